Background: an optimization exercise with open tools, aiming at small area, a short achievable clock period and few clock cycles per item. Do not read the settings as production practice. RTL that was checked went through simulation tests only; none was proved equivalent to the original. Order is by start time. A run may have started before the one above it ended, and the first run may already hold edits. Not every run is shown, and edits may drop behaviour that the tests do not exercise. Function not checked in runs 1 to 29, 37 to 39, 51 to 53, 65, 66, 75 and 76: the RTL went through the layout flow alone. Power figures rest on the tool's default switching activity, not on a simulated workload.

### flow/run.sh
#!/bin/bash
# synth_recipe.tcl (not shown) runs the flow's synth.tcl, then flattens the netlist and writes it again
# the make line also repeats each setting of config.mk as NAME=value (left out here)
make -C /OpenROAD-flow-scripts/flow DESIGN_CONFIG=/design/flow/config.mk WORK_HOME=/design/flow/orfs CLKGATE_MAP_FILE= SYNTH_SCRIPT=/design/flow/synth_recipe.tcl finish
### flow/config.mk
export PLATFORM = sky130hd
export DESIGN_NAME = axi4l_slv_top
export DESIGN_NICKNAME = axi4l_slv_top
export VERILOG_FILES = /design/flow/design.v
export SDC_FILE = /design/flow/constraint.sdc
export NUM_CORES = 4
export LEC_CHECK = 0
export CAP_MARGIN = 20
export CORE_MARGIN = 2
export CORE_UTILIZATION = 40
export SLEW_MARGIN = 20
### flow/design.v
`timescale 1 ns / 1 ps
`default_nettype none
module axi4l_slv_top #(
    parameter int ADDR_WIDTH = 12,
    parameter int DATA_WIDTH = 32
) (
    input var                     aclk,
    input var                     aresetn,
    input var  [  ADDR_WIDTH-1:0] s_axi_awaddr,
    input var  [             2:0] s_axi_awprot,
    input var                     s_axi_awvalid,
    output var                    s_axi_awready,
    input var  [  DATA_WIDTH-1:0] s_axi_wdata,
    input var  [DATA_WIDTH/8-1:0] s_axi_wstrb,
    input var                     s_axi_wvalid,
    output var                    s_axi_wready,
    output var [             1:0] s_axi_bresp,
    output var                    s_axi_bvalid,
    input var                     s_axi_bready,
    input var  [  ADDR_WIDTH-1:0] s_axi_araddr,
    input var  [             2:0] s_axi_arprot,
    input var                     s_axi_arvalid,
    output var                    s_axi_arready,
    output var [  DATA_WIDTH-1:0] s_axi_rdata,
    output var [             1:0] s_axi_rresp,
    output var                    s_axi_rvalid,
    input var                     s_axi_rready,
    output var                    irq_reg_irq,
    input var                     reg_irq_bit0,
    output var [            31:0] reg_a_b,
    input var  [            31:0] reg_c_d
);
  localparam logic [1:0] RespOkay = 2'b00;   
  localparam logic [1:0] ResqExokay = 2'b01;   
  localparam logic [1:0] ResqSlverr = 2'b10;   
  localparam logic [1:0] ResqDecerr = 2'b11;   
  typedef enum int {
    S_WRRST,   
    S_WRIDLE,   
    S_WRADDR,   
    S_WRDATA,   
    S_WRREQ,   
    S_WRDEC,   
    S_WRRESP   
  } wr_state_t;
  wr_state_t wr_state, wr_state_next;
  var logic wr_valid, wr_addr_valid, wr_data_valid;
  always_ff @(posedge aclk) begin
    if (!aresetn) begin
      wr_state <= S_WRRST;
    end else begin
      wr_state <= wr_state_next;
    end
  end
  always_comb begin
    case (wr_state)
      S_WRRST: wr_state_next = S_WRIDLE;
      S_WRIDLE:
      wr_state_next = (s_axi_awvalid && s_axi_wvalid) ? S_WRREQ :
                                                         s_axi_awvalid ? S_WRADDR :
                                                         s_axi_wvalid  ? S_WRDATA : S_WRIDLE;
      S_WRADDR: wr_state_next = !s_axi_wvalid ? S_WRADDR : S_WRREQ;
      S_WRDATA: wr_state_next = !s_axi_awvalid ? S_WRDATA : S_WRREQ;
      S_WRREQ: wr_state_next = S_WRDEC;
      S_WRDEC: wr_state_next = S_WRRESP;
      S_WRRESP: wr_state_next = !s_axi_bready ? S_WRRESP : S_WRIDLE;
      default: wr_state_next = S_WRRST;
    endcase
  end
  assign wr_valid = ((wr_state == S_WRIDLE) && s_axi_awvalid && s_axi_wvalid) ||
        ((wr_state == S_WRADDR) && s_axi_wvalid) ||
        ((wr_state == S_WRDATA) && s_axi_awvalid);
  assign wr_addr_valid = ((wr_state == S_WRIDLE) && s_axi_awvalid) ||
        ((wr_state == S_WRDATA) && s_axi_awvalid);
  assign wr_data_valid = ((wr_state == S_WRIDLE) && s_axi_wvalid) ||
        ((wr_state == S_WRADDR) && s_axi_wvalid);
  var logic [ADDR_WIDTH-3:0] wr_addr;
  always_ff @(posedge aclk) begin
    if (!aresetn) begin
      wr_addr <= 'd0;
    end else if (wr_addr_valid) begin
      wr_addr <= s_axi_awaddr[ADDR_WIDTH-1:2];
    end
  end
  always_ff @(posedge aclk) begin
    if (!aresetn) begin
      s_axi_awready <= 1'b0;
    end else begin
      s_axi_awready <= (wr_state_next == S_WRIDLE || wr_state_next == S_WRDATA);
    end
  end
  var logic [  DATA_WIDTH-1:0] wr_data;
  var logic [DATA_WIDTH/8-1:0] wr_be;
  always_ff @(posedge aclk) begin
    if (!aresetn) begin
      wr_data <= 'd0;
      wr_be   <= 'd0;
    end
    if (wr_data_valid) begin
      wr_data <= s_axi_wdata;
      wr_be   <= s_axi_wstrb;
    end
  end
  always_ff @(posedge aclk) begin
    if (!aresetn) begin
      s_axi_wready <= 1'b0;
    end else begin
      s_axi_wready <= (wr_state_next == S_WRIDLE || wr_state_next == S_WRADDR);
    end
  end
  var logic wr_req, wr_dec_err;
  always_ff @(posedge aclk) begin
    if (!aresetn) begin
      wr_req <= 1'b0;
    end else begin
      wr_req <= wr_valid;
    end
  end
  always_ff @(posedge aclk) begin
    if (!aresetn) begin
      s_axi_bvalid <= 1'b0;
    end else begin
      s_axi_bvalid <= (wr_state_next == S_WRRESP);
    end
  end
  always_ff @(posedge aclk) begin
    if (!aresetn) begin
      s_axi_bresp <= 0;
    end else if (wr_state == S_WRDEC) begin
      s_axi_bresp <= wr_dec_err ? ResqDecerr : RespOkay;
    end
  end
  typedef enum int {
    S_RDRST,
    S_RDIDLE,
    S_RDREQ,
    S_RDDEC,
    S_RDRESP
  } rd_state_t;
  rd_state_t rd_state, rd_state_next;
  var logic rd_valid;
  always_ff @(posedge aclk) begin
    if (!aresetn) begin
      rd_state <= S_RDRST;
    end else begin
      rd_state <= rd_state_next;
    end
  end
  always_comb begin
    case (rd_state)
      S_RDRST:  rd_state_next = S_RDIDLE;
      S_RDIDLE: rd_state_next = !s_axi_arvalid ? S_RDIDLE : S_RDREQ;
      S_RDREQ:  rd_state_next = S_RDDEC;
      S_RDDEC:  rd_state_next = S_RDRESP;
      S_RDRESP: rd_state_next = !s_axi_rready ? S_RDRESP : S_RDIDLE;
      default:  rd_state_next = S_RDRST;
    endcase
  end
  assign rd_valid = (rd_state == S_RDIDLE) && s_axi_arvalid;
  var logic [ADDR_WIDTH-3:0] rd_addr;
  always_ff @(posedge aclk) begin
    if (!aresetn) begin
      rd_addr <= 'd0;
    end else if (rd_valid) begin
      rd_addr <= s_axi_araddr[ADDR_WIDTH-1:2];
    end
  end
  always_ff @(posedge aclk) begin
    if (!aresetn) begin
      s_axi_arready <= 1'b0;
    end else begin
      s_axi_arready <= (rd_state_next == S_RDIDLE);
    end
  end
  var logic rd_req, rd_dec_err;
  var logic [DATA_WIDTH-1:0] rd_data;
  always_ff @(posedge aclk) begin
    if (!aresetn) begin
      rd_req <= 1'b0;
    end else begin
      rd_req <= rd_valid;
    end
  end
  always_ff @(posedge aclk) begin
    if (!aresetn) begin
      s_axi_rvalid <= 1'b0;
    end else begin
      s_axi_rvalid <= (rd_state_next == S_RDRESP);
    end
  end
  always_ff @(posedge aclk) begin
    if (!aresetn) begin
      s_axi_rdata <= 0;
    end else if (rd_state == S_RDDEC) begin
      s_axi_rdata <= rd_data;
    end
  end
  always_ff @(posedge aclk) begin
    if (!aresetn) begin
      s_axi_rresp <= 0;
    end else if (rd_state == S_RDDEC) begin
      s_axi_rresp <= rd_dec_err ? ResqDecerr : RespOkay;
    end
  end
  logic reg_irq_bit0_ireg;
  logic reg_irq_bit0_d;
  logic reg_irq_bit0_int;
  logic reg_irq_bit0_trap;
  logic reg_irq_bit0_mask;
  logic reg_irq_bit0_force;
  logic reg_irq_bit0_dbg;
  logic reg_irq_bit0_trig;
  always_ff @(posedge aclk) begin
    reg_irq_bit0_ireg <= reg_irq_bit0;
    reg_irq_bit0_d <= reg_irq_bit0_ireg;
  end
  always_ff @(posedge aclk) begin
    if (!aresetn) begin
      reg_irq_bit0_int <= 'b0;
    end else begin
      reg_irq_bit0_int <= reg_irq_bit0_trap & reg_irq_bit0_mask;
    end
  end
  always_ff @(posedge aclk) begin
    if (!aresetn) begin
      reg_irq_bit0_trap <= 'b0;
    end else if (wr_req && wr_addr == 'd1) begin
      reg_irq_bit0_trap <= (reg_irq_bit0_trap & wr_data[0]) | reg_irq_bit0_force |
        (reg_irq_bit0_ireg & (~reg_irq_bit0_d | ~reg_irq_bit0_trig));
    end else begin
      reg_irq_bit0_trap <= reg_irq_bit0_trap | reg_irq_bit0_force |
        (reg_irq_bit0_ireg & (~reg_irq_bit0_d | ~reg_irq_bit0_trig));
    end
  end
  always_ff @(posedge aclk) begin
    if (!aresetn) begin
      reg_irq_bit0_mask <= 'b0;
    end else if (wr_req && wr_addr == 'd2) begin
      reg_irq_bit0_mask <= wr_data[0];
    end else begin
      reg_irq_bit0_mask <= reg_irq_bit0_mask;
    end
  end
  always_ff @(posedge aclk) begin
    if (!aresetn) begin
      reg_irq_bit0_force <= 'b0;
    end else if (wr_req && wr_addr == 'd3) begin
      reg_irq_bit0_force <= wr_data[0];
    end else begin
      reg_irq_bit0_force <= 'b0;
    end
  end
  always_ff @(posedge aclk) begin
    reg_irq_bit0_dbg <= reg_irq_bit0_ireg;
  end
  always_ff @(posedge aclk) begin
    if (!aresetn) begin
      reg_irq_bit0_trig <= 'b0;
    end else if (wr_req && wr_addr == 'd5) begin
      reg_irq_bit0_trig <= wr_data[0];
    end else begin
      reg_irq_bit0_trig <= reg_irq_bit0_trig;
    end
  end
  logic [31:0] reg_a_b_oreg;
  always_ff @(posedge aclk) begin
    if (!aresetn) begin
      reg_a_b_oreg <= 'b0;
    end else if (wr_req && wr_addr == 'd8) begin
      reg_a_b_oreg <= wr_data;
    end else begin
      reg_a_b_oreg <= reg_a_b_oreg;
    end
  end
  assign reg_a_b = reg_a_b_oreg;
  assign irq_reg_irq = reg_irq_bit0_int;
  logic [31:0] reg_c_d_ireg;
  always_ff @(posedge aclk) begin
    reg_c_d_ireg <= reg_c_d;
  end
  always_ff @(posedge aclk) begin
    case (wr_addr)
      'd0:     wr_dec_err <= 1'b0;
      'd1:     wr_dec_err <= 1'b0;
      'd2:     wr_dec_err <= 1'b0;
      'd3:     wr_dec_err <= 1'b0;
      'd4:     wr_dec_err <= 1'b0;
      'd5:     wr_dec_err <= 1'b0;
      'd8:     wr_dec_err <= 1'b0;
      default: wr_dec_err <= 1'b1;
    endcase
  end
  always_ff @(posedge aclk) begin
    if (!aresetn) begin
      rd_data <= 'b0;
    end else if (rd_req) begin
      case (rd_addr)
        'd0:     rd_data <= {31'd0, reg_irq_bit0_trap & reg_irq_bit0_mask};
        'd1:     rd_data <= {31'd0, reg_irq_bit0_trap};
        'd2:     rd_data <= {31'd0, reg_irq_bit0_mask};
        'd4:     rd_data <= {31'd0, reg_irq_bit0_dbg};
        'd5:     rd_data <= {31'd0, reg_irq_bit0_trig};
        'd8:     rd_data <= reg_a_b_oreg;
        'd9:     rd_data <= reg_c_d_ireg;
        default: rd_data <= 'b0;
      endcase
    end
  end
  always_ff @(posedge aclk) begin
    case (rd_addr)
      'd0:     rd_dec_err <= 1'b0;
      'd1:     rd_dec_err <= 1'b0;
      'd2:     rd_dec_err <= 1'b0;
      'd3:     rd_dec_err <= 1'b0;
      'd4:     rd_dec_err <= 1'b0;
      'd5:     rd_dec_err <= 1'b0;
      'd8:     rd_dec_err <= 1'b0;
      'd9:     rd_dec_err <= 1'b0;
      default: rd_dec_err <= 1'b1;
    endcase
  end
endmodule
`default_nettype wire
### flow/constraint.sdc
create_clock -name core_clock -period 3.0 [get_ports {aclk}]
set_input_delay 0.6000 -clock core_clock [delete_from_list [all_inputs] [get_ports {aclk}]]
set_output_delay 0.6000 -clock core_clock [all_outputs]
set_load 0.01 [all_outputs]
==> results of run 1 <==
[stage by stage]
stage | instance area [sq um] | hold WS [ns] | total power [mW] | std cells | setup WS [ns]
after CTS | 9760 | 0.357 | 6.03 | 1132 | 0.876
after detailed placement | 9080 | 0.346 | 3.50 | 1096 | 0.466
after global placement | 9080 | 0.344 | 3.48 | 1096 | 0.473
final | 9770 | 0.355 | 5.95 | 1132 | 0.907
after floorplan | 7270 | 0.331 | 3.29 | 743 | 0.907
after global routing | 9770 | 0.369 | 6.20 | 1132 | 0.845
[cells by family after synthesis]
logic type / share of synthesized area, %
simple gates: 18.5
flops: 60.6
compound gates: 12.1
buf+inv: 3.32
mux: 5.23
xor+xnor: 0.120
fa+ha+maj: 0.172
[report_power, final]
group / total (mW) / switching (mW) / internal, mW
registers: 3.00 / 0.0734 / 2.92
logic: 0.441 / 0.204 / 0.237
clock network: 2.51 / 1.01 / 1.50
[synth_stat cells (2+ instances only)]
master	instances
a21oi_1	95
a2bb2oi_1	31
and2_1	35
buf_1	3
buf_2	10
buf_4	2
clkbuf_1	34
dfxtp_1	172
edfxtp_1	32
inv_1	7
mux2i_1	38
nand2_1	181
nand2b_1	3
nand3b_1	2
nand4_1	4
nor2_1	46
nor2b_1	7
nor3_1	6
nor3b_1	3
o22a_1	2
o31ai_1	3
or3b_1	2
[layout by cell type, fill, tap and decap left out, drive strengths merged, types with 2 or more instances in the layout]
| cell type | Yosys | routed |
|---|---|---|
| buf | 16 | 9 |
| mux2i | 38 | 38 |
| a211oi | 2 | 2 |
| nor2 | 46 | 46 |
| o31ai | 3 | 3 |
| nor4b | 2 | 2 |
| clkdlybuf4s50 | 0 | 165 |
| inv | 7 | 8 |
| or2 | 2 | 2 |
| a21oi | 95 | 95 |
| clkbuf | 34 | 31 |
| nor3 | 6 | 6 |
| nor3b | 4 | 4 |
| dfxtp | 172 | 172 |
| and2 | 35 | 35 |
| edfxtp | 32 | 32 |
| nor2b | 7 | 7 |
| nor4 | 2 | 2 |
| clkinv | 0 | 3 |
| nand4 | 4 | 4 |
| nand2 | 181 | 181 |
| a2bb2oi | 31 | 31 |
| or3b | 2 | 2 |
| nand3b | 2 | 2 |
| o22a | 2 | 2 |
| nand2b | 3 | 3 |
[worst min-delay path by stage]
stage / from / to / slack (ns) / depth (start not counted)
3_5_place_dp: reg_irq_bit0_ireg / reg_irq_bit0_dbg / 0.35 / 0
5_1_grt: reg_irq_bit0_ireg / reg_irq_bit0_dbg / 0.37 / 0
6_report: reg_irq_bit0_ireg / reg_irq_bit0_dbg / 0.36 / 0
4_1_cts: reg_irq_bit0_ireg / reg_irq_bit0_dbg / 0.36 / 0
2_1_floorplan: reg_irq_bit0_ireg / reg_irq_bit0_dbg / 0.33 / 0
3_3_place_gp: reg_irq_bit0_ireg / reg_irq_bit0_dbg / 0.34 / 0
[layer usage]
metal	track usage (%)	share of wire, %	routed length (microns)	vias up
li1	-	-	-	2801
met1	24.5	46	7880	2518
met2	27.5	46	7800	136
met3	2.73	4.8	813	39
met4	7.12	3.5	604	0
met5	0	0	0	-
[layout make-up]
class | instances | area [sq um] | area share [%]
clock buffers | 31 | 654 | 6.70
inverters | 7 | 28.8 | 0.295
multi-input cells | 482 | 2630 | 26.9
clock inverters | 5 | 28.8 | 0.295
well taps | 229 | 287 | 2.93
repair buffers | 174 | 1730 | 17.7
flip-flops and latches | 204 | 4410 | 45.1
[flip-flops by register name (all words and copies together), names as in the netlist, 3 cells and up]
signal        cells
s_axi_rdata      32
rd_state          3
rd_addr          10
reg_a_b_oreg     32
wr_addr          10
wr_state          3
wr_data          32
rd_data          32
reg_c_d_ireg     32
==> reports/metrics.csv, run 1 <==
metric,value,unit
status,finished clean,
# diodes,0,
drt wl/cell,15.1,microns
Post-Synthesis Cells,743,
routed vias,5494,
RSZ-0062 raised after global routing,no,
Crit path required time,2.40,ns
first-pass GRT wire length,27.7,mm
CTS Hold Bufs,0,
Final ANT Viol Nets,0,
Levels on crit path,1,
Post-DP HPWL,12.5,mm
Site Rows,49,
DRT iter0 DRCs,282,
critical-path cell list,clkdlybuf4s50_1,
"Top FF cell, synth",dfxtp_1,
drt pass-1 iters,4,
CP Launch Point,reg_a_b_oreg[2],
die width,139,microns
Worst Hold Class,flip-flop to flip-flop,
Initial Util,40.6,%
CP endpoint kind,output port,
post-layout min period,2.09,ns
"EDFF count, synth",32,
f_max,0.478,GHz
"Remaining Overflow, GRT",0,
final net count,997,
GPL Wtd Cong,0.841,
Post-Syn Area,7270,sq um
TritonCTS buffer count,21,
Reg2Reg Setup Slack,1.14,ns
Critical Path AT,1.49,ns
FF-to-FF End,rd_data[13],
Post-CTS Setup Inserts,0,
Fillers,1571,
final hold vios,0,
Port Buffer Count,165,
crit path buf inv count,1,
Crit path largest cell delay,0.62,ns
Layout area overhead,34.3,%
Area contributors post-synth,"dfxtp_1, edfxtp_1, nand2_1, a21oi_1, mux2i_1",
Syn. warnings,1,
r2r worst-path depth,4,
die height,139,microns
CTS tree,built,
crit-path leading delay family,buffers and inverters,
crit start category,flip-flop,
number of antenna violations at the first check in global routing,0,
crit-path max FO,3,
DR vias/cell,4.85,
clk buf depth,3,
"FF+latch count, synth",204,
clock skew,0.00772,ns
post-synth cell types,47,
Max-Cap Viols,0,
"Avg Cell Area, Syn",9.79,sq um
asr flop ratio synth,0,%
Setup crit end,reg_a_b[2],
overall routed net length,17.1,mm
Worst Tran Pin Value,0.971,ns
cell taking the most area after synthesis,dfxtp_1,
final core utilization,54.5,%
Pleak,3.43,nW
Final period util,69.8,%
vias in the first global route,5375,
RR Startpoint,rd_addr[0],
DR DRC count,0,
CTS sink count,204,
H-tree lvl count,1,
Clock Latency Late Sink,0.49,ns
Mapped Nets,850,
PwrDens,609,nW/um^2
CP Class,flip-flop to output port,
relative slew slack,35.2,%
share of post-route cells with drive strength above 1,5.65,%
total die area,19300,sq um
largest net degree at the start of global routing,74,
"Slew Viols, Final",0,
sequential area share after synthesis,60.6,%
"CTS clk-pin slew, worst paths",0.06,ns
core area,17900,sq um
critical path's slowest cell,clkdlybuf4s50_1,
post-cts resize count,0,
CTS root buffer,clkbuf_16,
I/O pin total,180,
Final Setup Violations,0,
VDD IR-drop max,0.000329,V
area share of the largest cell type after synthesis,47.3,%
GRT Total Usage,17.6,%
setup_tns,0,ns
==> inputs of run 2 (changes only) <==
==> flow/design.v (replaced) <==
`timescale 1 ns / 1 ps
`default_nettype none
module axi4l_slv_top #(
    parameter int ADDR_WIDTH = 12,
    parameter int DATA_WIDTH = 32
) (
    input var                     aclk,
    input var                     aresetn,
    input var  [  ADDR_WIDTH-1:0] s_axi_awaddr,
    input var  [             2:0] s_axi_awprot,
    input var                     s_axi_awvalid,
    output var                    s_axi_awready,
    input var  [  DATA_WIDTH-1:0] s_axi_wdata,
    input var  [DATA_WIDTH/8-1:0] s_axi_wstrb,
    input var                     s_axi_wvalid,
    output var                    s_axi_wready,
    output var [             1:0] s_axi_bresp,
    output var                    s_axi_bvalid,
    input var                     s_axi_bready,
    input var  [  ADDR_WIDTH-1:0] s_axi_araddr,
    input var  [             2:0] s_axi_arprot,
    input var                     s_axi_arvalid,
    output var                    s_axi_arready,
    output var [  DATA_WIDTH-1:0] s_axi_rdata,
    output var [             1:0] s_axi_rresp,
    output var                    s_axi_rvalid,
    input var                     s_axi_rready,
    output var                    irq_reg_irq,
    input var                     reg_irq_bit0,
    output var [            31:0] reg_a_b,
    input var  [            31:0] reg_c_d
);
  logic b_free, wr_hs;
  logic bvalid_q, berr_q;
  assign b_free = !bvalid_q || s_axi_bready;
  assign s_axi_awready = s_axi_wvalid && b_free;
  assign s_axi_wready = s_axi_awvalid && b_free;
  assign wr_hs = s_axi_awvalid && s_axi_wvalid && b_free;
  logic [9:0] wa;
  logic wa_lo;   
  assign wa = s_axi_awaddr[11:2];
  assign wa_lo = (wa[9:4] == 6'd0);
  logic wr_trap, wr_mask, wr_force, wr_trig, wr_a, wr_ok;
  assign wr_trap = wr_hs && wa_lo && (wa[3:0] == 4'd1);
  assign wr_mask = wr_hs && wa_lo && (wa[3:0] == 4'd2);
  assign wr_force = wr_hs && wa_lo && (wa[3:0] == 4'd3);
  assign wr_trig = wr_hs && wa_lo && (wa[3:0] == 4'd5);
  assign wr_a = wr_hs && wa_lo && (wa[3:0] == 4'd8);
  assign wr_ok = wa_lo && (wa[3:0] <= 4'd5 || wa[3:0] == 4'd8);
  always_ff @(posedge aclk) begin
    if (!aresetn) bvalid_q <= 1'b0;
    else if (wr_hs) bvalid_q <= 1'b1;
    else if (s_axi_bready) bvalid_q <= 1'b0;
  end
  always_ff @(posedge aclk) begin
    if (b_free) berr_q <= !wr_ok;
  end
  assign s_axi_bvalid = bvalid_q;
  assign s_axi_bresp = {berr_q, berr_q};
  logic trap_q, mask_q, trig_q, irq_in_q;
  logic [31:0] a_q;
  logic irq_event;
  always_ff @(posedge aclk) irq_in_q <= reg_irq_bit0;
  assign irq_event = reg_irq_bit0 && (!trig_q || !irq_in_q);
  always_ff @(posedge aclk) begin
    if (!aresetn) trap_q <= 1'b0;
    else
      trap_q <= (trap_q && !(wr_trap && !s_axi_wdata[0])) || (wr_force && s_axi_wdata[0]) ||
          irq_event;
  end
  always_ff @(posedge aclk) begin
    if (!aresetn) mask_q <= 1'b0;
    else if (wr_mask) mask_q <= s_axi_wdata[0];
  end
  always_ff @(posedge aclk) begin
    if (!aresetn) trig_q <= 1'b0;
    else if (wr_trig) trig_q <= s_axi_wdata[0];
  end
  always_ff @(posedge aclk) begin
    if (!aresetn) a_q <= '0;
    else if (wr_a) a_q <= s_axi_wdata;
  end
  assign reg_a_b = a_q;
  assign irq_reg_irq = trap_q && mask_q;
  logic rvalid_q, rerr_q, r_free;
  logic [31:0] rdata_q;
  assign r_free = !rvalid_q || s_axi_rready;
  assign s_axi_arready = r_free;
  logic [9:0] ra;
  logic ra_lo;
  assign ra = s_axi_araddr[11:2];
  assign ra_lo = (ra[9:4] == 6'd0);
  logic [31:0] rd_val;
  always_comb begin
    rd_val = '0;
    if (ra_lo) begin
      case (ra[3:0])
        4'd0: rd_val[0] = trap_q && mask_q;
        4'd1: rd_val[0] = trap_q;
        4'd2: rd_val[0] = mask_q;
        4'd4: rd_val[0] = irq_in_q;
        4'd5: rd_val[0] = trig_q;
        4'd8: rd_val = a_q;
        4'd9: rd_val = reg_c_d;
        default: rd_val = '0;
      endcase
    end
  end
  always_ff @(posedge aclk) begin
    if (!aresetn) rvalid_q <= 1'b0;
    else if (r_free) rvalid_q <= s_axi_arvalid;
  end
  always_ff @(posedge aclk) begin
    if (r_free) begin
      rdata_q <= rd_val;
      rerr_q  <= !(ra_lo && (ra[3:0] <= 4'd5 || ra[3:0] == 4'd8 || ra[3:0] == 4'd9));
    end
  end
  assign s_axi_rvalid = rvalid_q;
  assign s_axi_rdata = rdata_q;
  assign s_axi_rresp = {rerr_q, rerr_q};
endmodule
`default_nettype wire
==> run 2 against run 1 <==
Largest cell class unchanged. Wire length decreased by 42%. Worst hold slack improved by 0.13 ns. Synthesized cell count decreased by 57%. Still clean. Largest power group unchanged. Die area decreased by 54%. Clock skew increased by 0.0035 ns.
==> reports/metrics.csv, run 2 <==
metric,value,unit,change
status,finished clean,,
"Slew Viols, Final",0,,unchanged
Fillers,660,,-58%
CTS sink count,72,,-65%
Max-Cap Viols,0,,unchanged
Sequential Area,1780,sq um,-60%
Port Buffer Count,165,,unchanged
Initial Util,41.6,%,+0.96 points
"FF+latch count, synth",72,,-65%
post-layout min period,2.46,ns,+0.367 ns
final net count,581,,-42%
share of post-route cells with drive strength above 1,7.52,%,+1.9 points
Layout area overhead,57.4,%,
post-synth cell types,43,,-8.5%
Post-Syn Area,3230,sq um,-56%
"EDFF count, synth",34,,+6.3%
Largest regs,"a_q x32, rdata_q x32",,
Final ANT Viol Nets,0,,unchanged
relative slew slack,56.1,%,+21 points
area of the multi-input gates,1240,sq um,-53%
Pleak,1.70,nW,-50%
TritonCTS buffer count,9,,-57%
Synth top cells by count,"a21oi_1, dfxtp_1, nor2_1",,
CTS root buffer,clkbuf_8,,
GR peak layer,met2,,
FF-to-FF End,a_q[15],,
r2r worst-path depth,5,,+1
Final period util,82.0,%,+12 points
dpl ws,0.347,ns,-0.118 ns
final core utilization,65.5,%,+11 points
# diodes,0,,unchanged
clk buf depth,2,,-1
Hold WS,0.486,ns,+0.131 ns
"Top FF cell, synth",dfxtp_1,,
"CTS clk-pin slew, worst paths",0.07,ns,about the same
met3 Usage GRT,6.10,%,+3.4 points
number of antenna violations at the first check in global routing,0,,unchanged
RSZ-0062 raised after global routing,no,,
Worst Hold Class,flip-flop to flip-flop,,
CP endpoint kind,output port,,
Final WS setup,0.540,ns,-0.367 ns
total power,1.98,mW,-67%
f_max,0.406,GHz,-15%
DR vias/cell,5.34,,+10%
Crit path required time,2.40,ns,about the same
drt wl/cell,17.2,microns,+14%
die height,93.9,microns,-32%
Setup crit end,s_axi_awready,,
placed cells,566,,-48%
==> run 2: worst max-delay path, cell delays in order <==
cell,delay (ns)
clkdlybuf4s50_1,0.45
nand2b_4,0.15
and2_1,0.13
clkdlybuf4s50_1,0.53
==> run 2: cell type report <==
| class | instances | share of cell area [%] |
|---|---|---|
| Clock buffer | 11 | 2.78 |
| Clock inverter | 4 | 0.443 |
| Inverter | 2 | 0.148 |
| Multi-Input combinational cell | 213 | 24.3 |
| Sequential cell | 72 | 35.0 |
| Tap cell | 102 | 2.51 |
| Timing Repair Buffer | 177 | 34.7 |
==> run 2: logic make-up after synthesis <==
family,Yosys count,share of synthesized area [%]
compound gates,111,20.3
mux,1,0.349
simple gates,101,16.8
buf+inv,32,7.44
flops,72,55.2
==> run 2: power breakdown <==
group          switching (mW)  total [mW]  leakage (nW)  internal [mW]
Sequential            0.00685        1.05         0.694           1.04
Combinational          0.0965       0.259         0.921          0.162
Clock                   0.355       0.669        0.0850          0.315
==> run 2: how the worst min path moves through the flow <==
stage,slack [ns],depth (start not counted),endpoint,startpoint
final,0.49,2,mask_q,mask_q
after global routing,0.51,2,mask_q,mask_q
after CTS,0.49,2,mask_q,mask_q
after detailed placement,0.48,2,mask_q,mask_q
after global placement,0.47,2,mask_q,mask_q
after floorplan,0.45,2,trig_q,trig_q
==> inputs of run 3 (changes only) <==
==> flow/flow/run.sh (new file) <==
#!/bin/bash
# Standard ORFS layout, but the port buffers are small sky130 buf_1 cells
# instead of the delay buffers buffer_ports picks by default.
set -euo pipefail
export BUFFER_PORTS_ARGS="-buffer_cell sky130_fd_sc_hd__buf_1"
bash standard.sh > standard.log 2>&1
==> flow/standard.sh (new file) <==
#!/bin/bash
# synth_recipe.tcl (not shown) runs the flow's synth.tcl, then flattens the netlist and writes it again
# the make line also repeats each setting of config.mk as NAME=value (left out here)
make -C /OpenROAD-flow-scripts/flow DESIGN_CONFIG=/design/flow/config.mk WORK_HOME=/design/flow/orfs CLKGATE_MAP_FILE= SYNTH_SCRIPT=/design/flow/synth_recipe.tcl "${@:-finish}"
removed: flow/run.sh
==> run 3 against run 2 <==
Clock power increased by 26%. Register-to-register slack got worse by 0.02 ns. Non-clock buffer count decreased by 2. Die area unchanged. First-iteration DRC count increased by 4.7%. Synthesized area unchanged. Via count decreased by 1.4%. Critical path type is now input port to flip-flop. Sequential power about the same. Wire length decreased by 7.8%. Largest cell class unchanged. Clock skew decreased by 0.0052 ns. Total power increased by 3.3%. Sequential share of layout area increased by 8.8 points.
==> reports/metrics.csv, run 3 <==
metric,value,unit,change
post-layout min period,1.95,ns,-0.512 ns
final core utilization,52.4,%,-13 points
"FF+latch count, synth",72,,unchanged
relative slew slack,54.1,%,-2.0 points
CP Launch Point,s_axi_awaddr[7],,
critical-path cell list,buf_1 -> or4_4 -> nand4b_4 -> buf_4 -> o21ai_1 -> a21oi_1,,
Pleak,1.28,nW,-25%
Levels on crit path,6,,+2
"CTS clk-pin slew, worst paths",0.08,ns,about the same
Initial Util,41.6,%,unchanged
"Slew Viols, Final",0,,unchanged
RSZ-0062 raised after global routing,no,,
Synth top cells by count,"a21oi_1, dfxtp_1, nor2_1",,
Largest regs,"a_q x32, rdata_q x32",,
drt wl/cell,15.9,microns,-7.6%
total power,2.05,mW,+3.3%
final net count,579,,-0.34%
share of post-route cells with drive strength above 1,7.53,%,+0.016 points
FF-to-FF End,a_q[31],,
Layout area overhead,25.9,%,
Final WS setup,1.05,ns,+0.512 ns
final hold vios,0,,
crit path buf inv count,2,,unchanged
Post-Syn Area,3230,sq um,unchanged
Port Buffer Count,165,,unchanged
Final period util,65.0,%,-17 points
CTS tree,built,,
"EDFF count, synth",34,,unchanged
Max-Cap Viols,0,,unchanged
f_max,0.513,GHz,+26%
Final ANT Viol Nets,0,,unchanged
DR vias/cell,5.27,,-1.3%
area of the multi-input gates,1240,sq um,unchanged
placed cells,564,,-0.35%
r2r worst-path depth,5,,unchanged
H-tree lvl count,3,,
die height,93.9,microns,unchanged
critical path's slowest cell,or4_4,,
Crit path required time,3.20,ns,+0.80 ns
CTS root buffer,clkbuf_8,,
Setup crit end,a_q[31],,
Hold WS,0.406,ns,-0.0807 ns
# diodes,0,,unchanged
dpl ws,0.706,ns,+0.359 ns
crit-path leading delay family,simple AND/OR/NAND/NOR gates,,
Crit path largest cell delay,0.53,ns,about the same
clk buf depth,2,,unchanged
status,finished clean,,
CTS sink count,72,,unchanged
## run 3: cell counts after synthesis
No cell type changed its count.
## run 3: worst min-delay path by stage
stage | from | end | slack (ns) | cells after the start
global placement | mask_q | mask_q | 0.47 | 2
CTS | reg_irq_bit0 | irq_in_q | 0.38 | 1
detailed placement | mask_q | mask_q | 0.48 | 2
floorplan | trig_q | trig_q | 0.45 | 2
finish | reg_irq_bit0 | irq_in_q | 0.41 | 1
global route | reg_irq_bit0 | irq_in_q | 0.39 | 1
## run 3: layer usage
layer  global-route usage, %  wire length, microns  vias up
li1                        -                     -     1489
met1                    28.2                  4150     1411
met2                    32.4                  4130      149
met3                    4.90                   799       10
met4                    7.61                   116        0
met5                       0                     0        -
## run 3: power breakdown
group	leakage, nW	internal (mW)	switching (mW)	total (mW)
clock network	0.110	0.469	0.373	0.842
registers	0.694	1.04	0.00742	1.05
logic	0.480	0.0565	0.0944	0.151
## run 3: logic make-up after synthesis
| group | synth area share [%] |
|---|---|
| DFF | 55.2 |
| muxes | 0.349 |
| AOI/OAI and AO/OA | 20.3 |
| buffers and inverters | 7.44 |
| and+or+nand+nor | 16.8 |
## run 3: final cells by class
class | instances | area share (%)
multi-input cells | 213 | 30.4
inverters | 2 | 0.185
flip-flops and latches | 72 | 43.8
well taps | 102 | 3.14
repair buffers | 175 | 17.1
clock inverters | 7 | 2.34
clock buffers | 9 | 3.05
==> inputs of run 4 (changes only) <==
--- a/flow/config.mk
+++ b/flow/config.mk
@@ -9,3 +9,4 @@
 export CORE_MARGIN = 2
 export CORE_UTILIZATION = 40
+export SETUP_SLACK_MARGIN = 1.4
 export SLEW_MARGIN = 20
==> run 4 against run 3 <==
Clock skew grew 0.0015 ns. Sequential power about the same. Cell count rose by 2.2%. Worst hold slack improved by 0.0036 ns. Critical path depth rose by 1. Critical endpoint is now a_q[7].
==> reports/metrics.csv, run 4 <==
metric,value,unit,change
status,finished clean,,
simple-gate area share of the yosys netlist,16.8,%,unchanged
placed cells,563,,-0.18%
"EDFF count, synth",34,,unchanged
Max-Cap Viols,0,,unchanged
RR Startpoint,bvalid_q,,
post-layout min period,1.76,ns,-0.193 ns
met1 WL,4.21,mm,+1.3%
share of post-route cells with drive strength above 1,12.2,%,+4.7 points
"FF+latch count, synth",72,,unchanged
Port Buffer Count,165,,unchanged
drt wl/cell,16.4,microns,+3.3%
Layout area overhead,34.5,%,
critical-path cell list,buf_1 -> or4_4 -> nand4b_4 -> buf_12 -> clkbuf_16 -> o21ai_1 -> a21oi_1,,
Hold WS,0.409,ns,+0.00363 ns
crit path buf inv count,3,,+1
Post-Synth XOR/XNOR Area,0,%,unchanged
Synth top cells by count,"a21oi_1, dfxtp_1, nor2_1",,
Crit path largest cell delay,0.53,ns,about the same
clk buf depth,2,,unchanged
compound-gate portion of the synthesized area,20.3,%,unchanged
largest family of logic cells by synthesized area,compound AO/OA/AOI/OAI gates,,
WL met3,785,microns,-1.8%
metal2 WL,4.60,mm,+11%
DR top layer,met4,,
r2r worst-path depth,7,,+2
f_max,0.570,GHz,+11%
Final ANT Viol Nets,0,,unchanged
DR DRC count,0,,
total power,1.99,mW,-2.7%
DR vias/cell,5.33,,+1.0%
final core utilization,55.9,%,+3.6 points
Post-Syn Area,3230,sq um,unchanged
dpl ws,0.619,ns,-0.0877 ns
# diodes,0,,unchanged
die height,93.9,microns,unchanged
hold path depth,1,,unchanged
CTS sink count,72,,unchanged
Hold EP,irq_in_q,,
mux cell area share after synthesis,0.349,%,unchanged
H-tree lvl count,3,,unchanged
Post-Synth Adder-Cell Area,0,%,unchanged
final net count,592,,+2.2%
CTS root buffer,clkbuf_8,,
Final WS setup,1.24,ns,+0.193 ns
Final period util,58.5,%,-6.4 points
final hold vios,0,,unchanged
hold path startpoint,reg_irq_bit0,,
Largest regs,"a_q x32, rdata_q x32",,
-- run 4: cell families after synthesis --
kind of cell / Yosys count
AOI/OAI and AO/OA: 111
and+or+nand+nor: 101
buffers and inverters: 32
muxes: 1
DFF: 72
-- run 4: layout make-up --
type                       count  area, sq um  area share (%)
inverter                       2         7.51           0.173
timing repair buffer         188          955            22.0
sequential                    72         1780            41.0
clock inverter                 5         56.3            1.30
multi-input combinational    213         1270            29.3
tap                          102          128            2.94
clock buffer                  11          141            3.25
-- run 4: timing repair --
action	4_1_cts	5_1_grt
endpoints found under the setup margin	48	40
setup buffers	5	5
pin swaps	3	1
resized for setup	15	17
gates cloned	0	4
-- run 4: routing by layer --
metal  vias up  track usage (%)
li1       1519                -
met1      1487             26.4
met2       145             33.9
met3         9             4.74
met4         0             7.25
met5         -                0
-- run 4: how the worst max path moves through the flow --
stage / endpoint / start / cells after the start
final: a_q[7] / s_axi_awaddr[7] / 7
after global routing: a_q[7] / s_axi_awaddr[7] / 7
after CTS: a_q[9] / s_axi_awaddr[7] / 6
after detailed placement: a_q[9] / s_axi_awaddr[2] / 6
after global placement: a_q[19] / s_axi_awaddr[2] / 6
after floorplan: a_q[10] / s_axi_awaddr[7] / 6
-- run 4: power by group --
part	total, mW	internal [mW]	switching [mW]
clock	0.768	0.406	0.362
combinational	0.170	0.0695	0.100
sequential	1.05	1.04	0.00732
total	1.99	1.52	0.470
==> inputs of run 5 (changes only) <==
--- a/flow/config.mk
+++ b/flow/config.mk
@@ -6,4 +6,5 @@
 export NUM_CORES = 4
 export LEC_CHECK = 0
+export ABC_AREA = 1
 export CAP_MARGIN = 20
 export CORE_MARGIN = 2
==> run 5 against run 4 <==
Critical path type is now input port to output port. Sequential share of layout area is 1.7 points higher. Total power increased by 7.8%. Synthesized area about the same. Critical endpoint is now s_axi_wready.
==> reports/metrics.csv, run 5 <==
metric,value,unit,change
Setup crit end,s_axi_wready,,
TritonCTS buffer count,9,,
critical-path cell list,buf_1 -> inv_2 -> a21boi_1 -> buf_2,,
area of the multi-input gates,1260,sq um,-1.3%
Largest regs,"a_q x32, rdata_q x32",,
post-synth cell types,23,,
RR Startpoint,bvalid_q,,
crit start category,input port,,
GRT Total Usage,21.0,%,
Final ANT Viol Nets,0,,unchanged
P_seq,1.05,mW,about the same
post-cts resize count,12,,-3
CTS Hold Bufs,0,,
Comb pwr share,7.4,%,-1.1 points
Levels on crit path,4,,-3
DR DRC count,0,,unchanged
Site Rows,32,,
RSZ-0062 raised after global routing,yes,,
r2r worst-path depth,6,,-1
drt pass-1 iters,4,,
Comb. pwr,0.160,mW,-6%
Clock group,0.933,mW,+21%
switching portion of total power,21.9,%,-1.7 points
Hold WS,0.392,ns,-0.0175 ns
crit path buf inv count,3,,unchanged
Max-Cap Viols,0,,unchanged
Final WS setup,1.38,ns,+0.140 ns
"EDFF count, synth",34,,unchanged
Post-DP HPWL,6.05,mm,
Post-Synthesis Cells,371,,
drt wl/cell,14.3,microns,-13%
Seq pwr share,49.1,%,-3.8 points
final instance area,4190,sq um,
die height,93.9,microns,about the same
Worst Hold Class,input port to flip-flop,,
final net count,636,,+7.4%
"Avg Cell Area, Syn",8.70,sq um,
Switch Pwr,0.470,mW,about the same
"Remaining Overflow, GRT",0,,
CTS root buffer,clkbuf_8,,
total power,2.15,mW,+7.8%
DR vias/cell,4.95,,-7.1%
I/O pin total,180,,
share of post-route cells with drive strength above 1,9.16,%,-3.1 points
vias in the first global route,2953,,
Top Consumer,registers,,
f_max,0.619,GHz,+8.7%
Crit path largest cell delay,0.14,ns,-0.39 ns
Int Pwr,1.68,mW,+10%
"FF+latch count, synth",72,,unchanged
Synth top cells by count,"nand2_1, a21oi_1, nand3_1",,
Layout area overhead,29.7,%,
clk buf depth,2,,unchanged
Sequential Area,1790,sq um,+0.35%
Final period util,53.9,%,-4.7 points
Post-CTS Setup Inserts,2,,-3
post-layout min period,1.62,ns,-0.140 ns
H-tree lvl count,3,,unchanged
final core utilization,53.9,%,-2.0 points
"Cell Count, Final, Fillers Out",637,,
CTS sink count,72,,unchanged
placed cells,617,,+9.6%
Port Buffer Count,165,,unchanged
clock network power share,43.5,%,+4.9 points
final hold vios,0,,unchanged
CP Launch Point,s_axi_bready,,
Post-Syn Area,3230,sq um,about the same
dpl ws,0.892,ns,+0.274 ns
status,finished clean,,
top-count cell post-synth,nand2_1,,
# diodes,0,,unchanged
-- run 5: how the worst min path moves through the flow --
stage | startpoint | end | slack [ns] | cells past startpoint
floorplan | mask_q | mask_q | 0.45 | 2
global placement | a_q[21] | a_q[21] | 0.46 | 2
detailed placement | a_q[22] | a_q[22] | 0.47 | 2
CTS | reg_irq_bit0 | irq_in_q | 0.37 | 1
global route | reg_irq_bit0 | irq_in_q | 0.39 | 1
finish | reg_irq_bit0 | irq_in_q | 0.39 | 1
-- run 5: final cells by class --
class / instances / share of cell area [%]
Multi-Input combinational cell: 258 / 30.1
Inverter: 13 / 1.17
Clock inverter: 5 / 2.48
Tap cell: 102 / 3.05
Timing Repair Buffer: 176 / 17.2
Clock buffer: 11 / 3.38
Sequential cell: 72 / 42.7
-- run 5: logic make-up (layout without fill, tap and decap cells) --
family / count (synthesis) / in the layout / share of synthesized area (%)
AOI/OAI and AO/OA: 76 / 76 / 12.0
and+or+nand+nor: 181 / 182 / 25.0
DFF: 72 / 72 / 55.2
buffers and inverters: 42 / 205 / 7.79
-- run 5: layer usage --
metal / vias to the layer above / GRT usage (%) / wire length, microns
met5: - / 0 / 0
met4: 0 / 7.37 / 128
met3: 10 / 4.33 / 724
met2: 123 / 35.3 / 4440
met1: 1425 / 26.7 / 3790
li1: 1596 / - / -
==> inputs of run 6 (changes only) <==
--- a/flow/design.v
+++ b/flow/design.v
@@ -77,8 +77,8 @@
     else if (wr_trig) trig_q <= s_axi_wdata[0];
   end
-  always_ff @(posedge aclk) begin
-    if (!aresetn) a_q <= '0;
-    else if (wr_a) a_q <= s_axi_wdata;
-  end
+  logic a_ld, a_keep;
+  assign a_ld = wr_a && aresetn;
+  assign a_keep = !wr_a && aresetn;
+  always_ff @(posedge aclk) a_q <= ({32{a_ld}} & s_axi_wdata) | ({32{a_keep}} & a_q);
   assign reg_a_b = a_q;
   assign irq_reg_irq = trap_q && mask_q;
@@ -91,19 +91,20 @@
   assign ra = s_axi_araddr[11:2];
   assign ra_lo = (ra[9:4] == 6'd0);
-  logic [31:0] rd_val;
+  logic ra_ok, rd_a, rd_c;
+  assign ra_ok = ra_lo && (ra[3:0] <= 4'd5 || ra[3:0] == 4'd8 || ra[3:0] == 4'd9);
+  assign rd_a = ra_lo && (ra[3:0] == 4'd8);
+  assign rd_c = ra_lo && (ra[3:0] == 4'd9);
+  logic rd_bit0;
   always_comb begin
-    rd_val = '0;
-    if (ra_lo) begin
-      case (ra[3:0])
-        4'd0: rd_val[0] = trap_q && mask_q;
-        4'd1: rd_val[0] = trap_q;
-        4'd2: rd_val[0] = mask_q;
-        4'd4: rd_val[0] = irq_in_q;
-        4'd5: rd_val[0] = trig_q;
-        4'd8: rd_val = a_q;
-        4'd9: rd_val = reg_c_d;
-        default: rd_val = '0;
-      endcase
-    end
+    case (ra[3:0])
+      4'd0: rd_bit0 = trap_q && mask_q;
+      4'd1: rd_bit0 = trap_q;
+      4'd2: rd_bit0 = mask_q;
+      4'd4: rd_bit0 = irq_in_q;
+      4'd5: rd_bit0 = trig_q;
+      4'd8: rd_bit0 = a_q[0];
+      4'd9: rd_bit0 = reg_c_d[0];
+      default: rd_bit0 = 1'b0;
+    endcase
   end
   always_ff @(posedge aclk) begin
@@ -111,9 +112,13 @@
     else if (r_free) rvalid_q <= s_axi_arvalid;
   end
+  logic ld_a, ld_c, r_keep;
+  assign ld_a = r_free && rd_a;
+  assign ld_c = r_free && rd_c;
+  assign r_keep = !r_free;
   always_ff @(posedge aclk) begin
-    if (r_free) begin
-      rdata_q <= rd_val;
-      rerr_q  <= !(ra_lo && (ra[3:0] <= 4'd5 || ra[3:0] == 4'd8 || ra[3:0] == 4'd9));
-    end
+    rdata_q[31:1] <= ({31{ld_a}} & a_q[31:1]) | ({31{ld_c}} & reg_c_d[31:1]) |
+        ({31{r_keep}} & rdata_q[31:1]);
+    rdata_q[0] <= (r_free && ra_lo && rd_bit0) || (r_keep && rdata_q[0]);
+    rerr_q <= (r_free && !ra_ok) || (r_keep && rerr_q);
   end
   assign s_axi_rvalid = rvalid_q;
==> run 6 against run 5 <==
Critical path depth did not move. Still clean on timing, DRC and antenna. Synthesized cell count increased by 10%. Via count up 7.1%. Count of clock-buffer cells in the layout stayed put. Largest cell class is now multi-input gates. Cell area down 0.60%. Register-to-register slack barely moved. Setup slack improved by 0.035 ns. Cell count grew 6.8%. Clock power fell by 3.0%. Die area fell by 4.5%.
==> reports/metrics.csv, run 6 <==
metric,value,unit,change
share of post-route cells with drive strength above 1,12.2,%,+3.1 points
Post-Synth XOR/XNOR Area,0,%,unchanged
"Remaining Overflow, GRT",0,,unchanged
mux cell area share after synthesis,0,%,unchanged
hold path depth,1,,unchanged
Post-Synthesis Cells,408,,+10%
Final WS setup,1.42,ns,+0.0353 ns
Layout area overhead,35.3,%,
Post-Synth Adder-Cell Area,0,%,unchanged
f_max,0.633,GHz,+2.2%
Synth top cells by count,"nand3_1, nand2_1, dfxtp_1",,
post-layout min period,1.58,ns,-0.0353 ns
Site Rows,31,,-3.1%
Crit path largest cell delay,0.34,ns,+0.20 ns
Comb. pwr,0.130,mW,-19%
"EDFF count, synth",2,,-94%
Max-Cap Viols,0,,unchanged
clk buf depth,2,,unchanged
Final period util,52.7,%,-1.2 points
# diodes,0,,unchanged
Setup crit end,s_axi_arready,,
Comb pwr share,6.5,%,-0.9 points
TritonCTS buffer count,9,,unchanged
Switch Pwr,0.449,mW,-4.4%
CTS root buffer,clkbuf_8,,
H-tree lvl count,3,,unchanged
GRT Total Usage,21.2,%,+0.27 points
Seq pwr share,48.3,%,-0.8 points
P_seq,0.966,mW,-8%
Post-Syn Area,3080,sq um,-4.7%
Int Pwr,1.55,mW,-7.4%
Hold WS,0.372,ns,-0.0195 ns
total power,2.00,mW,-6.8%
"Avg Cell Area, Syn",7.54,sq um,-13%
Final ANT Viol Nets,0,,unchanged
r2r worst-path depth,6,,unchanged
Hold EP,irq_in_q,,
RSZ-0062 raised after global routing,yes,,
status,finished clean,,
die height,91.7,microns,-2.3%
simple-gate area share of the yosys netlist,42.6,%,+18 points
final net count,683,,+7.4%
drt pass-1 iters,4,,unchanged
clock network power share,45.2,%,+1.7 points
RR Startpoint,rvalid_q,,
Largest regs,"a_q x32, rdata_q x32",,
hold path startpoint,reg_irq_bit0,,
drt wl/cell,14.0,microns,-2.1%
"FF+latch count, synth",72,,unchanged
-- run 6: cell families (layout without fill, tap and decap cells) --
logic type	count (synthesis)	count (layout)
and+or+nand+nor	278	282
DFF	72	72
buffers and inverters	45	214
AOI/OAI and AO/OA	13	13
-- run 6: final cells by class --
| type | count | area [sq um] | share of cell area (%) |
|---|---|---|---|
| tap | 99 | 124 | 2.98 |
| timing repair buffer | 183 | 803 | 19.3 |
| clock buffer | 11 | 163 | 3.91 |
| clock inverter | 4 | 73.8 | 1.77 |
| multi-input combinational | 295 | 1470 | 35.4 |
| inverter | 16 | 60.1 | 1.44 |
| sequential | 72 | 1470 | 35.2 |
-- run 6: timing repair --
item,CTS,global route
cloned,2,2
endpoints found under the setup margin,66,67
hold buffers,0,0
buffers inserted,5,8
resized for setup,5,12
pin swaps,4,5
-- run 6: worst max-delay path, delay by kind of cell (launching register included) --
| kind | cells | cell delay (ns) |
|---|---|---|
| buffers and inverters | 3 | 0.20 |
| and+or+nand+nor | 1 | 0.10 |
| DFF | 1 | 0.34 |
-- run 6: stage by stage --
step	instances	cell area (sq um)
floorplan	408	3090
CTS	670	4060
detailed placement	648	3740
global route	680	4160
global placement	648	3740
finish	680	4160
-- run 6: routing by layer --
metal  track usage [%]  wire [microns]  vias up
li1                  -               -     1691
met1              26.2            4010     1539
met2              35.4            4560      133
met3              4.85             734       15
met4              9.45             191        0
met5                 0               0        -
==> inputs of run 7 (changes only) <==
--- a/flow/config.mk
+++ b/flow/config.mk
@@ -6,5 +6,4 @@
 export NUM_CORES = 4
 export LEC_CHECK = 0
-export ABC_AREA = 1
 export CAP_MARGIN = 20
 export CORE_MARGIN = 2
==> run 7 against run 6 <==
Critical path depth increased by 2. Wire length rose by 5.8%. Maximum frequency fell by 18%. Flip-flop and latch count stayed put. Synthesized cell count is 12% lower. Clock power fell by 18%. First-iteration DRC count is 9.7% higher. Critical endpoint is now trap_q. Global-route usage increased by 1.2 points. Largest cell class unchanged. Register-to-register slack got worse by 0.36 ns.
==> reports/metrics.csv, run 7 <==
metric,value,unit,change
drt wl/cell,15.5,microns,+11%
relative slew slack,60.1,%,
area of the multi-input gates,1650,sq um,+12%
GRT Total Usage,22.4,%,+1.2 points
Max-area cell class,multi-input gates,,
Synth top cells by count,"dfxtp_1, o21ai_0, a21oi_1",,
Final period util,64.6,%,+12 points
DR vias/cell,5.27,,
Layout non-clock buf frac,25.2,%,+5.9 points
Max-Cap Viols,0,,unchanged
RR Startpoint,bvalid_q,,
"EDFF count, synth",2,,unchanged
Hold WS,0.399,ns,+0.0267 ns
placed cells,606,,-6.5%
Clock-cell share,4.10,%,-1.6 points
Setup crit end,trap_q,,
"FF+latch count, synth",72,,unchanged
Final Setup Violations,0,,
hold path depth,1,,unchanged
Site Rows,32,,+3.2%
Post-Synthesis Cells,359,,-12%
Repair and plain buffers,204,,+11%
Signal inverters,8,,-8
RSZ-0062 raised after global routing,yes,,
r2r worst-path depth,8,,+2
total power,1.89,mW,-5.7%
multi-input gate share of total cell area,35.6,%,+0.19 points
Largest regs,"a_q x32, rdata_q x32",,
H-tree lvl count,3,,unchanged
Final ANT Viol Nets,0,,unchanged
Final WS setup,1.06,ns,-0.357 ns
multi-input gates,245,,-17%
post-layout min period,1.94,ns,+0.357 ns
final net count,646,,-5.4%
"Cell Count, Final, Fillers Out",647,,-4.9%
Sequential Area,1470,sq um,about the same
final instance area,4630,sq um,+11%
status,finished clean,,
f_max,0.516,GHz,-18%
share of post-route cells with drive strength above 1,20.6,%,+8.3 points
clk buf depth,2,,unchanged
TritonCTS buffer count,9,,unchanged
"Avg Cell Area, Syn",8.62,sq um,+14%
Layout area overhead,49.7,%,
sequential cell count,72,,unchanged
Clock Buffer Count,10,,-1
Post-Syn Area,3100,sq um,+0.61%
area share of the largest cell type after synthesis,45.3,%,
sequential cell area share,31.7,%,-3.5 points
## run 7: cell count changes after synthesis, sizes merged, moves of 17 or more
cell,delta
a21oi,+33
nand2,-83
buf,-17
mux2i,+31
nand4,+33
nand3,-130
o21ai,+63
clkbuf,+22
## run 7: critical path, cell delays in order
cell,delay (ns)
buf_1,0.07
or4_4,0.54
nor4b_4,0.34
buf_4,0.22
a31oi_1,0.10
o31a_1,0.29
## run 7: what timing repair did
action / 4_1_cts / 5_1_grt
hold buffers: 0 / 0
hold endpoints to repair: 0 / 0
setup buffers: 12 / 6
setup endpoints to repair: 71 / 71
pin swaps: 8 / 9
gates resized for setup: 34 / 37
gates cloned: 4 / 3
## run 7: cells by family (layout without fill, tap and decap cells)
logic type	Yosys count	in the layout	share of synthesized area, %
AND/OR/NAND/NOR	100	100	17.8
buffers and inverters	42	228	5.74
flip-flops	72	72	47.2
multiplexers	31	31	10.0
AO/OA/AOI/OAI	114	114	19.2
## run 7: per-layer routing
layer / vias to the layer above / wire (microns) / global-route usage, %
met5: - / 0 / 0
met1: 1608 / 4280 / 28.3
met2: 125 / 5040 / 38.1
met4: 0 / 114 / 7.21
li1: 1669 / - / -
met3: 10 / 608 / 5.18
## run 7: where the power goes
part           internal [mW]  switching [mW]  total (mW)
logic                 0.0796           0.102       0.182
clock network          0.352           0.388       0.741
registers              0.962         0.00259       0.965
total                   1.39           0.493        1.89
==> inputs of run 8 (changes only) <==
--- a/flow/config.mk
+++ b/flow/config.mk
@@ -6,7 +6,8 @@
 export NUM_CORES = 4
 export LEC_CHECK = 0
+export ABC_AREA = 1
 export CAP_MARGIN = 20
 export CORE_MARGIN = 2
 export CORE_UTILIZATION = 40
-export SETUP_SLACK_MARGIN = 1.4
+export SETUP_SLACK_MARGIN = 1.2
 export SLEW_MARGIN = 20
==> run 8 against run 7 <==
Total power is 3.5% lower. Synthesized cell count is 14% higher. Sequential power hardly changed. First-iteration DRC count is 0.81% higher. Critical path depth is 2 lower. Largest cell class is now registers.
==> reports/metrics.csv, run 8 <==
metric,value,unit,change
GR Util met2,33.1,%,-4.9 points
Final ANT Viol Nets,0,,unchanged
final net count,672,,+4.0%
status,finished clean,,
Pleak,1.66,nW,
DR vias/cell,4.87,,-7.7%
Final WS setup,1.33,ns,+0.265 ns
CP Class,flip-flop to output port,,
post-layout min period,1.67,ns,-0.265 ns
RSZ-0062 raised after global routing,no,,
Post-Synthesis Cells,408,,+14%
hold path depth,1,,unchanged
Post-CTS Setup Inserts,2,,-10
area share of the largest cell type after synthesis,45.5,%,+0.28 points
"EDFF count, synth",2,,unchanged
Critical Path AT,1.07,ns,
sequential area share after synthesis,47.5,%,
setup_tns,0,ns,
GRT Total Usage,20.7,%,-1.8 points
relative slew slack,60.0,%,about the same
largest net degree at the start of global routing,63,,
Worst Tran Pin Value,0.600,ns,
cell taking the most area after synthesis,dfxtp_1,,
GR peak layer,met2,,
share of post-route cells with drive strength above 1,8.60,%,-12 points
DRT iter0 DRCs,125,,
final instance area,3990,sq um,-14%
VDD IR-drop max,0.000334,V,
total power,1.82,mW,-3.5%
met1 GRT Util,26.8,%,-1.5 points
Largest regs,"a_q x32, rdata_q x32",,
Hold EP,irq_in_q,,
Post-Syn Area,3080,sq um,-0.61%
die height,91.7,microns,
CTS Hold Bufs,0,,unchanged
Reg2Reg Setup Slack,1.48,ns,
Synth top cells by count,"nand3_1, nand2_1, dfxtp_1",,
clk buf depth,2,,unchanged
dpl ws,0.769,ns,
Final Setup Violations,0,,unchanged
RR Startpoint,bvalid_q,,
hold path startpoint,reg_irq_bit0,,
r2r worst-path depth,8,,unchanged
die width,91.7,microns,
DR DRC count,0,,
Initial Util,41.7,%,
f_max,0.598,GHz,+16%
post-cts resize count,0,,-100%
Final period util,55.7,%,-8.8 points
Mapped Nets,514,,
"Avg Cell Area, Syn",7.54,sq um,-13%
Setup crit end,s_axi_arready,,
PwrDens,457,nW/um^2,
Post-Place Cell Area,3720,sq um,
Site Rows,31,,-3.1%
placed cells,649,,+7.1%
Max-Cap Viols,0,,unchanged
"Cell Count, Final, Fillers Out",669,,+3.4%
crit-path max FO,3,,
Layout area overhead,29.6,%,
H-tree lvl count,3,,unchanged
"FF+latch count, synth",72,,unchanged
drt wl/cell,13.0,microns,-16%
Hold WS,0.381,ns,-0.0176 ns
Area contributors post-synth,"dfxtp_1, nand3_1, nand2_1, buf_2, nand2_2",,
CTS sink count,72,,
met3 Usage GRT,4.60,%,-0.58 points
top-count cell post-synth,nand3_1,,
Fillers,760,,
post-synth cell types,28,,
TritonCTS buffer count,9,,unchanged
-- run 8: cell types whose count changed in the layout (fill, tap and decap cells not counted), sizes merged, moves of 15 or more --
cell	change
nand3	+130
o21ai	-63
buf	-26
nor2	+15
nand4	-33
mux2i	-31
a21oi	-33
nand2	+83
-- run 8: critical path: stages, from the launching register on --
cell	delay, ns
dfxtp_1	0.34
inv_1	0.07
nor2_4	0.12
inv_1	0.09
buf_1	0.13
-- run 8: routing by layer --
layer	wire, microns	part of all wire [%]
met1	3870	44
met3	617	7.1
met4	167	1.9
met5	0	0
met2	4040	46
-- run 8: report_power, final --
part | total [mW] | internal [mW] | switching (mW)
combinational | 0.120 | 0.0451 | 0.0750
sequential | 0.965 | 0.963 | 0.00259
clock | 0.735 | 0.380 | 0.355
total | 1.82 | 1.39 | 0.433
-- run 8: final cells by class --
class / instances / area, sq um / share of cell area (%)
Clock inverter: 5 / 57.6 / 1.44
Multi-Input combinational cell: 292 / 1440 / 36.0
Timing Repair Buffer: 175 / 721 / 18.1
Inverter: 16 / 60.1 / 1.51
Tap cell: 99 / 124 / 3.11
Clock buffer: 10 / 128 / 3.20
Sequential cell: 72 / 1460 / 36.7
-- run 8: cells by family (layout without fill, tap and decap cells) --
family	count (synthesis)	in the layout	synth area share [%]
AND/OR/NAND/NOR	278	279	42.6
buffers and inverters	45	206	7.44
AO/OA/AOI/OAI	13	13	2.44
flip-flops	72	72	47.5
==> inputs of run 9 (changes only) <==
--- a/flow/config.mk
+++ b/flow/config.mk
@@ -10,4 +10,4 @@
 export CORE_MARGIN = 2
 export CORE_UTILIZATION = 40
-export SETUP_SLACK_MARGIN = 1.2
+export SETUP_SLACK_MARGIN = 1.5
 export SLEW_MARGIN = 20
==> run 9 against run 8 <==
Total power up 9.8%. Sequential share of layout area down 3.8 points. Count of clock-buffer cells in the layout up 1. Critical path depth up 1. Critical path type unchanged. Setup slack worse by 0.013 ns. Via count up 6.1%. Maximum frequency down 0.74%. Register-to-register slack better by 0.17 ns. Worst hold slack worse by 0.0062 ns. First-iteration DRC count down 4.0%. Critical endpoint unchanged. Combinational power up 27%.
==> reports/metrics.csv, run 9 <==
metric,value,unit,change
Post-Syn Area,3080,sq um,unchanged
Post-Synthesis Cells,408,,unchanged
CTS Hold Bufs,0,,unchanged
critical path's slowest cell,dfxtp_2,,
Initial Util,41.7,%,unchanged
die height,91.7,microns,unchanged
Largest regs,"a_q x32, rdata_q x32",,
mux cell area share after synthesis,0,%,unchanged
dpl ws,0.797,ns,+0.0280 ns
Pleak,2.02,nW,+22%
post-cts resize count,19,,+19
die width,91.7,microns,unchanged
DR DRC count,0,,unchanged
drt wl/cell,14.8,microns,+14%
crit-path leading delay family,flip-flops,,
Comb. pwr,0.152,mW,+27%
crit path buf inv count,4,,+1
TritonCTS buffer count,9,,unchanged
"EDFF count, synth",2,,unchanged
Worst Tran Pin Value,0.534,ns,-0.0652 ns
clk buf depth,2,,unchanged
share of post-route cells with drive strength above 1,21.2,%,+13 points
Switch Pwr,0.457,mW,+5.5%
switching portion of total power,22.8,%,-0.92 points
status,finished clean,,
Seq pwr share,48.3,%,-4.7 points
Int Pwr,1.54,mW,+11%
largest family of logic cells by synthesized area,simple AND/OR/NAND/NOR gates,,
sequential area share after synthesis,47.5,%,unchanged
"FF+latch count, synth",72,,unchanged
Critical Path AT,1.08,ns,about the same
Synth top cells by count,"nand3_1, nand2_1, dfxtp_1",,
Mapped Nets,514,,unchanged
CP Class,flip-flop to output port,,
Final ANT Viol Nets,0,,unchanged
cell taking the most area after synthesis,dfxtp_1,,
final instance area,4470,sq um,+12%
Site Rows,31,,unchanged
largest net degree at the start of global routing,34,,-46%
Clock group,0.881,mW,+20%
Fillers,722,,-5.0%
Post-Synth Adder-Cell Area,0,%,unchanged
clock network power share,44.1,%,+3.7 points
relative slew slack,64.3,%,+4.3 points
VDD IR-drop max,0.000220,V,-34%
crit-path max FO,2,,-1
Post-CTS Setup Inserts,16,,+14
post-layout min period,1.68,ns,+0.0125 ns
Final period util,56.2,%,+0.42 points
-- run 9: layout make-up --
cell class | count | area, sq um | area share (%)
Sequential cell | 72 | 1470 | 32.9
Timing Repair Buffer | 193 | 1010 | 22.7
Tap cell | 99 | 124 | 2.77
Clock buffer | 11 | 153 | 3.41
Inverter | 16 | 62.6 | 1.40
Multi-Input combinational cell | 295 | 1570 | 35.2
Clock inverter | 4 | 76.3 | 1.71
-- run 9: through the flow --
stage	utilization [%]	hold slack (ns)	instances
final	60.7	0.375	690
after global routing	60.7	0.384	690
after CTS	57.6	0.369	685
after detailed placement	50.7	0.439	649
after global placement	50.7	0.438	649
after floorplan	-	0.450	408
-- run 9: worst paths after layout --
kind	start	endpoint	slack, ns	cells past startpoint
max	rvalid_q	s_axi_arready	1.32	5
min reg2reg	rdata_q[0]	rdata_q[0]	0.45	2
min	reg_irq_bit0	irq_in_q	0.38	1
max reg2reg	bvalid_q	a_q[1]	1.65	8
-- run 9: cells by family (layout without fill, tap and decap cells) --
kind of cell / after synthesis / after routing
AOI/OAI and AO/OA: 13 / 13
DFF: 72 / 72
buffers and inverters: 45 / 224
and+or+nand+nor: 278 / 282
-- run 9: metal layers --
metal  part of all wire (%)  track usage (%)  vias to the layer above  wire length (microns)
met5                      0                0                        -                      0
met4                    1.9             7.96                        0                    189
met3                    5.7             4.11                       13                    577
met2                     50             41.2                      113                   5120
met1                     42             29.6                     1618                   4300
li1                       -                -                     1711                      -
==> inputs of run 10 (changes only) <==
--- a/flow/config.mk
+++ b/flow/config.mk
@@ -10,4 +10,4 @@
 export CORE_MARGIN = 2
 export CORE_UTILIZATION = 40
-export SETUP_SLACK_MARGIN = 1.5
+export SETUP_SLACK_MARGIN = 1.6
 export SLEW_MARGIN = 20
==> run 10 against run 9 <==
Still clean. Maximum frequency increased by 6.0%. Total power increased by 4.6%. Clock skew decreased by 0.0017 ns.
==> reports/metrics.csv, run 10 <==
metric,value,unit,change
Repair and plain buffers,226,,+17%
Max-area cell class,buffers,,
post-layout min period,1.59,ns,-0.0951 ns
Post-Synthesis Cells,408,,unchanged
largest family of logic cells by synthesized area,simple AND/OR/NAND/NOR gates,,
Hold EP,irq_in_q,,
cell taking the most area after synthesis,dfxtp_1,,
status,finished clean,,
GR peak layer,met2,,
Comb. pwr,0.149,mW,about the same
relative slew slack,62.6,%,-1.8 points
Tapcells,99,,unchanged
die width,91.7,microns,unchanged
crit path buf inv count,2,,-2
DR DRC count,0,,unchanged
met1 GRT Util,31.2,%,+1.5 points
VDD IR-drop max,0.000242,V,+10%
Int Pwr,1.62,mW,+5.3%
Clock-cell share,4.75,%,-0.37 points
Site Rows,31,,unchanged
TritonCTS buffer count,9,,unchanged
Pleak,2.48,nW,+23%
met1 WL,4.46,mm,+3.7%
metal2 WL,5.43,mm,+6.1%
mux cell area share after synthesis,0,%,unchanged
crit-path max FO,2,,unchanged
Layout non-clock buf frac,31.6,%,+9.0 points
"FF+latch count, synth",72,,unchanged
Synth top cells by count,"nand3_1, nand2_1, dfxtp_1",,
die height,91.7,microns,unchanged
DR top layer,met4,,
clock network power share,46.7,%,+2.6 points
critical path's slowest cell,a21boi_2,,
clk buf depth,2,,unchanged
sequential cell count,72,,unchanged
RR Startpoint,rvalid_q,,
Reg2Reg Setup Slack,1.47,ns,-0.18 ns
Largest regs,"a_q x32, rdata_q x32",,
switching portion of total power,22.4,%,-0.49 points
CTS Hold Bufs,0,,unchanged
Signal inverters,16,,unchanged
sequential area share after synthesis,47.5,%,unchanged
"EDFF count, synth",2,,unchanged
drt wl/cell,14.8,microns,about the same
Sequential Area,1550,sq um,+5.3%
r2r worst-path depth,7,,-1
Final ANT Viol Nets,0,,unchanged
Fillers,580,,-20%
Initial Util,41.7,%,unchanged
[run 10: cell counts after synthesis]
Identical to the previous run, type by type.
[run 10: per-stage QoR]
stage	worst slack [ns]	cell area, sq um	cells	utilization (%)	power, mW
6_report	1.41	5290	724	71.8	2.09
5_1_grt	1.36	5290	724	71.8	2.16
4_1_cts	1.41	4910	714	66.6	2.09
3_5_place_dp	0.815	3760	650	51.0	1.11
3_3_place_gp	0.827	3760	650	51.0	1.11
2_1_floorplan	1.43	3130	408	-	1.04
[run 10: kinds of logic (layout without fill, tap and decap cells)]
logic type / Yosys count / after routing
AO/OA/AOI/OAI: 13 / 13
buffers and inverters: 45 / 257
flip-flops: 72 / 72
AND/OR/NAND/NOR: 278 / 283
[run 10: worst max path at each step]
| stage | start | cells past startpoint | to |
|---|---|---|---|
| 3_3_place_gp | s_axi_awaddr[9] | 8 | a_q[19] |
| 5_1_grt | rvalid_q | 7 | rdata_q[7] |
| 3_5_place_dp | s_axi_awaddr[11] | 8 | a_q[13] |
| 2_1_floorplan | s_axi_rready | 3 | s_axi_arready |
| 4_1_cts | rvalid_q | 4 | s_axi_arready |
| 6_report | s_axi_awvalid | 3 | s_axi_wready |
[run 10: timing repair]
item / 4_1_cts / 5_1_grt
gates resized for setup: 188 / 71
pin swaps: 8 / 18
gates cloned: 6 / 0
setup buffers: 43 / 10
endpoints found under the setup margin: 138 / 140
hold endpoints to repair: 0 / 0
==> inputs of run 11 (changes only) <==
--- a/flow/config.mk
+++ b/flow/config.mk
@@ -10,4 +10,6 @@
 export CORE_MARGIN = 2
 export CORE_UTILIZATION = 40
-export SETUP_SLACK_MARGIN = 1.6
+export CTS_CLUSTER_DIAMETER = 150
+export CTS_CLUSTER_SIZE = 40
+export SETUP_SLACK_MARGIN = 1.4
 export SLEW_MARGIN = 20
==> run 11 against run 10 <==
Non-clock buffer count shrank 43. Clock power fell by 7.4%. Setup slack improved by 0.0093 ns. Via count is 6.6% lower. Flip-flop and latch count unchanged. Sequential power is essentially flat. Critical path type is now flip-flop to output port.
==> reports/metrics.csv, run 11 <==
metric,value,unit,change
status,finished clean,,
CTS Hold Bufs,0,,unchanged
Int Pwr,1.55,mW,-4.4%
Port Buffer Count,165,,
final net count,683,,
total die area,8410,sq um,
clock skew,0.00972,ns,
asr flop ratio synth,0,%,
crit-path max FO,2,,unchanged
Syn. warnings,1,,
Crit path largest cell delay,0.34,ns,
total power,2.00,mW,-4.3%
post-synth cell types,28,,
Switch Pwr,0.449,mW,
Mapped Nets,514,,
VDD IR-drop max,0.000240,V,-1.2%
critical path's slowest cell,dfxtp_2,,
Post-CTS Setup Inserts,5,,-88%
Synth top cells by count,"nand3_1, nand2_1, dfxtp_1",,
f_max,0.633,GHz,
cell taking the most area after synthesis,dfxtp_1,,
clock network power share,45.2,%,-1.5 points
post-layout min period,1.58,ns,-0.00933 ns
RSZ-0062 raised after global routing,yes,,
final core utilization,56.5,%,-15 points
sequential area share after synthesis,47.5,%,unchanged
Pleak,1.76,nW,-29%
post-cts resize count,5,,-97%
metal2 WL,4.56,mm,-16%
final instance area,4160,sq um,-21%
Comb pwr share,6.5,%,
Initial Util,41.7,%,unchanged
Hold EP,irq_in_q,,
RR Startpoint,rvalid_q,,
Critical Path AT,0.98,ns,
Final period util,52.7,%,
DRT iter0 DRCs,113,,
"FF+latch count, synth",72,,unchanged
Hold WS,0.372,ns,
die height,91.7,microns,unchanged
DR DRC count,0,,unchanged
TritonCTS buffer count,9,,unchanged
Final ANT Viol Nets,0,,unchanged
drt pass-1 iters,4,,
dpl ws,0.803,ns,-0.0127 ns
Layout area overhead,35.3,%,
drt wl/cell,14.0,microns,-5.4%
final hold vios,0,,
"EDFF count, synth",2,,unchanged
Final WS setup,1.42,ns,+0.00933 ns
Fillers,762,,+31%
switching portion of total power,22.4,%,+0.075 points
Post-Synthesis Cells,408,,unchanged
"Cell Count, Final, Fillers Out",680,,-6.1%
Largest regs,"a_q x32, rdata_q x32",,
met1 WL,4.01,mm,-10%
Reg2Reg Setup Slack,1.70,ns,+0.23 ns
Crit path required time,2.40,ns,
Site Rows,31,,unchanged
die width,91.7,microns,unchanged
overall routed net length,9.49,mm,
met1 GRT Util,26.2,%,-4.9 points
r2r worst-path depth,6,,-1
Post-Place Cell Area,3740,sq um,-0.63%
Seq pwr share,48.3,%,
placed cells,648,,-0.31%
GRT Total Usage,21.2,%,
clk buf depth,2,,unchanged
GR peak layer,met2,,
relative slew slack,67.2,%,+4.6 points
DR top layer,met4,,
run 11: power by group through the flow:
stage | Combinational [mW] | Clock (mW) | Sequential, mW
CTS | 0.123 | 0.925 | 0.965
detailed placement | 0.119 | 0 | 0.988
global route | 0.145 | 0.959 | 0.966
floorplan | 0.0496 | 0 | 0.988
global placement | 0.119 | 0 | 0.987
finish | 0.130 | 0.905 | 0.966
run 11: critical path: cells and delay by family (launching register included):
family	cells	cell delay (ns)
and+or+nand+nor	1	0.10
buffers and inverters	3	0.20
DFF	1	0.34
run 11: final cells by class:
type	instances	area, sq um	area share (%)
multi-input cells	295	1470	35.4
flip-flops and latches	72	1470	35.2
repair buffers	183	803	19.3
clock buffers	11	163	3.91
well taps	99	124	2.98
clock inverters	4	73.8	1.77
inverters	16	60.1	1.44
run 11: how the worst max path moves through the flow:
stage	cells past startpoint	slack, ns	to	startpoint
after global routing	4	1.38	s_axi_arready	rvalid_q
after global placement	7	0.81	a_q[31]	s_axi_awaddr[5]
final	4	1.42	s_axi_arready	rvalid_q
after CTS	4	1.17	s_axi_arready	rvalid_q
after detailed placement	7	0.80	a_q[24]	s_axi_awaddr[5]
after floorplan	3	1.41	s_axi_arready	s_axi_rready
run 11: logic make-up after synthesis:
kind of cell	share of synthesized area (%)
AO/OA/AOI/OAI	2.44
buffers and inverters	7.44
flip-flops	47.5
AND/OR/NAND/NOR	42.6
==> inputs of run 12 (changes only) <==
--- a/flow/config.mk
+++ b/flow/config.mk
@@ -9,7 +9,5 @@
 export CAP_MARGIN = 20
 export CORE_MARGIN = 2
-export CORE_UTILIZATION = 40
-export CTS_CLUSTER_DIAMETER = 150
-export CTS_CLUSTER_SIZE = 40
+export CORE_UTILIZATION = 60
 export SETUP_SLACK_MARGIN = 1.4
 export SLEW_MARGIN = 20
==> run 12 against run 11 <==
Global-route usage rose by 10 points. Die area fell by 32%. Worst hold slack gained 0.040 ns. Critical path depth rose by 6. Flip-flop and latch count unchanged. First-iteration DRC count grew 47%. Non-clock buffer count is 10 higher. Synthesized area unchanged. Register-to-register slack worse by 0.33 ns. Via count grew 5.5%. Highest routed layer unchanged. Clock skew down 0.0032 ns. Count of clock-buffer cells in the layout shrank 2.
==> reports/metrics.csv, run 12 <==
metric,value,unit,change
status,finished clean,,
asr flop ratio synth,0,%,unchanged
Final WS setup,1.37,ns,-0.0472 ns
"FF+latch count, synth",72,,unchanged
GRT Total Usage,31.4,%,+10 points
critical path's slowest cell,dfxtp_2,,
cell taking the most area after synthesis,dfxtp_1,,
area of the multi-input gates,1460,sq um,-0.85%
CTS Hold Bufs,0,,unchanged
post-layout min period,1.63,ns,+0.0472 ns
Fillers,365,,-52%
clock network power share,39.9,%,-5.3 points
overall routed net length,9.55,mm,+0.59%
Hold WS,0.412,ns,+0.0398 ns
TritonCTS buffer count,9,,unchanged
GR peak layer,met2,,
total power,1.85,mW,-7.5%
DR DRC count,0,,unchanged
DRT iter0 DRCs,166,,+47%
final core utilization,82.6,%,+26 points
RR Startpoint,rvalid_q,,
final instance area,4170,sq um,about the same
Syn. warnings,1,,unchanged
drt pass-1 iters,4,,unchanged
RSZ-0062 raised after global routing,yes,,
die height,75.6,microns,-18%
Sequential Area,1470,sq um,about the same
clock skew,0.00652,ns,-0.00320 ns
dpl ws,0.845,ns,+0.0427 ns
Initial Util,61.0,%,+19 points
Port Buffer Count,165,,unchanged
post-synth cell types,28,,unchanged
crit-path max FO,2,,unchanged
met1 WL,3.87,mm,-3.4%
Crit path largest cell delay,0.34,ns,about the same
total die area,5720,sq um,-32%
final net count,692,,+1.3%
DR top layer,met4,,
Comb pwr share,7.9,%,+1.4 points
"Cell Count, Final, Fillers Out",660,,-2.9%
Post-Place Cell Area,3690,sq um,-1.1%
Crit path required time,3.13,ns,+0.73 ns
Critical Path AT,1.75,ns,+0.77 ns
switching portion of total power,24.4,%,+2.0 points
sequential area share after synthesis,47.5,%,unchanged
die width,75.6,microns,-18%
Layout area overhead,35.4,%,about the same
Final ANT Viol Nets,0,,unchanged
Site Rows,26,,-16%
run 12: cell counts after synthesis:
No cell type changed its count.
run 12: area by class of cell:
type | instances | area share, %
clock buffers | 9 | 2.97
well taps | 70 | 2.10
multi-input cells | 294 | 35.0
repair buffers | 193 | 21.7
flip-flops and latches | 72 | 35.2
clock inverters | 6 | 1.47
inverters | 16 | 1.53
run 12: worst max-delay path by stage:
stage,slack [ns],cells past startpoint,to,startpoint
after CTS,1.41,4,s_axi_arready,rvalid_q
after detailed placement,0.85,7,a_q[22],s_axi_awaddr[5]
after floorplan,1.41,3,s_axi_arready,s_axi_rready
after global placement,0.92,8,a_q[22],s_axi_awaddr[9]
final,1.37,10,flip-flop,rvalid_q
after global routing,1.35,10,flip-flop,rvalid_q
run 12: power by group through the flow:
stage	sequential, mW	combinational, mW	clock [mW]
2_1_floorplan	0.988	0.0496	0
3_3_place_gp	0.987	0.115	0
3_5_place_dp	0.987	0.117	0
4_1_cts	0.966	0.132	0.738
5_1_grt	0.966	0.157	0.780
6_report	0.966	0.145	0.739
run 12: cells by family (layout without fill, tap and decap cells):
logic type | count (synthesis) | in the layout | synth area share (%)
AO/OA/AOI/OAI | 13 | 13 | 2.44
buffers and inverters | 45 | 224 | 7.44
flip-flops | 72 | 72 | 47.5
AND/OR/NAND/NOR | 278 | 281 | 42.6
==> inputs of run 13 (changes only) <==
--- a/flow/config.mk
+++ b/flow/config.mk
@@ -9,5 +9,6 @@
 export CAP_MARGIN = 20
 export CORE_MARGIN = 2
-export CORE_UTILIZATION = 60
+export CORE_UTILIZATION = 40
 export SETUP_SLACK_MARGIN = 1.4
 export SLEW_MARGIN = 20
+export TNS_END_PERCENT = 100
==> run 13 against run 12 <==
Still clean. Worst hold slack lost 0.040 ns. Non-clock buffer count shrank 10. Die area grew 47%. Cell count grew 3.0%. Setup slack gained 0.047 ns. Synthesized area is the same. Wire length shrank 0.59%. Sequential share of layout area grew 0.062 points. Clock skew grew 0.0032 ns. Critical path depth shrank 6. Register-to-register slack gained 0.33 ns. Largest power group unchanged. Highest routed layer unchanged.
==> reports/metrics.csv, run 13 <==
metric,value,unit,change
Port Buffer Count,165,,unchanged
Comb pwr share,6.5,%,-1.4 points
Initial Util,41.7,%,-19 points
die width,91.7,microns,+21%
GRT Total Usage,21.2,%,-10 points
cell taking the most area after synthesis,dfxtp_1,,
status,finished clean,,
DR DRC count,0,,unchanged
die height,91.7,microns,+21%
sequential area share after synthesis,47.5,%,unchanged
largest family of logic cells by synthesized area,simple AND/OR/NAND/NOR gates,,
Post-Synth Adder-Cell Area,0,%,unchanged
Sequential Area,1470,sq um,about the same
P_seq,0.966,mW,about the same
met1 WL,4.01,mm,+3.5%
compound-gate portion of the synthesized area,2.44,%,unchanged
Final ANT Viol Nets,0,,unchanged
Final WS setup,1.42,ns,+0.0472 ns
clock network power share,45.2,%,+5.3 points
Syn. warnings,1,,unchanged
switching portion of total power,22.4,%,-2.0 points
post-synth cell types,28,,unchanged
drt pass-1 iters,4,,unchanged
total die area,8410,sq um,+47%
GR peak layer,met2,,
Clock group,0.905,mW,+22%
crit-path max FO,2,,unchanged
mux cell area share after synthesis,0,%,unchanged
Crit path required time,2.40,ns,-0.73 ns
CTS sink count,72,,
critical path's slowest cell,dfxtp_2,,
DR top layer,met4,,
dpl ws,0.803,ns,-0.0427 ns
Layout area overhead,35.3,%,about the same
DRT iter0 DRCs,113,,-32%
final net count,683,,-1.3%
Top Consumer,registers,,
simple-gate area share of the yosys netlist,42.6,%,unchanged
CTS Hold Bufs,0,,unchanged
RSZ-0062 raised after global routing,yes,,
Critical Path AT,0.98,ns,-0.77 ns
post-layout min period,1.58,ns,-0.0472 ns
overall routed net length,9.49,mm,-0.59%
asr flop ratio synth,0,%,unchanged
TritonCTS buffer count,9,,unchanged
clk buf depth,2,,
clock skew,0.00972,ns,+0.00320 ns
area of the multi-input gates,1470,sq um,+0.86%
Site Rows,31,,+19%
[run 13: cell counts after synthesis]
No cell type changed its count.
[run 13: worst paths after layout]
kind | startpoint | end | slack, ns | depth (start not counted)
setup / recovery | rvalid_q | s_axi_arready | 1.42 | 4
hold / removal | reg_irq_bit0 | irq_in_q | 0.37 | 1
setup reg to reg | rvalid_q | rdata_q[30] | 1.70 | 6
hold reg to reg | rdata_q[0] | rdata_q[0] | 0.45 | 2
[run 13: repair_timing]
| action | CTS | global route |
|---|---|---|
| cloned | 2 | 2 |
| pin swaps | 4 | 5 |
| resized for setup | 5 | 12 |
| setup buffers | 5 | 8 |
| setup endpoints to repair | 66 | 67 |
[run 13: layout make-up]
cell class | instances | area share, %
Multi-Input combinational cell | 295 | 35.4
Sequential cell | 72 | 35.2
Timing Repair Buffer | 183 | 19.3
Clock buffer | 11 | 3.91
Tap cell | 99 | 2.98
Clock inverter | 4 | 1.77
Inverter | 16 | 1.44
[run 13: through the flow]
step | instance area [sq um] | instances | total power [mW] | hold WS (ns) | utilization (%)
final | 4160 | 680 | 2.00 | 0.372 | 56.5
after global routing | 4160 | 680 | 2.07 | 0.374 | 56.5
after global placement | 3740 | 648 | 1.11 | 0.439 | 50.7
after floorplan | 3090 | 408 | 1.04 | 0.450 | -
after detailed placement | 3740 | 648 | 1.11 | 0.447 | 50.7
after CTS | 4060 | 670 | 2.01 | 0.360 | 55.1
==> inputs of run 14 (changes only) <==
--- a/flow/config.mk
+++ b/flow/config.mk
@@ -7,4 +7,5 @@
 export LEC_CHECK = 0
 export ABC_AREA = 1
+export ABC_CLOCK_PERIOD_IN_PS = 1000
 export CAP_MARGIN = 20
 export CORE_MARGIN = 2
@@ -12,3 +13,2 @@
 export SETUP_SLACK_MARGIN = 1.4
 export SLEW_MARGIN = 20
-export TNS_END_PERCENT = 100
==> run 14 against run 13 <==
Still clean on timing, DRC and antenna. Die area unchanged. Sequential power about the same. Sequential share of layout area unchanged. Via count unchanged.
==> reports/metrics.csv, run 14 <==
metric,value,unit,change
status,finished clean,,
top-count cell post-synth,nand3_1,,
first-pass GRT wire length,14.3,mm,
Site Rows,31,,unchanged
GR peak layer,met2,,
number of antenna violations at the first check in global routing,0,,
CTS sink count,72,,unchanged
relative slew slack,67.2,%,
total power,2.00,mW,unchanged
DR vias/cell,4.97,,
GPL Wtd Cong,0.799,,
met1 WL,4.01,mm,unchanged
clk buf depth,2,,unchanged
dpl ws,0.803,ns,unchanged
Hold WS,0.372,ns,unchanged
Final Setup Violations,0,,
WL met3,734,microns,
die width,91.7,microns,unchanged
final net count,683,,unchanged
post-layout min period,1.58,ns,unchanged
Final ANT Viol Nets,0,,unchanged
clock network power share,45.2,%,about the same
Syn. warnings,1,,unchanged
"Slew Viols, Final",0,,
Crit path required time,2.40,ns,about the same
die height,91.7,microns,unchanged
CTS tree,built,,
Worst Hold Class,input port to flip-flop,,
Layout area overhead,35.3,%,unchanged
Max-Cap Viols,0,,
Synth top cells by count,"nand3_1, nand2_1, dfxtp_1",,
"Remaining Overflow, GRT",0,,
DR DRC count,0,,unchanged
RSZ-0062 raised after global routing,yes,,
DRT iter0 DRCs,113,,unchanged
final instance area,4160,sq um,unchanged
sequential area share after synthesis,47.5,%,unchanged
"Top FF cell, synth",dfxtp_1,,
Seq pwr share,48.3,%,
post-synth cell types,28,,unchanged
GRT Total Usage,21.2,%,unchanged
"Cell Count, Final, Fillers Out",680,,unchanged
CTS Hold Bufs,0,,unchanged
Post-Syn Area,3080,sq um,
drt pass-1 iters,4,,unchanged
cell taking the most area after synthesis,dfxtp_1,,
largest net degree at the start of global routing,36,,
crit-path max FO,2,,unchanged
Post-Place Cell Area,3740,sq um,unchanged
Worst Tran Pin Value,0.492,ns,
H-tree lvl count,3,,
overall routed net length,9.49,mm,unchanged
asr flop ratio synth,0,%,unchanged
total die area,8410,sq um,unchanged
CP Class,flip-flop to output port,,
Critical Path AT,0.98,ns,about the same
met1 GRT Util,26.2,%,
TritonCTS buffer count,9,,unchanged
Port Buffer Count,165,,unchanged
Pleak,1.76,nW,
Post-Synthesis Cells,408,,
final core utilization,56.5,%,unchanged
clock skew,0.00972,ns,unchanged
Comb pwr share,6.5,%,about the same
Largest regs,"a_q x32, rdata_q x32",,
CP endpoint kind,output port,,
Final WS setup,1.42,ns,unchanged
switching portion of total power,22.4,%,unchanged
DR top layer,met4,,
Initial Util,41.7,%,unchanged
placed cells,648,,unchanged
-- run 14: repair_timing --
item,in CTS,in global routing
setup endpoints to repair,66,67
pin swaps,4,5
setup buffers,5,8
cloned,2,2
resized for setup,5,12
-- run 14: worst paths after layout --
kind / to / slack [ns] / from / cells past startpoint
max: s_axi_arready / 1.42 / rvalid_q / 4
min: irq_in_q / 0.37 / reg_irq_bit0 / 1
max reg2reg: rdata_q[30] / 1.70 / rvalid_q / 6
min reg2reg: rdata_q[0] / 0.45 / rdata_q[0] / 2
-- run 14: cell families (layout without fill, tap and decap cells) --
group	after synthesis	in the layout	share of synthesized area (%)
buffers and inverters	45	214	7.44
and+or+nand+nor	278	282	42.6
AOI/OAI and AO/OA	13	13	2.44
DFF	72	72	47.5
-- run 14: power by group through the flow --
stage	Combinational, mW	Clock (mW)	Sequential (mW)
floorplan	0.0496	0	0.988
global placement	0.119	0	0.987
detailed placement	0.119	0	0.988
CTS	0.123	0.925	0.965
global route	0.145	0.959	0.966
finish	0.130	0.905	0.966
-- run 14: worst max-delay path, cell delays in order (launching register included) --
cell and delay (ns):
dfxtp_2 0.34, inv_2 0.04, nor2_4 0.10, inv_2 0.05, buf_6 0.11
-- run 14: final cells by class --
class,instances,area (sq um)
Fill cell,762,3210
Multi-Input combinational cell,295,1470
Sequential cell,72,1470
Timing Repair Buffer,183,803
Clock buffer,11,163
Tap cell,99,124
Clock inverter,4,73.8
Inverter,16,60.1
==> inputs of run 15 (changes only) <==
--- a/flow/config.mk
+++ b/flow/config.mk
@@ -7,5 +7,5 @@
 export LEC_CHECK = 0
 export ABC_AREA = 1
-export ABC_CLOCK_PERIOD_IN_PS = 1000
+export ABC_CLOCK_PERIOD_IN_PS = 1500
 export CAP_MARGIN = 20
 export CORE_MARGIN = 2
==> run 15 against run 14 <==
Clock power about the same. Count of clock-buffer cells in the layout unchanged. Setup slack unchanged. Critical endpoint unchanged. First-iteration DRC count unchanged. Critical path type unchanged. Cell count unchanged. Total power stayed put. Combinational power is essentially flat. Cell area stayed put. Flip-flop and latch count is the same.
==> reports/metrics.csv, run 15 <==
metric,value,unit,change
Hold WS,0.372,ns,unchanged
Crit path required time,2.40,ns,about the same
Synth top cells by count,"nand3_1, nand2_1, dfxtp_1",,
CP Class,flip-flop to output port,,
Initial Util,41.7,%,unchanged
switching portion of total power,22.4,%,unchanged
Seq pwr share,48.3,%,about the same
placed cells,648,,unchanged
RSZ-0062 raised after global routing,yes,,
post-synth cell types,28,,unchanged
Post-Syn Area,3080,sq um,unchanged
number of antenna violations at the first check in global routing,0,,unchanged
top-count cell post-synth,nand3_1,,
Worst Hold Class,input port to flip-flop,,
"Slew Viols, Final",0,,unchanged
final instance area,4160,sq um,unchanged
Layout area overhead,35.3,%,unchanged
Most common cell on crit path,inv_2,,
Worst Tran Pin Value,0.492,ns,unchanged
sequential area share after synthesis,47.5,%,unchanged
Final WS setup,1.42,ns,unchanged
clock network power share,45.2,%,about the same
final core utilization,56.5,%,unchanged
cell taking the most area after synthesis,dfxtp_1,,
overall routed net length,9.49,mm,unchanged
die width,91.7,microns,unchanged
clk buf depth,2,,unchanged
first-pass GRT wire length,14.3,mm,unchanged
Fillers,762,,unchanged
Site Rows,31,,unchanged
Post-Synthesis Cells,408,,unchanged
DR DRC count,0,,unchanged
status,finished clean,,
post-layout min period,1.58,ns,unchanged
P_seq,0.966,mW,about the same
DRT iter0 DRCs,113,,unchanged
total die area,8410,sq um,unchanged
CP endpoint kind,output port,,
Final ANT Viol Nets,0,,unchanged
Top Consumer,registers,,
H-tree lvl count,3,,unchanged
drt pass-1 iters,4,,unchanged
CTS tree,built,,
Pleak,1.76,nW,unchanged
dpl ws,0.803,ns,unchanged
Critical Path AT,0.98,ns,about the same
"Top FF cell, synth",dfxtp_1,,
crit-path max FO,2,,unchanged
die height,91.7,microns,unchanged
-- run 15: layout make-up --
cell class | count | area (sq um) | share of cell area [%]
inverter | 16 | 60.1 | 1.44
clock buffer | 11 | 163 | 3.91
timing repair buffer | 183 | 803 | 19.3
multi-input combinational | 295 | 1470 | 35.4
clock inverter | 4 | 73.8 | 1.77
sequential | 72 | 1470 | 35.2
tap | 99 | 124 | 2.98
-- run 15: worst paths after layout --
check / slack [ns] / cells past startpoint / from / endpoint
hold / removal: 0.37 / 1 / reg_irq_bit0 / irq_in_q
setup reg to reg: 1.70 / 6 / rvalid_q / rdata_q[30]
setup / recovery: 1.42 / 4 / rvalid_q / s_axi_arready
hold reg to reg: 0.45 / 2 / rdata_q[0] / rdata_q[0]
-- run 15: what timing repair did --
action,4_1_cts,5_1_grt
pin swaps,4,5
resized for setup,5,12
endpoints found under the setup margin,66,67
setup buffers,5,8
cloned,2,2
-- run 15: metal layers --
metal,GRT usage (%),vias to the layer above,part of all wire [%]
li1,-,1691,-
met1,26.2,1539,42
met2,35.4,133,48
met3,4.85,15,7.7
met4,9.45,0,2.0
met5,0,-,0
-- run 15: cells by family (layout without fill, tap and decap cells) --
| logic type | after synthesis | after routing | share of synthesized area, % |
|---|---|---|---|
| simple gates | 278 | 282 | 42.6 |
| flops | 72 | 72 | 47.5 |
| buf+inv | 45 | 214 | 7.44 |
| compound gates | 13 | 13 | 2.44 |
==> inputs of run 16 (changes only) <==
--- a/flow/config.mk
+++ b/flow/config.mk
@@ -7,5 +7,5 @@
 export LEC_CHECK = 0
 export ABC_AREA = 1
-export ABC_CLOCK_PERIOD_IN_PS = 1500
+export ABC_CLOCK_PERIOD_IN_PS = 5000
 export CAP_MARGIN = 20
 export CORE_MARGIN = 2
==> run 16 against run 15 <==
Cell count is the same. Total power unchanged. Sequential power hardly changed. Worst hold slack stayed put. Via count unchanged. Wire length is the same. Synthesized area did not move. Die area did not move. Clock power barely moved. Cell area unchanged. Count of clock-buffer cells in the layout did not move. Critical path type unchanged. Critical endpoint unchanged. Largest power group unchanged.
==> reports/metrics.csv, run 16 <==
metric,value,unit,change
Levels on crit path,4,,unchanged
area of the multi-input gates,1470,sq um,unchanged
switching portion of total power,22.4,%,unchanged
Pleak,1.76,nW,unchanged
RSZ-0062 raised after global routing,yes,,
sequential area share after synthesis,47.5,%,unchanged
Post-Synthesis Cells,408,,unchanged
"Top FF cell, synth",dfxtp_1,,
Worst Hold Class,input port to flip-flop,,
Final ANT Viol Nets,0,,unchanged
Crit path required time,2.40,ns,about the same
post-layout min period,1.58,ns,unchanged
DR DRC count,0,,unchanged
cell taking the most area after synthesis,dfxtp_1,,
WL met3,734,microns,unchanged
DRT iter0 DRCs,113,,unchanged
dpl ws,0.803,ns,unchanged
H-tree lvl count,3,,unchanged
hold path startpoint,reg_irq_bit0,,
Fillers,762,,unchanged
Final WS setup,1.42,ns,unchanged
CTS root buffer,clkbuf_8,,
die height,91.7,microns,unchanged
die width,91.7,microns,unchanged
overall routed net length,9.49,mm,unchanged
CTS tree,built,,
status,finished clean,,
number of antenna violations at the first check in global routing,0,,unchanged
CP Class,flip-flop to output port,,
CP Launch Point,rvalid_q,,
drt wl/cell,14.0,microns,
f_max,0.633,GHz,
Post-Syn Area,3080,sq um,unchanged
Most common cell on crit path,inv_2,,
crit-path max FO,2,,unchanged
CP endpoint kind,output port,,
DR top layer,met4,,
final hold vios,0,,
placed cells,648,,unchanged
Top Consumer,registers,,
Hold EP,irq_in_q,,
FF-to-FF End,rdata_q[30],,
Critical Path AT,0.98,ns,about the same
post-synth cell types,28,,unchanged
Synth top cells by count,"nand3_1, nand2_1, dfxtp_1",,
Layout area overhead,35.3,%,unchanged
top-count cell post-synth,nand3_1,,
P_seq,0.966,mW,about the same
Worst Tran Pin Value,0.492,ns,unchanged
Clock group,0.905,mW,
clock network power share,45.2,%,about the same
Reg2Reg Setup Slack,1.70,ns,about the same
met1 WL,4.01,mm,unchanged
drt pass-1 iters,4,,unchanged
"Cell Count, Final, Fillers Out",680,,
Seq pwr share,48.3,%,about the same
Max-Cap Viols,0,,
Sequential Area,1470,sq um,unchanged
Initial Util,41.7,%,unchanged
clk buf depth,2,,unchanged
"Avg Cell Area, Syn",7.54,sq um,
Post-DP HPWL,5.94,mm,
hold path depth,1,,unchanged
"Slew Viols, Final",0,,unchanged
final net count,683,,
GRT Total Usage,21.2,%,
metal2 WL,4.56,mm,unchanged
Setup crit end,s_axi_arready,,
first-pass GRT wire length,14.3,mm,unchanged
RR Startpoint,rvalid_q,,
total die area,8410,sq um,unchanged
run 16: cell counts after synthesis:
Identical to the previous run, type by type.
run 16: kinds of logic after synthesis:
family | Yosys count | share of synthesized area, %
compound gates | 13 | 2.44
buf+inv | 45 | 7.44
flops | 72 | 47.5
simple gates | 278 | 42.6
run 16: stage by stage:
| step | cell area [sq um] | hold WS (ns) | util, % |
|---|---|---|---|
| floorplan | 3090 | 0.450 | - |
| global placement | 3740 | 0.439 | 50.7 |
| detailed placement | 3740 | 0.447 | 50.7 |
| CTS | 4060 | 0.360 | 55.1 |
| global route | 4160 | 0.374 | 56.5 |
| finish | 4160 | 0.372 | 56.5 |
run 16: cell type report:
cell class	count	share of cell area (%)
Timing Repair Buffer	183	19.3
Clock buffer	11	3.91
Sequential cell	72	35.2
Multi-Input combinational cell	295	35.4
Clock inverter	4	1.77
Inverter	16	1.44
Tap cell	99	2.98
run 16: timing repair:
item | 4_1_cts | 5_1_grt
endpoints found under the hold margin | 0 | 0
gates resized for setup | 5 | 12
buffers inserted | 5 | 8
endpoints found under the setup margin | 66 | 67
cloned | 2 | 2
pin swaps | 4 | 5
run 16: metal layers:
| metal | up-vias | GRT usage, % |
|---|---|---|
| met4 | 0 | 9.45 |
| met3 | 15 | 4.85 |
| li1 | 1691 | - |
| met2 | 133 | 35.4 |
| met1 | 1539 | 26.2 |
| met5 | - | 0 |
==> inputs of run 17 (changes only) <==
--- a/flow/config.mk
+++ b/flow/config.mk
@@ -6,6 +6,5 @@
 export NUM_CORES = 4
 export LEC_CHECK = 0
-export ABC_AREA = 1
-export ABC_CLOCK_PERIOD_IN_PS = 5000
+export ABC_CLOCK_PERIOD_IN_PS = 1000
 export CAP_MARGIN = 20
 export CORE_MARGIN = 2
==> run 17 against run 16 <==
Clock skew is essentially flat. Largest cell class unchanged. Die area is 0.59% higher. Critical endpoint is now trap_q. Wire length increased by 5.8%. Largest power group unchanged. Still clean. Critical path type is now input port to flip-flop. Setup slack worse by 0.36 ns. Via count up 1.0%. Synthesized cell count is 12% lower. Clock power is 18% lower. Synthesized area increased by 0.61%.
==> reports/metrics.csv, run 17 <==
metric,value,unit,change
Reg2Reg Setup Slack,1.34,ns,-0.36 ns
Top Consumer,registers,,
Setup crit end,trap_q,,
post-layout min period,1.94,ns,+0.357 ns
final net count,646,,-5.4%
switching portion of total power,26.1,%,+3.7 points
Post-CTS Setup Inserts,12,,+7
cell taking the most area after synthesis,dfxtp_1,,
Worst Tran Pin Value,0.595,ns,+0.103 ns
drt pass-1 iters,4,,unchanged
crit-path max FO,4,,+2
final core utilization,60.9,%,+4.4 points
CP Launch Point,s_axi_awaddr[7],,
top-count cell post-synth,dfxtp_1,,
Clock Buffer Count,10,,-1
status,finished clean,,
P_seq,0.965,mW,about the same
Critical Path AT,2.17,ns,+1.19 ns
Post-Synthesis Cells,359,,-12%
Max-Cap Viols,0,,unchanged
DRT iter0 DRCs,124,,+9.7%
GRT Total Usage,22.4,%,+1.2 points
first-pass GRT wire length,14.9,mm,+4.7%
"Top FF cell, synth",dfxtp_1,,
Layout non-clock buf frac,25.2,%,+5.9 points
multi-input gates,245,,-17%
H-tree lvl count,3,,unchanged
Max-area cell class,multi-input gates,,
Worst Hold Class,input port to flip-flop,,
Clock group,0.741,mW,-18%
"Avg Cell Area, Syn",8.62,sq um,+14%
number of antenna violations at the first check in global routing,0,,unchanged
Fillers,708,,-7.1%
Synth top cells by count,"dfxtp_1, o21ai_0, a21oi_1",,
Layout area overhead,49.7,%,
RR Startpoint,bvalid_q,,
multi-input gate share of total cell area,35.6,%,+0.19 points
post-cts resize count,34,,+29
Repair and plain buffers,204,,+11%
Post-Syn Area,3100,sq um,+0.61%
final hold vios,0,,unchanged
Levels on crit path,6,,+2
clock network power share,39.2,%,-6.0 points
area of the multi-input gates,1650,sq um,+12%
Initial Util,40.7,%,-1.1 points
total die area,8460,sq um,+0.59%
drt wl/cell,15.5,microns,+11%
Signal inverters,8,,-8
Tapcells,102,,+3.0%
run 17: cell types whose count changed in the layout (fill, tap and decap cells not counted), moves of 7 or more:
cell and delta:
o21ai_0 +23, nand2_1 -70, nand3_1 -130, o21ai_1 +10, buf_4 +7, o21ai_2 +30, a21oi_1 +29, inv_1 -7
mux2i_1 +31, nand2_2 -12, nor2_1 -10, nand4_1 +33
run 17: cells by family after synthesis:
group	Yosys count	synth area share, %
compound gates	114	19.2
buf+inv	42	5.74
flops	72	47.2
mux	31	10.0
simple gates	100	17.8
run 17: per-stage QoR:
step / setup slack, ns / std cells / cell area [sq um]
after floorplan: 0.848 / 359 / 3160
after global placement: 0.544 / 606 / 3830
after detailed placement: 0.495 / 606 / 3830
after CTS: 1.14 / 638 / 4350
after global routing: 1.01 / 647 / 4630
final: 1.06 / 647 / 4630
run 17: how the worst min path moves through the flow:
stage	slack, ns	start	to	depth (start not counted)
3_5_place_dp	0.44	rdata_q[25]	rdata_q[25]	2
6_report	0.40	reg_irq_bit0	irq_in_q	1
2_1_floorplan	0.46	trig_q	trig_q	2
3_3_place_gp	0.43	rdata_q[28]	rdata_q[28]	2
5_1_grt	0.37	reg_irq_bit0	irq_in_q	1
4_1_cts	0.37	reg_irq_bit0	irq_in_q	1
run 17: per-layer routing:
metal	vias up	wire [microns]	GRT usage, %
met5	-	0	0
met3	10	608	5.18
met4	0	114	7.21
li1	1669	-	-
met1	1608	4280	28.3
met2	125	5040	38.1
==> inputs of run 18 (changes only) <==
--- a/flow/config.mk
+++ b/flow/config.mk
@@ -6,8 +6,9 @@
 export NUM_CORES = 4
 export LEC_CHECK = 0
+export ABC_AREA = 1
 export ABC_CLOCK_PERIOD_IN_PS = 1000
 export CAP_MARGIN = 20
 export CORE_MARGIN = 2
 export CORE_UTILIZATION = 40
-export SETUP_SLACK_MARGIN = 1.4
+export SETUP_SLACK_MARGIN = 1.3
 export SLEW_MARGIN = 20
==> run 18 against run 17 <==
Still clean. Combinational power decreased by 32%. Setup slack improved by 0.30 ns. Wire length decreased by 8.5%. Critical path depth decreased by 2. Utilization decreased by 5.5 points. Non-clock buffer count decreased by 29. Die area decreased by 0.59%. Register-to-register slack improved by 0.13 ns. Clock skew decreased by 0.0032 ns. Via count decreased by 3.0%. Largest power group is now clock. Highest routed layer unchanged.
==> reports/metrics.csv, run 18 <==
metric,value,unit,change
status,finished clean,,
first-pass GRT wire length,14.5,mm,-3.2%
cell taking the most area after synthesis,dfxtp_1,,
number of antenna violations at the first check in global routing,0,,unchanged
Largest regs,"a_q x32, rdata_q x32",,
core area,7370,sq um,
"commonest non-fill, non-tap cell in the layout",buf_1,,
Hold EP,irq_in_q,,
Post-Syn Area,3080,sq um,-0.61%
Post-Place Cell Area,3740,sq um,-2.4%
Setup crit end,s_axi_wready,,
Initial Util,41.7,%,+1.1 points
Levels on crit path,4,,-2
Fillers,755,,+6.6%
final net count,674,,+4.3%
largest family of logic cells by synthesized area,simple AND/OR/NAND/NOR gates,,
CP Launch Point,s_axi_bready,,
"Cell Count, Final, Fillers Out",671,,+3.7%
"Avg Cell Area, Syn",7.54,sq um,-13%
simple-gate area share of the yosys netlist,42.6,%,+25 points
final hold vios,0,,unchanged
drt pass-1 iters,5,,+1
mux cell area share after synthesis,0,%,-10 points
total die area,8410,sq um,-0.59%
Final WS setup,1.36,ns,+0.302 ns
final core utilization,55.4,%,-5.5 points
final instance area,4080,sq um,-12%
Reg2Reg Setup Slack,1.47,ns,+0.13 ns
GRT Total Usage,21.4,%,-1.1 points
RR Startpoint,bvalid_q,,
dpl ws,0.780,ns,+0.285 ns
Worst Tran Pin Value,0.624,ns,+0.0289 ns
top-count cell post-synth,nand3_1,,
vias in the first global route,3019,,
Layout area overhead,32.7,%,
Critical Path AT,1.04,ns,-1.13 ns
DRT iter0 DRCs,139,,+12%
Post-Synth Adder-Cell Area,0,%,unchanged
post-layout min period,1.64,ns,-0.302 ns
"Top FF cell, synth",dfxtp_1,,
Post-Synth XOR/XNOR Area,0,%,unchanged
Synth top cells by count,"nand3_1, nand2_1, dfxtp_1",,
compound-gate portion of the synthesized area,2.44,%,-17 points
hold path startpoint,reg_irq_bit0,,
Post-Synthesis Cells,408,,+14%
Max-Cap Viols,0,,unchanged
crit-path max FO,3,,-1
placed cells,650,,+7.3%
die width,91.7,microns,
-- run 18: changes by cell type after synthesis, moves of 22 or more --
cell | before | now
a21oi_1 | 39 | 6
clkbuf_1 | 26 | 4
mux2i_1 | 31 | 0
nand4_1 | 34 | 1
nand2_1 | 37 | 107
o21ai_0 | 50 | 3
nand3_1 | 2 | 131
-- run 18: routing by layer --
metal,share of wire [%],vias up,GRT usage (%)
met5,0,-,0
met4,0.50,0,4.85
met3,7.4,4,5.83
met2,49,131,36.7
met1,43,1491,26.8
li1,-,1682,-
-- run 18: cell type report --
class / instances / area [sq um] / area share (%)
sequential: 72 / 1460 / 35.8
multi-input combinational: 294 / 1450 / 35.6
clock buffer: 11 / 163 / 3.99
inverter: 16 / 60.1 / 1.47
timing repair buffer: 175 / 721 / 17.7
tap: 99 / 124 / 3.03
clock inverter: 4 / 98.8 / 2.42
-- run 18: report_power, final --
group / total [mW] / switching, mW / internal, mW
clock network: 0.978 / 0.355 / 0.623
logic: 0.124 / 0.0783 / 0.0460
registers: 0.965 / 0.00249 / 0.963
-- run 18: repair_timing --
item,4_1_cts,5_1_grt
setup endpoints to repair,33,51
gates cloned,1,2
pin swaps,2,3
setup buffers,3,0
resized for setup,0,4
-- run 18: kinds of logic after synthesis --
logic type / count (synthesis)
buf+inv: 45
flops: 72
compound gates: 13
simple gates: 278
==> inputs of run 19 (changes only) <==
--- a/flow/design.v
+++ b/flow/design.v
@@ -120,5 +120,7 @@
         ({31{r_keep}} & rdata_q[31:1]);
     rdata_q[0] <= (r_free && ra_lo && rd_bit0) || (r_keep && rdata_q[0]);
-    rerr_q <= (r_free && !ra_ok) || (r_keep && rerr_q);
+  end
+  always_ff @(posedge aclk) begin
+    if (r_free) rerr_q <= !ra_ok;
   end
   assign s_axi_rvalid = rvalid_q;
==> flow/flow/run.sh (replaced) <==
#!/bin/bash
# Standard ORFS layout with two changes:
#  - synthesis maps logic with an area-oriented ABC script (flow/abc_area.script);
#    everything before ABC, so every register and its name, is the standard synthesis;
#  - the port buffers are sky130 buf_1 cells instead of buffer_ports' default.
set -euo pipefail
here=$PWD
rm -rf "$here/scripts_abc"
cp -r "$FLOW_HOME/scripts" "$here/scripts_abc"
cp "$here/flow/abc_area.script" "$here/scripts_abc/abc_area.script"
export BUFFER_PORTS_ARGS="-buffer_cell sky130_fd_sc_hd__buf_1"
bash standard.sh SCRIPTS_DIR="$here/scripts_abc" synth > synth.log 2>&1
bash standard.sh > standard.log 2>&1
==> flow/flow/abc_area.script (new file) <==
strash
&get -n
&dch
&nf -R 1000
&put
topo
stime -c
--- a/flow/config.mk
+++ b/flow/config.mk
@@ -7,8 +7,7 @@
 export LEC_CHECK = 0
 export ABC_AREA = 1
-export ABC_CLOCK_PERIOD_IN_PS = 1000
 export CAP_MARGIN = 20
 export CORE_MARGIN = 2
 export CORE_UTILIZATION = 40
-export SETUP_SLACK_MARGIN = 1.3
+export SETUP_SLACK_MARGIN = 1.4
 export SLEW_MARGIN = 20
==> run 19 against run 18 <==
Maximum frequency is 14% lower. Setup slack got worse by 0.28 ns. Register-to-register slack gained 0.03 ns. Worst hold slack got worse by 0.00099 ns. Synthesized area decreased by 17%. Critical endpoint is now a_q[12]. Largest cell class unchanged.
==> reports/metrics.csv, run 19 <==
metric,value,unit,change
Layout area overhead,60.7,%,
GR Util met2,41.7,%,+5.0 points
Post-Syn Area,2550,sq um,-17%
simple-gate area share of the yosys netlist,16.9,%,-26 points
Initial Util,40.7,%,-1.1 points
GRT Total Usage,24.3,%,+3.0 points
Worst Tran Pin Value,0.671,ns,+0.0471 ns
Post-Synth XOR/XNOR Area,0,%,unchanged
drt pass-1 iters,7,,+2
area of the multi-input gates,1390,sq um,-4.7%
Signal inverters,3,,-13
cell taking the most area after synthesis,dfxtp_1,,
number of antenna violations at the first check in global routing,0,,unchanged
total die area,7040,sq um,-16%
Fillers,555,,-26%
GR peak layer,met2,,
"commonest non-fill, non-tap cell in the layout",buf_1,,
Layout non-clock buf frac,22.8,%,+5.2 points
"Cell Count, Final, Fillers Out",541,,-19%
final core utilization,65.4,%,+10 points
status,finished clean,,
met1 WL,3.74,mm,-5.8%
Tapcells,77,,-22%
post-layout min period,1.91,ns,+0.277 ns
"Top FF cell, synth",dfxtp_1,,
final instance area,4100,sq um,+0.52%
WL met3,544,microns,-20%
compound-gate portion of the synthesized area,24.3,%,+22 points
Final ANT Viol Nets,0,,
Synth top cells by count,"dfxtp_1, nand2_1, a22o_1, a22oi_1",,
Repair and plain buffers,186,,+6.3%
multi-input gates,187,,-36%
Final period util,63.8,%,
placed cells,502,,-23%
Max-area cell class,registers,,
Post-Synthesis Cells,260,,-36%
final hold vios,0,,unchanged
core area,6280,sq um,-15%
sequential cell area share,35.7,%,-0.12 points
mux cell area share after synthesis,0,%,unchanged
metal2 WL,4.45,mm,-1.1%
Clock-cell share,4.94,%,-1.5 points
crit-path max FO,8,,+5
Largest regs,"a_q x32, rdata_q x32",,
final net count,565,,-16%
Max-Cap Viols,0,,unchanged
"Avg Cell Area, Syn",9.82,sq um,+30%
Final WS setup,1.09,ns,-0.277 ns
Clock Buffer Count,10,,-1
-- run 19: changes by cell type after synthesis, sizes merged, moves of 4 or more --
| cell | delta |
|---|---|
| nor2 | -9 |
| a22oi | +32 |
| clkbuf | -4 |
| nand2 | -51 |
| a22o | +32 |
| inv | -16 |
| and2 | +4 |
| buf | -21 |
| o21ai | +6 |
| nand3 | -131 |
-- run 19: critical path: stages --
cell and delay [ns]:
buf_1 0.07, or4_4 0.53, nor3_4 0.13, and3_4 0.23
buf_12 0.13, a31oi_4 0.18, a22o_1 0.27
-- run 19: logic make-up (layout without fill, tap and decap cells) --
logic type | after synthesis | in the layout
flip-flops | 72 | 72
AO/OA/AOI/OAI | 82 | 85
buffers and inverters | 7 | 205
AND/OR/NAND/NOR | 99 | 102
-- run 19: where the power goes --
| part | internal (mW) | total [mW] | leakage [nW] | switching (mW) |
|---|---|---|---|---|
| clock network | 0.409 | 0.789 | 0.0992 | 0.380 |
| logic | 0.0536 | 0.128 | 0.879 | 0.0743 |
| registers | 0.963 | 0.966 | 0.581 | 0.00260 |
-- run 19: worst paths after layout --
path / slack (ns) / cells past startpoint / end / from
min reg2reg: 0.45 / 2 / mask_q / mask_q
max: 1.09 / 7 / a_q[12] / s_axi_awaddr[7]
min: 0.39 / 1 / irq_in_q / reg_irq_bit0
max reg2reg: 1.50 / 6 / a_q[12] / bvalid_q
==> inputs of run 20 (changes only) <==
==> flow/flow/run.sh (replaced) <==
#!/bin/bash
# Standard ORFS layout, but the port buffers are small sky130 buf_1 cells
# instead of the delay buffers buffer_ports picks by default.
set -euo pipefail
export BUFFER_PORTS_ARGS="-buffer_cell sky130_fd_sc_hd__buf_1"
bash standard.sh > standard.log 2>&1
removed: flow/flow/abc_area.script
==> run 20 against run 19 <==
Critical path depth decreased by 3. Setup slack improved by 0.28 ns. Cell count increased by 26%. Sequential share of layout area about the same. Wire length increased by 8.3%. Via count increased by 21%. First-iteration DRC count increased by 51%. Largest cell class unchanged. Still clean on timing, DRC and antenna. Global-route usage decreased by 3.1 points. Critical path type is now input port to output port. Cell area about the same. Die area increased by 25%. Register-to-register slack improved by 0.05 ns.
==> reports/metrics.csv, run 20 <==
metric,value,unit,change
final net count,682,,+21%
Switch Pwr,0.461,mW,+0.96%
CTS tree,built,,
GRT Total Usage,21.2,%,-3.1 points
Post-Syn Area,3230,sq um,+27%
number of antenna violations at the first check in global routing,0,,unchanged
"Avg Cell Area, Syn",7.70,sq um,-22%
Layout area overhead,26.8,%,
total die area,8820,sq um,+25%
Initial Util,41.6,%,+0.96 points
drt pass-1 iters,5,,-2
post-layout min period,1.64,ns,-0.278 ns
Max-Cap Viols,0,,unchanged
CP endpoint kind,output port,,
final hold vios,0,,unchanged
crit-path max FO,2,,-6
status,finished clean,,
Crit path required time,2.40,ns,
hold path startpoint,reg_irq_bit0,,
top-count cell post-synth,nand2_1,,
Clock group,0.779,mW,-1%
Top Consumer,registers,,
FF-to-FF End,rdata_q[0],,
switching portion of total power,24.5,%,+0.22 points
Int Pwr,1.42,mW,-0.24%
Final period util,54.5,%,-9.3 points
Synth top cells by count,"nand2_1, dfxtp_1, nand3_1",,
Comb. pwr,0.139,mW,+9%
Post-Synthesis Cells,420,,+62%
"commonest non-fill, non-tap cell in the layout",buf_1,,
CP Launch Point,s_axi_rready,,
Worst Tran Pin Value,0.462,ns,-0.209 ns
Final WS setup,1.36,ns,+0.278 ns
CTS Hold Bufs,0,,
Largest regs,"a_q x32, rdata_q x32",,
clock network power share,41.3,%,-0.6 points
r2r worst-path depth,7,,+1
placed cells,660,,+31%
RR Startpoint,rvalid_q,,
Setup crit end,s_axi_arready,,
"Top FF cell, synth",dfxtp_1,,
Seq pwr share,51.3,%,about the same
"Cell Count, Final, Fillers Out",683,,+26%
P_seq,0.966,mW,about the same
cell taking the most area after synthesis,dfxtp_1,,
Final ANT Viol Nets,0,,unchanged
Reg2Reg Setup Slack,1.55,ns,+0.05 ns
final instance area,4100,sq um,about the same
core area,7770,sq um,+24%
[run 20: cell types whose count changed in the layout (fill, tap and decap cells not counted), moves of 5 or more]
cell,delta
a22oi_1,-13
nand2_2,-7
inv_2,+7
a22oi_2,-19
o21ai_0,-5
and3_4,-5
nand3_1,+67
nor2_1,+5
a22o_1,-32
inv_1,+13
nand2_1,+62
nand4_1,+66
buf_6,-6
[run 20: cell type report]
class	instances	area [sq um]
Sequential cell	72	1460
Clock inverter	6	67.6
Timing Repair inverter	1	6.26
Inverter	21	86.3
Multi-Input combinational cell	292	1450
Timing Repair Buffer	179	759
Tap cell	102	128
Clock buffer	10	138
Fill cell	833	3670
[run 20: metal layers]
| layer | global-route usage, % | part of all wire (%) | vias up |
|---|---|---|---|
| met2 | 35.4 | 48 | 119 |
| met5 | 0 | 0 | - |
| met1 | 27.8 | 45 | 1561 |
| met4 | 6.64 | 0.94 | 0 |
| li1 | - | - | 1753 |
| met3 | 3.61 | 6.1 | 8 |
[run 20: critical path, stage by stage]
cell	delay [ns]
buf_1	0.10
nor2_4	0.18
inv_8	0.04
clkbuf_2	0.12
[run 20: cell families (layout without fill, tap and decap cells)]
logic type             after synthesis  count (layout)  synth area share [%]
DFF                                 72              72                  45.2
buffers and inverters               57             217                  10.6
and+or+nand+nor                    280             281                  42.2
AOI/OAI and AO/OA                   11              11                  2.01
==> inputs of run 21 (changes only) <==
==> flow/flow/run.sh (replaced) <==
#!/bin/bash
# Standard ORFS layout with two changes:
#  - synthesis maps logic with an area-oriented ABC script (flow/abc_area.script);
#    everything before ABC, so every register and its name, is the standard synthesis;
#  - the port buffers are sky130 buf_1 cells instead of buffer_ports' default.
set -euo pipefail
here=$PWD
rm -rf "$here/scripts_abc"
cp -r "$FLOW_HOME/scripts" "$here/scripts_abc"
cp "$here/flow/abc_area.script" "$here/scripts_abc/abc_area.script"
export BUFFER_PORTS_ARGS="-buffer_cell sky130_fd_sc_hd__buf_1"
bash standard.sh SCRIPTS_DIR="$here/scripts_abc" synth > synth.log 2>&1
bash standard.sh > standard.log 2>&1
==> flow/flow/abc_area.script (new file) <==
strash
&get -n
&dch
&nf
&put
topo
stime -c
==> run 21 against run 20 <==
Still clean. Via count is 20% lower. Global-route usage is 0.14 points higher. Die area is 19% lower. Cell count is 21% lower. Utilization is 9.8 points higher. Sequential power hardly changed. Clock skew is 0.0018 ns lower. Synthesized cell count is 38% lower. Non-clock buffer count is 11 higher. Synthesized area is 20% lower. Cell area is 3.6% lower. Total power hardly changed. Critical path type is now input port to flip-flop.
==> reports/metrics.csv, run 21 <==
metric,value,unit,change
status,finished clean,,
core area,6310,sq um,-19%
r2r worst-path depth,7,,unchanged
top-count cell post-synth,dfxtp_1,,
GR Util met2,34.7,%,-0.70 points
crit path buf inv count,3,,unchanged
Largest regs,"a_q x32, rdata_q x32",,
Worst Tran Pin Value,0.390,ns,-0.0723 ns
GRT Total Usage,21.3,%,+0.14 points
CTS Hold Bufs,0,,unchanged
hold path startpoint,reg_irq_bit0,,
Synth top cells by count,"dfxtp_1, nand2_1, a22o_1",,
mux cell area share after synthesis,0,%,unchanged
Post-Syn Area,2600,sq um,-20%
critical path's slowest cell,or4_4,,
Max-Cap Viols,0,,unchanged
Final ANT Viol Nets,0,,unchanged
metal2 WL,4.05,mm,-11%
met1 GRT Util,26.9,%,-0.92 points
Initial Util,41.2,%,-0.48 points
compound-gate portion of the synthesized area,24.1,%,+22 points
"commonest non-fill, non-tap cell in the layout",buf_1,,
final instance area,3950,sq um,-3.6%
cell taking the most area after synthesis,dfxtp_1,,
CP endpoint kind,flip-flop,,
largest family of logic cells by synthesized area,compound AO/OA/AOI/OAI gates,,
drt pass-1 iters,4,,-1
RR Startpoint,rvalid_q,,
total die area,7160,sq um,-19%
final net count,565,,-17%
Post-Synth XOR/XNOR Area,0,%,unchanged
FF-to-FF End,rdata_q[30],,
Crit path required time,3.27,ns,+0.87 ns
Site Rows,29,,
crit-path max FO,8,,+6
DR top layer,met4,,
crit-path leading delay family,simple AND/OR/NAND/NOR gates,,
simple-gate area share of the yosys netlist,18.0,%,-24 points
Post-Synthesis Cells,262,,-38%
DR vias/cell,5.07,,
Final WS setup,1.31,ns,-0.0577 ns
Reg2Reg Setup Slack,1.41,ns,-0.14 ns
"Top FF cell, synth",dfxtp_1,,
Layout area overhead,52.1,%,
CTS sink count,72,,
WL met3,539,microns,-7.4%
Fillers,613,,-26%
met1 WL,3.59,mm,-16%
met3 Usage GRT,5.41,%,+1.8 points
run 21: worst max path at each step:
stage / endpoint / depth (start not counted) / startpoint / slack, ns
2_1_floorplan: rdata_q[15] / 4 / s_axi_araddr[11] / -0.74
3_3_place_gp: rdata_q[5] / 6 / s_axi_araddr[11] / 0.86
3_5_place_dp: rdata_q[15] / 6 / s_axi_araddr[11] / 0.84
4_1_cts: s_axi_awready / 4 / s_axi_bready / 1.33
5_1_grt: rdata_q[5] / 7 / s_axi_araddr[9] / 1.27
6_report: rdata_q[5] / 7 / s_axi_araddr[9] / 1.31
run 21: power by group:
group,switching (mW),internal (mW)
Combinational,0.0710,0.0680
Clock,0.351,0.428
Sequential,0.00242,0.963
Total,0.424,1.46
run 21: kinds of logic after synthesis:
kind of cell           after synthesis
and+or+nand+nor                    103
AOI/OAI and AO/OA                   79
DFF                                 72
buffers and inverters                8
run 21: timing repair:
item	in CTS	in global routing
setup buffers	7	8
pin swaps	8	38
resized for setup	29	23
setup endpoints to repair	67	70
endpoints found under the hold margin	0	0
gates cloned	2	3
run 21: area by class of cell:
class	instances	area, sq um	area share, %
sequential	72	1470	37.1
timing repair buffer	190	942	23.8
clock inverter	5	53.8	1.36
inverter	4	16.3	0.411
tap	77	96.3	2.44
multi-input combinational	182	1230	31.1
clock buffer	10	149	3.77
==> inputs of run 22 (changes only) <==
==> flow/flow/abc_area.script (replaced) <==
strash
dch
map
topo
stime -c
==> run 22 against run 21 <==
Critical path type is now flip-flop to output port. Global-route usage increased by 3.8 points. Critical endpoint is now s_axi_arready. Critical path depth decreased by 3. Synthesized area increased by 14%. Flip-flop and latch count unchanged. Clock skew increased by 0.0015 ns. First-iteration DRC count increased to 2.8 times the previous value. Setup slack got worse by 0.047 ns. Non-clock buffer count decreased by 5. Sequential share of layout area decreased by 4.2 points. Register-to-register slack improved by 0.10 ns.
==> reports/metrics.csv, run 22 <==
metric,value,unit,change
switching portion of total power,24.9,%,+2.4 points
total die area,8140,sq um,+14%
multi-input gate share of total cell area,36.4,%,+5.3 points
final net count,673,,+19%
"Top FF cell, synth",dfxtp_1,,
top-count cell post-synth,dfxtp_1,,
Final ANT Viol Nets,0,,unchanged
Switch Pwr,0.476,mW,+12%
Crit path required time,2.40,ns,-0.87 ns
crit-path max FO,2,,-6
Clock Buffer Count,11,,+1
post-cts resize count,19,,-34%
multi-input gates,253,,+39%
Signal inverters,46,,+42
CP endpoint kind,output port,,
Synth top cells by count,"dfxtp_1, nand4_1, nand3_1",,
Max-area cell class,multi-input gates,,
status,finished clean,,
Sequential Area,1470,sq um,+0.17%
core area,7210,sq um,+14%
crit path buf inv count,3,,unchanged
sequential cell count,72,,unchanged
Worst Tran Pin Value,0.679,ns,+0.289 ns
crit-path leading delay family,flip-flops,,
GRT Total Usage,25.2,%,+3.8 points
"EDFF count, synth",2,,
Fillers,695,,+13%
cell taking the most area after synthesis,dfxtp_1,,
Final WS setup,1.26,ns,-0.0473 ns
drt wl/cell,15.7,microns,
Layout non-clock buf frac,18.9,%,-4.9 points
critical path's slowest cell,dfxtp_2,,
final instance area,4470,sq um,+13%
sequential cell area share,32.9,%,-4.2 points
area of the multi-input gates,1630,sq um,+32%
"commonest non-fill, non-tap cell in the layout",buf_1,,
Post-Synthesis Cells,370,,+41%
Largest regs,"a_q x32, rdata_q x32",,
Max-Cap Viols,0,,unchanged
Initial Util,41.2,%,+0.080 points
drt pass-1 iters,4,,unchanged
CTS sink count,72,,unchanged
Layout area overhead,50.1,%,
Post-Syn Area,2980,sq um,+14%
Clock-cell share,4.43,%,-0.70 points
DR vias/cell,5.32,,+4.9%
Post-CTS Setup Inserts,11,,+4
Tapcells,99,,+29%
Repair and plain buffers,185,,-2.6%
run 22: changes by cell type after synthesis, moves of 3 or more:
cell	delta
a21boi_0	+3
nor3_1	-3
nor2b_1	-3
or4_1	-3
nand4_1	+68
nand3_1	+66
a22oi_1	-31
and2_0	-3
o21ai_0	+34
a22o_1	-33
nor2_1	+7
clkinv_1	+40
nand2_1	-32
a21oi_1	+4
run 22: kinds of logic after synthesis:
group	share of synthesized area, %
AND/OR/NAND/NOR	34.7
buffers and inverters	6.56
AO/OA/AOI/OAI	9.59
flip-flops	49.1
run 22: metal layers:
layer / part of all wire, % / GRT usage (%)
met5: 0 / 0
met1: 42 / 32.6
met4: 1.3 / 7.56
met2: 49 / 42.2
met3: 7.5 / 5.45
run 22: power groups by stage:
stage	registers (mW)	clock network (mW)	logic [mW]
4_1_cts	0.967	0.784	0.162
2_1_floorplan	0.988	0	0.0537
3_5_place_dp	0.988	0	0.144
5_1_grt	0.967	0.836	0.190
6_report	0.966	0.768	0.172
3_3_place_gp	0.988	0	0.142
run 22: path summary, 6_finish.rpt:
check                        to    startpoint  cells past startpoint  slack (ns)
setup / recovery  s_axi_arready      rvalid_q                      4        1.26
hold / removal         irq_in_q  reg_irq_bit0                      1        0.39
setup reg to reg     rdata_q[2]      rvalid_q                      8        1.51
hold reg to reg      rdata_q[0]    rdata_q[0]                      2        0.47
==> inputs of run 23 (changes only) <==
==> flow/flow/abc_area.script (replaced) <==
strash
&get -n
&dch
&nf -R 1000
&put
buffer -c
topo
stime -c
upsize -c
dnsize -c
==> run 23 against run 22 <==
Synthesized cell count down 25%. Cell area decreased by 6.0%. Sequential share of layout area grew 2.0 points. Clock power up 14%. Setup slack worse by 0.23 ns. Combinational power decreased by about 30%. Critical path depth is 4 higher. Highest routed layer unchanged. Maximum frequency down 11%. Clock skew increased by 0.0023 ns. Critical endpoint is now a_q[16]. Global-route usage is 3.8 points lower. Still clean.
==> reports/metrics.csv, run 23 <==
metric,value,unit,change
status,finished clean,,
critical path's slowest cell,or4_4,,
hold path startpoint,reg_irq_bit0,,
final net count,564,,-16%
final instance area,4200,sq um,-6.0%
Crit path required time,3.24,ns,+0.84 ns
CP Launch Point,s_axi_awaddr[7],,
hold path depth,1,,unchanged
Worst Tran Pin Value,0.569,ns,-0.110 ns
switching portion of total power,22.5,%,-2.5 points
Switch Pwr,0.440,mW,-7.4%
met1 WL,3.62,mm,-18%
total die area,7540,sq um,-7.4%
CP endpoint kind,flip-flop,,
core area,6720,sq um,-6.9%
WL met3,671,microns,-15%
"Top FF cell, synth",dfxtp_1,,
mux cell area share after synthesis,0,%,unchanged
crit-path max FO,21,,+19
cell taking the most area after synthesis,dfxtp_1,,
DR vias/cell,5.08,,-4.4%
Reg2Reg Setup Slack,1.52,ns,about the same
I/O pin total,180,,
Final ANT Viol Nets,0,,unchanged
Post-Synthesis Cells,278,,-25%
Post-Synth Adder-Cell Area,0,%,unchanged
FF-to-FF End,a_q[16],,
Max-Cap Viols,0,,unchanged
Layout area overhead,52.9,%,
Levels on crit path,8,,+4
Comb pwr share,6.1,%,
drt pass-1 iters,4,,unchanged
Post-Synth XOR/XNOR Area,0,%,unchanged
"commonest non-fill, non-tap cell in the layout",buf_1,,
largest family of logic cells by synthesized area,compound AO/OA/AOI/OAI gates,,
Initial Util,40.9,%,-0.39 points
r2r worst-path depth,7,,-1
Fillers,597,,-14%
Mapped Nets,384,,
crit-path leading delay family,simple AND/OR/NAND/NOR gates,,
Final WS setup,1.03,ns,-0.226 ns
crit path buf inv count,3,,unchanged
DR top layer,met4,,
Hold EP,irq_in_q,,
Setup crit end,a_q[16],,
Largest regs,"a_q x32, rdata_q x32",,
compound-gate portion of the synthesized area,23.1,%,+14 points
CTS sink count,72,,unchanged
metal2 WL,4.01,mm,-22%
-- run 23: cell types whose count changed after synthesis, sizes merged, moves of 32 or more --
cell / change
a22o: +32
nand4: -69
nand3: -66
a22oi: +32
clkinv: -44
nand2: +32
-- run 23: metal layers --
layer	up-vias	global-route usage [%]
met3	6	6.67
li1	1360	-
met5	-	0
met4	0	5.54
met1	1271	25.8
met2	118	36.8
-- run 23: layout make-up --
class / instances / area (sq um) / share of cell area [%]
Tap cell: 80 / 100 / 2.38
Clock inverter: 3 / 43.8 / 1.04
Inverter: 3 / 11.3 / 0.268
Clock buffer: 12 / 188 / 4.47
Sequential cell: 72 / 1470 / 34.9
Timing Repair Buffer: 190 / 1040 / 24.8
Multi-Input combinational cell: 182 / 1350 / 32.1
-- run 23: power by group through the flow --
stage / clock network [mW] / registers [mW] / logic [mW]
4_1_cts: 0.884 / 0.965 / 0.118
2_1_floorplan: 0 / 0.988 / 0.0374
6_report: 0.874 / 0.965 / 0.120
3_3_place_gp: 0 / 0.987 / 0.0997
3_5_place_dp: 0 / 0.987 / 0.101
5_1_grt: 0.920 / 0.966 / 0.132
-- run 23: repair_timing --
action	4_1_cts	5_1_grt
setup endpoints to repair	69	70
gates cloned	5	2
resized for setup	57	9
hold endpoints to repair	0	0
pin swaps	38	4
buffers inserted	11	2
==> inputs of run 24 (changes only) <==
==> flow/flow/run.sh (replaced) <==
#!/bin/bash
# Standard ORFS layout with these changes:
#  - synthesis maps logic with the ABC script flow/abc_area.script (when present);
#    everything before ABC, so every register and its name, is the standard synthesis;
#  - the cells listed in flow/dont_use.txt (when present) are not used, in synthesis
#    and in the resizer (slow many-input OR/NOR gates);
#  - the port buffers are sky130 buf_1 cells instead of buffer_ports' default.
set -euo pipefail
here=$PWD
rm -rf "$here/scripts_abc"
cp -r "$FLOW_HOME/scripts" "$here/scripts_abc"
if [[ -f "$here/flow/abc_area.script" ]]; then
  cp "$here/flow/abc_area.script" "$here/scripts_abc/abc_area.script"
fi
if [[ -f "$here/flow/dont_use.txt" ]]; then
  export DONT_USE_CELLS="$(tr '\n' ' ' < "$here/flow/dont_use.txt")"
fi
export BUFFER_PORTS_ARGS="-buffer_cell sky130_fd_sc_hd__buf_1"
bash standard.sh SCRIPTS_DIR="$here/scripts_abc" synth > synth.log 2>&1
bash standard.sh > standard.log 2>&1
==> flow/flow/abc_area.script (replaced) <==
strash
&get -n
&dch
&nf -R 1000
&put
topo
stime -c
==> flow/flow/dont_use.txt (new file) <==
sky130_fd_sc_hd__nor3_1
sky130_fd_sc_hd__nor3_2
sky130_fd_sc_hd__nor3_4
sky130_fd_sc_hd__nor3b_1
sky130_fd_sc_hd__nor3b_2
sky130_fd_sc_hd__nor3b_4
sky130_fd_sc_hd__nor4_1
sky130_fd_sc_hd__nor4_2
sky130_fd_sc_hd__nor4_4
sky130_fd_sc_hd__nor4b_1
sky130_fd_sc_hd__nor4b_2
sky130_fd_sc_hd__nor4b_4
sky130_fd_sc_hd__nor4bb_1
sky130_fd_sc_hd__nor4bb_2
sky130_fd_sc_hd__nor4bb_4
sky130_fd_sc_hd__or3_1
sky130_fd_sc_hd__or3_2
sky130_fd_sc_hd__or3_4
sky130_fd_sc_hd__or3b_1
sky130_fd_sc_hd__or3b_2
sky130_fd_sc_hd__or3b_4
sky130_fd_sc_hd__or4_1
sky130_fd_sc_hd__or4_2
sky130_fd_sc_hd__or4_4
sky130_fd_sc_hd__or4b_1
sky130_fd_sc_hd__or4b_2
sky130_fd_sc_hd__or4b_4
sky130_fd_sc_hd__or4bb_1
sky130_fd_sc_hd__or4bb_2
sky130_fd_sc_hd__or4bb_4
==> run 24 against run 23 <==
Wire length grew 5.0%. First-iteration DRC count is 3.8% lower. Worst hold slack better by 0.019 ns. Critical path depth decreased by 1. Flip-flop and latch count did not move. Count of clock-buffer cells in the layout is 2 lower. Via count grew 3.5%.
==> reports/metrics.csv, run 24 <==
metric,value,unit,change
CTS tree,built,,
overall routed net length,8.80,mm,
Hold WS,0.390,ns,
compound-gate portion of the synthesized area,24.3,%,+1.1 points
met1 WL,3.74,mm,+3.1%
crit-path leading delay family,simple AND/OR/NAND/NOR gates,,
Crit path required time,3.23,ns,about the same
drt pass-1 iters,7,,+3
Post-Synth Adder-Cell Area,0,%,unchanged
"Slew Viols, Final",0,,
area share of the largest cell type after synthesis,54.9,%,
die height,83.9,microns,
Post-Synth XOR/XNOR Area,0,%,unchanged
post-synth cell types,22,,
vias in the first global route,2650,,
GR Util met2,41.7,%,+5.0 points
Clock group,0.789,mW,-9.7%
"Avg Cell Area, Syn",9.82,sq um,
"Cell Count, Final, Fillers Out",541,,
Layout area overhead,60.7,%,
"Top FF cell, synth",dfxtp_1,,
Mapped Nets,366,,-4.7%
Largest regs,"a_q x32, rdata_q x32",,
Crit path largest cell delay,0.53,ns,
Pleak,1.56,nW,
VDD IR-drop max,0.000375,V,
cell taking the most area after synthesis,dfxtp_1,,
P_seq,0.966,mW,about the same
DR top layer,met4,,
top-count cell post-synth,dfxtp_1,,
core area,6280,sq um,-6.6%
critical path's slowest cell,or4_4,,
Post-Synthesis Cells,260,,-6.5%
met3 Usage GRT,4.85,%,-1.8 points
asr flop ratio synth,0,%,
PwrDens,459,nW/um^2,
Fillers,555,,-7.0%
Switch Pwr,0.457,mW,+3.7%
metal2 WL,4.45,mm,+11%
crit path buf inv count,2,,-1
CP endpoint kind,flip-flop,,
GR peak layer,met2,,
Comb pwr share,6.8,%,+0.7 points
I/O pin total,180,,unchanged
total die area,7040,sq um,-6.7%
GRT Total Usage,24.3,%,
crit start category,input port,,
crit-path max FO,8,,-62%
switching portion of total power,24.3,%,+1.8 points
met1 GRT Util,30.2,%,+4.4 points
relative slew slack,55.2,%,
Top Consumer,registers,,
WL met3,544,microns,-19%
Final ANT Viol Nets,0,,unchanged
critical-path cell list,buf_1 -> or4_4 -> nor3_4 -> and3_4 -> buf_12 -> a31oi_4 -> a22o_1,,
Worst Tran Pin Value,0.671,ns,+0.102 ns
mux cell area share after synthesis,0,%,unchanged
status,finished clean,,
Max-Cap Viols,0,,unchanged
largest family of logic cells by synthesized area,compound AO/OA/AOI/OAI gates,,
Final WS setup,1.09,ns,+0.0533 ns
"commonest non-fill, non-tap cell in the layout",buf_1,,
DR vias/cell,5.27,,+3.7%
Initial Util,40.7,%,-0.17 points
DRT iter0 DRCs,76,,
Synth top cells by count,"dfxtp_1, nand2_1, a22o_1, a22oi_1",,
Int Pwr,1.43,mW,
final instance area,4100,sq um,-2.3%
CTS sink count,72,,unchanged
Comb. pwr,0.128,mW,+7%
final net count,565,,+0.18%
[run 24: cell count changes after synthesis, moves of 2 or more]
| cell | before | now |
|---|---|---|
| and2_0 | 0 | 4 |
| buf_6 | 4 | 0 |
| inv_1 | 2 | 0 |
| clkbuf_1 | 5 | 0 |
| clkinv_1 | 0 | 3 |
| buf_2 | 6 | 0 |
| and2_1 | 4 | 0 |
| o21ai_1 | 3 | 0 |
| buf_8 | 3 | 0 |
| o21ai_0 | 6 | 9 |
[run 24: layout make-up]
class	count	area (sq um)	area share (%)
clock inverter	6	65.1	1.59
tap	77	96.3	2.35
sequential	72	1470	35.7
inverter	3	16.3	0.396
clock buffer	10	138	3.35
multi-input combinational	187	1390	33.8
timing repair buffer	186	937	22.8
[run 24: final timing paths]
| check | slack (ns) | depth (start not counted) | to | from |
|---|---|---|---|---|
| setup / recovery | 1.09 | 7 | a_q[12] | s_axi_awaddr[7] |
| hold / removal | 0.39 | 1 | irq_in_q | reg_irq_bit0 |
| setup reg to reg | 1.50 | 6 | a_q[12] | bvalid_q |
| hold reg to reg | 0.45 | 2 | mask_q | mask_q |
[run 24: repair_timing]
action	in CTS	in global routing
hold buffers	0	0
gates cloned	7	2
endpoints found under the setup margin	68	71
gates resized for setup	30	37
pin swaps	50	40
buffers inserted	11	3
==> inputs of run 25 (changes only) <==
==> flow/flow/abc_area.script (replaced) <==
strash
&get -n
&dch
&nf
&put
topo
stime -c
==> run 25 against run 24 <==
Sequential share of layout area is 1.4 points higher. Die area is 1.7% higher. Flip-flop and latch count unchanged. Non-clock buffer count rose by 4. Utilization is 2.7 points lower. Total power is essentially flat. Still clean on timing, DRC and antenna. Register-to-register slack lost 0.09 ns. Synthesized area grew 1.8%.
==> reports/metrics.csv, run 25 <==
metric,value,unit,change
Max-Cap Viols,0,,unchanged
status,finished clean,,
crit start category,input port,,
VDD IR-drop max,0.000309,V,-18%
crit path buf inv count,3,,+1
"Top FF cell, synth",dfxtp_1,,
Crit path required time,3.27,ns,+0.04 ns
CTS Hold Bufs,0,,unchanged
Initial Util,41.2,%,+0.48 points
Synth top cells by count,"dfxtp_1, nand2_1, a22o_1",,
PwrDens,476,nW/um^2,+3.8%
Final ANT Viol Nets,0,,unchanged
drt pass-1 iters,4,,-3
Post-Synth Adder-Cell Area,0,%,unchanged
relative slew slack,74.0,%,+19 points
compound-gate portion of the synthesized area,24.1,%,-0.18 points
post-cts resize count,29,,-3.3%
Worst Tran Pin Value,0.390,ns,-0.282 ns
Sequential Area,1470,sq um,about the same
total die area,7160,sq um,+1.7%
Post-CTS Setup Inserts,7,,-4
Pleak,1.57,nW,+0.89%
"Avg Cell Area, Syn",9.92,sq um,+0.99%
Largest regs,"a_q x32, rdata_q x32",,
Final WS setup,1.31,ns,+0.220 ns
area share of the largest cell type after synthesis,53.9,%,-0.95 points
"commonest non-fill, non-tap cell in the layout",buf_1,,
DR vias/cell,5.07,,-3.9%
Mapped Nets,368,,+0.55%
top-count cell post-synth,dfxtp_1,,
vias in the first global route,2431,,-8.3%
critical-path cell list,buf_1 -> or4_4 -> nor4_4 -> buf_6 -> buf_8 -> a22oi_1 -> nand2_1,,
CTS tree,built,,
area of the multi-input gates,1230,sq um,-11%
critical path's slowest cell,or4_4,,
Int Pwr,1.46,mW,+2.3%
largest family of logic cells by synthesized area,compound AO/OA/AOI/OAI gates,,
final instance area,3950,sq um,-3.6%
GR peak layer,met2,,
crit-path max FO,8,,unchanged
met3 Usage GRT,5.41,%,+0.56 points
Crit path largest cell delay,0.57,ns,+0.04 ns
GR Util met2,34.7,%,-7.0 points
core area,6310,sq um,+0.58%
Post-Synth XOR/XNOR Area,0,%,unchanged
Layout area overhead,52.1,%,
Hold WS,0.403,ns,+0.0132 ns
CTS sink count,72,,unchanged
"Cell Count, Final, Fillers Out",540,,-0.18%
==> run 25: cell count changes after synthesis, moves of 3 or more <==
cell,before,now
nor4_1,0,4
and3_1,3,0
a21oi_1,6,3
o21ai_0,9,2
==> run 25: area by class of cell <==
type	instances	share of cell area (%)
sequential	72	37.1
tap	77	2.44
inverter	4	0.411
clock buffer	10	3.77
timing repair buffer	190	23.8
multi-input combinational	182	31.1
clock inverter	5	1.36
==> run 25: power by group through the flow <==
stage                     clock network, mW  registers [mW]  logic, mW
after CTS                             0.797           0.965      0.113
after detailed placement                  0           0.987      0.103
after global routing                  0.850           0.966      0.151
final                                 0.779           0.966      0.139
after global placement                    0           0.987      0.102
after floorplan                           0           0.988     0.0339
==> run 25: path summary, 6_finish.rpt <==
path              startpoint           to  slack (ns)  cells after the start
min             reg_irq_bit0     irq_in_q        0.40                      1
max reg2reg         rvalid_q  rdata_q[30]        1.41                      7
min reg2reg       rdata_q[0]   rdata_q[0]        0.46                      2
max          s_axi_araddr[9]   rdata_q[5]        1.31                      7
==> run 25: routing by layer <==
layer / wire length (microns) / vias to the layer above / share of wire, %
li1: - / 1367 / -
met1: 3590 / 1264 / 43
met2: 4050 / 97 / 49
met3: 539 / 8 / 6.5
met4: 117 / 0 / 1.4
met5: 0 / - / 0
==> inputs of run 26 (changes only) <==
==> flow/flow/abc_area.script (replaced) <==
strash
dch
map -B 0.9
topo
stime -c
buffer -c
upsize -c
dnsize -c
==> run 26 against run 25 <==
Still clean on timing, DRC and antenna. Maximum frequency is 3.5% higher. Utilization decreased by 9.8 points. Synthesized cell count rose by 60%. Total power barely moved. Combinational power about the same. Register-to-register slack improved by 0.14 ns. Count of clock-buffer cells in the layout did not move. Critical path depth decreased by 3. First-iteration DRC count up 69%. Via count grew 26%. Cell area grew 3.7%. Critical endpoint is now s_axi_arready. Largest power group unchanged.
==> reports/metrics.csv, run 26 <==
metric,value,unit,change
Final ANT Viol Nets,0,,unchanged
status,finished clean,,
CTS tree,built,,
critical path's slowest cell,nor2_4,,
crit start category,input port,,
Layout area overhead,26.8,%,
Synth top cells by count,"nand2_1, dfxtp_1, nand3_1",,
Mapped Nets,526,,+43%
P_seq,0.966,mW,about the same
area share of the largest cell type after synthesis,43.3,%,-11 points
core area,7770,sq um,+23%
FF-to-FF End,rdata_q[0],,
total die area,8820,sq um,+23%
vias in the first global route,3074,,+26%
Reg2Reg Setup Slack,1.55,ns,+0.14 ns
PwrDens,459,nW/um^2,-3.6%
Hold EP,irq_in_q,,
Comb. pwr,0.139,mW,about the same
Crit path required time,2.40,ns,-0.87 ns
"Avg Cell Area, Syn",7.70,sq um,-22%
crit path buf inv count,3,,unchanged
Pleak,1.72,nW,+9.0%
# diodes,0,,
H-tree lvl count,3,,
"Cell Count, Final, Fillers Out",683,,+26%
Worst Tran Pin Value,0.462,ns,+0.0723 ns
hold path depth,1,,unchanged
r2r worst-path depth,7,,unchanged
"commonest non-fill, non-tap cell in the layout",buf_1,,
top-count cell post-synth,nand2_1,,
post-cts resize count,8,,-72%
DR vias/cell,5.04,,-0.56%
hold path startpoint,reg_irq_bit0,,
Max-Cap Viols,0,,unchanged
Critical Path AT,1.04,ns,
"Top FF cell, synth",dfxtp_1,,
CTS sink count,72,,unchanged
Int Pwr,1.42,mW,-2.5%
Final WS setup,1.36,ns,+0.0577 ns
CP Launch Point,s_axi_rready,,
Initial Util,41.6,%,+0.48 points
clock network power share,41.3,%,
Clock group,0.779,mW,about the same
die width,93.9,microns,
Crit path largest cell delay,0.18,ns,-0.39 ns
Setup crit end,s_axi_arready,,
critical-path cell list,buf_1 -> nor2_4 -> inv_8 -> clkbuf_2,,
VDD IR-drop max,0.000246,V,-20%
Largest regs,"a_q x32, rdata_q x32",,
==> run 26: cell count changes after synthesis, sizes merged, moves of 13 or more <==
cell,before,now
nand3,1,67
a22o,33,0
buf,4,23
nand2,69,124
inv,0,21
nand4,1,66
clkbuf,0,13
a22oi,31,0
==> run 26: cell type report <==
cell class / count / area (sq um)
repair inverters: 1 / 6.26
clock inverters: 6 / 67.6
repair buffers: 179 / 759
fillers: 833 / 3670
inverters: 21 / 86.3
multi-input cells: 292 / 1450
well taps: 102 / 128
flip-flops and latches: 72 / 1460
clock buffers: 10 / 138
==> run 26: routing by layer <==
| layer | part of all wire, % | vias to the layer above | global-route usage, % |
|---|---|---|---|
| met5 | 0 | - | 0 |
| met4 | 0.94 | 0 | 6.64 |
| met3 | 6.1 | 8 | 3.61 |
| met2 | 48 | 119 | 35.4 |
| met1 | 45 | 1561 | 27.8 |
| li1 | - | 1753 | - |
==> run 26: kinds of logic (layout without fill, tap and decap cells) <==
family                 Yosys count  after routing  synth area share [%]
flip-flops                      72             72                  45.2
AND/OR/NAND/NOR                280            281                  42.2
AO/OA/AOI/OAI                   11             11                  2.01
buffers and inverters           57            217                  10.6
==> run 26: per-stage QoR <==
stage / hold slack (ns) / area, sq um
5_1_grt: 0.379 / 4100
4_1_cts: 0.373 / 4040
3_3_place_gp: 0.452 / 3790
2_1_floorplan: 0.450 / 3240
3_5_place_dp: 0.453 / 3790
6_report: 0.385 / 4100
==> inputs of run 27 (changes only) <==
==> flow/flow/run.sh (replaced) <==
#!/bin/bash
# Standard ORFS layout with these changes:
#  - synthesis maps logic with the ABC script flow/abc_area.script (when present);
#    everything before ABC, so every register and its name, is the standard synthesis;
#  - the cells listed in flow/dont_use.txt (when present) are added to the platform's
#    don't-use list, for synthesis and the resizer (slow many-input OR/NOR gates);
#  - the port buffers are sky130 buf_1 cells instead of buffer_ports' default.
set -euo pipefail
here=$PWD
rm -rf "$here/scripts_abc"
cp -r "$FLOW_HOME/scripts" "$here/scripts_abc"
if [[ -f "$here/flow/abc_area.script" ]]; then
  cp "$here/flow/abc_area.script" "$here/scripts_abc/abc_area.script"
fi
args=()
if [[ -f "$here/flow/dont_use.txt" ]]; then
  base=$(make -s -C "$FLOW_HOME" DESIGN_CONFIG="$here/config.mk" WORK_HOME="$here/orfs" print-DONT_USE_CELLS | sed -n 's/^DONT_USE_CELLS: //p')
  args+=("DONT_USE_CELLS=$base $(tr '\n' ' ' < "$here/flow/dont_use.txt")")
fi
export BUFFER_PORTS_ARGS="-buffer_cell sky130_fd_sc_hd__buf_1"
bash standard.sh SCRIPTS_DIR="$here/scripts_abc" "${args[@]}" synth > synth.log 2>&1
bash standard.sh "${args[@]}" > standard.log 2>&1
==> flow/flow/abc_area.script (replaced) <==
strash
&get -n
&dch
&nf -R 1000
&put
topo
stime -c
==> run 27 against run 26 <==
Still clean on timing, DRC and antenna. Sequential power barely moved. First-iteration DRC count fell by 10%. Die area fell by 20%. Largest cell class unchanged. Highest routed layer unchanged.
==> reports/metrics.csv, run 27 <==
metric,value,unit,change
"commonest non-fill, non-tap cell in the layout",buf_1,,
vias in the first global route,2520,,-18%
critical path's slowest cell,nand2b_4,,
DR top layer,met4,,
Final ANT Viol Nets,0,,unchanged
CTS tree,built,,
met1 GRT Util,25.8,%,-2.0 points
Hold WS,0.389,ns,+0.00385 ns
core area,6280,sq um,-19%
Post-Syn Area,2570,sq um,
"Cell Count, Final, Fillers Out",533,,-22%
H-tree lvl count,3,,unchanged
DR DRC count,0,,
Critical Path AT,1.07,ns,+0.03 ns
critical-path cell list,buf_1 -> nand2b_4 -> and2_4 -> buf_6,,
Mapped Nets,371,,-29%
Syn. warnings,1,,
Layout area overhead,43.7,%,
area share of the largest cell type after synthesis,54.6,%,+11 points
Synth top cells by count,"dfxtp_1, nand2_1, a22o_1, a22oi_1, nor2_1",,
post-cts resize count,11,,+3
Max-Cap Viols,0,,unchanged
Crit path required time,2.40,ns,about the same
Pleak,1.45,nW,-16%
"EDFF count, synth",2,,
top-count cell post-synth,dfxtp_1,,
Final WS setup,1.33,ns,-0.0378 ns
Post-Synth XOR/XNOR Area,0,%,unchanged
met1 WL,3.46,mm,-19%
CTS sink count,72,,unchanged
r2r worst-path depth,7,,unchanged
GR Util met2,34.5,%,-0.93 points
Hold EP,irq_in_q,,
met3 Usage GRT,6.92,%,+3.3 points
largest family of logic cells by synthesized area,compound AO/OA/AOI/OAI gates,,
status,finished clean,,
final instance area,3690,sq um,-10%
"Avg Cell Area, Syn",9.68,sq um,+26%
mux cell area share after synthesis,0,%,unchanged
VDD IR-drop max,0.000246,V,-0.10%
Post-Place Cell Area,3360,sq um,-11%
share of post-route cells with drive strength above 1,11.6,%,
Crit path largest cell delay,0.14,ns,-0.04 ns
Worst Tran Pin Value,0.404,ns,-0.0577 ns
Initial Util,40.9,%,-0.76 points
GR peak layer,met2,,
PwrDens,484,nW/um^2,+5.3%
largest net degree at the start of global routing,34,,
total die area,7070,sq um,-20%
simple-gate area share of the yosys netlist,16.8,%,-25 points
cell taking the most area after synthesis,dfxtp_1,,
compound-gate portion of the synthesized area,24.4,%,+22 points
Largest regs,"a_q x32, rdata_q x32",,
metal2 WL,3.77,mm,-18%
setup_tns,0,ns,
# diodes,0,,unchanged
"FF+latch count, synth",72,,
Post-Synth Adder-Cell Area,0,%,unchanged
"Top FF cell, synth",dfxtp_1,,
GPL Wtd Cong,0.820,,
DR vias/cell,5.11,,+1.3%
Reg2Reg Setup Slack,1.48,ns,-0.07 ns
final hold vios,0,,
hold path depth,1,,unchanged
die width,84.1,microns,-10%
WL met3,528,microns,-9.3%
routed vias,2721,,
DRT iter0 DRCs,103,,
crit start category,input port,,
hold path startpoint,reg_irq_bit0,,
FF-to-FF End,a_q[5],,
run 27: changes by cell type after synthesis, moves of 7 or more:
cell and delta:
buf_6 -13, nand3_1 -64, inv_2 -7, nand2_1 -52, nand4_1 -66, a22o_1 +32, a22oi_1 +32, clkbuf_1 -11
o21ai_0 +9, inv_1 -13
run 27: worst max-delay path: cells and delay by family:
kind,cells,cell delay (ns)
AND/OR/NAND/NOR,2,0.28
buffers and inverters,2,0.19
run 27: report_power, final:
part           switching [mW]  internal, mW
Clock                   0.377         0.325
Combinational          0.0614        0.0550
Sequential            0.00256         0.963
Total                   0.441          1.34
run 27: worst max path at each step:
stage / start / to / slack (ns)
floorplan: s_axi_rready / rdata_q[10] / 1.17
global placement: s_axi_bready / a_q[6] / 0.90
detailed placement: s_axi_bready / a_q[6] / 0.88
CTS: s_axi_bready / s_axi_wready / 1.35
global route: s_axi_bready / s_axi_awready / 1.31
finish: s_axi_bready / s_axi_awready / 1.33
run 27: final cells by class:
| class | instances | area (sq um) |
|---|---|---|
| Multi-Input combinational cell | 185 | 1140 |
| Inverter | 5 | 23.8 |
| Clock buffer | 10 | 138 |
| Sequential cell | 72 | 1470 |
| Tap cell | 77 | 96.3 |
| Clock inverter | 6 | 41.3 |
| Timing Repair Buffer | 178 | 781 |
| Fill cell | 652 | 2590 |
==> inputs of run 28 (changes only) <==
==> flow/flow/abc_area.script (replaced) <==
strash
&get -n
&dch
&nf
&put
topo
stime -c
==> run 28 against run 27 <==
First-iteration DRC count fell by 4.9%. Non-clock buffer count fell by 4. Critical path depth did not move. Clock power fell by 6.6%. Combinational power barely moved. Cell area fell by 0.31%. Global-route usage fell by 0.13 points.
==> reports/metrics.csv, run 28 <==
metric,value,unit,change
"FF+latch count, synth",72,,unchanged
Initial Util,41.5,%,+0.62 points
DRT iter0 DRCs,98,,-4.9%
largest net degree at the start of global routing,34,,unchanged
status,finished clean,,
CTS tree,built,,
DR top layer,met4,,
compound-gate portion of the synthesized area,26.8,%,+2.4 points
Syn. warnings,1,,unchanged
"Avg Cell Area, Syn",11.4,sq um,+17%
Post-Place Cell Area,3420,sq um,+1.6%
Post-Synth Adder-Cell Area,0.378,%,+0.38 points
Synth top cells by count,"dfxtp_1, and2_0, a22o_1",,
"EDFF count, synth",2,,unchanged
top-count cell post-synth,dfxtp_1,,
"Top FF cell, synth",dfxtp_1,,
crit start category,input port,,
Post-Syn Area,2650,sq um,+3.3%
crit path buf inv count,2,,unchanged
cell taking the most area after synthesis,dfxtp_1,,
CTS sink count,72,,unchanged
vias in the first global route,2393,,-5.0%
Seq pwr share,55.7,%,+1.6 points
PwrDens,472,nW/um^2,-2.5%
share of post-route cells with drive strength above 1,9.79,%,-1.8 points
r2r worst-path depth,6,,-1
"Cell Count, Final, Fillers Out",496,,-6.9%
Clock group,0.656,mW,-6.6%
final instance area,3680,sq um,-0.31%
setup_tns,0,ns,unchanged
Comb. pwr,0.113,mW,about the same
"commonest non-fill, non-tap cell in the layout",buf_1,,
Switch Pwr,0.401,mW,-9.1%
Max-Cap Viols,0,,unchanged
Layout area overhead,38.8,%,
met1 WL,3.52,mm,+1.8%
die width,85.4,microns,+1.5%
final hold vios,0,,unchanged
critical path's slowest cell,nand2b_4,,
largest family of logic cells by synthesized area,compound AO/OA/AOI/OAI gates,,
Comb pwr share,6.5,%,about the same
Post-Synth XOR/XNOR Area,0,%,unchanged
VDD IR-drop max,0.000267,V,+8.6%
Crit path largest cell delay,0.13,ns,about the same
DR DRC count,0,,unchanged
Levels on crit path,4,,unchanged
Largest regs,"a_q x32, rdata_q x32",,
metal2 WL,3.83,mm,+1.8%
critical-path cell list,buf_1 -> nand2b_4 -> and2_0 -> buf_2,,
[run 28: final timing paths]
kind / startpoint / endpoint / slack [ns]
worst min register to register: rdata_q[0] / rdata_q[0] / 0.47
worst min-delay path: reg_irq_bit0 / irq_in_q / 0.41
worst max-delay path: s_axi_bready / s_axi_wready / 1.34
worst max register to register: bvalid_q / a_q[5] / 1.52
[run 28: what timing repair did]
action | 4_1_cts | 5_1_grt
setup buffers | 5 | 0
setup endpoints to repair | 23 | 67
hold endpoints to repair | 0 | 0
cloned | 0 | 1
pin swaps | 3 | 0
resized for setup | 8 | 10
[run 28: worst register-to-register path, stage by stage, from the launching register on]
cell      delay [ns]
dfxtp_2         0.34
nand2b_4        0.07
buf_4           0.10
buf_4           0.09
and3_4          0.23
and4_4          0.41
a22o_1          0.18
[run 28: area by class of cell]
class / instances / area [sq um]
clock inverter: 3 / 18.8
timing repair buffer: 174 / 722
multi-input combinational: 153 / 1210
fill: 605 / 2710
inverter: 5 / 21.3
clock buffer: 12 / 145
sequential: 72 / 1470
tap: 77 / 96.3
[run 28: metal layers]
metal  vias up  track usage, %
met4         0            7.65
met1      1239            28.0
met5         -               0
li1       1285               -
met2       133            33.2
met3        12            4.86
[run 28: cell families (layout without fill, tap and decap cells)]
family / count (synthesis) / count (layout)
AOI/OAI and AO/OA: 79 / 79
adders and majority gates: 1 / 1
buffers and inverters: 9 / 194
and+or+nand+nor: 72 / 73
DFF: 72 / 72
==> inputs of run 29 (changes only) <==
==> flow/flow/abc_area.script (replaced) <==
strash
dch
map -B 0.9
topo
stime -c
buffer -c
upsize -c
dnsize -c
==> run 29 against run 28 <==
Critical path type unchanged. Utilization shrank 2.5 points. Cell count grew 39%. Still clean. Synthesized cell count grew 78%. Combinational power grew 14%. Clock skew shrank 0.0031 ns. Clock power grew 47%.
==> reports/metrics.csv, run 29 <==
metric,value,unit,change
critical-path cell list,buf_1 -> a21boi_2 -> buf_2,,
cell taking the most area after synthesis,dfxtp_1,,
"Cell Count, Final, Fillers Out",690,,+39%
DRT iter0 DRCs,155,,+58%
Hold WS,0.399,ns,
met1 GRT Util,27.0,%,-1.0 points
share of post-route cells with drive strength above 1,12.6,%,+2.8 points
crit-path max FO,2,,
setup_tns,0,ns,unchanged
sequential area share after synthesis,47.2,%,
Post-Synthesis Cells,414,,
critical path's slowest cell,a21boi_2,,
overall routed net length,9.34,mm,
GR peak layer,met2,,
"Top FF cell, synth",dfxtp_1,,
clk buf depth,2,,
CP Class,input port to output port,,
DR top layer,met4,,
Syn. warnings,1,,unchanged
"CTS clk-pin slew, worst paths",0.07,ns,
final hold vios,0,,unchanged
crit path buf inv count,2,,unchanged
Final Setup Violations,0,,
CTS Hold Bufs,0,,
GPL Wtd Cong,0.810,,
Largest regs,"a_q x32, rdata_q x32",,
clock network power share,46.9,%,
number of antenna violations at the first check in global routing,0,,
Seq pwr share,46.8,%,-8.9 points
Comb. pwr,0.129,mW,+14%
CTS sink count,72,,unchanged
met1 WL,4.12,mm,+17%
"commonest non-fill, non-tap cell in the layout",buf_1,,
GR Util met2,35.3,%,+2.1 points
crit start category,input port,,
Clock group,0.967,mW,+47%
Crit path largest cell delay,0.16,ns,+0.03 ns
final instance area,4190,sq um,+14%
"FF+latch count, synth",72,,unchanged
vias in the first global route,2997,,+25%
DR DRC count,0,,unchanged
Synth top cells by count,"nand3_1, nand2_1, dfxtp_1",,
top-count cell post-synth,nand3_1,,
post-synth cell types,26,,
core area,7610,sq um,
Final period util,53.0,%,
Layout area overhead,35.2,%,
"Remaining Overflow, GRT",0,,
post-layout min period,1.59,ns,
drt pass-1 iters,4,,
PwrDens,493,nW/um^2,+4.4%
Fillers,765,,+26%
Comb pwr share,6.3,%,-0.2 points
Site Rows,32,,
Initial Util,40.7,%,-0.79 points
"EDFF count, synth",2,,unchanged
met3 Usage GRT,5.51,%,+0.64 points
Post-Place Cell Area,3730,sq um,+9.0%
status,finished clean,,
VDD IR-drop max,0.000189,V,-29%
Post-Syn Area,3100,sq um,+17%
switching portion of total power,21.4,%,
metal2 WL,4.47,mm,+17%
largest net degree at the start of global routing,38,,+12%
# diodes,0,,
CTS tree,built,,
Switch Pwr,0.441,mW,+10%
Max-Cap Viols,0,,unchanged
die width,92.0,microns,+7.7%
CTS root buffer,clkbuf_8,,
"Avg Cell Area, Syn",7.48,sq um,-34%
## run 29: timing repair
item,in CTS,in global routing
cloned,2,2
setup buffers,5,7
pin swaps,3,5
resized for setup,14,5
endpoints found under the setup margin,55,55
## run 29: final cells by class
| type | count | area [sq um] | share of cell area [%] |
|---|---|---|---|
| sequential | 72 | 1470 | 35.0 |
| multi-input combinational | 298 | 1450 | 34.7 |
| timing repair buffer | 184 | 820 | 19.6 |
| clock buffer | 12 | 156 | 3.73 |
| tap | 102 | 128 | 3.05 |
| clock inverter | 4 | 98.8 | 2.36 |
| inverter | 18 | 67.6 | 1.61 |
## run 29: worst paths after layout
path	from	endpoint	slack, ns	depth (start not counted)
setup / recovery	s_axi_wvalid	s_axi_awready	1.41	3
hold / removal	reg_irq_bit0	irq_in_q	0.40	1
setup reg to reg	rvalid_q	rdata_q[21]	1.55	10
hold reg to reg	rdata_q[0]	rdata_q[0]	0.47	2
## run 29: logic make-up after synthesis
group                  count (synthesis)  synth area share (%)
buffers and inverters                 48                  8.24
and+or+nand+nor                      282                  42.2
DFF                                   72                  47.2
AOI/OAI and AO/OA                     12                  2.34
## run 29: through the flow
step                      power, mW  util [%]  setup WS, ns
after floorplan                1.04         -          1.45
after global placement         1.10      49.0         0.824
after detailed placement       1.10      49.0         0.793
after CTS                      2.09      53.7          1.38
after global routing           2.14      55.0          1.38
final                          2.06      55.0          1.41
==> inputs of run 30 (changes only) <==
--- a/flow/design.v
+++ b/flow/design.v
@@ -32,6 +32,6 @@
 );
   logic b_free, wr_hs;
-  logic bvalid_q, berr_q;
-  assign b_free = !bvalid_q || s_axi_bready;
+  logic bvalid_q, bidle_q, berr_q;
+  assign b_free = bidle_q || s_axi_bready;
   assign s_axi_awready = s_axi_wvalid && b_free;
   assign s_axi_wready = s_axi_awvalid && b_free;
@@ -52,4 +52,9 @@
     else if (wr_hs) bvalid_q <= 1'b1;
     else if (s_axi_bready) bvalid_q <= 1'b0;
+  end
+  always_ff @(posedge aclk) begin
+    if (!aresetn) bidle_q <= 1'b1;
+    else if (wr_hs) bidle_q <= 1'b0;
+    else if (s_axi_bready) bidle_q <= 1'b1;
   end
   always_ff @(posedge aclk) begin
@@ -83,7 +88,7 @@
   assign reg_a_b = a_q;
   assign irq_reg_irq = trap_q && mask_q;
-  logic rvalid_q, rerr_q, r_free;
+  logic rvalid_q, ridle_q, rerr_q, r_free;
   logic [31:0] rdata_q;
-  assign r_free = !rvalid_q || s_axi_rready;
+  assign r_free = ridle_q || s_axi_rready;
   assign s_axi_arready = r_free;
   logic [9:0] ra;
@@ -112,4 +117,8 @@
     else if (r_free) rvalid_q <= s_axi_arvalid;
   end
+  always_ff @(posedge aclk) begin
+    if (!aresetn) ridle_q <= 1'b1;
+    else if (r_free) ridle_q <= !s_axi_arvalid;
+  end
   logic ld_a, ld_c, r_keep;
   assign ld_a = r_free && rd_a;
==> flow/flow/abc_area.script (replaced) <==
strash
&get -n
&dch
&nf
&put
topo
stime -c
==> run 30 against run 29 <==
Global-route usage fell by 0.34 points. Synthesized cell count decreased by 43%. Worst hold slack about the same. Cell count decreased by 27%. Count of clock-buffer cells in the layout up 1. Die area is 12% lower. Synthesized area down 13%. Wire length is 8.7% lower. Register-to-register slack lost 0.03 ns. Setup slack got worse by 0.0066 ns. Total power down 6.4%. Cell area shrank 9.7%. Critical path type unchanged. Largest power group is now registers.
==> reports/metrics.csv, run 30 <==
metric,value,unit,change
status,finished clean,,
PwrDens,511,nW/um^2,+3.7%
Clock group,0.819,mW,-15%
Repair and plain buffers,175,,-4.9%
Comb. pwr,0.117,mW,-9%
RR Startpoint,ridle_q,,
final core utilization,58.5,%,+3.5 points
setup_tns,0,ns,unchanged
Signal inverters,4,,-14
cell taking the most area after synthesis,dfxtp_1,,
Site Rows,29,,-9.4%
CTS Hold Bufs,0,,unchanged
Layout area overhead,39.9,%,
dpl ws,0.861,ns,+0.0688 ns
hold path depth,1,,unchanged
area of the multi-input gates,1220,sq um,-16%
post-layout min period,1.60,ns,+0.00661 ns
VDD IR-drop max,0.000229,V,+21%
Tapcells,77,,-25%
"Avg Cell Area, Syn",11.4,sq um,+52%
top-count cell post-synth,dfxtp_1,,
CP Class,input port to output port,,
DRT iter0 DRCs,79,,-49%
sequential cell area share,39.8,%,+4.8 points
crit start category,input port,,
Comb pwr share,6.1,%,-0.2 points
Final Setup Violations,0,,unchanged
Max-Cap Viols,0,,unchanged
number of antenna violations at the first check in global routing,0,,unchanged
core area,6460,sq um,-15%
DR DRC count,0,,unchanged
Hold WS,0.399,ns,-0.000342 ns
# diodes,0,,unchanged
Initial Util,41.8,%,+1.1 points
Max-area cell class,registers,,
Final WS setup,1.40,ns,-0.00661 ns
Post-Synthesis Cells,238,,-43%
Seq pwr share,51.5,%,+4.7 points
crit-path max FO,3,,+1
clock network power share,42.4,%,-4.5 points
"EDFF count, synth",2,,unchanged
FF-to-FF End,rdata_q[26],,
vias in the first global route,2457,,-18%
final hold vios,0,,unchanged
"CTS clk-pin slew, worst paths",0.08,ns,about the same
r2r worst-path depth,5,,-5
"Remaining Overflow, GRT",0,,unchanged
Synth top cells by count,"dfxtp_1, and3_1, a22o_1",,
"FF+latch count, synth",74,,+2.8%
==> run 30: cell types whose count changed after synthesis, moves of 7 or more <==
cell | before | now
a221o_1 | 0 | 31
nand3_1 | 133 | 1
buf_4 | 11 | 4
inv_1 | 14 | 0
a22o_1 | 0 | 33
and3_1 | 0 | 34
clkbuf_1 | 7 | 0
nand2_2 | 12 | 0
nand2_1 | 110 | 3
==> run 30: worst max-delay path, cell delays in order <==
cell	delay, ns
buf_6	0.10
nor2_4	0.11
nor2b_1	0.05
buf_2	0.13
==> run 30: how the worst max path moves through the flow <==
stage	startpoint	cells past startpoint	slack [ns]	end
finish	s_axi_bready	4	1.40	s_axi_wready
global route	bidle_q	3	1.37	s_axi_wready
CTS	s_axi_rready	4	1.40	s_axi_arready
detailed placement	s_axi_bready	5	0.86	a_q[7]
global placement	s_axi_bready	5	0.89	a_q[15]
floorplan	s_axi_rready	5	0.88	rdata_q[10]
==> run 30: kinds of logic (layout without fill, tap and decap cells) <==
kind of cell / count (synthesis) / count (layout) / share of synthesized area (%)
DFF: 74 / 74 / 55.6
and+or+nand+nor: 72 / 75 / 15.4
buffers and inverters: 8 / 195 / 1.67
AOI/OAI and AO/OA: 84 / 84 / 27.4
==> run 30: per-layer routing <==
layer | GRT usage (%) | wire length, microns
met5 | 0 | 0
met4 | 8.52 | 143
met3 | 4.19 | 565
met2 | 37.1 | 4110
met1 | 24.7 | 3710
Testbench counts for the RTL of run 30, summed over its fixed seeds: cycles 1,608, items 3,200.
==> inputs of run 31 (changes only) <==
==> flow/flow/abc_area.script (replaced) <==
strash
&get -n
&dch
&nf -R 1000
&put
topo
stime -c
==> run 31 against run 30 <==
Via count rose by 0.99%. Clock power rose by 5.1%. Clock skew fell by 0.0014 ns. Sequential power barely moved. Cell area rose by 3.2%.
==> reports/metrics.csv, run 31 <==
metric,value,unit,change
clock network power share,43.4,%,+1.0 points
Layout area overhead,48.3,%,
r2r worst-path depth,10,,+5
DRT iter0 DRCs,107,,+35%
crit start category,flip-flop,,
drt wl/cell,15.0,microns,
first-pass GRT wire length,11.9,mm,
Final Setup Violations,0,,unchanged
critical-path cell list,nor2_4 -> inv_4 -> and2_4 -> buf_6,,
post-layout min period,1.69,ns,+0.0949 ns
crit-path max FO,4,,+1
PwrDens,509,nW/um^2,-0.35%
DR top layer,met4,,
# diodes,0,,unchanged
clock skew,0.00856,ns,
FF-to-FF End,a_q[0],,
placed cells,514,,
core area,6350,sq um,-1.7%
Final WS setup,1.31,ns,-0.0949 ns
met1 WL,3.46,mm,-6.7%
sequential area share after synthesis,57.1,%,
RR Startpoint,bidle_q,,
P_seq,0.995,mW,
Initial Util,41.4,%,-0.41 points
area of the multi-input gates,1180,sq um,-3.8%
status,finished clean,,
Comb. pwr,0.130,mW,+11%
hold path depth,1,,unchanged
Hold EP,irq_in_q,,
WL met3,604,microns,+6.9%
Post-Synth Adder-Cell Area,0,%,unchanged
vias in the first global route,2412,,-1.8%
"Cell Count, Final, Fillers Out",547,,
crit path buf inv count,2,,unchanged
cell taking the most area after synthesis,dfxtp_1,,
number of antenna violations at the first check in global routing,0,,unchanged
CTS Hold Bufs,0,,unchanged
Max-Cap Viols,0,,unchanged
Post-Syn Area,2630,sq um,
dpl ws,0.889,ns,+0.0274 ns
Comb pwr share,6.5,%,+0.4 points
routed vias,2756,,
I/O pin total,180,,
"FF+latch count, synth",74,,unchanged
VDD IR-drop max,0.000326,V,+42%
CP Class,flip-flop to output port,,
overall routed net length,8.19,mm,
compound-gate portion of the synthesized area,24.1,%,-3.3 points
"Avg Cell Area, Syn",9.67,sq um,-15%
Crit path largest cell delay,0.34,ns,+0.21 ns
final core utilization,61.5,%,+2.9 points
total die area,7240,sq um,
Site Rows,29,,unchanged
Clock group,0.861,mW,+5.1%
final hold vios,0,,unchanged
Post-Synthesis Cells,272,,+14%
Port Buffer Count,165,,
metal2 WL,3.98,mm,-3.1%
Seq pwr share,50.1,%,-1.4 points
Synth top cells by count,"dfxtp_1, nand2_1, a22o_1, a22oi_1, nor2_1",,
simple-gate area share of the yosys netlist,17.2,%,+1.8 points
"Remaining Overflow, GRT",0,,unchanged
TritonCTS buffer count,9,,
mux cell area share after synthesis,0,%,unchanged
"CTS clk-pin slew, worst paths",0.07,ns,about the same
largest family of logic cells by synthesized area,compound AO/OA/AOI/OAI gates,,
setup_tns,0,ns,unchanged
critical path's slowest cell,dfxtp_2,,
DR DRC count,0,,unchanged
top-count cell post-synth,dfxtp_1,,
f_max,0.591,GHz,
run 31: worst max-delay path by stage:
stage | end | cells after the start | slack (ns) | start
4_1_cts | s_axi_wready | 5 | 1.27 | s_axi_bready
5_1_grt | s_axi_wready | 4 | 1.26 | bidle_q
2_1_floorplan | rdata_q[10] | 5 | 1.19 | s_axi_rready
3_3_place_gp | a_q[7] | 9 | 0.89 | s_axi_bready
6_report | s_axi_wready | 4 | 1.31 | bidle_q
3_5_place_dp | a_q[6] | 9 | 0.89 | s_axi_bready
run 31: per-layer routing:
metal	GRT usage [%]	up-vias
met3	6.03	11
met2	35.5	108
met5	0	-
li1	-	1383
met4	9.67	0
met1	25.4	1254
run 31: worst register-to-register path, cell delays in order (launching register included):
cell and delay, ns:
dfxtp_2 0.36, nor2_4 0.05, inv_4 0.05, buf_4 0.09, and3_4 0.18, nand2_4 0.06, nor2_4 0.18, buf_6 0.13
nor2b_4 0.04, clkbuf_16 0.15, a22o_1 0.20
run 31: area by class of cell:
| cell class | instances | area share [%] |
|---|---|---|
| Timing Repair Buffer | 185 | 22.5 |
| Tap cell | 77 | 2.47 |
| Clock buffer | 10 | 3.82 |
| Inverter | 4 | 0.577 |
| Sequential cell | 74 | 38.6 |
| Clock inverter | 4 | 1.89 |
| Multi-Input combinational cell | 193 | 30.2 |
==> inputs of run 32 (changes only) <==
==> flow/flow/abc_area.script (replaced) <==
strash
&get -n
&dch -f
&nf
&put
topo
stime -c
==> run 32 against run 31 <==
Cell area down 4.5%. Cell count decreased by 9.1%. Sequential share of layout area up 1.8 points. Worst hold slack lost 0.031 ns. Die area increased by 2.5%. First-iteration DRC count shrank 31%. Sequential power hardly changed.
==> reports/metrics.csv, run 32 <==
metric,value,unit,change
setup_tns,0,ns,unchanged
critical path's slowest cell,buf_2,,
"FF+latch count, synth",74,,unchanged
Max-Cap Viols,0,,unchanged
Synth top cells by count,"dfxtp_1, a22o_1, and2_0",,
cell taking the most area after synthesis,dfxtp_1,,
DR DRC count,0,,unchanged
core area,6420,sq um,+1.1%
"CTS clk-pin slew, worst paths",0.08,ns,about the same
I/O pin total,180,,unchanged
"Avg Cell Area, Syn",11.5,sq um,+19%
multi-input gate share of total cell area,32.7,%,+2.4 points
sequential cell count,74,,unchanged
CP Class,input port to output port,,
area of the multi-input gates,1220,sq um,+3.3%
Seq pwr share,55.1,%,+5.0 points
Clock group,0.702,mW,-18%
f_max,0.624,GHz,+5.6%
PwrDens,485,nW/um^2,-4.8%
Final WS setup,1.40,ns,+0.0898 ns
overall routed net length,8.00,mm,-2.3%
Crit path largest cell delay,0.13,ns,-0.21 ns
Clock-cell share,4.77,%,-0.94 points
Comb. pwr,0.109,mW,-16%
Site Rows,29,,unchanged
critical-path cell list,buf_8 -> nor2_4 -> nor2b_1 -> buf_2,,
crit start category,input port,,
first-pass GRT wire length,11.9,mm,-0.41%
final hold vios,0,,unchanged
VDD IR-drop max,0.000232,V,-29%
Post-Synthesis Cells,235,,-14%
routed vias,2631,,-4.5%
dpl ws,0.866,ns,-0.0223 ns
Layout non-clock buf frac,19.2,%,-3.2 points
crit path buf inv count,2,,unchanged
Final Setup Violations,0,,unchanged
DRT iter0 DRCs,74,,-31%
Tapcells,77,,unchanged
Max-area cell class,registers,,
total die area,7420,sq um,+2.5%
Repair and plain buffers,173,,-6.5%
status,finished clean,,
placed cells,477,,-7.2%
"Remaining Overflow, GRT",0,,unchanged
# diodes,0,,unchanged
final core utilization,58.1,%,-3.4 points
sequential area share after synthesis,55.6,%,-1.5 points
P_seq,0.995,mW,about the same
Comb pwr share,6.0,%,-0.5 points
==> run 32: cell count changes after synthesis, sizes merged, moves of 2 or more <==
cell	delta
nand2	-67
a22oi	-32
a221o	+31
and2	+28
o21ai	-7
nand4	+3
nor2	-3
a21oi	-2
a32oi	+2
and4bb	+2
nand2b	+2
nor2b	+2
o41ai	+2
==> run 32: cell families after synthesis <==
kind of cell / count (synthesis) / share of synthesized area (%)
flip-flops: 74 / 55.6
AND/OR/NAND/NOR: 69 / 15.0
buffers and inverters: 7 / 1.53
AO/OA/AOI/OAI: 85 / 27.9
==> run 32: timing repair <==
action / CTS / global route
cloned: 0 / 1
endpoints found under the setup margin: 35 / 66
buffers inserted: 4 / 0
pin swaps: 3 / 1
hold buffers: 0 / 0
resized for setup: 14 / 9
==> run 32: final timing paths <==
kind / from / endpoint / slack [ns] / depth (start not counted)
worst max-delay path: s_axi_bready / s_axi_wready / 1.40 / 4
worst max register to register: bidle_q / a_q[5] / 1.50 / 5
worst min register to register: rdata_q[0] / rdata_q[0] / 0.46 / 1
worst min-delay path: reg_irq_bit0 / irq_in_q / 0.39 / 1
==> run 32: layer usage <==
metal  wire length (microns)  global-route usage [%]  part of all wire, %  vias up
met5                       0                       0                    0        -
met2                    3650                    33.7                   46      112
li1                        -                       -                    -     1290
met4                     128                    9.38                  1.6        0
met1                    3600                    24.8                   45     1217
met3                     630                    5.77                  7.9       12
==> inputs of run 33 (changes only) <==
--- a/flow/config.mk
+++ b/flow/config.mk
@@ -10,4 +10,5 @@
 export CORE_MARGIN = 2
 export CORE_UTILIZATION = 40
+export CTS_BUF_LIST = sky130_fd_sc_hd__clkbuf_4
 export SETUP_SLACK_MARGIN = 1.4
 export SLEW_MARGIN = 20
==> run 33 against run 32 <==
Critical path depth down 1. Setup slack worse by 0.047 ns. Flip-flop and latch count is the same. Cell count grew 0.60%. First-iteration DRC count shrank 5.4%. Still clean. Critical path type is now flip-flop to output port. Clock skew up 0.0055 ns. Non-clock buffer count increased by 3. Worst hold slack got worse by 0.062 ns. Sequential share of layout area is 0.31 points higher. Highest routed layer unchanged. Global-route usage increased by 0.66 points.
==> reports/metrics.csv, run 33 <==
metric,value,unit,change
status,finished clean,,
Hold EP,irq_in_q,,
FF-to-FF End,a_q[28],,
post-cts resize count,13,,-1
Seq pwr share,58.8,%,+3.7 points
core area,6420,sq um,unchanged
Reg2Reg Setup Slack,1.44,ns,-0.06 ns
final hold vios,0,,unchanged
"EDFF count, synth",2,,
total die area,7420,sq um,unchanged
"Avg Cell Area, Syn",11.5,sq um,unchanged
Final Setup Violations,0,,unchanged
critical-path cell list,nor2_4 -> nor2b_1 -> clkbuf_2,,
final core utilization,58.2,%,+0.18 points
crit start category,flip-flop,,
"Remaining Overflow, GRT",0,,unchanged
# diodes,0,,unchanged
placed cells,477,,unchanged
Site Rows,29,,unchanged
setup_tns,0,ns,unchanged
P_seq,0.995,mW,about the same
RR Startpoint,bidle_q,,
Final WS setup,1.35,ns,-0.0471 ns
CP Class,flip-flop to output port,,
first-pass GRT wire length,12.1,mm,+2.0%
PwrDens,452,nW/um^2,-6.6%
Comb pwr share,6.4,%,+0.4 points
routed vias,2642,,+0.42%
Synth top cells by count,"dfxtp_1, a22o_1, and2_0",,
Crit path largest cell delay,0.37,ns,+0.24 ns
clk buf depth,2,,
dpl ws,0.866,ns,unchanged
Comb. pwr,0.109,mW,about the same
"FF+latch count, synth",74,,unchanged
CTS Hold Bufs,0,,unchanged
VDD IR-drop max,0.000225,V,-3.1%
overall routed net length,7.96,mm,-0.55%
Clock group,0.587,mW,-16%
hold path startpoint,reg_irq_bit0,,
"CTS clk-pin slew, worst paths",0.11,ns,+0.03 ns
top-count cell post-synth,dfxtp_1,,
crit path buf inv count,1,,-1
cell taking the most area after synthesis,dfxtp_1,,
hold path depth,1,,unchanged
critical path's slowest cell,dfxtp_2,,
Post-Synthesis Cells,235,,unchanged
DRT iter0 DRCs,70,,-5.4%
r2r worst-path depth,6,,+1
Post-CTS Setup Inserts,6,,+2
==> run 33: worst max-delay path by stage <==
stage                 start             to  slack [ns]
3_5_place_dp   s_axi_bready         a_q[2]        0.87
2_1_floorplan  s_axi_rready    rdata_q[10]        1.07
6_report            bidle_q  s_axi_awready        1.35
4_1_cts             bidle_q  s_axi_awready        1.31
3_3_place_gp   s_axi_bready        a_q[15]        0.88
5_1_grt             bidle_q   s_axi_wready        1.27
==> run 33: kinds of logic (layout without fill, tap and decap cells) <==
family,after synthesis,in the layout,share of synthesized area (%)
AOI/OAI and AO/OA,85,85,27.9
DFF,74,74,55.6
and+or+nand+nor,69,70,15.0
buffers and inverters,7,194,1.53
==> run 33: area by class of cell <==
cell class	instances	area (sq um)	area share (%)
clock inverters	5	55.1	1.47
flip-flops and latches	74	1520	40.7
clock buffers	10	75.1	2.01
inverters	3	13.8	0.368
well taps	77	96.3	2.58
multi-input cells	155	1220	32.6
repair buffers	176	757	20.2
==> run 33: per-layer routing <==
| layer | up-vias | track usage [%] | share of wire, % | wire [microns] |
|---|---|---|---|---|
| met5 | - | 0 | 0 | 0 |
| met4 | 0 | 9.81 | 1.4 | 108 |
| met3 | 10 | 5.58 | 7.6 | 606 |
| met2 | 111 | 34.3 | 46 | 3680 |
| met1 | 1222 | 26.2 | 45 | 3560 |
| li1 | 1299 | - | - | - |
==> inputs of run 34 (changes only) <==
--- a/flow/config.mk
+++ b/flow/config.mk
@@ -10,5 +10,5 @@
 export CORE_MARGIN = 2
 export CORE_UTILIZATION = 40
-export CTS_BUF_LIST = sky130_fd_sc_hd__clkbuf_4
+export CTS_BUF_LIST = sky130_fd_sc_hd__clkbuf_16
 export SETUP_SLACK_MARGIN = 1.4
 export SLEW_MARGIN = 20
==> run 34 against run 33 <==
Cell count decreased by 0.40%. Largest power group unchanged. Synthesized cell count is the same. Flip-flop and latch count unchanged. Count of clock-buffer cells in the layout stayed put. Critical path type is now input port to output port. Largest cell class unchanged.
==> reports/metrics.csv, run 34 <==
metric,value,unit,change
status,finished clean,,
CTS root buffer,clkbuf_16,,
Top Consumer,registers,,
"FF+latch count, synth",74,,unchanged
FF-to-FF End,a_q[5],,
Site Rows,29,,unchanged
cell taking the most area after synthesis,dfxtp_1,,
CP Class,input port to output port,,
Final WS setup,1.40,ns,+0.0487 ns
Mapped Nets,341,,
CTS Hold Bufs,0,,unchanged
Max-Cap Viols,0,,
hold path depth,1,,unchanged
CTS tree,built,,
crit start category,input port,,
final core utilization,59.7,%,+1.5 points
critical-path cell list,buf_8 -> nor2_4 -> nor2b_1 -> buf_2,,
"Avg Cell Area, Syn",11.5,sq um,unchanged
first-pass GRT wire length,11.8,mm,-3.0%
Setup crit end,s_axi_wready,,
share of post-route cells with drive strength above 1,9.26,%,
Hold EP,irq_in_q,,
Crit path largest cell delay,0.13,ns,-0.24 ns
area of the multi-input gates,1220,sq um,-0.20%
setup_tns,0,ns,unchanged
PwrDens,548,nW/um^2,+21%
P_seq,0.996,mW,about the same
r2r worst-path depth,5,,-1
"CTS clk-pin slew, worst paths",0.06,ns,-0.05 ns
vias in the first global route,2446,,
VDD IR-drop max,0.000305,V,+36%
# diodes,0,,unchanged
"Remaining Overflow, GRT",0,,unchanged
Post-DP HPWL,5.28,mm,
Comb. pwr,0.110,mW,about the same
Post-Synthesis Cells,235,,unchanged
Final Setup Violations,0,,unchanged
Sequential Area,1500,sq um,-1.3%
clk buf depth,2,,unchanged
hold path startpoint,reg_irq_bit0,,
dpl ws,0.866,ns,unchanged
Seq pwr share,47.4,%,-11 points
CP Launch Point,s_axi_bready,,
"Slew Viols, Final",0,,
Synth top cells by count,"dfxtp_1, a22o_1, and2_0",,
"commonest non-fill, non-tap cell in the layout",buf_1,,
DRT iter0 DRCs,91,,+30%
top-count cell post-synth,dfxtp_1,,
GRT Total Usage,20.2,%,
CP endpoint kind,output port,,
overall routed net length,7.97,mm,+0.19%
RSZ-0062 raised after global routing,yes,,
Pleak,1.42,nW,
Critical Path AT,1.00,ns,
final net count,523,,
Clock group,0.994,mW,+69%
clock network power share,47.3,%,
relative slew slack,69.1,%,
routed vias,2618,,-0.91%
RR Startpoint,bidle_q,,
Crit path required time,2.40,ns,
DR vias/cell,5.26,,
Int Pwr,1.64,mW,
Reg2Reg Setup Slack,1.50,ns,+0.06 ns
TritonCTS buffer count,9,,
"EDFF count, synth",2,,unchanged
critical path's slowest cell,buf_2,,
Comb pwr share,5.2,%,-1.2 points
total die area,7420,sq um,unchanged
core area,6420,sq um,unchanged
final hold vios,0,,unchanged
[run 34: per-stage QoR]
| stage | hold WS (ns) | instances |
|---|---|---|
| final | 0.406 | 498 |
| after global routing | 0.412 | 498 |
| after CTS | 0.399 | 496 |
| after detailed placement | 0.447 | 477 |
| after global placement | 0.435 | 477 |
| after floorplan | 0.456 | 235 |
[run 34: logic make-up after synthesis]
kind of cell / synth area share (%)
buffers and inverters: 1.53
and+or+nand+nor: 15.0
AOI/OAI and AO/OA: 27.9
DFF: 55.6
[run 34: worst max-delay path: cells and delay by family]
kind	cells	cell delay, ns
simple gates	2	0.16
buf+inv	2	0.23
[run 34: metal layers]
metal	vias up	part of all wire [%]	track usage (%)
met3	11	7.3	5.58
met4	0	1.7	9.09
li1	1291	-	-
met2	107	46	33.0
met5	-	0	0
met1	1209	45	24.8
[run 34: layout make-up]
| type | instances | share of cell area (%) |
|---|---|---|
| Sequential cell | 74 | 39.2 |
| Multi-Input combinational cell | 155 | 31.8 |
| Timing Repair Buffer | 174 | 18.9 |
| Clock buffer | 10 | 6.53 |
| Tap cell | 77 | 2.51 |
| Clock inverter | 5 | 0.751 |
| Inverter | 3 | 0.359 |
[run 34: timing repair]
| action | CTS | global route |
|---|---|---|
| gates cloned | 0 | 1 |
| gates resized for setup | 13 | 7 |
| setup endpoints to repair | 35 | 67 |
| pin swaps | 3 | 1 |
| setup buffers | 4 | 1 |
==> inputs of run 35 (changes only) <==
--- a/flow/config.mk
+++ b/flow/config.mk
@@ -10,5 +10,4 @@
 export CORE_MARGIN = 2
 export CORE_UTILIZATION = 40
-export CTS_BUF_LIST = sky130_fd_sc_hd__clkbuf_16
-export SETUP_SLACK_MARGIN = 1.4
+export SETUP_SLACK_MARGIN = 1.3
 export SLEW_MARGIN = 20
==> run 35 against run 34 <==
Still clean on timing, DRC and antenna. First-iteration DRC count down 9.9%. Non-clock buffer count down 4. Clock skew up 0.0060 ns. Combinational power down 8%. Total power down 15%. Die area unchanged. Register-to-register slack worse by 0.04 ns. Synthesized cell count unchanged. Synthesized area unchanged. Critical path depth unchanged. Sequential share of layout area up 2.0 points. Largest power group unchanged.
==> reports/metrics.csv, run 35 <==
metric,value,unit,change
met1 WL,3.42,mm,-5.6%
simple-gate area share of the yosys netlist,15.0,%,unchanged
Post-DP HPWL,5.28,mm,unchanged
"Avg Cell Area, Syn",11.5,sq um,unchanged
critical path's slowest cell,buf_1,,
DRT iter0 DRCs,82,,-9.9%
Top Consumer,registers,,
Synth top cells by count,"dfxtp_1, a22o_1, and2_0",,
vias in the first global route,2466,,+0.82%
clk buf depth,2,,unchanged
Final Setup Violations,0,,unchanged
CTS root buffer,clkbuf_8,,
core area,6420,sq um,unchanged
mux cell area share after synthesis,0,%,unchanged
Comb pwr share,5.6,%,+0.4 points
RSZ-0062 raised after global routing,no,,
P_seq,0.994,mW,about the same
status,finished clean,,
top-count cell post-synth,dfxtp_1,,
PwrDens,492,nW/um^2,-10%
WL met3,605,microns,+4.5%
crit-path leading delay family,buffers and inverters,,
Hold WS,0.395,ns,-0.0107 ns
Reg2Reg Setup Slack,1.46,ns,-0.04 ns
largest family of logic cells by synthesized area,compound AO/OA/AOI/OAI gates,,
first-pass GRT wire length,11.8,mm,+0.36%
GRT Total Usage,20.4,%,+0.17 points
hold path depth,1,,unchanged
"Remaining Overflow, GRT",0,,unchanged
"CTS clk-pin slew, worst paths",0.08,ns,+0.02 ns
Post-Synth Adder-Cell Area,0,%,unchanged
Critical Path AT,1.04,ns,+0.04 ns
"commonest non-fill, non-tap cell in the layout",buf_1,,
routed vias,2570,,-1.8%
metal2 WL,3.55,mm,-2.3%
DR top layer,met4,,
final net count,518,,-0.96%
Clock group,0.700,mW,-30%
Hold EP,irq_in_q,,
CP Launch Point,s_axi_rready,,
Crit path required time,2.40,ns,about the same
GR peak layer,met2,,
relative slew slack,74.2,%,+5.0 points
# diodes,0,,unchanged
RR Startpoint,bidle_q,,
Crit path largest cell delay,0.13,ns,about the same
Seq pwr share,55.4,%,+8.0 points
GR Util met2,33.4,%,+0.42 points
Mapped Nets,341,,unchanged
[run 35: cell counts after synthesis]
No cell type changed its count.
[run 35: final cells by class]
class | count | area [sq um] | area share, %
Clock buffer | 11 | 153 | 4.18
Multi-Input combinational cell | 154 | 1200 | 32.9
Clock inverter | 4 | 25.0 | 0.686
Timing Repair Buffer | 170 | 659 | 18.1
Sequential cell | 74 | 1500 | 41.2
Tap cell | 77 | 96.3 | 2.64
Inverter | 3 | 12.5 | 0.343
[run 35: worst max path at each step]
stage,endpoint,slack (ns),depth (start not counted)
final,s_axi_arready,1.36,4
after global routing,s_axi_wready,1.31,4
after CTS,s_axi_awready,1.34,4
after detailed placement,a_q[2],0.87,5
after global placement,a_q[15],0.88,5
after floorplan,rdata_q[10],1.07,5
[run 35: per-stage QoR]
step / util (%) / area (sq um) / instances / total power [mW] / worst slack [ns]
6_report: 56.8 / 3650 / 493 / 1.80 / 1.36
4_1_cts: 56.8 / 3650 / 493 / 1.81 / 1.34
3_5_place_dp: 53.8 / 3450 / 477 / 1.12 / 0.866
5_1_grt: 56.8 / 3650 / 493 / 1.87 / 1.31
3_3_place_gp: 53.8 / 3450 / 477 / 1.12 / 0.879
2_1_floorplan: - / 2740 / 235 / 1.05 / 1.07
[run 35: timing repair]
action,4_1_cts,5_1_grt
cloned,0,0
hold buffers,0,0
pin swaps,1,0
endpoints found under the setup margin,34,2
buffers inserted,1,0
gates resized for setup,2,2
==> inputs of run 36 (changes only) <==
--- a/flow/config.mk
+++ b/flow/config.mk
@@ -10,4 +10,4 @@
 export CORE_MARGIN = 2
 export CORE_UTILIZATION = 40
-export SETUP_SLACK_MARGIN = 1.3
+export SETUP_SLACK_MARGIN = 1.45
 export SLEW_MARGIN = 20
==> run 36 against run 35 <==
Die area stayed put. First-iteration DRC count up 1.2%. Still clean on timing, DRC and antenna. Largest cell class unchanged. Sequential share of layout area fell by 0.95 points. Largest power group unchanged. Critical path depth unchanged. Highest routed layer unchanged.
==> reports/metrics.csv, run 36 <==
metric,value,unit,change
"Slew Viols, Final",0,,
Clock group,0.695,mW,-0.7%
CP Launch Point,s_axi_bready,,
Largest regs,"a_q x32, rdata_q x32",,
Hold EP,irq_in_q,,
area share of the largest cell type after synthesis,53.4,%,
Clock-cell share,4.74,%,-0.13 points
Mapped Nets,341,,unchanged
RSZ-0062 raised after global routing,yes,,
Crit path required time,2.40,ns,about the same
hold path depth,1,,unchanged
most frequent cells in the layout,"buf_1, dfxtp_1, a22o_1",,
Switch Pwr,0.412,mW,
CTS tree,built,,
relative slew slack,69.5,%,-4.6 points
"Top FF cell, synth",dfxtp_1,,
die width,86.2,microns,
"CTS clk-pin slew, worst paths",0.07,ns,about the same
multi-input gate share of total cell area,32.6,%,-0.37 points
hold path startpoint,reg_irq_bit0,,
crit start category,input port,,
post-synth cell types,31,,
first-pass GRT wire length,12.2,mm,+3.2%
Top Consumer,registers,,
largest net degree at the start of global routing,34,,
Sequential Area,1510,sq um,+0.33%
Signal inverters,3,,unchanged
sequential cell count,74,,unchanged
Comb pwr share,6.1,%,+0.5 points
sequential cell area share,40.2,%,-0.95 points
VDD IR-drop max,0.000231,V,
Layout non-clock buf frac,19.6,%,+1.5 points
area of the multi-input gates,1220,sq um,+1.6%
final net count,523,,+0.97%
final instance area,3750,sq um,+2.7%
Setup crit end,s_axi_wready,,
CTS Hold Bufs,0,,unchanged
# diodes,0,,unchanged
vias in the first global route,2516,,+2.0%
"commonest non-fill, non-tap cell in the layout",buf_1,,
Reg2Reg Setup Slack,1.51,ns,+0.05 ns
I/O pin total,180,,
Max-area cell class,registers,,
Post-Place Cell Area,3450,sq um,unchanged
Tapcells,77,,unchanged
Worst Tran Pin Value,0.457,ns,
Synth top cells by count,"dfxtp_1, a22o_1, and2_0",,
RR Startpoint,bidle_q,,
Seq pwr share,55.3,%,about the same
Final Setup Violations,0,,unchanged
clk buf depth,2,,unchanged
P_seq,0.995,mW,about the same
core area,6420,sq um,unchanged
Repair and plain buffers,174,,+2.4%
GRT Total Usage,21.1,%,+0.75 points
Critical Path AT,1.00,ns,-0.04 ns
die height,86.2,microns,
PwrDens,481,nW/um^2,-2.3%
"Avg Cell Area, Syn",11.5,sq um,unchanged
Post-DP HPWL,5.28,mm,unchanged
top-count cell post-synth,dfxtp_1,,
CTS root buffer,clkbuf_8,,
Clock Buffer Count,11,,unchanged
"Remaining Overflow, GRT",0,,unchanged
multi-input gates,155,,+0.65%
Syn. warnings,1,,
Post-Synthesis Cells,235,,
DRT iter0 DRCs,83,,+1.2%
status,finished clean,,
routed vias,2640,,+2.7%
cell taking the most area after synthesis,dfxtp_1,,
-- run 36: cell counts after synthesis --
No cell type changed its count.
-- run 36: what timing repair did --
action                                  4_1_cts  5_1_grt
endpoints found under the setup margin       51       58
pin swaps                                     3        1
gates resized for setup                      18        9
gates cloned                                  1        0
setup buffers                                 5        0
-- run 36: worst max-delay path, cell delays in order --
cell and delay [ns]:
buf_8 0.10, nor2_4 0.10, nor2b_1 0.06, buf_2 0.13
-- run 36: per-stage QoR --
stage | worst slack (ns) | power, mW | util [%] | cells | hold slack [ns]
3_5_place_dp | 0.866 | 1.12 | 53.8 | 477 | 0.447
5_1_grt | 1.37 | 1.88 | 58.3 | 498 | 0.385
4_1_cts | 1.40 | 1.82 | 58.0 | 498 | 0.376
2_1_floorplan | 1.07 | 1.05 | - | 235 | 0.456
6_report | 1.40 | 1.80 | 58.3 | 498 | 0.396
3_3_place_gp | 0.879 | 1.12 | 53.8 | 477 | 0.435
-- run 36: kinds of logic after synthesis --
| group | synth area share [%] |
|---|---|
| and+or+nand+nor | 15.0 |
| buffers and inverters | 1.53 |
| DFF | 55.6 |
| AOI/OAI and AO/OA | 27.9 |
-- run 36: layer usage --
layer	share of wire (%)	vias to the layer above	track usage (%)
met5	0	-	0
li1	-	1295	-
met2	46	110	34.0
met1	45	1224	26.5
met3	7.3	11	5.39
met4	1.6	0	9.67
==> inputs of run 37 (changes only) <==
--- a/flow/design.v
+++ b/flow/design.v
@@ -33,6 +33,6 @@
   logic b_free, wr_hs;
   logic bvalid_q, bidle_q, berr_q;
-  assign b_free = bidle_q || s_axi_bready;
-  assign s_axi_awready = s_axi_wvalid && b_free;
+  assign b_free = !bvalid_q || s_axi_bready;
+  assign s_axi_awready = s_axi_wvalid && (bidle_q || s_axi_bready);
   assign s_axi_wready = s_axi_awvalid && b_free;
   assign wr_hs = s_axi_awvalid && s_axi_wvalid && b_free;
@@ -90,6 +90,6 @@
   logic rvalid_q, ridle_q, rerr_q, r_free;
   logic [31:0] rdata_q;
-  assign r_free = ridle_q || s_axi_rready;
-  assign s_axi_arready = r_free;
+  assign r_free = !rvalid_q || s_axi_rready;
+  assign s_axi_arready = ridle_q || s_axi_rready;
   logic [9:0] ra;
   logic ra_lo;
--- a/flow/config.mk
+++ b/flow/config.mk
@@ -10,4 +10,4 @@
 export CORE_MARGIN = 2
 export CORE_UTILIZATION = 40
-export SETUP_SLACK_MARGIN = 1.45
+export SETUP_SLACK_MARGIN = 1.4
 export SLEW_MARGIN = 20
==> run 37 against run 36 <==
Still clean on timing, DRC and antenna. Worst hold slack worse by 0.0059 ns. Flip-flop and latch count did not move. Via count is 2.8% higher. Critical endpoint unchanged. Largest cell class unchanged. Largest power group unchanged.
==> reports/metrics.csv, run 37 <==
metric,value,unit,change
Crit path largest cell delay,0.14,ns,about the same
VDD IR-drop max,0.000292,V,+27%
Seq pwr share,49.5,%,-5.8 points
CP Launch Point,s_axi_bready,,
CTS root buffer,clkbuf_8,,
CTS tree,built,,
Post-Synthesis Cells,240,,+2.1%
Synth top cells by count,"dfxtp_1, and2_0, a22o_1",,
critical path's slowest cell,nand2b_4,,
"Cell Count, Final, Fillers Out",506,,+1.6%
Final WS setup,1.33,ns,-0.0712 ns
Post-Place Cell Area,3470,sq um,+0.43%
Critical Path AT,1.07,ns,+0.07 ns
placed cells,483,,+1.3%
"CTS clk-pin slew, worst paths",0.08,ns,about the same
core area,6680,sq um,+4.0%
Clock group,0.909,mW,+31%
GRT Total Usage,20.5,%,-0.60 points
area share of the largest cell type after synthesis,53.1,%,-0.27 points
Comb pwr share,5.3,%,-0.8 points
clk buf depth,2,,unchanged
# diodes,0,,unchanged
Worst Tran Pin Value,0.392,ns,-0.0654 ns
"Avg Cell Area, Syn",11.3,sq um,-1.6%
I/O pin total,180,,unchanged
die width,86.4,microns,+0.24%
Final Setup Violations,0,,unchanged
total power,2.01,mW,+12%
Post-DP HPWL,5.33,mm,+0.95%
final core utilization,56.8,%,-1.5 points
crit start category,input port,,
routed vias,2714,,+2.8%
Mapped Nets,346,,+1.5%
vias in the first global route,2371,,-5.8%
status,finished clean,,
Crit path required time,2.40,ns,about the same
Switch Pwr,0.432,mW,+4.8%
dpl ws,0.868,ns,+0.00129 ns
P_seq,0.995,mW,about the same
hold path depth,1,,unchanged
RSZ-0062 raised after global routing,yes,,
RR Startpoint,bvalid_q,,
Top Consumer,registers,,
Syn. warnings,1,,unchanged
"Slew Viols, Final",0,,unchanged
CTS Hold Bufs,0,,unchanged
"commonest non-fill, non-tap cell in the layout",buf_1,,
final net count,528,,+0.96%
final instance area,3800,sq um,+1.3%
[run 37: cells by family (layout without fill, tap and decap cells)]
kind of cell,after synthesis,count (layout),synth area share [%]
flops,74,74,55.3
compound gates,82,82,26.7
simple gates,76,78,16.3
buf+inv,8,192,1.66
[run 37: how the worst min path moves through the flow]
stage                             from  endpoint  slack (ns)
after floorplan                ridle_q   ridle_q        0.41
after global placement         ridle_q   ridle_q        0.43
after detailed placement       ridle_q   ridle_q        0.44
after CTS                 reg_irq_bit0  irq_in_q        0.38
after global routing      reg_irq_bit0  irq_in_q        0.38
final                     reg_irq_bit0  irq_in_q        0.39
[run 37: repair_timing]
item | 4_1_cts | 5_1_grt
cloned | 1 | 1
gates resized for setup | 3 | 8
setup endpoints to repair | 49 | 67
setup buffers | 2 | 4
pin swaps | 1 | 4
[run 37: final cells by class]
cell class	count	area, sq um	share of cell area, %
clock buffer	12	166	4.38
multi-input combinational	160	1240	32.7
clock inverter	3	68.8	1.81
tap	80	100	2.64
timing repair buffer	173	698	18.4
sequential	74	1510	39.7
inverter	4	16.3	0.428
[run 37: worst max-delay path, delay by kind of cell]
family / cells / cell delay [ns]
AND/OR/NAND/NOR: 2 / 0.26
buffers and inverters: 2 / 0.21
[run 37: layer usage]
layer  part of all wire [%]  track usage (%)  vias up
li1                       -                -     1310
met1                     46             27.3     1286
met2                     45             32.0      112
met3                    7.8             6.38        6
met4                    1.2             6.39        0
met5                      0                0        -
==> inputs of run 38 (changes only) <==
==> flow/flow/abc_area.script (replaced) <==
strash
&get -n
&dch
&nf
&put
topo
stime -c
==> run 38 against run 37 <==
Non-clock buffer count is 1 higher. Clock power is 29% lower. Critical endpoint unchanged. Sequential share of layout area is 0.30 points higher. Setup slack better by 0.015 ns. Via count is 0.29% higher. Still clean on timing, DRC and antenna.
==> reports/metrics.csv, run 38 <==
metric,value,unit,change
status,finished clean,,
largest family of logic cells by synthesized area,compound AO/OA/AOI/OAI gates,,
core area,6680,sq um,unchanged
Hold EP,irq_in_q,,
Worst Tran Pin Value,0.338,ns,-0.0538 ns
"commonest non-fill, non-tap cell in the layout",buf_1,,
Comb pwr share,6.8,%,+1.5 points
clk buf depth,2,,unchanged
"Top FF cell, synth",dfxtp_1,,
Post-CTS Setup Inserts,6,,+4
final hold vios,0,,
hold path startpoint,reg_irq_bit0,,
routed vias,2722,,+0.29%
Syn. warnings,1,,unchanged
Mapped Nets,347,,+0.29%
Post-Synth Adder-Cell Area,0.369,%,+0.37 points
Final Setup Violations,0,,unchanged
final core utilization,56.3,%,-0.47 points
# diodes,0,,unchanged
mux cell area share after synthesis,0,%,unchanged
I/O pin total,180,,unchanged
RR Startpoint,rvalid_q,,
DR DRC count,0,,
Switch Pwr,0.428,mW,-0.97%
Post-DP HPWL,5.23,mm,-1.9%
final net count,530,,+0.38%
area share of the largest cell type after synthesis,53.1,%,about the same
"Avg Cell Area, Syn",11.3,sq um,-0.37%
CTS Hold Bufs,0,,unchanged
Post-Synth XOR/XNOR Area,0,%,unchanged
simple-gate area share of the yosys netlist,16.3,%,-0.054 points
hold path depth,1,,unchanged
GRT Total Usage,21.8,%,+1.3 points
final instance area,3760,sq um,-0.82%
Post-Place Cell Area,3480,sq um,+0.32%
crit start category,input port,,
Seq pwr share,56.4,%,+6.9 points
post-cts resize count,7,,+4
clock network power share,36.8,%,
RSZ-0062 raised after global routing,yes,,
CP Launch Point,s_axi_bready,,
die width,86.4,microns,about the same
vias in the first global route,2506,,+5.7%
"Remaining Overflow, GRT",0,,
CTS root buffer,clkbuf_8,,
compound-gate portion of the synthesized area,26.3,%,-0.43 points
CTS tree,built,,
drt wl/cell,16.3,microns,
Crit path required time,2.40,ns,about the same
==> run 38: area by class of cell <==
cell class	instances	area, sq um	area share, %
Clock buffer	9	124	3.29
Clock inverter	5	32.5	0.864
Inverter	5	20.0	0.532
Multi-Input combinational cell	160	1260	33.4
Sequential cell	74	1500	39.9
Tap cell	80	100	2.66
Timing Repair Buffer	174	727	19.3
==> run 38: routing by layer <==
metal	part of all wire [%]	GRT usage (%)	wire length, microns
met3	7.5	5.81	621
met1	42	26.4	3500
met2	48	36.4	3940
met4	2.3	9.52	192
met5	0	0	0
==> run 38: power groups by stage <==
stage	registers [mW]	clock network [mW]	logic, mW
after floorplan	1.02	0	0.0376
after detailed placement	1.02	0	0.104
after global routing	0.995	0.708	0.134
final	0.995	0.649	0.121
after CTS	0.994	0.664	0.119
after global placement	1.02	0	0.103
==> run 38: stage by stage <==
step	cells	setup slack (ns)	total power, mW
finish	507	1.34	1.76
global route	507	1.33	1.84
CTS	507	1.33	1.78
detailed placement	485	0.772	1.12
global placement	485	0.808	1.12
floorplan	241	1.15	1.06
==> run 38: worst max path at each step <==
stage | to | slack [ns]
after floorplan | rdata_q[10] | 1.15
after global placement | a_q[25] | 0.81
after detailed placement | a_q[18] | 0.77
after CTS | s_axi_wready | 1.33
after global routing | s_axi_wready | 1.33
final | s_axi_wready | 1.34
==> run 38: critical path, stage by stage <==
cell      delay [ns]
buf_1           0.08
nand2b_4        0.13
and2_4          0.13
buf_6           0.11
==> inputs of run 39 (changes only) <==
==> flow/flow/abc_area.script (replaced) <==
strash
&get -n
&dch -f
&nf -R 1000
&put
topo
stime -c
==> run 39 against run 38 <==
Wire length shrank 7.0%. Register-to-register slack better by 0.02 ns. Die area is 2.8% lower. Flip-flop and latch count did not move. First-iteration DRC count increased by 7.6%. Critical path type unchanged. Global-route usage is 0.70 points lower. Clock skew fell by 0.0015 ns. Non-clock buffer count unchanged.
==> reports/metrics.csv, run 39 <==
metric,value,unit,change
status,finished clean,,
metal2 WL,3.67,mm,-6.9%
"Remaining Overflow, GRT",0,,unchanged
"commonest non-fill, non-tap cell in the layout",buf_1,,
"FF+latch count, synth",74,,
vias in the first global route,2542,,+1.4%
drt wl/cell,14.3,microns,-12%
TritonCTS buffer count,9,,
Most common cell on crit path,buf_6,,
CTS root buffer,clkbuf_8,,
"Avg Cell Area, Syn",9.65,sq um,-14%
area share of the largest cell type after synthesis,54.7,%,+1.6 points
final core utilization,58.3,%,+2.0 points
post-layout min period,1.68,ns,
dpl ws,0.852,ns,+0.0799 ns
Int Pwr,1.39,mW,
clock network power share,39.6,%,+2.8 points
crit path buf inv count,2,,unchanged
crit start category,input port,,
routed vias,2706,,-0.59%
Crit path required time,2.40,ns,about the same
Post-DP HPWL,5.36,mm,+2.6%
clk buf depth,2,,unchanged
number of antenna violations at the first check in global routing,0,,
Clock Latency Late Sink,0.33,ns,
DR top layer,met4,,
Final Setup Violations,0,,unchanged
die width,85.2,microns,-1.4%
final hold vios,0,,unchanged
Crit path largest cell delay,0.15,ns,+0.02 ns
total power,1.83,mW,+3.4%
Switch Pwr,0.438,mW,+2.4%
Comb pwr share,5.9,%,-0.9 points
placed cells,516,,+6.4%
Syn. warnings,1,,unchanged
RSZ-0062 raised after global routing,yes,,
CTS tree,built,,
# diodes,0,,unchanged
final instance area,3700,sq um,-1.6%
VDD IR-drop max,0.000268,V,
core area,6350,sq um,-5.0%
I/O pin total,180,,unchanged
die height,85.2,microns,
Seq pwr share,54.5,%,-1.9 points
GRT Total Usage,21.1,%,-0.70 points
Mapped Nets,379,,+9.2%
final net count,560,,+5.7%
CTS Hold Bufs,0,,unchanged
WL met3,558,microns,-10%
## run 39: logic make-up after synthesis
kind of cell    Yosys count  share of synthesized area, %
simple gates            107                          17.3
compound gates           82                          23.7
buf+inv                  10                          1.99
flops                    74                          57.0
## run 39: power by group through the flow
stage                     clock, mW  sequential, mW  combinational (mW)
after CTS                     0.736           0.994               0.108
after global routing          0.783           0.995               0.121
after detailed placement          0            1.02               0.102
after floorplan                   0            1.02              0.0366
final                         0.723           0.995               0.108
after global placement            0            1.02               0.101
## run 39: worst paths after layout
path                startpoint            to  slack (ns)  cells after the start
setup / recovery  s_axi_bready  s_axi_wready        1.32                      4
setup reg to reg      bvalid_q        a_q[8]        1.53                      6
hold / removal    reg_irq_bit0      irq_in_q        0.40                      1
hold reg to reg        ridle_q       ridle_q        0.44                      2
## run 39: what timing repair did
| action | CTS | global route |
|---|---|---|
| pin swaps | 2 | 2 |
| setup endpoints to repair | 33 | 62 |
| gates resized for setup | 11 | 5 |
| buffers inserted | 1 | 3 |
## run 39: layer usage
metal  vias up  global-route usage, %
met5         -                      0
met4         0                   6.64
met3        10                   4.96
met2       100                   35.1
met1      1242                   27.2
li1       1354                      -
## run 39: cell type report
class	count	area, sq um
Clock buffer	11	151
Clock inverter	5	36.3
Fill cell	631	2650
Inverter	6	23.8
Multi-Input combinational cell	189	1160
Sequential cell	74	1500
Tap cell	77	96.3
Timing Repair Buffer	174	736
==> inputs of run 40 (changes only) <==
--- a/flow/design.v
+++ b/flow/design.v
@@ -33,6 +33,6 @@
   logic b_free, wr_hs;
   logic bvalid_q, bidle_q, berr_q;
-  assign b_free = !bvalid_q || s_axi_bready;
-  assign s_axi_awready = s_axi_wvalid && (bidle_q || s_axi_bready);
+  assign b_free = bidle_q || s_axi_bready;
+  assign s_axi_awready = s_axi_wvalid && b_free;
   assign s_axi_wready = s_axi_awvalid && b_free;
   assign wr_hs = s_axi_awvalid && s_axi_wvalid && b_free;
@@ -90,6 +90,6 @@
   logic rvalid_q, ridle_q, rerr_q, r_free;
   logic [31:0] rdata_q;
-  assign r_free = !rvalid_q || s_axi_rready;
-  assign s_axi_arready = ridle_q || s_axi_rready;
+  assign r_free = ridle_q || s_axi_rready;
+  assign s_axi_arready = r_free;
   logic [9:0] ra;
   logic ra_lo;
==> flow/flow/abc_area.script (replaced) <==
strash
&get -n
&dch -f
&nf
&put
topo
stime -c
--- a/flow/config.mk
+++ b/flow/config.mk
@@ -10,4 +10,5 @@
 export CORE_MARGIN = 2
 export CORE_UTILIZATION = 40
-export SETUP_SLACK_MARGIN = 1.4
+export SETUP_SLACK_MARGIN = 1.5
 export SLEW_MARGIN = 20
+export TNS_END_PERCENT = 0
==> run 40 against run 39 <==
Utilization down 0.41 points. Worst hold slack worse by 0.012 ns. Die area up 2.4%. Combinational power down 4%. Sequential power about the same. Critical endpoint is now s_axi_awready. Largest cell class unchanged.
==> reports/metrics.csv, run 40 <==
metric,value,unit,change
clk buf depth,2,,unchanged
met3 Usage GRT,8.18,%,+3.2 points
first-pass GRT wire length,12.6,mm,
Largest regs,"a_q x32, rdata_q x32",,
"CTS clk-pin slew, worst paths",0.07,ns,
critical path's slowest cell,buf_2,,
core area,6420,sq um,+1.1%
placed cells,477,,-7.6%
DR top layer,met4,,
I/O pin total,180,,unchanged
crit start category,input port,,
GR peak layer,met2,,
area share of the largest cell type after synthesis,53.4,%,-1.3 points
Reg2Reg Setup Slack,1.46,ns,-0.07 ns
post-layout min period,1.61,ns,-0.0743 ns
Post-CTS Setup Inserts,0,,-1
clock skew,0.00912,ns,
vias in the first global route,2523,,-0.75%
"commonest non-fill, non-tap cell in the layout",buf_1,,
routed vias,2596,,-4.1%
final net count,518,,-7.5%
critical-path cell list,buf_6 -> nor2_4 -> nor2b_1 -> buf_2,,
dpl ws,0.824,ns,-0.0282 ns
metal2 WL,3.65,mm,-0.41%
Crit path required time,2.40,ns,about the same
Clock Latency Late Sink,0.34,ns,about the same
setup_tns,0,ns,
sequential area share after synthesis,55.6,%,
status,finished clean,,
post-cts resize count,17,,+6
final hold vios,0,,unchanged
GRT Total Usage,21.7,%,+0.55 points
Final period util,53.7,%,
"Remaining Overflow, GRT",0,,unchanged
Layout area overhead,37.8,%,
Fillers,618,,-2.1%
met1 GRT Util,27.3,%,+0.061 points
"FF+latch count, synth",74,,unchanged
drt wl/cell,16.0,microns,+12%
# diodes,0,,unchanged
VDD IR-drop max,0.000301,V,+12%
"Slew Viols, Final",0,,
"Avg Cell Area, Syn",11.5,sq um,+19%
die height,86.2,microns,+1.2%
cell taking the most area after synthesis,dfxtp_1,,
GR Util met2,35.2,%,+0.080 points
Final WS setup,1.39,ns,
crit-path max FO,4,,
RSZ-0062 raised after global routing,yes,,
Post-DP HPWL,5.27,mm,-1.7%
final core utilization,57.9,%,-0.41 points
CP Class,input port to output port,,
CTS tree,built,,
Syn. warnings,1,,unchanged
post-synth cell types,31,,
number of antenna violations at the first check in global routing,0,,unchanged
CTS root buffer,clkbuf_8,,
Final Setup Violations,0,,unchanged
total power,1.91,mW,+4.6%
CTS Hold Bufs,0,,unchanged
Area contributors post-synth,"dfxtp_1, a221o_1, a22o_1, and2_0, edfxtp_1",,
WL met3,697,microns,+25%
Mapped Nets,341,,-10%
total die area,7420,sq um,
PwrDens,513,nW/um^2,
TritonCTS buffer count,9,,unchanged
GPL Wtd Cong,0.765,,
Crit path largest cell delay,0.13,ns,-0.02 ns
final instance area,3720,sq um,+0.44%
die width,86.2,microns,+1.2%
DR DRC count,0,,
## run 40: power by group
part / switching [mW] / total, mW / internal, mW / leakage, nW
sequential: 0.00360 / 0.995 / 0.991 / 0.596
combinational: 0.0564 / 0.104 / 0.0474 / 0.650
clock: 0.372 / 0.811 / 0.438 / 0.105
total: 0.432 / 1.91 / 1.48 / 1.35
## run 40: logic make-up (layout without fill, tap and decap cells)
| logic type | after synthesis | after routing | synth area share [%] |
|---|---|---|---|
| buffers and inverters | 7 | 188 | 1.53 |
| and+or+nand+nor | 69 | 70 | 15.0 |
| AOI/OAI and AO/OA | 85 | 85 | 27.9 |
| DFF | 74 | 74 | 55.6 |
## run 40: final cells by class
type | count | area, sq um | share of cell area (%)
Clock inverter | 5 | 60.1 | 1.61
Sequential cell | 74 | 1500 | 40.4
Inverter | 3 | 12.5 | 0.336
Clock buffer | 11 | 153 | 4.10
Multi-Input combinational cell | 155 | 1220 | 32.7
Timing Repair Buffer | 169 | 678 | 18.2
Tap cell | 77 | 96.3 | 2.59
## run 40: worst paths after layout
check | from | endpoint | depth (start not counted)
setup reg to reg | bidle_q | a_q[1] | 5
hold reg to reg | rdata_q[0] | rdata_q[0] | 1
hold / removal | reg_irq_bit0 | irq_in_q | 1
setup / recovery | s_axi_bready | s_axi_awready | 4
## run 40: worst max-delay path: cells and delay by family
family                 cells  cell delay, ns
buffers and inverters      2            0.23
and+or+nand+nor            2            0.18
Testbench counts for the RTL of run 40, summed over its fixed seeds: cycles 1,608, items 3,200.
==> inputs of run 41 (changes only) <==
--- a/flow/config.mk
+++ b/flow/config.mk
@@ -10,5 +10,5 @@
 export CORE_MARGIN = 2
 export CORE_UTILIZATION = 40
-export SETUP_SLACK_MARGIN = 1.5
+export SETUP_SLACK_MARGIN = 1.6
 export SLEW_MARGIN = 20
 export TNS_END_PERCENT = 0
==> run 41 against run 40 <==
Critical path type unchanged. Die area unchanged. Register-to-register slack about the same. Flip-flop and latch count unchanged. Clock power about the same. Largest cell class unchanged. Cell count unchanged. Global-route usage unchanged.
==> reports/metrics.csv, run 41 <==
metric,value,unit,change
post-synth cell types,31,,unchanged
FF-to-FF End,a_q[1],,
clock skew,0.00912,ns,unchanged
P_seq,0.995,mW,about the same
clock network power share,42.5,%,about the same
Initial Util,42.0,%,
"commonest non-fill, non-tap cell in the layout",buf_1,,
CP Launch Point,s_axi_bready,,
CTS tree,built,,
"CTS clk-pin slew, worst paths",0.07,ns,about the same
area of the multi-input gates,1220,sq um,unchanged
Largest regs,"a_q x32, rdata_q x32",,
GRT Total Usage,21.7,%,unchanged
post-cts resize count,17,,unchanged
CTS Hold Bufs,0,,unchanged
CTS root buffer,clkbuf_8,,
Switch Pwr,0.432,mW,unchanged
Fillers,618,,unchanged
Final WS setup,1.39,ns,unchanged
Comb pwr share,5.4,%,about the same
Sequential Area,1500,sq um,unchanged
"Slew Viols, Final",0,,unchanged
vias in the first global route,2523,,unchanged
area share of the largest cell type after synthesis,53.4,%,unchanged
r2r worst-path depth,5,,unchanged
"Avg Cell Area, Syn",11.5,sq um,unchanged
final hold vios,0,,unchanged
Int Pwr,1.48,mW,unchanged
die width,86.2,microns,unchanged
drt wl/cell,16.0,microns,unchanged
Layout area overhead,37.8,%,unchanged
Post-CTS Setup Inserts,0,,unchanged
Comb. pwr,0.104,mW,about the same
Syn. warnings,1,,unchanged
Mapped Nets,341,,unchanged
die height,86.2,microns,unchanged
post-layout min period,1.61,ns,unchanged
Setup crit end,s_axi_awready,,
I/O pin total,180,,unchanged
Reg2Reg Setup Slack,1.46,ns,about the same
"FF+latch count, synth",74,,unchanged
final net count,518,,unchanged
Area contributors post-synth,"dfxtp_1, a221o_1, a22o_1, and2_0, edfxtp_1",,
number of antenna violations at the first check in global routing,0,,unchanged
placed cells,477,,unchanged
final instance area,3720,sq um,unchanged
Crit path required time,2.40,ns,about the same
cell taking the most area after synthesis,dfxtp_1,,
status,finished clean,,
first-pass GRT wire length,12.6,mm,unchanged
crit-path max FO,4,,unchanged
total die area,7420,sq um,unchanged
Final Setup Violations,0,,unchanged
Seq pwr share,52.1,%,about the same
dpl ws,0.824,ns,unchanged
PwrDens,513,nW/um^2,unchanged
# diodes,0,,unchanged
clk buf depth,2,,unchanged
crit start category,input port,,
"Remaining Overflow, GRT",0,,unchanged
setup_tns,0,ns,unchanged
GPL Wtd Cong,0.765,,unchanged
RR Startpoint,bidle_q,,
CP Class,input port to output port,,
Clock group,0.811,mW,about the same
Post-DP HPWL,5.27,mm,unchanged
TritonCTS buffer count,9,,unchanged
Worst Hold Class,input port to flip-flop,,
sequential area share after synthesis,55.6,%,unchanged
total power,1.91,mW,unchanged
final core utilization,57.9,%,unchanged
==> run 41: worst min-delay path by stage <==
stage                      start    endpoint  slack [ns]  depth (start not counted)
finish              reg_irq_bit0    irq_in_q        0.39                          1
global route        reg_irq_bit0    irq_in_q        0.38                          1
CTS                 reg_irq_bit0    irq_in_q        0.37                          1
detailed placement    rdata_q[0]  rdata_q[0]        0.44                          1
global placement      rdata_q[0]  rdata_q[0]        0.43                          1
floorplan                 trap_q      trap_q        0.46                          2
==> run 41: cells by family after synthesis <==
kind of cell           share of synthesized area, %
flip-flops                                     55.6
AO/OA/AOI/OAI                                  27.9
AND/OR/NAND/NOR                                15.0
buffers and inverters                          1.53
==> run 41: area by class of cell <==
| type | instances | area share [%] |
|---|---|---|
| sequential | 74 | 40.4 |
| timing repair buffer | 169 | 18.2 |
| inverter | 3 | 0.336 |
| clock buffer | 11 | 4.10 |
| tap | 77 | 2.59 |
| clock inverter | 5 | 1.61 |
| multi-input combinational | 155 | 32.7 |
==> run 41: per-layer routing <==
metal	vias up	track usage [%]	wire, microns
li1	1281	-	-
met1	1204	27.3	3510
met2	107	35.2	3650
met5	-	0	0
met4	0	5.05	51
met3	4	8.18	697
==> run 41: critical path, cell delays in order <==
cell     delay (ns)
buf_6          0.10
nor2_4         0.12
nor2b_1        0.06
buf_2          0.13
==> inputs of run 42 (changes only) <==
--- a/flow/config.mk
+++ b/flow/config.mk
@@ -10,5 +10,5 @@
 export CORE_MARGIN = 2
 export CORE_UTILIZATION = 40
-export SETUP_SLACK_MARGIN = 1.6
+export SETUP_SLACK_MARGIN = 1.5
 export SLEW_MARGIN = 20
-export TNS_END_PERCENT = 0
+export TNS_END_PERCENT = 10
==> run 42 against run 41 <==
Still clean. Wire length rose by 1.2%. Register-to-register slack improved by 0.09 ns. Utilization rose by 0.37 points. Non-clock buffer count rose by 3. Count of clock-buffer cells in the layout rose by 2. Total power rose by 0.61%. Critical path depth did not move. Die area did not move. First-iteration DRC count fell by 4.1%. Flip-flop and latch count did not move. Via count rose by 4.2%.
==> reports/metrics.csv, run 42 <==
metric,value,unit,change
crit start category,input port,,
CP Launch Point,s_axi_bready,,
total power,1.92,mW,+0.61%
Final WS setup,1.41,ns,+0.0168 ns
drt wl/cell,16.1,microns,+0.59%
area share of the largest cell type after synthesis,53.4,%,unchanged
die width,86.2,microns,unchanged
critical-path cell list,buf_4 -> nor2_4 -> nor2b_1 -> buf_2,,
crit-path leading delay family,buffers and inverters,,
RR Startpoint,bidle_q,,
post-cts resize count,10,,-7
I/O pin total,180,,unchanged
Crit path largest cell delay,0.13,ns,about the same
total die area,7420,sq um,unchanged
Area contributors post-synth,"dfxtp_1, a221o_1, a22o_1, and2_0, edfxtp_1",,
Final Setup Violations,0,,unchanged
final instance area,3740,sq um,+0.64%
cell taking the most area after synthesis,dfxtp_1,,
CTS Hold Bufs,0,,unchanged
Crit path required time,2.40,ns,about the same
CTS tree,built,,
# diodes,0,,unchanged
Initial Util,42.0,%,unchanged
vias in the first global route,2580,,+2.3%
"commonest non-fill, non-tap cell in the layout",buf_1,,
first-pass GRT wire length,12.5,mm,-0.66%
crit-path max FO,3,,-1
"Slew Viols, Final",0,,unchanged
GPL Wtd Cong,0.753,,-1.6%
Layout area overhead,38.6,%,
"CTS clk-pin slew, worst paths",0.08,ns,about the same
setup_tns,0,ns,unchanged
dpl ws,0.863,ns,+0.0390 ns
crit path buf inv count,2,,unchanged
Syn. warnings,1,,unchanged
clk buf depth,2,,unchanged
status,finished clean,,
Largest regs,"a_q x32, rdata_q x32",,
die height,86.2,microns,unchanged
final hold vios,0,,unchanged
sequential area share after synthesis,55.6,%,unchanged
"Avg Cell Area, Syn",11.5,sq um,unchanged
critical path's slowest cell,buf_4,,
"Remaining Overflow, GRT",0,,unchanged
CP Class,input port to output port,,
CTS root buffer,clkbuf_8,,
number of antenna violations at the first check in global routing,0,,unchanged
final net count,521,,+0.58%
GRT Total Usage,21.8,%,+0.16 points
[run 42: kinds of logic (layout without fill, tap and decap cells)]
kind of cell           Yosys count  after routing  share of synthesized area, %
and+or+nand+nor                 69             70                          15.0
buffers and inverters            7            191                          1.53
DFF                             74             74                          55.6
AOI/OAI and AO/OA               85             85                          27.9
[run 42: final timing paths]
| path | to | slack, ns | cells after the start |
|---|---|---|---|
| hold reg to reg | rdata_q[0] | 0.47 | 1 |
| setup / recovery | s_axi_awready | 1.41 | 4 |
| hold / removal | irq_in_q | 0.39 | 1 |
| setup reg to reg | a_q[24] | 1.55 | 5 |
[run 42: power breakdown]
group | leakage (nW) | internal (mW) | switching (mW)
clock | 0.109 | 0.460 | 0.361
sequential | 0.596 | 0.991 | 0.00340
combinational | 0.665 | 0.0477 | 0.0573
[run 42: layout make-up]
| class | instances | area [sq um] |
|---|---|---|
| well taps | 77 | 96.3 |
| multi-input cells | 155 | 1220 |
| flip-flops and latches | 74 | 1500 |
| inverters | 3 | 13.8 |
| clock inverters | 3 | 43.8 |
| fillers | 626 | 2680 |
| clock buffers | 13 | 170 |
| repair buffers | 172 | 698 |
[run 42: layer usage]
metal / part of all wire (%) / global-route usage [%]
met1: 44 / 27.3
met5: 0 / 0
met2: 48 / 36.3
met4: 1.1 / 8.37
met3: 7.5 / 5.20
==> inputs of run 43 (changes only) <==
--- a/flow/config.mk
+++ b/flow/config.mk
@@ -10,5 +10,5 @@
 export CORE_MARGIN = 2
 export CORE_UTILIZATION = 40
-export SETUP_SLACK_MARGIN = 1.5
+export SETUP_SLACK_MARGIN = 1.4
 export SLEW_MARGIN = 20
-export TNS_END_PERCENT = 10
+export TNS_END_PERCENT = 0
==> run 43 against run 42 <==
Synthesized cell count stayed put. Utilization is 0.58 points lower. Critical path depth stayed put. Worst hold slack better by 0.0041 ns. Count of clock-buffer cells in the layout is 2 lower. Flip-flop and latch count stayed put. Wire length is 1.4% lower. Clock power is 2% lower. Die area stayed put. Via count is 3.7% lower. Critical endpoint unchanged. Largest cell class unchanged. Highest routed layer unchanged.
==> reports/metrics.csv, run 43 <==
metric,value,unit,change
Comb. pwr,0.102,mW,about the same
first-pass GRT wire length,12.6,mm,+0.77%
Max-area cell class,registers,,
Sequential Area,1500,sq um,about the same
Largest regs,"a_q x32, rdata_q x32",,
status,finished clean,,
vias in the first global route,2528,,-2.0%
clk buf depth,2,,unchanged
largest family of logic cells by synthesized area,compound AO/OA/AOI/OAI gates,,
final net count,518,,-0.58%
Signal inverters,3,,unchanged
GRT Total Usage,21.7,%,-0.080 points
"commonest non-fill, non-tap cell in the layout",buf_1,,
number of antenna violations at the first check in global routing,0,,unchanged
drt wl/cell,16.0,microns,-0.80%
Post-Synth XOR/XNOR Area,0,%,unchanged
Hold EP,irq_in_q,,
total die area,7420,sq um,unchanged
Initial Util,42.0,%,unchanged
Fillers,618,,-1.3%
mux cell area share after synthesis,0,%,unchanged
area of the multi-input gates,1220,sq um,-0.10%
met1 GRT Util,27.0,%,-0.27 points
Layout non-clock buf frac,17.9,%,-0.72 points
crit path buf inv count,2,,unchanged
# diodes,0,,unchanged
clock network power share,42.4,%,-0.3 points
setup_tns,0,ns,unchanged
Syn. warnings,1,,unchanged
Clock Buffer Count,11,,-2
WL met3,669,microns,+11%
"Slew Viols, Final",0,,unchanged
met3 Usage GRT,8.47,%,+3.3 points
Switch Pwr,0.430,mW,+2.1%
crit-path max FO,4,,+1
Clock-cell share,5.74,%,+0.024 points
Post-Synth Adder-Cell Area,0,%,unchanged
area share of the largest cell type after synthesis,53.4,%,unchanged
r2r worst-path depth,5,,unchanged
"CTS clk-pin slew, worst paths",0.07,ns,about the same
metal2 WL,3.67,mm,-4.0%
sequential area share after synthesis,55.6,%,unchanged
crit-path leading delay family,buffers and inverters,,
GPL Wtd Cong,0.765,,+1.6%
Final Setup Violations,0,,unchanged
die height,86.2,microns,unchanged
multi-input gates,155,,unchanged
Top Consumer,registers,,
sequential cell area share,40.5,%,+0.37 points
run 43: repair_timing:
item | in CTS | in global routing
pin swaps | 2 | 1
gates resized for setup | 11 | 3
buffers inserted | 0 | 0
cloned | 1 | 0
hold buffers | 0 | 0
endpoints found under the setup margin | 35 | 15
run 43: cell families (layout without fill, tap and decap cells):
kind of cell / after synthesis / count (layout)
buffers and inverters: 7 / 188
flip-flops: 74 / 74
AND/OR/NAND/NOR: 69 / 70
AO/OA/AOI/OAI: 85 / 85
run 43: through the flow:
| step | utilization, % | cell area, sq um | instances | setup slack [ns] |
|---|---|---|---|---|
| 4_1_cts | 57.6 | 3700 | 494 | 1.37 |
| 6_report | 57.7 | 3710 | 494 | 1.39 |
| 3_3_place_gp | 53.8 | 3450 | 477 | 0.851 |
| 3_5_place_dp | 53.8 | 3450 | 477 | 0.824 |
| 5_1_grt | 57.7 | 3710 | 494 | 1.32 |
| 2_1_floorplan | - | 2740 | 235 | 1.07 |
run 43: worst max-delay path by stage:
stage,start,to,slack (ns),cells past startpoint
final,s_axi_bready,s_axi_awready,1.39,4
after global routing,bidle_q,s_axi_wready,1.32,3
after CTS,ridle_q,s_axi_arready,1.37,3
after detailed placement,s_axi_bready,a_q[1],0.82,5
after global placement,s_axi_bready,a_q[29],0.85,5
after floorplan,s_axi_rready,rdata_q[10],1.07,5
==> inputs of run 44 (changes only) <==
--- a/flow/config.mk
+++ b/flow/config.mk
@@ -10,5 +10,5 @@
 export CORE_MARGIN = 2
 export CORE_UTILIZATION = 40
-export SETUP_SLACK_MARGIN = 1.4
+export SETUP_SLACK_MARGIN = 1.7
 export SLEW_MARGIN = 20
 export TNS_END_PERCENT = 0
==> run 44 against run 43 <==
Clock skew barely moved. Cell count did not move. Critical path depth did not move. Maximum frequency barely moved. Sequential power barely moved. Combinational power barely moved. Synthesized area did not move. Clock power barely moved. Critical endpoint unchanged. Still clean on timing, DRC and antenna. Synthesized cell count did not move. Flip-flop and latch count did not move. Register-to-register slack barely moved.
==> reports/metrics.csv, run 44 <==
metric,value,unit,change
status,finished clean,,
Top Consumer,registers,,
Max-Cap Viols,0,,
Mapped Nets,341,,
# diodes,0,,unchanged
sequential area share after synthesis,55.6,%,unchanged
"Cell Count, Final, Fillers Out",494,,unchanged
RSZ-0062 raised after global routing,yes,,
largest net degree at the start of global routing,34,,
"commonest non-fill, non-tap cell in the layout",buf_1,,
VDD IR-drop max,0.000301,V,
H-tree lvl count,3,,
setup_tns,0,ns,unchanged
Int Pwr,1.48,mW,
GPL Wtd Cong,0.765,,unchanged
hold path depth,1,,
vias in the first global route,2523,,-0.20%
Syn. warnings,1,,unchanged
CP endpoint kind,output port,,
placed cells,477,,unchanged
Port Buffer Count,165,,
Worst Hold Class,input port to flip-flop,,
r2r worst-path depth,5,,unchanged
final instance area,3720,sq um,+0.37%
switching portion of total power,22.6,%,
asr flop ratio synth,0,%,
clk buf depth,2,,unchanged
DR DRC count,0,,
CP Launch Point,s_axi_bready,,
crit-path max FO,4,,unchanged
share of post-route cells with drive strength above 1,8.39,%,
number of antenna violations at the first check in global routing,0,,unchanged
area share of the largest cell type after synthesis,53.4,%,unchanged
die height,86.2,microns,unchanged
P_seq,0.995,mW,
first-pass GRT wire length,12.6,mm,-0.11%
final core utilization,57.9,%,+0.21 points
Comb. pwr,0.104,mW,about the same
DRT iter0 DRCs,121,,
drt wl/cell,16.0,microns,+0.22%
total die area,7420,sq um,unchanged
Final Setup Violations,0,,unchanged
post-layout min period,1.61,ns,
CTS Hold Bufs,0,,unchanged
"FF+latch count, synth",74,,
crit start category,input port,,
f_max,0.621,GHz,
total power,1.91,mW,
Layout area overhead,37.8,%,
clock network power share,42.5,%,about the same
final net count,518,,unchanged
Switch Pwr,0.432,mW,+0.51%
"Avg Cell Area, Syn",11.5,sq um,
Final ANT Viol Nets,0,,
Final WS setup,1.39,ns,unchanged
Worst Tran Pin Value,0.463,ns,
Post-Place Cell Area,3450,sq um,unchanged
cell taking the most area after synthesis,dfxtp_1,,
Synth top cells by count,"dfxtp_1, a22o_1, and2_0",,
overall routed net length,7.91,mm,
Largest regs,"a_q x32, rdata_q x32",,
"CTS clk-pin slew, worst paths",0.07,ns,about the same
Critical Path AT,1.01,ns,
"Slew Viols, Final",0,,unchanged
Initial Util,42.0,%,unchanged
Post-DP HPWL,5.27,mm,
GRT Total Usage,21.7,%,-0.081 points
dpl ws,0.824,ns,unchanged
CTS root buffer,clkbuf_8,,
core area,6420,sq um,
Post-CTS Setup Inserts,0,,unchanged
-- run 44: final cells by class --
class	instances	area [sq um]
fill	618	2700
clock inverter	5	60.1
timing repair buffer	169	678
sequential	74	1500
inverter	3	12.5
clock buffer	11	153
tap	77	96.3
multi-input combinational	155	1220
-- run 44: metal layers --
| layer | GRT usage, % | vias to the layer above | routed length, microns |
|---|---|---|---|
| li1 | - | 1281 | - |
| met1 | 27.3 | 1204 | 3510 |
| met2 | 35.2 | 107 | 3650 |
| met3 | 8.18 | 4 | 697 |
| met4 | 5.05 | 0 | 51 |
| met5 | 0 | - | 0 |
-- run 44: kinds of logic (layout without fill, tap and decap cells) --
kind of cell / Yosys count / count (layout) / share of synthesized area (%)
simple gates: 69 / 70 / 15.0
buf+inv: 7 / 188 / 1.53
flops: 74 / 74 / 55.6
compound gates: 85 / 85 / 27.9
-- run 44: timing repair --
action | 4_1_cts | 5_1_grt
setup endpoints to repair | 139 | 141
resized for setup | 17 | 0
gates cloned | 1 | 0
pin swaps | 3 | 0
-- run 44: path summary, 6_finish.rpt --
path,endpoint,slack [ns]
setup / recovery,s_axi_awready,1.39
hold / removal,irq_in_q,0.39
setup reg to reg,a_q[1],1.46
hold reg to reg,rdata_q[0],0.46
-- run 44: critical path, cell delays in order --
cell and delay (ns):
buf_6 0.10, nor2_4 0.12, nor2b_1 0.06, buf_2 0.13
==> inputs of run 45 (changes only) <==
==> flow/flow/abc_area.script (replaced) <==
strash
&get -n
&dch -f
&nf -R 1000
&put
topo
stime -c
--- a/flow/config.mk
+++ b/flow/config.mk
@@ -10,5 +10,3 @@
 export CORE_MARGIN = 2
 export CORE_UTILIZATION = 40
-export SETUP_SLACK_MARGIN = 1.7
 export SLEW_MARGIN = 20
-export TNS_END_PERCENT = 0
==> run 45 against run 44 <==
Still clean on timing, DRC and antenna. Total power decreased by 5.3%. Critical path depth increased by 5. Wire length decreased by 4.3%.
==> reports/metrics.csv, run 45 <==
metric,value,unit,change
# diodes,0,,unchanged
"Avg Cell Area, Syn",9.64,sq um,-16%
"FF+latch count, synth",74,,unchanged
met1 GRT Util,25.8,%,-1.5 points
Worst Hold Class,input port to flip-flop,,
RSZ-0062 raised after global routing,no,,
Final Setup Violations,0,,unchanged
dpl ws,0.602,ns,-0.222 ns
post-layout min period,2.01,ns,+0.396 ns
Largest regs,"a_q x32, rdata_q x32",,
crit start category,input port,,
status,finished clean,,
Switch Pwr,0.427,mW,-1.3%
Final WS setup,0.994,ns,-0.396 ns
core area,6350,sq um,-1.1%
CP endpoint kind,flip-flop,,
cell taking the most area after synthesis,dfxtp_1,,
vias in the first global route,2532,,+0.36%
largest net degree at the start of global routing,34,,unchanged
drt wl/cell,14.2,microns,-11%
GR peak layer,met2,,
asr flop ratio synth,0,%,unchanged
area share of the largest cell type after synthesis,54.8,%,+1.4 points
GR Util met2,34.1,%,-1.1 points
Synth top cells by count,"dfxtp_1, nand2_1, a22o_1",,
"Cell Count, Final, Fillers Out",534,,+8.1%
overall routed net length,7.57,mm,-4.3%
die height,85.1,microns,-1.2%
f_max,0.499,GHz,-20%
Port Buffer Count,165,,unchanged
Max-Cap Viols,0,,unchanged
GPL Wtd Cong,0.754,,-1.4%
Int Pwr,1.38,mW,-6.5%
Reg2Reg Setup Slack,1.03,ns,-0.43 ns
"CTS clk-pin slew, worst paths",0.08,ns,about the same
H-tree lvl count,3,,unchanged
Post-Place Cell Area,3390,sq um,-1.7%
DRT iter0 DRCs,110,,-9.1%
share of post-route cells with drive strength above 1,5.91,%,-2.5 points
sequential area share after synthesis,57.0,%,+1.4 points
final instance area,3580,sq um,-3.7%
setup_tns,0,ns,unchanged
clock network power share,39.7,%,-2.8 points
placed cells,518,,+8.6%
Mapped Nets,379,,+11%
total power,1.81,mW,-5.3%
GRT Total Usage,20.8,%,-0.90 points
switching portion of total power,23.6,%,+0.96 points
metal2 WL,3.57,mm,-2.4%
-- run 45: worst paths after layout --
path,startpoint,endpoint,depth (start not counted)
worst max-delay path,s_axi_bready,a_q[14],9
worst min-delay path,reg_irq_bit0,irq_in_q,1
worst max register to register,bidle_q,a_q[14],8
worst min register to register,rdata_q[0],rdata_q[0],2
-- run 45: power groups by stage --
stage | combinational, mW | clock (mW) | sequential (mW)
floorplan | 0.0296 | 0 | 1.02
global placement | 0.0960 | 0 | 1.02
detailed placement | 0.0968 | 0 | 1.02
CTS | 0.0973 | 0.736 | 0.994
global route | 0.110 | 0.783 | 0.994
finish | 0.0969 | 0.718 | 0.994
-- run 45: worst max-delay path, cell delays in order --
cell and delay (ns):
buf_1 0.09, nor2_1 0.06, clkinv_1 0.07, and3_1 0.20, nand2_1 0.13, nor2_1 0.18, and2_1 0.42, buf_4 0.35
a22o_1 0.17
-- run 45: cell type report --
cell class                      instances  area [sq um]
Inverter                                5          18.8
Multi-Input combinational cell        190          1090
Clock inverter                          5          36.3
Clock buffer                           11           151
Sequential cell                        74          1500
Tap cell                               77          96.3
Fill cell                             645          2770
Timing Repair Buffer                  172           684
-- run 45: kinds of logic (layout without fill, tap and decap cells) --
logic type / count (synthesis) / in the layout / synth area share, %
AO/OA/AOI/OAI: 81 / 81 / 23.6
AND/OR/NAND/NOR: 109 / 109 / 17.5
buffers and inverters: 9 / 193 / 1.85
flip-flops: 74 / 74 / 57.0
==> inputs of run 46 (changes only) <==
--- a/flow/config.mk
+++ b/flow/config.mk
@@ -10,3 +10,4 @@
 export CORE_MARGIN = 2
 export CORE_UTILIZATION = 40
+export SETUP_SLACK_MARGIN = 1.0
 export SLEW_MARGIN = 20
==> run 46 against run 45 <==
Still clean. Synthesized area stayed put. Utilization is 0.79 points higher. Via count is 1.0% lower. Sequential power hardly changed. Register-to-register slack better by 0.14 ns. Count of clock-buffer cells in the layout stayed put. Worst hold slack better by 0.012 ns. Cell area is 1.4% higher. Maximum frequency is 7.3% higher. Setup slack better by 0.14 ns.
==> reports/metrics.csv, run 46 <==
metric,value,unit,change
r2r worst-path depth,8,,unchanged
critical path's slowest cell,nor2b_4,,
"FF+latch count, synth",74,,unchanged
Port Buffer Count,165,,unchanged
largest family of logic cells by synthesized area,compound AO/OA/AOI/OAI gates,,
H-tree lvl count,3,,unchanged
CP endpoint kind,flip-flop,,
Final WS setup,1.13,ns,+0.136 ns
area share of the largest cell type after synthesis,54.8,%,unchanged
overall routed net length,7.53,mm,-0.57%
GRT Total Usage,21.0,%,+0.20 points
f_max,0.535,GHz,+7.3%
"Cell Count, Final, Fillers Out",533,,-0.19%
final instance area,3630,sq um,+1.4%
total power,1.92,mW,+6.4%
CP Launch Point,s_axi_bready,,
DRT iter0 DRCs,114,,+3.6%
Setup crit end,a_q[2],,
critical-path cell list,buf_1 -> nor2_1 -> clkinv_1 -> and3_1 -> nand2_1 -> nor2_1 -> nor2b_4 -> buf_12 -> a22o_1,,
Worst Hold Class,input port to flip-flop,,
Post-Synth Adder-Cell Area,0,%,unchanged
compound-gate portion of the synthesized area,23.6,%,unchanged
"Avg Cell Area, Syn",9.64,sq um,unchanged
drt wl/cell,14.1,microns,-0.38%
met1 GRT Util,26.5,%,+0.68 points
Post-Place Cell Area,3410,sq um,+0.48%
crit path buf inv count,3,,unchanged
RR Startpoint,bidle_q,,
cell taking the most area after synthesis,dfxtp_1,,
FF-to-FF End,a_q[2],,
Levels on crit path,9,,unchanged
hold path depth,1,,unchanged
post-layout min period,1.87,ns,-0.136 ns
Max-Cap Viols,0,,unchanged
placed cells,517,,-0.19%
asr flop ratio synth,0,%,unchanged
core area,6350,sq um,unchanged
simple-gate area share of the yosys netlist,17.5,%,unchanged
Final Setup Violations,0,,unchanged
"CTS clk-pin slew, worst paths",0.08,ns,about the same
# diodes,0,,unchanged
Synth top cells by count,"dfxtp_1, nand2_1, a22o_1",,
Most common cell on crit path,nor2_1,,
status,finished clean,,
mux cell area share after synthesis,0,%,unchanged
GR peak layer,met2,,
setup_tns,0,ns,unchanged
GPL Wtd Cong,0.749,,-0.74%
largest net degree at the start of global routing,34,,unchanged
==> run 46: changes by cell type in the layout (fill, tap and decap cells not counted), sizes merged <==
cell,delta
bufinv,+1
clkinvlp,-1
buf,-1
==> run 46: cells by family (layout without fill, tap and decap cells) <==
group,Yosys count,after routing
AOI/OAI and AO/OA,81,81
buffers and inverters,9,192
DFF,74,74
and+or+nand+nor,109,109
==> run 46: final cells by class <==
| type | count | area (sq um) |
|---|---|---|
| inverters | 5 | 18.8 |
| clock buffers | 11 | 163 |
| repair buffers | 171 | 689 |
| fillers | 653 | 2720 |
| well taps | 77 | 96.3 |
| multi-input cells | 190 | 1100 |
| flip-flops and latches | 74 | 1500 |
| clock inverters | 5 | 57.6 |
==> run 46: worst min-delay path by stage <==
stage	startpoint	end	slack, ns
after floorplan	trap_q	trap_q	0.46
after global placement	rdata_q[0]	rdata_q[0]	0.44
after detailed placement	rdata_q[0]	rdata_q[0]	0.44
after CTS	reg_irq_bit0	irq_in_q	0.38
after global routing	reg_irq_bit0	irq_in_q	0.39
final	reg_irq_bit0	irq_in_q	0.40
==> run 46: report_power, final <==
part / leakage [nW] / internal (mW) / switching [mW]
Clock: 0.111 / 0.460 / 0.373
Combinational: 0.709 / 0.0435 / 0.0545
Sequential: 0.597 / 0.991 / 0.00288
==> run 46: what timing repair did <==
action	4_1_cts	5_1_grt
resized for setup	0	1
setup endpoints to repair	0	1
endpoints found under the hold margin	0	0
==> inputs of run 47 (changes only) <==
--- a/flow/config.mk
+++ b/flow/config.mk
@@ -10,4 +10,4 @@
 export CORE_MARGIN = 2
 export CORE_UTILIZATION = 40
-export SETUP_SLACK_MARGIN = 1.0
+export SETUP_SLACK_MARGIN = 1.2
 export SLEW_MARGIN = 20
==> run 47 against run 46 <==
Still clean. Critical endpoint is now s_axi_awready. Wire length is 4.6% higher. Setup slack better by 0.12 ns. Clock power down 2%. Non-clock buffer count rose by 3. Highest routed layer unchanged. Flip-flop and latch count unchanged. Combinational power is 9% higher. Global-route usage grew 0.46 points.
==> reports/metrics.csv, run 47 <==
metric,value,unit,change
status,finished clean,,
CP endpoint kind,output port,,
routed vias,2714,,
number of antenna violations at the first check in global routing,0,,
crit path buf inv count,3,,unchanged
"CTS clk-pin slew, worst paths",0.07,ns,about the same
Area contributors post-synth,"dfxtp_1, a22o_1, nand2_1, a22oi_1, nor2_1",,
asr flop ratio synth,0,%,unchanged
Port Buffer Count,165,,unchanged
final core utilization,58.0,%,
"Avg Cell Area, Syn",9.64,sq um,unchanged
Synth top cells by count,"dfxtp_1, nand2_1, a22o_1",,
Post-Synthesis Cells,273,,
Final WS setup,1.25,ns,+0.121 ns
placed cells,516,,-0.19%
# diodes,0,,unchanged
post-cts resize count,0,,unchanged
VDD IR-drop max,0.000304,V,
Worst Hold Class,input port to flip-flop,,
total power,1.92,mW,-0.20%
RR Startpoint,bidle_q,,
Max-Cap Viols,0,,unchanged
I/O pin total,180,,
area of the multi-input gates,1150,sq um,+4.0%
final instance area,3690,sq um,+1.5%
hold path startpoint,reg_irq_bit0,,
drt wl/cell,14.7,microns,+4.0%
DRT iter0 DRCs,92,,-19%
cell taking the most area after synthesis,dfxtp_1,,
CP Launch Point,s_axi_bready,,
sequential area share after synthesis,57.0,%,
"Cell Count, Final, Fillers Out",536,,+0.56%
post-layout min period,1.75,ns,-0.121 ns
"FF+latch count, synth",74,,unchanged
critical path's slowest cell,and2_0,,
area share of the largest cell type after synthesis,54.8,%,unchanged
Fillers,637,,-2.5%
overall routed net length,7.87,mm,+4.6%
Post-Place Cell Area,3410,sq um,unchanged
Final Setup Violations,0,,unchanged
GRT Total Usage,21.4,%,+0.46 points
GPL Wtd Cong,0.757,,+1.1%
H-tree lvl count,3,,unchanged
CTS Hold Bufs,0,,
setup_tns,0,ns,unchanged
core area,6350,sq um,unchanged
largest net degree at the start of global routing,34,,unchanged
f_max,0.572,GHz,+6.9%
critical-path cell list,clkbuf_2 -> nor2_4 -> inv_4 -> and2_0 -> buf_1,,
==> run 47: cell counts after synthesis <==
No cell type changed its count.
==> run 47: kinds of logic (layout without fill, tap and decap cells) <==
group / after synthesis / after routing / share of synthesized area [%]
AOI/OAI and AO/OA: 81 / 81 / 23.6
and+or+nand+nor: 109 / 110 / 17.5
DFF: 74 / 74 / 57.0
buffers and inverters: 9 / 194 / 1.85
==> run 47: power by group <==
group / switching, mW / internal [mW]
Combinational: 0.0580 / 0.0492
Sequential: 0.00317 / 0.991
Clock: 0.355 / 0.464
Total: 0.416 / 1.50
==> run 47: area by class of cell <==
| cell class | count | area share (%) |
|---|---|---|
| Inverter | 5 | 0.713 |
| Multi-Input combinational cell | 191 | 31.2 |
| Clock buffer | 10 | 3.46 |
| Timing Repair Buffer | 174 | 19.2 |
| Sequential cell | 74 | 40.7 |
| Clock inverter | 5 | 2.10 |
| Tap cell | 77 | 2.61 |
==> run 47: path summary, 6_finish.rpt <==
path / to / slack (ns) / depth (start not counted)
min: irq_in_q / 0.39 / 1
max: s_axi_awready / 1.25 / 5
min reg2reg: rdata_q[0] / 0.45 / 2
max reg2reg: a_q[17] / 1.39 / 7
==> run 47: routing by layer <==
layer	global-route usage (%)	share of wire [%]	vias to the layer above
met1	26.3	43	1237
met5	0	0	-
met3	4.86	7.5	16
met4	9.52	2.4	0
met2	35.8	48	106
li1	-	-	1355
==> inputs of run 48 (changes only) <==
==> flow/flow/abc_area.script (replaced) <==
strash
dch -f
amap
topo
stime -c
--- a/flow/config.mk
+++ b/flow/config.mk
@@ -10,4 +10,3 @@
 export CORE_MARGIN = 2
 export CORE_UTILIZATION = 40
-export SETUP_SLACK_MARGIN = 1.2
 export SLEW_MARGIN = 20
==> run 48 against run 47 <==
Still clean. Setup slack worse by 0.23 ns. Clock power rose by 0.7%. Synthesized area is 4.3% higher. Sequential power about the same. Cell count rose by 6.7%. Non-clock buffer count fell by 1. Synthesized cell count rose by 13%. Worst hold slack gained 0.011 ns. Flip-flop and latch count unchanged.
==> reports/metrics.csv, run 48 <==
metric,value,unit,change
Clock-cell share,5.82,%,+0.25 points
cell taking the most area after synthesis,dfxtp_1,,
GR Util met2,30.5,%,-5.3 points
DR top layer,met4,,
Layout non-clock buf frac,18.3,%,-0.95 points
Int Pwr,1.52,mW,+1.2%
Setup crit end,s_axi_arready,,
CP Launch Point,s_axi_rready,,
core area,6720,sq um,+5.8%
largest net degree at the start of global routing,32,,-5.9%
FF-to-FF End,rdata_q[4],,
f_max,0.506,GHz,-11%
critical path's slowest cell,buf_4,,
Max-area cell class,registers,,
Switch Pwr,0.404,mW,-3.0%
Post-Synth XOR/XNOR Area,0,%,unchanged
overall routed net length,7.24,mm,-8.1%
"FF+latch count, synth",74,,unchanged
Repair and plain buffers,173,,-0.57%
met3 Usage GRT,4.64,%,-0.22 points
RR Startpoint,ridle_q,,
Post-Synth Adder-Cell Area,0,%,unchanged
simple-gate area share of the yosys netlist,7.11,%,-10 points
Max-Cap Viols,0,,unchanged
DRT iter0 DRCs,175,,+90%
VDD IR-drop max,0.000315,V,+3.4%
metal2 WL,3.51,mm,-6.4%
sequential cell area share,40.4,%,-0.37 points
Comb. pwr,0.107,mW,about the same
compound-gate portion of the synthesized area,22.6,%,-0.93 points
Seq pwr share,51.6,%,-0.2 points
area share of the largest cell type after synthesis,52.5,%,-2.3 points
CTS Hold Bufs,0,,unchanged
"CTS clk-pin slew, worst paths",0.07,ns,about the same
clock network power share,42.8,%,+0.2 points
Tapcells,80,,+3.9%
Post-Synthesis Cells,308,,+13%
Reg2Reg Setup Slack,1.18,ns,-0.21 ns
number of antenna violations at the first check in global routing,0,,unchanged
P_seq,0.994,mW,about the same
mux cell area share after synthesis,0,%,unchanged
r2r worst-path depth,7,,unchanged
Clock group,0.825,mW,+0.7%
Levels on crit path,5,,unchanged
setup_tns,0,ns,unchanged
Clock Buffer Count,10,,unchanged
status,finished clean,,
area of the multi-input gates,825,sq um,-28%
"Avg Cell Area, Syn",8.92,sq um,-7.5%
==> run 48: changes by cell type after synthesis, sizes merged, moves of 3 or more <==
cell / change
a22oi: -30
nor2: +4
a22o: -32
o21ai: -4
a222oi: +31
nand3b: -4
a21oi: +3
nand2: -66
o22ai: +32
and2: -4
clkinv: +101
nand3: +4
==> run 48: worst min path at each step <==
stage	startpoint	end	slack [ns]	cells after the start
global placement	rdata_q[0]	rdata_q[0]	0.44	2
floorplan	mask_q	mask_q	0.47	2
finish	reg_irq_bit0	irq_in_q	0.41	1
detailed placement	rdata_q[0]	rdata_q[0]	0.45	2
global route	reg_irq_bit0	irq_in_q	0.40	1
CTS	reg_irq_bit0	irq_in_q	0.39	1
==> run 48: stage by stage <==
| stage | util [%] | hold slack (ns) | worst slack [ns] | area, sq um | instances |
|---|---|---|---|---|---|
| 2_1_floorplan | - | 0.469 | 0.235 | 2750 | 308 |
| 3_3_place_gp | 52.1 | 0.440 | 0.847 | 3500 | 557 |
| 3_5_place_dp | 52.1 | 0.446 | 0.786 | 3500 | 557 |
| 4_1_cts | 55.4 | 0.393 | 0.988 | 3720 | 572 |
| 5_1_grt | 55.4 | 0.396 | 0.917 | 3720 | 572 |
| 6_report | 55.4 | 0.406 | 1.03 | 3720 | 572 |
==> inputs of run 49 (changes only) <==
--- a/flow/config.mk
+++ b/flow/config.mk
@@ -10,3 +10,4 @@
 export CORE_MARGIN = 2
 export CORE_UTILIZATION = 40
+export SETUP_SLACK_MARGIN = 1.2
 export SLEW_MARGIN = 20
==> run 49 against run 48 <==
Largest cell class unchanged. Wire length grew 7.2%. First-iteration DRC count shrank 6.9%. Synthesized cell count is the same. Critical path depth shrank 1. Flip-flop and latch count is the same. Still clean. Maximum frequency grew 15%. Setup slack gained 0.26 ns. Global-route usage grew 0.19 points. Clock power grew 12%. Combinational power grew 7%.
==> reports/metrics.csv, run 49 <==
metric,value,unit,change
DRT iter0 DRCs,163,,-6.9%
status,finished clean,,
Largest regs,"a_q x32, rdata_q x32",,
overall routed net length,7.76,mm,+7.2%
Max-Cap Viols,0,,unchanged
metal2 WL,3.75,mm,+7.0%
simple-gate area share of the yosys netlist,7.11,%,unchanged
CTS Hold Bufs,0,,unchanged
Clock Buffer Count,9,,-1
VDD IR-drop max,0.000342,V,+8.6%
area share of the largest cell type after synthesis,52.5,%,unchanged
sequential cell area share,39.3,%,-1.1 points
Repair and plain buffers,172,,-0.58%
Post-Synth XOR/XNOR Area,0,%,unchanged
final instance area,3820,sq um,+2.8%
Final Setup Violations,0,,
Tapcells,80,,unchanged
Post-Place Cell Area,3510,sq um,+0.18%
"Avg Cell Area, Syn",8.92,sq um,unchanged
Final WS setup,1.29,ns,+0.260 ns
mux cell area share after synthesis,0,%,unchanged
cell taking the most area after synthesis,dfxtp_1,,
Post-Synth Adder-Cell Area,0,%,unchanged
setup_tns,0,ns,unchanged
core area,6720,sq um,unchanged
compound-gate portion of the synthesized area,22.6,%,unchanged
"CTS clk-pin slew, worst paths",0.08,ns,about the same
Max-area cell class,registers,,
clock skew,0.0113,ns,
DR top layer,met4,,
I/O pin total,180,,
"FF+latch count, synth",74,,unchanged
TritonCTS buffer count,9,,
sequential cell count,74,,
Clock-cell share,6.28,%,+0.46 points
crit start category,input port,,
f_max,0.583,GHz,+15%
met3 Usage GRT,4.17,%,-0.47 points
"commonest non-fill, non-tap cell in the layout",buf_1,,
CP Class,input port to output port,,
GR Util met2,31.9,%,+1.3 points
WL met3,643,microns,
dpl ws,0.820,ns,+0.0342 ns
largest net degree at the start of global routing,32,,unchanged
Signal inverters,106,,
Post-Synthesis Cells,308,,unchanged
number of antenna violations at the first check in global routing,0,,unchanged
Layout non-clock buf frac,18.1,%,-0.17 points
post-synth cell types,21,,
## run 49: cell types whose count changed in the layout (fill, tap and decap cells not counted), moves of 2 or more
| cell | before | now |
|---|---|---|
| buf_6 | 0 | 2 |
| nor2_1 | 21 | 19 |
| buf_4 | 8 | 4 |
| nand2_2 | 0 | 2 |
| nand2_1 | 5 | 3 |
| nor2_2 | 3 | 0 |
| clkinv_4 | 1 | 3 |
| nor2_4 | 0 | 7 |
## run 49: report_power, final
group,total (mW),leakage (nW),switching [mW],internal (mW)
clock network,0.927,0.119,0.374,0.552
registers,0.994,0.597,0.00356,0.991
logic,0.114,0.584,0.0654,0.0490
## run 49: per-stage QoR
stage | hold WS (ns) | util, % | std cells
4_1_cts | 0.367 | 56.0 | 569
5_1_grt | 0.379 | 56.9 | 573
2_1_floorplan | 0.469 | - | 308
3_3_place_gp | 0.445 | 52.2 | 552
6_report | 0.381 | 56.9 | 573
3_5_place_dp | 0.451 | 52.2 | 552
## run 49: path summary, 6_finish.rpt
path                start             to  slack, ns  depth (start not counted)
max reg2reg       bidle_q         a_q[6]       1.43                          7
max          s_axi_bready  s_axi_awready       1.29                          4
min          reg_irq_bit0       irq_in_q       0.38                          1
min reg2reg    rdata_q[0]     rdata_q[0]       0.46                          2
## run 49: repair_timing
item	4_1_cts	5_1_grt
hold endpoints to repair	0	0
setup endpoints to repair	2	57
setup buffers	2	2
cloned	0	2
gates resized for setup	0	5
pin swaps	1	3
==> inputs of run 50 (changes only) <==
==> flow/flow/abc_area.script (replaced) <==
strash
&get -n
&dch -f
&nf -R 1000
&put
topo
stime -c
--- a/flow/config.mk
+++ b/flow/config.mk
@@ -10,4 +10,4 @@
 export CORE_MARGIN = 2
 export CORE_UTILIZATION = 40
-export SETUP_SLACK_MARGIN = 1.2
+export SETUP_SLACK_MARGIN = 1.3
 export SLEW_MARGIN = 20
==> run 50 against run 49 <==
Maximum frequency grew 1.8%. Sequential share of layout area is 0.99 points higher. Register-to-register slack gained 0.13 ns. Critical endpoint is now s_axi_wready. Synthesized cell count decreased by 11%. First-iteration DRC count down 52%.
==> reports/metrics.csv, run 50 <==
metric,value,unit,change
status,finished clean,,
post-layout min period,1.68,ns,
mux cell area share after synthesis,0,%,unchanged
RSZ-0062 raised after global routing,yes,,
Critical Path AT,1.08,ns,
Largest regs,"a_q x32, rdata_q x32",,
Post-Synthesis Cells,273,,-11%
r2r worst-path depth,8,,+1
Post-DP HPWL,5.51,mm,
CP Class,input port to output port,,
Final Setup Violations,0,,unchanged
"Avg Cell Area, Syn",9.64,sq um,+8.1%
Setup crit end,s_axi_wready,,
setup_tns,0,ns,unchanged
VDD IR-drop max,0.000295,V,-14%
drt wl/cell,14.6,microns,
I/O pin total,180,,unchanged
post-cts resize count,8,,+8
Post-Syn Area,2630,sq um,
CTS Hold Bufs,0,,unchanged
crit start category,input port,,
Post-Place Cell Area,3440,sq um,-2.1%
final core utilization,58.8,%,+1.9 points
f_max,0.594,GHz,+1.8%
Max-Cap Viols,0,,unchanged
placed cells,516,,-6.5%
Pleak,1.48,nW,
clk buf depth,2,,
post-synth cell types,25,,+19%
Hold WS,0.404,ns,+0.0228 ns
area share of the largest cell type after synthesis,54.8,%,+2.3 points
drt pass-1 iters,4,,
simple-gate area share of the yosys netlist,17.5,%,+10 points
Reg2Reg Setup Slack,1.56,ns,+0.13 ns
routed vias,2699,,
"Slew Viols, Final",0,,
Post-Synth Adder-Cell Area,0,%,unchanged
"Cell Count, Final, Fillers Out",537,,-6.3%
Final WS setup,1.32,ns,+0.0297 ns
crit-path max FO,4,,
Syn. warnings,1,,
final instance area,3730,sq um,-2.4%
Hold EP,irq_in_q,,
Layout area overhead,41.8,%,
number of antenna violations at the first check in global routing,0,,unchanged
Final ANT Viol Nets,0,,
largest net degree at the start of global routing,34,,+6.3%
Clock Latency Late Sink,0.33,ns,
RR Startpoint,bidle_q,,
dpl ws,0.981,ns,+0.160 ns
Post-Synth XOR/XNOR Area,0,%,unchanged
hold path startpoint,reg_irq_bit0,,
FF-to-FF End,a_q[20],,
GRT Total Usage,20.8,%,
die height,85.1,microns,
Site Rows,29,,
Post-CTS Setup Inserts,1,,-1
DRT iter0 DRCs,78,,-52%
clock skew,0.00863,ns,-0.00263 ns
"FF+latch count, synth",74,,unchanged
core area,6350,sq um,-5.5%
"commonest non-fill, non-tap cell in the layout",buf_1,,
"CTS clk-pin slew, worst paths",0.07,ns,about the same
PwrDens,518,nW/um^2,
compound-gate portion of the synthesized area,23.6,%,+0.93 points
hold path depth,1,,unchanged
TritonCTS buffer count,9,,unchanged
cell taking the most area after synthesis,dfxtp_1,,
CP Launch Point,s_axi_bready,,
overall routed net length,7.82,mm,+0.77%
"Top FF cell, synth",dfxtp_1,,
-- run 50: cell types whose count changed after synthesis, moves of 3 or more --
cell	before	now
clkinv_1	106	5
nand2_1	5	71
a22o_1	0	32
o22ai_1	32	0
a222oi_1	31	0
a22oi_1	1	31
and2_0	0	4
nand3_1	6	2
nand3b_1	0	4
nor2_1	24	20
o21ai_0	3	7
a21oi_1	7	4
-- run 50: worst max-delay path, cell delays in order --
cell    delay, ns
buf_6        0.10
nor2_4       0.10
inv_4        0.05
and2_4       0.13
buf_6        0.11
-- run 50: final cells by class --
class / instances / area [sq um] / area share (%)
clock buffer: 12 / 176 / 4.73
clock inverter: 3 / 43.8 / 1.17
inverter: 5 / 26.3 / 0.704
multi-input combinational: 191 / 1160 / 31.0
sequential: 74 / 1500 / 40.2
tap: 77 / 96.3 / 2.58
timing repair buffer: 175 / 729 / 19.5
-- run 50: power by group --
group | internal, mW | leakage [nW] | switching (mW)
Clock | 0.478 | 0.114 | 0.353
Sequential | 0.991 | 0.596 | 0.00343
Combinational | 0.0522 | 0.767 | 0.0577
-- run 50: per-layer routing --
layer	wire [microns]	track usage (%)	vias to the layer above
met3	566	5.06	11
li1	-	-	1353
met1	3390	26.4	1222
met4	134	8.95	0
met5	0	0	-
met2	3730	33.9	113
==> inputs of run 51 (changes only) <==
--- a/flow/design.v
+++ b/flow/design.v
@@ -31,10 +31,11 @@
     input var  [            31:0] reg_c_d
 );
-  logic b_free, wr_hs;
-  logic bvalid_q, bidle_q, berr_q;
-  assign b_free = bidle_q || s_axi_bready;
-  assign s_axi_awready = s_axi_wvalid && b_free;
-  assign s_axi_wready = s_axi_awvalid && b_free;
-  assign wr_hs = s_axi_awvalid && s_axi_wvalid && b_free;
+  logic wr_hs, b_pop;
+  logic bv0_q, b1_free_q;   
+  logic be0_q, be1_q;   
+  assign s_axi_awready = s_axi_wvalid && b1_free_q;
+  assign s_axi_wready = s_axi_awvalid && b1_free_q;
+  assign wr_hs = s_axi_awvalid && s_axi_wvalid && b1_free_q;
+  assign b_pop = bv0_q && s_axi_bready;
   logic [9:0] wa;
   logic wa_lo;   
@@ -49,18 +50,20 @@
   assign wr_ok = wa_lo && (wa[3:0] <= 4'd5 || wa[3:0] == 4'd8);
   always_ff @(posedge aclk) begin
-    if (!aresetn) bvalid_q <= 1'b0;
-    else if (wr_hs) bvalid_q <= 1'b1;
-    else if (s_axi_bready) bvalid_q <= 1'b0;
+    if (!aresetn) begin
+      bv0_q <= 1'b0;
+      b1_free_q <= 1'b1;
+    end else begin
+      bv0_q <= (bv0_q && !b_pop) || !b1_free_q || wr_hs;
+      b1_free_q <= !((!b1_free_q && !b_pop) || (wr_hs && bv0_q && !b_pop));
+    end
   end
   always_ff @(posedge aclk) begin
-    if (!aresetn) bidle_q <= 1'b1;
-    else if (wr_hs) bidle_q <= 1'b0;
-    else if (s_axi_bready) bidle_q <= 1'b1;
+    if (!bv0_q || b_pop) be0_q <= b1_free_q ? !wr_ok : be1_q;
   end
   always_ff @(posedge aclk) begin
-    if (b_free) berr_q <= !wr_ok;
+    if (b1_free_q) be1_q <= !wr_ok;
   end
-  assign s_axi_bvalid = bvalid_q;
-  assign s_axi_bresp = {berr_q, berr_q};
+  assign s_axi_bvalid = bv0_q;
+  assign s_axi_bresp = {be0_q, be0_q};
   logic trap_q, mask_q, trig_q, irq_in_q;
   logic [31:0] a_q;
==> flow/flow/abc_area.script (replaced) <==
strash
&get -n
&dch -f
&nf
&put
topo
stime -c
--- a/flow/config.mk
+++ b/flow/config.mk
@@ -10,4 +10,4 @@
 export CORE_MARGIN = 2
 export CORE_UTILIZATION = 40
-export SETUP_SLACK_MARGIN = 1.3
+export SETUP_SLACK_MARGIN = 1.4
 export SLEW_MARGIN = 20
==> run 51 against run 50 <==
Still clean on timing, DRC and antenna. Clock power is 1% higher. Register-to-register slack worse by 0.13 ns. Critical path depth fell by 1. Utilization down 2.0 points. Die area grew 4.0%. Sequential power barely moved. Clock skew fell by 0.00071 ns. Non-clock buffer count down 1. Cell area is 2.2% higher. Global-route usage is 0.22 points higher. Cell count shrank 5.2%. Critical endpoint is now s_axi_arready. Highest routed layer unchanged.
==> reports/metrics.csv, run 51 <==
metric,value,unit,change
status,finished clean,,
clock network power share,42.8,%,about the same
Top Consumer,registers,,
post-layout min period,1.57,ns,-0.115 ns
Layout area overhead,39.2,%,
Syn. warnings,1,,unchanged
overall routed net length,8.17,mm,+4.5%
Crit path largest cell delay,0.11,ns,-0.02 ns
CP Class,input port to output port,,
"commonest non-fill, non-tap cell in the layout",buf_1,,
P_seq,1.01,mW,about the same
r2r worst-path depth,4,,-4
crit start category,input port,,
drt pass-1 iters,4,,unchanged
met1 GRT Util,27.4,%,+0.98 points
Int Pwr,1.53,mW,+0.79%
die height,86.8,microns,+2.0%
Final ANT Viol Nets,0,,unchanged
dpl ws,0.868,ns,-0.113 ns
clock skew,0.00792,ns,-0.000709 ns
hold path depth,1,,unchanged
Reg2Reg Setup Slack,1.43,ns,-0.13 ns
Clock Latency Late Sink,0.34,ns,about the same
placed cells,490,,-5.0%
Post-Syn Area,2740,sq um,+4.2%
"Cell Count, Final, Fillers Out",509,,-5.2%
RSZ-0062 raised after global routing,yes,,
Pleak,1.41,nW,-4.7%
Seq pwr share,51.4,%,about the same
critical path's slowest cell,nor2_4,,
crit-path max FO,4,,unchanged
GR Util met2,33.4,%,-0.50 points
met3 Usage GRT,5.62,%,+0.56 points
"Avg Cell Area, Syn",11.2,sq um,+17%
CTS Hold Bufs,0,,unchanged
Hold WS,0.382,ns,-0.0217 ns
Post-CTS Setup Inserts,4,,+3
Critical Path AT,0.97,ns,-0.11 ns
RR Startpoint,b1_free_q,,
"CTS clk-pin slew, worst paths",0.07,ns,about the same
cell taking the most area after synthesis,dfxtp_1,,
FF-to-FF End,a_q[17],,
Final WS setup,1.43,ns,+0.115 ns
"Top FF cell, synth",dfxtp_1,,
f_max,0.637,GHz,+7.3%
CP Launch Point,s_axi_rready,,
Hold EP,irq_in_q,,
"FF+latch count, synth",75,,+1.4%
Largest regs,"a_q x32, rdata_q x32",,
run 51: how the worst max path moves through the flow:
stage               endpoint  slack (ns)  cells past startpoint
2_1_floorplan    rdata_q[10]        1.07                      5
3_3_place_gp          a_q[3]        0.91                      6
3_5_place_dp          a_q[4]        0.87                      6
4_1_cts        s_axi_arready        1.39                      3
5_1_grt          rdata_q[22]        1.40                      6
6_report       s_axi_arready        1.43                      4
run 51: cell type report:
class,instances,area [sq um]
multi-input cells,163,1240
clock inverters,3,43.8
clock buffers,11,174
flip-flops and latches,75,1530
repair buffers,174,716
well taps,80,100
inverters,3,13.8
fillers,647,2900
run 51: kinds of logic (layout without fill, tap and decap cells):
family | count (synthesis) | in the layout | synth area share (%)
buf+inv | 7 | 191 | 1.51
compound gates | 85 | 85 | 27.2
flops | 75 | 75 | 55.5
simple gates | 77 | 78 | 15.8
run 51: per-stage QoR:
stage | util, % | power (mW) | area [sq um]
after floorplan | - | 1.07 | 2790
after global placement | 52.3 | 1.14 | 3520
after detailed placement | 52.3 | 1.14 | 3520
after CTS | 56.3 | 1.97 | 3780
after global routing | 56.8 | 2.04 | 3820
final | 56.8 | 1.96 | 3820
run 51: routing by layer:
layer | wire length (microns) | part of all wire [%]
met2 | 3700 | 45
met1 | 3790 | 46
met4 | 91 | 1.1
met5 | 0 | 0
met3 | 588 | 7.2
run 51: worst max-delay path: cells and delay by family:
kind,cells,cell delay (ns)
buf+inv,3,0.26
simple gates,1,0.11
==> inputs of run 52 (changes only) <==
--- a/flow/config.mk
+++ b/flow/config.mk
@@ -10,4 +10,5 @@
 export CORE_MARGIN = 2
 export CORE_UTILIZATION = 40
-export SETUP_SLACK_MARGIN = 1.4
+export SETUP_SLACK_MARGIN = 1.5
 export SLEW_MARGIN = 20
+export TNS_END_PERCENT = 10
==> run 52 against run 51 <==
Die area did not move. Critical endpoint unchanged. Largest power group unchanged. Cell count grew 0.79%. Synthesized cell count did not move. Clock power fell by 15%. Setup slack worse by 0.012 ns. Flip-flop and latch count unchanged.
==> reports/metrics.csv, run 52 <==
metric,value,unit,change
f_max,0.632,GHz,-0.76%
post-layout min period,1.58,ns,+0.0120 ns
Int Pwr,1.41,mW,-8.2%
Site Rows,30,,
Critical Path AT,0.98,ns,about the same
Seq pwr share,54.7,%,+3.3 points
clock network power share,39.0,%,-3.8 points
Comb pwr share,6.3,%,
dpl ws,0.944,ns,+0.0757 ns
Hold WS,0.388,ns,+0.00618 ns
"commonest non-fill, non-tap cell in the layout",buf_1,,
I/O pin total,180,,
critical path's slowest cell,nor2_4,,
largest family of logic cells by synthesized area,compound AO/OA/AOI/OAI gates,,
Crit path required time,2.40,ns,
clock skew,0.00585,ns,-0.00206 ns
overall routed net length,8.03,mm,-1.7%
Final Setup Violations,0,,
routed vias,2672,,
"Avg Cell Area, Syn",11.2,sq um,unchanged
DRT iter0 DRCs,92,,
CTS root buffer,clkbuf_8,,
Largest regs,"a_q x32, rdata_q x32",,
crit-path leading delay family,buffers and inverters,,
Top Consumer,registers,,
Post-Syn Area,2740,sq um,unchanged
switching portion of total power,23.6,%,
Layout area overhead,40.0,%,
total power,1.84,mW,-6.1%
# diodes,0,,
final core utilization,57.2,%,+0.34 points
status,finished clean,,
die height,86.8,microns,unchanged
Comb. pwr,0.116,mW,
"CTS clk-pin slew, worst paths",0.08,ns,about the same
compound-gate portion of the synthesized area,27.2,%,unchanged
Post-Synth Adder-Cell Area,0,%,unchanged
"Slew Viols, Final",0,,
crit-path max FO,4,,unchanged
Fillers,639,,-1.2%
Final ANT Viol Nets,0,,unchanged
drt pass-1 iters,4,,unchanged
clk buf depth,2,,
Crit path largest cell delay,0.12,ns,about the same
"Top FF cell, synth",dfxtp_1,,
Final WS setup,1.42,ns,-0.0120 ns
post-synth cell types,30,,
RSZ-0062 raised after global routing,yes,,
crit start category,input port,,
P_seq,1.01,mW,about the same
Post-Place Cell Area,3520,sq um,+0.14%
Worst Tran Pin Value,0.458,ns,
Syn. warnings,1,,unchanged
H-tree lvl count,3,,
Area contributors post-synth,"dfxtp_1, a221o_1, a22o_1, and2_0, nor2_1",,
largest net degree at the start of global routing,34,,
CTS Hold Bufs,0,,unchanged
cell taking the most area after synthesis,dfxtp_1,,
Post-Synth XOR/XNOR Area,0,%,unchanged
"Cell Count, Final, Fillers Out",513,,+0.79%
asr flop ratio synth,0,%,
crit path buf inv count,3,,unchanged
placed cells,489,,-0.20%
final instance area,3840,sq um,+0.59%
simple-gate area share of the yosys netlist,15.8,%,unchanged
"FF+latch count, synth",75,,unchanged
Pleak,1.41,nW,+0.15%
CP Class,input port to output port,,
Clock Latency Late Sink,0.33,ns,about the same
CTS sink count,75,,
mux cell area share after synthesis,0,%,unchanged
-- run 52: final cells by class --
cell class / instances / area (sq um) / area share, %
tap: 80 / 100 / 2.61
inverter: 3 / 13.8 / 0.358
sequential: 75 / 1530 / 39.8
clock buffer: 11 / 151 / 3.94
clock inverter: 5 / 33.8 / 0.880
timing repair buffer: 176 / 769 / 20.0
multi-input combinational: 163 / 1240 / 32.4
-- run 52: cell families (layout without fill, tap and decap cells) --
logic type | after synthesis | after routing
flops | 75 | 75
buf+inv | 7 | 195
simple gates | 77 | 78
compound gates | 85 | 85
-- run 52: final timing paths --
path	start	to	slack [ns]	cells after the start
max	s_axi_rready	s_axi_arready	1.42	4
min	reg_irq_bit0	irq_in_q	0.39	1
min reg2reg	rdata_q[0]	rdata_q[0]	0.47	1
max reg2reg	b1_free_q	a_q[17]	1.58	4
-- run 52: metal layers --
| metal | vias to the layer above | GRT usage, % | part of all wire [%] |
|---|---|---|---|
| met5 | - | 0 | 0 |
| met4 | 0 | 5.11 | 0.75 |
| met3 | 7 | 6.29 | 7.2 |
| met2 | 113 | 32.1 | 46 |
| met1 | 1223 | 27.5 | 46 |
| li1 | 1329 | - | - |
-- run 52: timing repair --
action | CTS | global route
endpoints found under the setup margin | 71 | 86
setup buffers | 3 | 4
pin swaps | 3 | 3
resized for setup | 8 | 15
gates cloned | 1 | 0
==> inputs of run 53 (changes only) <==
==> flow/flow/abc_area.script (replaced) <==
strash
&get -n
&dch
&nf
&put
topo
stime -c
--- a/flow/config.mk
+++ b/flow/config.mk
@@ -10,5 +10,4 @@
 export CORE_MARGIN = 2
 export CORE_UTILIZATION = 40
-export SETUP_SLACK_MARGIN = 1.5
+export SETUP_SLACK_MARGIN = 1.4
 export SLEW_MARGIN = 20
-export TNS_END_PERCENT = 10
==> run 53 against run 52 <==
Clock skew increased by 0.0057 ns. Register-to-register slack got worse by 0.17 ns. Synthesized cell count decreased by 0.82%. Sequential share of layout area down 1.0 points. Setup slack got worse by 0.025 ns. Synthesized area shrank 0.23%. Cell area is 2.6% higher. Critical path depth increased by 5. Total power increased by 2.7%. Utilization increased by 1.5 points. Critical endpoint is now rdata_q[21]. Highest routed layer unchanged.
==> reports/metrics.csv, run 53 <==
metric,value,unit,change
f_max,0.622,GHz,-1.6%
Clock-cell share,4.92,%,+0.10 points
Worst Tran Pin Value,0.388,ns,-0.0702 ns
CTS sink count,75,,unchanged
hold path startpoint,reg_irq_bit0,,
Clock Buffer Count,11,,unchanged
sequential cell count,75,,unchanged
area of the multi-input gates,1230,sq um,-1.3%
"Avg Cell Area, Syn",11.3,sq um,+0.60%
overall routed net length,8.32,mm,+3.6%
CTS Hold Bufs,0,,unchanged
Sequential Area,1530,sq um,unchanged
clock skew,0.0115,ns,+0.00568 ns
largest family of logic cells by synthesized area,compound AO/OA/AOI/OAI gates,,
FF-to-FF End,rdata_q[21],,
Fillers,623,,-2.5%
r2r worst-path depth,8,,+4
Levels on crit path,9,,+5
Syn. warnings,1,,unchanged
Max-area cell class,registers,,
"Cell Count, Final, Fillers Out",519,,+1.2%
Pleak,1.45,nW,+2.6%
Post-Synth XOR/XNOR Area,0,%,unchanged
final core utilization,58.6,%,+1.5 points
post-synth cell types,32,,+6.7%
mux cell area share after synthesis,0,%,unchanged
status,finished clean,,
hold path depth,1,,unchanged
Crit path largest cell delay,0.29,ns,+0.17 ns
Layout area overhead,44.0,%,
Clock Latency Late Sink,0.35,ns,+0.02 ns
crit path buf inv count,5,,+2
Final ANT Viol Nets,0,,unchanged
Hold EP,irq_in_q,,
Reg2Reg Setup Slack,1.41,ns,-0.17 ns
"FF+latch count, synth",75,,unchanged
"Top FF cell, synth",dfxtp_1,,
Final Setup Violations,0,,unchanged
Area contributors post-synth,"dfxtp_1, a221o_1, a22o_1, and2_0, nor2_1",,
RSZ-0062 raised after global routing,yes,,
multi-input gates,160,,-1.8%
# diodes,0,,unchanged
crit start category,input port,,
RR Startpoint,ridle_q,,
crit-path leading delay family,buffers and inverters,,
simple-gate area share of the yosys netlist,15.7,%,-0.055 points
"commonest non-fill, non-tap cell in the layout",buf_1,,
CP Launch Point,s_axi_rready,,
Setup crit end,rdata_q[21],,
## run 53: cell count changes after synthesis, moves of 2 or more
cell	previous run	this run
o22a_1	0	2
a31oi_1	2	0
o21ai_0	4	2
nor2_1	20	18
o21a_1	3	1
## run 53: repair_timing
item                       in CTS  in global routing
cloned                          0                  3
resized for setup               7                  9
buffers inserted                7                  5
hold endpoints to repair        0                  0
setup endpoints to repair      53                 57
pin swaps                       4                  3
## run 53: routing by layer
layer,wire length [microns],track usage [%]
met4,185,10.5
met1,3790,26.7
met3,527,5.33
met5,0,0
met2,3820,32.8
## run 53: kinds of logic (layout without fill, tap and decap cells)
logic type | Yosys count | count (layout)
AO/OA/AOI/OAI | 81 | 81
adder cells (fa/ha/maj) | 1 | 1
buffers and inverters | 8 | 204
flip-flops | 75 | 75
AND/OR/NAND/NOR | 77 | 78
## run 53: where the power goes
group	total [mW]	leakage (nW)	internal [mW]	switching (mW)
Sequential	1.01	0.605	1.00	0.00393
Clock	0.768	0.0980	0.390	0.378
Combinational	0.115	0.745	0.0536	0.0618
## run 53: metrics by stage
stage | hold WS [ns] | cell area, sq um | total power [mW]
floorplan | 0.443 | 2780 | 1.07
CTS | 0.376 | 3810 | 1.90
global route | 0.387 | 3940 | 1.97
finish | 0.394 | 3940 | 1.89
detailed placement | 0.453 | 3540 | 1.14
global placement | 0.438 | 3540 | 1.14
==> inputs of run 54 (changes only) <==
--- a/flow/design.v
+++ b/flow/design.v
@@ -93,6 +93,6 @@
   logic rvalid_q, ridle_q, rerr_q, r_free;
   logic [31:0] rdata_q;
-  assign r_free = ridle_q || s_axi_rready;
-  assign s_axi_arready = r_free;
+  assign r_free = !rvalid_q || s_axi_rready;
+  assign s_axi_arready = ridle_q || s_axi_rready;
   logic [9:0] ra;
   logic ra_lo;
==> flow/flow/abc_area.script (replaced) <==
strash
&get -n
&dch -f
&nf
&put
topo
stime -c
==> run 54 against run 53 <==
Clock skew is 0.0029 ns lower. Global-route usage down 0.44 points. Largest cell class unchanged. Clock power shrank 7.2%. Flip-flop and latch count stayed put. Wire length fell by 4.7%. Critical path depth is 6 lower. Cell area decreased by 4.4%.
==> reports/metrics.csv, run 54 <==
metric,value,unit,change
status,finished clean,,
relative slew slack,71.6,%,
"Slew Viols, Final",0,,
Post-DP HPWL,5.41,mm,
Final ANT Viol Nets,0,,unchanged
Comb. pwr,0.112,mW,about the same
f_max,0.613,GHz,-1.5%
Hold WS,0.380,ns,-0.0142 ns
final core utilization,56.0,%,-2.6 points
Top Consumer,registers,,
drt pass-1 iters,4,,
"Cell Count, Final, Fillers Out",511,,-1.5%
Synth top cells by count,"dfxtp_1, and2_0, a22o_1",,
Layout area overhead,36.9,%,
DR DRC count,0,,
"EDFF count, synth",2,,
DRT iter0 DRCs,107,,
"Avg Cell Area, Syn",11.2,sq um,-0.73%
Final Setup Violations,0,,unchanged
Port Buffer Count,165,,
overall routed net length,7.92,mm,-4.7%
I/O pin total,180,,
H-tree lvl count,3,,
Clock Latency Late Sink,0.35,ns,about the same
Seq pwr share,55.0,%,+1.7 points
"FF+latch count, synth",75,,unchanged
routed vias,2688,,
"commonest non-fill, non-tap cell in the layout",buf_1,,
cell taking the most area after synthesis,dfxtp_1,,
DR vias/cell,5.26,,
CTS sink count,75,,unchanged
PwrDens,487,nW/um^2,
switching portion of total power,25.3,%,+1.8 points
Pleak,1.39,nW,-4.0%
Area contributors post-synth,"dfxtp_1, a221o_1, a22o_1, and2_0, edfxtp_1",,
CP endpoint kind,output port,,
# diodes,0,,unchanged
final instance area,3760,sq um,-4.4%
Crit path required time,2.40,ns,
Post-Synthesis Cells,245,,
Clock group,0.713,mW,-7.2%
GPL Wtd Cong,0.725,,
Switch Pwr,0.463,mW,+4.3%
Comb pwr share,6.1,%,about the same
RSZ-0062 raised after global routing,yes,,
crit start category,input port,,
dpl ws,0.954,ns,
CTS tree,built,,
clk buf depth,2,,
clock network power share,38.9,%,-1.7 points
P_seq,1.01,mW,about the same
drt wl/cell,15.5,microns,
CTS Hold Bufs,0,,unchanged
RR Startpoint,b1_free_q,,
hold path startpoint,reg_irq_bit0,,
"Top FF cell, synth",dfxtp_1,,
Syn. warnings,1,,unchanged
"Remaining Overflow, GRT",0,,
share of post-route cells with drive strength above 1,10.2,%,
total power,1.83,mW,-3.2%
post-synth cell types,31,,-3.1%
Mapped Nets,351,,
CP Launch Point,s_axi_rready,,
VDD IR-drop max,0.000294,V,
clock skew,0.00862,ns,-0.00291 ns
area share of the largest cell type after synthesis,53.1,%,
sequential area share after synthesis,55.3,%,
Int Pwr,1.37,mW,-5.4%
Worst Tran Pin Value,0.427,ns,+0.0385 ns
"CTS clk-pin slew, worst paths",0.08,ns,
Post-Place Cell Area,3510,sq um,-0.60%
==> run 54: area by class of cell <==
cell class | count | area, sq um
Sequential cell | 75 | 1530
Tap cell | 80 | 100
Timing Repair Buffer | 173 | 702
Inverter | 3 | 12.5
Multi-Input combinational cell | 164 | 1240
Fill cell | 659 | 2950
Clock buffer | 9 | 124
Clock inverter | 7 | 57.6
==> run 54: per-layer routing <==
metal	global-route usage (%)	vias to the layer above	part of all wire (%)
met4	5.97	0	1.2
met2	33.3	102	46
li1	-	1327	-
met1	25.5	1250	44
met3	7.58	9	8.0
met5	0	-	0
==> run 54: what timing repair did <==
action | in CTS | in global routing
resized for setup | 11 | 6
endpoints found under the setup margin | 53 | 7
pin swaps | 2 | 4
buffers inserted | 3 | 1
cloned | 0 | 1
==> run 54: cells by family after synthesis <==
logic type	share of synthesized area, %
flip-flops	55.3
AO/OA/AOI/OAI	27.0
buffers and inverters	1.50
AND/OR/NAND/NOR	16.2
==> run 54: worst paths after layout <==
check	cells past startpoint	end	slack, ns
worst max-delay path	3	s_axi_arready	1.37
worst min-delay path	1	irq_in_q	0.38
worst max register to register	4	a_q[24]	1.48
worst min register to register	2	ridle_q	0.45
==> run 54: worst max-delay path, stage by stage <==
cell	delay, ns
buf_8	0.09
or2_0	0.19
buf_2	0.15
Testbench counts for the RTL of run 54, summed over its fixed seeds: cycles 1,608, items 3,200.
==> inputs of run 55 (changes only) <==
--- a/flow/config.mk
+++ b/flow/config.mk
@@ -10,4 +10,5 @@
 export CORE_MARGIN = 2
 export CORE_UTILIZATION = 40
-export SETUP_SLACK_MARGIN = 1.4
+export SETUP_SLACK_MARGIN = 1.5
 export SLEW_MARGIN = 20
+export TNS_END_PERCENT = 10
==> run 55 against run 54 <==
Wire length grew 8.9%. Setup slack got worse by 0.0051 ns. Combinational power barely moved. Critical endpoint unchanged.
==> reports/metrics.csv, run 55 <==
metric,value,unit,change
RSZ-0062 raised after global routing,yes,,
"commonest non-fill, non-tap cell in the layout",buf_1,,
Final ANT Viol Nets,0,,unchanged
# diodes,0,,unchanged
I/O pin total,180,,unchanged
sequential area share after synthesis,55.3,%,unchanged
"CTS clk-pin slew, worst paths",0.08,ns,about the same
Hold WS,0.389,ns,+0.00868 ns
dpl ws,1.12,ns,+0.161 ns
PwrDens,496,nW/um^2,+1.9%
total power,1.91,mW,+4.2%
"Avg Cell Area, Syn",11.2,sq um,unchanged
Switch Pwr,0.445,mW,-4.0%
Seq pwr share,52.8,%,-2.2 points
drt pass-1 iters,4,,unchanged
Port Buffer Count,165,,unchanged
area share of the largest cell type after synthesis,53.1,%,unchanged
clock skew,0.00727,ns,-0.00135 ns
routed vias,2703,,+0.56%
GPL Wtd Cong,0.740,,+2.1%
Final Setup Violations,0,,unchanged
DR vias/cell,5.26,,about the same
"Slew Viols, Final",0,,unchanged
Post-Place Cell Area,3510,sq um,-0.21%
Clock group,0.790,mW,+11%
f_max,0.611,GHz,-0.31%
post-synth cell types,31,,unchanged
Mapped Nets,351,,unchanged
r2r worst-path depth,4,,unchanged
switching portion of total power,23.3,%,-2.0 points
status,finished clean,,
CTS sink count,75,,unchanged
P_seq,1.01,mW,about the same
clk buf depth,2,,unchanged
Comb. pwr,0.112,mW,about the same
Worst Tran Pin Value,0.443,ns,+0.0164 ns
"Cell Count, Final, Fillers Out",514,,+0.59%
Top Consumer,registers,,
"EDFF count, synth",2,,unchanged
Pleak,1.42,nW,+2.0%
VDD IR-drop max,0.000374,V,+27%
overall routed net length,8.63,mm,+8.9%
"Top FF cell, synth",dfxtp_1,,
CP Launch Point,s_axi_rready,,
share of post-route cells with drive strength above 1,10.1,%,-0.071 points
H-tree lvl count,3,,unchanged
RR Startpoint,b1_free_q,,
drt wl/cell,16.8,microns,+8.3%
Area contributors post-synth,"dfxtp_1, a221o_1, a22o_1, and2_0, edfxtp_1",,
## run 55: what timing repair did
item                       4_1_cts  5_1_grt
pin swaps                        2        3
setup endpoints to repair       69      106
setup buffers                    2        2
hold endpoints to repair         0        0
resized for setup                8        9
gates cloned                     1        4
## run 55: final cells by class
type	count	area, sq um	area share (%)
sequential	75	1530	39.7
multi-input combinational	166	1250	32.6
timing repair buffer	174	752	19.5
clock buffer	11	141	3.67
tap	80	100	2.60
clock inverter	5	61.3	1.59
inverter	3	13.8	0.357
## run 55: cell families after synthesis
kind of cell | after synthesis | synth area share (%)
compound gates | 84 | 27.0
buf+inv | 7 | 1.50
flops | 75 | 55.3
simple gates | 79 | 16.2
## run 55: worst max-delay path, stage by stage
cell and delay (ns):
buf_6 0.09, or2_0 0.21, buf_2 0.14
## run 55: worst min path at each step
stage,end,cells past startpoint
after floorplan,ridle_q,2
after global placement,ridle_q,2
after detailed placement,ridle_q,2
after CTS,irq_in_q,1
after global routing,irq_in_q,1
final,irq_in_q,1
## run 55: metal layers
| layer | global-route usage [%] | vias to the layer above | part of all wire [%] | routed length [microns] |
|---|---|---|---|---|
| met3 | 6.73 | 5 | 6.4 | 554 |
| li1 | - | 1334 | - | - |
| met2 | 33.7 | 110 | 47 | 4030 |
| met5 | 0 | - | 0 | 0 |
| met4 | 5.11 | 0 | 0.74 | 64 |
| met1 | 27.0 | 1254 | 46 | 3980 |
==> inputs of run 56 (changes only) <==
==> flow/flow/abc_area.script (replaced) <==
strash
&get -n
&dch
&nf
&put
topo
stime -c
==> run 56 against run 55 <==
Flip-flop and latch count is the same. Combinational power is essentially flat. Clock power shrank 13%. Sequential share of layout area grew 0.41 points.
==> reports/metrics.csv, run 56 <==
metric,value,unit,change
status,finished clean,,
metal2 WL,3.88,mm,-3.6%
Hold EP,irq_in_q,,
drt pass-1 iters,5,,+1
final core utilization,56.7,%,
clock skew,0.00993,ns,+0.00267 ns
met1 GRT Util,26.0,%,-1.1 points
RR Startpoint,b1_free_q,,
Mapped Nets,349,,-0.57%
GR peak layer,met2,,
post-cts resize count,5,,-3
"Top FF cell, synth",dfxtp_1,,
GPL Wtd Cong,0.768,,+3.8%
crit start category,input port,,
Final Setup Violations,0,,unchanged
f_max,0.614,GHz,+0.53%
CTS sink count,75,,unchanged
"Cell Count, Final, Fillers Out",510,,-0.78%
"Slew Viols, Final",0,,unchanged
met3 Usage GRT,5.21,%,-1.5 points
DR vias/cell,5.32,,+1.2%
VDD IR-drop max,0.000257,V,-31%
DR top layer,met4,,
Worst Tran Pin Value,0.404,ns,-0.0386 ns
H-tree lvl count,3,,unchanged
r2r worst-path depth,4,,unchanged
"CTS clk-pin slew, worst paths",0.07,ns,about the same
drt wl/cell,16.3,microns,-2.9%
sequential area share after synthesis,55.4,%,about the same
WL met3,641,microns,+16%
Hold WS,0.391,ns,+0.00211 ns
I/O pin total,180,,unchanged
Max-Cap Viols,0,,
total power,1.81,mW,-5.4%
Final ANT Viol Nets,0,,unchanged
share of post-route cells with drive strength above 1,8.60,%,-1.5 points
PwrDens,474,nW/um^2,-4.4%
met1 WL,3.67,mm,-7.9%
post-synth cell types,33,,+6.5%
GR Util met2,34.1,%,+0.42 points
vias in the first global route,2432,,
clk buf depth,2,,unchanged
# diodes,0,,unchanged
"commonest non-fill, non-tap cell in the layout",buf_1,,
area share of the largest cell type after synthesis,53.2,%,about the same
Area contributors post-synth,"dfxtp_1, a221o_1, a22o_1, and2_0, edfxtp_1",,
asr flop ratio synth,0,%,
Post-CTS Setup Inserts,1,,-1
Pleak,1.36,nW,-4.0%
==> run 56: cell types whose count changed after synthesis, moves of 2 or more <==
cell / change
a31oi_1: -2
o22a_1: +2
and3_1: -3
o21ai_0: -3
==> run 56: power breakdown <==
group	internal (mW)	switching, mW
registers	1.00	0.00387
logic	0.0502	0.0592
clock network	0.305	0.383
==> run 56: worst max-delay path by stage <==
stage	cells after the start	to	from	slack (ns)
4_1_cts	3	s_axi_arready	s_axi_rready	1.35
3_3_place_gp	6	a_q[10]	s_axi_awaddr[2]	0.95
3_5_place_dp	6	a_q[20]	s_axi_awaddr[2]	0.92
2_1_floorplan	5	rdata_q[10]	s_axi_rready	1.15
6_report	3	s_axi_arready	s_axi_rready	1.37
5_1_grt	2	s_axi_arready	ridle_q	1.34
==> run 56: cell type report <==
class                           instances  area (sq um)  share of cell area (%)
Clock buffer                           11           131                    3.45
Clock inverter                          5          36.3                   0.953
Inverter                                4          16.3                   0.427
Multi-Input combinational cell        161          1240                    32.5
Sequential cell                        75          1530                    40.1
Tap cell                               80           100                    2.63
Timing Repair Buffer                  174           759                    19.9
==> run 56: cell families after synthesis <==
logic type / share of synthesized area, %
AO/OA/AOI/OAI: 26.6
adder cells (fa/ha/maj): 0.364
buffers and inverters: 1.64
flip-flops: 55.4
AND/OR/NAND/NOR: 16.0
==> run 56: critical path, stage by stage <==
cell   delay [ns]
buf_6        0.10
or2_0        0.18
buf_2        0.15
==> inputs of run 57 (changes only) <==
--- a/flow/design.v
+++ b/flow/design.v
@@ -31,11 +31,10 @@
     input var  [            31:0] reg_c_d
 );
-  logic wr_hs, b_pop;
-  logic bv0_q, b1_free_q;   
-  logic be0_q, be1_q;   
-  assign s_axi_awready = s_axi_wvalid && b1_free_q;
-  assign s_axi_wready = s_axi_awvalid && b1_free_q;
-  assign wr_hs = s_axi_awvalid && s_axi_wvalid && b1_free_q;
-  assign b_pop = bv0_q && s_axi_bready;
+  logic b_free, wr_hs;
+  logic bvalid_q, bidle_q, berr_q;
+  assign b_free = bidle_q || s_axi_bready;
+  assign s_axi_awready = s_axi_wvalid && b_free;
+  assign s_axi_wready = s_axi_awvalid && b_free;
+  assign wr_hs = s_axi_awvalid && s_axi_wvalid && b_free;
   logic [9:0] wa;
   logic wa_lo;   
@@ -50,20 +49,18 @@
   assign wr_ok = wa_lo && (wa[3:0] <= 4'd5 || wa[3:0] == 4'd8);
   always_ff @(posedge aclk) begin
-    if (!aresetn) begin
-      bv0_q <= 1'b0;
-      b1_free_q <= 1'b1;
-    end else begin
-      bv0_q <= (bv0_q && !b_pop) || !b1_free_q || wr_hs;
-      b1_free_q <= !((!b1_free_q && !b_pop) || (wr_hs && bv0_q && !b_pop));
-    end
+    if (!aresetn) bvalid_q <= 1'b0;
+    else if (wr_hs) bvalid_q <= 1'b1;
+    else if (s_axi_bready) bvalid_q <= 1'b0;
   end
   always_ff @(posedge aclk) begin
-    if (!bv0_q || b_pop) be0_q <= b1_free_q ? !wr_ok : be1_q;
+    if (!aresetn) bidle_q <= 1'b1;
+    else if (wr_hs) bidle_q <= 1'b0;
+    else if (s_axi_bready) bidle_q <= 1'b1;
   end
   always_ff @(posedge aclk) begin
-    if (b1_free_q) be1_q <= !wr_ok;
+    if (b_free) berr_q <= !wr_ok;
   end
-  assign s_axi_bvalid = bv0_q;
-  assign s_axi_bresp = {be0_q, be0_q};
+  assign s_axi_bvalid = bvalid_q;
+  assign s_axi_bresp = {berr_q, berr_q};
   logic trap_q, mask_q, trig_q, irq_in_q;
   logic [31:0] a_q;
@@ -93,6 +90,6 @@
   logic rvalid_q, ridle_q, rerr_q, r_free;
   logic [31:0] rdata_q;
-  assign r_free = !rvalid_q || s_axi_rready;
-  assign s_axi_arready = ridle_q || s_axi_rready;
+  assign r_free = ridle_q || s_axi_rready;
+  assign s_axi_arready = r_free;
   logic [9:0] ra;
   logic ra_lo;
==> flow/flow/abc_area.script (replaced) <==
strash
&get -n
&dch -f
&nf
&put
topo
stime -c
--- a/flow/config.mk
+++ b/flow/config.mk
@@ -10,5 +10,5 @@
 export CORE_MARGIN = 2
 export CORE_UTILIZATION = 40
-export SETUP_SLACK_MARGIN = 1.5
+export PLACE_DENSITY = 0.8
+export SETUP_SLACK_MARGIN = 1.4
 export SLEW_MARGIN = 20
-export TNS_END_PERCENT = 10
==> run 57 against run 56 <==
Via count increased by 0.77%. Worst hold slack improved by 0.021 ns. Sequential power about the same. Utilization increased by 3.1 points. Global-route usage increased by 1.1 points. Synthesized cell count decreased by 3.3%. Critical path type unchanged.
==> reports/metrics.csv, run 57 <==
metric,value,unit,change
Comb pwr share,6.0,%,about the same
critical-path cell list,buf_6 -> nor2_4 -> nor2b_1 -> buf_2,,
dpl ws,0.824,ns,
final core utilization,59.8,%,+3.1 points
crit path buf inv count,2,,unchanged
VDD IR-drop max,0.000284,V,+10%
Max-Cap Viols,0,,unchanged
f_max,0.617,GHz,+0.50%
I/O pin total,180,,unchanged
GR peak layer,met2,,
Area contributors post-synth,"dfxtp_1, a221o_1, a22o_1, and2_0, edfxtp_1",,
Clock group,0.740,mW,+7.6%
Final ANT Viol Nets,0,,unchanged
post-synth cell types,31,,-6.1%
drt pass-1 iters,4,,-1
H-tree lvl count,3,,unchanged
largest family of logic cells by synthesized area,compound AO/OA/AOI/OAI gates,,
# diodes,0,,unchanged
sequential area share after synthesis,55.6,%,+0.23 points
clock network power share,40.0,%,+1.9 points
drt wl/cell,16.8,microns,+3.2%
Crit path largest cell delay,0.13,ns,-0.05 ns
compound-gate portion of the synthesized area,27.8,%,+1.2 points
clock skew,0.0116,ns,+0.00165 ns
"commonest non-fill, non-tap cell in the layout",buf_1,,
met3 Usage GRT,5.00,%,-0.21 points
Post-Synth Adder-Cell Area,0,%,-0.36 points
Switch Pwr,0.404,mW,-9.5%
CP endpoint kind,output port,,
clk buf depth,2,,unchanged
met1 GRT Util,26.6,%,+0.61 points
"Top FF cell, synth",dfxtp_1,,
Top Consumer,registers,,
Pleak,1.42,nW,+4.0%
Mapped Nets,341,,-2.3%
"Slew Viols, Final",0,,unchanged
status,finished clean,,
Final Setup Violations,0,,unchanged
GR Util met2,38.3,%,+4.3 points
Post-Synth XOR/XNOR Area,0,%,unchanged
switching portion of total power,21.9,%,-2.8 points
critical path's slowest cell,buf_2,,
DR vias/cell,5.42,,+1.8%
vias in the first global route,2576,,+5.9%
GPL Wtd Cong,0.799,,+4.0%
"Avg Cell Area, Syn",11.5,sq um,
Seq pwr share,53.9,%,-1.9 points
Int Pwr,1.44,mW,+6.2%
mux cell area share after synthesis,0,%,unchanged
-- run 57: stage by stage --
step,hold WS (ns),cells,total power [mW]
final,0.412,505,1.85
after global placement,0.434,475,1.11
after CTS,0.393,504,1.86
after detailed placement,0.459,475,1.12
after global routing,0.410,505,1.92
after floorplan,0.456,235,1.05
-- run 57: path summary, 6_finish.rpt --
check	from	end	cells after the start
max	s_axi_bready	s_axi_wready	4
min reg2reg	trap_q	trap_q	2
min	reg_irq_bit0	irq_in_q	1
max reg2reg	ridle_q	rdata_q[28]	8
-- run 57: per-layer routing --
layer / share of wire [%] / vias to the layer above
met5: 0 / -
met4: 1.1 / 0
met3: 7.0 / 12
met2: 49 / 132
met1: 43 / 1284
li1: - / 1308
-- run 57: cells by family after synthesis --
group | after synthesis
AOI/OAI and AO/OA | 85
DFF | 74
and+or+nand+nor | 69
buffers and inverters | 7
-- run 57: repair_timing --
| action | in CTS | in global routing |
|---|---|---|
| endpoints found under the setup margin | 67 | 47 |
| pin swaps | 4 | 2 |
| setup buffers | 12 | 0 |
| gates resized for setup | 12 | 11 |
| gates cloned | 2 | 1 |
-- run 57: layout make-up --
| type | count | area [sq um] |
|---|---|---|
| fill | 547 | 2580 |
| sequential | 74 | 1500 |
| multi-input combinational | 157 | 1240 |
| timing repair buffer | 179 | 800 |
| clock buffer | 12 | 145 |
| tap | 77 | 96.3 |
| clock inverter | 3 | 40.0 |
| inverter | 3 | 13.8 |
Testbench counts for the RTL of run 57, summed over its fixed seeds: cycles 1,608, items 3,200.
==> inputs of run 58 (changes only) <==
--- a/flow/config.mk
+++ b/flow/config.mk
@@ -10,5 +10,5 @@
 export CORE_MARGIN = 2
 export CORE_UTILIZATION = 40
-export PLACE_DENSITY = 0.8
+export PLACE_DENSITY = 0.9
 export SETUP_SLACK_MARGIN = 1.4
 export SLEW_MARGIN = 20
==> run 58 against run 57 <==
Setup slack better by 0.015 ns. Synthesized area unchanged. Flip-flop and latch count unchanged. Sequential share of layout area down 0.59 points. Non-clock buffer count up 5. Clock power down 3%. Synthesized cell count unchanged. Count of clock-buffer cells in the layout down 3. Clock skew down 0.0014 ns. Worst hold slack worse by 0.012 ns. Critical path type unchanged.
==> reports/metrics.csv, run 58 <==
metric,value,unit,change
Signal inverters,3,,unchanged
sequential cell count,74,,unchanged
Final ANT Viol Nets,0,,unchanged
post-cts resize count,12,,unchanged
Clock-cell share,4.71,%,-0.11 points
Fillers,562,,+2.7%
critical path's slowest cell,buf_2,,
drt wl/cell,17.1,microns,+1.5%
multi-input gates,157,,unchanged
clk buf depth,2,,unchanged
placed cells,475,,unchanged
I/O pin total,180,,unchanged
Repair and plain buffers,184,,+2.8%
Max-Cap Viols,0,,unchanged
Syn. warnings,1,,
final core utilization,60.8,%,+1.0 points
Layout non-clock buf frac,22.1,%,+1.3 points
DR vias/cell,5.47,,+0.92%
H-tree lvl count,3,,unchanged
critical-path cell list,buf_6 -> nor2_4 -> nor2b_1 -> buf_2,,
# diodes,0,,unchanged
post-synth cell types,31,,unchanged
Final Setup Violations,0,,unchanged
sequential cell area share,38.6,%,-0.59 points
Crit path largest cell delay,0.13,ns,about the same
clock skew,0.0102,ns,-0.00136 ns
vias in the first global route,2638,,+2.4%
crit path buf inv count,2,,unchanged
"Cell Count, Final, Fillers Out",511,,+1.2%
status,finished clean,,
Post-CTS Setup Inserts,13,,+1
dpl ws,0.822,ns,-0.00228 ns
GPL Wtd Cong,0.742,,-7.1%
Mapped Nets,341,,unchanged
drt pass-1 iters,4,,unchanged
VDD IR-drop max,0.000261,V,-8.1%
"Top FF cell, synth",dfxtp_1,,
Pleak,1.43,nW,+1.2%
Hold WS,0.399,ns,-0.0125 ns
Tapcells,77,,unchanged
multi-input gate share of total cell area,31.8,%,-0.54 points
Sequential Area,1510,sq um,+0.17%
CP endpoint kind,output port,,
area of the multi-input gates,1240,sq um,unchanged
Clock Buffer Count,9,,-3
"Slew Viols, Final",0,,unchanged
Area contributors post-synth,"dfxtp_1, a221o_1, a22o_1, and2_0, edfxtp_1",,
"Avg Cell Area, Syn",11.5,sq um,unchanged
sequential area share after synthesis,55.6,%,unchanged
## run 58: cell counts after synthesis
No cell type changed its count.
## run 58: worst reg2reg max path: stages, from the launching register on
cell and delay, ns:
dfxtp_2 0.36, o211a_1 0.22, and4_4 0.28, a21boi_4 0.07
buf_4 0.22, a22o_1 0.26
## run 58: cells by family (layout without fill, tap and decap cells)
| group | Yosys count | in the layout | share of synthesized area (%) |
|---|---|---|---|
| buffers and inverters | 7 | 203 | 1.53 |
| DFF | 74 | 74 | 55.6 |
| and+or+nand+nor | 69 | 72 | 15.0 |
| AOI/OAI and AO/OA | 85 | 85 | 27.9 |
## run 58: per-layer routing
metal,part of all wire [%],routed length [microns],global-route usage [%]
met4,0.80,70,6.49
met1,41,3540,24.4
met3,6.6,578,5.97
met2,52,4540,40.3
met5,0,0,0
## run 58: path summary, 6_finish.rpt
| path | cells after the start | endpoint | startpoint | slack (ns) |
|---|---|---|---|---|
| worst max register to register | 5 | a_q[25] | bidle_q | 1.50 |
| worst max-delay path | 4 | s_axi_wready | s_axi_bready | 1.39 |
| worst min register to register | 1 | rdata_q[0] | rdata_q[0] | 0.48 |
| worst min-delay path | 1 | irq_in_q | reg_irq_bit0 | 0.40 |
## run 58: where the power goes
| group | switching, mW | internal, mW |
|---|---|---|
| clock network | 0.407 | 0.314 |
| logic | 0.0622 | 0.0537 |
| registers | 0.00368 | 0.991 |
==> inputs of run 59 (changes only) <==
--- a/flow/config.mk
+++ b/flow/config.mk
@@ -9,6 +9,6 @@
 export CAP_MARGIN = 20
 export CORE_MARGIN = 2
-export CORE_UTILIZATION = 40
-export PLACE_DENSITY = 0.9
+export CORE_UTILIZATION = 50
+export PLACE_DENSITY = 0.8
 export SETUP_SLACK_MARGIN = 1.4
 export SLEW_MARGIN = 20
==> run 59 against run 58 <==
Still clean. Highest routed layer unchanged. Setup slack got worse by 0.024 ns. Total power increased by 7.8%. Die area decreased by 19%.
==> reports/metrics.csv, run 59 <==
metric,value,unit,change
Final Setup Violations,0,,unchanged
Hold EP,irq_in_q,,
"Avg Cell Area, Syn",11.5,sq um,unchanged
r2r worst-path depth,5,,unchanged
clk buf depth,2,,unchanged
CP Launch Point,s_axi_bready,,
"commonest non-fill, non-tap cell in the layout",buf_1,,
dpl ws,0.849,ns,+0.0273 ns
CP endpoint kind,output port,,
switching portion of total power,21.2,%,-4.6 points
H-tree lvl count,3,,unchanged
Syn. warnings,1,,unchanged
Crit path largest cell delay,0.14,ns,about the same
clock network power share,44.0,%,+4.6 points
Worst Hold Class,input port to flip-flop,,
critical-path cell list,buf_8 -> nor2_4 -> nor2b_1 -> buf_2,,
final core utilization,74.7,%,+14 points
post-synth cell types,31,,unchanged
Final ANT Viol Nets,0,,unchanged
sequential area share after synthesis,55.6,%,unchanged
Site Rows,26,,
clock skew,0.00800,ns,-0.00222 ns
"CTS clk-pin slew, worst paths",0.07,ns,
I/O pin total,180,,unchanged
DRT iter0 DRCs,137,,
drt wl/cell,17.0,microns,-0.27%
final instance area,3860,sq um,
routed vias,2759,,
overall routed net length,8.46,mm,
CTS root buffer,clkbuf_8,,
Final WS setup,1.37,ns,
Port Buffer Count,165,,
status,finished clean,,
total die area,6000,sq um,
Seq pwr share,50.4,%,-3.9 points
Max-Cap Viols,0,,unchanged
# diodes,0,,unchanged
Reg2Reg Setup Slack,1.48,ns,-0.02 ns
Hold WS,0.384,ns,-0.0157 ns
final net count,529,,
hold path startpoint,reg_irq_bit0,,
critical path's slowest cell,buf_2,,
Comb pwr share,5.6,%,-0.7 points
Pleak,1.43,nW,-0.52%
Mapped Nets,341,,unchanged
Critical Path AT,1.03,ns,
FF-to-FF End,a_q[24],,
Switch Pwr,0.419,mW,-11%
hold path depth,1,,unchanged
RR Startpoint,bidle_q,,
vias in the first global route,2689,,+1.9%
DR vias/cell,5.55,,+1.5%
"Top FF cell, synth",dfxtp_1,,
most frequent cells in the layout,"buf_1, dfxtp_1, and2_0, a22o_1, a221o_1",,
core area,5170,sq um,
drt pass-1 iters,4,,unchanged
Setup crit end,s_axi_awready,,
VDD IR-drop max,0.000409,V,+57%
total power,1.98,mW,
GPL Wtd Cong,0.828,,+12%
final hold vios,0,,
CTS Hold Bufs,0,,
"Slew Viols, Final",0,,unchanged
share of post-route cells with drive strength above 1,11.2,%,
Int Pwr,1.56,mW,+15%
largest net degree at the start of global routing,34,,
Area contributors post-synth,"dfxtp_1, a221o_1, a22o_1, and2_0, edfxtp_1",,
area share of the largest cell type after synthesis,53.4,%,
placed cells,468,,-1.5%
"Cell Count, Final, Fillers Out",497,,-2.7%
TritonCTS buffer count,9,,
## run 59: cell counts after synthesis
No cell type changed its count.
## run 59: power by group through the flow
stage	Combinational [mW]	Clock, mW	Sequential [mW]
after floorplan	0.0331	0	1.02
after global placement	0.0970	0	1.02
after detailed placement	0.0991	0	1.02
after CTS	0.107	0.882	0.995
after global routing	0.123	0.923	0.995
final	0.111	0.870	0.995
## run 59: repair_timing
item | 4_1_cts | 5_1_grt
buffers inserted | 8 | 2
pin swaps | 3 | 3
setup endpoints to repair | 66 | 59
gates resized for setup | 15 | 13
cloned | 2 | 2
## run 59: metal layers
metal	wire, microns	track usage (%)	vias to the layer above
met5	0	0	-
met4	172	8.93	0
met3	675	9.77	17
met2	4080	48.0	131
met1	3530	33.4	1305
li1	-	-	1306
## run 59: logic make-up (layout without fill, tap and decap cells)
family,Yosys count,after routing,share of synthesized area (%)
compound gates,85,85,27.9
flops,74,74,55.6
buf+inv,7,196,1.53
simple gates,69,72,15.0
## run 59: final cells by class
cell class | instances | area (sq um)
inverters | 3 | 13.8
fillers | 404 | 1310
multi-input cells | 157 | 1240
flip-flops and latches | 74 | 1510
clock buffers | 11 | 153
repair buffers | 178 | 788
well taps | 70 | 87.6
clock inverters | 4 | 73.8
## run 59: worst max-delay path: cells and delay by family
kind	cells	cell delay, ns
buffers and inverters	2	0.24
and+or+nand+nor	2	0.19
==> inputs of run 60 (changes only) <==
==> flow/flow/abc_area.script (replaced) <==
&get -n
&st
&dch
&nf
&st
&syn2
&if -g -K 6
&synch2
&nf
&st
&syn2
&if -g -K 6
&synch2
&nf
&st
&syn2
&if -g -K 6
&synch2
&nf
&st
&syn2
&if -g -K 6
&synch2
&nf
&st
&syn2
&if -g -K 6
&synch2
&nf
&put
topo
stime -c
--- a/flow/config.mk
+++ b/flow/config.mk
@@ -9,6 +9,5 @@
 export CAP_MARGIN = 20
 export CORE_MARGIN = 2
-export CORE_UTILIZATION = 50
-export PLACE_DENSITY = 0.8
+export CORE_UTILIZATION = 40
 export SETUP_SLACK_MARGIN = 1.4
 export SLEW_MARGIN = 20
==> run 60 against run 59 <==
Clock power fell by about 20%. Register-to-register slack got worse by 0.06 ns. Utilization fell by 17 points. Critical path type is now flip-flop to output port. Critical endpoint unchanged.
==> reports/metrics.csv, run 60 <==
metric,value,unit,change
status,finished clean,,
Crit path largest cell delay,0.36,ns,+0.22 ns
Int Pwr,1.39,mW,-11%
CP Launch Point,bidle_q,,
Final WS setup,1.39,ns,+0.0223 ns
r2r worst-path depth,4,,-1
drt pass-1 iters,5,,+1
routed vias,3415,,+24%
"Slew Viols, Final",0,,unchanged
Max-Cap Viols,0,,unchanged
switching portion of total power,24.9,%,+3.7 points
crit path buf inv count,1,,-1
Switch Pwr,0.461,mW,+10%
"Avg Cell Area, Syn",9.72,sq um,-15%
H-tree lvl count,3,,unchanged
Reg2Reg Setup Slack,1.42,ns,-0.06 ns
Worst Hold Class,input port to flip-flop,,
Seq pwr share,53.8,%,+3.4 points
I/O pin total,180,,unchanged
most frequent cells in the layout,"buf_1, dfxtp_1, a21oi_1",,
DR vias/cell,5.68,,+2.4%
Area contributors post-synth,"dfxtp_1, nand4_1, a221o_1, o21ai_0, a21oi_1",,
clock skew,0.00606,ns,-0.00194 ns
Final Setup Violations,0,,unchanged
Mapped Nets,411,,+21%
final hold vios,0,,unchanged
CTS Hold Bufs,0,,unchanged
# diodes,0,,unchanged
core area,7210,sq um,+39%
Hold EP,irq_in_q,,
Final ANT Viol Nets,0,,unchanged
clock network power share,37.5,%,-6.5 points
TritonCTS buffer count,9,,unchanged
crit-path leading delay family,flip-flops,,
DRT iter0 DRCs,179,,+31%
"Top FF cell, synth",dfxtp_1,,
share of post-route cells with drive strength above 1,12.4,%,+1.1 points
Levels on crit path,3,,-1
total die area,8110,sq um,+35%
Post-CTS Setup Inserts,3,,-5
CP endpoint kind,output port,,
final net count,605,,+14%
VDD IR-drop max,0.000205,V,-50%
"CTS clk-pin slew, worst paths",0.08,ns,about the same
CTS root buffer,clkbuf_8,,
Site Rows,31,,+19%
dpl ws,0.862,ns,+0.0128 ns
clk buf depth,2,,unchanged
Pleak,1.47,nW,+2.9%
[run 60: cell types whose count changed after synthesis, sizes merged, moves of 11 or more]
cell   previous run  this run
a32o              0        12
and2             32        21
nand4             4        36
a221o            31        19
a21oi             3        37
o21ai             3        38
a22o             32         1
a21o              1        12
[run 60: layout make-up]
type                    instances  area [sq um]
fillers                       710          3030
multi-input cells             229          1590
flip-flops and latches         74          1510
repair buffers                178           758
clock buffers                  11           153
well taps                      99           124
inverters                       7          32.5
clock inverters                 3          15.0
[run 60: routing by layer]
metal  up-vias  GRT usage, %  wire (microns)
met5         -             0               0
met4         0          11.0             231
met3        16          3.77             803
met2       165          39.7            5090
met1      1619          33.2            4750
li1       1615             -               -
[run 60: cell families after synthesis]
group,Yosys count,share of synthesized area (%)
AND/OR/NAND/NOR,91,17.9
buffers and inverters,11,1.90
multiplexers,2,0.760
flip-flops,74,50.7
AO/OA/AOI/OAI,127,28.7
[run 60: through the flow]
stage	cells	hold WS, ns
global route	601	0.404
finish	601	0.391
floorplan	305	0.459
detailed placement	570	0.473
global placement	570	0.451
CTS	591	0.387
[run 60: power by group through the flow]
stage,sequential (mW),combinational (mW),clock [mW]
2_1_floorplan,1.02,0.0527,0
6_report,0.995,0.160,0.695
4_1_cts,0.995,0.145,0.703
3_3_place_gp,1.02,0.131,0
3_5_place_dp,1.02,0.133,0
5_1_grt,0.996,0.173,0.747
==> inputs of run 61 (changes only) <==
==> flow/flow/abc_area.script (replaced) <==
strash
&get -n
&st
&dch -f
&nf
&st
&syn2
&dch -f
&nf
&put
topo
stime -c
==> run 61 against run 60 <==
Still clean on timing, DRC and antenna. Total power up 7.1%. Maximum frequency down 0.69%. Sequential power about the same. Die area down 7.3%. Clock skew up 0.0037 ns. Critical path depth up 7. Combinational power down 12%. First-iteration DRC count up 0.56%. Count of clock-buffer cells in the layout up 1. Critical path type is now input port to flip-flop. Critical endpoint is now rerr_q. Largest cell class is now registers.
==> reports/metrics.csv, run 61 <==
metric,value,unit,change
H-tree lvl count,3,,unchanged
status,finished clean,,
Area contributors post-synth,"dfxtp_1, a22o_1, a32oi_1, nand3_1, nand2_1",,
DRT iter0 DRCs,180,,+0.56%
routed vias,2958,,-13%
mux cell area share after synthesis,0,%,-0.76 points
Max-area cell class,registers,,
Layout non-clock buf frac,20.1,%,+2.0 points
largest family of logic cells by synthesized area,compound AO/OA/AOI/OAI gates,,
CP endpoint kind,flip-flop,,
WL met3,600,microns,-25%
"Avg Cell Area, Syn",10.2,sq um,+5.1%
final hold vios,0,,unchanged
Int Pwr,1.54,mW,+11%
share of post-route cells with drive strength above 1,11.6,%,-0.79 points
I/O pin total,180,,unchanged
TritonCTS buffer count,9,,unchanged
sequential cell area share,38.3,%,+2.3 points
"Top FF cell, synth",dfxtp_1,,
Final ANT Viol Nets,0,,unchanged
"CTS clk-pin slew, worst paths",0.08,ns,about the same
multi-input gates,188,,-18%
DR vias/cell,5.41,,-4.8%
crit-path leading delay family,buffers and inverters,,
crit path buf inv count,9,,+8
Repair and plain buffers,183,,+2.8%
Post-Synth XOR/XNOR Area,0,%,unchanged
Signal inverters,6,,-1
Top Consumer,registers,,
Final Setup Violations,0,,unchanged
Crit path largest cell delay,0.13,ns,-0.23 ns
P_seq,0.995,mW,about the same
Hold WS,0.414,ns,+0.0228 ns
total die area,7520,sq um,-7.3%
met1 WL,4.19,mm,-12%
compound-gate portion of the synthesized area,25.1,%,-3.7 points
simple-gate area share of the yosys netlist,18.1,%,+0.20 points
"Slew Viols, Final",0,,unchanged
core area,6720,sq um,-6.9%
GR Util met2,38.0,%,-1.7 points
Comb. pwr,0.141,mW,-12%
clock network power share,42.7,%,+5.2 points
CTS root buffer,clkbuf_8,,
VDD IR-drop max,0.000229,V,+12%
Post-Synth Adder-Cell Area,0,%,unchanged
metal2 WL,4.22,mm,-17%
clock skew,0.00974,ns,+0.00368 ns
Clock Buffer Count,12,,+1
most frequent cells in the layout,"buf_1, dfxtp_1, nand2_1",,
run 61: cell count changes in the layout (fill, tap and decap cells not counted), moves of 7 or more:
| cell | change |
|---|---|
| nand3_1 | +30 |
| nor2_1 | +7 |
| and2_0 | -20 |
| a32o_1 | -12 |
| a22o_1 | +32 |
| a21oi_1 | -33 |
| a32oi_1 | +32 |
| o21ai_1 | -31 |
| a21o_1 | -12 |
| nand2_1 | +32 |
| a221o_1 | -19 |
| nand4_1 | -34 |
| and3_4 | -7 |
run 61: per-stage QoR:
stage / instance area (sq um) / instances / utilization (%)
2_1_floorplan: 2770 / 268 / -
3_3_place_gp: 3470 / 511 / 51.7
3_5_place_dp: 3470 / 511 / 51.7
4_1_cts: 3890 / 544 / 57.9
5_1_grt: 3930 / 547 / 58.4
6_report: 3930 / 547 / 58.4
run 61: what timing repair did:
item,in CTS,in global routing
setup buffers,15,1
hold buffers,0,0
pin swaps,3,4
gates cloned,2,2
endpoints found under the setup margin,43,67
gates resized for setup,15,7
run 61: path summary, 6_finish.rpt:
path	startpoint	cells after the start	to
min reg2reg	rdata_q[17]	2	rdata_q[17]
max	s_axi_rready	10	rerr_q
min	reg_irq_bit0	1	irq_in_q
max reg2reg	ridle_q	9	rerr_q
==> inputs of run 62 (changes only) <==
==> flow/flow/abc_area.script (replaced) <==
strash
&get -n
&st
&syn2
&dch -f
&nf
&put
topo
stime -c
==> run 62 against run 61 <==
Largest cell class unchanged. Clock skew decreased by 0.0019 ns. Utilization increased by 1.4 points. Non-clock buffer count decreased by 5. Largest power group unchanged. Critical path type is now input port to output port.
==> reports/metrics.csv, run 62 <==
metric,value,unit,change
status,finished clean,,
asr flop ratio synth,0,%,
"Slew Viols, Final",0,,unchanged
core area,6460,sq um,-3.9%
"EDFF count, synth",2,,
dpl ws,0.793,ns,
Synth top cells by count,"dfxtp_1, a22o_1, and2_0",,
met1 WL,3.82,mm,-9.0%
die width,86.2,microns,
total die area,7430,sq um,-1.2%
final core utilization,59.9,%,+1.4 points
Pleak,1.43,nW,
final hold vios,0,,unchanged
"CTS clk-pin slew, worst paths",0.07,ns,about the same
CTS root buffer,clkbuf_8,,
routed vias,2777,,-6.1%
"FF+latch count, synth",74,,
clock skew,0.00780,ns,-0.00194 ns
Final ANT Viol Nets,0,,unchanged
die height,86.2,microns,
first-pass GRT wire length,12.8,mm,
Post-DP HPWL,5.47,mm,
CP endpoint kind,output port,,
WL met3,710,microns,+18%
CP Class,input port to output port,,
vias in the first global route,2521,,
DR vias/cell,5.47,,+1.1%
H-tree lvl count,3,,unchanged
crit-path leading delay family,buffers and inverters,,
Area contributors post-synth,"dfxtp_1, a221o_1, a22o_1, and2_0, nor2_1",,
switching portion of total power,21.0,%,
post-synth cell types,29,,
"Avg Cell Area, Syn",11.3,sq um,+11%
RSZ-0062 raised after global routing,yes,,
Final Setup Violations,0,,unchanged
crit-path max FO,3,,
placed cells,480,,-6.1%
"Cell Count, Final, Fillers Out",508,,-7.1%
share of post-route cells with drive strength above 1,11.8,%,+0.27 points
Largest regs,"a_q x32, rdata_q x32",,
area of the multi-input gates,1230,sq um,
Crit path largest cell delay,0.13,ns,about the same
Clock Latency Late Sink,0.35,ns,
number of antenna violations at the first check in global routing,0,,
post-layout min period,1.59,ns,
Final WS setup,1.41,ns,
cell taking the most area after synthesis,dfxtp_1,,
Layout area overhead,43.1,%,
I/O pin total,180,,unchanged
GR Util met2,36.2,%,-1.9 points
"Top FF cell, synth",dfxtp_1,,
DR DRC count,0,,
PwrDens,535,nW/um^2,
Hold WS,0.379,ns,-0.0349 ns
metal2 WL,4.01,mm,-4.9%
TritonCTS buffer count,9,,unchanged
VDD IR-drop max,0.000200,V,-13%
DRT iter0 DRCs,122,,-32%
crit start category,input port,,
crit path buf inv count,2,,-7
Int Pwr,1.64,mW,+5.9%
most frequent cells in the layout,"buf_1, dfxtp_1, a22o_1",,
Worst Hold Class,input port to flip-flop,,
# diodes,0,,
CTS Hold Bufs,0,,unchanged
clock network power share,46.3,%,+3.6 points
Crit path required time,2.40,ns,
clk buf depth,2,,
final instance area,3870,sq um,-1.5%
Post-Place Cell Area,3450,sq um,-0.79%
relative slew slack,73.6,%,
run 62: path summary, 6_finish.rpt:
kind | slack, ns | depth (start not counted) | end | start
worst max-delay path | 1.41 | 4 | s_axi_awready | s_axi_bready
worst min-delay path | 0.38 | 1 | irq_in_q | reg_irq_bit0
worst max register to register | 1.45 | 5 | a_q[15] | bidle_q
worst min register to register | 0.47 | 2 | rdata_q[0] | rdata_q[0]
run 62: timing repair:
item,CTS,global route
pin swaps,3,2
resized for setup,20,8
cloned,1,1
endpoints found under the setup margin,59,43
buffers inserted,4,6
run 62: area by class of cell:
cell class	count	share of cell area, %
Tap cell	77	2.49
Clock inverter	3	1.68
Clock buffer	13	4.95
Inverter	7	0.744
Sequential cell	74	39.0
Multi-Input combinational cell	156	31.7
Timing Repair Buffer	178	19.4
run 62: cells by family (layout without fill, tap and decap cells):
family | after synthesis | count (layout) | synth area share (%)
buf+inv | 11 | 201 | 2.08
compound gates | 85 | 85 | 27.7
flops | 74 | 74 | 55.6
simple gates | 69 | 71 | 14.7
run 62: power groups by stage:
stage | clock (mW) | combinational [mW] | sequential (mW)
6_report | 0.957 | 0.116 | 0.995
2_1_floorplan | 0 | 0.0349 | 1.02
3_5_place_dp | 0 | 0.102 | 1.02
4_1_cts | 0.969 | 0.113 | 0.995
5_1_grt | 1.02 | 0.128 | 0.995
3_3_place_gp | 0 | 0.101 | 1.02
==> inputs of run 63 (changes only) <==
==> flow/flow/abc_area.script (replaced) <==
strash
&get -n
&dch -f
&nf
&put
topo
stime -c
--- a/flow/flow/dont_use.txt
+++ b/flow/flow/dont_use.txt
@@ -29,2 +29,7 @@
 sky130_fd_sc_hd__or4bb_2
 sky130_fd_sc_hd__or4bb_4
+sky130_fd_sc_hd__or2_0
+sky130_fd_sc_hd__or2_1
+sky130_fd_sc_hd__or2_2
+sky130_fd_sc_hd__or2_4
+sky130_fd_sc_hd__and2_0
==> run 63 against run 62 <==
Largest power group unchanged. Register-to-register slack improved by 0.02 ns. Die area is essentially flat. Cell area decreased by 0.42%. Via count fell by 5.0%. Global-route usage shrank 1.1 points. Maximum frequency down 5.1%.
==> reports/metrics.csv, run 63 <==
metric,value,unit,change
sequential cell area share,39.1,%,+0.13 points
CP Class,input port to output port,,
RR Startpoint,bidle_q,,
relative slew slack,72.9,%,-0.69 points
FF-to-FF End,a_q[27],,
Post-DP HPWL,5.36,mm,-1.9%
CP Launch Point,s_axi_rready,,
hold path startpoint,reg_irq_bit0,,
final core utilization,59.6,%,-0.25 points
clock skew,0.00614,ns,-0.00165 ns
Max-area cell class,registers,,
share of post-route cells with drive strength above 1,10.7,%,-1.2 points
final hold vios,0,,unchanged
die height,86.2,microns,about the same
Post-Place Cell Area,3470,sq um,+0.62%
Post-Synth XOR/XNOR Area,0,%,unchanged
Final WS setup,1.32,ns,-0.0848 ns
Final ANT Viol Nets,0,,unchanged
asr flop ratio synth,0,%,unchanged
"Slew Viols, Final",0,,unchanged
post-layout min period,1.68,ns,+0.0848 ns
"Cell Count, Final, Fillers Out",499,,-1.8%
Hold EP,irq_in_q,,
Post-Synth Adder-Cell Area,0,%,unchanged
Largest regs,"a_q x32, rdata_q x32",,
"FF+latch count, synth",74,,unchanged
Tapcells,77,,unchanged
Post-CTS Setup Inserts,5,,+1
post-synth cell types,32,,+10%
multi-input gates,152,,-2.6%
multi-input gate share of total cell area,31.6,%,-0.19 points
DR DRC count,0,,unchanged
TritonCTS buffer count,9,,unchanged
first-pass GRT wire length,12.1,mm,-5.5%
Reg2Reg Setup Slack,1.47,ns,+0.02 ns
"CTS clk-pin slew, worst paths",0.07,ns,about the same
Layout area overhead,42.5,%,
CTS root buffer,clkbuf_8,,
sequential cell count,74,,unchanged
Crit path required time,2.40,ns,about the same
status,finished clean,,
Clock Buffer Count,12,,-1
r2r worst-path depth,4,,-1
Clock-cell share,5.30,%,-1.3 points
crit path buf inv count,4,,+2
Layout non-clock buf frac,21.1,%,+1.7 points
"Avg Cell Area, Syn",11.6,sq um,+3.0%
crit start category,input port,,
Synth top cells by count,"dfxtp_1, a22o_1, and2_1",,
[run 63: cell types whose count changed in the layout (fill, tap and decap cells not counted), moves of 3 or more]
cell      delta
buf_4        -6
and2_0      -31
and2_1      +32
clkinv_1     -4
nor2_1       -4
buf_12       +3
[run 63: cells by family after synthesis]
logic type             Yosys count
AOI/OAI and AO/OA               86
DFF                             74
and+or+nand+nor                 65
buffers and inverters            7
[run 63: metal layers]
| metal | vias up | track usage, % | routed length [microns] |
|---|---|---|---|
| met1 | 1217 | 27.0 | 3440 |
| met3 | 12 | 5.52 | 606 |
| met5 | - | 0 | 0 |
| met2 | 112 | 34.2 | 3960 |
| met4 | 0 | 10.1 | 156 |
| li1 | 1298 | - | - |
[run 63: worst max path at each step]
| stage | to | slack (ns) | depth (start not counted) |
|---|---|---|---|
| floorplan | rdata_q[10] | 1.20 | 4 |
| global placement | a_q[14] | 0.89 | 5 |
| detailed placement | a_q[1] | 0.87 | 5 |
| CTS | s_axi_arready | 1.32 | 4 |
| global route | s_axi_arready | 1.30 | 5 |
| finish | s_axi_arready | 1.32 | 5 |
[run 63: worst register-to-register path, cell delays in order (launching register included)]
cell and delay (ns):
dfxtp_2 0.35, o211a_1 0.22, and4_4 0.26, and3_2 0.46, a22o_1 0.19
[run 63: where the power goes]
part | total (mW) | switching, mW | internal [mW]
Sequential | 0.995 | 0.00341 | 0.991
Clock | 0.794 | 0.365 | 0.429
Combinational | 0.116 | 0.0587 | 0.0572
==> inputs of run 64 (changes only) <==
--- a/flow/design.v
+++ b/flow/design.v
@@ -31,10 +31,11 @@
     input var  [            31:0] reg_c_d
 );
-  logic b_free, wr_hs;
-  logic bvalid_q, bidle_q, berr_q;
-  assign b_free = bidle_q || s_axi_bready;
-  assign s_axi_awready = s_axi_wvalid && b_free;
-  assign s_axi_wready = s_axi_awvalid && b_free;
-  assign wr_hs = s_axi_awvalid && s_axi_wvalid && b_free;
+  logic wr_hs, b_pop;
+  logic bv0_q, b1_free_q;   
+  logic be0_q, be1_q;   
+  assign s_axi_awready = s_axi_wvalid && b1_free_q;
+  assign s_axi_wready = s_axi_awvalid && b1_free_q;
+  assign wr_hs = s_axi_awvalid && s_axi_wvalid && b1_free_q;
+  assign b_pop = bv0_q && s_axi_bready;
   logic [9:0] wa;
   logic wa_lo;   
@@ -49,18 +50,20 @@
   assign wr_ok = wa_lo && (wa[3:0] <= 4'd5 || wa[3:0] == 4'd8);
   always_ff @(posedge aclk) begin
-    if (!aresetn) bvalid_q <= 1'b0;
-    else if (wr_hs) bvalid_q <= 1'b1;
-    else if (s_axi_bready) bvalid_q <= 1'b0;
+    if (!aresetn) begin
+      bv0_q <= 1'b0;
+      b1_free_q <= 1'b1;
+    end else begin
+      bv0_q <= (bv0_q && !b_pop) || !b1_free_q || wr_hs;
+      b1_free_q <= !((!b1_free_q && !b_pop) || (wr_hs && bv0_q && !b_pop));
+    end
   end
   always_ff @(posedge aclk) begin
-    if (!aresetn) bidle_q <= 1'b1;
-    else if (wr_hs) bidle_q <= 1'b0;
-    else if (s_axi_bready) bidle_q <= 1'b1;
+    if (!bv0_q || b_pop) be0_q <= b1_free_q ? !wr_ok : be1_q;
   end
   always_ff @(posedge aclk) begin
-    if (b_free) berr_q <= !wr_ok;
+    if (b1_free_q) be1_q <= !wr_ok;
   end
-  assign s_axi_bvalid = bvalid_q;
-  assign s_axi_bresp = {berr_q, berr_q};
+  assign s_axi_bvalid = bv0_q;
+  assign s_axi_bresp = {be0_q, be0_q};
   logic trap_q, mask_q, trig_q, irq_in_q;
   logic [31:0] a_q;
@@ -90,6 +93,6 @@
   logic rvalid_q, ridle_q, rerr_q, r_free;
   logic [31:0] rdata_q;
-  assign r_free = ridle_q || s_axi_rready;
-  assign s_axi_arready = r_free;
+  assign r_free = !rvalid_q || s_axi_rready;
+  assign s_axi_arready = ridle_q || s_axi_rready;
   logic [9:0] ra;
   logic ra_lo;
==> run 64 against run 63 <==
Still clean. Non-clock buffer count fell by 4. Setup slack improved by 0.11 ns. Worst hold slack improved by 0.0067 ns. Global-route usage down 0.57 points.
==> reports/metrics.csv, run 64 <==
metric,value,unit,change
hold path startpoint,reg_irq_bit0,,
Synth top cells by count,"dfxtp_1, and2_1, a22o_1",,
critical path's slowest cell,dfxtp_4,,
status,finished clean,,
Post-Synthesis Cells,244,,
die width,87.0,microns,
clk buf depth,2,,
DR DRC count,0,,unchanged
VDD IR-drop max,0.000246,V,
r2r worst-path depth,4,,unchanged
DRT iter0 DRCs,97,,
Max-Cap Viols,0,,
Final ANT Viol Nets,0,,unchanged
Post-Synth Adder-Cell Area,0,%,unchanged
CTS root buffer,clkbuf_8,,
PwrDens,480,nW/um^2,
area share of the largest cell type after synthesis,53.0,%,
setup_tns,0,ns,
"commonest non-fill, non-tap cell in the layout",buf_1,,
vias in the first global route,2470,,
"FF+latch count, synth",75,,+1.4%
asr flop ratio synth,0,%,unchanged
Area contributors post-synth,"dfxtp_1, a221o_1, a22o_1, and2_1, edfxtp_1",,
routed vias,2693,,
Layout area overhead,38.1,%,
Post-Synth XOR/XNOR Area,0,%,unchanged
Levels on crit path,2,,-3
Setup crit end,s_axi_awready,,
die height,87.0,microns,+0.95%
Post-Syn Area,2760,sq um,
final net count,531,,
Reg2Reg Setup Slack,1.49,ns,+0.02 ns
relative slew slack,70.5,%,-2.5 points
share of post-route cells with drive strength above 1,9.77,%,-0.90 points
Final period util,52.2,%,
CTS tree,built,,
TritonCTS buffer count,9,,unchanged
Port Buffer Count,165,,
GRT Total Usage,20.8,%,
Largest regs,"a_q x32, rdata_q x32",,
FF-to-FF End,a_q[7],,
final core utilization,56.6,%,-3.0 points
area of the multi-input gates,1250,sq um,
CP Launch Point,b1_free_q,,
CP Class,flip-flop to output port,,
"CTS clk-pin slew, worst paths",0.08,ns,about the same
crit path buf inv count,1,,-3
Clock Latency Late Sink,0.34,ns,
H-tree lvl count,3,,
simple-gate area share of the yosys netlist,15.9,%,
Crit path required time,2.40,ns,about the same
Mapped Nets,350,,
Post-DP HPWL,5.57,mm,+3.9%
mux cell area share after synthesis,0,%,
crit-path leading delay family,flip-flops,,
post-synth cell types,31,,-3.1%
"Top FF cell, synth",dfxtp_1,,
"EDFF count, synth",2,,
Hold EP,irq_in_q,,
Worst Tran Pin Value,0.443,ns,
crit start category,flip-flop,,
RR Startpoint,b1_free_q,,
total die area,7570,sq um,
first-pass GRT wire length,12.2,mm,+0.22%
# diodes,0,,
"Avg Cell Area, Syn",11.3,sq um,-3.0%
"Slew Viols, Final",0,,unchanged
post-layout min period,1.57,ns,-0.109 ns
final hold vios,0,,unchanged
critical-path cell list,and2_1 -> clkbuf_2,,
clock skew,0.0105,ns,+0.00438 ns
## run 64: where the power goes
part | internal, mW | switching (mW) | total [mW]
sequential | 1.00 | 0.00430 | 1.01
combinational | 0.0521 | 0.0612 | 0.113
clock | 0.328 | 0.379 | 0.707
total | 1.38 | 0.444 | 1.83
## run 64: stage by stage
step	total power [mW]	setup slack (ns)	instance area (sq um)	std cells	hold slack [ns]
floorplan	1.07	1.16	2800	244	0.416
global placement	1.13	0.973	3530	489	0.428
detailed placement	1.14	0.945	3530	489	0.436
CTS	1.84	1.40	3770	508	0.382
global route	1.91	1.38	3800	510	0.391
finish	1.83	1.43	3800	510	0.399
## run 64: logic make-up after synthesis
| group | Yosys count |
|---|---|
| AO/OA/AOI/OAI | 84 |
| AND/OR/NAND/NOR | 77 |
| buffers and inverters | 8 |
| flip-flops | 75 |
## run 64: cell type report
cell class,instances,share of cell area [%]
flip-flops and latches,75,40.1
clock buffers,11,3.72
multi-input cells,162,33.0
inverters,4,0.428
clock inverters,5,0.921
well taps,80,2.63
repair buffers,173,19.2
## run 64: layer usage
layer	wire, microns	global-route usage (%)	share of wire (%)
met1	3670	26.7	45
met2	3770	33.4	46
met3	574	5.40	7.0
met4	142	8.24	1.7
met5	0	0	0
## run 64: timing repair
item                                    4_1_cts  5_1_grt
endpoints found under the setup margin       54       48
pin swaps                                     3        1
buffers inserted                              3        1
gates resized for setup                      10        7
cloned                                        0        1
hold buffers                                  0        0
Testbench counts for the RTL of run 64, summed over its fixed seeds: cycles 1,608, items 3,200.
==> inputs of run 65 (changes only) <==
--- a/flow/design.v
+++ b/flow/design.v
@@ -31,11 +31,10 @@
     input var  [            31:0] reg_c_d
 );
-  logic wr_hs, b_pop;
-  logic bv0_q, b1_free_q;   
-  logic be0_q, be1_q;   
-  assign s_axi_awready = s_axi_wvalid && b1_free_q;
-  assign s_axi_wready = s_axi_awvalid && b1_free_q;
-  assign wr_hs = s_axi_awvalid && s_axi_wvalid && b1_free_q;
-  assign b_pop = bv0_q && s_axi_bready;
+  logic b_free, wr_hs;
+  logic bvalid_q, bidle_q, berr_q;
+  assign b_free = bidle_q || s_axi_bready;
+  assign s_axi_awready = s_axi_wvalid && b_free;
+  assign s_axi_wready = s_axi_awvalid && b_free;
+  assign wr_hs = s_axi_awvalid && s_axi_wvalid && b_free;
   logic [9:0] wa;
   logic wa_lo;   
@@ -50,20 +49,18 @@
   assign wr_ok = wa_lo && (wa[3:0] <= 4'd5 || wa[3:0] == 4'd8);
   always_ff @(posedge aclk) begin
-    if (!aresetn) begin
-      bv0_q <= 1'b0;
-      b1_free_q <= 1'b1;
-    end else begin
-      bv0_q <= (bv0_q && !b_pop) || !b1_free_q || wr_hs;
-      b1_free_q <= !((!b1_free_q && !b_pop) || (wr_hs && bv0_q && !b_pop));
-    end
+    if (!aresetn) bvalid_q <= 1'b0;
+    else if (wr_hs) bvalid_q <= 1'b1;
+    else if (s_axi_bready) bvalid_q <= 1'b0;
   end
   always_ff @(posedge aclk) begin
-    if (!bv0_q || b_pop) be0_q <= b1_free_q ? !wr_ok : be1_q;
+    if (!aresetn) bidle_q <= 1'b1;
+    else if (wr_hs) bidle_q <= 1'b0;
+    else if (s_axi_bready) bidle_q <= 1'b1;
   end
   always_ff @(posedge aclk) begin
-    if (b1_free_q) be1_q <= !wr_ok;
+    if (b_free) berr_q <= !wr_ok;
   end
-  assign s_axi_bvalid = bv0_q;
-  assign s_axi_bresp = {be0_q, be0_q};
+  assign s_axi_bvalid = bvalid_q;
+  assign s_axi_bresp = {berr_q, berr_q};
   logic trap_q, mask_q, trig_q, irq_in_q;
   logic [31:0] a_q;
==> run 65 against run 64 <==
Via count down 1.9%. Synthesized cell count fell by 1.6%. Utilization up 1.7 points. Register-to-register slack barely moved. Clock power up 21%. Die area fell by 1.1%.
==> reports/metrics.csv, run 65 <==
metric,value,unit,change
total die area,7480,sq um,-1.1%
vias in the first global route,2407,,-2.6%
Post-CTS Setup Inserts,5,,+2
"Top FF cell, synth",dfxtp_1,,
crit path buf inv count,2,,+1
relative slew slack,72.5,%,+2.0 points
Final WS setup,1.40,ns,-0.0304 ns
GRT Total Usage,20.7,%,-0.067 points
"Avg Cell Area, Syn",11.3,sq um,+0.47%
"FF+latch count, synth",74,,-1.3%
Final period util,53.2,%,+1.0 points
VDD IR-drop max,0.000262,V,+6.4%
RR Startpoint,bidle_q,,
routed vias,2643,,-1.9%
placed cells,485,,-0.82%
CP Class,input port to output port,,
P_seq,0.995,mW,about the same
final core utilization,58.3,%,+1.7 points
switching portion of total power,21.9,%,-2.5 points
"EDFF count, synth",2,,unchanged
post-cts resize count,18,,+8
Largest regs,"a_q x32, rdata_q x32",,
CTS tree,built,,
Comb. pwr,0.110,mW,about the same
dpl ws,0.875,ns,-0.0693 ns
Layout area overhead,43.1,%,
Clock Latency Late Sink,0.34,ns,about the same
final instance area,3890,sq um,+2.4%
FF-to-FF End,a_q[12],,
# diodes,0,,unchanged
die width,86.5,microns,-0.57%
"CTS clk-pin slew, worst paths",0.08,ns,about the same
die height,86.5,microns,-0.57%
met3 Usage GRT,8.38,%,+3.0 points
TritonCTS buffer count,9,,unchanged
CTS Hold Bufs,0,,unchanged
Max-Cap Viols,0,,unchanged
post-layout min period,1.60,ns,+0.0304 ns
final hold vios,0,,unchanged
DRT iter0 DRCs,110,,+13%
Final ANT Viol Nets,0,,unchanged
status,finished clean,,
GR Util met2,32.2,%,-1.2 points
Post-Syn Area,2720,sq um,-1.2%
DR DRC count,0,,unchanged
H-tree lvl count,3,,unchanged
crit-path leading delay family,buffers and inverters,,
Top Consumer,registers,,
Hold WS,0.391,ns,-0.00716 ns
largest net degree at the start of global routing,35,,
CTS root buffer,clkbuf_8,,
Reg2Reg Setup Slack,1.49,ns,about the same
critical path's slowest cell,buf_2,,
Seq pwr share,50.8,%,-4.3 points
met1 GRT Util,26.1,%,-0.52 points
final net count,532,,+0.19%
r2r worst-path depth,5,,+1
Switch Pwr,0.428,mW,-3.6%
hold path startpoint,reg_irq_bit0,,
asr flop ratio synth,0,%,unchanged
Post-DP HPWL,5.23,mm,-6.2%
"Slew Viols, Final",0,,unchanged
Synth top cells by count,"dfxtp_1, a22o_1, and2_1",,
clock skew,0.00860,ns,-0.00193 ns
first-pass GRT wire length,11.9,mm,-2.0%
Comb pwr share,5.6,%,-0.6 points
total power,1.96,mW,+7.2%
clk buf depth,2,,unchanged
"commonest non-fill, non-tap cell in the layout",buf_1,,
critical-path cell list,buf_6 -> nor2_4 -> nor2b_1 -> buf_2,,
crit start category,input port,,
## run 65: area by class of cell
type,instances,area [sq um]
Fill cell,658,2790
Sequential cell,74,1500
Multi-Input combinational cell,159,1250
Timing Repair Buffer,178,810
Clock buffer,11,141
Tap cell,80,100
Clock inverter,5,76.3
Inverter,4,17.5
## run 65: logic make-up (layout without fill, tap and decap cells)
group / after synthesis / after routing / share of synthesized area [%]
AO/OA/AOI/OAI: 85 / 85 / 27.7
buffers and inverters: 8 / 198 / 1.65
flip-flops: 74 / 74 / 55.1
AND/OR/NAND/NOR: 73 / 74 / 15.5
## run 65: worst reg2reg max path, cell delays in order (launching register included)
cell and delay, ns:
dfxtp_2 0.37, o211a_1 0.23, and4_4 0.28, a21boi_4 0.06
buf_6 0.21, a22o_1 0.27
## run 65: worst max path at each step
stage	cells after the start	to	slack [ns]	startpoint
finish	4	s_axi_awready	1.40	s_axi_bready
global route	3	s_axi_wready	1.33	bidle_q
CTS	4	s_axi_wready	1.40	s_axi_bready
detailed placement	5	a_q[22]	0.88	s_axi_bready
global placement	5	a_q[21]	0.89	s_axi_awvalid
floorplan	5	rdata_q[10]	1.16	s_axi_rready
## run 65: routing by layer
layer | routed length [microns] | vias up
li1 | - | 1321
met1 | 3630 | 1227
met2 | 3800 | 88
met3 | 603 | 7
met4 | 80 | 0
met5 | 0 | -
==> inputs of run 66 (changes only) <==
--- a/flow/design.v
+++ b/flow/design.v
@@ -33,6 +33,6 @@
   logic b_free, wr_hs;
   logic bvalid_q, bidle_q, berr_q;
-  assign b_free = bidle_q || s_axi_bready;
-  assign s_axi_awready = s_axi_wvalid && b_free;
+  assign b_free = !bvalid_q || s_axi_bready;
+  assign s_axi_awready = s_axi_wvalid && (bidle_q || s_axi_bready);
   assign s_axi_wready = s_axi_awvalid && b_free;
   assign wr_hs = s_axi_awvalid && s_axi_wvalid && b_free;
==> run 66 against run 65 <==
Wire length up 2.6%. Sequential power is essentially flat. Highest routed layer unchanged. Still clean on timing, DRC and antenna. Global-route usage rose by 1.4 points. Critical endpoint is now s_axi_wready. Largest cell class unchanged. Die area fell by 0.44%. Cell area shrank 1.7%.
==> reports/metrics.csv, run 66 <==
metric,value,unit,change
vias in the first global route,2603,,+8.1%
"Top FF cell, synth",dfxtp_1,,
Post-DP HPWL,5.49,mm,+4.9%
"commonest non-fill, non-tap cell in the layout",buf_1,,
Largest regs,"a_q x32, rdata_q x32",,
RR Startpoint,rvalid_q,,
"Avg Cell Area, Syn",11.3,sq um,about the same
critical-path cell list,buf_6 -> nand2b_4 -> and2_4 -> buf_6,,
critical path's slowest cell,nand2b_4,,
total die area,7450,sq um,-0.44%
Tapcells,77,,-3.8%
total power,1.96,mW,-0.14%
hold path startpoint,reg_irq_bit0,,
relative slew slack,77.8,%,+5.3 points
Clock-cell share,5.62,%,+0.031 points
multi-input gate share of total cell area,33.0,%,+0.98 points
CP Class,input port to output port,,
routed vias,2743,,+3.8%
r2r worst-path depth,6,,+1
Seq pwr share,50.9,%,about the same
Post-Syn Area,2710,sq um,-0.46%
multi-input gates,159,,unchanged
"Slew Viols, Final",0,,unchanged
Max-Cap Viols,0,,unchanged
clk buf depth,2,,unchanged
sequential cell count,74,,unchanged
Layout non-clock buf frac,19.2,%,-1.6 points
final net count,529,,-0.56%
area of the multi-input gates,1260,sq um,+1.3%
P_seq,0.995,mW,about the same
clock skew,0.0165,ns,+0.00786 ns
switching portion of total power,22.4,%,+0.54 points
Comb. pwr,0.121,mW,+10%
"CTS clk-pin slew, worst paths",0.08,ns,about the same
Comb pwr share,6.2,%,+0.6 points
status,finished clean,,
Top Consumer,registers,,
post-layout min period,1.66,ns,+0.0668 ns
Synth top cells by count,"dfxtp_1, and2_1, a22o_1",,
Final period util,55.5,%,+2.2 points
die height,86.3,microns,-0.22%
# diodes,0,,unchanged
DRT iter0 DRCs,87,,-21%
CTS tree,built,,
GRT Total Usage,22.1,%,+1.4 points
Post-CTS Setup Inserts,7,,+2
CTS Hold Bufs,0,,unchanged
TritonCTS buffer count,9,,unchanged
dpl ws,0.793,ns,-0.0821 ns
==> run 66: through the flow <==
stage,utilization [%],instance area [sq um],hold slack [ns]
2_1_floorplan,-,2760,0.416
3_3_place_gp,53.8,3470,0.429
3_5_place_dp,53.8,3470,0.433
4_1_cts,59.0,3810,0.389
5_1_grt,59.3,3830,0.389
6_report,59.3,3830,0.401
==> run 66: cell families after synthesis <==
family	share of synthesized area [%]
DFF	55.4
AOI/OAI and AO/OA	26.9
buffers and inverters	1.66
and+or+nand+nor	16.0
==> run 66: metal layers <==
layer | up-vias | global-route usage, % | wire, microns
met2 | 116 | 36.6 | 3980
li1 | 1317 | - | -
met4 | 0 | 8.24 | 116
met5 | - | 0 | 0
met3 | 11 | 4.67 | 568
met1 | 1299 | 28.5 | 3670
==> run 66: critical path, delay by kind of cell <==
kind | cells | cell delay, ns
buffers and inverters | 2 | 0.20
AND/OR/NAND/NOR | 2 | 0.26
==> run 66: worst max-delay path by stage <==
stage	startpoint	end	slack, ns	cells after the start
3_3_place_gp	s_axi_bready	a_q[2]	0.79	5
6_report	s_axi_bready	s_axi_wready	1.34	4
2_1_floorplan	s_axi_rready	rdata_q[10]	1.17	5
3_5_place_dp	s_axi_bready	a_q[26]	0.79	5
5_1_grt	s_axi_bready	s_axi_wready	1.32	4
4_1_cts	s_axi_bready	s_axi_wready	1.34	4
==> inputs of run 67 (changes only) <==
--- a/flow/design.v
+++ b/flow/design.v
@@ -31,10 +31,11 @@
     input var  [            31:0] reg_c_d
 );
-  logic b_free, wr_hs;
-  logic bvalid_q, bidle_q, berr_q;
-  assign b_free = !bvalid_q || s_axi_bready;
-  assign s_axi_awready = s_axi_wvalid && (bidle_q || s_axi_bready);
-  assign s_axi_wready = s_axi_awvalid && b_free;
-  assign wr_hs = s_axi_awvalid && s_axi_wvalid && b_free;
+  logic wr_hs, b_pop;
+  logic bv0_q, b1_free_q;   
+  logic be0_q, be1_q;   
+  assign s_axi_awready = s_axi_wvalid && b1_free_q;
+  assign s_axi_wready = s_axi_awvalid && b1_free_q;
+  assign wr_hs = s_axi_awvalid && s_axi_wvalid && b1_free_q;
+  assign b_pop = bv0_q && s_axi_bready;
   logic [9:0] wa;
   logic wa_lo;   
@@ -49,18 +50,20 @@
   assign wr_ok = wa_lo && (wa[3:0] <= 4'd5 || wa[3:0] == 4'd8);
   always_ff @(posedge aclk) begin
-    if (!aresetn) bvalid_q <= 1'b0;
-    else if (wr_hs) bvalid_q <= 1'b1;
-    else if (s_axi_bready) bvalid_q <= 1'b0;
+    if (!aresetn) begin
+      bv0_q <= 1'b0;
+      b1_free_q <= 1'b1;
+    end else begin
+      bv0_q <= (bv0_q && !b_pop) || !b1_free_q || wr_hs;
+      b1_free_q <= !((!b1_free_q && !b_pop) || (wr_hs && bv0_q && !b_pop));
+    end
   end
   always_ff @(posedge aclk) begin
-    if (!aresetn) bidle_q <= 1'b1;
-    else if (wr_hs) bidle_q <= 1'b0;
-    else if (s_axi_bready) bidle_q <= 1'b1;
+    if (!bv0_q || b_pop) be0_q <= b1_free_q ? !wr_ok : be1_q;
   end
   always_ff @(posedge aclk) begin
-    if (b_free) berr_q <= !wr_ok;
+    if (b1_free_q) be1_q <= !wr_ok;
   end
-  assign s_axi_bvalid = bvalid_q;
-  assign s_axi_bresp = {berr_q, berr_q};
+  assign s_axi_bvalid = bv0_q;
+  assign s_axi_bresp = {be0_q, be0_q};
   logic trap_q, mask_q, trig_q, irq_in_q;
   logic [31:0] a_q;
==> flow/flow/abc_area.script (replaced) <==
strash
&get -n
&dch
&nf
&put
topo
stime -c
==> run 67 against run 66 <==
Still clean on timing, DRC and antenna. Utilization fell by 2.8 points. Setup slack improved by 0.098 ns. Wire length rose by 2.2%. Critical path depth did not move. Sequential share of layout area rose by 0.96 points. Non-clock buffer count did not move. Count of clock-buffer cells in the layout rose by 2. Sequential power barely moved. Clock power fell by 15%. Via count rose by 0.33%.
==> reports/metrics.csv, run 67 <==
metric,value,unit,change
status,finished clean,,
Post-Syn Area,2750,sq um,+1.4%
met1 GRT Util,27.0,%,-1.4 points
hold path startpoint,reg_irq_bit0,,
Initial Util,40.9,%,
CP Class,input port to output port,,
total power,1.84,mW,-5.9%
GR peak layer,met2,,
"Slew Viols, Final",0,,unchanged
r2r worst-path depth,5,,-1
Hold WS,0.402,ns,+0.000945 ns
crit-path max FO,2,,
Synth top cells by count,"dfxtp_1, and2_1, a22o_1",,
relative slew slack,69.8,%,-8.0 points
DR top layer,met4,,
Post-Place Cell Area,3510,sq um,+1.2%
WL met3,572,microns,+0.70%
"commonest non-fill, non-tap cell in the layout",buf_1,,
final instance area,3790,sq um,-0.91%
dpl ws,0.809,ns,+0.0158 ns
critical path's slowest cell,buf_2,,
metal2 WL,3.95,mm,-0.68%
Final period util,52.2,%,-3.3 points
clk buf depth,2,,unchanged
post-layout min period,1.57,ns,-0.0979 ns
routed vias,2752,,+0.33%
Comb pwr share,6.3,%,about the same
switching portion of total power,23.7,%,+1.3 points
Levels on crit path,4,,unchanged
GR Util met2,33.6,%,-3.1 points
CTS tree,built,,
CP Launch Point,s_axi_rready,,
TritonCTS buffer count,9,,unchanged
crit path buf inv count,3,,+1
Largest regs,"a_q x32, rdata_q x32",,
RR Startpoint,b1_free_q,,
DRT iter0 DRCs,109,,+25%
Max-Cap Viols,0,,unchanged
"CTS clk-pin slew, worst paths",0.07,ns,about the same
critical-path cell list,buf_6 -> nor2_4 -> inv_2 -> buf_2,,
# diodes,0,,unchanged
final core utilization,56.5,%,-2.8 points
GRT Total Usage,20.8,%,-1.3 points
final net count,537,,+1.5%
Seq pwr share,54.8,%,+3.9 points
"Avg Cell Area, Syn",11.1,sq um,-2.3%
vias in the first global route,2446,,-6.0%
met3 Usage GRT,5.12,%,+0.45 points
total die area,7550,sq um,+1.3%
-- run 67: changes by cell type after synthesis, sizes merged, moves of 2 or more --
cell	delta
nand2	+6
nand4	+2
and3b	-2
a31oi	-3
o22a	+2
a311oi	-2
a32oi	-2
nor2b	-2
nand2b	+2
o21a	+2
nor2	+4
-- run 67: power by group through the flow --
stage	combinational, mW	clock (mW)	sequential, mW
floorplan	0.0387	0	1.03
global placement	0.106	0	1.03
detailed placement	0.107	0	1.03
CTS	0.111	0.731	1.01
global route	0.127	0.788	1.01
finish	0.116	0.717	1.01
-- run 67: timing repair --
| item | 4_1_cts | 5_1_grt |
|---|---|---|
| hold buffers | 0 | 0 |
| cloned | 0 | 1 |
| setup buffers | 1 | 5 |
| gates resized for setup | 13 | 6 |
| setup endpoints to repair | 60 | 60 |
| pin swaps | 3 | 3 |
| hold endpoints to repair | 0 | 0 |
-- run 67: final cells by class --
type	instances	area [sq um]	area share, %
Clock buffer	12	156	4.12
Clock inverter	4	23.8	0.627
Inverter	5	20.0	0.528
Multi-Input combinational cell	165	1240	32.8
Sequential cell	75	1530	40.3
Tap cell	80	100	2.64
Timing Repair Buffer	175	721	19.0
-- run 67: cell families after synthesis --
family	after synthesis	synth area share [%]
AOI/OAI and AO/OA	81	26.3
buffers and inverters	9	1.78
DFF	75	55.4
and+or+nand+nor	83	16.5
Testbench counts for the RTL of run 67, summed over its fixed seeds: cycles 1,608, items 3,200.
==> inputs of run 68 (changes only) <==
--- a/flow/config.mk
+++ b/flow/config.mk
@@ -9,5 +9,5 @@
 export CAP_MARGIN = 20
 export CORE_MARGIN = 2
-export CORE_UTILIZATION = 40
+export CORE_UTILIZATION = 55
 export SETUP_SLACK_MARGIN = 1.4
 export SLEW_MARGIN = 20
==> run 68 against run 67 <==
Via count up 6.5%. Critical endpoint unchanged. Still clean. Highest routed layer unchanged. Synthesized cell count unchanged. Cell count down 1.2%. Combinational power up 9%.
==> reports/metrics.csv, run 68 <==
metric,value,unit,change
Initial Util,57.4,%,+17 points
Sequential Area,1530,sq um,about the same
"CTS clk-pin slew, worst paths",0.08,ns,about the same
sequential cell area share,38.7,%,-1.6 points
Max-Cap Viols,0,,unchanged
Max-area cell class,registers,,
multi-input gates,168,,+1.8%
relative slew slack,66.1,%,-3.7 points
Post-Synth XOR/XNOR Area,0,%,unchanged
crit path buf inv count,3,,unchanged
dpl ws,0.856,ns,+0.0474 ns
Tapcells,67,,-16%
compound-gate portion of the synthesized area,26.3,%,unchanged
simple-gate area share of the yosys netlist,16.5,%,unchanged
Signal inverters,5,,unchanged
placed cells,477,,
post-layout min period,1.64,ns,+0.0736 ns
multi-input gate share of total cell area,32.6,%,-0.19 points
CP Launch Point,s_axi_rready,,
# diodes,0,,unchanged
CTS tree,built,,
"Slew Viols, Final",0,,unchanged
largest family of logic cells by synthesized area,compound AO/OA/AOI/OAI gates,,
GRT Total Usage,30.5,%,+9.7 points
CP Class,input port to output port,,
clk buf depth,2,,unchanged
Clock-cell share,5.84,%,+1.1 points
final core utilization,82.4,%,+26 points
routed vias,2931,,+6.5%
final instance area,3940,sq um,+3.9%
"Avg Cell Area, Syn",11.1,sq um,unchanged
total die area,5580,sq um,-26%
Repair and plain buffers,179,,+2.3%
Post-Place Cell Area,3480,sq um,-1.1%
mux cell area share after synthesis,0,%,unchanged
hold path startpoint,reg_irq_bit0,,
TritonCTS buffer count,9,,unchanged
Post-Syn Area,2750,sq um,unchanged
Post-Synth Adder-Cell Area,0,%,unchanged
area of the multi-input gates,1290,sq um,+3.3%
status,finished clean,,
Layout non-clock buf frac,20.2,%,+1.2 points
RR Startpoint,rvalid_q,,
vias in the first global route,2717,,+11%
Clock Buffer Count,11,,-1
"commonest non-fill, non-tap cell in the layout",buf_1,,
Crit path largest cell delay,0.14,ns,
Synth top cells by count,"dfxtp_1, and2_1, a22o_1",,
Largest regs,"a_q x32, rdata_q x32",,
-- run 68: cell counts after synthesis --
Identical to the previous run, type by type.
-- run 68: report_power, final --
part / total (mW) / switching (mW) / internal [mW] / leakage (nW)
logic: 0.127 / 0.0677 / 0.0590 / 0.769
registers: 1.01 / 0.00421 / 1.00 / 0.605
clock network: 0.853 / 0.370 / 0.483 / 0.116
total: 1.99 / 0.442 / 1.55 / 1.49
-- run 68: repair_timing --
item	CTS	global route
buffers inserted	8	5
hold buffers	0	0
pin swaps	5	5
cloned	4	0
resized for setup	12	11
setup endpoints to repair	66	64
-- run 68: final timing paths --
path	to	slack, ns	cells past startpoint
worst max-delay path	s_axi_arready	1.36	4
worst min-delay path	irq_in_q	0.39	1
worst max register to register	rdata_q[15]	1.47	7
worst min register to register	rdata_q[0]	0.50	2
-- run 68: cells by family after synthesis --
group,count (synthesis)
simple gates,83
flops,75
buf+inv,9
compound gates,81
-- run 68: per-layer routing --
layer / vias to the layer above / GRT usage [%] / share of wire [%]
met3: 23 / 10.3 / 9.3
met1: 1401 / 34.4 / 40
met5: - / 0 / 0
li1: 1350 / - / -
met4: 0 / 11.7 / 2.7
met2: 157 / 53.2 / 48
-- run 68: worst register-to-register path, delay by kind of cell (launching register included) --
kind | cells | cell delay [ns]
flops | 1 | 0.33
simple gates | 3 | 0.38
buf+inv | 3 | 0.40
compound gates | 1 | 0.31
==> inputs of run 69 (changes only) <==
--- a/flow/config.mk
+++ b/flow/config.mk
@@ -9,5 +9,5 @@
 export CAP_MARGIN = 20
 export CORE_MARGIN = 2
-export CORE_UTILIZATION = 55
+export CORE_UTILIZATION = 30
 export SETUP_SLACK_MARGIN = 1.4
 export SLEW_MARGIN = 20
==> run 69 against run 68 <==
Synthesized cell count stayed put. Worst hold slack better by 0.0031 ns. First-iteration DRC count is 11% lower. Count of clock-buffer cells in the layout is 1 higher. Cell area is 2.6% lower. Non-clock buffer count is 7 lower. Highest routed layer unchanged. Cell count is 6.1% higher. Sequential share of layout area is 1.1 points higher. Sequential power hardly changed. Via count is 7.0% lower.
==> reports/metrics.csv, run 69 <==
metric,value,unit,change
post-layout min period,1.58,ns,-0.0636 ns
dpl ws,0.850,ns,-0.00594 ns
Post-Syn Area,2750,sq um,unchanged
Worst Tran Pin Value,0.467,ns,
relative slew slack,68.9,%,+2.8 points
CP Class,flip-flop to output port,,
Max-Cap Viols,0,,unchanged
TritonCTS buffer count,9,,unchanged
Clock Latency Late Sink,0.34,ns,
Largest regs,"a_q x32, rdata_q x32",,
GRT Total Usage,16.4,%,-14 points
routed vias,2725,,-7.0%
WL met3,623,microns,-23%
clock skew,0.00858,ns,
I/O pin total,180,,
total die area,9940,sq um,+78%
metal2 WL,4.04,mm,-4.3%
crit path buf inv count,1,,-2
GR peak layer,met2,,
CTS tree,built,,
number of antenna violations at the first check in global routing,0,,
final instance area,3840,sq um,-2.6%
# diodes,0,,unchanged
"commonest non-fill, non-tap cell in the layout",buf_1,,
Final WS setup,1.42,ns,
Post-Place Cell Area,3550,sq um,+2.1%
CP endpoint kind,output port,,
drt wl/cell,15.6,microns,
CTS Hold Bufs,0,,unchanged
Crit path largest cell delay,0.36,ns,+0.22 ns
Worst Hold Class,input port to flip-flop,,
crit start category,flip-flop,,
crit-path leading delay family,flip-flops,,
die height,99.7,microns,
status,finished clean,,
CTS sink count,75,,
Synth top cells by count,"dfxtp_1, and2_1, a22o_1",,
DR top layer,met4,,
final core utilization,43.6,%,-39 points
clk buf depth,2,,unchanged
GR Util met2,27.7,%,-26 points
"CTS clk-pin slew, worst paths",0.08,ns,about the same
vias in the first global route,2634,,-3.1%
Syn. warnings,1,,
placed cells,521,,+9.2%
met1 GRT Util,20.0,%,-14 points
Initial Util,31.2,%,-26 points
met3 Usage GRT,6.18,%,-4.1 points
"Slew Viols, Final",0,,unchanged
==> run 69: cell counts after synthesis <==
No cell type changed its count.
==> run 69: worst paths after layout <==
kind                      from      endpoint  slack (ns)  cells past startpoint
hold reg to reg        ridle_q       ridle_q        0.46                      2
setup reg to reg      rvalid_q   rdata_q[16]        1.48                      6
setup / recovery     b1_free_q  s_axi_wready        1.42                      2
hold / removal    reg_irq_bit0      irq_in_q        0.39                      1
==> run 69: what timing repair did <==
item                       in CTS  in global routing
buffers inserted                2                  0
setup endpoints to repair      60                 65
gates cloned                    0                  2
gates resized for setup        10                 13
pin swaps                       2                  1
==> run 69: cell families after synthesis <==
family | synth area share (%)
buffers and inverters | 1.78
and+or+nand+nor | 16.5
AOI/OAI and AO/OA | 26.3
DFF | 55.4
==> run 69: area by class of cell <==
cell class | count | area (sq um)
fill | 868 | 4970
sequential | 75 | 1530
clock buffer | 12 | 166
tap | 108 | 135
clock inverter | 4 | 21.3
timing repair buffer | 172 | 728
inverter | 5 | 20.0
multi-input combinational | 165 | 1240
==> run 69: power by group <==
part	switching (mW)	leakage, nW	internal [mW]
clock	0.368	0.102	0.371
sequential	0.00385	0.605	1.00
combinational	0.0621	0.715	0.0509
==> run 69: worst reg2reg max path, cell delays in order, from the launching register on <==
cell and delay [ns]:
dfxtp_2 0.33, nor2b_4 0.19, clkinv_2 0.08, nand4_1 0.21, nor2_4 0.09, clkbuf_16 0.19, a221o_1 0.32
==> inputs of run 70 (changes only) <==
--- a/flow/config.mk
+++ b/flow/config.mk
@@ -9,5 +9,6 @@
 export CAP_MARGIN = 20
 export CORE_MARGIN = 2
-export CORE_UTILIZATION = 30
-export SETUP_SLACK_MARGIN = 1.4
+export CORE_UTILIZATION = 40
+export SETUP_SLACK_MARGIN = 1.45
 export SLEW_MARGIN = 20
+export TNS_END_PERCENT = 10
==> run 70 against run 69 <==
Sequential share of layout area down 0.085 points. Largest power group unchanged. Critical path type unchanged. Critical endpoint is now s_axi_awready. Die area down 24%. Non-clock buffer count up 2. Cell area up 0.13%. Setup slack better by 0.0054 ns. Utilization up 14 points. Global-route usage up 3.7 points. Synthesized area unchanged. Cell count down 4.8%.
==> reports/metrics.csv, run 70 <==
metric,value,unit,change
Clock group,0.803,mW,+8.8%
Post-Syn Area,2750,sq um,unchanged
Comb pwr share,6.0,%,about the same
Int Pwr,1.47,mW,+3.3%
Clock Buffer Count,10,,-2
CP Class,flip-flop to output port,,
P_seq,1.01,mW,about the same
"Slew Viols, Final",0,,unchanged
Post-CTS Setup Inserts,4,,+2
clk buf depth,2,,unchanged
Switch Pwr,0.453,mW,+4.3%
Synth top cells by count,"dfxtp_1, and2_1, a22o_1",,
status,finished clean,,
# diodes,0,,unchanged
CP endpoint kind,output port,,
sequential cell count,75,,unchanged
multi-input gates,165,,unchanged
relative slew slack,72.9,%,+4.1 points
I/O pin total,180,,unchanged
Clock Latency Late Sink,0.34,ns,about the same
Tapcells,80,,-26%
area of the multi-input gates,1240,sq um,-0.10%
crit path buf inv count,1,,unchanged
clock skew,0.0117,ns,+0.00314 ns
Signal inverters,5,,unchanged
Comb. pwr,0.115,mW,about the same
CTS tree,built,,
Fillers,609,,-30%
routed vias,2714,,-0.40%
Layout non-clock buf frac,19.5,%,+0.56 points
GRT Total Usage,20.1,%,+3.7 points
"CTS clk-pin slew, worst paths",0.08,ns,about the same
Top Consumer,registers,,
vias in the first global route,2442,,-7.3%
CTS Hold Bufs,0,,unchanged
"commonest non-fill, non-tap cell in the layout",buf_1,,
CTS sink count,75,,unchanged
total die area,7550,sq um,-24%
post-cts resize count,14,,+4
Clock-cell share,5.40,%,+0.51 points
multi-input gate share of total cell area,32.2,%,-0.075 points
Initial Util,40.9,%,+9.7 points
Repair and plain buffers,174,,+1.2%
Seq pwr share,52.3,%,-1.9 points
Worst Tran Pin Value,0.406,ns,-0.0612 ns
drt wl/cell,15.7,microns,+0.60%
post-layout min period,1.57,ns,-0.00537 ns
Max-area cell class,registers,,
Sequential Area,1530,sq um,about the same
==> run 70: cell counts after synthesis <==
No cell type changed its count.
==> run 70: through the flow <==
step           instance area (sq um)  std cells  util (%)  setup WS [ns]  total power [mW]
6_report                        3840        515      57.2           1.43              1.93
5_1_grt                         3840        515      57.2           1.37              2.01
3_3_place_gp                    3540        493      52.7          0.931              1.14
4_1_cts                         3820        513      56.9           1.41              1.95
2_1_floorplan                   2800        248         -           1.17              1.07
3_5_place_dp                    3540        493      52.7          0.909              1.14
==> run 70: worst register-to-register path, cell delays in order (launching register included) <==
cell and delay, ns:
dfxtp_4 0.37, and3_4 0.20, and4_4 0.27, and3_2 0.47, a22o_1 0.20
==> run 70: worst paths after layout <==
check | startpoint | to | slack (ns) | depth (start not counted)
hold / removal | reg_irq_bit0 | irq_in_q | 0.38 | 1
setup / recovery | b1_free_q | s_axi_awready | 1.43 | 2
setup reg to reg | b1_free_q | a_q[9] | 1.45 | 4
hold reg to reg | rdata_q[0] | rdata_q[0] | 0.46 | 2
==> run 70: routing by layer <==
metal  track usage (%)  routed length (microns)
met1              24.9                     3550
met5                 0                        0
met3              5.31                      546
met2              32.5                     3870
met4              9.23                      132
==> run 70: kinds of logic after synthesis <==
kind of cell / share of synthesized area [%]
compound gates: 26.3
buf+inv: 1.78
flops: 55.4
simple gates: 16.5
==> inputs of run 71 (changes only) <==
--- a/flow/config.mk
+++ b/flow/config.mk
@@ -10,5 +10,5 @@
 export CORE_MARGIN = 2
 export CORE_UTILIZATION = 40
-export SETUP_SLACK_MARGIN = 1.45
+export SETUP_SLACK_MARGIN = 1.5
 export SLEW_MARGIN = 20
-export TNS_END_PERCENT = 10
+export TNS_END_PERCENT = 0
==> run 71 against run 70 <==
Sequential share of layout area fell by 0.40 points. Wire length is 3.5% higher. Still clean. Combinational power grew 9%. Via count up 1.4%. Critical path depth did not move. Die area stayed put.
==> reports/metrics.csv, run 71 <==
metric,value,unit,change
final instance area,3890,sq um,+1.2%
I/O pin total,180,,unchanged
Switch Pwr,0.421,mW,-7.0%
"commonest non-fill, non-tap cell in the layout",buf_1,,
final hold vios,0,,
CTS sink count,75,,unchanged
clock skew,0.00989,ns,-0.00184 ns
CTS Hold Bufs,0,,unchanged
routed vias,2752,,+1.4%
Layout non-clock buf frac,19.5,%,about the same
hold path startpoint,reg_irq_bit0,,
crit path buf inv count,1,,unchanged
Post-CTS Setup Inserts,7,,+3
"Cell Count, Final, Fillers Out",519,,+0.78%
total die area,7550,sq um,unchanged
CP Class,flip-flop to output port,,
"CTS clk-pin slew, worst paths",0.07,ns,about the same
Fillers,650,,+6.7%
Levels on crit path,2,,unchanged
area of the multi-input gates,1270,sq um,+2.5%
cell taking the most area after synthesis,dfxtp_1,,
placed cells,492,,-0.20%
Comb. pwr,0.125,mW,+9%
post-cts resize count,22,,+8
relative slew slack,63.5,%,-9.4 points
hold path depth,1,,unchanged
Max-area cell class,registers,,
RR Startpoint,rvalid_q,,
Sequential Area,1530,sq um,+0.16%
Clock Buffer Count,14,,+4
die height,86.9,microns,
Final WS setup,1.43,ns,+0.00542 ns
# diodes,0,,unchanged
GRT Total Usage,22.1,%,+2.1 points
dpl ws,0.693,ns,-0.216 ns
crit-path leading delay family,flip-flops,,
asr flop ratio synth,0,%,
vias in the first global route,2636,,+7.9%
Post-Syn Area,2750,sq um,unchanged
Worst Tran Pin Value,0.548,ns,+0.142 ns
drt wl/cell,16.1,microns,+2.7%
Repair and plain buffers,176,,+1.1%
CP endpoint kind,output port,,
status,finished clean,,
Comb pwr share,6.5,%,+0.5 points
multi-input gate share of total cell area,32.7,%,+0.43 points
Top Consumer,registers,,
Seq pwr share,52.8,%,+0.5 points
r2r worst-path depth,6,,+2
"Slew Viols, Final",0,,unchanged
clk buf depth,2,,unchanged
DR vias/cell,5.30,,
P_seq,1.01,mW,about the same
Initial Util,40.9,%,unchanged
VDD IR-drop max,0.000256,V,
Reg2Reg Setup Slack,1.48,ns,+0.03 ns
Crit path required time,2.40,ns,
sequential cell count,75,,unchanged
multi-input gates,167,,+1.2%
post-layout min period,1.57,ns,-0.00542 ns
Clock-cell share,5.37,%,-0.030 points
Signal inverters,5,,unchanged
FF-to-FF End,rdata_q[23],,
Synth top cells by count,"dfxtp_1, and2_1, a22o_1",,
sequential area share after synthesis,55.4,%,
Clock group,0.778,mW,-3.1%
Int Pwr,1.49,mW,+1.1%
Hold EP,irq_in_q,,
CTS tree,built,,
Clock Latency Late Sink,0.33,ns,about the same
Max-Cap Viols,0,,
[run 71: cell counts after synthesis]
Identical to the previous run, type by type.
[run 71: per-layer routing]
layer	vias up	share of wire, %	GRT usage (%)
met1	1283	43	27.5
li1	1336	-	-
met2	124	48	37.5
met4	0	1.1	7.53
met5	-	0	0
met3	9	8.6	5.40
[run 71: cells by family (layout without fill, tap and decap cells)]
| group | count (synthesis) | count (layout) | share of synthesized area (%) |
|---|---|---|---|
| AO/OA/AOI/OAI | 81 | 82 | 26.3 |
| flip-flops | 75 | 75 | 55.4 |
| buffers and inverters | 9 | 197 | 1.78 |
| AND/OR/NAND/NOR | 83 | 85 | 16.5 |
[run 71: stage by stage]
step	power (mW)	util, %
final	1.91	57.9
after global routing	2.00	57.9
after CTS	1.93	57.5
after detailed placement	1.14	52.0
after global placement	1.13	52.0
after floorplan	1.07	-
[run 71: worst max path at each step]
| stage | to | start | slack, ns |
|---|---|---|---|
| 6_report | s_axi_wready | b1_free_q | 1.43 |
| 5_1_grt | s_axi_arready | ridle_q | 1.40 |
| 4_1_cts | s_axi_arready | s_axi_rready | 1.42 |
| 3_5_place_dp | a_q[17] | s_axi_wvalid | 0.69 |
| 3_3_place_gp | a_q[13] | s_axi_wvalid | 0.73 |
| 2_1_floorplan | rdata_q[10] | s_axi_rready | 1.17 |
==> inputs of run 72 (changes only) <==
--- a/flow/config.mk
+++ b/flow/config.mk
@@ -10,5 +10,4 @@
 export CORE_MARGIN = 2
 export CORE_UTILIZATION = 40
-export SETUP_SLACK_MARGIN = 1.5
+export SETUP_SLACK_MARGIN = 1.3
 export SLEW_MARGIN = 20
-export TNS_END_PERCENT = 0
==> run 72 against run 71 <==
Still clean. Register-to-register slack got worse by 0.07 ns. Critical path depth up 2. Clock skew down 0.0012 ns. Wire length shrank 6.7%. Total power rose by 2.2%. Global-route usage down 1.9 points. Maximum frequency fell by 5.1%. Sequential share of layout area rose by 1.4 points. Cell area down 3.7%. Utilization down 2.1 points. First-iteration DRC count shrank 8.8%. Die area is the same. Largest cell class unchanged.
==> reports/metrics.csv, run 72 <==
metric,value,unit,change
Post-Syn Area,2750,sq um,unchanged
die height,86.9,microns,unchanged
placed cells,493,,+0.20%
Clock-cell share,5.65,%,+0.27 points
VDD IR-drop max,0.000285,V,+12%
# diodes,0,,unchanged
CP endpoint kind,output port,,
GR Util met2,33.9,%,-3.6 points
sequential area share after synthesis,55.4,%,unchanged
vias in the first global route,2433,,-7.7%
Fillers,658,,+1.2%
DR vias/cell,5.30,,about the same
crit-path leading delay family,buffers and inverters,,
Max-area cell class,registers,,
Comb pwr share,5.5,%,-1.0 points
status,finished clean,,
relative slew slack,71.3,%,+7.8 points
crit path buf inv count,3,,+2
final hold vios,0,,unchanged
CTS tree,built,,
r2r worst-path depth,4,,-2
Crit path required time,2.40,ns,about the same
CTS Hold Bufs,0,,unchanged
hold path depth,1,,unchanged
sequential cell count,75,,unchanged
Repair and plain buffers,169,,-4.0%
GRT Total Usage,20.3,%,-1.9 points
post-layout min period,1.65,ns,+0.0843 ns
"Slew Viols, Final",0,,unchanged
clk buf depth,2,,unchanged
"commonest non-fill, non-tap cell in the layout",buf_1,,
hold path startpoint,reg_irq_bit0,,
Worst Tran Pin Value,0.431,ns,-0.117 ns
met1 GRT Util,24.7,%,-2.8 points
Clock Latency Late Sink,0.33,ns,about the same
Final WS setup,1.35,ns,-0.0843 ns
Signal inverters,5,,unchanged
total power,1.95,mW,+2.2%
met3 Usage GRT,7.39,%,+2.0 points
asr flop ratio synth,0,%,unchanged
dpl ws,0.857,ns,+0.164 ns
area of the multi-input gates,1220,sq um,-3.6%
Post-CTS Setup Inserts,0,,-7
I/O pin total,180,,unchanged
Reg2Reg Setup Slack,1.41,ns,-0.07 ns
"Cell Count, Final, Fillers Out",508,,-2.1%
Synth top cells by count,"dfxtp_1, and2_1, a22o_1",,
CTS sink count,75,,unchanged
Layout non-clock buf frac,17.8,%,-1.8 points
==> run 72: cell counts after synthesis <==
No cell type changed its count.
==> run 72: logic make-up after synthesis <==
kind of cell / synth area share [%]
AOI/OAI and AO/OA: 26.3
DFF: 55.4
and+or+nand+nor: 16.5
buffers and inverters: 1.78
==> run 72: routing by layer <==
metal  vias to the layer above  share of wire, %
met5                         -                 0
met4                         0               1.2
met3                         7               8.5
met2                       109                46
met1                      1268                44
li1                       1310                 -
==> run 72: worst max-delay path by stage <==
stage                                 from  slack [ns]       endpoint
after floorplan               s_axi_rready        1.17    rdata_q[10]
after global placement        s_axi_wvalid        0.87         a_q[6]
after detailed placement      s_axi_wvalid        0.86         a_q[0]
after CTS                        b1_free_q        1.30  s_axi_awready
after global routing      s_axi_araddr[11]        1.29    rdata_q[18]
final                         s_axi_rready        1.35  s_axi_arready
==> run 72: what timing repair did <==
item,in CTS,in global routing
endpoints found under the hold margin,0,0
gates resized for setup,2,6
endpoints found under the setup margin,32,60
==> run 72: power groups by stage <==
stage / combinational [mW] / sequential, mW / clock, mW
floorplan: 0.0386 / 1.03 / 0
global placement: 0.106 / 1.03 / 0
detailed placement: 0.106 / 1.03 / 0
CTS: 0.108 / 1.01 / 0.859
global route: 0.119 / 1.01 / 0.909
finish: 0.107 / 1.01 / 0.838
==> inputs of run 73 (changes only) <==
--- a/flow/config.mk
+++ b/flow/config.mk
@@ -10,4 +10,5 @@
 export CORE_MARGIN = 2
 export CORE_UTILIZATION = 40
-export SETUP_SLACK_MARGIN = 1.3
+export CTS_BUF_LIST = sky130_fd_sc_hd__clkbuf_8
+export SETUP_SLACK_MARGIN = 1.4
 export SLEW_MARGIN = 20
==> run 73 against run 72 <==
Still clean on timing, DRC and antenna. Worst hold slack improved by 0.016 ns. Synthesized area unchanged. First-iteration DRC count increased by 59%. Sequential power about the same. Die area unchanged. Cell count increased by 1.6%. Via count increased by 3.3%. Maximum frequency increased by 5.4%. Critical path depth unchanged. Global-route usage increased by 0.51 points. Combinational power increased by 7%. Count of clock-buffer cells in the layout unchanged. Critical endpoint unchanged.
==> reports/metrics.csv, run 73 <==
metric,value,unit,change
Final WS setup,1.43,ns,+0.0840 ns
CP endpoint kind,output port,,
Reg2Reg Setup Slack,1.50,ns,+0.09 ns
VDD IR-drop max,0.000221,V,-23%
status,finished clean,,
Post-Synth XOR/XNOR Area,0,%,unchanged
post-synth cell types,30,,
P_seq,1.01,mW,about the same
Synth top cells by count,"dfxtp_1, and2_1, a22o_1",,
clk buf depth,2,,unchanged
CTS sink count,75,,unchanged
sequential area share after synthesis,55.4,%,unchanged
hold path depth,1,,unchanged
DR top layer,met4,,
dpl ws,0.809,ns,-0.0480 ns
asr flop ratio synth,0,%,unchanged
CP Launch Point,s_axi_rready,,
Port Buffer Count,165,,
largest family of logic cells by synthesized area,compound AO/OA/AOI/OAI gates,,
# diodes,0,,unchanged
met1 WL,3.80,mm,+11%
CTS tree,built,,
die height,86.9,microns,unchanged
mux cell area share after synthesis,0,%,unchanged
I/O pin total,180,,unchanged
Comb pwr share,6.2,%,+0.7 points
hold path startpoint,reg_irq_bit0,,
Clock group,0.744,mW,-11%
met1 GRT Util,27.0,%,+2.3 points
GPL Wtd Cong,0.746,,
Top Consumer,registers,,
placed cells,493,,unchanged
Worst Tran Pin Value,0.453,ns,+0.0225 ns
Comb. pwr,0.115,mW,+7%
r2r worst-path depth,5,,+1
Fillers,645,,-2.0%
Setup crit end,s_axi_arready,,
DR vias/cell,5.40,,+1.7%
most frequent cells in the layout,"buf_1, dfxtp_1, and2_1, a22o_1, a221o_1",,
metal2 WL,3.92,mm,+8.0%
critical-path cell list,buf_6 -> nor2_4 -> inv_2 -> buf_2,,
Post-Syn Area,2750,sq um,unchanged
relative slew slack,69.8,%,-1.5 points
compound-gate portion of the synthesized area,26.3,%,unchanged
Crit path required time,2.40,ns,about the same
"Cell Count, Final, Fillers Out",516,,+1.6%
simple-gate area share of the yosys netlist,16.5,%,unchanged
vias in the first global route,2446,,+0.53%
met3 Usage GRT,5.12,%,-2.3 points
## run 73: cell counts after synthesis
No cell type changed its count.
## run 73: per-stage QoR
stage | hold WS [ns] | utilization, % | total power, mW
floorplan | 0.416 | - | 1.07
global placement | 0.429 | 52.3 | 1.14
detailed placement | 0.431 | 52.3 | 1.14
CTS | 0.402 | 55.6 | 1.88
global route | 0.393 | 56.5 | 1.95
finish | 0.403 | 56.5 | 1.87
## run 73: repair_timing
item / 4_1_cts / 5_1_grt
endpoints found under the setup margin: 60 / 60
cloned: 0 / 1
pin swaps: 3 / 3
setup buffers: 1 / 5
gates resized for setup: 13 / 6
## run 73: critical path: cells and delay by family
kind	cells	cell delay [ns]
buf+inv	3	0.27
simple gates	1	0.10
## run 73: final cells by class
type / count / area, sq um / share of cell area, %
Clock inverter: 7 / 61.3 / 1.61
Clock buffer: 9 / 124 / 3.26
Tap cell: 80 / 100 / 2.64
Multi-Input combinational cell: 165 / 1240 / 32.8
Timing Repair Buffer: 175 / 721 / 19.0
Sequential cell: 75 / 1530 / 40.2
Inverter: 5 / 20.0 / 0.527
## run 73: kinds of logic (layout without fill, tap and decap cells)
family / after synthesis / after routing
AOI/OAI and AO/OA: 81 / 81
buffers and inverters: 9 / 196
DFF: 75 / 75
and+or+nand+nor: 83 / 84
==> inputs of run 74 (changes only) <==
--- a/flow/config.mk
+++ b/flow/config.mk
@@ -10,5 +10,5 @@
 export CORE_MARGIN = 2
 export CORE_UTILIZATION = 40
-export CTS_BUF_LIST = sky130_fd_sc_hd__clkbuf_8
+export CTS_BUF_LIST = sky130_fd_sc_hd__clkbuf_4 sky130_fd_sc_hd__clkbuf_8
 export SETUP_SLACK_MARGIN = 1.4
 export SLEW_MARGIN = 20
==> run 74 against run 73 <==
Combinational power is essentially flat. Maximum frequency shrank 0.13%. Non-clock buffer count is the same. Count of clock-buffer cells in the layout grew 2. Largest cell class unchanged. Wire length shrank 0.19%. Critical path depth shrank 2. Synthesized cell count is the same. Via count shrank 1.7%. Register-to-register slack is essentially flat. Cell area grew 0.20%.
==> reports/metrics.csv, run 74 <==
metric,value,unit,change
status,finished clean,,
most frequent cells in the layout,"buf_1, dfxtp_1, and2_1, a22o_1, a221o_1",,
Clock Latency Late Sink,0.34,ns,
TritonCTS buffer count,9,,
Sequential Area,1530,sq um,unchanged
GPL Wtd Cong,0.746,,unchanged
post-layout min period,1.57,ns,
CP Launch Point,b1_free_q,,
sequential area share after synthesis,55.4,%,unchanged
critical-path cell list,and2_4 -> buf_6,,
post-synth cell types,30,,unchanged
asr flop ratio synth,0,%,unchanged
share of post-route cells with drive strength above 1,10.6,%,
area of the multi-input gates,1240,sq um,unchanged
hold path startpoint,reg_irq_bit0,,
r2r worst-path depth,5,,unchanged
"CTS clk-pin slew, worst paths",0.08,ns,
# diodes,0,,unchanged
CP endpoint kind,output port,,
CTS tree,built,,
Reg2Reg Setup Slack,1.50,ns,about the same
VDD IR-drop max,0.000220,V,about the same
clk buf depth,2,,unchanged
CTS sink count,75,,unchanged
Hold WS,0.401,ns,-0.00147 ns
relative slew slack,70.0,%,+0.21 points
placed cells,493,,unchanged
dpl ws,0.809,ns,unchanged
"EDFF count, synth",2,,
final core utilization,56.6,%,+0.11 points
Synth top cells by count,"dfxtp_1, and2_1, a22o_1",,
Setup crit end,s_axi_awready,,
Max-Cap Viols,0,,
Final WS setup,1.43,ns,-0.00210 ns
Crit path required time,2.40,ns,about the same
I/O pin total,180,,unchanged
DR vias/cell,5.30,,-1.7%
area share of the largest cell type after synthesis,53.2,%,
die height,86.9,microns,unchanged
Post-Syn Area,2750,sq um,unchanged
Final ANT Viol Nets,0,,
total power,1.90,mW,+1.6%
Worst Tran Pin Value,0.450,ns,-0.00308 ns
hold path depth,1,,unchanged
vias in the first global route,2448,,+0.082%
Syn. warnings,1,,
Port Buffer Count,165,,unchanged
Fillers,646,,+0.16%
"Cell Count, Final, Fillers Out",516,,unchanged
[run 74: cell counts after synthesis]
Identical to the previous run, type by type.
[run 74: cells by family after synthesis]
group                  Yosys count  synth area share (%)
AO/OA/AOI/OAI                   81                  26.3
AND/OR/NAND/NOR                 83                  16.5
flip-flops                      75                  55.4
buffers and inverters            9                  1.78
[run 74: critical path: cells and delay by family (launching register included)]
kind                   cells  cell delay [ns]
AND/OR/NAND/NOR            1             0.15
flip-flops                 1             0.36
buffers and inverters      1             0.11
[run 74: metal layers]
metal  vias to the layer above  GRT usage (%)  part of all wire (%)
li1                       1328              -                     -
met1                      1277           27.1                    46
met2                       119           33.6                    46
met3                        13           5.12                   7.2
met4                         0           7.24                   1.3
met5                         -              0                     0
[run 74: repair_timing]
action,CTS,global route
pin swaps,3,3
setup buffers,1,5
setup endpoints to repair,60,60
gates cloned,0,1
hold buffers,0,0
gates resized for setup,13,6
endpoints found under the hold margin,0,0
[run 74: report_power, final]
part	total, mW	internal, mW	leakage (nW)	switching (mW)
clock	0.774	0.401	0.104	0.373
sequential	1.01	1.00	0.605	0.00413
combinational	0.115	0.0525	0.722	0.0630
total	1.90	1.46	1.43	0.440
[run 74: cell type report]
class,instances,share of cell area [%]
Timing Repair Buffer,175,18.9
Clock inverter,5,1.41
Clock buffer,11,3.65
Inverter,5,0.526
Tap cell,80,2.63
Sequential cell,75,40.1
Multi-Input combinational cell,165,32.7
==> inputs of run 75 (changes only) <==
--- a/flow/design.v
+++ b/flow/design.v
@@ -91,8 +91,8 @@
   assign reg_a_b = a_q;
   assign irq_reg_irq = trap_q && mask_q;
-  logic rvalid_q, ridle_q, rerr_q, r_free;
+  logic rvalid_q, rerr_q, r_free;
   logic [31:0] rdata_q;
   assign r_free = !rvalid_q || s_axi_rready;
-  assign s_axi_arready = ridle_q || s_axi_rready;
+  assign s_axi_arready = r_free;
   logic [9:0] ra;
   logic ra_lo;
@@ -120,8 +120,4 @@
     else if (r_free) rvalid_q <= s_axi_arvalid;
   end
-  always_ff @(posedge aclk) begin
-    if (!aresetn) ridle_q <= 1'b1;
-    else if (r_free) ridle_q <= !s_axi_arvalid;
-  end
   logic ld_a, ld_c, r_keep;
   assign ld_a = r_free && rd_a;
--- a/flow/config.mk
+++ b/flow/config.mk
@@ -10,5 +10,4 @@
 export CORE_MARGIN = 2
 export CORE_UTILIZATION = 40
-export CTS_BUF_LIST = sky130_fd_sc_hd__clkbuf_4 sky130_fd_sc_hd__clkbuf_8
 export SETUP_SLACK_MARGIN = 1.4
 export SLEW_MARGIN = 20
==> run 75 against run 74 <==
Combinational power grew 5%. Total power grew 5.6%. Largest power group unchanged. Sequential power is essentially flat. Clock power grew 15%. Count of clock-buffer cells in the layout shrank 1. Synthesized cell count shrank 2.0%. Largest cell class unchanged. Via count shrank 1.8%.
==> reports/metrics.csv, run 75 <==
metric,value,unit,change
Clock Latency Late Sink,0.33,ns,about the same
die height,86.4,microns,-0.61%
VDD IR-drop max,0.000312,V,+41%
clock network power share,44.4,%,+3.6 points
hold path startpoint,reg_irq_bit0,,
"CTS clk-pin slew, worst paths",0.07,ns,about the same
compound-gate portion of the synthesized area,26.7,%,+0.34 points
GPL Wtd Cong,0.796,,+6.7%
Port Buffer Count,165,,unchanged
Reg2Reg Setup Slack,1.43,ns,-0.07 ns
simple-gate area share of the yosys netlist,16.3,%,-0.20 points
Int Pwr,1.57,mW,+7.7%
WL met3,551,microns,-9.7%
P_seq,0.993,mW,about the same
"EDFF count, synth",2,,unchanged
CTS sink count,74,,-1.3%
hold path depth,1,,unchanged
DR vias/cell,5.26,,-0.87%
post-layout min period,1.60,ns,+0.0281 ns
# diodes,0,,unchanged
Seq pwr share,49.5,%,-3.6 points
TritonCTS buffer count,9,,unchanged
most frequent cells in the layout,"buf_1, dfxtp_1, a22o_1",,
relative slew slack,70.5,%,+0.55 points
Top Consumer,registers,,
Worst Tran Pin Value,0.442,ns,-0.00827 ns
Syn. warnings,1,,unchanged
clk buf depth,2,,unchanged
Fillers,649,,+0.46%
Hold WS,0.388,ns,-0.0129 ns
placed cells,488,,-1.0%
post-synth cell types,30,,unchanged
status,finished clean,,
sequential area share after synthesis,55.4,%,about the same
Final WS setup,1.40,ns,-0.0281 ns
Crit path required time,3.23,ns,+0.83 ns
"Cell Count, Final, Fillers Out",511,,-0.97%
dpl ws,0.939,ns,+0.130 ns
Final ANT Viol Nets,0,,unchanged
area of the multi-input gates,1220,sq um,-1.6%
r2r worst-path depth,6,,+1
Comb pwr share,6.0,%,about the same
I/O pin total,180,,unchanged
share of post-route cells with drive strength above 1,10.9,%,+0.35 points
Post-Synth Adder-Cell Area,0,%,unchanged
CP endpoint kind,flip-flop,,
DR top layer,met4,,
largest family of logic cells by synthesized area,compound AO/OA/AOI/OAI gates,,
crit path buf inv count,3,,+2
-- run 75: metal layers --
| layer | GRT usage [%] | vias up |
|---|---|---|
| met3 | 5.05 | 11 |
| met4 | 7.81 | 0 |
| met1 | 25.2 | 1270 |
| li1 | - | 1310 |
| met5 | 0 | - |
| met2 | 32.0 | 96 |
-- run 75: worst max-delay path by stage --
stage / from / to / slack [ns] / cells past startpoint
2_1_floorplan: s_axi_rready / rdata_q[10] / 1.11 / 5
3_3_place_gp: s_axi_rready / rdata_q[11] / 0.97 / 7
3_5_place_dp: s_axi_rready / rdata_q[23] / 0.94 / 7
4_1_cts: rvalid_q / s_axi_arready / 1.36 / 3
5_1_grt: rvalid_q / s_axi_arready / 1.36 / 3
6_report: s_axi_wvalid / a_q[16] / 1.40 / 7
-- run 75: final cells by class --
| cell class | count | share of cell area, % |
|---|---|---|
| flip-flops and latches | 74 | 39.2 |
| multi-input cells | 162 | 31.8 |
| repair buffers | 176 | 20.0 |
| clock buffers | 10 | 3.86 |
| well taps | 80 | 2.60 |
| clock inverters | 5 | 2.18 |
| inverters | 4 | 0.455 |
-- run 75: repair_timing --
item / 4_1_cts / 5_1_grt
endpoints found under the hold margin: 0 / 0
setup buffers: 2 / 5
pin swaps: 1 / 4
cloned: 0 / 1
hold buffers: 0 / 0
resized for setup: 11 / 13
endpoints found under the setup margin: 56 / 64
==> inputs of run 76 (changes only) <==
--- a/flow/design.v
+++ b/flow/design.v
@@ -90,9 +90,16 @@
   always_ff @(posedge aclk) a_q <= ({32{a_ld}} & s_axi_wdata) | ({32{a_keep}} & a_q);
   assign reg_a_b = a_q;
-  assign irq_reg_irq = trap_q && mask_q;
-  logic rvalid_q, rerr_q, r_free;
+  logic irq_q;
+  always_ff @(posedge aclk) begin
+    if (!aresetn) irq_q <= 1'b0;
+    else
+      irq_q <= ((trap_q && !(wr_trap && !s_axi_wdata[0])) || (wr_force && s_axi_wdata[0]) ||
+          irq_event) && (wr_mask ? s_axi_wdata[0] : mask_q);
+  end
+  assign irq_reg_irq = irq_q;
+  logic rvalid_q, ridle_q, rerr_q, r_free;
   logic [31:0] rdata_q;
   assign r_free = !rvalid_q || s_axi_rready;
-  assign s_axi_arready = r_free;
+  assign s_axi_arready = ridle_q || s_axi_rready;
   logic [9:0] ra;
   logic ra_lo;
@@ -120,4 +127,8 @@
     else if (r_free) rvalid_q <= s_axi_arvalid;
   end
+  always_ff @(posedge aclk) begin
+    if (!aresetn) ridle_q <= 1'b1;
+    else if (r_free) ridle_q <= !s_axi_arvalid;
+  end
   logic ld_a, ld_c, r_keep;
   assign ld_a = r_free && rd_a;
==> run 76 against run 75 <==
Still clean. Count of clock-buffer cells in the layout did not move. Setup slack better by 0.012 ns. Worst hold slack gained 0.0049 ns. Via count up 0.26%. Maximum frequency rose by 0.73%. Sequential share of layout area rose by 1.0 points. Critical path depth decreased by 2. Critical path type unchanged. Largest cell class unchanged. Highest routed layer unchanged.
==> reports/metrics.csv, run 76 <==
metric,value,unit,change
hold path depth,1,,unchanged
Critical Path AT,1.87,ns,
status,finished clean,,
"Cell Count, Final, Fillers Out",512,,+0.20%
placed cells,488,,unchanged
FF-to-FF End,a_q[3],,
Clock Latency Late Sink,0.34,ns,about the same
Final ANT Viol Nets,0,,unchanged
hold path startpoint,reg_irq_bit0,,
post-cts resize count,12,,+1
# diodes,0,,unchanged
Syn. warnings,1,,unchanged
dpl ws,0.844,ns,-0.0949 ns
CP Launch Point,s_axi_araddr[2],,
die height,86.9,microns,+0.64%
RSZ-0062 raised after global routing,yes,,
CTS Hold Bufs,0,,unchanged
final instance area,3850,sq um,
met1 WL,3.71,mm,
Hold EP,irq_in_q,,
Fillers,649,,unchanged
"EDFF count, synth",2,,unchanged
TritonCTS buffer count,9,,unchanged
clk buf depth,2,,unchanged
GPL Wtd Cong,0.852,,+7.1%
post-layout min period,1.58,ns,-0.0116 ns
WL met3,492,microns,-11%
relative slew slack,66.7,%,-3.8 points
most frequent cells in the layout,"buf_1, dfxtp_1, a22o_1",,
r2r worst-path depth,6,,unchanged
VDD IR-drop max,0.000223,V,-28%
Worst Tran Pin Value,0.499,ns,+0.0569 ns
DR vias/cell,5.26,,about the same
CTS sink count,76,,+2.7%
sequential area share after synthesis,56.1,%,+0.73 points
CP endpoint kind,flip-flop,,
met3 Usage GRT,4.64,%,-0.40 points
GR Util met2,35.5,%,+3.6 points
met1 GRT Util,24.8,%,-0.36 points
Reg2Reg Setup Slack,1.43,ns,about the same
"CTS clk-pin slew, worst paths",0.08,ns,about the same
CP Class,input port to flip-flop,,
GR peak layer,met2,,
Post-CTS Setup Inserts,4,,+2
I/O pin total,180,,unchanged
share of post-route cells with drive strength above 1,10.2,%,-0.72 points
Crit path required time,3.28,ns,+0.05 ns
Port Buffer Count,165,,unchanged
DR top layer,met4,,
-- run 76: cell types whose count changed after synthesis, moves of 3 or more --
cell,change
nor2_1,-6
and2_1,-19
a22o_1,+22
a21o_1,+22
a221o_1,-21
nor2b_1,+3
-- run 76: report_power, final --
group	internal [mW]	switching, mW
combinational	0.0524	0.0618
sequential	1.02	0.00352
clock	0.432	0.372
-- run 76: cell families (layout without fill, tap and decap cells) --
kind of cell / after synthesis / count (layout) / share of synthesized area [%]
DFF: 76 / 76 / 56.1
buffers and inverters: 8 / 194 / 1.64
and+or+nand+nor: 56 / 59 / 11.4
muxes: 1 / 1 / 0.364
AOI/OAI and AO/OA: 102 / 102 / 30.5
-- run 76: layout make-up --
type	instances	area, sq um	share of cell area (%)
multi-input combinational	162	1250	32.4
timing repair buffer	174	728	18.9
inverter	4	16.3	0.423
tap	80	100	2.60
clock buffer	10	149	3.87
clock inverter	6	61.3	1.59
sequential	76	1550	40.2
-- run 76: critical path: cells and delay by family --
kind | cells | cell delay, ns
AO/OA/AOI/OAI | 2 | 0.28
buffers and inverters | 1 | 0.15
AND/OR/NAND/NOR | 2 | 0.84
-- run 76: per-stage QoR --
stage	util (%)	hold slack (ns)
after floorplan	-	0.416
after CTS	56.3	0.384
after global routing	57.3	0.379
final	57.3	0.393
after detailed placement	52.1	0.438
after global placement	52.1	0.431
==> inputs of run 77 (changes only) <==
--- a/flow/design.v
+++ b/flow/design.v
@@ -90,12 +90,5 @@
   always_ff @(posedge aclk) a_q <= ({32{a_ld}} & s_axi_wdata) | ({32{a_keep}} & a_q);
   assign reg_a_b = a_q;
-  logic irq_q;
-  always_ff @(posedge aclk) begin
-    if (!aresetn) irq_q <= 1'b0;
-    else
-      irq_q <= ((trap_q && !(wr_trap && !s_axi_wdata[0])) || (wr_force && s_axi_wdata[0]) ||
-          irq_event) && (wr_mask ? s_axi_wdata[0] : mask_q);
-  end
-  assign irq_reg_irq = irq_q;
+  assign irq_reg_irq = trap_q && mask_q;
   logic rvalid_q, ridle_q, rerr_q, r_free;
   logic [31:0] rdata_q;
==> flow/flow/abc_area.script (replaced) <==
strash
&get -n
&dch
&nf -a
&put
topo
stime -c
==> run 77 against run 76 <==
Synthesized area about the same. Via count up 2.2%. Critical path depth down 1. Cell area down 1.4%. Largest power group unchanged. Critical endpoint is now s_axi_arready. Register-to-register slack better by 0.07 ns.
==> reports/metrics.csv, run 77 <==
metric,value,unit,change
Site Rows,30,,
GRT Total Usage,20.8,%,
hold path startpoint,reg_irq_bit0,,
sequential area share after synthesis,55.4,%,-0.70 points
Final period util,52.2,%,
compound-gate portion of the synthesized area,26.3,%,-4.2 points
Worst Tran Pin Value,0.453,ns,-0.0460 ns
Post-Synth XOR/XNOR Area,0,%,unchanged
largest family of logic cells by synthesized area,compound AO/OA/AOI/OAI gates,,
Critical Path AT,0.97,ns,-0.90 ns
relative slew slack,69.8,%,+3.1 points
clk buf depth,2,,unchanged
f_max,0.638,GHz,
FF-to-FF End,a_q[17],,
Seq pwr share,54.8,%,+2.2 points
RR Startpoint,b1_free_q,,
Layout area overhead,38.1,%,
Worst Hold Class,input port to flip-flop,,
CP Class,input port to output port,,
Fillers,646,,-0.46%
most frequent cells in the layout,"buf_1, dfxtp_1, and2_1, a22o_1, a221o_1",,
I/O pin total,180,,unchanged
"Avg Cell Area, Syn",11.1,sq um,
GPL Wtd Cong,0.746,,-13%
DR vias/cell,5.33,,+1.4%
TritonCTS buffer count,9,,unchanged
routed vias,2752,,
simple-gate area share of the yosys netlist,16.5,%,+5.2 points
die height,86.9,microns,about the same
Final ANT Viol Nets,0,,unchanged
clock skew,0.00910,ns,
clock network power share,39.0,%,-2.5 points
Reg2Reg Setup Slack,1.50,ns,+0.07 ns
placed cells,493,,+1.0%
Hold EP,irq_in_q,,
Comb pwr share,6.3,%,+0.4 points
Crit path required time,2.40,ns,-0.88 ns
status,finished clean,,
"Cell Count, Final, Fillers Out",516,,+0.78%
drt pass-1 iters,4,,
Int Pwr,1.41,mW,-6.4%
CTS sink count,75,,-1.3%
# diodes,0,,unchanged
drt wl/cell,16.5,microns,
Post-Synth Adder-Cell Area,0,%,unchanged
hold path depth,1,,unchanged
VDD IR-drop max,0.000221,V,-1.2%
mux cell area share after synthesis,0,%,-0.36 points
r2r worst-path depth,5,,-1
Switch Pwr,0.435,mW,-0.38%
dpl ws,0.809,ns,-0.0346 ns
RSZ-0062 raised after global routing,no,,
"CTS clk-pin slew, worst paths",0.07,ns,about the same
"EDFF count, synth",2,,unchanged
PwrDens,485,nW/um^2,
final core utilization,56.5,%,-0.80 points
CP Launch Point,s_axi_rready,,
share of post-route cells with drive strength above 1,10.1,%,-0.093 points
CTS tree,built,,
crit start category,input port,,
Clock Latency Late Sink,0.34,ns,about the same
DRT iter0 DRCs,109,,
Port Buffer Count,165,,unchanged
Syn. warnings,1,,unchanged
CP endpoint kind,output port,,
Final Setup Violations,0,,
post-synth cell types,30,,
post-layout min period,1.57,ns,-0.0181 ns
switching portion of total power,23.7,%,+1.1 points
CTS Hold Bufs,0,,unchanged
setup_tns,0,ns,
[run 77: critical path: stages]
cell and delay [ns]:
buf_6 0.11, nor2_4 0.10, inv_2 0.03, buf_2 0.13
[run 77: cell type report]
class,instances,area (sq um),area share [%]
flip-flops and latches,75,1530,40.3
multi-input cells,165,1240,32.8
repair buffers,175,721,19.0
clock buffers,12,156,4.12
well taps,80,100,2.64
clock inverters,4,23.8,0.627
inverters,5,20.0,0.528
[run 77: power by group through the flow]
stage | clock network, mW | registers (mW) | logic [mW]
floorplan | 0 | 1.03 | 0.0387
global placement | 0 | 1.03 | 0.106
detailed placement | 0 | 1.03 | 0.107
CTS | 0.731 | 1.01 | 0.111
global route | 0.788 | 1.01 | 0.127
finish | 0.717 | 1.01 | 0.116
[run 77: metal layers]
metal  vias to the layer above  track usage (%)  wire [microns]
li1                       1329                -               -
met1                      1308             27.0            3890
met2                       106             33.6            3950
met3                         9             5.12             572
met4                         0             7.24              99
met5                         -                0               0
[run 77: metrics by stage]
stage	hold slack [ns]	area, sq um
floorplan	0.416	2800
global placement	0.429	3510
detailed placement	0.431	3510
CTS	0.401	3730
global route	0.393	3790
finish	0.402	3790
[run 77: what timing repair did]
item                       CTS  global route
setup buffers                1             5
pin swaps                    3             3
cloned                       0             1
setup endpoints to repair   60            60
gates resized for setup     13             6
Testbench counts for the RTL of run 77, summed over its fixed seeds: cycles 1,608, items 3,200.
==> inputs of run 78 (changes only) <==
==> flow/flow/abc_area.script (replaced) <==
strash
&get -n
&dch
&nf
&put
mfs2
topo
stime -c
==> run 78 against run 77 <==
The run now fails in synthesis (1_2_yosys).
==> reports/metrics.csv, run 78 <==
metric,value,unit,change
Syn. warnings,1,,unchanged
Stop stage,synthesis (1_2_yosys),,
Log Error,ERROR: ABC script did not complete successfully,,
status,did not finish,,

==> what the ideal ports hide <==
No port has a modelled driver above. Below, the same layouts with a new extraction and two added sets of constraints.
Step 1 assumes that a clkbuf_16 drives the clock port and a buf_2 every other input.
Step 2, shift: input delay + t, output delay - t, t = (earliest + latest rising clock arrival at the registers) / 2. This alone moves slack from input paths to output paths.
a / b / c = ideal / step 1 / step 2; a / b = the first two.
run	t, ns	setup WS [ns]	clock arrival spread, ns
run 1	0.525	0.907 / 0.865 / 0.449	0.009 / 0.008
run 2	0.360	0.540 / 0.513 / 0.303	0.011 / 0.012
run 3	0.364	1.051 / 1.056 / 0.692	0.011 / 0.011
run 4	0.359	1.244 / 1.253 / 0.894	0.008 / 0.008
run 5	0.362	1.384 / 1.360 / 1.111	0.012 / 0.013
run 6	0.370	1.420 / 1.386 / 1.137	0.014 / 0.014
run 7	0.367	1.062 / 1.075 / 0.707	0.011 / 0.011
run 8	0.364	1.328 / 1.298 / 1.046	0.011 / 0.011
run 9	0.363	1.315 / 1.281 / 1.129	0.012 / 0.013
run 10	0.368	1.410 / 1.380 / 1.092	0.012 / 0.012
run 11	0.370	1.420 / 1.386 / 1.137	0.014 / 0.014
run 12	0.377	1.372 / 1.361 / 1.009	0.008 / 0.007
run 13	0.370	1.420 / 1.386 / 1.137	0.014 / 0.014
run 14	0.370	1.420 / 1.386 / 1.137	0.014 / 0.014
run 15	0.370	1.420 / 1.386 / 1.137	0.014 / 0.014
run 16	0.370	1.420 / 1.386 / 1.137	0.014 / 0.014
run 17	0.367	1.062 / 1.075 / 0.707	0.011 / 0.011
run 18	0.365	1.364 / 1.338 / 1.059	0.007 / 0.007
run 19	0.362	1.087 / 1.096 / 0.733	0.007 / 0.007
run 20	0.358	1.365 / 1.336 / 1.135	0.012 / 0.012
run 21	0.356	1.307 / 1.317 / 0.962	0.011 / 0.011
run 22	0.371	1.260 / 1.227 / 1.046	0.009 / 0.009
run 23	0.372	1.034 / 1.043 / 0.671	0.012 / 0.012
run 24	0.362	1.087 / 1.096 / 0.733	0.007 / 0.007
run 25	0.356	1.307 / 1.317 / 0.962	0.011 / 0.011
run 26	0.358	1.365 / 1.336 / 1.135	0.012 / 0.012
run 27	0.368	1.327 / 1.307 / 1.062	0.010 / 0.010
run 28	0.357	1.338 / 1.316 / 1.122	0.012 / 0.012
run 29	0.371	1.409 / 1.386 / 1.154	0.009 / 0.009
run 30	0.357	1.402 / 1.372 / 1.149	0.012 / 0.013
run 31	0.363	1.307 / 1.275 / 1.030	0.009 / 0.009
run 32	0.362	1.397 / 1.358 / 1.134	0.012 / 0.011
run 33	0.420	1.350 / 1.322 / 1.075	0.017 / 0.017
run 34	0.357	1.399 / 1.359 / 1.125	0.008 / 0.008
run 35	0.359	1.357 / 1.327 / 1.065	0.014 / 0.014
run 36	0.359	1.398 / 1.358 / 1.142	0.012 / 0.012
run 37	0.371	1.326 / 1.303 / 1.101	0.015 / 0.014
run 38	0.367	1.341 / 1.313 / 1.103	0.014 / 0.014
run 39	0.353	1.315 / 1.284 / 1.118	0.010 / 0.011
run 40	0.363	1.390 / 1.350 / 1.070	0.011 / 0.011
run 41	0.363	1.390 / 1.350 / 1.070	0.011 / 0.011
run 42	0.361	1.407 / 1.384 / 1.136	0.011 / 0.012
run 43	0.362	1.390 / 1.359 / 1.072	0.009 / 0.009
run 44	0.363	1.390 / 1.350 / 1.070	0.011 / 0.011
run 45	0.362	0.994 / 0.999 / 0.637	0.010 / 0.009
run 46	0.358	1.130 / 1.141 / 0.783	0.010 / 0.009
run 47	0.363	1.251 / 1.231 / 0.988	0.008 / 0.008
run 48	0.351	1.025 / 1.004 / 0.782	0.007 / 0.007
run 49	0.362	1.286 / 1.262 / 0.995	0.012 / 0.011
run 50	0.358	1.315 / 1.284 / 1.048	0.009 / 0.009
run 51	0.365	1.430 / 1.401 / 1.083	0.010 / 0.010
run 52	0.358	1.418 / 1.382 / 1.178	0.006 / 0.006
run 53	0.372	1.393 / 1.392 / 1.020	0.013 / 0.013
run 54	0.370	1.368 / 1.318 / 1.123	0.009 / 0.009
run 55	0.371	1.363 / 1.327 / 1.077	0.010 / 0.009
run 56	0.368	1.371 / 1.332 / 1.109	0.011 / 0.011
run 57	0.355	1.379 / 1.349 / 1.056	0.012 / 0.012
run 58	0.366	1.394 / 1.361 / 1.077	0.016 / 0.016
run 59	0.367	1.370 / 1.330 / 1.077	0.008 / 0.009
run 60	0.375	1.392 / 1.361 / 1.041	0.007 / 0.006
run 61	0.362	1.381 / 1.353 / 1.030	0.013 / 0.013
run 62	0.374	1.409 / 1.369 / 1.071	0.008 / 0.009
run 63	0.367	1.325 / 1.286 / 1.071	0.006 / 0.007
run 64	0.366	1.433 / 1.393 / 1.127	0.014 / 0.014
run 65	0.374	1.403 / 1.371 / 1.115	0.009 / 0.009
run 66	0.367	1.336 / 1.306 / 1.121	0.017 / 0.016
run 67	0.366	1.434 / 1.389 / 1.116	0.010 / 0.009
run 68	0.371	1.360 / 1.340 / 1.082	0.011 / 0.012
run 69	0.362	1.424 / 1.394 / 1.114	0.009 / 0.009
run 70	0.365	1.429 / 1.398 / 1.087	0.012 / 0.012
run 71	0.357	1.435 / 1.404 / 1.127	0.010 / 0.010
run 72	0.362	1.350 / 1.317 / 1.039	0.015 / 0.015
run 73	0.367	1.434 / 1.390 / 1.112	0.011 / 0.012
run 74	0.368	1.432 / 1.388 / 1.125	0.011 / 0.011
run 75	0.359	1.404 / 1.368 / 1.052	0.009 / 0.009
run 76	0.363	1.416 / 1.397 / 1.057	0.011 / 0.010
run 77	0.366	1.434 / 1.389 / 1.116	0.010 / 0.009
After both steps setup and hold are still met in every run listed. For run 1, which loses most, drivers alone change the setup slack by -0.042 ns; drivers and shift together by -0.458 ns.
